This design comes from an exercise in tuning for small area and a short achievable clock period on the open sky130 flow, not from production work.
Function was checked by simulation only, so behaviour that the tests miss may differ from the original.
Order is by start time. A run may have started before the one above it ended, and the first run may already hold edits.
Some runs may be left out. An edit can pass the tests and still lose a function that they never use.
No activity file was given, so power comes from the tool's default toggle rates.

--- flow/run.sh ---
#!/bin/bash
# synth_recipe.tcl (not shown) runs the flow's synth.tcl, then flattens the netlist and writes it again
# the make line also repeats each setting of config.mk as NAME=value (left out here)
make -C /OpenROAD-flow-scripts/flow DESIGN_CONFIG=/design/flow/config.mk WORK_HOME=/design/flow/orfs CLKGATE_MAP_FILE= SYNTH_SCRIPT=/design/flow/synth_recipe.tcl finish
--- flow/config.mk ---
export PLATFORM = sky130hd
export DESIGN_NAME = Microprocessor
export DESIGN_NICKNAME = Microprocessor
export VERILOG_FILES = /design/flow/design.v
export SDC_FILE = /design/flow/constraint.sdc
export NUM_CORES = 4
export LEC_CHECK = 0
export CAP_MARGIN = 20
export CORE_MARGIN = 2
export CORE_UTILIZATION = 40
export SETUP_SLACK_MARGIN = 0.2
export SLEW_MARGIN = 30
--- flow/constraint.sdc ---
create_clock -name core_clock -period 15.0 [get_ports {clk}]
set_input_delay 3.0000 -clock core_clock [delete_from_list [all_inputs] [get_ports {clk}]]
set_output_delay 3.0000 -clock core_clock [all_outputs]
set_load 0.01 [all_outputs]
--- flow/design.v ---
`timescale 1ns / 1ps
module Program_Counter
    #
    (
        parameter ADDRESS_SIZE = 32
    )
    (
        input logic [ADDRESS_SIZE-1:0] in,
        output logic [ADDRESS_SIZE-1:0] out,
        input wire clk,
        input wire rst
    );
    always @(posedge clk) begin
        if(rst)
            out <= 0;
        else
            out <= in;
    end
endmodule
`timescale 1ns / 1ps
module ALU
    #
    (
    parameter WORD = 32,
    parameter FUNCTIONS_NUM = 16,
    localparam ADD = 4'h0,
    localparam SUBTRACT = 4'h8,
    localparam XOR = 4'h4,
    localparam OR = 4'h6,
    localparam AND = 4'h7,
    localparam LEFT_SHIFT = 4'h1,
    localparam RIGHT_SHIFT_LOGIC = 4'h5,
    localparam RIGHT_SHIFT_ARITH = 4'hC,
    localparam SET_LESS_THAN = 4'h2,
    localparam SET_LESS_THAN_U = 4'h3
    )
    (
    input logic [WORD-1:0]   A_in,
    input logic [WORD-1:0]   B_in,
    input logic [$clog2(FUNCTIONS_NUM)-1:0] Function_select,
    output logic [WORD-1:0]  Result,
    output logic branch
    );
    always_comb begin
        case(Function_select)
            ADD: Result = A_in + B_in;
            SUBTRACT: Result = A_in - B_in;
            XOR: Result = A_in ^ B_in;
            OR: Result = A_in | B_in;
            AND: Result = A_in & B_in;
            LEFT_SHIFT: Result = A_in << B_in;
            RIGHT_SHIFT_LOGIC: Result = A_in >> B_in;
            RIGHT_SHIFT_ARITH: Result = A_in >>> B_in;
            SET_LESS_THAN: Result = ($signed(A_in) < $signed(B_in)) ? 1 : 0;
            SET_LESS_THAN_U: Result = (A_in < B_in) ? 1 : 0;
            default: Result = 32'h0;
        endcase
        case(Function_select)
            3'h0: branch = (A_in == B_in) ? 1'b1 : 1'b0;
            3'h1: branch = (A_in != B_in) ? 1'b1 : 1'b0;
            3'h4: branch = (A_in < B_in) ? 1'b1 : 1'b0;
            3'h5: branch = (A_in >= B_in) ? 1'b1 : 1'b0;
            3'h6: branch = (A_in < B_in) ? 1'b1 : 1'b0;
            3'h7: branch = (A_in >= B_in) ? 1'b1 : 1'b0;
            default: branch = 1'b0;
        endcase
    end
endmodule
`timescale 1ns / 1ps
module Register_File
#
(
    parameter WORD = 32,
    parameter REGISTER_NUMBER = 32
)
(
    input logic [WORD-1:0] data_in,  
    input logic [$clog2(REGISTER_NUMBER)-1:0] readA_select,  
    input logic [$clog2(REGISTER_NUMBER)-1:0] readB_select,  
    input logic [$clog2(REGISTER_NUMBER)-1:0] write_select,  
    input logic write_enable,  
    input logic reset,  
    input wire clk,  
    output logic [WORD-1:0] dataA_out,  
    output logic [WORD-1:0] dataB_out  
);
logic [REGISTER_NUMBER-1:0][WORD-1:0] registers;
always_comb begin
    dataA_out = registers[readA_select];  
    dataB_out = registers[readB_select];
end
always @(posedge clk) begin
    if(reset) begin
        for(int i = 0; i < REGISTER_NUMBER; i++)
            registers[i] <= 32'h0;
    end
    else begin
        if(write_enable && (write_select != 5'h0)) begin
            registers[write_select] <= data_in;
        end
    end
end
endmodule
`timescale 1ns / 1ps
module Memory_Interface
    #
    (
        localparam WORD = 32,
        localparam ADDRESS_SIZE = 32,
        localparam HALF = 16,
        localparam BYTE = 8,
        localparam LATENCY = 2,
        localparam WORD_SELECT = 2,
        localparam HALF_SELECT = 1,
        localparam BYTE_SELECT = 0,
        localparam SIGNED_EXTEND = 1'b0,
        localparam UNSIGNED_EXTEND = 1'b1
    )
    ( 
        input logic [ADDRESS_SIZE-1:0] address,
        input logic [WORD-1:0] data_in,
        output logic [WORD-1:0] data_out,
        input wire clk,
        input logic enable,
        input logic write_en,
        input logic [1:0] size_select,
        input logic extension_mode,
        output logic exception,
        output logic bram_en,
        output logic [3:0] bram_we,
        output logic [12:0] bram_addr,
        output logic [WORD-1:0] bram_din,
        input logic [WORD-1:0] bram_dout
    );
    logic [WORD-1:0] data_read;
    logic [WORD-1:0] data_write;
    logic [$clog2((WORD/BYTE))-1:0] byte_address_0, byte_address_1, byte_address_2;
    always_comb byte_address_0 = address[$clog2((WORD/BYTE))-1:0];
   logic [1:0] read_size_0, read_size_1, read_size_2;
   always_comb read_size_0 = size_select;
    always @(posedge clk) begin
        byte_address_1 <= byte_address_0;
        byte_address_2 <= byte_address_1;
        read_size_1 <= read_size_0;
        read_size_2 <= read_size_1;
    end
    logic [(WORD/BYTE)-1:0] byte_wr_en;
    always_comb begin
    if(write_en) begin  
       case(size_select)
            WORD_SELECT: byte_wr_en = 4'b1111;
            HALF_SELECT: if(byte_address_0 == 2'b00)  
                                byte_wr_en = 4'b0011;
                         else if(byte_address_0 == 2'b10)  
                                byte_wr_en = 4'b1100;
                         else begin
                                byte_wr_en = 4'b0000;  
                         end
            BYTE_SELECT: byte_wr_en = 4'b0001 << byte_address_0;
            default: byte_wr_en = 4'b0000;
       endcase
    end
    else  
        byte_wr_en = 4'b0000;            
    end
    always_comb begin
    data_write = 0;
    data_out = 0;
    if(write_en) begin
        case(size_select)
            WORD_SELECT: data_write = data_in;
            HALF_SELECT: data_write = data_in[HALF-1:0] << BYTE*byte_address_0; 
            BYTE_SELECT: data_write = data_in[BYTE-1:0] << BYTE*byte_address_0;
        endcase
    end
    else
        case(read_size_2)
            WORD_SELECT: data_out = data_read;
            HALF_SELECT: case(byte_address_2)
                            2'b00: data_out =  extension_mode == SIGNED_EXTEND ? WORD'(signed'(data_read[HALF-1:0])) :  data_read[HALF-1:0];
                            2'b10: data_out =  extension_mode == SIGNED_EXTEND ? WORD'(signed'(data_read[WORD-1:HALF])) :  data_read[WORD-1:HALF]; 
                          endcase 
            BYTE_SELECT:  case(byte_address_2)
                            2'b00: data_out =  extension_mode == SIGNED_EXTEND ? WORD'(signed'(data_read[BYTE-1:0])) :  data_read[BYTE-1:0];
                            2'b01: data_out =  extension_mode == SIGNED_EXTEND ? WORD'(signed'(data_read[HALF-1:BYTE])) :  data_read[HALF-1:BYTE];
                            2'b10: data_out =  extension_mode == SIGNED_EXTEND ? WORD'(signed'(data_read[HALF+BYTE-1:HALF])) :  data_read[HALF+BYTE-1:HALF]; 
                            2'b11: data_out =  extension_mode == SIGNED_EXTEND ? WORD'(signed'(data_read[WORD-1:WORD-BYTE])) :  data_read[WORD-1:WORD-BYTE];    
                          endcase         
        endcase
    end
    always_comb exception = 1'b0;
    always_comb begin
        bram_en = enable;
        bram_we = byte_wr_en;
        bram_addr = address[14:2];
        bram_din = data_write;
        data_read = bram_dout;
    end
endmodule
`timescale 1ns / 1ps
module Control_Unit
    #
    (
        localparam INSTRUCTION_SIZE = 32,
        localparam WORD = 32,
        localparam ALU_FUNC_NUM = 16,
        localparam RR_ARITH_OPCODE = 7'b0110011,
        localparam RI_ARITH_OPCODE = 7'b0010011,
        localparam LOAD_OPCODE = 7'b0000011,
        localparam END_LOAD_OPCODE = 7'b0000111,
        localparam STORE_OPCODE = 7'b0100011,
        localparam BRANCH_OPCODE = 7'b1100011,
        localparam JUMP_LINK_OPCODE = 7'b1101111,
        localparam JUMP_LINK_REG_OPCODE = 7'b1100111,
        localparam LOAD_UPPER_OPCODE = 7'b0110111,
        localparam ADD_UPPER_OPCODE = 7'b0010111,
        localparam WAIT_OPCODE = 7'b0000000,
        localparam LATENCY = 2
    )
    (
        input logic [INSTRUCTION_SIZE-1:0] instruction,
        output logic [WORD-1:0] immediate,
        output logic [2:0] pc_select,
        output logic [$clog2(ALU_FUNC_NUM)-1:0] ALU_function,
        output logic ALU_select,
        output logic [2:0] reg_in_select,
        output logic reg_wr_en,
        output logic reg_reset,
        output logic mem_en,
        output logic mem_wr_en,
        output logic [1:0] mem_size_sel,
        output logic mem_extension_mode,
        input wire clk,
        input wire rst
    );
    logic wait_flag;
    logic [1:0] wait_;
    logic [6:0] opcode;
    always @(posedge clk) begin
        if(rst)
            wait_ <= 0;
        else if(wait_flag)
            wait_ <= wait_ + 1'b1;
        else
            wait_ <= 0;
    end
    always_comb begin
    wait_flag = 0;
    if(wait_ <= 0)  
        opcode = instruction[6:0];
    else if(wait_ < LATENCY)  
        opcode = WAIT_OPCODE;
    else   
        opcode = END_LOAD_OPCODE;
    case(opcode)  
        RR_ARITH_OPCODE: begin  
                                immediate = instruction[31:20];
                                pc_select = 0;
                                ALU_select = 0;
                                ALU_function[2:0] = instruction[14:12];  
                                ALU_function[3] = instruction[30];  
                                reg_in_select = 0; 
                                reg_wr_en = 1;
                                mem_en = 1;
                                mem_wr_en = 0;
                                mem_size_sel = 0;  
                                mem_extension_mode = 0;
                                wait_flag = 0;
                                reg_reset = 0;
                         end
        RI_ARITH_OPCODE: begin  
                                immediate = (instruction[14:12] == 3'h5 || instruction[14:12] == 3'h1) ? instruction[23:20] : instruction[31:20];
                                pc_select = 0;
                                ALU_select = 1;
                                ALU_function[2:0] = instruction[14:12];  
                                ALU_function[3] = (instruction[14:12] == 3'h5 || instruction[14:12] == 3'h1) ? instruction[30] : 1'b0;  
                                reg_in_select = 0; 
                                reg_wr_en = 1;
                                reg_reset = 0;
                                mem_en = 1;
                                mem_wr_en = 0;
                                mem_size_sel = 0;  
                                mem_extension_mode = 0;
                         end
        BRANCH_OPCODE:   begin  
                                immediate = (instruction[14] && instruction [13]) ? {instruction[31], instruction[7], instruction[30:25], instruction[11:6], 1'b0} : WORD'(signed'({instruction[31], instruction[7], instruction[30:25], instruction[11:8], 1'b0}));
                                pc_select = 1;
                                ALU_select = 0;
                                ALU_function[2:0] = instruction[14:12];  
                                ALU_function[3] = (instruction[14:12] == 3'h5 || instruction[14:12] == 3'h1) ? instruction[30] : 1'b0;  
                                reg_in_select = 0; 
                                reg_wr_en = 0;
                                reg_reset = 0;
                                mem_en = 1;
                                mem_wr_en = 0;
                                mem_size_sel = 0;  
                                mem_extension_mode = 0;
                         end
       JUMP_LINK_OPCODE: begin  
                                immediate = {instruction[31], instruction[19:12], instruction[20], instruction[30:21], 1'b0};
                                pc_select = 2;
                                ALU_select = 0;
                                ALU_function[2:0] = instruction[14:12];  
                                ALU_function[3] = instruction[30];  
                                reg_in_select = 3; 
                                reg_wr_en = 1;
                                reg_reset = 0;
                                mem_en = 1;
                                mem_wr_en = 0;
                                mem_size_sel = 0;  
                                mem_extension_mode = 0;
                         end
       JUMP_LINK_REG_OPCODE: begin  
                                immediate = instruction[31:20];
                                pc_select = 3;
                                ALU_select = 0;
                                ALU_function[2:0] = instruction[14:12];  
                                ALU_function[3] = instruction[30];  
                                reg_in_select = 2; 
                                reg_wr_en = 1;
                                reg_reset = 0;
                                mem_en = 1;
                                mem_wr_en = 0;
                                mem_size_sel = 0;  
                                mem_extension_mode = 0;
                         end
       LOAD_UPPER_OPCODE:  begin  
                                immediate = instruction[31:12];
                                pc_select = 0;
                                ALU_select = 0;
                                ALU_function[2:0] = instruction[14:12];  
                                ALU_function[3] = instruction[30];  
                                reg_in_select = 3; 
                                reg_wr_en = 1;
                                reg_reset = 0;
                                mem_en = 1;
                                mem_wr_en = 0;
                                mem_size_sel = 0;  
                                mem_extension_mode = 0;
                         end
       ADD_UPPER_OPCODE: begin  
                                immediate = instruction[31:20];
                                pc_select = 4;
                                ALU_select = 0;
                                ALU_function[2:0] = instruction[14:12];  
                                ALU_function[3] = instruction[30];  
                                reg_in_select = 4; 
                                reg_wr_en = 1;
                                reg_reset = 0;
                                mem_en = 1;
                                mem_wr_en = 0;
                                mem_size_sel = 0;  
                                mem_extension_mode = 0;
                         end 
       STORE_OPCODE: begin  
                                mem_en = 1;
                                mem_wr_en = 1;
                                mem_size_sel = instruction[13:12];  
                                mem_extension_mode = 0;
                                immediate = {instruction[31:25], instruction[11:7]};
                                pc_select = 0;
                                ALU_select = 0;
                                ALU_function[2:0] = instruction[14:12];  
                                ALU_function[3] = instruction[30];  
                                reg_in_select = 0; 
                                reg_wr_en = 0;
                                reg_reset = 0;
                         end
       LOAD_OPCODE: begin  
                                mem_en = 1;
                                mem_wr_en = 0;
                                mem_size_sel = instruction[13:12];  
                                mem_extension_mode = instruction[14];
                                immediate = instruction[31:20];
                                pc_select = 5;
                                ALU_select = 1;
                                ALU_function = 4'h0;  
                                reg_in_select = 1; 
                                reg_wr_en = 0;
                                reg_reset = 0;
                                wait_flag = 1;
                         end
       END_LOAD_OPCODE: begin  
                                mem_en = 1;
                                mem_wr_en = 0;
                                mem_size_sel = instruction[13:12];  
                                mem_extension_mode = instruction[14];
                                immediate = instruction[31:20];
                                pc_select = 0;
                                ALU_select = 0;
                                ALU_function[2:0] = instruction[14:12];  
                                ALU_function[3] = instruction[30];  
                                reg_in_select = 1; 
                                reg_wr_en = 1;
                                wait_flag = 0;
                                reg_reset = 0;
                         end
       WAIT_OPCODE:      begin
                                mem_en = 1;
                                mem_wr_en = 0;
                                mem_size_sel = 0;  
                                mem_extension_mode = 0;
                                immediate = instruction[31:20];
                                pc_select = 5;
                                ALU_select = 0;
                                ALU_function[2:0] = instruction[14:12];
                                ALU_function[3] = instruction[30];
                                reg_in_select = 0; 
                                reg_wr_en = 0;
                                wait_flag = 1;
                                reg_reset = 0;
                         end
       default:          begin  
                                mem_en = 1;
                                mem_wr_en = 0;
                                mem_size_sel = 0;  
                                mem_extension_mode = 0;
                                immediate = instruction[31:20];
                                pc_select = 0;
                                ALU_select = 0;
                                ALU_function[2:0] = instruction[14:12];
                                ALU_function[3] = instruction[30];
                                reg_in_select = 0; 
                                reg_wr_en = 0;
                                wait_flag = 0;
                                reg_reset = 1;
                         end      
    endcase  
    end
endmodule
`timescale 1ns / 1ps
module Microprocessor
    #
    (
        localparam WORD = 32,
        localparam ADDRESS = 32,
        localparam FUNC_SEL = $clog2(16),
        localparam REGISTER_NUMBER = 32,
        localparam REG_SEL = $clog2(REGISTER_NUMBER)
    )
    (
        input wire clk,
        input wire rst,
        output logic [WORD-1:0] imem_addr,
        input logic [WORD-1:0] imem_data,
        output logic dmem_en,
        output logic [3:0] dmem_we,
        output logic [12:0] dmem_addr,
        output logic [WORD-1:0] dmem_wdata,
        input logic [WORD-1:0] dmem_rdata,
        output logic [WORD-1:0] register_in,
        output logic [WORD-1:0] pc,
        output logic reg_wr,
        output logic [REG_SEL-1:0] reg_wr_sel
    );
   logic [WORD-1:0] PC_in;
   logic [WORD-1:0] PC_out;
   logic [WORD-1:0] PC_inc;
   Program_Counter PC(.in(PC_in),
                      .out(PC_out),
                      .clk(clk),
                      .rst(rst));
   logic [WORD-1:0] Instruction;
   always_comb begin
        imem_addr = PC_out;
        Instruction = imem_data;
   end
    logic [WORD-1:0] ALU_A;
    logic [WORD-1:0] ALU_B;
    logic [WORD-1:0] ALU_out;
    logic ALU_branch;
    logic [FUNC_SEL-1:0] ALU_sel;
    ALU ALU(.A_in(ALU_A),
            .B_in(ALU_B),
            .Result(ALU_out),
            .branch(ALU_branch),
            .Function_select(ALU_sel));
    logic [WORD-1:0] Reg_A;
    logic [WORD-1:0] Reg_B;
    logic [WORD-1:0] Reg_in;
    logic Reg_wr_en;
    logic Reg_reset;
    Register_File Reg_file(.dataA_out(Reg_A),
                           .readA_select(Instruction[19:15]),
                           .dataB_out(Reg_B),
                           .readB_select(Instruction[24:20]),
                           .data_in(Reg_in),
                           .write_select(Instruction[11:7]),
                           .write_enable(Reg_wr_en),
                           .reset(Reg_reset),
                           .clk(clk));
   logic [WORD-1:0] RAM_out;
   logic RAM_en;
   logic RAM_wr_en;
   logic [1:0] RAM_size_sel;
   logic RAM_extension;
   Memory_Interface RAM(.address(ALU_out),
                        .data_in(Reg_B),
                        .data_out(RAM_out),
                        .enable(RAM_en),
                        .write_en(RAM_wr_en),
                        .size_select(RAM_size_sel),
                        .extension_mode(RAM_extension),
                        .exception(),
                        .bram_en(dmem_en),
                        .bram_we(dmem_we),
                        .bram_addr(dmem_addr),
                        .bram_din(dmem_wdata),
                        .bram_dout(dmem_rdata),
                        .clk(clk));
   logic [WORD-1:0] imm;
   logic [2:0] PC_ctrl;
   logic [2:0] Reg_in_ctrl;
   logic ALU_in_ctrl;
   Control_Unit Control(.instruction(Instruction),
                         .immediate(imm),
                         .pc_select(PC_ctrl),
                         .ALU_function(ALU_sel),
                         .ALU_select(ALU_in_ctrl),
                         .reg_in_select(Reg_in_ctrl),
                         .reg_wr_en(Reg_wr_en),
                         .reg_reset(Reg_reset),
                         .mem_en(RAM_en),
                         .mem_wr_en(RAM_wr_en),
                         .mem_size_sel(RAM_size_sel),
                         .mem_extension_mode(RAM_extension),
                         .clk(clk),
                         .rst(rst));
   always_comb begin
        PC_inc = PC_out + 32'h4;
        case(PC_ctrl)
            default:  PC_in = PC_inc;  
            1: begin
                    if(ALU_branch)
                      PC_in = PC_out + imm;
                    else
                      PC_in = PC_inc; 
               end
            2:  PC_in = PC_out + imm;  
            3:  PC_in = Reg_A + imm;  
            4:  PC_in = PC_out + (imm << 12);  
            5:  PC_in = PC_out;  
        endcase
   end
   always_comb begin
        ALU_A = Reg_A;  
        case(ALU_in_ctrl)
            0:       ALU_B = Reg_B;  
            default: ALU_B = imm;  
        endcase
   end
   always_comb begin
        case(Reg_in_ctrl)
            default: Reg_in = ALU_out;  
            1:       Reg_in = RAM_out;  
            2:       Reg_in = PC_inc;   
            3:       Reg_in = imm << 12;  
            4:       Reg_in = PC_out + (imm << 12);  
        endcase
   end
   always @(posedge clk) begin
        register_in <= Reg_in;
        pc <= PC_out;
        reg_wr <= Reg_wr_en && !Reg_reset && (Instruction[11:7] != 5'h0);
        reg_wr_sel <= Instruction[11:7];
   end
endmodule
==> results of run 1 <==
-- Yosys cell counts (180+ instances only) --
| cell type | count | area [um2] |
|---|---|---|
| a21oi_1 | 824 | 4120 |
| nand2_1 | 935 | 3510 |
| buf_2 | 180 | 901 |
| mux2i_1 | 668 | 6690 |
| o21ai_0 | 751 | 3760 |
| nand3_1 | 342 | 1710 |
| dfxtp_1 | 1136 | 22700 |
| a22oi_1 | 292 | 2190 |
| ha_1 | 180 | 2250 |
| nor2_1 | 674 | 2530 |
| mux4_2 | 253 | 5700 |
| clkbuf_1 | 544 | 2040 |
-- state kept, by name, indices dropped and copies added, names as in the netlist --
signal	count
RAM.read_size_1	2
pc	32
PC.out	32
reg_wr	1
RAM.byte_address_2	2
reg_wr_sel	5
Reg_file.registers	1024
register_in	32
RAM.byte_address_1	2
Control.wait_	2
RAM.read_size_2	2
-- final cells by class --
class | instances | area (um2)
clock buffer | 180 | 3740
inverter | 154 | 581
fill | 17400 | 97300
tap | 2355 | 2950
sequential | 1136 | 22700
timing repair buffer | 527 | 4870
antenna | 12 | 30.0
multi-input combinational | 6479 | 45500
clock inverter | 56 | 772
-- power groups by stage --
| stage | Combinational (mW) | Sequential, mW | Clock, mW |
|---|---|---|---|
| 2_1_floorplan | 0.749 | 3.12 | 0 |
| 3_3_place_gp | 1.28 | 3.12 | 0 |
| 3_5_place_dp | 1.30 | 3.12 | 0 |
| 4_1_cts | 1.31 | 3.05 | 3.44 |
| 5_1_grt | 1.40 | 3.05 | 3.56 |
| 6_report | 1.37 | 3.05 | 3.42 |
-- timing repair --
item | 4_1_cts | 5_1_grt
endpoints found under the hold margin | 0 | 0
setup endpoints to repair | 0 | 2
resized for setup | 0 | 1
-- routing by layer --
layer	track usage, %	share of wire [%]
met5	0	0.035
met4	26.8	8.5
met3	11.1	13
met2	55.9	42
met1	47.7	37
-- cells by family (layout without fill, tap and decap cells) --
| family | after synthesis | after routing | share of synthesized area [%] |
|---|---|---|---|
| AND/OR/NAND/NOR | 2540 | 2540 | 16.0 |
| buffers and inverters | 996 | 917 | 6.21 |
| other | 1 | 13 | 0.00522 |
| XOR/XNOR | 112 | 112 | 1.36 |
| flip-flops | 1136 | 1136 | 31.6 |
| adder cells (fa/ha/maj) | 185 | 185 | 3.27 |
| AO/OA/AOI/OAI | 2661 | 2661 | 23.0 |
| multiplexers | 980 | 980 | 18.5 |
-- worst min path at each step --
stage | start | endpoint | slack, ns | cells after the start
floorplan | RAM.byte_address_1[0] | RAM.byte_address_2[0] | 0.31 | 0
detailed placement | RAM.read_size_1[0] | RAM.read_size_2[0] | 0.31 | 0
CTS | RAM.read_size_1[0] | RAM.read_size_2[0] | 0.33 | 0
global placement | RAM.read_size_1[0] | RAM.read_size_2[0] | 0.31 | 0
finish | RAM.read_size_1[0] | RAM.read_size_2[0] | 0.33 | 0
global route | RAM.read_size_1[0] | RAM.read_size_2[0] | 0.34 | 0
-- metrics by stage --
stage	std cells	hold WS (ns)	instance area, um2
2_1_floorplan	8611	0.310	71900
3_3_place_gp	10600	0.312	76200
3_5_place_dp	10600	0.314	76500
4_1_cts	10900	0.328	81000
5_1_grt	10900	0.339	81100
6_report	10900	0.326	81200
==> impl_metrics.yaml, run 1 <==
critical_path:
  r2r_slack_ns: 5.91
  r2r_start: "Control.wait_[1]"
  reg2regPathDepth: 24
  crit_family: "buffers and inverters"
  setup.worst_path.start: "imem_data[20]"
  cp_num_cells: 21
  cp.required_ns: 12.00
  endpoint: "dmem_wdata[19]"
  startpoint_type: "input pin"
  crit_fanout: 59
  regToRegEndpoint: "Reg_file.registers[214]"
  cp-end-kind: "primary output"
  critPathMaxStageDelay_ns: 0.92
  critPathMostFrequentCell: "buf_4"
  crit_chain: "buf_8 -> buf_4 -> buf_6 -> mux2i_1 -> a22oi_1 -> a21oi_1 -> nor4_1 -> buf_4 -> nand2_1 -> ha_1 -> inv_1 -> nor2_1 -> nand4_1 -> buf_4 -> o31ai_1 -> nor3b_1 -> a211oi_2 -> nand2b_1 -> or3_1 -> o32ai_1 -> clkdlybuf4s50_1"
  path_class: "input pin to primary output"
  critPathSlowestCell: "nor4_1"
  arrival_ns: 11.38
  critPathBufInv: 7
clock_network:
  tritoncts: "built"
  holdBufCountCts: 0
  cts_setup_buffers: 0
  cts_inserted_buffers: 133
  clk_latency_ns: 0.83
  cts-root-buf: "clkbuf_16"
  h-tree-depth: 4
  clk_pin_slew_ns: 0.06
  clock-sinks: 1136
  cts_buffer_depth: 3
routing:
  first_pass_iters: 7
  ant_nets: 0
  vias_per_cell: 6.74
  routed_wl_um: 364000
  wl_per_cell_um: 33.4
  drt_iter0_drc: 11300
  drc_errors: 0
  num_vias: 73500
finish:
  final_cell_mix: "dfxtp_1, nand2_1, a21oi_1, o21ai_0, mux2i_1"
  area_growth_syn_to_layout_pct: 12.9
  fin_util_pct: 45.5
  layout.nets: 8682
  drive_above_1_share_pct: 12.4
  layout_commonest_cell: "dfxtp_1"
place:
  dp_hpwl_um: 244000
  gp_congestion: 1.06
  dp_slack_ns: 0.681
  port_buffers: 216
power_and_ir_drop:
  clkPwrFrac_pct: 43.6
  power.switching_mw: 2.43
  seq_power_share_pct: 38.9
  powerDensity_nw_per_um2: 96.7
  vdd_drop_max_uv: 79.5
  swShare_pct: 30.9
  p_total_mw: 7.85
  power_frac_comb_pct: 17.5
  internal_power_mw: 5.42
  leakagePower_nw: 30.8
floorplanning:
  rows: 155
  fp.dieW_um: 428
  core-area_um2: 178000
  ioPinCount: 218
  die_h_um: 428
  initial_core_util_pct: 40.3
  dieArea_um2: 183000
synth:
  syn_area_per_cell_um2: 8.35
  yosys_warnings: 6
  seq_area_frac_synth_pct: 31.6
  synth_area_um2: 71900
  synth_nets: 8862
  synth_edf_count: 0
  synth_cell_type_count: 114
  ys_async_sr_fraction_pct: 0
  ys_ff_latch: 1136
  synth_cells: 8611
  yosys_most_used_dff: "dfxtp_1"
grt:
  antenna_found_initial: 28
  first_global_vias: 68200
  grt_pass1_wl_um: 510000
  overflow: 0
  grt_use_total_pct: 38.0
  grt_max_degree: 195
run_status:
  status: "timing/DRC/antenna clean"
timing:
  fmax_mhz: 69.5
  hold_violations: 0
  setup_viol: 0
  fin_crit_sh_pct: 95.9
  setup_ws_ns: 0.617
  fin_crit_ns: 14.38
  slew_viol_final: 0
  tightest_slew_ns: 1.16
  tns_ns: 0
  rsz0062_at_grt: "no"
  max_slew_margin_pct: 22.3
  clock-skew-final_ns: 0.0443
run:
  drv_cap: 0
hold_path:
  hp-class: "flop to flop"
==> run 2, diff against run 1 <==
==> flow/design.v (replaced) <==
`timescale 1ns / 1ps
module RF_Write_Cell (input logic k, input logic q, input logic e, input logic d, output logic y);
    assign y = (k & q) | (e & d);
endmodule
module RF_AOI222 (input logic a1, input logic a2, input logic b1, input logic b2,
                  input logic c1, input logic c2, output logic y);
    assign y = ~((a1 & a2) | (b1 & b2) | (c1 & c2));
endmodule
module RF_Read_Port (input logic [31:1][31:0] rf, input logic [4:0] sel, output logic [31:0] q);
    logic [31:1] oh;
    always_comb
        for (int i = 1; i < 32; i++) oh[i] = (sel == i);
    genvar b, k;
    generate for (b = 0; b < 32; b++) begin : bit_
        logic [10:0] n;
        for (k = 0; k < 10; k++) begin : grp
            RF_AOI222 u (.a1(rf[3*k+1][b]), .a2(oh[3*k+1]),
                         .b1(rf[3*k+2][b]), .b2(oh[3*k+2]),
                         .c1(rf[3*k+3][b]), .c2(oh[3*k+3]), .y(n[k]));
        end
        assign n[10] = ~(rf[31][b] & oh[31]);
        assign q[b] = ~(&n[3:0]) | ~(&n[7:4]) | ~(&n[10:8]);
    end endgenerate
endmodule
`timescale 1ns / 1ps
module Microprocessor
    (
        input wire clk,
        input wire rst,
        output logic [31:0] imem_addr,
        input logic [31:0] imem_data,
        output logic dmem_en,
        output logic [3:0] dmem_we,
        output logic [12:0] dmem_addr,
        output logic [31:0] dmem_wdata,
        input logic [31:0] dmem_rdata,
        output logic [31:0] register_in,
        output logic [31:0] pc,
        output logic reg_wr,
        output logic [4:0] reg_wr_sel
    );
    logic [31:0] PC;
    logic [1:0] wait_;
    logic [31:1][31:0] rf;
    logic [1:0] ba1, ba2, rsz1, rsz2;
    wire [31:0] I = imem_data;
    wire [6:0] op = I[6:0];
    wire [2:0] f3 = I[14:12];
    wire [4:0] rd = I[11:7];
    wire [4:0] ra = I[19:15];
    wire [4:0] rb = I[24:20];
    wire w0 = (wait_ == 2'd0);
    wire w1 = (wait_ == 2'd1);
    wire w2 = wait_[1];
    wire d_rr    = (op == 7'b0110011);
    wire d_ri    = (op == 7'b0010011);
    wire d_ld    = (op == 7'b0000011);
    wire d_end   = (op == 7'b0000111);
    wire d_st    = (op == 7'b0100011);
    wire d_br    = (op == 7'b1100011);
    wire d_jal   = (op == 7'b1101111);
    wire d_jalr  = (op == 7'b1100111);
    wire d_lui   = (op == 7'b0110111);
    wire d_auipc = (op == 7'b0010111);
    wire d_wait  = (op == 7'b0000000);
    wire o_rr    = w0 & d_rr;
    wire o_ri    = w0 & d_ri;
    wire o_ld    = w0 & d_ld;
    wire o_st    = w0 & d_st;
    wire o_br    = w0 & d_br;
    wire o_jal   = w0 & d_jal;
    wire o_jalr  = w0 & d_jalr;
    wire o_lui   = w0 & d_lui;
    wire o_auipc = w0 & d_auipc;
    wire o_end   = w2 | (w0 & d_end);
    wire o_wait  = w1 | (w0 & d_wait);
    wire o_clr   = w0 & ~(d_rr | d_ri | d_ld | d_end | d_st | d_br | d_jal |
                          d_jalr | d_lui | d_auipc | d_wait);
    logic [31:0] A, RB;
    RF_Read_Port rpa (.rf(rf), .sel(ra), .q(A));
    RF_Read_Port rpb (.rf(rf), .sel(rb), .q(RB));
    wire sh = (f3[1:0] == 2'b01);
    wire [31:0] immB = (o_ri & sh) ? {28'h0, I[23:20]} : {20'h0, I[31:20]};
    wire [31:0] B = (o_ri | o_ld) ? immB : RB;
    wire [3:0] code;
    assign code[2:0] = o_ld ? 3'b000 : f3;
    assign code[3] = ~o_ld & ~((o_ri | o_br) & ~sh) & I[30];
    wire sub = (code != 4'd0);
    wire [31:0] Bx = B ^ {32{sub}};
    wire [31:0] p = A ^ Bx;
    wire [32:0] sum = {1'b0, A} + {1'b0, Bx} + {32'h0, sub};
    wire ltu = ~sum[32];
    wire lts = (A[31] ^ B[31]) ? A[31] : ltu;
    wire eq = sub ? (&p) : ~(|p);
    wire big = |B[31:5];
    wire left = (code[2:0] == 3'b001);
    logic [31:0] Ash, srl, sll;
    always_comb
        for (int i = 0; i < 32; i++) Ash[i] = left ? A[31-i] : A[i];
    assign srl = big ? 32'h0 : (Ash >> B[4:0]);
    always_comb
        for (int i = 0; i < 32; i++) sll[i] = srl[31-i];
    logic [31:0] res;
    always_comb begin
        case (code)
            4'h0, 4'h8: res = sum[31:0];
            4'h4: res = A ^ B;
            4'h6: res = A | B;
            4'h7: res = A & B;
            4'h1: res = sll;
            4'h5, 4'hC: res = srl;
            4'h2: res = {31'h0, lts};
            4'h3: res = {31'h0, ltu};
            default: res = 32'h0;
        endcase
    end
    logic flag;
    always_comb begin
        case (code)
            4'h0: flag = eq;
            4'h1: flag = ~eq;
            4'h4, 4'h6: flag = ltu;
            4'h5, 4'h7: flag = ~ltu;
            default: flag = 1'b0;
        endcase
    end
    wire [31:0] bimm = (f3[2:1] == 2'b11) ?
        {17'h0, I[31], I[7], I[30:25], I[11:6], 1'b0} :
        {{20{I[31]}}, I[7], I[30:25], I[11:8], 1'b0};
    wire [31:0] jimm = {11'h0, I[31], I[19:12], I[20], I[30:21], 1'b0};
    wire [31:0] uimm = {8'h0, I[31:20], 12'h0};
    wire [31:0] off = o_br ? bimm : (o_jal ? jimm : (o_jalr ? {20'h0, I[31:20]} : uimm));
    wire [31:0] pcbase = o_jalr ? A : PC;
    wire [31:0] pcoff = pcbase + off;
    wire [31:0] pc4 = PC + 32'd4;
    wire taken = o_br & flag;
    logic [31:0] PC_next;
    always_comb begin
        if (o_ld | o_wait) PC_next = PC;
        else if (taken | o_jal | o_auipc | o_jalr) PC_next = pcoff;
        else PC_next = pc4;
    end
    always @(posedge clk) begin
        if (rst) PC <= 32'h0;
        else PC <= PC_next;
    end
    wire [31:0] rdat = dmem_rdata;
    wire uext = I[14];
    logic [31:0] ldata;
    always_comb begin
        ldata = 32'h0;
        case (rsz2)
            2'd2: ldata = rdat;
            2'd1: case (ba2)
                      2'd0: ldata = {{16{~uext & rdat[15]}}, rdat[15:0]};
                      2'd2: ldata = {{16{~uext & rdat[31]}}, rdat[31:16]};
                      default: ldata = 32'h0;
                  endcase
            2'd0: case (ba2)
                      2'd0: ldata = {{24{~uext & rdat[7]}}, rdat[7:0]};
                      2'd1: ldata = {{24{~uext & rdat[15]}}, rdat[15:8]};
                      2'd2: ldata = {{24{~uext & rdat[23]}}, rdat[23:16]};
                      default: ldata = {{24{~uext & rdat[31]}}, rdat[31:24]};
                  endcase
            default: ldata = 32'h0;
        endcase
    end
    logic [31:0] Reg_in;
    always_comb begin
        if (o_end) Reg_in = ldata;
        else if (o_jalr) Reg_in = pc4;
        else if (o_jal) Reg_in = {I[19:12], I[20], I[30:21], 1'b0, 12'h0};
        else if (o_lui) Reg_in = {I[31:12], 12'h0};
        else if (o_auipc) Reg_in = pcoff;
        else Reg_in = res;
    end
    wire wr_en = o_rr | o_ri | o_jal | o_jalr | o_lui | o_auipc | o_end;
    logic [31:1] rf_e, rf_k;
    logic [31:1][31:0] rf_d;
    wire [31:0] dc = o_clr ? 32'h0 : Reg_in;
    always_comb
        for (int i = 1; i < 32; i++) begin
            rf_e[i] = o_clr | (wr_en & (rd == i));
            rf_k[i] = ~rf_e[i];
        end
    genvar gi, gb;
    generate for (gi = 1; gi < 32; gi++) begin : wreg
        for (gb = 0; gb < 32; gb++) begin : wbit
            RF_Write_Cell u (.k(rf_k[gi]), .q(rf[gi][gb]), .e(rf_e[gi]), .d(dc[gb]), .y(rf_d[gi][gb]));
        end
    end endgenerate
    always @(posedge clk) rf <= rf_d;
    always @(posedge clk) begin
        if (rst) wait_ <= 2'd0;
        else if (o_ld | o_wait) wait_ <= wait_ + 2'd1;
        else wait_ <= 2'd0;
    end
    wire [1:0] ba0 = res[1:0];
    wire [1:0] size = (o_st | o_ld | o_end) ? f3[1:0] : 2'd0;
    always_comb begin
        dmem_en = 1'b1;
        dmem_addr = res[14:2];
        dmem_we = 4'b0000;
        if (o_st) begin
            case (f3[1:0])
                2'd2: dmem_we = 4'b1111;
                2'd1: dmem_we = (ba0 == 2'd0) ? 4'b0011 : (ba0 == 2'd2) ? 4'b1100 : 4'b0000;
                2'd0: dmem_we = 4'b0001 << ba0;
                default: dmem_we = 4'b0000;
            endcase
        end
        case (f3[1:0])
            2'd2: dmem_wdata = RB;
            2'd1: dmem_wdata = ba0[1] ? {RB[15:0], 16'h0} : {16'h0, RB[15:0]};
            default: dmem_wdata = {24'h0, RB[7:0]} << {ba0, 3'b000};
        endcase
        imem_addr = PC;
    end
    always @(posedge clk) begin
        ba1 <= ba0;
        ba2 <= ba1;
        rsz1 <= size;
        rsz2 <= rsz1;
        register_in <= Reg_in;
        pc <= PC;
        reg_wr <= wr_en & (rd != 5'd0);
        reg_wr_sel <= rd;
    end
endmodule
--- a/flow/config.mk
+++ b/flow/config.mk
@@ -9,4 +9,6 @@
 export CORE_MARGIN = 2
-export CORE_UTILIZATION = 40
-export SETUP_SLACK_MARGIN = 0.2
+export CORE_UTILIZATION = 42
+export SETUP_SLACK_MARGIN = 5
 export SLEW_MARGIN = 30
+export SYNTH_HIERARCHICAL = 1
+export SYNTH_MINIMUM_KEEP_SIZE = 0
==> run 2 against run 1 <==
Compared with the run above: clock-buffer cell count grew 1; maximum frequency increased by 26%; still clean; critical path type unchanged; core utilization is 9.3 points higher; sequential power about the same; largest power group is now registers; via count is 13% lower; worst setup slack gained 3.0 ns; clock power shrank 11%; critical endpoint is now dmem_wdata[25]; synthesized cell count fell by 36%; sequential share of layout area is 2.8 points higher; wire length is 7.4% lower.
==> impl_metrics.yaml, run 2 <==
run_status:
  status: "timing/DRC/antenna clean"
grt:
  grt_max_degree: 73
  grt_pass1_wl_um: 461000
  first_global_vias: 58100
  grt_use_total_pct: 47.4
  overflow: 0
  antenna_found_initial: 18
critical_path:
  cp.required_ns: 12.00
  critPathSlowestCell: "a222oi_1"
  arrival_ns: 8.42
  r2r_start: "rf[691]"
  cp-end-kind: "primary output"
  startpoint_type: "input pin"
  crit_fanout: 31
  critPathMaxStageDelay_ns: 0.88
  cp_num_cells: 24
  r2r_slack_ns: 7.88
  reg2regPathDepth: 13
  critPathBufInv: 7
  critPathMostFrequentCell: "buf_12"
  regToRegEndpoint: "rf[255]"
  crit_chain: "bufbuf_16 -> nand3b_1 -> buf_12 -> buf_12 -> nor2_4 -> buf_12 -> a222oi_1 -> nand2_1 -> a2111o_1 -> nand2_2 -> xnor2_1 -> ha_4 -> and3_4 -> and3_4 -> and2_4 -> a22o_4 -> a21oi_4 -> o2111ai_4 -> o31a_4 -> a211oi_4 -> buf_4 -> buf_6 -> a21o_1 -> buf_6"
  path_class: "input pin to primary output"
  endpoint: "dmem_wdata[25]"
  setup.worst_path.start: "imem_data[23]"
  crit_family: "compound AO/OA/AOI/OAI gates"
finish:
  layout.nets: 6519
  layout_commonest_cell: "dfxtp_1"
  largest_reg_flops: 992
  area_growth_syn_to_layout_pct: 29.9
  top_register: "rf"
  drive_above_1_share_pct: 21.8
  final_cell_mix: "dfxtp_1, a22o_1, a222oi_1, buf_4, nand2_1"
timing:
  hold_violations: 0
  tns_ns: 0
  holdWs_ns: 0.327
  setup_viol: 0
  fmax_mhz: 87.5
  fin_crit_ns: 11.42
  rsz0062_at_grt: "yes"
  max_slew_margin_pct: 22.9
  slew_viol_final: 0
  fin_crit_sh_pct: 76.2
  tightest_slew_ns: 1.15
  clock-skew-final_ns: 0.0671
routing:
  wl_per_cell_um: 41.2
  num_vias: 64100
  first_pass_iters: 17
  routed_wl_um: 337000
  ant_nets: 0
  drt_iter0_drc: 17100
  drc_errors: 0
  vias_per_cell: 7.83
floorplanning:
  initial_core_util_pct: 42.2
  core-area_um2: 131000
  fp.dieW_um: 367
  die_h_um: 367
  rows: 133
  ioPinCount: 218
  dieArea_um2: 134000
synth:
  synth_cells: 5539
  ys_ff_latch: 1104
  yosysTopAreaCell: "dfxtp_1"
  synth_xor_area_share_pct: 1.62
  synth_cell_type_count: 118
  synthAdderAreaFrac_pct: 3.11
  syn_area_per_cell_um2: 9.97
  yosys_warnings: 8
  synth.most_common_cell: "dfxtp_1"
  ys_async_sr_fraction_pct: 0
  synth_edf_count: 0
  synthSimpleGateAreaFrac_pct: 10.2
  seq_area_frac_synth_pct: 40.0
  synth_top_area_share_pct: 40.0
  yosys_most_used_dff: "dfxtp_1"
  synth_nets: 5741
  synth.area.mux_share_pct: 2.16
  synth_top_family_by_area: "compound AO/OA/AOI/OAI gates"
  synthTopCellsByCount: "dfxtp_1, a22o_1, a222oi_1"
  synth_compound_gate_area_share_pct: 40.3
  synthTopCellsByArea: "dfxtp_1, a22o_1, a222oi_1, ha_1, nand2_1"
  synth_area_um2: 55200
place:
  gp_congestion: 1.12
  port_buffers: 216
  dp_hpwl_um: 218000
clock_network:
  clk_pin_slew_ns: 0.06
  clock-sinks: 1104
  clk_latency_ns: 0.80
  tritoncts: "built"
  cts_inserted_buffers: 118
  h-tree-depth: 3
  cts-root-buf: "clkbuf_16"
  cts_buffer_depth: 3
hold_path:
  hp-class: "flop to flop"
power_and_ir_drop:
  vdd_drop_max_uv: 107
  powerDensity_nw_per_um2: 99.8
  leakagePower_nw: 27.9
run:
  drv_cap: 0
==> run 2: cell types whose count changed after synthesis, sizes merged, moves of 270 or more <==
cell | previous run | this run
nand3 | 342 | 72
a22o | 14 | 1029
o21ai | 761 | 197
a21oi | 855 | 195
nand2 | 965 | 347
nor2 | 675 | 263
mux2i | 670 | 75
clkbuf | 547 | 134
a222oi | 13 | 642
==> run 2: area by class of cell <==
cell class / instances / area [um2]
clock inverters: 35 / 393
inverters: 134 / 576
multi-input cells: 4121 / 34800
well taps: 1755 / 2200
repair inverters: 2 / 20.0
flip-flops and latches: 1104 / 22100
fillers: 11600 / 59200
repair buffers: 836 / 8000
diodes: 16 / 40.0
clock buffers: 181 / 3610
==> run 2: cell families after synthesis <==
| logic type | after synthesis |
|---|---|
| adders and majority gates | 136 |
| buffers and inverters | 332 |
| muxes | 98 |
| and+or+nand+nor | 1138 |
| other | 1 |
| DFF | 1104 |
| xor gates and xnor gates | 102 |
| AOI/OAI and AO/OA | 2628 |
==> run 2: report_power, final <==
group | internal [mW] | leakage [nW] | switching (mW)
Clock | 1.71 | 1.95 | 1.32
Combinational | 0.360 | 17.0 | 0.728
Sequential | 2.99 | 8.91 | 0.0491
Total | 5.06 | 27.9 | 2.10
==> run 2: what timing repair did <==
action | in CTS | in global routing
hold buffers | 0 | 0
pin swaps | 290 | 146
setup buffers | 306 | 65
resized for setup | 711 | 109
setup endpoints to repair | 776 | 49
cloned | 32 | 6
hold endpoints to repair | 0 | 0
==> run 2: how the worst min path moves through the flow <==
stage	start	to	cells after the start
6_report	rsz1[1]	rsz2[1]	0
5_1_grt	ba1[0]	ba2[0]	0
4_1_cts	rsz1[1]	rsz2[1]	0
3_5_place_dp	rsz1[1]	rsz2[1]	0
3_3_place_gp	ba1[0]	ba2[0]	0
2_1_floorplan	ba1[0]	ba2[0]	0
==> run 2: metrics by stage <==
stage          utilization (%)  setup WS (ns)  power [mW]  area [um2]  instances
6_report                  54.8           3.58        7.16       71700       8184
5_1_grt                   54.8           3.63        7.28       71700       8170
4_1_cts                   53.9           3.98        7.06       70600       8097
3_5_place_dp              47.0           1.34        3.93       61500       7543
3_3_place_gp              47.0           1.47        3.93       61500       7542
2_1_floorplan                -           4.51        3.51       55800       5539
==> run 2: Yosys stat by module (local to each module, per instance) <==
| module | flip-flops and latches | cell area (um2) |
|---|---|---|
| Microprocessor | 1104 | 37800 |
| RF_AOI222 | 0 | 10.0 |
| RF_Read_Port | 0 | 1140 |
| RF_Write_Cell | 0 | 8.76 |
==> run 2: metal layers <==
metal / vias up / track usage, % / routed length [um] / part of all wire, %
met5: - / 1.25 / 433 / 0.13
met4: 10 / 31.7 / 30100 / 8.9
met3: 1327 / 19.9 / 55300 / 16
met2: 6026 / 64.2 / 129000 / 38
met1: 31400 / 60.6 / 123000 / 36
li1: 25300 / - / - / -
==> run 3, diff against run 2 <==
--- a/flow/design.v
+++ b/flow/design.v
@@ -7,2 +7,14 @@
     assign y = ~((a1 & a2) | (b1 & b2) | (c1 & c2));
+endmodule
+module RF_NAND4 (input logic a, input logic b, input logic c, input logic d, output logic y);
+    assign y = ~(a & b & c & d);
+endmodule
+module RF_AND3 (input logic a, input logic b, input logic c, output logic y);
+    assign y = a & b & c;
+endmodule
+module RF_NOR2 (input logic a, input logic b, output logic y);
+    assign y = ~(a | b);
+endmodule
+module RF_NAND2 (input logic a, input logic b, output logic y);
+    assign y = ~(a & b);
 endmodule
@@ -15,2 +27,3 @@
         logic [10:0] n;
+        logic h0, h1, g2, m;
         for (k = 0; k < 10; k++) begin : grp
@@ -20,4 +33,8 @@
         end
-        assign n[10] = ~(rf[31][b] & oh[31]);
-        assign q[b] = ~(&n[3:0]) | ~(&n[7:4]) | ~(&n[10:8]);
+        RF_NAND2 u31 (.a(rf[31][b]), .b(oh[31]), .y(n[10]));
+        RF_NAND4 u_h0 (.a(n[0]), .b(n[1]), .c(n[2]), .d(n[3]), .y(h0));
+        RF_NAND4 u_h1 (.a(n[4]), .b(n[5]), .c(n[6]), .d(n[7]), .y(h1));
+        RF_AND3 u_g2 (.a(n[8]), .b(n[9]), .c(n[10]), .y(g2));
+        RF_NOR2 u_m (.a(h0), .b(h1), .y(m));
+        RF_NAND2 u_q (.a(m), .b(g2), .y(q[b]));
     end endgenerate
--- a/flow/config.mk
+++ b/flow/config.mk
@@ -8,4 +8,7 @@
 export CAP_MARGIN = 20
+export CELL_PAD_IN_SITES_DETAIL_PLACEMENT = 1
+export CELL_PAD_IN_SITES_GLOBAL_PLACEMENT = 1
 export CORE_MARGIN = 2
 export CORE_UTILIZATION = 42
+export PLACE_DENSITY = 0.5
 export SETUP_SLACK_MARGIN = 5
==> run 3 against run 2 <==
Compared with the run above: cell area grew 0.34%; sequential power is essentially flat; largest power group is now clock; core utilization grew 0.81 points; clock power grew 6.9%; still clean; combinational power shrank 6%; critical path type unchanged; hold slack gained 0.0045 ns; final cell count grew 0.43%.
==> impl_metrics.yaml, run 3 <==
critical_path:
  critPathBufInv: 7
  critPathSlowestCell: "nand4_1"
  r2r_start: "rf[480]"
  path_class: "input pin to primary output"
  cp-end-kind: "primary output"
  startpoint_type: "input pin"
  crit_family: "simple AND/OR/NAND/NOR gates"
  regToRegEndpoint: "rf[850]"
  cp.required_ns: 12.00
  crit_fanout: 8
  arrival_ns: 8.65
  cp_num_cells: 26
  critPathMaxStageDelay_ns: 0.65
  r2r_slack_ns: 7.41
  reg2regPathDepth: 22
timing:
  fin_crit_sh_pct: 77.7
  fmax_mhz: 85.8
  setup_viol: 0
  rsz0062_at_grt: "yes"
  tightest_slew_ns: 1.19
  max_slew_margin_pct: 20.2
  tns_ns: 0
  hold_violations: 0
  setup_ws_ns: 3.35
  fin_crit_ns: 11.65
  slew_viol_final: 0
  clock-skew-final_ns: 0.0774
finish:
  fillers: 14000
  fin_util_pct: 55.6
  area_growth_syn_to_layout_pct: 31.3
  multiInputGateArea_um2: 35400
  top_register: "rf"
  largest_reg_flops: 992
  regArea_um2: 22100
  layout_commonest_cell: "dfxtp_1"
  layout.nets: 6568
  drive_above_1_share_pct: 22.6
  final_cell_mix: "dfxtp_1, a22o_1, a222oi_1, buf_4, nand2_1"
place:
  dp_hpwl_um: 223000
  dp_slack_ns: 0.772
  port_buffers: 216
  gp_congestion: 1.05
synth:
  synth_cells: 5607
  synth_nets: 5809
  syn_area_per_cell_um2: 9.78
  synthTopCellsByArea: "dfxtp_1, a22o_1, a222oi_1, ha_1, nand2_1"
  synth.most_common_cell: "dfxtp_1"
  yosysTopAreaCell: "dfxtp_1"
  synth_edf_count: 0
  ys_async_sr_fraction_pct: 0
  synth_top_area_share_pct: 40.3
  ys_ff_latch: 1104
  yosys_warnings: 8
  synth_area_um2: 54800
  synth_cell_type_count: 102
  yosys_most_used_dff: "dfxtp_1"
  synthTopCellsByCount: "dfxtp_1, a22o_1, a222oi_1"
  seq_area_frac_synth_pct: 40.3
hold_path:
  hp-class: "flop to flop"
  worstHoldPathCells: 0
  whs_endpoint: "rsz2[0]"
  hold_start: "rsz1[0]"
clock_network:
  h-tree-depth: 3
  tritoncts: "built"
  clk_pin_slew_ns: 0.06
  holdBufCountCts: 0
  cts_inserted_buffers: 115
  cts_buffer_depth: 3
  clock-sinks: 1104
  clk_latency_ns: 0.80
  cts-root-buf: "clkbuf_16"
run_status:
  status: "timing/DRC/antenna clean"
grt:
  overflow: 0
  first_global_vias: 61500
  antenna_found_initial: 35
  grt_use_total_pct: 50.1
  grt_max_degree: 47
  grt_pass1_wl_um: 482000
power_and_ir_drop:
  leakagePower_nw: 26.8
  powerDensity_nw_per_um2: 101
  vdd_drop_max_uv: 92.8
routing:
  drt_iter0_drc: 14900
  num_vias: 65700
  drc_errors: 0
  ant_nets: 0
  first_pass_iters: 30
  routed_wl_um: 351000
  wl_per_cell_um: 42.8
  vias_per_cell: 7.99
floorplanning:
  ioPinCount: 218
  fp.dieW_um: 365
  rows: 132
  initial_core_util_pct: 42.3
  core-area_um2: 129000
  die_h_um: 365
  dieArea_um2: 133000
run:
  drv_cap: 0
run 3: what timing repair did:
item,4_1_cts,5_1_grt
pin swaps,296,99
resized for setup,800,111
gates cloned,25,1
setup endpoints to repair,1034,120
buffers inserted,268,42
run 3: routing by layer:
metal  track usage, %  part of all wire (%)  wire (um)
met1             63.6                    37     130000
met2             68.0                    39     136000
met3             24.3                    17      58500
met4             28.9                   7.4      26000
met5             1.05                  0.12        423
run 3: stage by stage:
stage	hold WS, ns	area, um2	instances	power (mW)
CTS	0.331	71000	8163	7.16
floorplan	0.310	55400	5607	3.45
detailed placement	0.313	61900	7654	3.88
global route	0.341	72000	8207	7.38
finish	0.332	72000	8219	7.28
global placement	0.311	61800	7648	3.87
run 3: Yosys stat by module (local to each module, per instance):
module          cell area (um2)  cells inside  flip-flops and latches
RF_Write_Cell              8.76             1                       0
RF_AND3                    6.26             1                       0
RF_NOR2                    3.75             1                       0
RF_NAND4                   6.26             1                       0
RF_AOI222                  10.0             1                       0
RF_NAND2                   3.75             1                       0
Microprocessor            37400          3499                    1104
RF_Read_Port                218            46                       0
run 3: how the worst max path moves through the flow:
stage / startpoint / to / slack [ns]
floorplan: imem_data[21] / dmem_we[2] / 4.75
global placement: imem_data[22] / dmem_wdata[9] / 0.50
detailed placement: imem_data[22] / dmem_wdata[31] / 0.77
CTS: imem_data[21] / dmem_we[2] / 3.85
global route: imem_data[22] / dmem_we[2] / 3.42
finish: imem_data[21] / dmem_we[2] / 3.35
run 3: area by class of cell:
class / count / share of cell area [%]
clock buffers: 154 / 4.61
clock inverters: 62 / 1.29
multi-input cells: 4207 / 49.1
inverters: 127 / 0.746
repair buffers: 810 / 10.4
well taps: 1742 / 3.03
repair inverters: 1 / 0.0122
diodes: 12 / 0.0417
flip-flops and latches: 1104 / 30.7
run 3: power breakdown:
part           switching [mW]  internal, mW
combinational           0.715         0.316
sequential             0.0398          2.98
clock                    1.35          1.89
total                    2.10          5.18
run 3: logic make-up (layout without fill, tap and decap cells):
kind of cell               after synthesis  after routing  synth area share, %
AOI/OAI and AO/OA                     2523           2523                 38.7
xor gates and xnor gates               117            117                 1.87
adders and majority gates              136            136                 3.13
buffers and inverters                  318           1154                 2.35
DFF                                   1104           1104                 40.3
muxes                                   75             75                 1.75
other                                    1             13              0.00684
and+or+nand+nor                       1333           1355                 11.9
==> run 4, diff against run 3 <==
--- a/flow/design.v
+++ b/flow/design.v
@@ -1,2 +1,931 @@
 `timescale 1ns / 1ps
+module G_XOR2 (input logic a, input logic b, output logic y);
+    assign y = a ^ b;
+endmodule
+module G_AND2 (input logic a, input logic b, output logic y);
+    assign y = a & b;
+endmodule
+module G_AO21 (input logic a, input logic b, input logic c, output logic y);
+    assign y = a | (b & c);
+endmodule
+module G_MUX2I (input logic s, input logic a, input logic b, output logic y);
+    assign y = ~(s ? b : a);
+endmodule
+module G_ZERO_T (input logic s, input logic a, output logic y);
+    assign y = ~(a & ~s);
+endmodule
+module G_ZERO_I (input logic s, input logic an, output logic y);
+    assign y = ~(an | s);
+endmodule
+module ALU_Logic_Bit (input logic a, input logic b, input logic s_and, input logic s_or,
+                      input logic s_xor, output logic y);
+    assign y = (s_and & a & b) | (s_or & (a | b)) | (s_xor & (a ^ b));
+endmodule
+module ALU_Result_Bit (input logic sum, input logic s_sum, input logic lg,
+                       input logic sr, input logic s_sr, input logic sl, input logic s_sl,
+                       output logic y);
+    assign y = (sum & s_sum) | lg | (sr & s_sr) | (sl & s_sl);
+endmodule
+module ALU
+    (
+    input logic [31:0] A_in,
+    input logic [31:0] B_in,
+    input logic sub,        
+    input logic left,       
+    input logic s_sum, s_xor, s_or, s_and, s_sr, s_sl, s_slt, s_sltu,   
+    output logic [31:0] Result,
+    output logic eq,        
+    output logic ltu,       
+    output logic lts        
+    );
+    logic [31:0] bx, g, p, sum, lg, ash;
+    logic [31:0] c;
+    G_XOR2 u_bx0 (.a(B_in[0]), .b(sub), .y(bx[0]));
+    G_AND2 u_g0 (.a(A_in[0]), .b(bx[0]), .y(g[0]));
+    G_XOR2 u_p0 (.a(A_in[0]), .b(bx[0]), .y(p[0]));
+    G_XOR2 u_bx1 (.a(B_in[1]), .b(sub), .y(bx[1]));
+    G_AND2 u_g1 (.a(A_in[1]), .b(bx[1]), .y(g[1]));
+    G_XOR2 u_p1 (.a(A_in[1]), .b(bx[1]), .y(p[1]));
+    G_XOR2 u_bx2 (.a(B_in[2]), .b(sub), .y(bx[2]));
+    G_AND2 u_g2 (.a(A_in[2]), .b(bx[2]), .y(g[2]));
+    G_XOR2 u_p2 (.a(A_in[2]), .b(bx[2]), .y(p[2]));
+    G_XOR2 u_bx3 (.a(B_in[3]), .b(sub), .y(bx[3]));
+    G_AND2 u_g3 (.a(A_in[3]), .b(bx[3]), .y(g[3]));
+    G_XOR2 u_p3 (.a(A_in[3]), .b(bx[3]), .y(p[3]));
+    G_XOR2 u_bx4 (.a(B_in[4]), .b(sub), .y(bx[4]));
+    G_AND2 u_g4 (.a(A_in[4]), .b(bx[4]), .y(g[4]));
+    G_XOR2 u_p4 (.a(A_in[4]), .b(bx[4]), .y(p[4]));
+    G_XOR2 u_bx5 (.a(B_in[5]), .b(sub), .y(bx[5]));
+    G_AND2 u_g5 (.a(A_in[5]), .b(bx[5]), .y(g[5]));
+    G_XOR2 u_p5 (.a(A_in[5]), .b(bx[5]), .y(p[5]));
+    G_XOR2 u_bx6 (.a(B_in[6]), .b(sub), .y(bx[6]));
+    G_AND2 u_g6 (.a(A_in[6]), .b(bx[6]), .y(g[6]));
+    G_XOR2 u_p6 (.a(A_in[6]), .b(bx[6]), .y(p[6]));
+    G_XOR2 u_bx7 (.a(B_in[7]), .b(sub), .y(bx[7]));
+    G_AND2 u_g7 (.a(A_in[7]), .b(bx[7]), .y(g[7]));
+    G_XOR2 u_p7 (.a(A_in[7]), .b(bx[7]), .y(p[7]));
+    G_XOR2 u_bx8 (.a(B_in[8]), .b(sub), .y(bx[8]));
+    G_AND2 u_g8 (.a(A_in[8]), .b(bx[8]), .y(g[8]));
+    G_XOR2 u_p8 (.a(A_in[8]), .b(bx[8]), .y(p[8]));
+    G_XOR2 u_bx9 (.a(B_in[9]), .b(sub), .y(bx[9]));
+    G_AND2 u_g9 (.a(A_in[9]), .b(bx[9]), .y(g[9]));
+    G_XOR2 u_p9 (.a(A_in[9]), .b(bx[9]), .y(p[9]));
+    G_XOR2 u_bx10 (.a(B_in[10]), .b(sub), .y(bx[10]));
+    G_AND2 u_g10 (.a(A_in[10]), .b(bx[10]), .y(g[10]));
+    G_XOR2 u_p10 (.a(A_in[10]), .b(bx[10]), .y(p[10]));
+    G_XOR2 u_bx11 (.a(B_in[11]), .b(sub), .y(bx[11]));
+    G_AND2 u_g11 (.a(A_in[11]), .b(bx[11]), .y(g[11]));
+    G_XOR2 u_p11 (.a(A_in[11]), .b(bx[11]), .y(p[11]));
+    G_XOR2 u_bx12 (.a(B_in[12]), .b(sub), .y(bx[12]));
+    G_AND2 u_g12 (.a(A_in[12]), .b(bx[12]), .y(g[12]));
+    G_XOR2 u_p12 (.a(A_in[12]), .b(bx[12]), .y(p[12]));
+    G_XOR2 u_bx13 (.a(B_in[13]), .b(sub), .y(bx[13]));
+    G_AND2 u_g13 (.a(A_in[13]), .b(bx[13]), .y(g[13]));
+    G_XOR2 u_p13 (.a(A_in[13]), .b(bx[13]), .y(p[13]));
+    G_XOR2 u_bx14 (.a(B_in[14]), .b(sub), .y(bx[14]));
+    G_AND2 u_g14 (.a(A_in[14]), .b(bx[14]), .y(g[14]));
+    G_XOR2 u_p14 (.a(A_in[14]), .b(bx[14]), .y(p[14]));
+    G_XOR2 u_bx15 (.a(B_in[15]), .b(sub), .y(bx[15]));
+    G_AND2 u_g15 (.a(A_in[15]), .b(bx[15]), .y(g[15]));
+    G_XOR2 u_p15 (.a(A_in[15]), .b(bx[15]), .y(p[15]));
+    G_XOR2 u_bx16 (.a(B_in[16]), .b(sub), .y(bx[16]));
+    G_AND2 u_g16 (.a(A_in[16]), .b(bx[16]), .y(g[16]));
+    G_XOR2 u_p16 (.a(A_in[16]), .b(bx[16]), .y(p[16]));
+    G_XOR2 u_bx17 (.a(B_in[17]), .b(sub), .y(bx[17]));
+    G_AND2 u_g17 (.a(A_in[17]), .b(bx[17]), .y(g[17]));
+    G_XOR2 u_p17 (.a(A_in[17]), .b(bx[17]), .y(p[17]));
+    G_XOR2 u_bx18 (.a(B_in[18]), .b(sub), .y(bx[18]));
+    G_AND2 u_g18 (.a(A_in[18]), .b(bx[18]), .y(g[18]));
+    G_XOR2 u_p18 (.a(A_in[18]), .b(bx[18]), .y(p[18]));
+    G_XOR2 u_bx19 (.a(B_in[19]), .b(sub), .y(bx[19]));
+    G_AND2 u_g19 (.a(A_in[19]), .b(bx[19]), .y(g[19]));
+    G_XOR2 u_p19 (.a(A_in[19]), .b(bx[19]), .y(p[19]));
+    G_XOR2 u_bx20 (.a(B_in[20]), .b(sub), .y(bx[20]));
+    G_AND2 u_g20 (.a(A_in[20]), .b(bx[20]), .y(g[20]));
+    G_XOR2 u_p20 (.a(A_in[20]), .b(bx[20]), .y(p[20]));
+    G_XOR2 u_bx21 (.a(B_in[21]), .b(sub), .y(bx[21]));
+    G_AND2 u_g21 (.a(A_in[21]), .b(bx[21]), .y(g[21]));
+    G_XOR2 u_p21 (.a(A_in[21]), .b(bx[21]), .y(p[21]));
+    G_XOR2 u_bx22 (.a(B_in[22]), .b(sub), .y(bx[22]));
+    G_AND2 u_g22 (.a(A_in[22]), .b(bx[22]), .y(g[22]));
+    G_XOR2 u_p22 (.a(A_in[22]), .b(bx[22]), .y(p[22]));
+    G_XOR2 u_bx23 (.a(B_in[23]), .b(sub), .y(bx[23]));
+    G_AND2 u_g23 (.a(A_in[23]), .b(bx[23]), .y(g[23]));
+    G_XOR2 u_p23 (.a(A_in[23]), .b(bx[23]), .y(p[23]));
+    G_XOR2 u_bx24 (.a(B_in[24]), .b(sub), .y(bx[24]));
+    G_AND2 u_g24 (.a(A_in[24]), .b(bx[24]), .y(g[24]));
+    G_XOR2 u_p24 (.a(A_in[24]), .b(bx[24]), .y(p[24]));
+    G_XOR2 u_bx25 (.a(B_in[25]), .b(sub), .y(bx[25]));
+    G_AND2 u_g25 (.a(A_in[25]), .b(bx[25]), .y(g[25]));
+    G_XOR2 u_p25 (.a(A_in[25]), .b(bx[25]), .y(p[25]));
+    G_XOR2 u_bx26 (.a(B_in[26]), .b(sub), .y(bx[26]));
+    G_AND2 u_g26 (.a(A_in[26]), .b(bx[26]), .y(g[26]));
+    G_XOR2 u_p26 (.a(A_in[26]), .b(bx[26]), .y(p[26]));
+    G_XOR2 u_bx27 (.a(B_in[27]), .b(sub), .y(bx[27]));
+    G_AND2 u_g27 (.a(A_in[27]), .b(bx[27]), .y(g[27]));
+    G_XOR2 u_p27 (.a(A_in[27]), .b(bx[27]), .y(p[27]));
+    G_XOR2 u_bx28 (.a(B_in[28]), .b(sub), .y(bx[28]));
+    G_AND2 u_g28 (.a(A_in[28]), .b(bx[28]), .y(g[28]));
+    G_XOR2 u_p28 (.a(A_in[28]), .b(bx[28]), .y(p[28]));
+    G_XOR2 u_bx29 (.a(B_in[29]), .b(sub), .y(bx[29]));
+    G_AND2 u_g29 (.a(A_in[29]), .b(bx[29]), .y(g[29]));
+    G_XOR2 u_p29 (.a(A_in[29]), .b(bx[29]), .y(p[29]));
+    G_XOR2 u_bx30 (.a(B_in[30]), .b(sub), .y(bx[30]));
+    G_AND2 u_g30 (.a(A_in[30]), .b(bx[30]), .y(g[30]));
+    G_XOR2 u_p30 (.a(A_in[30]), .b(bx[30]), .y(p[30]));
+    G_XOR2 u_bx31 (.a(B_in[31]), .b(sub), .y(bx[31]));
+    G_AND2 u_g31 (.a(A_in[31]), .b(bx[31]), .y(g[31]));
+    G_XOR2 u_p31 (.a(A_in[31]), .b(bx[31]), .y(p[31]));
+    logic g0c;
+    G_AO21 u_g0c (.a(g[0]), .b(p[0]), .c(sub), .y(g0c));
+    logic G1_1;
+    G_AO21 u_G1_1 (.a(g[1]), .b(p[1]), .c(g0c), .y(G1_1));
+    logic G1_2;
+    G_AO21 u_G1_2 (.a(g[2]), .b(p[2]), .c(g[1]), .y(G1_2));
+    logic P1_2;
+    G_AND2 u_P1_2 (.a(p[2]), .b(p[1]), .y(P1_2));
+    logic G1_3;
+    G_AO21 u_G1_3 (.a(g[3]), .b(p[3]), .c(g[2]), .y(G1_3));
+    logic P1_3;
+    G_AND2 u_P1_3 (.a(p[3]), .b(p[2]), .y(P1_3));
+    logic G1_4;
+    G_AO21 u_G1_4 (.a(g[4]), .b(p[4]), .c(g[3]), .y(G1_4));
+    logic P1_4;
+    G_AND2 u_P1_4 (.a(p[4]), .b(p[3]), .y(P1_4));
+    logic G1_5;
+    G_AO21 u_G1_5 (.a(g[5]), .b(p[5]), .c(g[4]), .y(G1_5));
+    logic P1_5;
+    G_AND2 u_P1_5 (.a(p[5]), .b(p[4]), .y(P1_5));
+    logic G1_6;
+    G_AO21 u_G1_6 (.a(g[6]), .b(p[6]), .c(g[5]), .y(G1_6));
+    logic P1_6;
+    G_AND2 u_P1_6 (.a(p[6]), .b(p[5]), .y(P1_6));
+    logic G1_7;
+    G_AO21 u_G1_7 (.a(g[7]), .b(p[7]), .c(g[6]), .y(G1_7));
+    logic P1_7;
+    G_AND2 u_P1_7 (.a(p[7]), .b(p[6]), .y(P1_7));
+    logic G1_8;
+    G_AO21 u_G1_8 (.a(g[8]), .b(p[8]), .c(g[7]), .y(G1_8));
+    logic P1_8;
+    G_AND2 u_P1_8 (.a(p[8]), .b(p[7]), .y(P1_8));
+    logic G1_9;
+    G_AO21 u_G1_9 (.a(g[9]), .b(p[9]), .c(g[8]), .y(G1_9));
+    logic P1_9;
+    G_AND2 u_P1_9 (.a(p[9]), .b(p[8]), .y(P1_9));
+    logic G1_10;
+    G_AO21 u_G1_10 (.a(g[10]), .b(p[10]), .c(g[9]), .y(G1_10));
+    logic P1_10;
+    G_AND2 u_P1_10 (.a(p[10]), .b(p[9]), .y(P1_10));
+    logic G1_11;
+    G_AO21 u_G1_11 (.a(g[11]), .b(p[11]), .c(g[10]), .y(G1_11));
+    logic P1_11;
+    G_AND2 u_P1_11 (.a(p[11]), .b(p[10]), .y(P1_11));
+    logic G1_12;
+    G_AO21 u_G1_12 (.a(g[12]), .b(p[12]), .c(g[11]), .y(G1_12));
+    logic P1_12;
+    G_AND2 u_P1_12 (.a(p[12]), .b(p[11]), .y(P1_12));
+    logic G1_13;
+    G_AO21 u_G1_13 (.a(g[13]), .b(p[13]), .c(g[12]), .y(G1_13));
+    logic P1_13;
+    G_AND2 u_P1_13 (.a(p[13]), .b(p[12]), .y(P1_13));
+    logic G1_14;
+    G_AO21 u_G1_14 (.a(g[14]), .b(p[14]), .c(g[13]), .y(G1_14));
+    logic P1_14;
+    G_AND2 u_P1_14 (.a(p[14]), .b(p[13]), .y(P1_14));
+    logic G1_15;
+    G_AO21 u_G1_15 (.a(g[15]), .b(p[15]), .c(g[14]), .y(G1_15));
+    logic P1_15;
+    G_AND2 u_P1_15 (.a(p[15]), .b(p[14]), .y(P1_15));
+    logic G1_16;
+    G_AO21 u_G1_16 (.a(g[16]), .b(p[16]), .c(g[15]), .y(G1_16));
+    logic P1_16;
+    G_AND2 u_P1_16 (.a(p[16]), .b(p[15]), .y(P1_16));
+    logic G1_17;
+    G_AO21 u_G1_17 (.a(g[17]), .b(p[17]), .c(g[16]), .y(G1_17));
+    logic P1_17;
+    G_AND2 u_P1_17 (.a(p[17]), .b(p[16]), .y(P1_17));
+    logic G1_18;
+    G_AO21 u_G1_18 (.a(g[18]), .b(p[18]), .c(g[17]), .y(G1_18));
+    logic P1_18;
+    G_AND2 u_P1_18 (.a(p[18]), .b(p[17]), .y(P1_18));
+    logic G1_19;
+    G_AO21 u_G1_19 (.a(g[19]), .b(p[19]), .c(g[18]), .y(G1_19));
+    logic P1_19;
+    G_AND2 u_P1_19 (.a(p[19]), .b(p[18]), .y(P1_19));
+    logic G1_20;
+    G_AO21 u_G1_20 (.a(g[20]), .b(p[20]), .c(g[19]), .y(G1_20));
+    logic P1_20;
+    G_AND2 u_P1_20 (.a(p[20]), .b(p[19]), .y(P1_20));
+    logic G1_21;
+    G_AO21 u_G1_21 (.a(g[21]), .b(p[21]), .c(g[20]), .y(G1_21));
+    logic P1_21;
+    G_AND2 u_P1_21 (.a(p[21]), .b(p[20]), .y(P1_21));
+    logic G1_22;
+    G_AO21 u_G1_22 (.a(g[22]), .b(p[22]), .c(g[21]), .y(G1_22));
+    logic P1_22;
+    G_AND2 u_P1_22 (.a(p[22]), .b(p[21]), .y(P1_22));
+    logic G1_23;
+    G_AO21 u_G1_23 (.a(g[23]), .b(p[23]), .c(g[22]), .y(G1_23));
+    logic P1_23;
+    G_AND2 u_P1_23 (.a(p[23]), .b(p[22]), .y(P1_23));
+    logic G1_24;
+    G_AO21 u_G1_24 (.a(g[24]), .b(p[24]), .c(g[23]), .y(G1_24));
+    logic P1_24;
+    G_AND2 u_P1_24 (.a(p[24]), .b(p[23]), .y(P1_24));
+    logic G1_25;
+    G_AO21 u_G1_25 (.a(g[25]), .b(p[25]), .c(g[24]), .y(G1_25));
+    logic P1_25;
+    G_AND2 u_P1_25 (.a(p[25]), .b(p[24]), .y(P1_25));
+    logic G1_26;
+    G_AO21 u_G1_26 (.a(g[26]), .b(p[26]), .c(g[25]), .y(G1_26));
+    logic P1_26;
+    G_AND2 u_P1_26 (.a(p[26]), .b(p[25]), .y(P1_26));
+    logic G1_27;
+    G_AO21 u_G1_27 (.a(g[27]), .b(p[27]), .c(g[26]), .y(G1_27));
+    logic P1_27;
+    G_AND2 u_P1_27 (.a(p[27]), .b(p[26]), .y(P1_27));
+    logic G1_28;
+    G_AO21 u_G1_28 (.a(g[28]), .b(p[28]), .c(g[27]), .y(G1_28));
+    logic P1_28;
+    G_AND2 u_P1_28 (.a(p[28]), .b(p[27]), .y(P1_28));
+    logic G1_29;
+    G_AO21 u_G1_29 (.a(g[29]), .b(p[29]), .c(g[28]), .y(G1_29));
+    logic P1_29;
+    G_AND2 u_P1_29 (.a(p[29]), .b(p[28]), .y(P1_29));
+    logic G1_30;
+    G_AO21 u_G1_30 (.a(g[30]), .b(p[30]), .c(g[29]), .y(G1_30));
+    logic P1_30;
+    G_AND2 u_P1_30 (.a(p[30]), .b(p[29]), .y(P1_30));
+    logic G1_31;
+    G_AO21 u_G1_31 (.a(g[31]), .b(p[31]), .c(g[30]), .y(G1_31));
+    logic P1_31;
+    G_AND2 u_P1_31 (.a(p[31]), .b(p[30]), .y(P1_31));
+    logic G2_2;
+    G_AO21 u_G2_2 (.a(G1_2), .b(P1_2), .c(g0c), .y(G2_2));
+    logic G2_3;
+    G_AO21 u_G2_3 (.a(G1_3), .b(P1_3), .c(G1_1), .y(G2_3));
+    logic G2_4;
+    G_AO21 u_G2_4 (.a(G1_4), .b(P1_4), .c(G1_2), .y(G2_4));
+    logic P2_4;
+    G_AND2 u_P2_4 (.a(P1_4), .b(P1_2), .y(P2_4));
+    logic G2_5;
+    G_AO21 u_G2_5 (.a(G1_5), .b(P1_5), .c(G1_3), .y(G2_5));
+    logic P2_5;
+    G_AND2 u_P2_5 (.a(P1_5), .b(P1_3), .y(P2_5));
+    logic G2_6;
+    G_AO21 u_G2_6 (.a(G1_6), .b(P1_6), .c(G1_4), .y(G2_6));
+    logic P2_6;
+    G_AND2 u_P2_6 (.a(P1_6), .b(P1_4), .y(P2_6));
+    logic G2_7;
+    G_AO21 u_G2_7 (.a(G1_7), .b(P1_7), .c(G1_5), .y(G2_7));
+    logic P2_7;
+    G_AND2 u_P2_7 (.a(P1_7), .b(P1_5), .y(P2_7));
+    logic G2_8;
+    G_AO21 u_G2_8 (.a(G1_8), .b(P1_8), .c(G1_6), .y(G2_8));
+    logic P2_8;
+    G_AND2 u_P2_8 (.a(P1_8), .b(P1_6), .y(P2_8));
+    logic G2_9;
+    G_AO21 u_G2_9 (.a(G1_9), .b(P1_9), .c(G1_7), .y(G2_9));
+    logic P2_9;
+    G_AND2 u_P2_9 (.a(P1_9), .b(P1_7), .y(P2_9));
+    logic G2_10;
+    G_AO21 u_G2_10 (.a(G1_10), .b(P1_10), .c(G1_8), .y(G2_10));
+    logic P2_10;
+    G_AND2 u_P2_10 (.a(P1_10), .b(P1_8), .y(P2_10));
+    logic G2_11;
+    G_AO21 u_G2_11 (.a(G1_11), .b(P1_11), .c(G1_9), .y(G2_11));
+    logic P2_11;
+    G_AND2 u_P2_11 (.a(P1_11), .b(P1_9), .y(P2_11));
+    logic G2_12;
+    G_AO21 u_G2_12 (.a(G1_12), .b(P1_12), .c(G1_10), .y(G2_12));
+    logic P2_12;
+    G_AND2 u_P2_12 (.a(P1_12), .b(P1_10), .y(P2_12));
+    logic G2_13;
+    G_AO21 u_G2_13 (.a(G1_13), .b(P1_13), .c(G1_11), .y(G2_13));
+    logic P2_13;
+    G_AND2 u_P2_13 (.a(P1_13), .b(P1_11), .y(P2_13));
+    logic G2_14;
+    G_AO21 u_G2_14 (.a(G1_14), .b(P1_14), .c(G1_12), .y(G2_14));
+    logic P2_14;
+    G_AND2 u_P2_14 (.a(P1_14), .b(P1_12), .y(P2_14));
+    logic G2_15;
+    G_AO21 u_G2_15 (.a(G1_15), .b(P1_15), .c(G1_13), .y(G2_15));
+    logic P2_15;
+    G_AND2 u_P2_15 (.a(P1_15), .b(P1_13), .y(P2_15));
+    logic G2_16;
+    G_AO21 u_G2_16 (.a(G1_16), .b(P1_16), .c(G1_14), .y(G2_16));
+    logic P2_16;
+    G_AND2 u_P2_16 (.a(P1_16), .b(P1_14), .y(P2_16));
+    logic G2_17;
+    G_AO21 u_G2_17 (.a(G1_17), .b(P1_17), .c(G1_15), .y(G2_17));
+    logic P2_17;
+    G_AND2 u_P2_17 (.a(P1_17), .b(P1_15), .y(P2_17));
+    logic G2_18;
+    G_AO21 u_G2_18 (.a(G1_18), .b(P1_18), .c(G1_16), .y(G2_18));
+    logic P2_18;
+    G_AND2 u_P2_18 (.a(P1_18), .b(P1_16), .y(P2_18));
+    logic G2_19;
+    G_AO21 u_G2_19 (.a(G1_19), .b(P1_19), .c(G1_17), .y(G2_19));
+    logic P2_19;
+    G_AND2 u_P2_19 (.a(P1_19), .b(P1_17), .y(P2_19));
+    logic G2_20;
+    G_AO21 u_G2_20 (.a(G1_20), .b(P1_20), .c(G1_18), .y(G2_20));
+    logic P2_20;
+    G_AND2 u_P2_20 (.a(P1_20), .b(P1_18), .y(P2_20));
+    logic G2_21;
+    G_AO21 u_G2_21 (.a(G1_21), .b(P1_21), .c(G1_19), .y(G2_21));
+    logic P2_21;
+    G_AND2 u_P2_21 (.a(P1_21), .b(P1_19), .y(P2_21));
+    logic G2_22;
+    G_AO21 u_G2_22 (.a(G1_22), .b(P1_22), .c(G1_20), .y(G2_22));
+    logic P2_22;
+    G_AND2 u_P2_22 (.a(P1_22), .b(P1_20), .y(P2_22));
+    logic G2_23;
+    G_AO21 u_G2_23 (.a(G1_23), .b(P1_23), .c(G1_21), .y(G2_23));
+    logic P2_23;
+    G_AND2 u_P2_23 (.a(P1_23), .b(P1_21), .y(P2_23));
+    logic G2_24;
+    G_AO21 u_G2_24 (.a(G1_24), .b(P1_24), .c(G1_22), .y(G2_24));
+    logic P2_24;
+    G_AND2 u_P2_24 (.a(P1_24), .b(P1_22), .y(P2_24));
+    logic G2_25;
+    G_AO21 u_G2_25 (.a(G1_25), .b(P1_25), .c(G1_23), .y(G2_25));
+    logic P2_25;
+    G_AND2 u_P2_25 (.a(P1_25), .b(P1_23), .y(P2_25));
+    logic G2_26;
+    G_AO21 u_G2_26 (.a(G1_26), .b(P1_26), .c(G1_24), .y(G2_26));
+    logic P2_26;
+    G_AND2 u_P2_26 (.a(P1_26), .b(P1_24), .y(P2_26));
+    logic G2_27;
+    G_AO21 u_G2_27 (.a(G1_27), .b(P1_27), .c(G1_25), .y(G2_27));
+    logic P2_27;
+    G_AND2 u_P2_27 (.a(P1_27), .b(P1_25), .y(P2_27));
+    logic G2_28;
+    G_AO21 u_G2_28 (.a(G1_28), .b(P1_28), .c(G1_26), .y(G2_28));
+    logic P2_28;
+    G_AND2 u_P2_28 (.a(P1_28), .b(P1_26), .y(P2_28));
+    logic G2_29;
+    G_AO21 u_G2_29 (.a(G1_29), .b(P1_29), .c(G1_27), .y(G2_29));
+    logic P2_29;
+    G_AND2 u_P2_29 (.a(P1_29), .b(P1_27), .y(P2_29));
+    logic G2_30;
+    G_AO21 u_G2_30 (.a(G1_30), .b(P1_30), .c(G1_28), .y(G2_30));
+    logic P2_30;
+    G_AND2 u_P2_30 (.a(P1_30), .b(P1_28), .y(P2_30));
+    logic G2_31;
+    G_AO21 u_G2_31 (.a(G1_31), .b(P1_31), .c(G1_29), .y(G2_31));
+    logic P2_31;
+    G_AND2 u_P2_31 (.a(P1_31), .b(P1_29), .y(P2_31));
+    logic G3_4;
+    G_AO21 u_G3_4 (.a(G2_4), .b(P2_4), .c(g0c), .y(G3_4));
+    logic G3_5;
+    G_AO21 u_G3_5 (.a(G2_5), .b(P2_5), .c(G1_1), .y(G3_5));
+    logic G3_6;
+    G_AO21 u_G3_6 (.a(G2_6), .b(P2_6), .c(G2_2), .y(G3_6));
+    logic G3_7;
+    G_AO21 u_G3_7 (.a(G2_7), .b(P2_7), .c(G2_3), .y(G3_7));
+    logic G3_8;
+    G_AO21 u_G3_8 (.a(G2_8), .b(P2_8), .c(G2_4), .y(G3_8));
+    logic P3_8;
+    G_AND2 u_P3_8 (.a(P2_8), .b(P2_4), .y(P3_8));
+    logic G3_9;
+    G_AO21 u_G3_9 (.a(G2_9), .b(P2_9), .c(G2_5), .y(G3_9));
+    logic P3_9;
+    G_AND2 u_P3_9 (.a(P2_9), .b(P2_5), .y(P3_9));
+    logic G3_10;
+    G_AO21 u_G3_10 (.a(G2_10), .b(P2_10), .c(G2_6), .y(G3_10));
+    logic P3_10;
+    G_AND2 u_P3_10 (.a(P2_10), .b(P2_6), .y(P3_10));
+    logic G3_11;
+    G_AO21 u_G3_11 (.a(G2_11), .b(P2_11), .c(G2_7), .y(G3_11));
+    logic P3_11;
+    G_AND2 u_P3_11 (.a(P2_11), .b(P2_7), .y(P3_11));
+    logic G3_12;
+    G_AO21 u_G3_12 (.a(G2_12), .b(P2_12), .c(G2_8), .y(G3_12));
+    logic P3_12;
+    G_AND2 u_P3_12 (.a(P2_12), .b(P2_8), .y(P3_12));
+    logic G3_13;
+    G_AO21 u_G3_13 (.a(G2_13), .b(P2_13), .c(G2_9), .y(G3_13));
+    logic P3_13;
+    G_AND2 u_P3_13 (.a(P2_13), .b(P2_9), .y(P3_13));
+    logic G3_14;
+    G_AO21 u_G3_14 (.a(G2_14), .b(P2_14), .c(G2_10), .y(G3_14));
+    logic P3_14;
+    G_AND2 u_P3_14 (.a(P2_14), .b(P2_10), .y(P3_14));
+    logic G3_15;
+    G_AO21 u_G3_15 (.a(G2_15), .b(P2_15), .c(G2_11), .y(G3_15));
+    logic P3_15;
+    G_AND2 u_P3_15 (.a(P2_15), .b(P2_11), .y(P3_15));
+    logic G3_16;
+    G_AO21 u_G3_16 (.a(G2_16), .b(P2_16), .c(G2_12), .y(G3_16));
+    logic P3_16;
+    G_AND2 u_P3_16 (.a(P2_16), .b(P2_12), .y(P3_16));
+    logic G3_17;
+    G_AO21 u_G3_17 (.a(G2_17), .b(P2_17), .c(G2_13), .y(G3_17));
+    logic P3_17;
+    G_AND2 u_P3_17 (.a(P2_17), .b(P2_13), .y(P3_17));
+    logic G3_18;
+    G_AO21 u_G3_18 (.a(G2_18), .b(P2_18), .c(G2_14), .y(G3_18));
+    logic P3_18;
+    G_AND2 u_P3_18 (.a(P2_18), .b(P2_14), .y(P3_18));
+    logic G3_19;
+    G_AO21 u_G3_19 (.a(G2_19), .b(P2_19), .c(G2_15), .y(G3_19));
+    logic P3_19;
+    G_AND2 u_P3_19 (.a(P2_19), .b(P2_15), .y(P3_19));
+    logic G3_20;
+    G_AO21 u_G3_20 (.a(G2_20), .b(P2_20), .c(G2_16), .y(G3_20));
+    logic P3_20;
+    G_AND2 u_P3_20 (.a(P2_20), .b(P2_16), .y(P3_20));
+    logic G3_21;
+    G_AO21 u_G3_21 (.a(G2_21), .b(P2_21), .c(G2_17), .y(G3_21));
+    logic P3_21;
+    G_AND2 u_P3_21 (.a(P2_21), .b(P2_17), .y(P3_21));
+    logic G3_22;
+    G_AO21 u_G3_22 (.a(G2_22), .b(P2_22), .c(G2_18), .y(G3_22));
+    logic P3_22;
+    G_AND2 u_P3_22 (.a(P2_22), .b(P2_18), .y(P3_22));
+    logic G3_23;
+    G_AO21 u_G3_23 (.a(G2_23), .b(P2_23), .c(G2_19), .y(G3_23));
+    logic P3_23;
+    G_AND2 u_P3_23 (.a(P2_23), .b(P2_19), .y(P3_23));
+    logic G3_24;
+    G_AO21 u_G3_24 (.a(G2_24), .b(P2_24), .c(G2_20), .y(G3_24));
+    logic P3_24;
+    G_AND2 u_P3_24 (.a(P2_24), .b(P2_20), .y(P3_24));
+    logic G3_25;
+    G_AO21 u_G3_25 (.a(G2_25), .b(P2_25), .c(G2_21), .y(G3_25));
+    logic P3_25;
+    G_AND2 u_P3_25 (.a(P2_25), .b(P2_21), .y(P3_25));
+    logic G3_26;
+    G_AO21 u_G3_26 (.a(G2_26), .b(P2_26), .c(G2_22), .y(G3_26));
+    logic P3_26;
+    G_AND2 u_P3_26 (.a(P2_26), .b(P2_22), .y(P3_26));
+    logic G3_27;
+    G_AO21 u_G3_27 (.a(G2_27), .b(P2_27), .c(G2_23), .y(G3_27));
+    logic P3_27;
+    G_AND2 u_P3_27 (.a(P2_27), .b(P2_23), .y(P3_27));
+    logic G3_28;
+    G_AO21 u_G3_28 (.a(G2_28), .b(P2_28), .c(G2_24), .y(G3_28));
+    logic P3_28;
+    G_AND2 u_P3_28 (.a(P2_28), .b(P2_24), .y(P3_28));
+    logic G3_29;
+    G_AO21 u_G3_29 (.a(G2_29), .b(P2_29), .c(G2_25), .y(G3_29));
+    logic P3_29;
+    G_AND2 u_P3_29 (.a(P2_29), .b(P2_25), .y(P3_29));
+    logic G3_30;
+    G_AO21 u_G3_30 (.a(G2_30), .b(P2_30), .c(G2_26), .y(G3_30));
+    logic P3_30;
+    G_AND2 u_P3_30 (.a(P2_30), .b(P2_26), .y(P3_30));
+    logic G3_31;
+    G_AO21 u_G3_31 (.a(G2_31), .b(P2_31), .c(G2_27), .y(G3_31));
+    logic P3_31;
+    G_AND2 u_P3_31 (.a(P2_31), .b(P2_27), .y(P3_31));
+    logic G4_8;
+    G_AO21 u_G4_8 (.a(G3_8), .b(P3_8), .c(g0c), .y(G4_8));
+    logic G4_9;
+    G_AO21 u_G4_9 (.a(G3_9), .b(P3_9), .c(G1_1), .y(G4_9));
+    logic G4_10;
+    G_AO21 u_G4_10 (.a(G3_10), .b(P3_10), .c(G2_2), .y(G4_10));
+    logic G4_11;
+    G_AO21 u_G4_11 (.a(G3_11), .b(P3_11), .c(G2_3), .y(G4_11));
+    logic G4_12;
+    G_AO21 u_G4_12 (.a(G3_12), .b(P3_12), .c(G3_4), .y(G4_12));
+    logic G4_13;
+    G_AO21 u_G4_13 (.a(G3_13), .b(P3_13), .c(G3_5), .y(G4_13));
+    logic G4_14;
+    G_AO21 u_G4_14 (.a(G3_14), .b(P3_14), .c(G3_6), .y(G4_14));
+    logic G4_15;
+    G_AO21 u_G4_15 (.a(G3_15), .b(P3_15), .c(G3_7), .y(G4_15));
+    logic G4_16;
+    G_AO21 u_G4_16 (.a(G3_16), .b(P3_16), .c(G3_8), .y(G4_16));
+    logic P4_16;
+    G_AND2 u_P4_16 (.a(P3_16), .b(P3_8), .y(P4_16));
+    logic G4_17;
+    G_AO21 u_G4_17 (.a(G3_17), .b(P3_17), .c(G3_9), .y(G4_17));
+    logic P4_17;
+    G_AND2 u_P4_17 (.a(P3_17), .b(P3_9), .y(P4_17));
+    logic G4_18;
+    G_AO21 u_G4_18 (.a(G3_18), .b(P3_18), .c(G3_10), .y(G4_18));
+    logic P4_18;
+    G_AND2 u_P4_18 (.a(P3_18), .b(P3_10), .y(P4_18));
+    logic G4_19;
+    G_AO21 u_G4_19 (.a(G3_19), .b(P3_19), .c(G3_11), .y(G4_19));
+    logic P4_19;
+    G_AND2 u_P4_19 (.a(P3_19), .b(P3_11), .y(P4_19));
+    logic G4_20;
+    G_AO21 u_G4_20 (.a(G3_20), .b(P3_20), .c(G3_12), .y(G4_20));
+    logic P4_20;
+    G_AND2 u_P4_20 (.a(P3_20), .b(P3_12), .y(P4_20));
+    logic G4_21;
+    G_AO21 u_G4_21 (.a(G3_21), .b(P3_21), .c(G3_13), .y(G4_21));
+    logic P4_21;
+    G_AND2 u_P4_21 (.a(P3_21), .b(P3_13), .y(P4_21));
+    logic G4_22;
+    G_AO21 u_G4_22 (.a(G3_22), .b(P3_22), .c(G3_14), .y(G4_22));
+    logic P4_22;
+    G_AND2 u_P4_22 (.a(P3_22), .b(P3_14), .y(P4_22));
+    logic G4_23;
+    G_AO21 u_G4_23 (.a(G3_23), .b(P3_23), .c(G3_15), .y(G4_23));
+    logic P4_23;
+    G_AND2 u_P4_23 (.a(P3_23), .b(P3_15), .y(P4_23));
+    logic G4_24;
+    G_AO21 u_G4_24 (.a(G3_24), .b(P3_24), .c(G3_16), .y(G4_24));
+    logic P4_24;
+    G_AND2 u_P4_24 (.a(P3_24), .b(P3_16), .y(P4_24));
+    logic G4_25;
+    G_AO21 u_G4_25 (.a(G3_25), .b(P3_25), .c(G3_17), .y(G4_25));
+    logic P4_25;
+    G_AND2 u_P4_25 (.a(P3_25), .b(P3_17), .y(P4_25));
+    logic G4_26;
+    G_AO21 u_G4_26 (.a(G3_26), .b(P3_26), .c(G3_18), .y(G4_26));
+    logic P4_26;
+    G_AND2 u_P4_26 (.a(P3_26), .b(P3_18), .y(P4_26));
+    logic G4_27;
+    G_AO21 u_G4_27 (.a(G3_27), .b(P3_27), .c(G3_19), .y(G4_27));
+    logic P4_27;
+    G_AND2 u_P4_27 (.a(P3_27), .b(P3_19), .y(P4_27));
+    logic G4_28;
+    G_AO21 u_G4_28 (.a(G3_28), .b(P3_28), .c(G3_20), .y(G4_28));
+    logic P4_28;
+    G_AND2 u_P4_28 (.a(P3_28), .b(P3_20), .y(P4_28));
+    logic G4_29;
+    G_AO21 u_G4_29 (.a(G3_29), .b(P3_29), .c(G3_21), .y(G4_29));
+    logic P4_29;
+    G_AND2 u_P4_29 (.a(P3_29), .b(P3_21), .y(P4_29));
+    logic G4_30;
+    G_AO21 u_G4_30 (.a(G3_30), .b(P3_30), .c(G3_22), .y(G4_30));
+    logic P4_30;
+    G_AND2 u_P4_30 (.a(P3_30), .b(P3_22), .y(P4_30));
+    logic G4_31;
+    G_AO21 u_G4_31 (.a(G3_31), .b(P3_31), .c(G3_23), .y(G4_31));
+    logic P4_31;
+    G_AND2 u_P4_31 (.a(P3_31), .b(P3_23), .y(P4_31));
+    logic G5_16;
+    G_AO21 u_G5_16 (.a(G4_16), .b(P4_16), .c(g0c), .y(G5_16));
+    logic G5_17;
+    G_AO21 u_G5_17 (.a(G4_17), .b(P4_17), .c(G1_1), .y(G5_17));
+    logic G5_18;
+    G_AO21 u_G5_18 (.a(G4_18), .b(P4_18), .c(G2_2), .y(G5_18));
+    logic G5_19;
+    G_AO21 u_G5_19 (.a(G4_19), .b(P4_19), .c(G2_3), .y(G5_19));
+    logic G5_20;
+    G_AO21 u_G5_20 (.a(G4_20), .b(P4_20), .c(G3_4), .y(G5_20));
+    logic G5_21;
+    G_AO21 u_G5_21 (.a(G4_21), .b(P4_21), .c(G3_5), .y(G5_21));
+    logic G5_22;
+    G_AO21 u_G5_22 (.a(G4_22), .b(P4_22), .c(G3_6), .y(G5_22));
+    logic G5_23;
+    G_AO21 u_G5_23 (.a(G4_23), .b(P4_23), .c(G3_7), .y(G5_23));
+    logic G5_24;
+    G_AO21 u_G5_24 (.a(G4_24), .b(P4_24), .c(G4_8), .y(G5_24));
+    logic G5_25;
+    G_AO21 u_G5_25 (.a(G4_25), .b(P4_25), .c(G4_9), .y(G5_25));
+    logic G5_26;
+    G_AO21 u_G5_26 (.a(G4_26), .b(P4_26), .c(G4_10), .y(G5_26));
+    logic G5_27;
+    G_AO21 u_G5_27 (.a(G4_27), .b(P4_27), .c(G4_11), .y(G5_27));
+    logic G5_28;
+    G_AO21 u_G5_28 (.a(G4_28), .b(P4_28), .c(G4_12), .y(G5_28));
+    logic G5_29;
+    G_AO21 u_G5_29 (.a(G4_29), .b(P4_29), .c(G4_13), .y(G5_29));
+    logic G5_30;
+    G_AO21 u_G5_30 (.a(G4_30), .b(P4_30), .c(G4_14), .y(G5_30));
+    logic G5_31;
+    G_AO21 u_G5_31 (.a(G4_31), .b(P4_31), .c(G4_15), .y(G5_31));
+    assign c[0] = sub;
+    assign c[1] = g0c;
+    assign c[2] = G1_1;
+    assign c[3] = G2_2;
+    assign c[4] = G2_3;
+    assign c[5] = G3_4;
+    assign c[6] = G3_5;
+    assign c[7] = G3_6;
+    assign c[8] = G3_7;
+    assign c[9] = G4_8;
+    assign c[10] = G4_9;
+    assign c[11] = G4_10;
+    assign c[12] = G4_11;
+    assign c[13] = G4_12;
+    assign c[14] = G4_13;
+    assign c[15] = G4_14;
+    assign c[16] = G4_15;
+    assign c[17] = G5_16;
+    assign c[18] = G5_17;
+    assign c[19] = G5_18;
+    assign c[20] = G5_19;
+    assign c[21] = G5_20;
+    assign c[22] = G5_21;
+    assign c[23] = G5_22;
+    assign c[24] = G5_23;
+    assign c[25] = G5_24;
+    assign c[26] = G5_25;
+    assign c[27] = G5_26;
+    assign c[28] = G5_27;
+    assign c[29] = G5_28;
+    assign c[30] = G5_29;
+    assign c[31] = G5_30;
+    G_XOR2 u_s0 (.a(p[0]), .b(c[0]), .y(sum[0]));
+    G_XOR2 u_s1 (.a(p[1]), .b(c[1]), .y(sum[1]));
+    G_XOR2 u_s2 (.a(p[2]), .b(c[2]), .y(sum[2]));
+    G_XOR2 u_s3 (.a(p[3]), .b(c[3]), .y(sum[3]));
+    G_XOR2 u_s4 (.a(p[4]), .b(c[4]), .y(sum[4]));
+    G_XOR2 u_s5 (.a(p[5]), .b(c[5]), .y(sum[5]));
+    G_XOR2 u_s6 (.a(p[6]), .b(c[6]), .y(sum[6]));
+    G_XOR2 u_s7 (.a(p[7]), .b(c[7]), .y(sum[7]));
+    G_XOR2 u_s8 (.a(p[8]), .b(c[8]), .y(sum[8]));
+    G_XOR2 u_s9 (.a(p[9]), .b(c[9]), .y(sum[9]));
+    G_XOR2 u_s10 (.a(p[10]), .b(c[10]), .y(sum[10]));
+    G_XOR2 u_s11 (.a(p[11]), .b(c[11]), .y(sum[11]));
+    G_XOR2 u_s12 (.a(p[12]), .b(c[12]), .y(sum[12]));
+    G_XOR2 u_s13 (.a(p[13]), .b(c[13]), .y(sum[13]));
+    G_XOR2 u_s14 (.a(p[14]), .b(c[14]), .y(sum[14]));
+    G_XOR2 u_s15 (.a(p[15]), .b(c[15]), .y(sum[15]));
+    G_XOR2 u_s16 (.a(p[16]), .b(c[16]), .y(sum[16]));
+    G_XOR2 u_s17 (.a(p[17]), .b(c[17]), .y(sum[17]));
+    G_XOR2 u_s18 (.a(p[18]), .b(c[18]), .y(sum[18]));
+    G_XOR2 u_s19 (.a(p[19]), .b(c[19]), .y(sum[19]));
+    G_XOR2 u_s20 (.a(p[20]), .b(c[20]), .y(sum[20]));
+    G_XOR2 u_s21 (.a(p[21]), .b(c[21]), .y(sum[21]));
+    G_XOR2 u_s22 (.a(p[22]), .b(c[22]), .y(sum[22]));
+    G_XOR2 u_s23 (.a(p[23]), .b(c[23]), .y(sum[23]));
+    G_XOR2 u_s24 (.a(p[24]), .b(c[24]), .y(sum[24]));
+    G_XOR2 u_s25 (.a(p[25]), .b(c[25]), .y(sum[25]));
+    G_XOR2 u_s26 (.a(p[26]), .b(c[26]), .y(sum[26]));
+    G_XOR2 u_s27 (.a(p[27]), .b(c[27]), .y(sum[27]));
+    G_XOR2 u_s28 (.a(p[28]), .b(c[28]), .y(sum[28]));
+    G_XOR2 u_s29 (.a(p[29]), .b(c[29]), .y(sum[29]));
+    G_XOR2 u_s30 (.a(p[30]), .b(c[30]), .y(sum[30]));
+    G_XOR2 u_s31 (.a(p[31]), .b(c[31]), .y(sum[31]));
+    wire cout = G5_31;
+    assign ltu = ~cout;
+    assign lts = (A_in[31] ^ B_in[31]) ? A_in[31] : ltu;
+    assign eq = ~(|p);
+    ALU_Logic_Bit u_lg0 (.a(A_in[0]), .b(B_in[0]), .s_and(s_and), .s_or(s_or), .s_xor(s_xor), .y(lg[0]));
+    ALU_Logic_Bit u_lg1 (.a(A_in[1]), .b(B_in[1]), .s_and(s_and), .s_or(s_or), .s_xor(s_xor), .y(lg[1]));
+    ALU_Logic_Bit u_lg2 (.a(A_in[2]), .b(B_in[2]), .s_and(s_and), .s_or(s_or), .s_xor(s_xor), .y(lg[2]));
+    ALU_Logic_Bit u_lg3 (.a(A_in[3]), .b(B_in[3]), .s_and(s_and), .s_or(s_or), .s_xor(s_xor), .y(lg[3]));
+    ALU_Logic_Bit u_lg4 (.a(A_in[4]), .b(B_in[4]), .s_and(s_and), .s_or(s_or), .s_xor(s_xor), .y(lg[4]));
+    ALU_Logic_Bit u_lg5 (.a(A_in[5]), .b(B_in[5]), .s_and(s_and), .s_or(s_or), .s_xor(s_xor), .y(lg[5]));
+    ALU_Logic_Bit u_lg6 (.a(A_in[6]), .b(B_in[6]), .s_and(s_and), .s_or(s_or), .s_xor(s_xor), .y(lg[6]));
+    ALU_Logic_Bit u_lg7 (.a(A_in[7]), .b(B_in[7]), .s_and(s_and), .s_or(s_or), .s_xor(s_xor), .y(lg[7]));
+    ALU_Logic_Bit u_lg8 (.a(A_in[8]), .b(B_in[8]), .s_and(s_and), .s_or(s_or), .s_xor(s_xor), .y(lg[8]));
+    ALU_Logic_Bit u_lg9 (.a(A_in[9]), .b(B_in[9]), .s_and(s_and), .s_or(s_or), .s_xor(s_xor), .y(lg[9]));
+    ALU_Logic_Bit u_lg10 (.a(A_in[10]), .b(B_in[10]), .s_and(s_and), .s_or(s_or), .s_xor(s_xor), .y(lg[10]));
+    ALU_Logic_Bit u_lg11 (.a(A_in[11]), .b(B_in[11]), .s_and(s_and), .s_or(s_or), .s_xor(s_xor), .y(lg[11]));
+    ALU_Logic_Bit u_lg12 (.a(A_in[12]), .b(B_in[12]), .s_and(s_and), .s_or(s_or), .s_xor(s_xor), .y(lg[12]));
+    ALU_Logic_Bit u_lg13 (.a(A_in[13]), .b(B_in[13]), .s_and(s_and), .s_or(s_or), .s_xor(s_xor), .y(lg[13]));
+    ALU_Logic_Bit u_lg14 (.a(A_in[14]), .b(B_in[14]), .s_and(s_and), .s_or(s_or), .s_xor(s_xor), .y(lg[14]));
+    ALU_Logic_Bit u_lg15 (.a(A_in[15]), .b(B_in[15]), .s_and(s_and), .s_or(s_or), .s_xor(s_xor), .y(lg[15]));
+    ALU_Logic_Bit u_lg16 (.a(A_in[16]), .b(B_in[16]), .s_and(s_and), .s_or(s_or), .s_xor(s_xor), .y(lg[16]));
+    ALU_Logic_Bit u_lg17 (.a(A_in[17]), .b(B_in[17]), .s_and(s_and), .s_or(s_or), .s_xor(s_xor), .y(lg[17]));
+    ALU_Logic_Bit u_lg18 (.a(A_in[18]), .b(B_in[18]), .s_and(s_and), .s_or(s_or), .s_xor(s_xor), .y(lg[18]));
+    ALU_Logic_Bit u_lg19 (.a(A_in[19]), .b(B_in[19]), .s_and(s_and), .s_or(s_or), .s_xor(s_xor), .y(lg[19]));
+    ALU_Logic_Bit u_lg20 (.a(A_in[20]), .b(B_in[20]), .s_and(s_and), .s_or(s_or), .s_xor(s_xor), .y(lg[20]));
+    ALU_Logic_Bit u_lg21 (.a(A_in[21]), .b(B_in[21]), .s_and(s_and), .s_or(s_or), .s_xor(s_xor), .y(lg[21]));
+    ALU_Logic_Bit u_lg22 (.a(A_in[22]), .b(B_in[22]), .s_and(s_and), .s_or(s_or), .s_xor(s_xor), .y(lg[22]));
+    ALU_Logic_Bit u_lg23 (.a(A_in[23]), .b(B_in[23]), .s_and(s_and), .s_or(s_or), .s_xor(s_xor), .y(lg[23]));
+    ALU_Logic_Bit u_lg24 (.a(A_in[24]), .b(B_in[24]), .s_and(s_and), .s_or(s_or), .s_xor(s_xor), .y(lg[24]));
+    ALU_Logic_Bit u_lg25 (.a(A_in[25]), .b(B_in[25]), .s_and(s_and), .s_or(s_or), .s_xor(s_xor), .y(lg[25]));
+    ALU_Logic_Bit u_lg26 (.a(A_in[26]), .b(B_in[26]), .s_and(s_and), .s_or(s_or), .s_xor(s_xor), .y(lg[26]));
+    ALU_Logic_Bit u_lg27 (.a(A_in[27]), .b(B_in[27]), .s_and(s_and), .s_or(s_or), .s_xor(s_xor), .y(lg[27]));
+    ALU_Logic_Bit u_lg28 (.a(A_in[28]), .b(B_in[28]), .s_and(s_and), .s_or(s_or), .s_xor(s_xor), .y(lg[28]));
+    ALU_Logic_Bit u_lg29 (.a(A_in[29]), .b(B_in[29]), .s_and(s_and), .s_or(s_or), .s_xor(s_xor), .y(lg[29]));
+    ALU_Logic_Bit u_lg30 (.a(A_in[30]), .b(B_in[30]), .s_and(s_and), .s_or(s_or), .s_xor(s_xor), .y(lg[30]));
+    ALU_Logic_Bit u_lg31 (.a(A_in[31]), .b(B_in[31]), .s_and(s_and), .s_or(s_or), .s_xor(s_xor), .y(lg[31]));
+    G_MUX2I u_ash0 (.s(left), .a(A_in[0]), .b(A_in[31]), .y(ash[0]));
+    G_MUX2I u_ash1 (.s(left), .a(A_in[1]), .b(A_in[30]), .y(ash[1]));
+    G_MUX2I u_ash2 (.s(left), .a(A_in[2]), .b(A_in[29]), .y(ash[2]));
+    G_MUX2I u_ash3 (.s(left), .a(A_in[3]), .b(A_in[28]), .y(ash[3]));
+    G_MUX2I u_ash4 (.s(left), .a(A_in[4]), .b(A_in[27]), .y(ash[4]));
+    G_MUX2I u_ash5 (.s(left), .a(A_in[5]), .b(A_in[26]), .y(ash[5]));
+    G_MUX2I u_ash6 (.s(left), .a(A_in[6]), .b(A_in[25]), .y(ash[6]));
+    G_MUX2I u_ash7 (.s(left), .a(A_in[7]), .b(A_in[24]), .y(ash[7]));
+    G_MUX2I u_ash8 (.s(left), .a(A_in[8]), .b(A_in[23]), .y(ash[8]));
+    G_MUX2I u_ash9 (.s(left), .a(A_in[9]), .b(A_in[22]), .y(ash[9]));
+    G_MUX2I u_ash10 (.s(left), .a(A_in[10]), .b(A_in[21]), .y(ash[10]));
+    G_MUX2I u_ash11 (.s(left), .a(A_in[11]), .b(A_in[20]), .y(ash[11]));
+    G_MUX2I u_ash12 (.s(left), .a(A_in[12]), .b(A_in[19]), .y(ash[12]));
+    G_MUX2I u_ash13 (.s(left), .a(A_in[13]), .b(A_in[18]), .y(ash[13]));
+    G_MUX2I u_ash14 (.s(left), .a(A_in[14]), .b(A_in[17]), .y(ash[14]));
+    G_MUX2I u_ash15 (.s(left), .a(A_in[15]), .b(A_in[16]), .y(ash[15]));
+    G_MUX2I u_ash16 (.s(left), .a(A_in[16]), .b(A_in[15]), .y(ash[16]));
+    G_MUX2I u_ash17 (.s(left), .a(A_in[17]), .b(A_in[14]), .y(ash[17]));
+    G_MUX2I u_ash18 (.s(left), .a(A_in[18]), .b(A_in[13]), .y(ash[18]));
+    G_MUX2I u_ash19 (.s(left), .a(A_in[19]), .b(A_in[12]), .y(ash[19]));
+    G_MUX2I u_ash20 (.s(left), .a(A_in[20]), .b(A_in[11]), .y(ash[20]));
+    G_MUX2I u_ash21 (.s(left), .a(A_in[21]), .b(A_in[10]), .y(ash[21]));
+    G_MUX2I u_ash22 (.s(left), .a(A_in[22]), .b(A_in[9]), .y(ash[22]));
+    G_MUX2I u_ash23 (.s(left), .a(A_in[23]), .b(A_in[8]), .y(ash[23]));
+    G_MUX2I u_ash24 (.s(left), .a(A_in[24]), .b(A_in[7]), .y(ash[24]));
+    G_MUX2I u_ash25 (.s(left), .a(A_in[25]), .b(A_in[6]), .y(ash[25]));
+    G_MUX2I u_ash26 (.s(left), .a(A_in[26]), .b(A_in[5]), .y(ash[26]));
+    G_MUX2I u_ash27 (.s(left), .a(A_in[27]), .b(A_in[4]), .y(ash[27]));
+    G_MUX2I u_ash28 (.s(left), .a(A_in[28]), .b(A_in[3]), .y(ash[28]));
+    G_MUX2I u_ash29 (.s(left), .a(A_in[29]), .b(A_in[2]), .y(ash[29]));
+    G_MUX2I u_ash30 (.s(left), .a(A_in[30]), .b(A_in[1]), .y(ash[30]));
+    G_MUX2I u_ash31 (.s(left), .a(A_in[31]), .b(A_in[0]), .y(ash[31]));
+    logic [31:0] sh0;
+    G_MUX2I u_sh0_0 (.s(B_in[0]), .a(ash[0]), .b(ash[1]), .y(sh0[0]));
+    G_MUX2I u_sh0_1 (.s(B_in[0]), .a(ash[1]), .b(ash[2]), .y(sh0[1]));
+    G_MUX2I u_sh0_2 (.s(B_in[0]), .a(ash[2]), .b(ash[3]), .y(sh0[2]));
+    G_MUX2I u_sh0_3 (.s(B_in[0]), .a(ash[3]), .b(ash[4]), .y(sh0[3]));
+    G_MUX2I u_sh0_4 (.s(B_in[0]), .a(ash[4]), .b(ash[5]), .y(sh0[4]));
+    G_MUX2I u_sh0_5 (.s(B_in[0]), .a(ash[5]), .b(ash[6]), .y(sh0[5]));
+    G_MUX2I u_sh0_6 (.s(B_in[0]), .a(ash[6]), .b(ash[7]), .y(sh0[6]));
+    G_MUX2I u_sh0_7 (.s(B_in[0]), .a(ash[7]), .b(ash[8]), .y(sh0[7]));
+    G_MUX2I u_sh0_8 (.s(B_in[0]), .a(ash[8]), .b(ash[9]), .y(sh0[8]));
+    G_MUX2I u_sh0_9 (.s(B_in[0]), .a(ash[9]), .b(ash[10]), .y(sh0[9]));
+    G_MUX2I u_sh0_10 (.s(B_in[0]), .a(ash[10]), .b(ash[11]), .y(sh0[10]));
+    G_MUX2I u_sh0_11 (.s(B_in[0]), .a(ash[11]), .b(ash[12]), .y(sh0[11]));
+    G_MUX2I u_sh0_12 (.s(B_in[0]), .a(ash[12]), .b(ash[13]), .y(sh0[12]));
+    G_MUX2I u_sh0_13 (.s(B_in[0]), .a(ash[13]), .b(ash[14]), .y(sh0[13]));
+    G_MUX2I u_sh0_14 (.s(B_in[0]), .a(ash[14]), .b(ash[15]), .y(sh0[14]));
+    G_MUX2I u_sh0_15 (.s(B_in[0]), .a(ash[15]), .b(ash[16]), .y(sh0[15]));
+    G_MUX2I u_sh0_16 (.s(B_in[0]), .a(ash[16]), .b(ash[17]), .y(sh0[16]));
+    G_MUX2I u_sh0_17 (.s(B_in[0]), .a(ash[17]), .b(ash[18]), .y(sh0[17]));
+    G_MUX2I u_sh0_18 (.s(B_in[0]), .a(ash[18]), .b(ash[19]), .y(sh0[18]));
+    G_MUX2I u_sh0_19 (.s(B_in[0]), .a(ash[19]), .b(ash[20]), .y(sh0[19]));
+    G_MUX2I u_sh0_20 (.s(B_in[0]), .a(ash[20]), .b(ash[21]), .y(sh0[20]));
+    G_MUX2I u_sh0_21 (.s(B_in[0]), .a(ash[21]), .b(ash[22]), .y(sh0[21]));
+    G_MUX2I u_sh0_22 (.s(B_in[0]), .a(ash[22]), .b(ash[23]), .y(sh0[22]));
+    G_MUX2I u_sh0_23 (.s(B_in[0]), .a(ash[23]), .b(ash[24]), .y(sh0[23]));
+    G_MUX2I u_sh0_24 (.s(B_in[0]), .a(ash[24]), .b(ash[25]), .y(sh0[24]));
+    G_MUX2I u_sh0_25 (.s(B_in[0]), .a(ash[25]), .b(ash[26]), .y(sh0[25]));
+    G_MUX2I u_sh0_26 (.s(B_in[0]), .a(ash[26]), .b(ash[27]), .y(sh0[26]));
+    G_MUX2I u_sh0_27 (.s(B_in[0]), .a(ash[27]), .b(ash[28]), .y(sh0[27]));
+    G_MUX2I u_sh0_28 (.s(B_in[0]), .a(ash[28]), .b(ash[29]), .y(sh0[28]));
+    G_MUX2I u_sh0_29 (.s(B_in[0]), .a(ash[29]), .b(ash[30]), .y(sh0[29]));
+    G_MUX2I u_sh0_30 (.s(B_in[0]), .a(ash[30]), .b(ash[31]), .y(sh0[30]));
+    G_ZERO_I u_sh0_31 (.s(B_in[0]), .an(ash[31]), .y(sh0[31]));
+    logic [31:0] sh1;
+    G_MUX2I u_sh1_0 (.s(B_in[1]), .a(sh0[0]), .b(sh0[2]), .y(sh1[0]));
+    G_MUX2I u_sh1_1 (.s(B_in[1]), .a(sh0[1]), .b(sh0[3]), .y(sh1[1]));
+    G_MUX2I u_sh1_2 (.s(B_in[1]), .a(sh0[2]), .b(sh0[4]), .y(sh1[2]));
+    G_MUX2I u_sh1_3 (.s(B_in[1]), .a(sh0[3]), .b(sh0[5]), .y(sh1[3]));
+    G_MUX2I u_sh1_4 (.s(B_in[1]), .a(sh0[4]), .b(sh0[6]), .y(sh1[4]));
+    G_MUX2I u_sh1_5 (.s(B_in[1]), .a(sh0[5]), .b(sh0[7]), .y(sh1[5]));
+    G_MUX2I u_sh1_6 (.s(B_in[1]), .a(sh0[6]), .b(sh0[8]), .y(sh1[6]));
+    G_MUX2I u_sh1_7 (.s(B_in[1]), .a(sh0[7]), .b(sh0[9]), .y(sh1[7]));
+    G_MUX2I u_sh1_8 (.s(B_in[1]), .a(sh0[8]), .b(sh0[10]), .y(sh1[8]));
+    G_MUX2I u_sh1_9 (.s(B_in[1]), .a(sh0[9]), .b(sh0[11]), .y(sh1[9]));
+    G_MUX2I u_sh1_10 (.s(B_in[1]), .a(sh0[10]), .b(sh0[12]), .y(sh1[10]));
+    G_MUX2I u_sh1_11 (.s(B_in[1]), .a(sh0[11]), .b(sh0[13]), .y(sh1[11]));
+    G_MUX2I u_sh1_12 (.s(B_in[1]), .a(sh0[12]), .b(sh0[14]), .y(sh1[12]));
+    G_MUX2I u_sh1_13 (.s(B_in[1]), .a(sh0[13]), .b(sh0[15]), .y(sh1[13]));
+    G_MUX2I u_sh1_14 (.s(B_in[1]), .a(sh0[14]), .b(sh0[16]), .y(sh1[14]));
+    G_MUX2I u_sh1_15 (.s(B_in[1]), .a(sh0[15]), .b(sh0[17]), .y(sh1[15]));
+    G_MUX2I u_sh1_16 (.s(B_in[1]), .a(sh0[16]), .b(sh0[18]), .y(sh1[16]));
+    G_MUX2I u_sh1_17 (.s(B_in[1]), .a(sh0[17]), .b(sh0[19]), .y(sh1[17]));
+    G_MUX2I u_sh1_18 (.s(B_in[1]), .a(sh0[18]), .b(sh0[20]), .y(sh1[18]));
+    G_MUX2I u_sh1_19 (.s(B_in[1]), .a(sh0[19]), .b(sh0[21]), .y(sh1[19]));
+    G_MUX2I u_sh1_20 (.s(B_in[1]), .a(sh0[20]), .b(sh0[22]), .y(sh1[20]));
+    G_MUX2I u_sh1_21 (.s(B_in[1]), .a(sh0[21]), .b(sh0[23]), .y(sh1[21]));
+    G_MUX2I u_sh1_22 (.s(B_in[1]), .a(sh0[22]), .b(sh0[24]), .y(sh1[22]));
+    G_MUX2I u_sh1_23 (.s(B_in[1]), .a(sh0[23]), .b(sh0[25]), .y(sh1[23]));
+    G_MUX2I u_sh1_24 (.s(B_in[1]), .a(sh0[24]), .b(sh0[26]), .y(sh1[24]));
+    G_MUX2I u_sh1_25 (.s(B_in[1]), .a(sh0[25]), .b(sh0[27]), .y(sh1[25]));
+    G_MUX2I u_sh1_26 (.s(B_in[1]), .a(sh0[26]), .b(sh0[28]), .y(sh1[26]));
+    G_MUX2I u_sh1_27 (.s(B_in[1]), .a(sh0[27]), .b(sh0[29]), .y(sh1[27]));
+    G_MUX2I u_sh1_28 (.s(B_in[1]), .a(sh0[28]), .b(sh0[30]), .y(sh1[28]));
+    G_MUX2I u_sh1_29 (.s(B_in[1]), .a(sh0[29]), .b(sh0[31]), .y(sh1[29]));
+    G_ZERO_T u_sh1_30 (.s(B_in[1]), .a(sh0[30]), .y(sh1[30]));
+    G_ZERO_T u_sh1_31 (.s(B_in[1]), .a(sh0[31]), .y(sh1[31]));
+    logic [31:0] sh2;
+    G_MUX2I u_sh2_0 (.s(B_in[2]), .a(sh1[0]), .b(sh1[4]), .y(sh2[0]));
+    G_MUX2I u_sh2_1 (.s(B_in[2]), .a(sh1[1]), .b(sh1[5]), .y(sh2[1]));
+    G_MUX2I u_sh2_2 (.s(B_in[2]), .a(sh1[2]), .b(sh1[6]), .y(sh2[2]));
+    G_MUX2I u_sh2_3 (.s(B_in[2]), .a(sh1[3]), .b(sh1[7]), .y(sh2[3]));
+    G_MUX2I u_sh2_4 (.s(B_in[2]), .a(sh1[4]), .b(sh1[8]), .y(sh2[4]));
+    G_MUX2I u_sh2_5 (.s(B_in[2]), .a(sh1[5]), .b(sh1[9]), .y(sh2[5]));
+    G_MUX2I u_sh2_6 (.s(B_in[2]), .a(sh1[6]), .b(sh1[10]), .y(sh2[6]));
+    G_MUX2I u_sh2_7 (.s(B_in[2]), .a(sh1[7]), .b(sh1[11]), .y(sh2[7]));
+    G_MUX2I u_sh2_8 (.s(B_in[2]), .a(sh1[8]), .b(sh1[12]), .y(sh2[8]));
+    G_MUX2I u_sh2_9 (.s(B_in[2]), .a(sh1[9]), .b(sh1[13]), .y(sh2[9]));
+    G_MUX2I u_sh2_10 (.s(B_in[2]), .a(sh1[10]), .b(sh1[14]), .y(sh2[10]));
+    G_MUX2I u_sh2_11 (.s(B_in[2]), .a(sh1[11]), .b(sh1[15]), .y(sh2[11]));
+    G_MUX2I u_sh2_12 (.s(B_in[2]), .a(sh1[12]), .b(sh1[16]), .y(sh2[12]));
+    G_MUX2I u_sh2_13 (.s(B_in[2]), .a(sh1[13]), .b(sh1[17]), .y(sh2[13]));
+    G_MUX2I u_sh2_14 (.s(B_in[2]), .a(sh1[14]), .b(sh1[18]), .y(sh2[14]));
+    G_MUX2I u_sh2_15 (.s(B_in[2]), .a(sh1[15]), .b(sh1[19]), .y(sh2[15]));
+    G_MUX2I u_sh2_16 (.s(B_in[2]), .a(sh1[16]), .b(sh1[20]), .y(sh2[16]));
+    G_MUX2I u_sh2_17 (.s(B_in[2]), .a(sh1[17]), .b(sh1[21]), .y(sh2[17]));
+    G_MUX2I u_sh2_18 (.s(B_in[2]), .a(sh1[18]), .b(sh1[22]), .y(sh2[18]));
+    G_MUX2I u_sh2_19 (.s(B_in[2]), .a(sh1[19]), .b(sh1[23]), .y(sh2[19]));
+    G_MUX2I u_sh2_20 (.s(B_in[2]), .a(sh1[20]), .b(sh1[24]), .y(sh2[20]));
+    G_MUX2I u_sh2_21 (.s(B_in[2]), .a(sh1[21]), .b(sh1[25]), .y(sh2[21]));
+    G_MUX2I u_sh2_22 (.s(B_in[2]), .a(sh1[22]), .b(sh1[26]), .y(sh2[22]));
+    G_MUX2I u_sh2_23 (.s(B_in[2]), .a(sh1[23]), .b(sh1[27]), .y(sh2[23]));
+    G_MUX2I u_sh2_24 (.s(B_in[2]), .a(sh1[24]), .b(sh1[28]), .y(sh2[24]));
+    G_MUX2I u_sh2_25 (.s(B_in[2]), .a(sh1[25]), .b(sh1[29]), .y(sh2[25]));
+    G_MUX2I u_sh2_26 (.s(B_in[2]), .a(sh1[26]), .b(sh1[30]), .y(sh2[26]));
+    G_MUX2I u_sh2_27 (.s(B_in[2]), .a(sh1[27]), .b(sh1[31]), .y(sh2[27]));
+    G_ZERO_I u_sh2_28 (.s(B_in[2]), .an(sh1[28]), .y(sh2[28]));
+    G_ZERO_I u_sh2_29 (.s(B_in[2]), .an(sh1[29]), .y(sh2[29]));
+    G_ZERO_I u_sh2_30 (.s(B_in[2]), .an(sh1[30]), .y(sh2[30]));
+    G_ZERO_I u_sh2_31 (.s(B_in[2]), .an(sh1[31]), .y(sh2[31]));
+    logic [31:0] sh3;
+    G_MUX2I u_sh3_0 (.s(B_in[3]), .a(sh2[0]), .b(sh2[8]), .y(sh3[0]));
+    G_MUX2I u_sh3_1 (.s(B_in[3]), .a(sh2[1]), .b(sh2[9]), .y(sh3[1]));
+    G_MUX2I u_sh3_2 (.s(B_in[3]), .a(sh2[2]), .b(sh2[10]), .y(sh3[2]));
+    G_MUX2I u_sh3_3 (.s(B_in[3]), .a(sh2[3]), .b(sh2[11]), .y(sh3[3]));
+    G_MUX2I u_sh3_4 (.s(B_in[3]), .a(sh2[4]), .b(sh2[12]), .y(sh3[4]));
+    G_MUX2I u_sh3_5 (.s(B_in[3]), .a(sh2[5]), .b(sh2[13]), .y(sh3[5]));
+    G_MUX2I u_sh3_6 (.s(B_in[3]), .a(sh2[6]), .b(sh2[14]), .y(sh3[6]));
+    G_MUX2I u_sh3_7 (.s(B_in[3]), .a(sh2[7]), .b(sh2[15]), .y(sh3[7]));
+    G_MUX2I u_sh3_8 (.s(B_in[3]), .a(sh2[8]), .b(sh2[16]), .y(sh3[8]));
+    G_MUX2I u_sh3_9 (.s(B_in[3]), .a(sh2[9]), .b(sh2[17]), .y(sh3[9]));
+    G_MUX2I u_sh3_10 (.s(B_in[3]), .a(sh2[10]), .b(sh2[18]), .y(sh3[10]));
+    G_MUX2I u_sh3_11 (.s(B_in[3]), .a(sh2[11]), .b(sh2[19]), .y(sh3[11]));
+    G_MUX2I u_sh3_12 (.s(B_in[3]), .a(sh2[12]), .b(sh2[20]), .y(sh3[12]));
+    G_MUX2I u_sh3_13 (.s(B_in[3]), .a(sh2[13]), .b(sh2[21]), .y(sh3[13]));
+    G_MUX2I u_sh3_14 (.s(B_in[3]), .a(sh2[14]), .b(sh2[22]), .y(sh3[14]));
+    G_MUX2I u_sh3_15 (.s(B_in[3]), .a(sh2[15]), .b(sh2[23]), .y(sh3[15]));
+    G_MUX2I u_sh3_16 (.s(B_in[3]), .a(sh2[16]), .b(sh2[24]), .y(sh3[16]));
+    G_MUX2I u_sh3_17 (.s(B_in[3]), .a(sh2[17]), .b(sh2[25]), .y(sh3[17]));
+    G_MUX2I u_sh3_18 (.s(B_in[3]), .a(sh2[18]), .b(sh2[26]), .y(sh3[18]));
+    G_MUX2I u_sh3_19 (.s(B_in[3]), .a(sh2[19]), .b(sh2[27]), .y(sh3[19]));
+    G_MUX2I u_sh3_20 (.s(B_in[3]), .a(sh2[20]), .b(sh2[28]), .y(sh3[20]));
+    G_MUX2I u_sh3_21 (.s(B_in[3]), .a(sh2[21]), .b(sh2[29]), .y(sh3[21]));
+    G_MUX2I u_sh3_22 (.s(B_in[3]), .a(sh2[22]), .b(sh2[30]), .y(sh3[22]));
+    G_MUX2I u_sh3_23 (.s(B_in[3]), .a(sh2[23]), .b(sh2[31]), .y(sh3[23]));
+    G_ZERO_T u_sh3_24 (.s(B_in[3]), .a(sh2[24]), .y(sh3[24]));
+    G_ZERO_T u_sh3_25 (.s(B_in[3]), .a(sh2[25]), .y(sh3[25]));
+    G_ZERO_T u_sh3_26 (.s(B_in[3]), .a(sh2[26]), .y(sh3[26]));
+    G_ZERO_T u_sh3_27 (.s(B_in[3]), .a(sh2[27]), .y(sh3[27]));
+    G_ZERO_T u_sh3_28 (.s(B_in[3]), .a(sh2[28]), .y(sh3[28]));
+    G_ZERO_T u_sh3_29 (.s(B_in[3]), .a(sh2[29]), .y(sh3[29]));
+    G_ZERO_T u_sh3_30 (.s(B_in[3]), .a(sh2[30]), .y(sh3[30]));
+    G_ZERO_T u_sh3_31 (.s(B_in[3]), .a(sh2[31]), .y(sh3[31]));
+    logic [31:0] sh4;
+    G_MUX2I u_sh4_0 (.s(B_in[4]), .a(sh3[0]), .b(sh3[16]), .y(sh4[0]));
+    G_MUX2I u_sh4_1 (.s(B_in[4]), .a(sh3[1]), .b(sh3[17]), .y(sh4[1]));
+    G_MUX2I u_sh4_2 (.s(B_in[4]), .a(sh3[2]), .b(sh3[18]), .y(sh4[2]));
+    G_MUX2I u_sh4_3 (.s(B_in[4]), .a(sh3[3]), .b(sh3[19]), .y(sh4[3]));
+    G_MUX2I u_sh4_4 (.s(B_in[4]), .a(sh3[4]), .b(sh3[20]), .y(sh4[4]));
+    G_MUX2I u_sh4_5 (.s(B_in[4]), .a(sh3[5]), .b(sh3[21]), .y(sh4[5]));
+    G_MUX2I u_sh4_6 (.s(B_in[4]), .a(sh3[6]), .b(sh3[22]), .y(sh4[6]));
+    G_MUX2I u_sh4_7 (.s(B_in[4]), .a(sh3[7]), .b(sh3[23]), .y(sh4[7]));
+    G_MUX2I u_sh4_8 (.s(B_in[4]), .a(sh3[8]), .b(sh3[24]), .y(sh4[8]));
+    G_MUX2I u_sh4_9 (.s(B_in[4]), .a(sh3[9]), .b(sh3[25]), .y(sh4[9]));
+    G_MUX2I u_sh4_10 (.s(B_in[4]), .a(sh3[10]), .b(sh3[26]), .y(sh4[10]));
+    G_MUX2I u_sh4_11 (.s(B_in[4]), .a(sh3[11]), .b(sh3[27]), .y(sh4[11]));
+    G_MUX2I u_sh4_12 (.s(B_in[4]), .a(sh3[12]), .b(sh3[28]), .y(sh4[12]));
+    G_MUX2I u_sh4_13 (.s(B_in[4]), .a(sh3[13]), .b(sh3[29]), .y(sh4[13]));
+    G_MUX2I u_sh4_14 (.s(B_in[4]), .a(sh3[14]), .b(sh3[30]), .y(sh4[14]));
+    G_MUX2I u_sh4_15 (.s(B_in[4]), .a(sh3[15]), .b(sh3[31]), .y(sh4[15]));
+    G_ZERO_I u_sh4_16 (.s(B_in[4]), .an(sh3[16]), .y(sh4[16]));
+    G_ZERO_I u_sh4_17 (.s(B_in[4]), .an(sh3[17]), .y(sh4[17]));
+    G_ZERO_I u_sh4_18 (.s(B_in[4]), .an(sh3[18]), .y(sh4[18]));
+    G_ZERO_I u_sh4_19 (.s(B_in[4]), .an(sh3[19]), .y(sh4[19]));
+    G_ZERO_I u_sh4_20 (.s(B_in[4]), .an(sh3[20]), .y(sh4[20]));
+    G_ZERO_I u_sh4_21 (.s(B_in[4]), .an(sh3[21]), .y(sh4[21]));
+    G_ZERO_I u_sh4_22 (.s(B_in[4]), .an(sh3[22]), .y(sh4[22]));
+    G_ZERO_I u_sh4_23 (.s(B_in[4]), .an(sh3[23]), .y(sh4[23]));
+    G_ZERO_I u_sh4_24 (.s(B_in[4]), .an(sh3[24]), .y(sh4[24]));
+    G_ZERO_I u_sh4_25 (.s(B_in[4]), .an(sh3[25]), .y(sh4[25]));
+    G_ZERO_I u_sh4_26 (.s(B_in[4]), .an(sh3[26]), .y(sh4[26]));
+    G_ZERO_I u_sh4_27 (.s(B_in[4]), .an(sh3[27]), .y(sh4[27]));
+    G_ZERO_I u_sh4_28 (.s(B_in[4]), .an(sh3[28]), .y(sh4[28]));
+    G_ZERO_I u_sh4_29 (.s(B_in[4]), .an(sh3[29]), .y(sh4[29]));
+    G_ZERO_I u_sh4_30 (.s(B_in[4]), .an(sh3[30]), .y(sh4[30]));
+    G_ZERO_I u_sh4_31 (.s(B_in[4]), .an(sh3[31]), .y(sh4[31]));
+    wire big = |B_in[31:5];
+    wire s_sr_e = s_sr & ~big;
+    wire s_sl_e = s_sl & ~big;
+    logic [31:0] r;
+    ALU_Result_Bit u_r0 (.sum(sum[0]), .s_sum(s_sum), .lg(lg[0]), .sr(sh4[0]), .s_sr(s_sr_e), .sl(sh4[31]), .s_sl(s_sl_e), .y(r[0]));
+    ALU_Result_Bit u_r1 (.sum(sum[1]), .s_sum(s_sum), .lg(lg[1]), .sr(sh4[1]), .s_sr(s_sr_e), .sl(sh4[30]), .s_sl(s_sl_e), .y(r[1]));
+    ALU_Result_Bit u_r2 (.sum(sum[2]), .s_sum(s_sum), .lg(lg[2]), .sr(sh4[2]), .s_sr(s_sr_e), .sl(sh4[29]), .s_sl(s_sl_e), .y(r[2]));
+    ALU_Result_Bit u_r3 (.sum(sum[3]), .s_sum(s_sum), .lg(lg[3]), .sr(sh4[3]), .s_sr(s_sr_e), .sl(sh4[28]), .s_sl(s_sl_e), .y(r[3]));
+    ALU_Result_Bit u_r4 (.sum(sum[4]), .s_sum(s_sum), .lg(lg[4]), .sr(sh4[4]), .s_sr(s_sr_e), .sl(sh4[27]), .s_sl(s_sl_e), .y(r[4]));
+    ALU_Result_Bit u_r5 (.sum(sum[5]), .s_sum(s_sum), .lg(lg[5]), .sr(sh4[5]), .s_sr(s_sr_e), .sl(sh4[26]), .s_sl(s_sl_e), .y(r[5]));
+    ALU_Result_Bit u_r6 (.sum(sum[6]), .s_sum(s_sum), .lg(lg[6]), .sr(sh4[6]), .s_sr(s_sr_e), .sl(sh4[25]), .s_sl(s_sl_e), .y(r[6]));
+    ALU_Result_Bit u_r7 (.sum(sum[7]), .s_sum(s_sum), .lg(lg[7]), .sr(sh4[7]), .s_sr(s_sr_e), .sl(sh4[24]), .s_sl(s_sl_e), .y(r[7]));
+    ALU_Result_Bit u_r8 (.sum(sum[8]), .s_sum(s_sum), .lg(lg[8]), .sr(sh4[8]), .s_sr(s_sr_e), .sl(sh4[23]), .s_sl(s_sl_e), .y(r[8]));
+    ALU_Result_Bit u_r9 (.sum(sum[9]), .s_sum(s_sum), .lg(lg[9]), .sr(sh4[9]), .s_sr(s_sr_e), .sl(sh4[22]), .s_sl(s_sl_e), .y(r[9]));
+    ALU_Result_Bit u_r10 (.sum(sum[10]), .s_sum(s_sum), .lg(lg[10]), .sr(sh4[10]), .s_sr(s_sr_e), .sl(sh4[21]), .s_sl(s_sl_e), .y(r[10]));
+    ALU_Result_Bit u_r11 (.sum(sum[11]), .s_sum(s_sum), .lg(lg[11]), .sr(sh4[11]), .s_sr(s_sr_e), .sl(sh4[20]), .s_sl(s_sl_e), .y(r[11]));
+    ALU_Result_Bit u_r12 (.sum(sum[12]), .s_sum(s_sum), .lg(lg[12]), .sr(sh4[12]), .s_sr(s_sr_e), .sl(sh4[19]), .s_sl(s_sl_e), .y(r[12]));
+    ALU_Result_Bit u_r13 (.sum(sum[13]), .s_sum(s_sum), .lg(lg[13]), .sr(sh4[13]), .s_sr(s_sr_e), .sl(sh4[18]), .s_sl(s_sl_e), .y(r[13]));
+    ALU_Result_Bit u_r14 (.sum(sum[14]), .s_sum(s_sum), .lg(lg[14]), .sr(sh4[14]), .s_sr(s_sr_e), .sl(sh4[17]), .s_sl(s_sl_e), .y(r[14]));
+    ALU_Result_Bit u_r15 (.sum(sum[15]), .s_sum(s_sum), .lg(lg[15]), .sr(sh4[15]), .s_sr(s_sr_e), .sl(sh4[16]), .s_sl(s_sl_e), .y(r[15]));
+    ALU_Result_Bit u_r16 (.sum(sum[16]), .s_sum(s_sum), .lg(lg[16]), .sr(sh4[16]), .s_sr(s_sr_e), .sl(sh4[15]), .s_sl(s_sl_e), .y(r[16]));
+    ALU_Result_Bit u_r17 (.sum(sum[17]), .s_sum(s_sum), .lg(lg[17]), .sr(sh4[17]), .s_sr(s_sr_e), .sl(sh4[14]), .s_sl(s_sl_e), .y(r[17]));
+    ALU_Result_Bit u_r18 (.sum(sum[18]), .s_sum(s_sum), .lg(lg[18]), .sr(sh4[18]), .s_sr(s_sr_e), .sl(sh4[13]), .s_sl(s_sl_e), .y(r[18]));
+    ALU_Result_Bit u_r19 (.sum(sum[19]), .s_sum(s_sum), .lg(lg[19]), .sr(sh4[19]), .s_sr(s_sr_e), .sl(sh4[12]), .s_sl(s_sl_e), .y(r[19]));
+    ALU_Result_Bit u_r20 (.sum(sum[20]), .s_sum(s_sum), .lg(lg[20]), .sr(sh4[20]), .s_sr(s_sr_e), .sl(sh4[11]), .s_sl(s_sl_e), .y(r[20]));
+    ALU_Result_Bit u_r21 (.sum(sum[21]), .s_sum(s_sum), .lg(lg[21]), .sr(sh4[21]), .s_sr(s_sr_e), .sl(sh4[10]), .s_sl(s_sl_e), .y(r[21]));
+    ALU_Result_Bit u_r22 (.sum(sum[22]), .s_sum(s_sum), .lg(lg[22]), .sr(sh4[22]), .s_sr(s_sr_e), .sl(sh4[9]), .s_sl(s_sl_e), .y(r[22]));
+    ALU_Result_Bit u_r23 (.sum(sum[23]), .s_sum(s_sum), .lg(lg[23]), .sr(sh4[23]), .s_sr(s_sr_e), .sl(sh4[8]), .s_sl(s_sl_e), .y(r[23]));
+    ALU_Result_Bit u_r24 (.sum(sum[24]), .s_sum(s_sum), .lg(lg[24]), .sr(sh4[24]), .s_sr(s_sr_e), .sl(sh4[7]), .s_sl(s_sl_e), .y(r[24]));
+    ALU_Result_Bit u_r25 (.sum(sum[25]), .s_sum(s_sum), .lg(lg[25]), .sr(sh4[25]), .s_sr(s_sr_e), .sl(sh4[6]), .s_sl(s_sl_e), .y(r[25]));
+    ALU_Result_Bit u_r26 (.sum(sum[26]), .s_sum(s_sum), .lg(lg[26]), .sr(sh4[26]), .s_sr(s_sr_e), .sl(sh4[5]), .s_sl(s_sl_e), .y(r[26]));
+    ALU_Result_Bit u_r27 (.sum(sum[27]), .s_sum(s_sum), .lg(lg[27]), .sr(sh4[27]), .s_sr(s_sr_e), .sl(sh4[4]), .s_sl(s_sl_e), .y(r[27]));
+    ALU_Result_Bit u_r28 (.sum(sum[28]), .s_sum(s_sum), .lg(lg[28]), .sr(sh4[28]), .s_sr(s_sr_e), .sl(sh4[3]), .s_sl(s_sl_e), .y(r[28]));
+    ALU_Result_Bit u_r29 (.sum(sum[29]), .s_sum(s_sum), .lg(lg[29]), .sr(sh4[29]), .s_sr(s_sr_e), .sl(sh4[2]), .s_sl(s_sl_e), .y(r[29]));
+    ALU_Result_Bit u_r30 (.sum(sum[30]), .s_sum(s_sum), .lg(lg[30]), .sr(sh4[30]), .s_sr(s_sr_e), .sl(sh4[1]), .s_sl(s_sl_e), .y(r[30]));
+    ALU_Result_Bit u_r31 (.sum(sum[31]), .s_sum(s_sum), .lg(lg[31]), .sr(sh4[31]), .s_sr(s_sr_e), .sl(sh4[0]), .s_sl(s_sl_e), .y(r[31]));
+    assign Result = {r[31:1], r[0] | (s_slt & lts) | (s_sltu & ltu)};
+endmodule
+`timescale 1ns / 1ps
 module RF_Write_Cell (input logic k, input logic q, input logic e, input logic d, output logic y);
@@ -41,2 +970,25 @@
 endmodule
+module Store_Offset (input logic [31:0] A, input logic [31:0] RB, input logic [2:0] f3,
+                     input logic b30, output logic [1:0] ba);
+    logic [31:0] oh;
+    always_comb
+        for (int i = 0; i < 32; i++) oh[i] = (RB[4:0] == i);
+    wire big = |RB[31:5];
+    wire z1 = ~(|RB[31:1]);
+    wire sr0 = |(A & oh);
+    wire sr1 = |({1'b0, A[31:1]} & oh);
+    wire [1:0] srl2 = big ? 2'b00 : {sr1, sr0};
+    wire [1:0] sll2 = z1 ? (RB[0] ? {A[0], 1'b0} : A[1:0]) : 2'b00;
+    wire c1 = b30 ? (A[0] | ~RB[0]) : (A[0] & RB[0]);
+    wire [1:0] add2 = {A[1] ^ RB[1] ^ b30 ^ c1, A[0] ^ RB[0]};
+    always_comb begin
+        case ({b30, f3})
+            4'h0, 4'h8: ba = add2;
+            4'h1: ba = sll2;
+            4'h4: ba = A[1:0] ^ RB[1:0];
+            4'h5, 4'hC: ba = srl2;
+            default: ba = 2'b00;
+        endcase
+    end
+endmodule
 `timescale 1ns / 1ps
@@ -104,31 +1056,10 @@
     assign code[3] = ~o_ld & ~((o_ri | o_br) & ~sh) & I[30];
-    wire sub = (code != 4'd0);
-    wire [31:0] Bx = B ^ {32{sub}};
-    wire [31:0] p = A ^ Bx;
-    wire [32:0] sum = {1'b0, A} + {1'b0, Bx} + {32'h0, sub};
-    wire ltu = ~sum[32];
-    wire lts = (A[31] ^ B[31]) ? A[31] : ltu;
-    wire eq = sub ? (&p) : ~(|p);
-    wire big = |B[31:5];
-    wire left = (code[2:0] == 3'b001);
-    logic [31:0] Ash, srl, sll;
-    always_comb
-        for (int i = 0; i < 32; i++) Ash[i] = left ? A[31-i] : A[i];
-    assign srl = big ? 32'h0 : (Ash >> B[4:0]);
-    always_comb
-        for (int i = 0; i < 32; i++) sll[i] = srl[31-i];
+    wire sub = (code == 4'h8) | (code == 4'h2) | (code == 4'h3) | (o_br & code[2]);
     logic [31:0] res;
-    always_comb begin
-        case (code)
-            4'h0, 4'h8: res = sum[31:0];
-            4'h4: res = A ^ B;
-            4'h6: res = A | B;
-            4'h7: res = A & B;
-            4'h1: res = sll;
-            4'h5, 4'hC: res = srl;
-            4'h2: res = {31'h0, lts};
-            4'h3: res = {31'h0, ltu};
-            default: res = 32'h0;
-        endcase
-    end
+    logic eq, ltu;
+    ALU alu (.A_in(A), .B_in(B), .sub(sub), .left(code[2:0] == 3'b001),
+             .s_sum(code == 4'h0 || code == 4'h8), .s_xor(code == 4'h4), .s_or(code == 4'h6),
+             .s_and(code == 4'h7), .s_sr(code == 4'h5 || code == 4'hC), .s_sl(code == 4'h1),
+             .s_slt(code == 4'h2), .s_sltu(code == 4'h3),
+             .Result(res), .eq(eq), .ltu(ltu), .lts());
     logic flag;
@@ -216,2 +1147,9 @@
     wire [1:0] size = (o_st | o_ld | o_end) ? f3[1:0] : 2'd0;
+    logic [1:0] bst;
+    Store_Offset sto (.A(A), .RB(RB), .f3(f3), .b30(I[30]), .ba(bst));
+    wire sz_b = (f3[1:0] == 2'd0);
+    wire sz_h = (f3[1:0] == 2'd1);
+    wire sz_w = (f3[1:0] == 2'd2);
+    wire [3:0] bl = 4'b0001 << bst;
+    wire lo_h = sz_w | (sz_h & ~bst[1]);
     always_comb begin
@@ -223,4 +1161,4 @@
                 2'd2: dmem_we = 4'b1111;
-                2'd1: dmem_we = (ba0 == 2'd0) ? 4'b0011 : (ba0 == 2'd2) ? 4'b1100 : 4'b0000;
-                2'd0: dmem_we = 4'b0001 << ba0;
+                2'd1: dmem_we = (bst == 2'd0) ? 4'b0011 : (bst == 2'd2) ? 4'b1100 : 4'b0000;
+                2'd0: dmem_we = bl;
                 default: dmem_we = 4'b0000;
@@ -228,7 +1166,7 @@
         end
-        case (f3[1:0])
-            2'd2: dmem_wdata = RB;
-            2'd1: dmem_wdata = ba0[1] ? {RB[15:0], 16'h0} : {16'h0, RB[15:0]};
-            default: dmem_wdata = {24'h0, RB[7:0]} << {ba0, 3'b000};
-        endcase
+        dmem_wdata[7:0]   = RB[7:0] & {8{lo_h | (sz_b & bl[0])}};
+        dmem_wdata[15:8]  = (RB[15:8] & {8{lo_h}}) | (RB[7:0] & {8{sz_b & bl[1]}});
+        dmem_wdata[23:16] = (RB[23:16] & {8{sz_w}}) | (RB[7:0] & {8{(sz_h & bst[1]) | (sz_b & bl[2])}});
+        dmem_wdata[31:24] = (RB[31:24] & {8{sz_w}}) | (RB[15:8] & {8{sz_h & bst[1]}}) |
+                            (RB[7:0] & {8{sz_b & bl[3]}});
         imem_addr = PC;
--- a/flow/config.mk
+++ b/flow/config.mk
@@ -8,7 +8,4 @@
 export CAP_MARGIN = 20
-export CELL_PAD_IN_SITES_DETAIL_PLACEMENT = 1
-export CELL_PAD_IN_SITES_GLOBAL_PLACEMENT = 1
 export CORE_MARGIN = 2
 export CORE_UTILIZATION = 42
-export PLACE_DENSITY = 0.5
 export SETUP_SLACK_MARGIN = 5
==> run 4 against run 3 <==
Compared with the run above: first-iteration DRC count increased by 1.1%; sequential power about the same; hold slack got worse by 0.0037 ns; critical path depth decreased by 4; non-clock buffer count increased by 85; sequential share of layout area decreased by 0.27 points; area after synthesis increased by 1.2%; worst setup slack improved by 0.93 ns; highest routed layer unchanged.
==> impl_metrics.yaml, run 4 <==
finish:
  area_growth_syn_to_layout_pct: 30.8
  layout_commonest_cell: "dfxtp_1"
  fillers: 11600
  top_register: "rf"
  finish.instance_area_um2: 72600
  fin_util_pct: 55.3
  largest_reg_flops: 992
  drive_above_1_share_pct: 21.3
  final_cell_mix: "dfxtp_1, a22o_1, a222oi_1, buf_4, nand2_1"
  finalNonFillerCells: 8442
  layout.nets: 6719
timing:
  max_slew_margin_pct: 22.8
  fin_crit_sh_pct: 71.5
  holdWs_ns: 0.328
  fmax_mhz: 93.2
  hold_violations: 0
  clock-skew-final_ns: 0.0870
  setup_ws_ns: 4.27
  slew_viol_final: 0
  fin_crit_ns: 10.73
  tightest_slew_ns: 1.15
  setup_viol: 0
  rsz0062_at_grt: "yes"
  tns_ns: 0
floorplanning:
  rows: 133
  core-area_um2: 131000
  dieArea_um2: 135000
  fp.dieW_um: 368
  die_h_um: 368
  ioPinCount: 218
  initial_core_util_pct: 42.3
hold_path:
  hp-class: "flop to flop"
power_and_ir_drop:
  power_frac_comb_pct: 11.0
  internal_power_mw: 5.01
  seq_power_share_pct: 43.6
  powerDensity_nw_per_um2: 94.8
  leakagePower_nw: 28.3
  vdd_drop_max_uv: 104
  swShare_pct: 27.2
  power.switching_mw: 1.88
  clkPwrFrac_pct: 45.4
  p_total_mw: 6.89
critical_path:
  startpoint_type: "input pin"
  critPathBufInv: 6
  path_class: "input pin to primary output"
  critPathMaxStageDelay_ns: 0.67
  critPathSlowestCell: "nand4_1"
  crit_family: "simple AND/OR/NAND/NOR gates"
  crit_chain: "buf_12 -> or3b_4 -> buf_6 -> buf_6 -> nor2_4 -> buf_8 -> a222oi_1 -> nand4_1 -> nor2_2 -> nand2_4 -> buf_6 -> and2_4 -> xor2_4 -> xor2_4 -> a21o_1 -> a21o_1 -> a21o_1 -> a21o_1 -> xor2_2 -> a22oi_2 -> nand2_2 -> buf_6"
  cp-end-kind: "primary output"
  arrival_ns: 7.73
  crit_fanout: 8
  cp.required_ns: 12.00
place:
  dp_hpwl_um: 198000
  port_buffers: 216
  dp_cells: 7740
  gp_congestion: 1.08
  dpl_cell_area_um2: 62000
  dp_slack_ns: 1.75
clock_network:
  clk_latency_ns: 0.80
  cts_inserted_buffers: 117
  holdBufCountCts: 0
  h-tree-depth: 3
  cts-root-buf: "clkbuf_16"
  cts_buffer_depth: 3
  clk_pin_slew_ns: 0.06
  clock-sinks: 1104
  tritoncts: "built"
grt:
  overflow: 0
  antenna_found_initial: 13
  grt_use_total_pct: 44.1
  grt_max_degree: 49
  grt_pass1_wl_um: 436000
  first_global_vias: 57500
run:
  drv_cap: 0
synth:
  synth_cells: 5714
  synth.most_common_cell: "dfxtp_1"
  synth_cell_type_count: 95
  synth_nets: 5848
  synthTopCellsByArea: "dfxtp_1, a22o_1, a222oi_1, mux2i_1, nand2_1"
  ys_async_sr_fraction_pct: 0
  synth_area_um2: 55500
  yosysTopAreaCell: "dfxtp_1"
  synthTopCellsByCount: "dfxtp_1, a22o_1, a222oi_1"
  yosys_warnings: 9
  yosys_most_used_dff: "dfxtp_1"
  syn_area_per_cell_um2: 9.71
  ys_ff_latch: 1104
  seq_area_frac_synth_pct: 39.8
  synth_edf_count: 0
  synth_top_area_share_pct: 39.8
routing:
  first_pass_iters: 22
  drc_errors: 0
  drt_iter0_drc: 15100
  vias_per_cell: 7.49
  wl_per_cell_um: 37.7
  routed_wl_um: 318000
  num_vias: 63200
  ant_nets: 0
run_status:
  status: "timing/DRC/antenna clean"
run 4: cell count changes in the layout (fill, tap and decap cells not counted), sizes merged, moves of 32 or more:
cell,change
a22oi,+37
buf,+81
ha,-67
nand2,+61
xor2,+70
a21o,+109
mux2i,+143
xnor2,-32
and2,+162
nand2b,+52
run 4: worst paths after layout:
kind | from | endpoint | slack, ns | cells after the start
setup reg to reg | wait_[1] | rf[509] | 7.60 | 28
hold reg to reg | rsz1[0] | rsz2[0] | 0.33 | 0
hold / removal | rsz1[0] | rsz2[0] | 0.33 | 0
setup / recovery | imem_data[20] | dmem_addr[12] | 4.27 | 22
run 4: Yosys stat by module, one instance, submodules excluded, excerpt:
module | cells | copies in the design | area, um2
G_ZERO_T | 1 | 10 | 6.26
G_XOR2 | 1 | 96 | 8.76
ALU_Logic_Bit | 7 | 32 | 40.0
G_AND2 | 1 | 130 | 6.26
ALU | 59 | 1 | 404
RF_AOI222 | 1 | 640 | 10.0
RF_Write_Cell | 1 | 992 | 8.76
G_MUX2I | 1 | 161 | 10.0
run 4: repair_timing:
item	CTS	global route
gates cloned	31	5
pin swaps	271	141
gates resized for setup	711	137
setup buffers	334	110
endpoints found under the setup margin	855	49
hold endpoints to repair	0	0
run 4: power by group through the flow:
stage                     logic [mW]  clock network [mW]  registers (mW)
after floorplan                0.284                   0            3.06
after global placement         0.585                   0            3.06
after CTS                      0.691                3.13            3.00
after detailed placement       0.593                   0            3.06
final                          0.761                3.12            3.00
after global routing           0.761                3.24            3.00
run 4: cell families (layout without fill, tap and decap cells):
| kind of cell | count (synthesis) | count (layout) | share of synthesized area, % |
|---|---|---|---|
| other cells | 1 | 4 | 0.00676 |
| compound gates | 2372 | 2372 | 36.1 |
| mux | 208 | 208 | 3.96 |
| flops | 1104 | 1104 | 39.8 |
| xor+xnor | 155 | 155 | 2.45 |
| fa+ha+maj | 69 | 69 | 1.57 |
| buf+inv | 275 | 1221 | 2.23 |
| simple gates | 1530 | 1554 | 13.8 |
run 4: area by class of cell:
cell class	instances	area (um2)	area share (%)
timing repair buffer	895	8700	12.0
clock buffer	163	3380	4.66
inverter	108	405	0.558
clock inverter	55	749	1.03
tap	1755	2200	3.02
multi-input combinational	4359	35100	48.3
antenna	3	7.51	0.0103
sequential	1104	22100	30.4
run 4: metal layers:
layer	wire length, um	part of all wire [%]	GRT usage [%]	vias to the layer above
li1	-	-	-	25500
met1	110000	34	52.1	30400
met4	33000	10	33.8	16
met2	129000	41	64.5	5714
met3	45900	14	16.5	1577
met5	192	0.060	0.356	-
==> run 5, diff against run 4 <==
--- a/flow/config.mk
+++ b/flow/config.mk
@@ -10,2 +10,5 @@
 export CORE_UTILIZATION = 42
+export CTS_BUF_LIST = sky130_fd_sc_hd__clkbuf_8
+export CTS_CLUSTER_DIAMETER = 50
+export CTS_CLUSTER_SIZE = 16
 export SETUP_SLACK_MARGIN = 5
==> run 5 against run 4 <==
Compared with the run above: critical path depth grew 2; final cell count fell by 0.31%; synthesized cell count unchanged; core utilization is 1.3 points lower; critical endpoint is now dmem_wdata[9].
==> impl_metrics.yaml, run 5 <==
hold_path:
  hp-class: "flop to flop"
  worstHoldPathCells: 0
  hold_start: "rsz1[0]"
  whs_endpoint: "rsz2[0]"
critical_path:
  r2r_start: "wait_[1]"
  crit_family: "simple AND/OR/NAND/NOR gates"
  critPathBufInv: 8
  cp.required_ns: 12.00
  critPathMostFrequentCell: "buf_6"
  path_class: "input pin to primary output"
  reg2regPathDepth: 24
  regToRegEndpoint: "rf[219]"
  arrival_ns: 7.84
  crit_fanout: 32
  critPathSlowestCell: "nand4_1"
  critPathMaxStageDelay_ns: 0.88
  startpoint_type: "input pin"
  cp-end-kind: "primary output"
  r2r_slack_ns: 7.78
  crit_chain: "buf_16 -> buf_4 -> nand3_4 -> nor2_4 -> buf_6 -> a222oi_1 -> nand4_1 -> nor2_2 -> nand2_4 -> buf_6 -> nor4_4 -> nand4_1 -> nor2_2 -> nand4_1 -> o221ai_2 -> inv_2 -> nor2_4 -> buf_6 -> nand2_2 -> nor2_1 -> a21oi_1 -> o21ai_2 -> buf_4 -> buf_6"
timing:
  tightest_slew_ns: 1.07
  setup_viol: 0
  max_slew_margin_pct: 28.6
  slew_viol_final: 0
  rsz0062_at_grt: "yes"
  fin_crit_sh_pct: 72.3
  holdWs_ns: 0.338
  hold_violations: 0
  fmax_mhz: 92.2
  clock-skew-final_ns: 0.0661
  tns_ns: 0
  fin_crit_ns: 10.84
routing:
  wl_per_cell_um: 37.5
  routed_wl_um: 316000
  drt_iter0_drc: 14600
  vias_per_cell: 7.50
  num_vias: 63100
  drc_errors: 0
  first_pass_iters: 17
  ant_nets: 0
synth:
  seq_area_frac_synth_pct: 39.8
  synth_edf_count: 0
  synth.area.mux_share_pct: 3.96
  synth_area_um2: 55500
  yosys_most_used_dff: "dfxtp_1"
  yosysTopAreaCell: "dfxtp_1"
  synth_xor_area_share_pct: 2.45
  synth_top_family_by_area: "compound AO/OA/AOI/OAI gates"
  synthAdderAreaFrac_pct: 1.57
  synth_nets: 5848
  syn_area_per_cell_um2: 9.71
  yosys_warnings: 9
  synthSimpleGateAreaFrac_pct: 13.8
  synthTopCellsByCount: "dfxtp_1, a22o_1, a222oi_1"
  ys_ff_latch: 1104
  synthTopCellsByArea: "dfxtp_1, a22o_1, a222oi_1, mux2i_1, nand2_1"
  ys_async_sr_fraction_pct: 0
  synth.most_common_cell: "dfxtp_1"
  synth_compound_gate_area_share_pct: 36.1
  synth_cell_type_count: 95
  synth_top_area_share_pct: 39.8
  synth_cells: 5714
power_and_ir_drop:
  leakagePower_nw: 27.5
  p_total_mw: 5.99
  vdd_drop_max_uv: 72.0
  powerDensity_nw_per_um2: 84.5
floorplanning:
  initial_core_util_pct: 42.3
  core-area_um2: 131000
  fp.dieW_um: 368
  rows: 133
  dieArea_um2: 135000
  die_h_um: 368
  ioPinCount: 218
grt:
  grt_use_total_pct: 44.2
  antenna_found_initial: 20
  met2_usage_pct: 64.4
  grt.busiest_layer: "met2"
  gr-usage-met3_pct: 17.0
  grt_max_degree: 49
  overflow: 0
  use_met1_pct: 51.9
  first_global_vias: 57600
  grt_pass1_wl_um: 436000
finish:
  layout_commonest_cell: "dfxtp_1"
  top_register: "rf"
  area_growth_syn_to_layout_pct: 27.7
  finalNonFillerCells: 8416
  fillers: 11800
  largest_reg_flops: 992
  layout.nets: 6697
  fin_util_pct: 54.0
  drive_above_1_share_pct: 21.0
  final_cell_mix: "dfxtp_1, a22o_1, a222oi_1, buf_4, nand2_1"
place:
  dp_cells: 7740
  gp_congestion: 1.08
  port_buffers: 216
  dp_hpwl_um: 198000
clock_network:
  cts-root-buf: "clkbuf_8"
  h-tree-depth: 3
  cts_buffer_depth: 3
  clock-sinks: 1104
  cts_inserted_buffers: 112
  clk_latency_ns: 0.92
  holdBufCountCts: 0
  clk_pin_slew_ns: 0.08
  tritoncts: "built"
run:
  drv_cap: 0
run_status:
  status: "timing/DRC/antenna clean"
run 5: cell counts after synthesis:
Identical to the previous run, type by type.
run 5: per-module statistics from Yosys (local to each module, per instance), a selection:
module         cells inside  flops+latches  cell area [um2]  times used
RF_NAND4                  1              0             6.26         128
RF_AOI222                 1              0             10.0         640
RF_NAND2                  1              0             3.75         128
G_AND2                    1              0             6.26         130
ALU                      59              0              404           1
ALU_Logic_Bit             7              0             40.0          32
run 5: what timing repair did:
action / CTS / global route
endpoints found under the setup margin: 610 / 49
cloned: 33 / 2
pin swaps: 292 / 130
resized for setup: 719 / 125
setup buffers: 340 / 89
run 5: area by class of cell:
| type | count | area, um2 | area share (%) |
|---|---|---|---|
| Tap cell | 1755 | 2200 | 3.10 |
| Antenna cell | 4 | 10.0 | 0.0141 |
| Sequential cell | 1104 | 22100 | 31.2 |
| Clock buffer | 126 | 1730 | 2.45 |
| Inverter | 108 | 405 | 0.572 |
| Multi-Input combinational cell | 4362 | 35100 | 49.5 |
| Clock inverter | 82 | 896 | 1.26 |
| Timing Repair Buffer | 875 | 8440 | 11.9 |
run 5: kinds of logic after synthesis:
family | count (synthesis)
simple gates | 1530
fa+ha+maj | 69
buf+inv | 275
flops | 1104
xor+xnor | 155
other cells | 1
compound gates | 2372
mux | 208
run 5: routing by layer:
metal  up-vias  share of wire [%]  wire length, um
met5         -               0.11              340
met2      5639                 41           129000
met3      1575                 15            46400
met1     30400                 34           108000
li1      25500                  -                -
met4        28                 10            32200
run 5: worst max path at each step:
stage / start / end / cells past startpoint
2_1_floorplan: imem_data[24] / dmem_addr[6] / 19
3_3_place_gp: imem_data[24] / dmem_wdata[20] / 18
3_5_place_dp: imem_data[22] / dmem_wdata[9] / 22
4_1_cts: imem_data[20] / dmem_wdata[9] / 23
5_1_grt: imem_data[22] / dmem_wdata[9] / 25
6_report: imem_data[22] / dmem_wdata[9] / 24
run 5: where the power goes:
part           internal (mW)  total, mW  switching, mW  leakage (nW)
clock network          0.961       2.24           1.28          1.35
registers               2.96       3.00         0.0329          8.90
logic                  0.235      0.757          0.522          17.2
run 5: metrics by stage:
| step | setup WS, ns | cell area (um2) |
|---|---|---|
| after floorplan | 4.99 | 55800 |
| after global placement | 1.64 | 61800 |
| after detailed placement | 1.75 | 62000 |
| after CTS | 4.67 | 69700 |
| after global routing | 4.22 | 70900 |
| final | 4.16 | 70900 |
==> run 6, diff against run 5 <==
==> flow/flow/run.sh (new file) <==
#!/bin/bash
# Layout flow: the standard ORFS layout (standard.sh) with one change: the
# input and output ports are buffered with buf_2 cells instead of the
# clkdlybuf4s50 delay cells that buffer_ports picks on its own. Every port
# still gets its buffer; everything else is the standard flow. ORFS keeps each
# step's full log under orfs/logs/; make's own output goes to orfs_flow.log.
set -euo pipefail
cd "$(dirname "$0")/.."
bash ./standard.sh "BUFFER_PORTS_ARGS=-buffer_cell sky130_fd_sc_hd__buf_2" finish > orfs_flow.log 2>&1
==> flow/standard.sh (new file) <==
#!/bin/bash
# synth_recipe.tcl (not shown) runs the flow's synth.tcl, then flattens the netlist and writes it again
# the make line also repeats each setting of config.mk as NAME=value (left out here)
make -C /OpenROAD-flow-scripts/flow DESIGN_CONFIG=/design/flow/config.mk WORK_HOME=/design/flow/orfs CLKGATE_MAP_FILE= SYNTH_SCRIPT=/design/flow/synth_recipe.tcl "${@:-finish}"
removed: flow/run.sh
==> run 6 against run 5 <==
Compared with the run above: power about the same; still clean on timing, DRC and antenna; combinational power down 3.4%; global-route usage down 0.096 points; area after synthesis unchanged; synthesized cell count unchanged; non-clock buffer count down 96; clock-buffer cell count down 7.
==> impl_metrics.yaml, run 6 <==
run_status:
  status: "timing/DRC/antenna clean"
place:
  gp_congestion: 1.06
  dp_hpwl_um: 198000
  port_buffers: 216
clock_network:
  clk_latency_ns: 0.94
  cts-root-buf: "clkbuf_8"
  h-tree-depth: 3
  clk_pin_slew_ns: 0.09
  tritoncts: "built"
  clock-sinks: 1104
  cts_inserted_buffers: 110
  cts_buffer_depth: 3
hold_path:
  hp-class: "flop to flop"
  hold_start: "rsz1[1]"
power_and_ir_drop:
  leakagePower_nw: 27.4
  vdd_drop_max_uv: 76.6
  powerDensity_nw_per_um2: 85.8
critical_path:
  crit_family: "simple AND/OR/NAND/NOR gates"
  path_class: "input pin to primary output"
  cp-end-kind: "primary output"
  setup.worst_path.start: "imem_data[16]"
  startpoint_type: "input pin"
  critPathSlowestCell: "a222oi_1"
  critPathMaxStageDelay_ns: 0.65
  crit_fanout: 32
  crit_chain: "buf_12 -> nand3b_1 -> buf_12 -> buf_12 -> nor2_4 -> buf_12 -> a222oi_1 -> nand4_1 -> nor2_1 -> nand2_2 -> nand3_1 -> a21oi_1 -> o221ai_1 -> o21ai_1 -> nor4_2 -> o221ai_2 -> inv_2 -> buf_6 -> nor2_4 -> nor3b_4 -> buf_12 -> a22o_1 -> buf_2"
  critPathBufInv: 8
  critPathMostFrequentCell: "buf_12"
  arrival_ns: 7.86
  cp.required_ns: 12.00
  r2r_start: "wait_[1]"
run:
  drv_cap: 0
grt:
  antenna_found_initial: 15
  first_global_vias: 56000
  grt_use_total_pct: 44.1
  grt_max_degree: 49
  overflow: 0
  grt_pass1_wl_um: 434000
timing:
  rsz0062_at_grt: "yes"
  slew_viol_final: 0
  fin_crit_sh_pct: 72.4
  clock-skew-final_ns: 0.0957
  tightest_slew_ns: 1.09
  fmax_mhz: 92.1
  hold_violations: 0
  fin_crit_ns: 10.86
  setup_viol: 0
  holdWs_ns: 0.346
  tns_ns: 0
  max_slew_margin_pct: 27.7
synth:
  synth_nets: 5848
  synthTopCellsByCount: "dfxtp_1, a22o_1, a222oi_1"
  synth_cell_type_count: 95
  synth_cells: 5714
  synthTopCellsByArea: "dfxtp_1, a22o_1, a222oi_1, mux2i_1, nand2_1"
  yosys_most_used_dff: "dfxtp_1"
  ys_async_sr_fraction_pct: 0
  seq_area_frac_synth_pct: 39.8
  yosysTopAreaCell: "dfxtp_1"
  synth.most_common_cell: "dfxtp_1"
  syn_area_per_cell_um2: 9.71
  synth_area_um2: 55500
  synth_edf_count: 0
  synth_top_area_share_pct: 39.8
  ys_ff_latch: 1104
  yosys_warnings: 9
routing:
  wl_per_cell_um: 38.9
  drc_errors: 0
  first_pass_iters: 17
  ant_nets: 0
  vias_per_cell: 7.59
  drt_iter0_drc: 15300
  num_vias: 63000
  routed_wl_um: 323000
floorplanning:
  initial_core_util_pct: 42.3
  core-area_um2: 131000
  dieArea_um2: 135000
  rows: 133
  ioPinCount: 218
  die_h_um: 368
  fp.dieW_um: 368
finish:
  fin_util_pct: 53.2
  layout_commonest_cell: "dfxtp_1"
  top_register: "rf"
  layout.nets: 6583
  area_growth_syn_to_layout_pct: 26.0
  final_cell_mix: "dfxtp_1, a22o_1, a222oi_1, nand2_1, buf_4"
  drive_above_1_share_pct: 21.8
  largest_reg_flops: 992
run 6: cell counts after synthesis:
Identical to the previous run, type by type.
run 6: per-layer routing:
layer / track usage, % / vias up / wire length [um]
li1: - / 25300 / -
met1: 53.5 / 30600 / 113000
met2: 64.6 / 5721 / 132000
met3: 14.8 / 1409 / 45900
met4: 32.4 / 10 / 31300
met5: 0.677 / - / 167
run 6: modules after synthesis, one instance, submodules excluded, a selection:
module	cells inside	flip-flops and latches
RF_NOR2	1	0
RF_AOI222	1	0
G_ZERO_I	1	0
RF_NAND2	1	0
RF_NAND4	1	0
Microprocessor	2530	1104
RF_AND3	1	0
ALU	59	0
run 6: final cells by class:
class	count	area (um2)
diodes	8	20.0
clock buffers	119	1640
multi-input cells	4346	34800
well taps	1755	2200
inverters	108	405
clock inverters	84	986
fillers	11900	61400
flip-flops and latches	1104	22100
repair buffers	779	7760
run 6: power breakdown:
part	leakage, nW	internal (mW)	switching [mW]
clock network	1.33	1.01	1.26
registers	8.90	2.96	0.0327
logic	17.2	0.215	0.516
run 6: through the flow:
stage | worst slack (ns) | std cells | power, mW | cell area [um2]
3_5_place_dp | 2.88 | 7725 | 3.64 | 60800
6_report | 4.14 | 8303 | 6.00 | 69900
5_1_grt | 4.29 | 8298 | 6.10 | 69900
4_1_cts | 4.76 | 8202 | 5.91 | 68300
3_3_place_gp | 2.86 | 7716 | 3.63 | 60600
2_1_floorplan | 4.99 | 5714 | 3.34 | 55800
run 6: cells by family after synthesis:
family | after synthesis | share of synthesized area, %
AO/OA/AOI/OAI | 2372 | 36.1
adder cells (fa/ha/maj) | 69 | 1.57
buffers and inverters | 275 | 2.23
other | 1 | 0.00676
XOR/XNOR | 155 | 2.45
flip-flops | 1104 | 39.8
AND/OR/NAND/NOR | 1530 | 13.8
multiplexers | 208 | 3.96
run 6: worst paths after layout:
| check | end | cells after the start | slack (ns) |
|---|---|---|---|
| max | dmem_wdata[20] | 23 | 4.14 |
| min | rsz2[1] | 0 | 0.35 |
| max reg2reg | rf[721] | 25 | 7.71 |
| min reg2reg | rsz2[1] | 0 | 0.35 |
run 6: repair_timing:
| action | CTS | global route |
|---|---|---|
| buffers inserted | 239 | 76 |
| pin swaps | 233 | 119 |
| gates resized for setup | 477 | 121 |
| hold buffers | 0 | 0 |
| setup endpoints to repair | 49 | 49 |
| gates cloned | 35 | 15 |
run 6: worst reg2reg max path, stage by stage, from the launching register on:
cell and delay (ns):
dfxtp_1 0.36, inv_1 0.09, ha_1 0.44, or3b_1 0.59, a2111oi_4 0.42, o21ai_0 0.12, o311ai_0 0.13, and3_2 0.26
buf_12 0.30, xor2_1 0.26, xor2_1 0.75, and2_1 0.29, and2_1 0.18, and2_1 0.19, and2_1 0.14, a21o_1 0.13
xor2_1 0.21, a22oi_1 0.12, nand2_1 0.27, nand2_1 0.15, nand2_1 0.16, o211ai_1 0.14, o221ai_1 0.54, and2_1 0.23
buf_4 0.47, a22o_1 0.29
==> run 7, diff against run 6 <==
--- a/flow/design.v
+++ b/flow/design.v
@@ -4,2 +4,20 @@
 endmodule
+module G_XNOR2 (input logic a, input logic b, output logic y);
+    assign y = ~(a ^ b);
+endmodule
+module G_INV (input logic a, output logic y);
+    assign y = ~a;
+endmodule
+module G_NAND2 (input logic a, input logic b, output logic y);
+    assign y = ~(a & b);
+endmodule
+module G_NOR2 (input logic a, input logic b, output logic y);
+    assign y = ~(a | b);
+endmodule
+module G_AOI21 (input logic a, input logic b, input logic c, output logic y);
+    assign y = ~(a | (b & c));
+endmodule
+module G_OAI21 (input logic an, input logic bn, input logic cn, output logic y);
+    assign y = ~((bn | cn) & an);
+endmodule
 module G_AND2 (input logic a, input logic b, output logic y);
@@ -10,2 +28,5 @@
 endmodule
+module G_MUX2 (input logic s, input logic a, input logic b, output logic y);
+    assign y = s ? b : a;
+endmodule
 module G_MUX2I (input logic s, input logic a, input logic b, output logic y);
@@ -28,2 +49,6 @@
 endmodule
+module G_HA (input logic a, input logic b, output logic s, output logic co);
+    assign s = a ^ b;
+    assign co = a & b;
+endmodule
 module ALU
@@ -140,473 +165,535 @@
     G_AO21 u_g0c (.a(g[0]), .b(p[0]), .c(sub), .y(g0c));
+    logic G1_0;
+    G_INV u_G1_0 (.a(g0c), .y(G1_0));
     logic G1_1;
-    G_AO21 u_G1_1 (.a(g[1]), .b(p[1]), .c(g0c), .y(G1_1));
+    G_AOI21 u_G1_1 (.a(g[1]), .b(p[1]), .c(g0c), .y(G1_1));
     logic G1_2;
-    G_AO21 u_G1_2 (.a(g[2]), .b(p[2]), .c(g[1]), .y(G1_2));
+    G_AOI21 u_G1_2 (.a(g[2]), .b(p[2]), .c(g[1]), .y(G1_2));
     logic P1_2;
-    G_AND2 u_P1_2 (.a(p[2]), .b(p[1]), .y(P1_2));
+    G_NAND2 u_P1_2 (.a(p[2]), .b(p[1]), .y(P1_2));
     logic G1_3;
-    G_AO21 u_G1_3 (.a(g[3]), .b(p[3]), .c(g[2]), .y(G1_3));
+    G_AOI21 u_G1_3 (.a(g[3]), .b(p[3]), .c(g[2]), .y(G1_3));
     logic P1_3;
-    G_AND2 u_P1_3 (.a(p[3]), .b(p[2]), .y(P1_3));
+    G_NAND2 u_P1_3 (.a(p[3]), .b(p[2]), .y(P1_3));
     logic G1_4;
-    G_AO21 u_G1_4 (.a(g[4]), .b(p[4]), .c(g[3]), .y(G1_4));
+    G_AOI21 u_G1_4 (.a(g[4]), .b(p[4]), .c(g[3]), .y(G1_4));
     logic P1_4;
-    G_AND2 u_P1_4 (.a(p[4]), .b(p[3]), .y(P1_4));
+    G_NAND2 u_P1_4 (.a(p[4]), .b(p[3]), .y(P1_4));
     logic G1_5;
-    G_AO21 u_G1_5 (.a(g[5]), .b(p[5]), .c(g[4]), .y(G1_5));
+    G_AOI21 u_G1_5 (.a(g[5]), .b(p[5]), .c(g[4]), .y(G1_5));
     logic P1_5;
-    G_AND2 u_P1_5 (.a(p[5]), .b(p[4]), .y(P1_5));
+    G_NAND2 u_P1_5 (.a(p[5]), .b(p[4]), .y(P1_5));
     logic G1_6;
-    G_AO21 u_G1_6 (.a(g[6]), .b(p[6]), .c(g[5]), .y(G1_6));
+    G_AOI21 u_G1_6 (.a(g[6]), .b(p[6]), .c(g[5]), .y(G1_6));
     logic P1_6;
-    G_AND2 u_P1_6 (.a(p[6]), .b(p[5]), .y(P1_6));
+    G_NAND2 u_P1_6 (.a(p[6]), .b(p[5]), .y(P1_6));
     logic G1_7;
-    G_AO21 u_G1_7 (.a(g[7]), .b(p[7]), .c(g[6]), .y(G1_7));
+    G_AOI21 u_G1_7 (.a(g[7]), .b(p[7]), .c(g[6]), .y(G1_7));
     logic P1_7;
-    G_AND2 u_P1_7 (.a(p[7]), .b(p[6]), .y(P1_7));
+    G_NAND2 u_P1_7 (.a(p[7]), .b(p[6]), .y(P1_7));
     logic G1_8;
-    G_AO21 u_G1_8 (.a(g[8]), .b(p[8]), .c(g[7]), .y(G1_8));
+    G_AOI21 u_G1_8 (.a(g[8]), .b(p[8]), .c(g[7]), .y(G1_8));
     logic P1_8;
-    G_AND2 u_P1_8 (.a(p[8]), .b(p[7]), .y(P1_8));
+    G_NAND2 u_P1_8 (.a(p[8]), .b(p[7]), .y(P1_8));
     logic G1_9;
-    G_AO21 u_G1_9 (.a(g[9]), .b(p[9]), .c(g[8]), .y(G1_9));
+    G_AOI21 u_G1_9 (.a(g[9]), .b(p[9]), .c(g[8]), .y(G1_9));
     logic P1_9;
-    G_AND2 u_P1_9 (.a(p[9]), .b(p[8]), .y(P1_9));
+    G_NAND2 u_P1_9 (.a(p[9]), .b(p[8]), .y(P1_9));
     logic G1_10;
-    G_AO21 u_G1_10 (.a(g[10]), .b(p[10]), .c(g[9]), .y(G1_10));
+    G_AOI21 u_G1_10 (.a(g[10]), .b(p[10]), .c(g[9]), .y(G1_10));
     logic P1_10;
-    G_AND2 u_P1_10 (.a(p[10]), .b(p[9]), .y(P1_10));
+    G_NAND2 u_P1_10 (.a(p[10]), .b(p[9]), .y(P1_10));
     logic G1_11;
-    G_AO21 u_G1_11 (.a(g[11]), .b(p[11]), .c(g[10]), .y(G1_11));
+    G_AOI21 u_G1_11 (.a(g[11]), .b(p[11]), .c(g[10]), .y(G1_11));
     logic P1_11;
-    G_AND2 u_P1_11 (.a(p[11]), .b(p[10]), .y(P1_11));
+    G_NAND2 u_P1_11 (.a(p[11]), .b(p[10]), .y(P1_11));
     logic G1_12;
-    G_AO21 u_G1_12 (.a(g[12]), .b(p[12]), .c(g[11]), .y(G1_12));
+    G_AOI21 u_G1_12 (.a(g[12]), .b(p[12]), .c(g[11]), .y(G1_12));
     logic P1_12;
-    G_AND2 u_P1_12 (.a(p[12]), .b(p[11]), .y(P1_12));
+    G_NAND2 u_P1_12 (.a(p[12]), .b(p[11]), .y(P1_12));
     logic G1_13;
-    G_AO21 u_G1_13 (.a(g[13]), .b(p[13]), .c(g[12]), .y(G1_13));
+    G_AOI21 u_G1_13 (.a(g[13]), .b(p[13]), .c(g[12]), .y(G1_13));
     logic P1_13;
-    G_AND2 u_P1_13 (.a(p[13]), .b(p[12]), .y(P1_13));
+    G_NAND2 u_P1_13 (.a(p[13]), .b(p[12]), .y(P1_13));
     logic G1_14;
-    G_AO21 u_G1_14 (.a(g[14]), .b(p[14]), .c(g[13]), .y(G1_14));
+    G_AOI21 u_G1_14 (.a(g[14]), .b(p[14]), .c(g[13]), .y(G1_14));
     logic P1_14;
-    G_AND2 u_P1_14 (.a(p[14]), .b(p[13]), .y(P1_14));
+    G_NAND2 u_P1_14 (.a(p[14]), .b(p[13]), .y(P1_14));
     logic G1_15;
-    G_AO21 u_G1_15 (.a(g[15]), .b(p[15]), .c(g[14]), .y(G1_15));
+    G_AOI21 u_G1_15 (.a(g[15]), .b(p[15]), .c(g[14]), .y(G1_15));
     logic P1_15;
-    G_AND2 u_P1_15 (.a(p[15]), .b(p[14]), .y(P1_15));
+    G_NAND2 u_P1_15 (.a(p[15]), .b(p[14]), .y(P1_15));
     logic G1_16;
-    G_AO21 u_G1_16 (.a(g[16]), .b(p[16]), .c(g[15]), .y(G1_16));
+    G_AOI21 u_G1_16 (.a(g[16]), .b(p[16]), .c(g[15]), .y(G1_16));
     logic P1_16;
-    G_AND2 u_P1_16 (.a(p[16]), .b(p[15]), .y(P1_16));
+    G_NAND2 u_P1_16 (.a(p[16]), .b(p[15]), .y(P1_16));
     logic G1_17;
-    G_AO21 u_G1_17 (.a(g[17]), .b(p[17]), .c(g[16]), .y(G1_17));
+    G_AOI21 u_G1_17 (.a(g[17]), .b(p[17]), .c(g[16]), .y(G1_17));
     logic P1_17;
-    G_AND2 u_P1_17 (.a(p[17]), .b(p[16]), .y(P1_17));
+    G_NAND2 u_P1_17 (.a(p[17]), .b(p[16]), .y(P1_17));
     logic G1_18;
-    G_AO21 u_G1_18 (.a(g[18]), .b(p[18]), .c(g[17]), .y(G1_18));
+    G_AOI21 u_G1_18 (.a(g[18]), .b(p[18]), .c(g[17]), .y(G1_18));
     logic P1_18;
-    G_AND2 u_P1_18 (.a(p[18]), .b(p[17]), .y(P1_18));
+    G_NAND2 u_P1_18 (.a(p[18]), .b(p[17]), .y(P1_18));
     logic G1_19;
-    G_AO21 u_G1_19 (.a(g[19]), .b(p[19]), .c(g[18]), .y(G1_19));
+    G_AOI21 u_G1_19 (.a(g[19]), .b(p[19]), .c(g[18]), .y(G1_19));
     logic P1_19;
-    G_AND2 u_P1_19 (.a(p[19]), .b(p[18]), .y(P1_19));
+    G_NAND2 u_P1_19 (.a(p[19]), .b(p[18]), .y(P1_19));
     logic G1_20;
-    G_AO21 u_G1_20 (.a(g[20]), .b(p[20]), .c(g[19]), .y(G1_20));
+    G_AOI21 u_G1_20 (.a(g[20]), .b(p[20]), .c(g[19]), .y(G1_20));
     logic P1_20;
-    G_AND2 u_P1_20 (.a(p[20]), .b(p[19]), .y(P1_20));
+    G_NAND2 u_P1_20 (.a(p[20]), .b(p[19]), .y(P1_20));
     logic G1_21;
-    G_AO21 u_G1_21 (.a(g[21]), .b(p[21]), .c(g[20]), .y(G1_21));
+    G_AOI21 u_G1_21 (.a(g[21]), .b(p[21]), .c(g[20]), .y(G1_21));
     logic P1_21;
-    G_AND2 u_P1_21 (.a(p[21]), .b(p[20]), .y(P1_21));
+    G_NAND2 u_P1_21 (.a(p[21]), .b(p[20]), .y(P1_21));
     logic G1_22;
-    G_AO21 u_G1_22 (.a(g[22]), .b(p[22]), .c(g[21]), .y(G1_22));
+    G_AOI21 u_G1_22 (.a(g[22]), .b(p[22]), .c(g[21]), .y(G1_22));
     logic P1_22;
-    G_AND2 u_P1_22 (.a(p[22]), .b(p[21]), .y(P1_22));
+    G_NAND2 u_P1_22 (.a(p[22]), .b(p[21]), .y(P1_22));
     logic G1_23;
-    G_AO21 u_G1_23 (.a(g[23]), .b(p[23]), .c(g[22]), .y(G1_23));
+    G_AOI21 u_G1_23 (.a(g[23]), .b(p[23]), .c(g[22]), .y(G1_23));
     logic P1_23;
-    G_AND2 u_P1_23 (.a(p[23]), .b(p[22]), .y(P1_23));
+    G_NAND2 u_P1_23 (.a(p[23]), .b(p[22]), .y(P1_23));
     logic G1_24;
-    G_AO21 u_G1_24 (.a(g[24]), .b(p[24]), .c(g[23]), .y(G1_24));
+    G_AOI21 u_G1_24 (.a(g[24]), .b(p[24]), .c(g[23]), .y(G1_24));
     logic P1_24;
-    G_AND2 u_P1_24 (.a(p[24]), .b(p[23]), .y(P1_24));
+    G_NAND2 u_P1_24 (.a(p[24]), .b(p[23]), .y(P1_24));
     logic G1_25;
-    G_AO21 u_G1_25 (.a(g[25]), .b(p[25]), .c(g[24]), .y(G1_25));
+    G_AOI21 u_G1_25 (.a(g[25]), .b(p[25]), .c(g[24]), .y(G1_25));
     logic P1_25;
-    G_AND2 u_P1_25 (.a(p[25]), .b(p[24]), .y(P1_25));
+    G_NAND2 u_P1_25 (.a(p[25]), .b(p[24]), .y(P1_25));
     logic G1_26;
-    G_AO21 u_G1_26 (.a(g[26]), .b(p[26]), .c(g[25]), .y(G1_26));
+    G_AOI21 u_G1_26 (.a(g[26]), .b(p[26]), .c(g[25]), .y(G1_26));
     logic P1_26;
-    G_AND2 u_P1_26 (.a(p[26]), .b(p[25]), .y(P1_26));
+    G_NAND2 u_P1_26 (.a(p[26]), .b(p[25]), .y(P1_26));
     logic G1_27;
-    G_AO21 u_G1_27 (.a(g[27]), .b(p[27]), .c(g[26]), .y(G1_27));
+    G_AOI21 u_G1_27 (.a(g[27]), .b(p[27]), .c(g[26]), .y(G1_27));
     logic P1_27;
-    G_AND2 u_P1_27 (.a(p[27]), .b(p[26]), .y(P1_27));
+    G_NAND2 u_P1_27 (.a(p[27]), .b(p[26]), .y(P1_27));
     logic G1_28;
-    G_AO21 u_G1_28 (.a(g[28]), .b(p[28]), .c(g[27]), .y(G1_28));
+    G_AOI21 u_G1_28 (.a(g[28]), .b(p[28]), .c(g[27]), .y(G1_28));
     logic P1_28;
-    G_AND2 u_P1_28 (.a(p[28]), .b(p[27]), .y(P1_28));
+    G_NAND2 u_P1_28 (.a(p[28]), .b(p[27]), .y(P1_28));
     logic G1_29;
-    G_AO21 u_G1_29 (.a(g[29]), .b(p[29]), .c(g[28]), .y(G1_29));
+    G_AOI21 u_G1_29 (.a(g[29]), .b(p[29]), .c(g[28]), .y(G1_29));
     logic P1_29;
-    G_AND2 u_P1_29 (.a(p[29]), .b(p[28]), .y(P1_29));
+    G_NAND2 u_P1_29 (.a(p[29]), .b(p[28]), .y(P1_29));
     logic G1_30;
-    G_AO21 u_G1_30 (.a(g[30]), .b(p[30]), .c(g[29]), .y(G1_30));
+    G_AOI21 u_G1_30 (.a(g[30]), .b(p[30]), .c(g[29]), .y(G1_30));
     logic P1_30;
-    G_AND2 u_P1_30 (.a(p[30]), .b(p[29]), .y(P1_30));
+    G_NAND2 u_P1_30 (.a(p[30]), .b(p[29]), .y(P1_30));
     logic G1_31;
-    G_AO21 u_G1_31 (.a(g[31]), .b(p[31]), .c(g[30]), .y(G1_31));
+    G_AOI21 u_G1_31 (.a(g[31]), .b(p[31]), .c(g[30]), .y(G1_31));
     logic P1_31;
-    G_AND2 u_P1_31 (.a(p[31]), .b(p[30]), .y(P1_31));
+    G_NAND2 u_P1_31 (.a(p[31]), .b(p[30]), .y(P1_31));
+    logic G2_0;
+    G_INV u_G2_0 (.a(G1_0), .y(G2_0));
+    logic G2_1;
+    G_INV u_G2_1 (.a(G1_1), .y(G2_1));
     logic G2_2;
-    G_AO21 u_G2_2 (.a(G1_2), .b(P1_2), .c(g0c), .y(G2_2));
+    G_OAI21 u_G2_2 (.an(G1_2), .bn(P1_2), .cn(G1_0), .y(G2_2));
     logic G2_3;
-    G_AO21 u_G2_3 (.a(G1_3), .b(P1_3), .c(G1_1), .y(G2_3));
+    G_OAI21 u_G2_3 (.an(G1_3), .bn(P1_3), .cn(G1_1), .y(G2_3));
     logic G2_4;
-    G_AO21 u_G2_4 (.a(G1_4), .b(P1_4), .c(G1_2), .y(G2_4));
+    G_OAI21 u_G2_4 (.an(G1_4), .bn(P1_4), .cn(G1_2), .y(G2_4));
     logic P2_4;
-    G_AND2 u_P2_4 (.a(P1_4), .b(P1_2), .y(P2_4));
+    G_NOR2 u_P2_4 (.a(P1_4), .b(P1_2), .y(P2_4));
     logic G2_5;
-    G_AO21 u_G2_5 (.a(G1_5), .b(P1_5), .c(G1_3), .y(G2_5));
+    G_OAI21 u_G2_5 (.an(G1_5), .bn(P1_5), .cn(G1_3), .y(G2_5));
     logic P2_5;
-    G_AND2 u_P2_5 (.a(P1_5), .b(P1_3), .y(P2_5));
+    G_NOR2 u_P2_5 (.a(P1_5), .b(P1_3), .y(P2_5));
     logic G2_6;
-    G_AO21 u_G2_6 (.a(G1_6), .b(P1_6), .c(G1_4), .y(G2_6));
+    G_OAI21 u_G2_6 (.an(G1_6), .bn(P1_6), .cn(G1_4), .y(G2_6));
     logic P2_6;
-    G_AND2 u_P2_6 (.a(P1_6), .b(P1_4), .y(P2_6));
+    G_NOR2 u_P2_6 (.a(P1_6), .b(P1_4), .y(P2_6));
     logic G2_7;
-    G_AO21 u_G2_7 (.a(G1_7), .b(P1_7), .c(G1_5), .y(G2_7));
+    G_OAI21 u_G2_7 (.an(G1_7), .bn(P1_7), .cn(G1_5), .y(G2_7));
     logic P2_7;
-    G_AND2 u_P2_7 (.a(P1_7), .b(P1_5), .y(P2_7));
+    G_NOR2 u_P2_7 (.a(P1_7), .b(P1_5), .y(P2_7));
     logic G2_8;
-    G_AO21 u_G2_8 (.a(G1_8), .b(P1_8), .c(G1_6), .y(G2_8));
+    G_OAI21 u_G2_8 (.an(G1_8), .bn(P1_8), .cn(G1_6), .y(G2_8));
     logic P2_8;
-    G_AND2 u_P2_8 (.a(P1_8), .b(P1_6), .y(P2_8));
+    G_NOR2 u_P2_8 (.a(P1_8), .b(P1_6), .y(P2_8));
     logic G2_9;
-    G_AO21 u_G2_9 (.a(G1_9), .b(P1_9), .c(G1_7), .y(G2_9));
+    G_OAI21 u_G2_9 (.an(G1_9), .bn(P1_9), .cn(G1_7), .y(G2_9));
     logic P2_9;
-    G_AND2 u_P2_9 (.a(P1_9), .b(P1_7), .y(P2_9));
+    G_NOR2 u_P2_9 (.a(P1_9), .b(P1_7), .y(P2_9));
     logic G2_10;
-    G_AO21 u_G2_10 (.a(G1_10), .b(P1_10), .c(G1_8), .y(G2_10));
+    G_OAI21 u_G2_10 (.an(G1_10), .bn(P1_10), .cn(G1_8), .y(G2_10));
     logic P2_10;
-    G_AND2 u_P2_10 (.a(P1_10), .b(P1_8), .y(P2_10));
+    G_NOR2 u_P2_10 (.a(P1_10), .b(P1_8), .y(P2_10));
     logic G2_11;
-    G_AO21 u_G2_11 (.a(G1_11), .b(P1_11), .c(G1_9), .y(G2_11));
+    G_OAI21 u_G2_11 (.an(G1_11), .bn(P1_11), .cn(G1_9), .y(G2_11));
     logic P2_11;
-    G_AND2 u_P2_11 (.a(P1_11), .b(P1_9), .y(P2_11));
+    G_NOR2 u_P2_11 (.a(P1_11), .b(P1_9), .y(P2_11));
     logic G2_12;
-    G_AO21 u_G2_12 (.a(G1_12), .b(P1_12), .c(G1_10), .y(G2_12));
+    G_OAI21 u_G2_12 (.an(G1_12), .bn(P1_12), .cn(G1_10), .y(G2_12));
     logic P2_12;
-    G_AND2 u_P2_12 (.a(P1_12), .b(P1_10), .y(P2_12));
+    G_NOR2 u_P2_12 (.a(P1_12), .b(P1_10), .y(P2_12));
     logic G2_13;
-    G_AO21 u_G2_13 (.a(G1_13), .b(P1_13), .c(G1_11), .y(G2_13));
+    G_OAI21 u_G2_13 (.an(G1_13), .bn(P1_13), .cn(G1_11), .y(G2_13));
     logic P2_13;
-    G_AND2 u_P2_13 (.a(P1_13), .b(P1_11), .y(P2_13));
+    G_NOR2 u_P2_13 (.a(P1_13), .b(P1_11), .y(P2_13));
     logic G2_14;
-    G_AO21 u_G2_14 (.a(G1_14), .b(P1_14), .c(G1_12), .y(G2_14));
+    G_OAI21 u_G2_14 (.an(G1_14), .bn(P1_14), .cn(G1_12), .y(G2_14));
     logic P2_14;
-    G_AND2 u_P2_14 (.a(P1_14), .b(P1_12), .y(P2_14));
+    G_NOR2 u_P2_14 (.a(P1_14), .b(P1_12), .y(P2_14));
     logic G2_15;
-    G_AO21 u_G2_15 (.a(G1_15), .b(P1_15), .c(G1_13), .y(G2_15));
+    G_OAI21 u_G2_15 (.an(G1_15), .bn(P1_15), .cn(G1_13), .y(G2_15));
     logic P2_15;
-    G_AND2 u_P2_15 (.a(P1_15), .b(P1_13), .y(P2_15));
+    G_NOR2 u_P2_15 (.a(P1_15), .b(P1_13), .y(P2_15));
     logic G2_16;
-    G_AO21 u_G2_16 (.a(G1_16), .b(P1_16), .c(G1_14), .y(G2_16));
+    G_OAI21 u_G2_16 (.an(G1_16), .bn(P1_16), .cn(G1_14), .y(G2_16));
     logic P2_16;
-    G_AND2 u_P2_16 (.a(P1_16), .b(P1_14), .y(P2_16));
+    G_NOR2 u_P2_16 (.a(P1_16), .b(P1_14), .y(P2_16));
     logic G2_17;
-    G_AO21 u_G2_17 (.a(G1_17), .b(P1_17), .c(G1_15), .y(G2_17));
+    G_OAI21 u_G2_17 (.an(G1_17), .bn(P1_17), .cn(G1_15), .y(G2_17));
     logic P2_17;
-    G_AND2 u_P2_17 (.a(P1_17), .b(P1_15), .y(P2_17));
+    G_NOR2 u_P2_17 (.a(P1_17), .b(P1_15), .y(P2_17));
     logic G2_18;
-    G_AO21 u_G2_18 (.a(G1_18), .b(P1_18), .c(G1_16), .y(G2_18));
+    G_OAI21 u_G2_18 (.an(G1_18), .bn(P1_18), .cn(G1_16), .y(G2_18));
     logic P2_18;
-    G_AND2 u_P2_18 (.a(P1_18), .b(P1_16), .y(P2_18));
+    G_NOR2 u_P2_18 (.a(P1_18), .b(P1_16), .y(P2_18));
     logic G2_19;
-    G_AO21 u_G2_19 (.a(G1_19), .b(P1_19), .c(G1_17), .y(G2_19));
+    G_OAI21 u_G2_19 (.an(G1_19), .bn(P1_19), .cn(G1_17), .y(G2_19));
     logic P2_19;
-    G_AND2 u_P2_19 (.a(P1_19), .b(P1_17), .y(P2_19));
+    G_NOR2 u_P2_19 (.a(P1_19), .b(P1_17), .y(P2_19));
     logic G2_20;
-    G_AO21 u_G2_20 (.a(G1_20), .b(P1_20), .c(G1_18), .y(G2_20));
+    G_OAI21 u_G2_20 (.an(G1_20), .bn(P1_20), .cn(G1_18), .y(G2_20));
     logic P2_20;
-    G_AND2 u_P2_20 (.a(P1_20), .b(P1_18), .y(P2_20));
+    G_NOR2 u_P2_20 (.a(P1_20), .b(P1_18), .y(P2_20));
     logic G2_21;
-    G_AO21 u_G2_21 (.a(G1_21), .b(P1_21), .c(G1_19), .y(G2_21));
+    G_OAI21 u_G2_21 (.an(G1_21), .bn(P1_21), .cn(G1_19), .y(G2_21));
     logic P2_21;
-    G_AND2 u_P2_21 (.a(P1_21), .b(P1_19), .y(P2_21));
+    G_NOR2 u_P2_21 (.a(P1_21), .b(P1_19), .y(P2_21));
     logic G2_22;
-    G_AO21 u_G2_22 (.a(G1_22), .b(P1_22), .c(G1_20), .y(G2_22));
+    G_OAI21 u_G2_22 (.an(G1_22), .bn(P1_22), .cn(G1_20), .y(G2_22));
     logic P2_22;
-    G_AND2 u_P2_22 (.a(P1_22), .b(P1_20), .y(P2_22));
+    G_NOR2 u_P2_22 (.a(P1_22), .b(P1_20), .y(P2_22));
     logic G2_23;
-    G_AO21 u_G2_23 (.a(G1_23), .b(P1_23), .c(G1_21), .y(G2_23));
+    G_OAI21 u_G2_23 (.an(G1_23), .bn(P1_23), .cn(G1_21), .y(G2_23));
     logic P2_23;
-    G_AND2 u_P2_23 (.a(P1_23), .b(P1_21), .y(P2_23));
+    G_NOR2 u_P2_23 (.a(P1_23), .b(P1_21), .y(P2_23));
     logic G2_24;
-    G_AO21 u_G2_24 (.a(G1_24), .b(P1_24), .c(G1_22), .y(G2_24));
+    G_OAI21 u_G2_24 (.an(G1_24), .bn(P1_24), .cn(G1_22), .y(G2_24));
     logic P2_24;
-    G_AND2 u_P2_24 (.a(P1_24), .b(P1_22), .y(P2_24));
+    G_NOR2 u_P2_24 (.a(P1_24), .b(P1_22), .y(P2_24));
     logic G2_25;
-    G_AO21 u_G2_25 (.a(G1_25), .b(P1_25), .c(G1_23), .y(G2_25));
+    G_OAI21 u_G2_25 (.an(G1_25), .bn(P1_25), .cn(G1_23), .y(G2_25));
     logic P2_25;
-    G_AND2 u_P2_25 (.a(P1_25), .b(P1_23), .y(P2_25));
+    G_NOR2 u_P2_25 (.a(P1_25), .b(P1_23), .y(P2_25));
     logic G2_26;
-    G_AO21 u_G2_26 (.a(G1_26), .b(P1_26), .c(G1_24), .y(G2_26));
+    G_OAI21 u_G2_26 (.an(G1_26), .bn(P1_26), .cn(G1_24), .y(G2_26));
     logic P2_26;
-    G_AND2 u_P2_26 (.a(P1_26), .b(P1_24), .y(P2_26));
+    G_NOR2 u_P2_26 (.a(P1_26), .b(P1_24), .y(P2_26));
     logic G2_27;
-    G_AO21 u_G2_27 (.a(G1_27), .b(P1_27), .c(G1_25), .y(G2_27));
+    G_OAI21 u_G2_27 (.an(G1_27), .bn(P1_27), .cn(G1_25), .y(G2_27));
     logic P2_27;
-    G_AND2 u_P2_27 (.a(P1_27), .b(P1_25), .y(P2_27));
+    G_NOR2 u_P2_27 (.a(P1_27), .b(P1_25), .y(P2_27));
     logic G2_28;
-    G_AO21 u_G2_28 (.a(G1_28), .b(P1_28), .c(G1_26), .y(G2_28));
+    G_OAI21 u_G2_28 (.an(G1_28), .bn(P1_28), .cn(G1_26), .y(G2_28));
     logic P2_28;
-    G_AND2 u_P2_28 (.a(P1_28), .b(P1_26), .y(P2_28));
+    G_NOR2 u_P2_28 (.a(P1_28), .b(P1_26), .y(P2_28));
     logic G2_29;
-    G_AO21 u_G2_29 (.a(G1_29), .b(P1_29), .c(G1_27), .y(G2_29));
+    G_OAI21 u_G2_29 (.an(G1_29), .bn(P1_29), .cn(G1_27), .y(G2_29));
     logic P2_29;
-    G_AND2 u_P2_29 (.a(P1_29), .b(P1_27), .y(P2_29));
+    G_NOR2 u_P2_29 (.a(P1_29), .b(P1_27), .y(P2_29));
     logic G2_30;
-    G_AO21 u_G2_30 (.a(G1_30), .b(P1_30), .c(G1_28), .y(G2_30));
+    G_OAI21 u_G2_30 (.an(G1_30), .bn(P1_30), .cn(G1_28), .y(G2_30));
     logic P2_30;
-    G_AND2 u_P2_30 (.a(P1_30), .b(P1_28), .y(P2_30));
+    G_NOR2 u_P2_30 (.a(P1_30), .b(P1_28), .y(P2_30));
     logic G2_31;
-    G_AO21 u_G2_31 (.a(G1_31), .b(P1_31), .c(G1_29), .y(G2_31));
+    G_OAI21 u_G2_31 (.an(G1_31), .bn(P1_31), .cn(G1_29), .y(G2_31));
     logic P2_31;
-    G_AND2 u_P2_31 (.a(P1_31), .b(P1_29), .y(P2_31));
+    G_NOR2 u_P2_31 (.a(P1_31), .b(P1_29), .y(P2_31));
+    logic G3_0;
+    G_INV u_G3_0 (.a(G2_0), .y(G3_0));
+    logic G3_1;
+    G_INV u_G3_1 (.a(G2_1), .y(G3_1));
+    logic G3_2;
+    G_INV u_G3_2 (.a(G2_2), .y(G3_2));
+    logic G3_3;
+    G_INV u_G3_3 (.a(G2_3), .y(G3_3));
     logic G3_4;
-    G_AO21 u_G3_4 (.a(G2_4), .b(P2_4), .c(g0c), .y(G3_4));
+    G_AOI21 u_G3_4 (.a(G2_4), .b(P2_4), .c(G2_0), .y(G3_4));
     logic G3_5;
-    G_AO21 u_G3_5 (.a(G2_5), .b(P2_5), .c(G1_1), .y(G3_5));
+    G_AOI21 u_G3_5 (.a(G2_5), .b(P2_5), .c(G2_1), .y(G3_5));
     logic G3_6;
-    G_AO21 u_G3_6 (.a(G2_6), .b(P2_6), .c(G2_2), .y(G3_6));
+    G_AOI21 u_G3_6 (.a(G2_6), .b(P2_6), .c(G2_2), .y(G3_6));
     logic G3_7;
-    G_AO21 u_G3_7 (.a(G2_7), .b(P2_7), .c(G2_3), .y(G3_7));
+    G_AOI21 u_G3_7 (.a(G2_7), .b(P2_7), .c(G2_3), .y(G3_7));
     logic G3_8;
-    G_AO21 u_G3_8 (.a(G2_8), .b(P2_8), .c(G2_4), .y(G3_8));
+    G_AOI21 u_G3_8 (.a(G2_8), .b(P2_8), .c(G2_4), .y(G3_8));
     logic P3_8;
-    G_AND2 u_P3_8 (.a(P2_8), .b(P2_4), .y(P3_8));
+    G_NAND2 u_P3_8 (.a(P2_8), .b(P2_4), .y(P3_8));
     logic G3_9;
-    G_AO21 u_G3_9 (.a(G2_9), .b(P2_9), .c(G2_5), .y(G3_9));
+    G_AOI21 u_G3_9 (.a(G2_9), .b(P2_9), .c(G2_5), .y(G3_9));
     logic P3_9;
-    G_AND2 u_P3_9 (.a(P2_9), .b(P2_5), .y(P3_9));
+    G_NAND2 u_P3_9 (.a(P2_9), .b(P2_5), .y(P3_9));
     logic G3_10;
-    G_AO21 u_G3_10 (.a(G2_10), .b(P2_10), .c(G2_6), .y(G3_10));
+    G_AOI21 u_G3_10 (.a(G2_10), .b(P2_10), .c(G2_6), .y(G3_10));
     logic P3_10;
-    G_AND2 u_P3_10 (.a(P2_10), .b(P2_6), .y(P3_10));
+    G_NAND2 u_P3_10 (.a(P2_10), .b(P2_6), .y(P3_10));
     logic G3_11;
-    G_AO21 u_G3_11 (.a(G2_11), .b(P2_11), .c(G2_7), .y(G3_11));
+    G_AOI21 u_G3_11 (.a(G2_11), .b(P2_11), .c(G2_7), .y(G3_11));
     logic P3_11;
-    G_AND2 u_P3_11 (.a(P2_11), .b(P2_7), .y(P3_11));
+    G_NAND2 u_P3_11 (.a(P2_11), .b(P2_7), .y(P3_11));
     logic G3_12;
-    G_AO21 u_G3_12 (.a(G2_12), .b(P2_12), .c(G2_8), .y(G3_12));
+    G_AOI21 u_G3_12 (.a(G2_12), .b(P2_12), .c(G2_8), .y(G3_12));
     logic P3_12;
-    G_AND2 u_P3_12 (.a(P2_12), .b(P2_8), .y(P3_12));
+    G_NAND2 u_P3_12 (.a(P2_12), .b(P2_8), .y(P3_12));
     logic G3_13;
-    G_AO21 u_G3_13 (.a(G2_13), .b(P2_13), .c(G2_9), .y(G3_13));
+    G_AOI21 u_G3_13 (.a(G2_13), .b(P2_13), .c(G2_9), .y(G3_13));
     logic P3_13;
-    G_AND2 u_P3_13 (.a(P2_13), .b(P2_9), .y(P3_13));
+    G_NAND2 u_P3_13 (.a(P2_13), .b(P2_9), .y(P3_13));
     logic G3_14;
-    G_AO21 u_G3_14 (.a(G2_14), .b(P2_14), .c(G2_10), .y(G3_14));
+    G_AOI21 u_G3_14 (.a(G2_14), .b(P2_14), .c(G2_10), .y(G3_14));
     logic P3_14;
-    G_AND2 u_P3_14 (.a(P2_14), .b(P2_10), .y(P3_14));
+    G_NAND2 u_P3_14 (.a(P2_14), .b(P2_10), .y(P3_14));
     logic G3_15;
-    G_AO21 u_G3_15 (.a(G2_15), .b(P2_15), .c(G2_11), .y(G3_15));
+    G_AOI21 u_G3_15 (.a(G2_15), .b(P2_15), .c(G2_11), .y(G3_15));
     logic P3_15;
-    G_AND2 u_P3_15 (.a(P2_15), .b(P2_11), .y(P3_15));
+    G_NAND2 u_P3_15 (.a(P2_15), .b(P2_11), .y(P3_15));
     logic G3_16;
-    G_AO21 u_G3_16 (.a(G2_16), .b(P2_16), .c(G2_12), .y(G3_16));
+    G_AOI21 u_G3_16 (.a(G2_16), .b(P2_16), .c(G2_12), .y(G3_16));
     logic P3_16;
-    G_AND2 u_P3_16 (.a(P2_16), .b(P2_12), .y(P3_16));
+    G_NAND2 u_P3_16 (.a(P2_16), .b(P2_12), .y(P3_16));
     logic G3_17;
-    G_AO21 u_G3_17 (.a(G2_17), .b(P2_17), .c(G2_13), .y(G3_17));
+    G_AOI21 u_G3_17 (.a(G2_17), .b(P2_17), .c(G2_13), .y(G3_17));
     logic P3_17;
-    G_AND2 u_P3_17 (.a(P2_17), .b(P2_13), .y(P3_17));
+    G_NAND2 u_P3_17 (.a(P2_17), .b(P2_13), .y(P3_17));
     logic G3_18;
-    G_AO21 u_G3_18 (.a(G2_18), .b(P2_18), .c(G2_14), .y(G3_18));
+    G_AOI21 u_G3_18 (.a(G2_18), .b(P2_18), .c(G2_14), .y(G3_18));
     logic P3_18;
-    G_AND2 u_P3_18 (.a(P2_18), .b(P2_14), .y(P3_18));
+    G_NAND2 u_P3_18 (.a(P2_18), .b(P2_14), .y(P3_18));
     logic G3_19;
-    G_AO21 u_G3_19 (.a(G2_19), .b(P2_19), .c(G2_15), .y(G3_19));
+    G_AOI21 u_G3_19 (.a(G2_19), .b(P2_19), .c(G2_15), .y(G3_19));
     logic P3_19;
-    G_AND2 u_P3_19 (.a(P2_19), .b(P2_15), .y(P3_19));
+    G_NAND2 u_P3_19 (.a(P2_19), .b(P2_15), .y(P3_19));
     logic G3_20;
-    G_AO21 u_G3_20 (.a(G2_20), .b(P2_20), .c(G2_16), .y(G3_20));
+    G_AOI21 u_G3_20 (.a(G2_20), .b(P2_20), .c(G2_16), .y(G3_20));
     logic P3_20;
-    G_AND2 u_P3_20 (.a(P2_20), .b(P2_16), .y(P3_20));
+    G_NAND2 u_P3_20 (.a(P2_20), .b(P2_16), .y(P3_20));
     logic G3_21;
-    G_AO21 u_G3_21 (.a(G2_21), .b(P2_21), .c(G2_17), .y(G3_21));
+    G_AOI21 u_G3_21 (.a(G2_21), .b(P2_21), .c(G2_17), .y(G3_21));
     logic P3_21;
-    G_AND2 u_P3_21 (.a(P2_21), .b(P2_17), .y(P3_21));
+    G_NAND2 u_P3_21 (.a(P2_21), .b(P2_17), .y(P3_21));
     logic G3_22;
-    G_AO21 u_G3_22 (.a(G2_22), .b(P2_22), .c(G2_18), .y(G3_22));
+    G_AOI21 u_G3_22 (.a(G2_22), .b(P2_22), .c(G2_18), .y(G3_22));
     logic P3_22;
-    G_AND2 u_P3_22 (.a(P2_22), .b(P2_18), .y(P3_22));
+    G_NAND2 u_P3_22 (.a(P2_22), .b(P2_18), .y(P3_22));
     logic G3_23;
-    G_AO21 u_G3_23 (.a(G2_23), .b(P2_23), .c(G2_19), .y(G3_23));
+    G_AOI21 u_G3_23 (.a(G2_23), .b(P2_23), .c(G2_19), .y(G3_23));
     logic P3_23;
-    G_AND2 u_P3_23 (.a(P2_23), .b(P2_19), .y(P3_23));
+    G_NAND2 u_P3_23 (.a(P2_23), .b(P2_19), .y(P3_23));
     logic G3_24;
-    G_AO21 u_G3_24 (.a(G2_24), .b(P2_24), .c(G2_20), .y(G3_24));
+    G_AOI21 u_G3_24 (.a(G2_24), .b(P2_24), .c(G2_20), .y(G3_24));
     logic P3_24;
-    G_AND2 u_P3_24 (.a(P2_24), .b(P2_20), .y(P3_24));
+    G_NAND2 u_P3_24 (.a(P2_24), .b(P2_20), .y(P3_24));
     logic G3_25;
-    G_AO21 u_G3_25 (.a(G2_25), .b(P2_25), .c(G2_21), .y(G3_25));
+    G_AOI21 u_G3_25 (.a(G2_25), .b(P2_25), .c(G2_21), .y(G3_25));
     logic P3_25;
-    G_AND2 u_P3_25 (.a(P2_25), .b(P2_21), .y(P3_25));
+    G_NAND2 u_P3_25 (.a(P2_25), .b(P2_21), .y(P3_25));
     logic G3_26;
-    G_AO21 u_G3_26 (.a(G2_26), .b(P2_26), .c(G2_22), .y(G3_26));
+    G_AOI21 u_G3_26 (.a(G2_26), .b(P2_26), .c(G2_22), .y(G3_26));
     logic P3_26;
-    G_AND2 u_P3_26 (.a(P2_26), .b(P2_22), .y(P3_26));
+    G_NAND2 u_P3_26 (.a(P2_26), .b(P2_22), .y(P3_26));
     logic G3_27;
-    G_AO21 u_G3_27 (.a(G2_27), .b(P2_27), .c(G2_23), .y(G3_27));
+    G_AOI21 u_G3_27 (.a(G2_27), .b(P2_27), .c(G2_23), .y(G3_27));
     logic P3_27;
-    G_AND2 u_P3_27 (.a(P2_27), .b(P2_23), .y(P3_27));
+    G_NAND2 u_P3_27 (.a(P2_27), .b(P2_23), .y(P3_27));
     logic G3_28;
-    G_AO21 u_G3_28 (.a(G2_28), .b(P2_28), .c(G2_24), .y(G3_28));
+    G_AOI21 u_G3_28 (.a(G2_28), .b(P2_28), .c(G2_24), .y(G3_28));
     logic P3_28;
-    G_AND2 u_P3_28 (.a(P2_28), .b(P2_24), .y(P3_28));
+    G_NAND2 u_P3_28 (.a(P2_28), .b(P2_24), .y(P3_28));
     logic G3_29;
-    G_AO21 u_G3_29 (.a(G2_29), .b(P2_29), .c(G2_25), .y(G3_29));
+    G_AOI21 u_G3_29 (.a(G2_29), .b(P2_29), .c(G2_25), .y(G3_29));
     logic P3_29;
-    G_AND2 u_P3_29 (.a(P2_29), .b(P2_25), .y(P3_29));
+    G_NAND2 u_P3_29 (.a(P2_29), .b(P2_25), .y(P3_29));
     logic G3_30;
-    G_AO21 u_G3_30 (.a(G2_30), .b(P2_30), .c(G2_26), .y(G3_30));
+    G_AOI21 u_G3_30 (.a(G2_30), .b(P2_30), .c(G2_26), .y(G3_30));
     logic P3_30;
-    G_AND2 u_P3_30 (.a(P2_30), .b(P2_26), .y(P3_30));
+    G_NAND2 u_P3_30 (.a(P2_30), .b(P2_26), .y(P3_30));
     logic G3_31;
-    G_AO21 u_G3_31 (.a(G2_31), .b(P2_31), .c(G2_27), .y(G3_31));
+    G_AOI21 u_G3_31 (.a(G2_31), .b(P2_31), .c(G2_27), .y(G3_31));
     logic P3_31;
-    G_AND2 u_P3_31 (.a(P2_31), .b(P2_27), .y(P3_31));
+    G_NAND2 u_P3_31 (.a(P2_31), .b(P2_27), .y(P3_31));
+    logic G4_0;
+    G_INV u_G4_0 (.a(G3_0), .y(G4_0));
+    logic G4_1;
+    G_INV u_G4_1 (.a(G3_1), .y(G4_1));
+    logic G4_2;
+    G_INV u_G4_2 (.a(G3_2), .y(G4_2));
+    logic G4_3;
+    G_INV u_G4_3 (.a(G3_3), .y(G4_3));
+    logic G4_4;
+    G_INV u_G4_4 (.a(G3_4), .y(G4_4));
+    logic G4_5;
+    G_INV u_G4_5 (.a(G3_5), .y(G4_5));
+    logic G4_6;
+    G_INV u_G4_6 (.a(G3_6), .y(G4_6));
+    logic G4_7;
+    G_INV u_G4_7 (.a(G3_7), .y(G4_7));
     logic G4_8;
-    G_AO21 u_G4_8 (.a(G3_8), .b(P3_8), .c(g0c), .y(G4_8));
+    G_OAI21 u_G4_8 (.an(G3_8), .bn(P3_8), .cn(G3_0), .y(G4_8));
     logic G4_9;
-    G_AO21 u_G4_9 (.a(G3_9), .b(P3_9), .c(G1_1), .y(G4_9));
+    G_OAI21 u_G4_9 (.an(G3_9), .bn(P3_9), .cn(G3_1), .y(G4_9));
     logic G4_10;
-    G_AO21 u_G4_10 (.a(G3_10), .b(P3_10), .c(G2_2), .y(G4_10));
+    G_OAI21 u_G4_10 (.an(G3_10), .bn(P3_10), .cn(G3_2), .y(G4_10));
     logic G4_11;
-    G_AO21 u_G4_11 (.a(G3_11), .b(P3_11), .c(G2_3), .y(G4_11));
+    G_OAI21 u_G4_11 (.an(G3_11), .bn(P3_11), .cn(G3_3), .y(G4_11));
     logic G4_12;
-    G_AO21 u_G4_12 (.a(G3_12), .b(P3_12), .c(G3_4), .y(G4_12));
+    G_OAI21 u_G4_12 (.an(G3_12), .bn(P3_12), .cn(G3_4), .y(G4_12));
     logic G4_13;
-    G_AO21 u_G4_13 (.a(G3_13), .b(P3_13), .c(G3_5), .y(G4_13));
+    G_OAI21 u_G4_13 (.an(G3_13), .bn(P3_13), .cn(G3_5), .y(G4_13));
     logic G4_14;
-    G_AO21 u_G4_14 (.a(G3_14), .b(P3_14), .c(G3_6), .y(G4_14));
+    G_OAI21 u_G4_14 (.an(G3_14), .bn(P3_14), .cn(G3_6), .y(G4_14));
     logic G4_15;
-    G_AO21 u_G4_15 (.a(G3_15), .b(P3_15), .c(G3_7), .y(G4_15));
+    G_OAI21 u_G4_15 (.an(G3_15), .bn(P3_15), .cn(G3_7), .y(G4_15));
     logic G4_16;
-    G_AO21 u_G4_16 (.a(G3_16), .b(P3_16), .c(G3_8), .y(G4_16));
+    G_OAI21 u_G4_16 (.an(G3_16), .bn(P3_16), .cn(G3_8), .y(G4_16));
     logic P4_16;
-    G_AND2 u_P4_16 (.a(P3_16), .b(P3_8), .y(P4_16));
+    G_NOR2 u_P4_16 (.a(P3_16), .b(P3_8), .y(P4_16));
     logic G4_17;
-    G_AO21 u_G4_17 (.a(G3_17), .b(P3_17), .c(G3_9), .y(G4_17));
+    G_OAI21 u_G4_17 (.an(G3_17), .bn(P3_17), .cn(G3_9), .y(G4_17));
     logic P4_17;
-    G_AND2 u_P4_17 (.a(P3_17), .b(P3_9), .y(P4_17));
+    G_NOR2 u_P4_17 (.a(P3_17), .b(P3_9), .y(P4_17));
     logic G4_18;
-    G_AO21 u_G4_18 (.a(G3_18), .b(P3_18), .c(G3_10), .y(G4_18));
+    G_OAI21 u_G4_18 (.an(G3_18), .bn(P3_18), .cn(G3_10), .y(G4_18));
     logic P4_18;
-    G_AND2 u_P4_18 (.a(P3_18), .b(P3_10), .y(P4_18));
+    G_NOR2 u_P4_18 (.a(P3_18), .b(P3_10), .y(P4_18));
     logic G4_19;
-    G_AO21 u_G4_19 (.a(G3_19), .b(P3_19), .c(G3_11), .y(G4_19));
+    G_OAI21 u_G4_19 (.an(G3_19), .bn(P3_19), .cn(G3_11), .y(G4_19));
     logic P4_19;
-    G_AND2 u_P4_19 (.a(P3_19), .b(P3_11), .y(P4_19));
+    G_NOR2 u_P4_19 (.a(P3_19), .b(P3_11), .y(P4_19));
     logic G4_20;
-    G_AO21 u_G4_20 (.a(G3_20), .b(P3_20), .c(G3_12), .y(G4_20));
+    G_OAI21 u_G4_20 (.an(G3_20), .bn(P3_20), .cn(G3_12), .y(G4_20));
     logic P4_20;
-    G_AND2 u_P4_20 (.a(P3_20), .b(P3_12), .y(P4_20));
+    G_NOR2 u_P4_20 (.a(P3_20), .b(P3_12), .y(P4_20));
     logic G4_21;
-    G_AO21 u_G4_21 (.a(G3_21), .b(P3_21), .c(G3_13), .y(G4_21));
+    G_OAI21 u_G4_21 (.an(G3_21), .bn(P3_21), .cn(G3_13), .y(G4_21));
     logic P4_21;
-    G_AND2 u_P4_21 (.a(P3_21), .b(P3_13), .y(P4_21));
+    G_NOR2 u_P4_21 (.a(P3_21), .b(P3_13), .y(P4_21));
     logic G4_22;
-    G_AO21 u_G4_22 (.a(G3_22), .b(P3_22), .c(G3_14), .y(G4_22));
+    G_OAI21 u_G4_22 (.an(G3_22), .bn(P3_22), .cn(G3_14), .y(G4_22));
     logic P4_22;
-    G_AND2 u_P4_22 (.a(P3_22), .b(P3_14), .y(P4_22));
+    G_NOR2 u_P4_22 (.a(P3_22), .b(P3_14), .y(P4_22));
     logic G4_23;
-    G_AO21 u_G4_23 (.a(G3_23), .b(P3_23), .c(G3_15), .y(G4_23));
+    G_OAI21 u_G4_23 (.an(G3_23), .bn(P3_23), .cn(G3_15), .y(G4_23));
     logic P4_23;
-    G_AND2 u_P4_23 (.a(P3_23), .b(P3_15), .y(P4_23));
+    G_NOR2 u_P4_23 (.a(P3_23), .b(P3_15), .y(P4_23));
     logic G4_24;
-    G_AO21 u_G4_24 (.a(G3_24), .b(P3_24), .c(G3_16), .y(G4_24));
+    G_OAI21 u_G4_24 (.an(G3_24), .bn(P3_24), .cn(G3_16), .y(G4_24));
     logic P4_24;
-    G_AND2 u_P4_24 (.a(P3_24), .b(P3_16), .y(P4_24));
+    G_NOR2 u_P4_24 (.a(P3_24), .b(P3_16), .y(P4_24));
     logic G4_25;
-    G_AO21 u_G4_25 (.a(G3_25), .b(P3_25), .c(G3_17), .y(G4_25));
+    G_OAI21 u_G4_25 (.an(G3_25), .bn(P3_25), .cn(G3_17), .y(G4_25));
     logic P4_25;
-    G_AND2 u_P4_25 (.a(P3_25), .b(P3_17), .y(P4_25));
+    G_NOR2 u_P4_25 (.a(P3_25), .b(P3_17), .y(P4_25));
     logic G4_26;
-    G_AO21 u_G4_26 (.a(G3_26), .b(P3_26), .c(G3_18), .y(G4_26));
+    G_OAI21 u_G4_26 (.an(G3_26), .bn(P3_26), .cn(G3_18), .y(G4_26));
     logic P4_26;
-    G_AND2 u_P4_26 (.a(P3_26), .b(P3_18), .y(P4_26));
+    G_NOR2 u_P4_26 (.a(P3_26), .b(P3_18), .y(P4_26));
     logic G4_27;
-    G_AO21 u_G4_27 (.a(G3_27), .b(P3_27), .c(G3_19), .y(G4_27));
+    G_OAI21 u_G4_27 (.an(G3_27), .bn(P3_27), .cn(G3_19), .y(G4_27));
     logic P4_27;
-    G_AND2 u_P4_27 (.a(P3_27), .b(P3_19), .y(P4_27));
+    G_NOR2 u_P4_27 (.a(P3_27), .b(P3_19), .y(P4_27));
     logic G4_28;
-    G_AO21 u_G4_28 (.a(G3_28), .b(P3_28), .c(G3_20), .y(G4_28));
+    G_OAI21 u_G4_28 (.an(G3_28), .bn(P3_28), .cn(G3_20), .y(G4_28));
     logic P4_28;
-    G_AND2 u_P4_28 (.a(P3_28), .b(P3_20), .y(P4_28));
+    G_NOR2 u_P4_28 (.a(P3_28), .b(P3_20), .y(P4_28));
     logic G4_29;
-    G_AO21 u_G4_29 (.a(G3_29), .b(P3_29), .c(G3_21), .y(G4_29));
+    G_OAI21 u_G4_29 (.an(G3_29), .bn(P3_29), .cn(G3_21), .y(G4_29));
     logic P4_29;
-    G_AND2 u_P4_29 (.a(P3_29), .b(P3_21), .y(P4_29));
+    G_NOR2 u_P4_29 (.a(P3_29), .b(P3_21), .y(P4_29));
     logic G4_30;
-    G_AO21 u_G4_30 (.a(G3_30), .b(P3_30), .c(G3_22), .y(G4_30));
+    G_OAI21 u_G4_30 (.an(G3_30), .bn(P3_30), .cn(G3_22), .y(G4_30));
     logic P4_30;
-    G_AND2 u_P4_30 (.a(P3_30), .b(P3_22), .y(P4_30));
+    G_NOR2 u_P4_30 (.a(P3_30), .b(P3_22), .y(P4_30));
     logic G4_31;
-    G_AO21 u_G4_31 (.a(G3_31), .b(P3_31), .c(G3_23), .y(G4_31));
+    G_OAI21 u_G4_31 (.an(G3_31), .bn(P3_31), .cn(G3_23), .y(G4_31));
     logic P4_31;
-    G_AND2 u_P4_31 (.a(P3_31), .b(P3_23), .y(P4_31));
+    G_NOR2 u_P4_31 (.a(P3_31), .b(P3_23), .y(P4_31));
+    logic G5_0;
+    G_INV u_G5_0 (.a(G4_0), .y(G5_0));
+    logic G5_1;
+    G_INV u_G5_1 (.a(G4_1), .y(G5_1));
+    logic G5_2;
+    G_INV u_G5_2 (.a(G4_2), .y(G5_2));
+    logic G5_3;
+    G_INV u_G5_3 (.a(G4_3), .y(G5_3));
+    logic G5_4;
+    G_INV u_G5_4 (.a(G4_4), .y(G5_4));
+    logic G5_5;
+    G_INV u_G5_5 (.a(G4_5), .y(G5_5));
+    logic G5_6;
+    G_INV u_G5_6 (.a(G4_6), .y(G5_6));
+    logic G5_7;
+    G_INV u_G5_7 (.a(G4_7), .y(G5_7));
+    logic G5_8;
+    G_INV u_G5_8 (.a(G4_8), .y(G5_8));
+    logic G5_9;
+    G_INV u_G5_9 (.a(G4_9), .y(G5_9));
+    logic G5_10;
+    G_INV u_G5_10 (.a(G4_10), .y(G5_10));
+    logic G5_11;
+    G_INV u_G5_11 (.a(G4_11), .y(G5_11));
+    logic G5_12;
+    G_INV u_G5_12 (.a(G4_12), .y(G5_12));
+    logic G5_13;
+    G_INV u_G5_13 (.a(G4_13), .y(G5_13));
+    logic G5_14;
+    G_INV u_G5_14 (.a(G4_14), .y(G5_14));
+    logic G5_15;
+    G_INV u_G5_15 (.a(G4_15), .y(G5_15));
     logic G5_16;
-    G_AO21 u_G5_16 (.a(G4_16), .b(P4_16), .c(g0c), .y(G5_16));
+    G_AOI21 u_G5_16 (.a(G4_16), .b(P4_16), .c(G4_0), .y(G5_16));
     logic G5_17;
-    G_AO21 u_G5_17 (.a(G4_17), .b(P4_17), .c(G1_1), .y(G5_17));
+    G_AOI21 u_G5_17 (.a(G4_17), .b(P4_17), .c(G4_1), .y(G5_17));
     logic G5_18;
-    G_AO21 u_G5_18 (.a(G4_18), .b(P4_18), .c(G2_2), .y(G5_18));
+    G_AOI21 u_G5_18 (.a(G4_18), .b(P4_18), .c(G4_2), .y(G5_18));
     logic G5_19;
-    G_AO21 u_G5_19 (.a(G4_19), .b(P4_19), .c(G2_3), .y(G5_19));
+    G_AOI21 u_G5_19 (.a(G4_19), .b(P4_19), .c(G4_3), .y(G5_19));
     logic G5_20;
-    G_AO21 u_G5_20 (.a(G4_20), .b(P4_20), .c(G3_4), .y(G5_20));
+    G_AOI21 u_G5_20 (.a(G4_20), .b(P4_20), .c(G4_4), .y(G5_20));
     logic G5_21;
-    G_AO21 u_G5_21 (.a(G4_21), .b(P4_21), .c(G3_5), .y(G5_21));
+    G_AOI21 u_G5_21 (.a(G4_21), .b(P4_21), .c(G4_5), .y(G5_21));
     logic G5_22;
-    G_AO21 u_G5_22 (.a(G4_22), .b(P4_22), .c(G3_6), .y(G5_22));
+    G_AOI21 u_G5_22 (.a(G4_22), .b(P4_22), .c(G4_6), .y(G5_22));
     logic G5_23;
-    G_AO21 u_G5_23 (.a(G4_23), .b(P4_23), .c(G3_7), .y(G5_23));
+    G_AOI21 u_G5_23 (.a(G4_23), .b(P4_23), .c(G4_7), .y(G5_23));
     logic G5_24;
-    G_AO21 u_G5_24 (.a(G4_24), .b(P4_24), .c(G4_8), .y(G5_24));
+    G_AOI21 u_G5_24 (.a(G4_24), .b(P4_24), .c(G4_8), .y(G5_24));
     logic G5_25;
-    G_AO21 u_G5_25 (.a(G4_25), .b(P4_25), .c(G4_9), .y(G5_25));
+    G_AOI21 u_G5_25 (.a(G4_25), .b(P4_25), .c(G4_9), .y(G5_25));
     logic G5_26;
-    G_AO21 u_G5_26 (.a(G4_26), .b(P4_26), .c(G4_10), .y(G5_26));
+    G_AOI21 u_G5_26 (.a(G4_26), .b(P4_26), .c(G4_10), .y(G5_26));
     logic G5_27;
-    G_AO21 u_G5_27 (.a(G4_27), .b(P4_27), .c(G4_11), .y(G5_27));
+    G_AOI21 u_G5_27 (.a(G4_27), .b(P4_27), .c(G4_11), .y(G5_27));
     logic G5_28;
-    G_AO21 u_G5_28 (.a(G4_28), .b(P4_28), .c(G4_12), .y(G5_28));
+    G_AOI21 u_G5_28 (.a(G4_28), .b(P4_28), .c(G4_12), .y(G5_28));
     logic G5_29;
-    G_AO21 u_G5_29 (.a(G4_29), .b(P4_29), .c(G4_13), .y(G5_29));
+    G_AOI21 u_G5_29 (.a(G4_29), .b(P4_29), .c(G4_13), .y(G5_29));
     logic G5_30;
-    G_AO21 u_G5_30 (.a(G4_30), .b(P4_30), .c(G4_14), .y(G5_30));
+    G_AOI21 u_G5_30 (.a(G4_30), .b(P4_30), .c(G4_14), .y(G5_30));
     logic G5_31;
-    G_AO21 u_G5_31 (.a(G4_31), .b(P4_31), .c(G4_15), .y(G5_31));
+    G_AOI21 u_G5_31 (.a(G4_31), .b(P4_31), .c(G4_15), .y(G5_31));
     assign c[0] = sub;
-    assign c[1] = g0c;
-    assign c[2] = G1_1;
-    assign c[3] = G2_2;
-    assign c[4] = G2_3;
-    assign c[5] = G3_4;
-    assign c[6] = G3_5;
-    assign c[7] = G3_6;
-    assign c[8] = G3_7;
-    assign c[9] = G4_8;
-    assign c[10] = G4_9;
-    assign c[11] = G4_10;
-    assign c[12] = G4_11;
-    assign c[13] = G4_12;
-    assign c[14] = G4_13;
-    assign c[15] = G4_14;
-    assign c[16] = G4_15;
+    assign c[1] = G5_0;
+    assign c[2] = G5_1;
+    assign c[3] = G5_2;
+    assign c[4] = G5_3;
+    assign c[5] = G5_4;
+    assign c[6] = G5_5;
+    assign c[7] = G5_6;
+    assign c[8] = G5_7;
+    assign c[9] = G5_8;
+    assign c[10] = G5_9;
+    assign c[11] = G5_10;
+    assign c[12] = G5_11;
+    assign c[13] = G5_12;
+    assign c[14] = G5_13;
+    assign c[15] = G5_14;
+    assign c[16] = G5_15;
     assign c[17] = G5_16;
@@ -627,34 +714,34 @@
     G_XOR2 u_s0 (.a(p[0]), .b(c[0]), .y(sum[0]));
-    G_XOR2 u_s1 (.a(p[1]), .b(c[1]), .y(sum[1]));
-    G_XOR2 u_s2 (.a(p[2]), .b(c[2]), .y(sum[2]));
-    G_XOR2 u_s3 (.a(p[3]), .b(c[3]), .y(sum[3]));
-    G_XOR2 u_s4 (.a(p[4]), .b(c[4]), .y(sum[4]));
-    G_XOR2 u_s5 (.a(p[5]), .b(c[5]), .y(sum[5]));
-    G_XOR2 u_s6 (.a(p[6]), .b(c[6]), .y(sum[6]));
-    G_XOR2 u_s7 (.a(p[7]), .b(c[7]), .y(sum[7]));
-    G_XOR2 u_s8 (.a(p[8]), .b(c[8]), .y(sum[8]));
-    G_XOR2 u_s9 (.a(p[9]), .b(c[9]), .y(sum[9]));
-    G_XOR2 u_s10 (.a(p[10]), .b(c[10]), .y(sum[10]));
-    G_XOR2 u_s11 (.a(p[11]), .b(c[11]), .y(sum[11]));
-    G_XOR2 u_s12 (.a(p[12]), .b(c[12]), .y(sum[12]));
-    G_XOR2 u_s13 (.a(p[13]), .b(c[13]), .y(sum[13]));
-    G_XOR2 u_s14 (.a(p[14]), .b(c[14]), .y(sum[14]));
-    G_XOR2 u_s15 (.a(p[15]), .b(c[15]), .y(sum[15]));
-    G_XOR2 u_s16 (.a(p[16]), .b(c[16]), .y(sum[16]));
-    G_XOR2 u_s17 (.a(p[17]), .b(c[17]), .y(sum[17]));
-    G_XOR2 u_s18 (.a(p[18]), .b(c[18]), .y(sum[18]));
-    G_XOR2 u_s19 (.a(p[19]), .b(c[19]), .y(sum[19]));
-    G_XOR2 u_s20 (.a(p[20]), .b(c[20]), .y(sum[20]));
-    G_XOR2 u_s21 (.a(p[21]), .b(c[21]), .y(sum[21]));
-    G_XOR2 u_s22 (.a(p[22]), .b(c[22]), .y(sum[22]));
-    G_XOR2 u_s23 (.a(p[23]), .b(c[23]), .y(sum[23]));
-    G_XOR2 u_s24 (.a(p[24]), .b(c[24]), .y(sum[24]));
-    G_XOR2 u_s25 (.a(p[25]), .b(c[25]), .y(sum[25]));
-    G_XOR2 u_s26 (.a(p[26]), .b(c[26]), .y(sum[26]));
-    G_XOR2 u_s27 (.a(p[27]), .b(c[27]), .y(sum[27]));
-    G_XOR2 u_s28 (.a(p[28]), .b(c[28]), .y(sum[28]));
-    G_XOR2 u_s29 (.a(p[29]), .b(c[29]), .y(sum[29]));
-    G_XOR2 u_s30 (.a(p[30]), .b(c[30]), .y(sum[30]));
-    G_XOR2 u_s31 (.a(p[31]), .b(c[31]), .y(sum[31]));
-    wire cout = G5_31;
+    G_XNOR2 u_s1 (.a(p[1]), .b(c[1]), .y(sum[1]));
+    G_XNOR2 u_s2 (.a(p[2]), .b(c[2]), .y(sum[2]));
+    G_XNOR2 u_s3 (.a(p[3]), .b(c[3]), .y(sum[3]));
+    G_XNOR2 u_s4 (.a(p[4]), .b(c[4]), .y(sum[4]));
+    G_XNOR2 u_s5 (.a(p[5]), .b(c[5]), .y(sum[5]));
+    G_XNOR2 u_s6 (.a(p[6]), .b(c[6]), .y(sum[6]));
+    G_XNOR2 u_s7 (.a(p[7]), .b(c[7]), .y(sum[7]));
+    G_XNOR2 u_s8 (.a(p[8]), .b(c[8]), .y(sum[8]));
+    G_XNOR2 u_s9 (.a(p[9]), .b(c[9]), .y(sum[9]));
+    G_XNOR2 u_s10 (.a(p[10]), .b(c[10]), .y(sum[10]));
+    G_XNOR2 u_s11 (.a(p[11]), .b(c[11]), .y(sum[11]));
+    G_XNOR2 u_s12 (.a(p[12]), .b(c[12]), .y(sum[12]));
+    G_XNOR2 u_s13 (.a(p[13]), .b(c[13]), .y(sum[13]));
+    G_XNOR2 u_s14 (.a(p[14]), .b(c[14]), .y(sum[14]));
+    G_XNOR2 u_s15 (.a(p[15]), .b(c[15]), .y(sum[15]));
+    G_XNOR2 u_s16 (.a(p[16]), .b(c[16]), .y(sum[16]));
+    G_XNOR2 u_s17 (.a(p[17]), .b(c[17]), .y(sum[17]));
+    G_XNOR2 u_s18 (.a(p[18]), .b(c[18]), .y(sum[18]));
+    G_XNOR2 u_s19 (.a(p[19]), .b(c[19]), .y(sum[19]));
+    G_XNOR2 u_s20 (.a(p[20]), .b(c[20]), .y(sum[20]));
+    G_XNOR2 u_s21 (.a(p[21]), .b(c[21]), .y(sum[21]));
+    G_XNOR2 u_s22 (.a(p[22]), .b(c[22]), .y(sum[22]));
+    G_XNOR2 u_s23 (.a(p[23]), .b(c[23]), .y(sum[23]));
+    G_XNOR2 u_s24 (.a(p[24]), .b(c[24]), .y(sum[24]));
+    G_XNOR2 u_s25 (.a(p[25]), .b(c[25]), .y(sum[25]));
+    G_XNOR2 u_s26 (.a(p[26]), .b(c[26]), .y(sum[26]));
+    G_XNOR2 u_s27 (.a(p[27]), .b(c[27]), .y(sum[27]));
+    G_XNOR2 u_s28 (.a(p[28]), .b(c[28]), .y(sum[28]));
+    G_XNOR2 u_s29 (.a(p[29]), .b(c[29]), .y(sum[29]));
+    G_XNOR2 u_s30 (.a(p[30]), .b(c[30]), .y(sum[30]));
+    G_XNOR2 u_s31 (.a(p[31]), .b(c[31]), .y(sum[31]));
+    wire cout = ~G5_31;
     assign ltu = ~cout;
@@ -929,2 +1016,308 @@
 endmodule
+module PC_Unit
+    (
+    input logic [31:0] PC,
+    input logic [31:0] A,
+    input logic [31:0] off,
+    input logic jalr,
+    output logic [31:0] pcoff,
+    output logic [31:0] pc4
+    );
+    logic [31:0] x, g, p;
+    G_MUX2 u_x0 (.s(jalr), .a(PC[0]), .b(A[0]), .y(x[0]));
+    G_HA u_pg0 (.a(x[0]), .b(off[0]), .s(p[0]), .co(g[0]));
+    G_MUX2 u_x1 (.s(jalr), .a(PC[1]), .b(A[1]), .y(x[1]));
+    G_HA u_pg1 (.a(x[1]), .b(off[1]), .s(p[1]), .co(g[1]));
+    G_MUX2 u_x2 (.s(jalr), .a(PC[2]), .b(A[2]), .y(x[2]));
+    G_HA u_pg2 (.a(x[2]), .b(off[2]), .s(p[2]), .co(g[2]));
+    G_MUX2 u_x3 (.s(jalr), .a(PC[3]), .b(A[3]), .y(x[3]));
+    G_HA u_pg3 (.a(x[3]), .b(off[3]), .s(p[3]), .co(g[3]));
+    G_MUX2 u_x4 (.s(jalr), .a(PC[4]), .b(A[4]), .y(x[4]));
+    G_HA u_pg4 (.a(x[4]), .b(off[4]), .s(p[4]), .co(g[4]));
+    G_MUX2 u_x5 (.s(jalr), .a(PC[5]), .b(A[5]), .y(x[5]));
+    G_HA u_pg5 (.a(x[5]), .b(off[5]), .s(p[5]), .co(g[5]));
+    G_MUX2 u_x6 (.s(jalr), .a(PC[6]), .b(A[6]), .y(x[6]));
+    G_HA u_pg6 (.a(x[6]), .b(off[6]), .s(p[6]), .co(g[6]));
+    G_MUX2 u_x7 (.s(jalr), .a(PC[7]), .b(A[7]), .y(x[7]));
+    G_HA u_pg7 (.a(x[7]), .b(off[7]), .s(p[7]), .co(g[7]));
+    G_MUX2 u_x8 (.s(jalr), .a(PC[8]), .b(A[8]), .y(x[8]));
+    G_HA u_pg8 (.a(x[8]), .b(off[8]), .s(p[8]), .co(g[8]));
+    G_MUX2 u_x9 (.s(jalr), .a(PC[9]), .b(A[9]), .y(x[9]));
+    G_HA u_pg9 (.a(x[9]), .b(off[9]), .s(p[9]), .co(g[9]));
+    G_MUX2 u_x10 (.s(jalr), .a(PC[10]), .b(A[10]), .y(x[10]));
+    G_HA u_pg10 (.a(x[10]), .b(off[10]), .s(p[10]), .co(g[10]));
+    G_MUX2 u_x11 (.s(jalr), .a(PC[11]), .b(A[11]), .y(x[11]));
+    G_HA u_pg11 (.a(x[11]), .b(off[11]), .s(p[11]), .co(g[11]));
+    G_MUX2 u_x12 (.s(jalr), .a(PC[12]), .b(A[12]), .y(x[12]));
+    G_HA u_pg12 (.a(x[12]), .b(off[12]), .s(p[12]), .co(g[12]));
+    G_MUX2 u_x13 (.s(jalr), .a(PC[13]), .b(A[13]), .y(x[13]));
+    G_HA u_pg13 (.a(x[13]), .b(off[13]), .s(p[13]), .co(g[13]));
+    G_MUX2 u_x14 (.s(jalr), .a(PC[14]), .b(A[14]), .y(x[14]));
+    G_HA u_pg14 (.a(x[14]), .b(off[14]), .s(p[14]), .co(g[14]));
+    G_MUX2 u_x15 (.s(jalr), .a(PC[15]), .b(A[15]), .y(x[15]));
+    G_HA u_pg15 (.a(x[15]), .b(off[15]), .s(p[15]), .co(g[15]));
+    G_MUX2 u_x16 (.s(jalr), .a(PC[16]), .b(A[16]), .y(x[16]));
+    G_HA u_pg16 (.a(x[16]), .b(off[16]), .s(p[16]), .co(g[16]));
+    G_MUX2 u_x17 (.s(jalr), .a(PC[17]), .b(A[17]), .y(x[17]));
+    G_HA u_pg17 (.a(x[17]), .b(off[17]), .s(p[17]), .co(g[17]));
+    G_MUX2 u_x18 (.s(jalr), .a(PC[18]), .b(A[18]), .y(x[18]));
+    G_HA u_pg18 (.a(x[18]), .b(off[18]), .s(p[18]), .co(g[18]));
+    G_MUX2 u_x19 (.s(jalr), .a(PC[19]), .b(A[19]), .y(x[19]));
+    G_HA u_pg19 (.a(x[19]), .b(off[19]), .s(p[19]), .co(g[19]));
+    G_MUX2 u_x20 (.s(jalr), .a(PC[20]), .b(A[20]), .y(x[20]));
+    G_HA u_pg20 (.a(x[20]), .b(off[20]), .s(p[20]), .co(g[20]));
+    G_MUX2 u_x21 (.s(jalr), .a(PC[21]), .b(A[21]), .y(x[21]));
+    G_HA u_pg21 (.a(x[21]), .b(off[21]), .s(p[21]), .co(g[21]));
+    G_MUX2 u_x22 (.s(jalr), .a(PC[22]), .b(A[22]), .y(x[22]));
+    G_HA u_pg22 (.a(x[22]), .b(off[22]), .s(p[22]), .co(g[22]));
+    G_MUX2 u_x23 (.s(jalr), .a(PC[23]), .b(A[23]), .y(x[23]));
+    G_HA u_pg23 (.a(x[23]), .b(off[23]), .s(p[23]), .co(g[23]));
+    G_MUX2 u_x24 (.s(jalr), .a(PC[24]), .b(A[24]), .y(x[24]));
+    G_HA u_pg24 (.a(x[24]), .b(off[24]), .s(p[24]), .co(g[24]));
+    G_MUX2 u_x25 (.s(jalr), .a(PC[25]), .b(A[25]), .y(x[25]));
+    G_HA u_pg25 (.a(x[25]), .b(off[25]), .s(p[25]), .co(g[25]));
+    G_MUX2 u_x26 (.s(jalr), .a(PC[26]), .b(A[26]), .y(x[26]));
+    G_HA u_pg26 (.a(x[26]), .b(off[26]), .s(p[26]), .co(g[26]));
+    G_MUX2 u_x27 (.s(jalr), .a(PC[27]), .b(A[27]), .y(x[27]));
+    G_HA u_pg27 (.a(x[27]), .b(off[27]), .s(p[27]), .co(g[27]));
+    G_MUX2 u_x28 (.s(jalr), .a(PC[28]), .b(A[28]), .y(x[28]));
+    G_HA u_pg28 (.a(x[28]), .b(off[28]), .s(p[28]), .co(g[28]));
+    G_MUX2 u_x29 (.s(jalr), .a(PC[29]), .b(A[29]), .y(x[29]));
+    G_HA u_pg29 (.a(x[29]), .b(off[29]), .s(p[29]), .co(g[29]));
+    G_MUX2 u_x30 (.s(jalr), .a(PC[30]), .b(A[30]), .y(x[30]));
+    G_HA u_pg30 (.a(x[30]), .b(off[30]), .s(p[30]), .co(g[30]));
+    G_MUX2 u_x31 (.s(jalr), .a(PC[31]), .b(A[31]), .y(x[31]));
+    G_HA u_pg31 (.a(x[31]), .b(off[31]), .s(p[31]), .co(g[31]));
+    logic bk_g1;
+    G_AO21 u_bk_g1 (.a(g[1]), .b(p[1]), .c(g[0]), .y(bk_g1));
+    logic bk_g2;
+    G_AO21 u_bk_g2 (.a(g[3]), .b(p[3]), .c(g[2]), .y(bk_g2));
+    logic bk_p3;
+    G_AND2 u_bk_p3 (.a(p[3]), .b(p[2]), .y(bk_p3));
+    logic bk_g4;
+    G_AO21 u_bk_g4 (.a(g[5]), .b(p[5]), .c(g[4]), .y(bk_g4));
+    logic bk_p5;
+    G_AND2 u_bk_p5 (.a(p[5]), .b(p[4]), .y(bk_p5));
+    logic bk_g6;
+    G_AO21 u_bk_g6 (.a(g[7]), .b(p[7]), .c(g[6]), .y(bk_g6));
+    logic bk_p7;
+    G_AND2 u_bk_p7 (.a(p[7]), .b(p[6]), .y(bk_p7));
+    logic bk_g8;
+    G_AO21 u_bk_g8 (.a(g[9]), .b(p[9]), .c(g[8]), .y(bk_g8));
+    logic bk_p9;
+    G_AND2 u_bk_p9 (.a(p[9]), .b(p[8]), .y(bk_p9));
+    logic bk_g10;
+    G_AO21 u_bk_g10 (.a(g[11]), .b(p[11]), .c(g[10]), .y(bk_g10));
+    logic bk_p11;
+    G_AND2 u_bk_p11 (.a(p[11]), .b(p[10]), .y(bk_p11));
+    logic bk_g12;
+    G_AO21 u_bk_g12 (.a(g[13]), .b(p[13]), .c(g[12]), .y(bk_g12));
+    logic bk_p13;
+    G_AND2 u_bk_p13 (.a(p[13]), .b(p[12]), .y(bk_p13));
+    logic bk_g14;
+    G_AO21 u_bk_g14 (.a(g[15]), .b(p[15]), .c(g[14]), .y(bk_g14));
+    logic bk_p15;
+    G_AND2 u_bk_p15 (.a(p[15]), .b(p[14]), .y(bk_p15));
+    logic bk_g16;
+    G_AO21 u_bk_g16 (.a(g[17]), .b(p[17]), .c(g[16]), .y(bk_g16));
+    logic bk_p17;
+    G_AND2 u_bk_p17 (.a(p[17]), .b(p[16]), .y(bk_p17));
+    logic bk_g18;
+    G_AO21 u_bk_g18 (.a(g[19]), .b(p[19]), .c(g[18]), .y(bk_g18));
+    logic bk_p19;
+    G_AND2 u_bk_p19 (.a(p[19]), .b(p[18]), .y(bk_p19));
+    logic bk_g20;
+    G_AO21 u_bk_g20 (.a(g[21]), .b(p[21]), .c(g[20]), .y(bk_g20));
+    logic bk_p21;
+    G_AND2 u_bk_p21 (.a(p[21]), .b(p[20]), .y(bk_p21));
+    logic bk_g22;
+    G_AO21 u_bk_g22 (.a(g[23]), .b(p[23]), .c(g[22]), .y(bk_g22));
+    logic bk_p23;
+    G_AND2 u_bk_p23 (.a(p[23]), .b(p[22]), .y(bk_p23));
+    logic bk_g24;
+    G_AO21 u_bk_g24 (.a(g[25]), .b(p[25]), .c(g[24]), .y(bk_g24));
+    logic bk_p25;
+    G_AND2 u_bk_p25 (.a(p[25]), .b(p[24]), .y(bk_p25));
+    logic bk_g26;
+    G_AO21 u_bk_g26 (.a(g[27]), .b(p[27]), .c(g[26]), .y(bk_g26));
+    logic bk_p27;
+    G_AND2 u_bk_p27 (.a(p[27]), .b(p[26]), .y(bk_p27));
+    logic bk_g28;
+    G_AO21 u_bk_g28 (.a(g[29]), .b(p[29]), .c(g[28]), .y(bk_g28));
+    logic bk_p29;
+    G_AND2 u_bk_p29 (.a(p[29]), .b(p[28]), .y(bk_p29));
+    logic bk_g30;
+    G_AO21 u_bk_g30 (.a(g[31]), .b(p[31]), .c(g[30]), .y(bk_g30));
+    logic bk_p31;
+    G_AND2 u_bk_p31 (.a(p[31]), .b(p[30]), .y(bk_p31));
+    logic bk_g32;
+    G_AO21 u_bk_g32 (.a(bk_g2), .b(bk_p3), .c(bk_g1), .y(bk_g32));
+    logic bk_g33;
+    G_AO21 u_bk_g33 (.a(bk_g6), .b(bk_p7), .c(bk_g4), .y(bk_g33));
+    logic bk_p34;
+    G_AND2 u_bk_p34 (.a(bk_p7), .b(bk_p5), .y(bk_p34));
+    logic bk_g35;
+    G_AO21 u_bk_g35 (.a(bk_g10), .b(bk_p11), .c(bk_g8), .y(bk_g35));
+    logic bk_p36;
+    G_AND2 u_bk_p36 (.a(bk_p11), .b(bk_p9), .y(bk_p36));
+    logic bk_g37;
+    G_AO21 u_bk_g37 (.a(bk_g14), .b(bk_p15), .c(bk_g12), .y(bk_g37));
+    logic bk_p38;
+    G_AND2 u_bk_p38 (.a(bk_p15), .b(bk_p13), .y(bk_p38));
+    logic bk_g39;
+    G_AO21 u_bk_g39 (.a(bk_g18), .b(bk_p19), .c(bk_g16), .y(bk_g39));
+    logic bk_p40;
+    G_AND2 u_bk_p40 (.a(bk_p19), .b(bk_p17), .y(bk_p40));
+    logic bk_g41;
+    G_AO21 u_bk_g41 (.a(bk_g22), .b(bk_p23), .c(bk_g20), .y(bk_g41));
+    logic bk_p42;
+    G_AND2 u_bk_p42 (.a(bk_p23), .b(bk_p21), .y(bk_p42));
+    logic bk_g43;
+    G_AO21 u_bk_g43 (.a(bk_g26), .b(bk_p27), .c(bk_g24), .y(bk_g43));
+    logic bk_p44;
+    G_AND2 u_bk_p44 (.a(bk_p27), .b(bk_p25), .y(bk_p44));
+    logic bk_g45;
+    G_AO21 u_bk_g45 (.a(bk_g30), .b(bk_p31), .c(bk_g28), .y(bk_g45));
+    logic bk_p46;
+    G_AND2 u_bk_p46 (.a(bk_p31), .b(bk_p29), .y(bk_p46));
+    logic bk_g47;
+    G_AO21 u_bk_g47 (.a(bk_g33), .b(bk_p34), .c(bk_g32), .y(bk_g47));
+    logic bk_g48;
+    G_AO21 u_bk_g48 (.a(bk_g37), .b(bk_p38), .c(bk_g35), .y(bk_g48));
+    logic bk_p49;
+    G_AND2 u_bk_p49 (.a(bk_p38), .b(bk_p36), .y(bk_p49));
+    logic bk_g50;
+    G_AO21 u_bk_g50 (.a(bk_g41), .b(bk_p42), .c(bk_g39), .y(bk_g50));
+    logic bk_p51;
+    G_AND2 u_bk_p51 (.a(bk_p42), .b(bk_p40), .y(bk_p51));
+    logic bk_g52;
+    G_AO21 u_bk_g52 (.a(bk_g45), .b(bk_p46), .c(bk_g43), .y(bk_g52));
+    logic bk_p53;
+    G_AND2 u_bk_p53 (.a(bk_p46), .b(bk_p44), .y(bk_p53));
+    logic bk_g54;
+    G_AO21 u_bk_g54 (.a(bk_g48), .b(bk_p49), .c(bk_g47), .y(bk_g54));
+    logic bk_g55;
+    G_AO21 u_bk_g55 (.a(bk_g52), .b(bk_p53), .c(bk_g50), .y(bk_g55));
+    logic bk_p56;
+    G_AND2 u_bk_p56 (.a(bk_p53), .b(bk_p51), .y(bk_p56));
+    logic bk_g57;
+    G_AO21 u_bk_g57 (.a(bk_g55), .b(bk_p56), .c(bk_g54), .y(bk_g57));
+    logic bk_g58;
+    G_AO21 u_bk_g58 (.a(bk_g50), .b(bk_p51), .c(bk_g54), .y(bk_g58));
+    logic bk_g59;
+    G_AO21 u_bk_g59 (.a(bk_g35), .b(bk_p36), .c(bk_g47), .y(bk_g59));
+    logic bk_g60;
+    G_AO21 u_bk_g60 (.a(bk_g39), .b(bk_p40), .c(bk_g54), .y(bk_g60));
+    logic bk_g61;
+    G_AO21 u_bk_g61 (.a(bk_g43), .b(bk_p44), .c(bk_g58), .y(bk_g61));
+    logic bk_g62;
+    G_AO21 u_bk_g62 (.a(bk_g4), .b(bk_p5), .c(bk_g32), .y(bk_g62));
+    logic bk_g63;
+    G_AO21 u_bk_g63 (.a(bk_g8), .b(bk_p9), .c(bk_g47), .y(bk_g63));
+    logic bk_g64;
+    G_AO21 u_bk_g64 (.a(bk_g12), .b(bk_p13), .c(bk_g59), .y(bk_g64));
+    logic bk_g65;
+    G_AO21 u_bk_g65 (.a(bk_g16), .b(bk_p17), .c(bk_g54), .y(bk_g65));
+    logic bk_g66;
+    G_AO21 u_bk_g66 (.a(bk_g20), .b(bk_p21), .c(bk_g60), .y(bk_g66));
+    logic bk_g67;
+    G_AO21 u_bk_g67 (.a(bk_g24), .b(bk_p25), .c(bk_g58), .y(bk_g67));
+    logic bk_g68;
+    G_AO21 u_bk_g68 (.a(bk_g28), .b(bk_p29), .c(bk_g61), .y(bk_g68));
+    logic bk_g69;
+    G_AO21 u_bk_g69 (.a(g[2]), .b(p[2]), .c(bk_g1), .y(bk_g69));
+    logic bk_g70;
+    G_AO21 u_bk_g70 (.a(g[4]), .b(p[4]), .c(bk_g32), .y(bk_g70));
+    logic bk_g71;
+    G_AO21 u_bk_g71 (.a(g[6]), .b(p[6]), .c(bk_g62), .y(bk_g71));
+    logic bk_g72;
+    G_AO21 u_bk_g72 (.a(g[8]), .b(p[8]), .c(bk_g47), .y(bk_g72));
+    logic bk_g73;
+    G_AO21 u_bk_g73 (.a(g[10]), .b(p[10]), .c(bk_g63), .y(bk_g73));
+    logic bk_g74;
+    G_AO21 u_bk_g74 (.a(g[12]), .b(p[12]), .c(bk_g59), .y(bk_g74));
+    logic bk_g75;
+    G_AO21 u_bk_g75 (.a(g[14]), .b(p[14]), .c(bk_g64), .y(bk_g75));
+    logic bk_g76;
+    G_AO21 u_bk_g76 (.a(g[16]), .b(p[16]), .c(bk_g54), .y(bk_g76));
+    logic bk_g77;
+    G_AO21 u_bk_g77 (.a(g[18]), .b(p[18]), .c(bk_g65), .y(bk_g77));
+    logic bk_g78;
+    G_AO21 u_bk_g78 (.a(g[20]), .b(p[20]), .c(bk_g60), .y(bk_g78));
+    logic bk_g79;
+    G_AO21 u_bk_g79 (.a(g[22]), .b(p[22]), .c(bk_g66), .y(bk_g79));
+    logic bk_g80;
+    G_AO21 u_bk_g80 (.a(g[24]), .b(p[24]), .c(bk_g58), .y(bk_g80));
+    logic bk_g81;
+    G_AO21 u_bk_g81 (.a(g[26]), .b(p[26]), .c(bk_g67), .y(bk_g81));
+    logic bk_g82;
+    G_AO21 u_bk_g82 (.a(g[28]), .b(p[28]), .c(bk_g61), .y(bk_g82));
+    logic bk_g83;
+    G_AO21 u_bk_g83 (.a(g[30]), .b(p[30]), .c(bk_g68), .y(bk_g83));
+    assign pcoff[0] = p[0];
+    G_XOR2 u_ps1 (.a(p[1]), .b(g[0]), .y(pcoff[1]));
+    G_XOR2 u_ps2 (.a(p[2]), .b(bk_g1), .y(pcoff[2]));
+    G_XOR2 u_ps3 (.a(p[3]), .b(bk_g69), .y(pcoff[3]));
+    G_XOR2 u_ps4 (.a(p[4]), .b(bk_g32), .y(pcoff[4]));
+    G_XOR2 u_ps5 (.a(p[5]), .b(bk_g70), .y(pcoff[5]));
+    G_XOR2 u_ps6 (.a(p[6]), .b(bk_g62), .y(pcoff[6]));
+    G_XOR2 u_ps7 (.a(p[7]), .b(bk_g71), .y(pcoff[7]));
+    G_XOR2 u_ps8 (.a(p[8]), .b(bk_g47), .y(pcoff[8]));
+    G_XOR2 u_ps9 (.a(p[9]), .b(bk_g72), .y(pcoff[9]));
+    G_XOR2 u_ps10 (.a(p[10]), .b(bk_g63), .y(pcoff[10]));
+    G_XOR2 u_ps11 (.a(p[11]), .b(bk_g73), .y(pcoff[11]));
+    G_XOR2 u_ps12 (.a(p[12]), .b(bk_g59), .y(pcoff[12]));
+    G_XOR2 u_ps13 (.a(p[13]), .b(bk_g74), .y(pcoff[13]));
+    G_XOR2 u_ps14 (.a(p[14]), .b(bk_g64), .y(pcoff[14]));
+    G_XOR2 u_ps15 (.a(p[15]), .b(bk_g75), .y(pcoff[15]));
+    G_XOR2 u_ps16 (.a(p[16]), .b(bk_g54), .y(pcoff[16]));
+    G_XOR2 u_ps17 (.a(p[17]), .b(bk_g76), .y(pcoff[17]));
+    G_XOR2 u_ps18 (.a(p[18]), .b(bk_g65), .y(pcoff[18]));
+    G_XOR2 u_ps19 (.a(p[19]), .b(bk_g77), .y(pcoff[19]));
+    G_XOR2 u_ps20 (.a(p[20]), .b(bk_g60), .y(pcoff[20]));
+    G_XOR2 u_ps21 (.a(p[21]), .b(bk_g78), .y(pcoff[21]));
+    G_XOR2 u_ps22 (.a(p[22]), .b(bk_g66), .y(pcoff[22]));
+    G_XOR2 u_ps23 (.a(p[23]), .b(bk_g79), .y(pcoff[23]));
+    G_XOR2 u_ps24 (.a(p[24]), .b(bk_g58), .y(pcoff[24]));
+    G_XOR2 u_ps25 (.a(p[25]), .b(bk_g80), .y(pcoff[25]));
+    G_XOR2 u_ps26 (.a(p[26]), .b(bk_g67), .y(pcoff[26]));
+    G_XOR2 u_ps27 (.a(p[27]), .b(bk_g81), .y(pcoff[27]));
+    G_XOR2 u_ps28 (.a(p[28]), .b(bk_g61), .y(pcoff[28]));
+    G_XOR2 u_ps29 (.a(p[29]), .b(bk_g82), .y(pcoff[29]));
+    G_XOR2 u_ps30 (.a(p[30]), .b(bk_g68), .y(pcoff[30]));
+    G_XOR2 u_ps31 (.a(p[31]), .b(bk_g83), .y(pcoff[31]));
+    logic [32:2] ic;
+    assign ic[2] = 1'b1;
+    assign pc4[1:0] = PC[1:0];
+    G_HA u_inc2 (.a(PC[2]), .b(ic[2]), .s(pc4[2]), .co(ic[3]));
+    G_HA u_inc3 (.a(PC[3]), .b(ic[3]), .s(pc4[3]), .co(ic[4]));
+    G_HA u_inc4 (.a(PC[4]), .b(ic[4]), .s(pc4[4]), .co(ic[5]));
+    G_HA u_inc5 (.a(PC[5]), .b(ic[5]), .s(pc4[5]), .co(ic[6]));
+    G_HA u_inc6 (.a(PC[6]), .b(ic[6]), .s(pc4[6]), .co(ic[7]));
+    G_HA u_inc7 (.a(PC[7]), .b(ic[7]), .s(pc4[7]), .co(ic[8]));
+    G_HA u_inc8 (.a(PC[8]), .b(ic[8]), .s(pc4[8]), .co(ic[9]));
+    G_HA u_inc9 (.a(PC[9]), .b(ic[9]), .s(pc4[9]), .co(ic[10]));
+    G_HA u_inc10 (.a(PC[10]), .b(ic[10]), .s(pc4[10]), .co(ic[11]));
+    G_HA u_inc11 (.a(PC[11]), .b(ic[11]), .s(pc4[11]), .co(ic[12]));
+    G_HA u_inc12 (.a(PC[12]), .b(ic[12]), .s(pc4[12]), .co(ic[13]));
+    G_HA u_inc13 (.a(PC[13]), .b(ic[13]), .s(pc4[13]), .co(ic[14]));
+    G_HA u_inc14 (.a(PC[14]), .b(ic[14]), .s(pc4[14]), .co(ic[15]));
+    G_HA u_inc15 (.a(PC[15]), .b(ic[15]), .s(pc4[15]), .co(ic[16]));
+    G_HA u_inc16 (.a(PC[16]), .b(ic[16]), .s(pc4[16]), .co(ic[17]));
+    G_HA u_inc17 (.a(PC[17]), .b(ic[17]), .s(pc4[17]), .co(ic[18]));
+    G_HA u_inc18 (.a(PC[18]), .b(ic[18]), .s(pc4[18]), .co(ic[19]));
+    G_HA u_inc19 (.a(PC[19]), .b(ic[19]), .s(pc4[19]), .co(ic[20]));
+    G_HA u_inc20 (.a(PC[20]), .b(ic[20]), .s(pc4[20]), .co(ic[21]));
+    G_HA u_inc21 (.a(PC[21]), .b(ic[21]), .s(pc4[21]), .co(ic[22]));
+    G_HA u_inc22 (.a(PC[22]), .b(ic[22]), .s(pc4[22]), .co(ic[23]));
+    G_HA u_inc23 (.a(PC[23]), .b(ic[23]), .s(pc4[23]), .co(ic[24]));
+    G_HA u_inc24 (.a(PC[24]), .b(ic[24]), .s(pc4[24]), .co(ic[25]));
+    G_HA u_inc25 (.a(PC[25]), .b(ic[25]), .s(pc4[25]), .co(ic[26]));
+    G_HA u_inc26 (.a(PC[26]), .b(ic[26]), .s(pc4[26]), .co(ic[27]));
+    G_HA u_inc27 (.a(PC[27]), .b(ic[27]), .s(pc4[27]), .co(ic[28]));
+    G_HA u_inc28 (.a(PC[28]), .b(ic[28]), .s(pc4[28]), .co(ic[29]));
+    G_HA u_inc29 (.a(PC[29]), .b(ic[29]), .s(pc4[29]), .co(ic[30]));
+    G_HA u_inc30 (.a(PC[30]), .b(ic[30]), .s(pc4[30]), .co(ic[31]));
+    G_HA u_inc31 (.a(PC[31]), .b(ic[31]), .s(pc4[31]), .co(ic[32]));
+endmodule
 `timescale 1ns / 1ps
@@ -949,3 +1342,14 @@
 endmodule
-module RF_Read_Port (input logic [31:1][31:0] rf, input logic [4:0] sel, output logic [31:0] q);
+module RF_NAND3 (input logic a, input logic b, input logic c, output logic y);
+    assign y = ~(a & b & c);
+endmodule
+module RF_AOI21 (input logic a, input logic b, input logic c, output logic y);
+    assign y = ~((a & b) | c);
+endmodule
+module RF_Tail_Imm (input logic m, input logic g2, input logic s, input logic imm, output logic y);
+    assign y = s ? imm : ~(m & g2);
+endmodule
+module RF_Read_Port #(parameter IMM = 0)
+    (input logic [31:1][31:0] rf, input logic [4:0] sel, input logic imm_sel,
+     input logic [11:0] imm, output logic [31:0] q);
     logic [31:1] oh;
@@ -967,3 +1371,9 @@
         RF_NOR2 u_m (.a(h0), .b(h1), .y(m));
-        RF_NAND2 u_q (.a(m), .b(g2), .y(q[b]));
+        if (IMM != 0 && b < 12) begin : wi
+            RF_Tail_Imm u_q (.m(m), .g2(g2), .s(imm_sel), .imm(imm[b]), .y(q[b]));
+        end else if (IMM != 0) begin : wz
+            RF_AOI21 u_q (.a(m), .b(g2), .c(imm_sel), .y(q[b]));
+        end else begin : ni
+            RF_NAND2 u_q (.a(m), .b(g2), .y(q[b]));
+        end
     end endgenerate
@@ -993,2 +1403,25 @@
 endmodule
+module WD_Bit2 (input logic d0, input logic e0, input logic d1, input logic e1, output logic y);
+    assign y = (d0 & e0) | (d1 & e1);
+endmodule
+module WD_Bit3 (input logic d0, input logic e0, input logic d1, input logic e1,
+                input logic d2, input logic e2, output logic y);
+    assign y = (d0 & e0) | (d1 & e1) | (d2 & e2);
+endmodule
+module Store_Data (input logic [31:0] B, input logic sz_b, input logic sz_h, input logic sz_w,
+                   input logic [1:0] ba, output logic [31:0] wdata);
+    wire e0  = sz_w | (~ba[1] & (sz_h | (sz_b & ~ba[0])));
+    wire e1w = sz_w | (sz_h & ~ba[1]);
+    wire e1b = sz_b & ~ba[1] & ba[0];
+    wire e2b = ba[1] & (sz_h | (sz_b & ~ba[0]));
+    wire e3h = sz_h & ba[1];
+    wire e3b = sz_b & ba[1] & ba[0];
+    genvar j;
+    generate for (j = 0; j < 8; j++) begin : l
+        assign wdata[j] = B[j] & e0;
+        WD_Bit2 u1 (.d0(B[8+j]), .e0(e1w), .d1(B[j]), .e1(e1b), .y(wdata[8+j]));
+        WD_Bit2 u2 (.d0(B[16+j]), .e0(sz_w), .d1(B[j]), .e1(e2b), .y(wdata[16+j]));
+        WD_Bit3 u3 (.d0(B[24+j]), .e0(sz_w), .d1(B[8+j]), .e1(e3h), .d2(B[j]), .e2(e3b), .y(wdata[24+j]));
+    end endgenerate
+endmodule
 `timescale 1ns / 1ps
@@ -1047,8 +1480,8 @@
                           d_jalr | d_lui | d_auipc | d_wait);
-    logic [31:0] A, RB;
-    RF_Read_Port rpa (.rf(rf), .sel(ra), .q(A));
-    RF_Read_Port rpb (.rf(rf), .sel(rb), .q(RB));
     wire sh = (f3[1:0] == 2'b01);
-    wire [31:0] immB = (o_ri & sh) ? {28'h0, I[23:20]} : {20'h0, I[31:20]};
-    wire [31:0] B = (o_ri | o_ld) ? immB : RB;
+    wire [11:0] immB = (o_ri & sh) ? {8'h0, I[23:20]} : I[31:20];
+    wire imm_sel = o_ri | o_ld;
+    logic [31:0] A, B;
+    RF_Read_Port #(.IMM(0)) rpa (.rf(rf), .sel(ra), .imm_sel(1'b0), .imm(12'h0), .q(A));
+    RF_Read_Port #(.IMM(1)) rpb (.rf(rf), .sel(rb), .imm_sel(imm_sel), .imm(immB), .q(B));
     wire [3:0] code;
@@ -1080,5 +1513,4 @@
     wire [31:0] off = o_br ? bimm : (o_jal ? jimm : (o_jalr ? {20'h0, I[31:20]} : uimm));
-    wire [31:0] pcbase = o_jalr ? A : PC;
-    wire [31:0] pcoff = pcbase + off;
-    wire [31:0] pc4 = PC + 32'd4;
+    logic [31:0] pcoff, pc4;
+    PC_Unit pcu (.PC(PC), .A(A), .off(off), .jalr(o_jalr), .pcoff(pcoff), .pc4(pc4));
     wire taken = o_br & flag;
@@ -1148,3 +1580,3 @@
     logic [1:0] bst;
-    Store_Offset sto (.A(A), .RB(RB), .f3(f3), .b30(I[30]), .ba(bst));
+    Store_Offset sto (.A(A), .RB(B), .f3(f3), .b30(I[30]), .ba(bst));
     wire sz_b = (f3[1:0] == 2'd0);
@@ -1153,3 +1585,3 @@
     wire [3:0] bl = 4'b0001 << bst;
-    wire lo_h = sz_w | (sz_h & ~bst[1]);
+    Store_Data std (.B(B), .sz_b(sz_b), .sz_h(sz_h), .sz_w(sz_w), .ba(bst), .wdata(dmem_wdata));
     always_comb begin
@@ -1166,7 +1598,2 @@
         end
-        dmem_wdata[7:0]   = RB[7:0] & {8{lo_h | (sz_b & bl[0])}};
-        dmem_wdata[15:8]  = (RB[15:8] & {8{lo_h}}) | (RB[7:0] & {8{sz_b & bl[1]}});
-        dmem_wdata[23:16] = (RB[23:16] & {8{sz_w}}) | (RB[7:0] & {8{(sz_h & bst[1]) | (sz_b & bl[2])}});
-        dmem_wdata[31:24] = (RB[31:24] & {8{sz_w}}) | (RB[15:8] & {8{sz_h & bst[1]}}) |
-                            (RB[7:0] & {8{sz_b & bl[3]}});
         imem_addr = PC;
==> run 7 against run 6 <==
Compared with the run above: first-iteration DRC count decreased by 6.7%; register-to-register slack worse by 0.75 ns; hold slack got worse by 0.020 ns; clock skew is 0.037 ns lower; via count decreased by 5.5%; clock power barely moved; core utilization down 0.11 points; synthesized cell count shrank 5.6%; worst setup slack improved by 0.12 ns.
==> impl_metrics.yaml, run 7 <==
finish:
  finish.instance_area_um2: 68800
  top_register: "rf"
  finalNonFillerCells: 7922
  layout_commonest_cell: "dfxtp_1"
  layout.nets: 6238
  regArea_um2: 22100
  multiInputGateArea_um2: 34700
  largest_reg_flops: 992
  drive_above_1_share_pct: 24.6
  fillers: 11600
  final_cell_mix: "dfxtp_1, a22o_1, a222oi_1, buf_4, nand2_1"
  fin_util_pct: 53.1
  area_growth_syn_to_layout_pct: 25.7
routing:
  drt_iter0_drc: 14200
  ant_nets: 0
  wl_per_cell_um: 37.3
  num_vias: 59600
  drc_errors: 0
  routed_wl_um: 296000
  vias_per_cell: 7.52
  first_pass_iters: 15
clock_network:
  h-tree-depth: 3
  tritoncts: "built"
  clock-sinks: 1104
  cts_inserted_buffers: 115
  clk_latency_ns: 0.92
  clk_pin_slew_ns: 0.08
  cts-root-buf: "clkbuf_8"
  cts_buffer_depth: 3
power_and_ir_drop:
  leakagePower_nw: 25.8
  vdd_drop_max_uv: 73.8
  powerDensity_nw_per_um2: 87.5
critical_path:
  critPathMaxStageDelay_ns: 0.76
  cp.required_ns: 12.00
  critPathSlowestCell: "nand4_1"
  regToRegEndpoint: "rf[95]"
  crit_chain: "buf_16 -> nand2b_4 -> buf_6 -> buf_12 -> nor2_4 -> buf_8 -> a222oi_1 -> nand4_1 -> nor2_4 -> a21oi_2 -> nor4_2 -> nand3_1 -> nor2_4 -> nand4_1 -> o32a_1 -> o21ai_4 -> inv_4 -> a21o_4 -> a22o_4 -> buf_6"
  arrival_ns: 7.75
  path_class: "input pin to primary output"
  r2r_slack_ns: 6.96
  critPathMostFrequentCell: "nor2_4"
  crit_fanout: 32
  reg2regPathDepth: 36
  startpoint_type: "input pin"
  cp-end-kind: "primary output"
  r2r_start: "PC[2]"
floorplanning:
  rows: 132
  core-area_um2: 129000
  die_h_um: 365
  initial_core_util_pct: 42.3
  ioPinCount: 218
  dieArea_um2: 133000
  fp.dieW_um: 365
timing:
  fin_crit_sh_pct: 71.6
  hold_violations: 0
  clock-skew-final_ns: 0.0589
  slew_viol_final: 0
  tns_ns: 0
  tightest_slew_ns: 1.08
  fin_crit_ns: 10.75
  setup_viol: 0
  max_slew_margin_pct: 27.8
  setup_ws_ns: 4.25
  rsz0062_at_grt: "yes"
  fmax_mhz: 93.1
place:
  dp_cells: 7403
  port_buffers: 216
  dp_slack_ns: 3.05
  dpl_cell_area_um2: 60500
  dp_hpwl_um: 176000
  gp_congestion: 1.09
grt:
  grt_use_total_pct: 41.3
  antenna_found_initial: 10
  grt_max_degree: 41
  grt_pass1_wl_um: 402000
  overflow: 0
  first_global_vias: 53700
hold_path:
  hold_start: "rsz1[0]"
  hp-class: "flop to flop"
  whs_endpoint: "rsz2[0]"
  worstHoldPathCells: 0
synth:
  yosys_warnings: 10
  synth_cells: 5393
  syn_area_per_cell_um2: 10.2
  synth_nets: 5556
  synth_area_um2: 54800
run:
  drv_cap: 0
run_status:
  status: "timing/DRC/antenna clean"
run 7: cell types whose count changed in the layout (fill, tap and decap cells not counted), sizes merged, moves of 22 or more:
cell / before / now
xor2: 126 / 100
a21oi: 183 / 246
nor2: 282 / 248
o22ai: 12 / 34
buf: 741 / 685
mux2: 14 / 66
mux2i: 188 / 227
inv: 133 / 178
a21o: 151 / 62
and2: 193 / 112
ha: 67 / 97
a221o: 12 / 34
nand2: 483 / 301
nor3: 36 / 13
run 7: final cells by class:
class,instances,share of cell area [%]
antenna,8,0.0291
clock buffer,118,2.36
clock inverter,96,1.61
inverter,139,0.769
multi-input combinational,4015,50.5
sequential,1104,32.1
tap,1742,3.17
timing repair buffer,700,9.48
run 7: worst max-delay path by stage:
stage | startpoint | endpoint | cells past startpoint
6_report | imem_data[23] | dmem_wdata[9] | 20
5_1_grt | imem_data[23] | dmem_we[1] | 24
4_1_cts | imem_data[23] | dmem_addr[11] | 23
3_5_place_dp | imem_data[19] | dmem_wdata[25] | 18
3_3_place_gp | imem_data[19] | dmem_wdata[25] | 18
2_1_floorplan | imem_data[2] | dmem_wdata[16] | 15
run 7: power by group:
part | switching, mW | internal (mW) | total (mW)
registers | 0.0307 | 2.96 | 2.99
clock network | 1.30 | 1.00 | 2.30
logic | 0.511 | 0.211 | 0.722
total | 1.84 | 4.17 | 6.02
run 7: metrics by stage:
step	hold slack, ns	power [mW]
floorplan	0.310	3.35
global placement	0.313	3.63
detailed placement	0.312	3.64
CTS	0.331	5.95
global route	0.343	6.14
finish	0.326	6.02
run 7: what timing repair did:
item                                    4_1_cts  5_1_grt
endpoints found under the setup margin       49       49
cloned                                       28       13
resized for setup                           452      128
setup buffers                               153      102
hold buffers                                  0        0
pin swaps                                   193      108
run 7: routing by layer:
metal  track usage, %  wire (um)  up-vias
met5           0.0363         70        -
met4             32.6      29500        4
met3             13.5      42200     1266
met2             58.9     119000     5361
met1             51.1     105000    28800
li1                 -          -    24100
run 7: worst max-delay path, delay by kind of cell:
family          cells  cell delay (ns)
simple gates        8             2.36
compound gates      6             1.56
buf+inv             6             0.78
==> run 8, diff against run 7 <==
--- a/flow/config.mk
+++ b/flow/config.mk
@@ -7,3 +7,3 @@
 export LEC_CHECK = 0
-export CAP_MARGIN = 20
+export CAP_MARGIN = 10
 export CORE_MARGIN = 2
@@ -14,3 +14,3 @@
 export SETUP_SLACK_MARGIN = 5
-export SLEW_MARGIN = 30
+export SLEW_MARGIN = 15
 export SYNTH_HIERARCHICAL = 1
==> run 8 against run 7 <==
Compared with the run above: still clean; worst setup slack better by 0.043 ns; non-clock buffer count down 70; synthesized cell count unchanged; sequential share of layout area up 0.46 points; global-route usage down 0.45 points; power down 1.9%; area after synthesis unchanged; clock power down 4%; register-to-register slack worse by 0.02 ns.
==> impl_metrics.yaml, run 8 <==
run_status:
  status: "timing/DRC/antenna clean"
critical_path:
  cp.required_ns: 12.00
  crit_chain: "buf_12 -> nand3b_1 -> buf_12 -> nor2_4 -> buf_8 -> a222oi_1 -> nand4_1 -> nor2_4 -> nand2_8 -> a31o_1 -> o221ai_1 -> o21ai_1 -> nor4_2 -> o221ai_2 -> and3_4 -> a222oi_1 -> inv_1 -> buf_2"
  arrival_ns: 7.70
  r2r_slack_ns: 6.94
  critPathMaxStageDelay_ns: 0.68
  reg2regPathDepth: 36
  regToRegEndpoint: "rf[927]"
  path_class: "input pin to primary output"
  crit_fanout: 32
  critPathSlowestCell: "nand4_1"
  r2r_start: "PC[2]"
  cp-end-kind: "primary output"
  startpoint_type: "input pin"
grt:
  grt_max_degree: 40
  overflow: 0
  first_global_vias: 53400
  antenna_found_initial: 9
  grt_pass1_wl_um: 399000
  grt_use_total_pct: 40.9
synth:
  yosys_warnings: 10
  synth_nets: 5556
  syn_area_per_cell_um2: 10.2
  synth_area_um2: 54800
  synth_cells: 5393
routing:
  routed_wl_um: 290000
  drc_errors: 0
  vias_per_cell: 7.48
  first_pass_iters: 15
  wl_per_cell_um: 37.0
  ant_nets: 0
  drt_iter0_drc: 13700
  num_vias: 58700
timing:
  fin_crit_ns: 10.70
  setup_viol: 0
  fmax_mhz: 93.4
  rsz0062_at_grt: "yes"
  clock-skew-final_ns: 0.0596
  hold_violations: 0
  fin_crit_sh_pct: 71.4
  tightest_slew_ns: 1.36
  max_slew_margin_pct: 9.19
  slew_viol_final: 0
  setup_ws_ns: 4.30
  tns_ns: 0
floorplanning:
  die_h_um: 365
  initial_core_util_pct: 42.3
  ioPinCount: 218
  rows: 132
  core-area_um2: 129000
  fp.dieW_um: 365
  dieArea_um2: 133000
power_and_ir_drop:
  powerDensity_nw_per_um2: 87.0
  vdd_drop_max_uv: 66.6
  leakagePower_nw: 25.3
place:
  dp_slack_ns: 3.01
  port_buffers: 216
  dp_hpwl_um: 175000
  gp_congestion: 1.09
finish:
  largest_reg_flops: 992
  area_growth_syn_to_layout_pct: 23.9
  final_cell_mix: "dfxtp_1, a22o_1, a222oi_1, buf_4, nand2_1"
  layout.nets: 6165
  drive_above_1_share_pct: 23.7
  layout_commonest_cell: "dfxtp_1"
  top_register: "rf"
clock_network:
  clk_pin_slew_ns: 0.09
  clk_latency_ns: 0.88
  h-tree-depth: 3
  cts_buffer_depth: 3
  cts_inserted_buffers: 112
  cts-root-buf: "clkbuf_8"
  clock-sinks: 1104
  tritoncts: "built"
  holdBufCountCts: 0
hold_path:
  worstHoldPathCells: 0
  hold_start: "ba1[0]"
  whs_endpoint: "ba2[0]"
  hp-class: "flop to flop"
run:
  drv_cap: 0
-- run 8: what timing repair did --
item / in CTS / in global routing
cloned: 25 / 7
setup buffers: 147 / 61
pin swaps: 172 / 106
gates resized for setup: 439 / 140
endpoints found under the setup margin: 49 / 49
-- run 8: worst max-delay path by stage --
stage	startpoint	end
after floorplan	imem_data[2]	dmem_wdata[16]
after global placement	imem_data[19]	dmem_wdata[25]
after detailed placement	imem_data[23]	dmem_addr[9]
after global routing	imem_data[23]	dmem_we[3]
after CTS	imem_data[23]	dmem_addr[11]
final	imem_data[17]	dmem_wdata[26]
-- run 8: metal layers --
layer | vias to the layer above | GRT usage (%) | part of all wire [%]
li1 | 23900 | - | -
met5 | - | 0 | 0
met3 | 1096 | 12.4 | 14
met1 | 28400 | 50.9 | 36
met4 | 0 | 31.5 | 9.5
met2 | 5198 | 58.9 | 41
-- run 8: through the flow --
stage                     power (mW)  std cells  cell area, um2  util [%]  hold slack (ns)
after floorplan                 3.35       5393           55000         -            0.310
after global placement          3.63       7387           60200      46.5            0.313
after detailed placement        3.63       7387           60200      46.5            0.315
after CTS                       5.84       7767           66400      51.3            0.333
after global routing            6.03       7842           67800      52.4            0.343
final                           5.90       7842           67800      52.4            0.333
-- run 8: cell type report --
| cell class | instances | area, um2 |
|---|---|---|
| Multi-Input combinational cell | 4015 | 34800 |
| Antenna cell | 4 | 10.0 |
| Tap cell | 1742 | 2180 |
| Fill cell | 11700 | 61700 |
| Inverter | 139 | 532 |
| Timing Repair Buffer | 630 | 5600 |
| Clock inverter | 88 | 932 |
| Clock buffer | 120 | 1650 |
| Sequential cell | 1104 | 22100 |
-- run 8: critical path, delay by kind of cell --
kind	cells	cell delay, ns
AOI/OAI and AO/OA	6	1.85
and+or+nand+nor	7	2.04
buffers and inverters	5	0.78
-- run 8: power breakdown --
group          total [mW]  leakage, nW  internal [mW]  switching (mW)
combinational       0.703         15.0          0.198           0.504
sequential           2.99         8.90           2.96          0.0305
clock                2.20         1.31          0.942            1.26
total                5.90         25.3           4.10            1.80
==> run 9, diff against run 8 <==
--- a/flow/design.v
+++ b/flow/design.v
@@ -40,5 +40,5 @@
 endmodule
-module ALU_Logic_Bit (input logic a, input logic b, input logic s_and, input logic s_or,
-                      input logic s_xor, output logic y);
-    assign y = (s_and & a & b) | (s_or & (a | b)) | (s_xor & (a ^ b));
+module ALU_Logic_Bit (input logic a, input logic b, input logic s_an, input logic s_xo,
+                      output logic y);
+    assign y = (s_an & a & b) | (s_xo & (a ^ b));
 endmodule
@@ -749,34 +749,36 @@
     assign eq = ~(|p);
-    ALU_Logic_Bit u_lg0 (.a(A_in[0]), .b(B_in[0]), .s_and(s_and), .s_or(s_or), .s_xor(s_xor), .y(lg[0]));
-    ALU_Logic_Bit u_lg1 (.a(A_in[1]), .b(B_in[1]), .s_and(s_and), .s_or(s_or), .s_xor(s_xor), .y(lg[1]));
-    ALU_Logic_Bit u_lg2 (.a(A_in[2]), .b(B_in[2]), .s_and(s_and), .s_or(s_or), .s_xor(s_xor), .y(lg[2]));
-    ALU_Logic_Bit u_lg3 (.a(A_in[3]), .b(B_in[3]), .s_and(s_and), .s_or(s_or), .s_xor(s_xor), .y(lg[3]));
-    ALU_Logic_Bit u_lg4 (.a(A_in[4]), .b(B_in[4]), .s_and(s_and), .s_or(s_or), .s_xor(s_xor), .y(lg[4]));
-    ALU_Logic_Bit u_lg5 (.a(A_in[5]), .b(B_in[5]), .s_and(s_and), .s_or(s_or), .s_xor(s_xor), .y(lg[5]));
-    ALU_Logic_Bit u_lg6 (.a(A_in[6]), .b(B_in[6]), .s_and(s_and), .s_or(s_or), .s_xor(s_xor), .y(lg[6]));
-    ALU_Logic_Bit u_lg7 (.a(A_in[7]), .b(B_in[7]), .s_and(s_and), .s_or(s_or), .s_xor(s_xor), .y(lg[7]));
-    ALU_Logic_Bit u_lg8 (.a(A_in[8]), .b(B_in[8]), .s_and(s_and), .s_or(s_or), .s_xor(s_xor), .y(lg[8]));
-    ALU_Logic_Bit u_lg9 (.a(A_in[9]), .b(B_in[9]), .s_and(s_and), .s_or(s_or), .s_xor(s_xor), .y(lg[9]));
-    ALU_Logic_Bit u_lg10 (.a(A_in[10]), .b(B_in[10]), .s_and(s_and), .s_or(s_or), .s_xor(s_xor), .y(lg[10]));
-    ALU_Logic_Bit u_lg11 (.a(A_in[11]), .b(B_in[11]), .s_and(s_and), .s_or(s_or), .s_xor(s_xor), .y(lg[11]));
-    ALU_Logic_Bit u_lg12 (.a(A_in[12]), .b(B_in[12]), .s_and(s_and), .s_or(s_or), .s_xor(s_xor), .y(lg[12]));
-    ALU_Logic_Bit u_lg13 (.a(A_in[13]), .b(B_in[13]), .s_and(s_and), .s_or(s_or), .s_xor(s_xor), .y(lg[13]));
-    ALU_Logic_Bit u_lg14 (.a(A_in[14]), .b(B_in[14]), .s_and(s_and), .s_or(s_or), .s_xor(s_xor), .y(lg[14]));
-    ALU_Logic_Bit u_lg15 (.a(A_in[15]), .b(B_in[15]), .s_and(s_and), .s_or(s_or), .s_xor(s_xor), .y(lg[15]));
-    ALU_Logic_Bit u_lg16 (.a(A_in[16]), .b(B_in[16]), .s_and(s_and), .s_or(s_or), .s_xor(s_xor), .y(lg[16]));
-    ALU_Logic_Bit u_lg17 (.a(A_in[17]), .b(B_in[17]), .s_and(s_and), .s_or(s_or), .s_xor(s_xor), .y(lg[17]));
-    ALU_Logic_Bit u_lg18 (.a(A_in[18]), .b(B_in[18]), .s_and(s_and), .s_or(s_or), .s_xor(s_xor), .y(lg[18]));
-    ALU_Logic_Bit u_lg19 (.a(A_in[19]), .b(B_in[19]), .s_and(s_and), .s_or(s_or), .s_xor(s_xor), .y(lg[19]));
-    ALU_Logic_Bit u_lg20 (.a(A_in[20]), .b(B_in[20]), .s_and(s_and), .s_or(s_or), .s_xor(s_xor), .y(lg[20]));
-    ALU_Logic_Bit u_lg21 (.a(A_in[21]), .b(B_in[21]), .s_and(s_and), .s_or(s_or), .s_xor(s_xor), .y(lg[21]));
-    ALU_Logic_Bit u_lg22 (.a(A_in[22]), .b(B_in[22]), .s_and(s_and), .s_or(s_or), .s_xor(s_xor), .y(lg[22]));
-    ALU_Logic_Bit u_lg23 (.a(A_in[23]), .b(B_in[23]), .s_and(s_and), .s_or(s_or), .s_xor(s_xor), .y(lg[23]));
-    ALU_Logic_Bit u_lg24 (.a(A_in[24]), .b(B_in[24]), .s_and(s_and), .s_or(s_or), .s_xor(s_xor), .y(lg[24]));
-    ALU_Logic_Bit u_lg25 (.a(A_in[25]), .b(B_in[25]), .s_and(s_and), .s_or(s_or), .s_xor(s_xor), .y(lg[25]));
-    ALU_Logic_Bit u_lg26 (.a(A_in[26]), .b(B_in[26]), .s_and(s_and), .s_or(s_or), .s_xor(s_xor), .y(lg[26]));
-    ALU_Logic_Bit u_lg27 (.a(A_in[27]), .b(B_in[27]), .s_and(s_and), .s_or(s_or), .s_xor(s_xor), .y(lg[27]));
-    ALU_Logic_Bit u_lg28 (.a(A_in[28]), .b(B_in[28]), .s_and(s_and), .s_or(s_or), .s_xor(s_xor), .y(lg[28]));
-    ALU_Logic_Bit u_lg29 (.a(A_in[29]), .b(B_in[29]), .s_and(s_and), .s_or(s_or), .s_xor(s_xor), .y(lg[29]));
-    ALU_Logic_Bit u_lg30 (.a(A_in[30]), .b(B_in[30]), .s_and(s_and), .s_or(s_or), .s_xor(s_xor), .y(lg[30]));
-    ALU_Logic_Bit u_lg31 (.a(A_in[31]), .b(B_in[31]), .s_and(s_and), .s_or(s_or), .s_xor(s_xor), .y(lg[31]));
+    wire s_an = s_and | s_or;
+    wire s_xo = s_xor | s_or;
+    ALU_Logic_Bit u_lg0 (.a(A_in[0]), .b(B_in[0]), .s_an(s_an), .s_xo(s_xo), .y(lg[0]));
+    ALU_Logic_Bit u_lg1 (.a(A_in[1]), .b(B_in[1]), .s_an(s_an), .s_xo(s_xo), .y(lg[1]));
+    ALU_Logic_Bit u_lg2 (.a(A_in[2]), .b(B_in[2]), .s_an(s_an), .s_xo(s_xo), .y(lg[2]));
+    ALU_Logic_Bit u_lg3 (.a(A_in[3]), .b(B_in[3]), .s_an(s_an), .s_xo(s_xo), .y(lg[3]));
+    ALU_Logic_Bit u_lg4 (.a(A_in[4]), .b(B_in[4]), .s_an(s_an), .s_xo(s_xo), .y(lg[4]));
+    ALU_Logic_Bit u_lg5 (.a(A_in[5]), .b(B_in[5]), .s_an(s_an), .s_xo(s_xo), .y(lg[5]));
+    ALU_Logic_Bit u_lg6 (.a(A_in[6]), .b(B_in[6]), .s_an(s_an), .s_xo(s_xo), .y(lg[6]));
+    ALU_Logic_Bit u_lg7 (.a(A_in[7]), .b(B_in[7]), .s_an(s_an), .s_xo(s_xo), .y(lg[7]));
+    ALU_Logic_Bit u_lg8 (.a(A_in[8]), .b(B_in[8]), .s_an(s_an), .s_xo(s_xo), .y(lg[8]));
+    ALU_Logic_Bit u_lg9 (.a(A_in[9]), .b(B_in[9]), .s_an(s_an), .s_xo(s_xo), .y(lg[9]));
+    ALU_Logic_Bit u_lg10 (.a(A_in[10]), .b(B_in[10]), .s_an(s_an), .s_xo(s_xo), .y(lg[10]));
+    ALU_Logic_Bit u_lg11 (.a(A_in[11]), .b(B_in[11]), .s_an(s_an), .s_xo(s_xo), .y(lg[11]));
+    ALU_Logic_Bit u_lg12 (.a(A_in[12]), .b(B_in[12]), .s_an(s_an), .s_xo(s_xo), .y(lg[12]));
+    ALU_Logic_Bit u_lg13 (.a(A_in[13]), .b(B_in[13]), .s_an(s_an), .s_xo(s_xo), .y(lg[13]));
+    ALU_Logic_Bit u_lg14 (.a(A_in[14]), .b(B_in[14]), .s_an(s_an), .s_xo(s_xo), .y(lg[14]));
+    ALU_Logic_Bit u_lg15 (.a(A_in[15]), .b(B_in[15]), .s_an(s_an), .s_xo(s_xo), .y(lg[15]));
+    ALU_Logic_Bit u_lg16 (.a(A_in[16]), .b(B_in[16]), .s_an(s_an), .s_xo(s_xo), .y(lg[16]));
+    ALU_Logic_Bit u_lg17 (.a(A_in[17]), .b(B_in[17]), .s_an(s_an), .s_xo(s_xo), .y(lg[17]));
+    ALU_Logic_Bit u_lg18 (.a(A_in[18]), .b(B_in[18]), .s_an(s_an), .s_xo(s_xo), .y(lg[18]));
+    ALU_Logic_Bit u_lg19 (.a(A_in[19]), .b(B_in[19]), .s_an(s_an), .s_xo(s_xo), .y(lg[19]));
+    ALU_Logic_Bit u_lg20 (.a(A_in[20]), .b(B_in[20]), .s_an(s_an), .s_xo(s_xo), .y(lg[20]));
+    ALU_Logic_Bit u_lg21 (.a(A_in[21]), .b(B_in[21]), .s_an(s_an), .s_xo(s_xo), .y(lg[21]));
+    ALU_Logic_Bit u_lg22 (.a(A_in[22]), .b(B_in[22]), .s_an(s_an), .s_xo(s_xo), .y(lg[22]));
+    ALU_Logic_Bit u_lg23 (.a(A_in[23]), .b(B_in[23]), .s_an(s_an), .s_xo(s_xo), .y(lg[23]));
+    ALU_Logic_Bit u_lg24 (.a(A_in[24]), .b(B_in[24]), .s_an(s_an), .s_xo(s_xo), .y(lg[24]));
+    ALU_Logic_Bit u_lg25 (.a(A_in[25]), .b(B_in[25]), .s_an(s_an), .s_xo(s_xo), .y(lg[25]));
+    ALU_Logic_Bit u_lg26 (.a(A_in[26]), .b(B_in[26]), .s_an(s_an), .s_xo(s_xo), .y(lg[26]));
+    ALU_Logic_Bit u_lg27 (.a(A_in[27]), .b(B_in[27]), .s_an(s_an), .s_xo(s_xo), .y(lg[27]));
+    ALU_Logic_Bit u_lg28 (.a(A_in[28]), .b(B_in[28]), .s_an(s_an), .s_xo(s_xo), .y(lg[28]));
+    ALU_Logic_Bit u_lg29 (.a(A_in[29]), .b(B_in[29]), .s_an(s_an), .s_xo(s_xo), .y(lg[29]));
+    ALU_Logic_Bit u_lg30 (.a(A_in[30]), .b(B_in[30]), .s_an(s_an), .s_xo(s_xo), .y(lg[30]));
+    ALU_Logic_Bit u_lg31 (.a(A_in[31]), .b(B_in[31]), .s_an(s_an), .s_xo(s_xo), .y(lg[31]));
     G_MUX2I u_ash0 (.s(left), .a(A_in[0]), .b(A_in[31]), .y(ash[0]));
==> run 9 against run 8 <==
Compared with the run above: non-clock buffer count increased by 81; clock-buffer cell count increased by 5; sequential cell count unchanged; combinational power increased by 3.7%; synthesized cell count decreased by 2.3%; largest cell class unchanged.
==> impl_metrics.yaml, run 9 <==
power_and_ir_drop:
  power_frac_comb_pct: 12.2
  clkPwrFrac_pct: 37.8
  power.switching_mw: 1.81
  vdd_drop_max_uv: 84.6
  powerDensity_nw_per_um2: 87.5
  leakagePower_nw: 25.4
  swShare_pct: 30.3
  seq_power_share_pct: 50.0
  internal_power_mw: 4.17
place:
  gp_congestion: 1.04
  dp_hpwl_um: 171000
  dp_cells: 7169
  dpl_cell_area_um2: 59400
  port_buffers: 216
timing:
  tightest_slew_ns: 1.33
  hold_violations: 0
  rsz0062_at_grt: "yes"
  fin_crit_ns: 10.65
  max_slew_margin_pct: 10.9
  fmax_mhz: 93.9
  fin_crit_sh_pct: 71.0
  slew_viol_final: 0
  holdWs_ns: 0.312
  clock-skew-final_ns: 0.115
  tns_ns: 0
  setup_viol: 0
run_status:
  status: "timing/DRC/antenna clean"
floorplanning:
  rows: 131
  ioPinCount: 218
  initial_core_util_pct: 42.4
  dieArea_um2: 132000
  core-area_um2: 128000
  die_h_um: 363
  fp.dieW_um: 363
critical_path:
  critPathSlowestCell: "nand4_1"
  critPathMaxStageDelay_ns: 0.71
  critPathBufInv: 4
  r2r_start: "wait_[1]"
  crit_family: "simple AND/OR/NAND/NOR gates"
  crit_fanout: 18
  regToRegEndpoint: "rf[960]"
  cp-end-kind: "primary output"
  crit_chain: "buf_8 -> nand3b_1 -> buf_4 -> nor2_4 -> a222oi_1 -> nand4_1 -> nor2_4 -> nand2_2 -> nand2_1 -> o21ai_1 -> nand3_1 -> o2111ai_1 -> nor4_2 -> o221ai_2 -> and3_4 -> a222oi_1 -> inv_1 -> buf_2"
  startpoint_type: "input pin"
  arrival_ns: 7.65
  path_class: "input pin to primary output"
  reg2regPathDepth: 43
  cp.required_ns: 12.00
  r2r_slack_ns: 6.24
finish:
  drive_above_1_share_pct: 25.9
  layout_commonest_cell: "dfxtp_1"
  final_cell_mix: "dfxtp_1, a22o_1, a222oi_1, buf_4, mux2i_1"
  fillers: 11300
  layout.nets: 6093
  area_growth_syn_to_layout_pct: 26.1
  finalNonFillerCells: 7724
  top_register: "rf"
  finish.instance_area_um2: 68400
  largest_reg_flops: 992
run:
  drv_cap: 0
hold_path:
  whs_endpoint: "rsz2[0]"
  worstHoldPathCells: 0
  hp-class: "flop to flop"
  hold_start: "rsz1[0]"
clock_network:
  cts-root-buf: "clkbuf_8"
  cts_inserted_buffers: 110
  h-tree-depth: 3
  clk_latency_ns: 0.94
  cts_buffer_depth: 3
  clk_pin_slew_ns: 0.08
  tritoncts: "built"
  clock-sinks: 1104
synth:
  yosys_warnings: 10
  synth_area_um2: 54200
  synth_cells: 5267
  syn_area_per_cell_um2: 10.3
  synth_nets: 5398
routing:
  wl_per_cell_um: 37.8
  routed_wl_um: 292000
  num_vias: 58800
  vias_per_cell: 7.61
  first_pass_iters: 20
  drt_iter0_drc: 14000
  drc_errors: 0
  ant_nets: 0
grt:
  first_global_vias: 53600
  grt_pass1_wl_um: 397000
  antenna_found_initial: 8
  grt_use_total_pct: 41.0
  grt_max_degree: 65
  overflow: 0
run 9: cell types whose count changed in the layout (fill, tap and decap cells not counted), sizes merged, moves of 10 or more:
cell	previous run	this run
buf	617	693
nand3	92	28
ha	97	65
mux2i	227	291
clkbuf	128	140
nand2b	67	34
clkinv	33	23
inv	172	107
run 9: final cells by class:
| class | count | area, um2 | area share, % |
|---|---|---|---|
| multi-input combinational | 3960 | 34900 | 51.0 |
| inverter | 75 | 284 | 0.415 |
| antenna | 8 | 20.0 | 0.0293 |
| clock buffer | 125 | 1720 | 2.52 |
| clock inverter | 79 | 922 | 1.35 |
| sequential | 1104 | 22100 | 32.3 |
| timing repair buffer | 711 | 6350 | 9.29 |
| tap | 1662 | 2080 | 3.04 |
run 9: stage by stage:
stage                     total power, mW  utilization, %  setup slack (ns)
final                                5.98            53.5              4.35
after global routing                 6.09            53.5              4.40
after CTS                            5.89            51.8              4.78
after detailed placement             3.63            46.5              3.12
after global placement               3.63            46.5              3.11
after floorplan                      3.35               -              4.76
run 9: power by group through the flow:
| stage | clock (mW) | sequential, mW | combinational (mW) |
|---|---|---|---|
| 2_1_floorplan | 0 | 3.05 | 0.294 |
| 3_3_place_gp | 0 | 3.06 | 0.571 |
| 3_5_place_dp | 0 | 3.06 | 0.573 |
| 4_1_cts | 2.26 | 2.99 | 0.645 |
| 5_1_grt | 2.36 | 3.00 | 0.731 |
| 6_report | 2.26 | 2.99 | 0.729 |
run 9: worst reg2reg max path, delay by kind of cell (launching register included):
kind	cells	cell delay [ns]
AO/OA/AOI/OAI	12	2.27
XOR/XNOR	2	0.32
adder cells (fa/ha/maj)	2	1.00
buffers and inverters	24	3.63
flip-flops	1	0.40
multiplexers	1	0.42
AND/OR/NAND/NOR	2	0.57
run 9: how the worst max path moves through the flow:
| stage | from | end | slack, ns | cells past startpoint |
|---|---|---|---|---|
| 2_1_floorplan | imem_data[2] | dmem_wdata[16] | 4.76 | 15 |
| 3_3_place_gp | imem_data[23] | dmem_wdata[26] | 3.11 | 19 |
| 3_5_place_dp | imem_data[23] | dmem_wdata[23] | 3.12 | 19 |
| 4_1_cts | imem_data[20] | dmem_wdata[26] | 4.78 | 19 |
| 5_1_grt | imem_data[23] | dmem_wdata[30] | 4.40 | 21 |
| 6_report | imem_data[17] | dmem_wdata[26] | 4.35 | 18 |
run 9: layer usage:
| layer | routed length [um] | global-route usage, % | share of wire (%) |
|---|---|---|---|
| met5 | 133 | 0.654 | 0.046 |
| met4 | 29200 | 31.2 | 10 |
| met3 | 40800 | 12.5 | 14 |
| met2 | 118000 | 58.9 | 40 |
| met1 | 104000 | 51.2 | 36 |
run 9: what timing repair did:
| action | CTS | global route |
|---|---|---|
| resized for setup | 435 | 205 |
| buffers inserted | 209 | 85 |
| pin swaps | 174 | 139 |
| gates cloned | 28 | 17 |
| endpoints found under the setup margin | 49 | 150 |
| hold buffers | 0 | 0 |
==> run 10, diff against run 9 <==
==> flow/run.sh (new file) <==
#!/bin/bash
# synth_recipe.tcl (not shown) runs the flow's synth.tcl, then flattens the netlist and writes it again
# the make line also repeats each setting of config.mk as NAME=value (left out here)
make -C /OpenROAD-flow-scripts/flow DESIGN_CONFIG=/design/flow/config.mk WORK_HOME=/design/flow/orfs CLKGATE_MAP_FILE= SYNTH_SCRIPT=/design/flow/synth_recipe.tcl finish
removed: flow/flow/run.sh
removed: flow/standard.sh
==> run 10 against run 9 <==
Compared with the run above: clock power grew 5%; via count grew 0.75%; power grew 2.2%; non-clock buffer count grew 33; final cell count grew 0.61%; sequential share of layout area shrank 0.38 points; wire length grew 1.9%.
==> impl_metrics.yaml, run 10 <==
place:
  dp_slack_ns: 1.83
  dp_hpwl_um: 177000
  dp_cells: 7175
  gp_congestion: 1.06
  dpl_cell_area_um2: 60600
  port_buffers: 216
finish:
  regArea_um2: 22100
  final_cell_mix: "dfxtp_1, a22o_1, a222oi_1, buf_4, mux2i_1"
  finalNonFillerCells: 7771
  drive_above_1_share_pct: 23.8
  layout.nets: 6138
  finish.instance_area_um2: 69200
  fin_util_pct: 54.1
  top_register: "rf"
  largest_reg_flops: 992
  fillers: 11200
  area_growth_syn_to_layout_pct: 27.6
  multiInputGateArea_um2: 34900
  layout_commonest_cell: "dfxtp_1"
critical_path:
  r2r_slack_ns: 7.48
  critPathSlowestCell: "a222oi_1"
  cp.required_ns: 12.00
  startpoint_type: "input pin"
  path_class: "input pin to primary output"
  r2r_start: "PC[2]"
  arrival_ns: 7.84
  regToRegEndpoint: "rf[925]"
  setup.worst_path.start: "imem_data[16]"
  cp-end-kind: "primary output"
  endpoint: "dmem_wdata[26]"
  critPathMaxStageDelay_ns: 0.56
  crit_chain: "buf_6 -> nand3b_1 -> buf_4 -> nor2_4 -> buf_4 -> a222oi_1 -> nand4_1 -> nor2_4 -> nand2_1 -> buf_8 -> mux2i_1 -> o21ai_0 -> o221ai_1 -> o21ai_1 -> nor4_2 -> o221ai_4 -> and3_4 -> buf_6 -> a222oi_1 -> inv_1 -> buf_2"
  reg2regPathDepth: 34
  crit_fanout: 22
timing:
  slew_viol_final: 0
  holdWs_ns: 0.337
  setup_viol: 0
  rsz0062_at_grt: "yes"
  tns_ns: 0
  clock-skew-final_ns: 0.123
  hold_violations: 0
  fin_crit_sh_pct: 72.2
  setup_ws_ns: 4.16
  fmax_mhz: 92.3
  tightest_slew_ns: 1.34
  max_slew_margin_pct: 10.5
  fin_crit_ns: 10.84
routing:
  first_pass_iters: 15
  drc_errors: 0
  routed_wl_um: 298000
  wl_per_cell_um: 38.3
  ant_nets: 0
  vias_per_cell: 7.62
  num_vias: 59200
  drt_iter0_drc: 14000
clock_network:
  holdBufCountCts: 0
  clock-sinks: 1104
  cts-root-buf: "clkbuf_8"
  h-tree-depth: 3
  cts_inserted_buffers: 113
  cts_buffer_depth: 3
  clk_latency_ns: 0.93
  tritoncts: "built"
  clk_pin_slew_ns: 0.09
synth:
  synth_area_um2: 54200
  syn_area_per_cell_um2: 10.3
  synth_nets: 5398
  yosys_warnings: 10
  synth_cells: 5267
power_and_ir_drop:
  power.switching_mw: 1.84
  internal_power_mw: 4.28
  vdd_drop_max_uv: 72.8
  clkPwrFrac_pct: 38.7
  leakagePower_nw: 25.3
  p_total_mw: 6.12
  power_frac_comb_pct: 12.3
  swShare_pct: 30.1
  seq_power_share_pct: 48.9
  powerDensity_nw_per_um2: 88.4
floorplanning:
  fp.dieW_um: 363
  die_h_um: 363
  core-area_um2: 128000
  initial_core_util_pct: 42.4
  dieArea_um2: 132000
  ioPinCount: 218
  rows: 131
grt:
  first_global_vias: 54000
  grt_pass1_wl_um: 411000
  overflow: 0
  antenna_found_initial: 11
  grt_max_degree: 65
  grt_use_total_pct: 42.7
run:
  drv_cap: 0
run_status:
  status: "timing/DRC/antenna clean"
hold_path:
  worstHoldPathCells: 0
  hp-class: "flop to flop"
## run 10: final cells by class
cell class                 count  area share (%)
multi-input combinational   3969            50.5
clock buffer                 127            2.53
inverter                      75           0.456
antenna                        7          0.0253
clock inverter                83            1.55
sequential                  1104            31.9
timing repair buffer         744            10.0
tap                         1662            3.01
## run 10: timing repair
item,in CTS,in global routing
cloned,37,1
hold endpoints to repair,0,0
gates resized for setup,666,192
pin swaps,240,146
setup endpoints to repair,824,49
setup buffers,248,93
## run 10: power groups by stage
stage	clock network [mW]	logic, mW	registers, mW
6_report	2.37	0.755	3.00
5_1_grt	2.48	0.755	3.00
4_1_cts	2.37	0.685	2.99
3_5_place_dp	0	0.598	3.06
3_3_place_gp	0	0.594	3.06
2_1_floorplan	0	0.294	3.05
## run 10: routing by layer
layer | global-route usage, % | wire, um | vias to the layer above
met4 | 32.3 | 28500 | 4
met2 | 61.0 | 120000 | 5337
met3 | 13.8 | 41700 | 1247
met5 | 0.0726 | 152 | -
met1 | 53.2 | 107000 | 28700
li1 | - | - | 23900
## run 10: worst min path at each step
| stage | to | start |
|---|---|---|
| after floorplan | ba2[0] | ba1[0] |
| after global placement | rsz2[0] | rsz1[0] |
| after global routing | ba2[1] | ba1[1] |
| final | rsz2[1] | rsz1[1] |
| after detailed placement | ba2[1] | ba1[1] |
| after CTS | rsz2[1] | rsz1[1] |
## run 10: critical path: cells and delay by family
family	cells	cell delay, ns
AND/OR/NAND/NOR	7	2.01
AO/OA/AOI/OAI	6	1.51
buffers and inverters	7	1.16
multiplexers	1	0.13

-- re-timing with driven ports --
Ports are ideal in the flow. The routed layouts listed here were re-timed in OpenROAD.
Step 1, drivers: a clkbuf_16 drives clk and a buf_2 each remaining input, both assumed.
Step 2 times the ports against the registers' clock, not the clock port: input delays grow and output delays shrink by t, the midpoint of the rising clock arrivals with the driver on.
Three values: no drivers, after step 1, after step 2; two values: the first two.
run	t (ns)	setup WS [ns]	worst setup path at the end	worst slew at a driven data input, ns
run 1	0.897	0.617 / 0.565 / 0.565	input to output	0.08
run 2	0.851	3.577 / 3.401 / 3.401	input to output	0.28
run 3	0.843	3.345 / 3.256 / 3.256	input to output	0.12
run 4	0.839	4.274 / 4.080 / 4.080	input to output	0.28
run 5	0.957	4.158 / 3.906 / 3.906	input to output	0.33
run 6	0.968	4.138 / 3.972 / 3.972	input to output	0.34
run 7	0.971	4.255 / 4.002 / 4.002	input to output	0.30
run 8	0.928	4.297 / 4.219 / 4.219	input to output	0.12
run 9	0.952	4.352 / 4.274 / 3.822	input to register	0.15
run 10	0.953	4.163 / 4.103 / 4.103	input to output	0.11
After both steps setup and hold are still met in every run listed. For run 9, which loses most, drivers alone change the setup slack by -0.078 ns; drivers and shift together by -0.530 ns.
